Context: an optimization exercise on an open-source flow, tuned for small area, a short achievable clock period and few clock cycles. The choices shown serve that exercise and are no tape-out recipe. At most, simulation tests tie the RTL to the original design; equivalence was not proved. Runs are listed by start time; runs that overlapped did not see each other's results, and the first one shown may already differ from the original design. Not every run is shown, and edits may drop behaviour that the tests do not exercise. Only the layout flow was run in runs 3 to 6 and 14 to 16; the RTL was not checked for function there. No activity file was given, so power comes from the tool's default toggle rates.

[design/flow/run.sh]
#!/bin/bash
# synth_recipe.tcl (not shown) runs the flow's synth.tcl, then flattens the netlist and writes it again
# the make line also repeats each setting of config.mk as NAME=value (left out here)
make -C /OpenROAD-flow-scripts/flow DESIGN_CONFIG=/design/flow/config.mk WORK_HOME=/design/flow/orfs CLKGATE_MAP_FILE= SYNTH_SCRIPT=/design/flow/synth_recipe.tcl finish
[design/flow/config.mk]
export PLATFORM = sky130hd
export DESIGN_NAME = dot_prod
export DESIGN_NICKNAME = dot_prod
export VERILOG_FILES = /design/flow/design.v
export SDC_FILE = /design/flow/constraint.sdc
export NUM_CORES = 4
export LEC_CHECK = 0
export CAP_MARGIN = 20
export CORE_MARGIN = 2
export CORE_UTILIZATION = 40
export SLEW_MARGIN = 20
[design/flow/constraint.sdc]
create_clock -name core_clock -period 14.0 [get_ports {clk}]
set_input_delay 2.8000 -clock core_clock [delete_from_list [all_inputs] [get_ports {clk}]]
set_output_delay 2.8000 -clock core_clock [all_outputs]
set_load 0.01 [all_outputs]
[design/flow/design.v]
`default_nettype none
module dot_prod (
  input wire clk, r_enable,
  input wire[9:0] init_i_t_a,
  input wire signed[63:0] init_acc_t_a,
  output wire[9:0] a_addr,
  input wire signed[26:0] a_rdata,
  output wire[9:0] b_addr,
  input wire signed[26:0] b_rdata,
  output reg w_enable,
  output reg signed[63:0] result
);
  reg[4:0] stateR;
  reg[4:0] linkreg;
  reg[63:0] reg0;
  wire[63:0] stationReg0;
  reg[63:0] reg1;
  wire[63:0] stationReg1;
  reg[63:0] reg2;
  wire[63:0] stationReg2;
  reg[63:0] reg3;
  wire[63:0] stationReg3;
  reg[63:0] reg4;
  wire[63:0] stationReg4;
  reg[63:0] reg5;
  wire[63:0] stationReg5;
  reg[63:0] reg6;
  wire[63:0] stationReg6;
  reg[63:0] reg7;
  wire[63:0] stationReg7;
  reg[63:0] reg8;
  wire[63:0] stationReg8;
  reg[63:0] reg9;
  wire[63:0] stationReg9;
  reg[63:0] reg10;
  wire[63:0] stationReg10;
  reg[63:0] reg11;
  wire[63:0] stationReg11;
  reg[63:0] reg12;
  wire[63:0] stationReg12;
  reg[63:0] reg13;
  wire[63:0] stationReg13;
  reg[63:0] reg14;
  wire[63:0] stationReg14;
  reg[63:0] reg15;
  wire[63:0] stationReg15;
  reg[63:0] reg16;
  wire[63:0] stationReg16;
  reg[63:0] reg17;
  wire[63:0] stationReg17;
  reg[63:0] reg18;
  wire[63:0] stationReg18;
  reg[63:0] reg19;
  wire[63:0] stationReg19;
  reg[63:0] reg20;
  wire[63:0] stationReg20;
  reg[63:0] reg21;
  wire[63:0] stationReg21;
  reg[63:0] reg22;
  wire[63:0] stationReg22;
  reg[63:0] reg23;
  wire[63:0] stationReg23;
  wire[9:0] in0_Bin0;
  wire[9:0] in1_Bin0;
  wire out0_Bin0 = in0_Bin0 == in1_Bin0;
  wire[9:0] in0_Bin1;
  wire in1_Bin1;
  wire[9:0] out0_Bin1 = in0_Bin1 + in1_Bin1;
  wire signed[63:0] in0_Bin2;
  wire signed[26:0] in1_Bin2;
  wire signed[63:0] out0_Bin2 = in0_Bin2 * in1_Bin2;
  wire signed[63:0] in0_Bin3;
  wire signed[63:0] in1_Bin3;
  wire signed[63:0] out0_Bin3 = in0_Bin3 + in1_Bin3;
  wire[9:0] arrAddr_a;
  wire signed[26:0] arrRData_a = a_rdata;
  assign a_addr = arrAddr_a;
  wire[9:0] arrAddr_b;
  wire signed[26:0] arrRData_b = b_rdata;
  assign b_addr = arrAddr_b;
  assign in1_Bin2 =
    stateR == 5'd7 ? {reg14[63], reg14[26:0]} :
    stateR == 5'd10 ? {reg14[63], reg14[26:0]} :
    stateR == 5'd11 ? {reg14[63], reg14[26:0]} :
    stateR == 5'd12 ? {reg19[63], reg19[26:0]} :
    stateR == 5'd15 ? {reg19[63], reg19[26:0]} :
    stateR == 5'd16 ? {reg19[63], reg19[26:0]} :
    stateR == 5'd17 ? {reg9[63], reg9[26:0]} :
    'x;
  assign in0_Bin0 =
    stateR == 5'd1 ? reg0[9:0] :
    stateR == 5'd2 ? reg10[9:0] :
    stateR == 5'd5 ? reg12[9:0] :
    stateR == 5'd10 ? reg13[9:0] :
    stateR == 5'd15 ? reg20[9:0] :
    'x;
  assign in1_Bin3 =
    stateR == 5'd8 ? reg17 :
    stateR == 5'd12 ? reg17 :
    stateR == 5'd13 ? reg15 :
    stateR == 5'd15 ? reg17 :
    stateR == 5'd16 ? reg17 :
    stateR == 5'd17 ? reg15 :
    stateR == 5'd18 ? reg23 :
    'x;
  assign in0_Bin1 =
    stateR == 5'd1 ? reg0[9:0] :
    stateR == 5'd2 ? reg10[9:0] :
    stateR == 5'd5 ? reg12[9:0] :
    stateR == 5'd10 ? reg13[9:0] :
    stateR == 5'd15 ? reg20[9:0] :
    'x;
  assign in0_Bin3 =
    stateR == 5'd8 ? reg1 :
    stateR == 5'd12 ? reg1 :
    stateR == 5'd13 ? reg17 :
    stateR == 5'd15 ? reg1 :
    stateR == 5'd16 ? reg1 :
    stateR == 5'd17 ? reg17 :
    stateR == 5'd18 ? reg22 :
    'x;
  assign in1_Bin1 =
    stateR == 5'd1 ? 1'd1 :
    stateR == 5'd2 ? 1'd1 :
    stateR == 5'd5 ? 1'd1 :
    stateR == 5'd10 ? 1'd1 :
    stateR == 5'd15 ? 1'd1 :
    'x;
  assign in0_Bin2 =
    stateR == 5'd7 ? reg15 :
    stateR == 5'd10 ? reg15 :
    stateR == 5'd11 ? reg15 :
    stateR == 5'd12 ? reg18 :
    stateR == 5'd15 ? reg18 :
    stateR == 5'd16 ? reg18 :
    stateR == 5'd17 ? reg14 :
    'x;
  assign in1_Bin0 =
    stateR == 5'd1 ? 10'd1000 :
    stateR == 5'd2 ? 10'd1000 :
    stateR == 5'd5 ? 10'd1000 :
    stateR == 5'd10 ? 10'd1000 :
    stateR == 5'd15 ? 10'd1000 :
    'x;
  assign arrAddr_a =
    stateR == 5'd2 ? reg0[9:0] :
    stateR == 5'd5 ? reg10[9:0] :
    stateR == 5'd10 ? reg12[9:0] :
    stateR == 5'd15 ? reg13[9:0] :
    10'd0;
  assign arrAddr_b =
    stateR == 5'd2 ? reg0[9:0] :
    stateR == 5'd5 ? reg10[9:0] :
    stateR == 5'd10 ? reg12[9:0] :
    stateR == 5'd15 ? reg13[9:0] :
    10'd0;
  assign stationReg0 =
    stateR == 5'd15 ? {54'd0, out0_Bin1} :
    reg0;
  assign stationReg1 =
    stateR == 5'd15 ? {63'd0, out0_Bin0} :
    reg1;
  assign stationReg2 =
    stateR == 5'd18 ? out0_Bin3 :
    reg2;
  assign stationReg3 =
    reg3;
  assign stationReg4 =
    reg4;
  assign stationReg5 =
    reg5;
  assign stationReg6 =
    reg6;
  assign stationReg7 =
    reg7;
  assign stationReg8 =
    reg8;
  assign stationReg9 =
    stateR == 5'd1 ? {63'd0, out0_Bin0} :
    stateR == 5'd15 ? {{37{arrRData_b[26]}}, arrRData_b} :
    stateR == 5'd16 ? {{37{arrRData_b[26]}}, arrRData_b} :
    reg9;
  assign stationReg10 =
    stateR == 5'd1 ? {54'd0, out0_Bin1} :
    reg10;
  assign stationReg11 =
    stateR == 5'd2 ? {63'd0, out0_Bin0} :
    reg11;
  assign stationReg12 =
    stateR == 5'd2 ? {54'd0, out0_Bin1} :
    reg12;
  assign stationReg13 =
    stateR == 5'd5 ? {54'd0, out0_Bin1} :
    reg13;
  assign stationReg14 =
    stateR == 5'd5 ? {{37{arrRData_b[26]}}, arrRData_b} :
    stateR == 5'd6 ? {{37{arrRData_b[26]}}, arrRData_b} :
    stateR == 5'd15 ? {{37{arrRData_a[26]}}, arrRData_a} :
    stateR == 5'd16 ? {{37{arrRData_a[26]}}, arrRData_a} :
    reg14;
  assign stationReg15 =
    stateR == 5'd5 ? {{37{arrRData_a[26]}}, arrRData_a} :
    stateR == 5'd6 ? {{37{arrRData_a[26]}}, arrRData_a} :
    stateR == 5'd12 ? out0_Bin2 :
    stateR == 5'd15 ? out0_Bin2 :
    stateR == 5'd16 ? out0_Bin2 :
    reg15;
  assign stationReg16 =
    stateR == 5'd5 ? {63'd0, out0_Bin0} :
    reg16;
  assign stationReg17 =
    stateR == 5'd7 ? out0_Bin2 :
    stateR == 5'd8 ? out0_Bin3 :
    stateR == 5'd10 ? out0_Bin2 :
    stateR == 5'd11 ? out0_Bin2 :
    stateR == 5'd12 ? out0_Bin3 :
    stateR == 5'd15 ? out0_Bin3 :
    stateR == 5'd16 ? out0_Bin3 :
    reg17;
  assign stationReg18 =
    stateR == 5'd10 ? {{37{arrRData_a[26]}}, arrRData_a} :
    stateR == 5'd11 ? {{37{arrRData_a[26]}}, arrRData_a} :
    reg18;
  assign stationReg19 =
    stateR == 5'd10 ? {{37{arrRData_b[26]}}, arrRData_b} :
    stateR == 5'd11 ? {{37{arrRData_b[26]}}, arrRData_b} :
    reg19;
  assign stationReg20 =
    stateR == 5'd10 ? {54'd0, out0_Bin1} :
    reg20;
  assign stationReg21 =
    stateR == 5'd10 ? {63'd0, out0_Bin0} :
    reg21;
  assign stationReg22 =
    stateR == 5'd13 ? out0_Bin3 :
    stateR == 5'd17 ? out0_Bin3 :
    reg22;
  assign stationReg23 =
    stateR == 5'd17 ? out0_Bin2 :
    reg23;
  always @(posedge clk) begin
    if(r_enable) begin
      stateR <= '0;
      linkreg <= '1;
      w_enable <= 1'd0;
      reg0 <= {54'd0, init_i_t_a};
      reg1 <= init_acc_t_a;
    end else begin
      case(stateR)
        '1: begin
          w_enable <= 1'd1;
          result <= reg0;
        end
        5'd0: stateR <= 5'd1;
        5'd1: stateR <= (stationReg9) ? 5'd4 : 5'd2;
        5'd2: stateR <= (stationReg11) ? 5'd6 : 5'd5;
        5'd4: stateR <= linkreg;
        5'd5: stateR <= (stationReg16) ? 5'd11 : 5'd10;
        5'd6: stateR <= 5'd7;
        5'd7: stateR <= 5'd8;
        5'd8: stateR <= linkreg;
        5'd10: stateR <= (stationReg21) ? 5'd16 : 5'd15;
        5'd11: stateR <= 5'd12;
        5'd12: stateR <= 5'd13;
        5'd13: stateR <= linkreg;
        5'd15: stateR <= (stationReg1) ? 5'd16 : 5'd15;
        5'd16: stateR <= 5'd17;
        5'd17: stateR <= 5'd18;
        5'd18: stateR <= linkreg;
      endcase
      case(stateR)
        5'd4: reg0 <= stationReg1;
        5'd8: reg0 <= stationReg17;
        5'd13: reg0 <= stationReg22;
        5'd15: reg0 <= stationReg10;
        5'd18: reg0 <= stationReg2;
        default: reg0 <= stationReg0;
      endcase
      case(stateR)
        5'd15: reg1 <= stationReg17;
        default: reg1 <= stationReg1;
      endcase
      case(stateR)
        5'd15: reg2 <= stationReg5;
        default: reg2 <= stationReg2;
      endcase
      case(stateR)
        default: reg3 <= stationReg3;
      endcase
      case(stateR)
        default: reg4 <= stationReg4;
      endcase
      case(stateR)
        5'd15: reg5 <= stationReg3;
        default: reg5 <= stationReg5;
      endcase
      case(stateR)
        default: reg6 <= stationReg6;
      endcase
      case(stateR)
        default: reg7 <= stationReg7;
      endcase
      case(stateR)
        5'd15: reg8 <= stationReg6;
        default: reg8 <= stationReg8;
      endcase
      case(stateR)
        5'd15: reg9 <= stationReg11;
        default: reg9 <= stationReg9;
      endcase
      case(stateR)
        5'd15: reg10 <= stationReg12;
        default: reg10 <= stationReg10;
      endcase
      case(stateR)
        5'd15: reg11 <= stationReg16;
        default: reg11 <= stationReg11;
      endcase
      case(stateR)
        5'd15: reg12 <= stationReg13;
        default: reg12 <= stationReg12;
      endcase
      case(stateR)
        5'd15: reg13 <= stationReg20;
        default: reg13 <= stationReg13;
      endcase
      case(stateR)
        5'd15: reg14 <= stationReg19;
        default: reg14 <= stationReg14;
      endcase
      case(stateR)
        5'd15: reg15 <= stationReg18;
        default: reg15 <= stationReg15;
      endcase
      case(stateR)
        5'd15: reg16 <= stationReg21;
        default: reg16 <= stationReg16;
      endcase
      case(stateR)
        5'd15: reg17 <= stationReg15;
        default: reg17 <= stationReg17;
      endcase
      case(stateR)
        5'd15: reg18 <= stationReg14;
        default: reg18 <= stationReg18;
      endcase
      case(stateR)
        5'd15: reg19 <= stationReg9;
        default: reg19 <= stationReg19;
      endcase
      case(stateR)
        5'd15: reg20 <= stationReg0;
        default: reg20 <= stationReg20;
      endcase
      case(stateR)
        5'd15: reg21 <= stationReg1;
        default: reg21 <= stationReg21;
      endcase
      case(stateR)
        5'd15: reg22 <= stationReg2;
        default: reg22 <= stationReg22;
      endcase
      case(stateR)
        5'd15: reg23 <= stationReg8;
        default: reg23 <= stationReg23;
      endcase
    end
  end
endmodule  
`default_nettype wire
==> impl_metrics.ini, run 1 <==
[status]
status = timing/DRC/antenna clean

[clock_network]
cts_hold_buf = 0
cts_buffers = 120
htree_num_levels = 3
cts.sinks = 1074
cts_buffer_depth = 3
clk_pin_slew_worst_paths_ps = 60
clock_latency_ps = 800
tritoncts = built
cts_root_buf = clkbuf_16
cts_resized = 0
cts_setup_buffers = 0

[route]
drtPass1Iterations = 9
antenna_left = 0
vias_per_cell = 5.92
drc = 0
wl_per_cell_um = 28.1
routed_wl_mm = 385
num_vias = 81000
drtIter0Drc = 10100

[final_layout]
finalNetCount = 12000
area_growth_pct = 10.4
final_common_cell = nand2_1
layout-drive-gt1-share_pct = 6.11
layout.cells.most_common_list = 1,947 x nand2_1, 1,349 x inv_1, 1,206 x fa_1

[synthesis]
synth_edf_count = 1003
synth_top_area_share_pct = 31.0
ys_warn_count = 1
syn_area_mm2 = 0.0971
ys_seq_area_share_pct = 32.5
yosysTopAreaCell = edfxtp_1
ys_top_cells_by_area = edfxtp_1 31%, fa_1 25%, nand2_1 7.6%, inv_1 5.2%, nor2_1 3.8%
synth.distinct_cells = 84
postSynth.asyncResetShare_pct = 0
ys_ff_latch = 1074
avgSynthCellArea_um2 = 9.22
synth_nets = 12100
synthCells = 10500
synth_flop_cell = edfxtp_1

[worst_setup_path]
critPathSlowestCell = mux2i_2
worst-path-buf-inv = 6
r2r_cells = 32
worstPathRequired_ps = 14610
crit_top_cell = fa_1
r2r_start = stateR[4]$_SDFFE_PP0P_
crit_path_max_incr_delay_ps = 870
crit_type = reg -> reg
arrival_ps = 13420
timing.rr.end = reg15[60]$_DFFE_PN_
path_delay_family = adder cells
critPathMaxFanout = 53
setup.worst_path.start_class = flop
r2r_setup_slack_ps = 1190
cp-end-kind = flop

[sta]
setup_viol = 0
fmax_ghz = 0.0781
slew_headroom_pct = 22.7
finalClockSkew_ps = 100
period_minus_slack_ps = 12810
worst_slew_pin_slew_ps = 1140
slew_viol_final = 0
hold_viol = 0
rsz0062_at_grt = false
fin_setup_tns_ps = 0
finalCritPeriodShare_pct = 91.5

[floorplan]
fp.coreArea_mm2 = 0.241
rows = 180
die_x_um = 497
die_y_um = 497
initial_utilization_pct = 40.3
dieArea_mm2 = 0.247
io_pins = 215

[run]
max-cap-violations = 0

[placed_design]
hpwl_mm = 288
gp_congestion = 0.997
place.port_buffers = 214

[hold_path]
hp-class = reg -> reg
worstHoldEndpoint = result[42]$_DFFE_PP_
holdPathStages = 0
hp-start = reg0[42]$_SDFF_PP0_

[grt]
grt_pass1_wl_mm = 558
antenna_found_initial = 22
grt.total_usage_pct = 30.9
grt_pass1_vias = 80100
grt_max_degree = 194
globalRoute.totalOverflow = 0
-- routing by layer --
layer,GRT usage [%],share of wire [%],up-vias
met5,0,0.014,-
met4,15.6,6.0,8
met3,7.08,11,761
met2,45.2,43,4632
met1,42.8,40,41200
li1,-,-,34400
-- cells in the mapped netlist (61+ instances only) --
cell type	number
xnor2_1	113
and2_1	61
nand2_1	1955
a21oi_1	659
a22o_1	67
a31oi_1	118
buf_1	73
and3_1	109
fa_1	1206
inv_1	1350
nor2_1	982
clkbuf_1	657
o22ai_1	197
ha_1	257
dfxtp_1	71
o21ai_0	490
edfxtp_1	1003
a21o_1	184
nand3_1	201
-- logic make-up after synthesis --
kind of cell / Yosys count / share of synthesized area [%]
compound gates: 2124 / 13.6
xor+xnor: 170 / 1.60
fa+ha+maj: 1463 / 28.2
buf+inv: 2118 / 8.29
flops: 1074 / 32.5
mux: 116 / 1.30
simple gates: 3470 / 14.6
-- how the worst max path moves through the flow --
stage,start,endpoint,slack (ps),depth (start not counted)
after floorplan,r_enable,flop,400,4
after global placement,stateR[4]$_SDFFE_PP0P_,flop,1800,32
after detailed placement,stateR[4]$_SDFFE_PP0P_,reg15[60]$_DFFE_PN_,1590,32
after CTS,stateR[4]$_SDFFE_PP0P_,flop,1520,32
after global routing,stateR[4]$_SDFFE_PP0P_,reg15[56]$_DFFE_PN_,790,32
final,stateR[4]$_SDFFE_PP0P_,reg15[60]$_DFFE_PN_,1190,32
-- area by class of cell --
| type | instances | area (µm²) |
|---|---|---|
| fillers | 23300 | 134000 |
| multi-input cells | 7343 | 58100 |
| flip-flops and latches | 1074 | 31500 |
| inverters | 1352 | 5080 |
| repair buffers | 496 | 4370 |
| well taps | 3185 | 3990 |
| clock buffers | 174 | 3370 |
| clock inverters | 52 | 666 |
| diodes | 5 | 12.5 |
-- stage by stage --
stage / setup slack [ps] / hold WS [ps] / cells / utilization (%) / cell area [µm²]
after global placement: 1800 / 418 / 13400 / 42.7 / 103000
after global routing: 790 / 441 / 13700 / 44.5 / 107000
after floorplan: 399 / 408 / 10500 / - / 97100
final: 1190 / 431 / 13700 / 44.5 / 107000
after detailed placement: 1590 / 420 / 13400 / 42.8 / 103000
after CTS: 1520 / 433 / 13700 / 44.5 / 107000
-- worst register-to-register path: cells and delay by family (launching register included) --
family | cells | cell delay [ps]
compound gates | 10 | 3710
xor+xnor | 1 | 700
fa+ha+maj | 8 | 3910
buf+inv | 6 | 770
flops | 1 | 810
mux | 2 | 1300
simple gates | 5 | 1450
Testbench counts, summed over its fixed seeds: cycles 64,448.
Power of run 1 is left out: the tool's default activity adds up to more than one toggle a clock period on the data nets, which glitch-free logic cannot reach.
==> run 2: changes to the inputs <==
==> design/flow/design.v (replaced) <==
`default_nettype none
module dot_prod (
  input wire clk, r_enable,
  input wire[9:0] init_i_t_a,
  input wire signed[63:0] init_acc_t_a,
  output wire[9:0] a_addr,
  input wire signed[26:0] a_rdata,
  output wire[9:0] b_addr,
  input wire signed[26:0] b_rdata,
  output reg w_enable,
  output reg signed[63:0] result
);
  reg [9:0] k;
  assign a_addr = k;
  assign b_addr = k;
  wire stop = (k == 10'd1000);
  reg v1;       
  reg f;        
  reg q1, q2;   
  always @(posedge clk) begin
    if (r_enable) begin
      k <= init_i_t_a;
      v1 <= 1'b0;
      q1 <= 1'b0;
      q2 <= 1'b0;
      w_enable <= 1'b0;
    end else begin
      if (!stop) k <= k + 10'd1;
      v1 <= !stop;
      q1 <= stop;
      q2 <= q1;
      w_enable <= q2;
    end
    f <= r_enable;
  end
  reg [26:0] ra;
  reg [13:0] bone, btwo, bneg;
  wire [27:0] bx = {b_rdata[26], b_rdata};
  wire [13:0] e_one, e_two, e_neg;
  genvar gi;
  generate
    for (gi = 0; gi < 14; gi = gi + 1) begin : enc
      wire bl = (gi == 0) ? 1'b0 : bx[2*gi-1];
      wire bm = bx[2*gi];
      wire bh = bx[2*gi+1];
      assign e_one[gi] = bm ^ bl;
      assign e_two[gi] = (bh & ~bm & ~bl) | (~bh & bm & bl);
      assign e_neg[gi] = bh;
    end
  endgenerate
  always @(posedge clk) begin
    ra <= (v1 && !r_enable) ? a_rdata : 27'd0;
    bone <= e_one;
    btwo <= e_two;
    bneg <= e_neg;
  end
  wire [27:0] ax = {ra[26], ra};
  wire [27:0] pp0;
  wire [27:0] pp1;
  wire [27:0] pp2;
  wire [27:0] pp3;
  wire [27:0] pp4;
  wire [27:0] pp5;
  wire [27:0] pp6;
  wire [27:0] pp7;
  wire [27:0] pp8;
  wire [27:0] pp9;
  wire [27:0] pp10;
  wire [27:0] pp11;
  wire [27:0] pp12;
  wire [27:0] pp13;
  generate
    for (gi = 0; gi < 28; gi = gi + 1) begin : sel
      wire alo = (gi == 0) ? 1'b0 : ax[gi-1];
      wire y0 = ((bone[0] & ax[gi]) | (btwo[0] & alo)) ^ bneg[0];
      assign pp0[gi] = (gi == 27) ? ~y0 : y0;
      wire y1 = ((bone[1] & ax[gi]) | (btwo[1] & alo)) ^ bneg[1];
      assign pp1[gi] = (gi == 27) ? ~y1 : y1;
      wire y2 = ((bone[2] & ax[gi]) | (btwo[2] & alo)) ^ bneg[2];
      assign pp2[gi] = (gi == 27) ? ~y2 : y2;
      wire y3 = ((bone[3] & ax[gi]) | (btwo[3] & alo)) ^ bneg[3];
      assign pp3[gi] = (gi == 27) ? ~y3 : y3;
      wire y4 = ((bone[4] & ax[gi]) | (btwo[4] & alo)) ^ bneg[4];
      assign pp4[gi] = (gi == 27) ? ~y4 : y4;
      wire y5 = ((bone[5] & ax[gi]) | (btwo[5] & alo)) ^ bneg[5];
      assign pp5[gi] = (gi == 27) ? ~y5 : y5;
      wire y6 = ((bone[6] & ax[gi]) | (btwo[6] & alo)) ^ bneg[6];
      assign pp6[gi] = (gi == 27) ? ~y6 : y6;
      wire y7 = ((bone[7] & ax[gi]) | (btwo[7] & alo)) ^ bneg[7];
      assign pp7[gi] = (gi == 27) ? ~y7 : y7;
      wire y8 = ((bone[8] & ax[gi]) | (btwo[8] & alo)) ^ bneg[8];
      assign pp8[gi] = (gi == 27) ? ~y8 : y8;
      wire y9 = ((bone[9] & ax[gi]) | (btwo[9] & alo)) ^ bneg[9];
      assign pp9[gi] = (gi == 27) ? ~y9 : y9;
      wire y10 = ((bone[10] & ax[gi]) | (btwo[10] & alo)) ^ bneg[10];
      assign pp10[gi] = (gi == 27) ? ~y10 : y10;
      wire y11 = ((bone[11] & ax[gi]) | (btwo[11] & alo)) ^ bneg[11];
      assign pp11[gi] = (gi == 27) ? ~y11 : y11;
      wire y12 = ((bone[12] & ax[gi]) | (btwo[12] & alo)) ^ bneg[12];
      assign pp12[gi] = (gi == 27) ? ~y12 : y12;
      wire y13 = ((bone[13] & ax[gi]) | (btwo[13] & alo)) ^ bneg[13];
      assign pp13[gi] = (gi == 27) ? ~y13 : y13;
    end
  endgenerate
  wire [299:0] fs, fc;
  wire [37:0] hs, hc;
  assign hs[0] = bneg[12] ^ pp0[24];
  assign hc[0] = bneg[12] & pp0[24];
  assign hs[1] = pp0[25] ^ pp10[5];
  assign hc[1] = pp0[25] & pp10[5];
  assign fs[0] = bneg[13] ^ pp0[26] ^ pp10[6];
  assign fc[0] = (bneg[13] & pp0[26]) | (bneg[13] & pp10[6]) | (pp0[26] & pp10[6]);
  assign hs[2] = pp11[4] ^ pp12[2];
  assign hc[2] = pp11[4] & pp12[2];
  assign fs[1] = pp0[27] ^ pp10[7] ^ pp11[5];
  assign fc[1] = (pp0[27] & pp10[7]) | (pp0[27] & pp11[5]) | (pp10[7] & pp11[5]);
  assign hs[3] = pp12[3] ^ pp13[1];
  assign hc[3] = pp12[3] & pp13[1];
  assign fs[2] = pp10[8] ^ pp11[6] ^ pp12[4];
  assign fc[2] = (pp10[8] & pp11[6]) | (pp10[8] & pp12[4]) | (pp11[6] & pp12[4]);
  assign hs[4] = pp10[9] ^ pp11[7];
  assign hc[4] = pp10[9] & pp11[7];
  assign hs[5] = bneg[8] ^ pp0[16];
  assign hc[5] = bneg[8] & pp0[16];
  assign hs[6] = pp0[17] ^ pp1[15];
  assign hc[6] = pp0[17] & pp1[15];
  assign fs[3] = bneg[9] ^ pp0[18] ^ pp1[16];
  assign fc[3] = (bneg[9] & pp0[18]) | (bneg[9] & pp1[16]) | (pp0[18] & pp1[16]);
  assign hs[7] = pp2[14] ^ pp3[12];
  assign hc[7] = pp2[14] & pp3[12];
  assign fs[4] = pp0[19] ^ pp1[17] ^ pp2[15];
  assign fc[4] = (pp0[19] & pp1[17]) | (pp0[19] & pp2[15]) | (pp1[17] & pp2[15]);
  assign hs[8] = pp3[13] ^ pp4[11];
  assign hc[8] = pp3[13] & pp4[11];
  assign fs[5] = bneg[10] ^ pp0[20] ^ pp10[0];
  assign fc[5] = (bneg[10] & pp0[20]) | (bneg[10] & pp10[0]) | (pp0[20] & pp10[0]);
  assign fs[6] = pp1[18] ^ pp2[16] ^ pp3[14];
  assign fc[6] = (pp1[18] & pp2[16]) | (pp1[18] & pp3[14]) | (pp2[16] & pp3[14]);
  assign hs[9] = pp4[12] ^ pp5[10];
  assign hc[9] = pp4[12] & pp5[10];
  assign fs[7] = pp0[21] ^ pp10[1] ^ pp1[19];
  assign fc[7] = (pp0[21] & pp10[1]) | (pp0[21] & pp1[19]) | (pp10[1] & pp1[19]);
  assign fs[8] = pp2[17] ^ pp3[15] ^ pp4[13];
  assign fc[8] = (pp2[17] & pp3[15]) | (pp2[17] & pp4[13]) | (pp3[15] & pp4[13]);
  assign hs[10] = pp5[11] ^ pp6[9];
  assign hc[10] = pp5[11] & pp6[9];
  assign fs[9] = bneg[11] ^ pp0[22] ^ pp10[2];
  assign fc[9] = (bneg[11] & pp0[22]) | (bneg[11] & pp10[2]) | (pp0[22] & pp10[2]);
  assign fs[10] = pp11[0] ^ pp1[20] ^ pp2[18];
  assign fc[10] = (pp11[0] & pp1[20]) | (pp11[0] & pp2[18]) | (pp1[20] & pp2[18]);
  assign fs[11] = pp3[16] ^ pp4[14] ^ pp5[12];
  assign fc[11] = (pp3[16] & pp4[14]) | (pp3[16] & pp5[12]) | (pp4[14] & pp5[12]);
  assign hs[11] = pp6[10] ^ pp7[8];
  assign hc[11] = pp6[10] & pp7[8];
  assign fs[12] = pp0[23] ^ pp10[3] ^ pp11[1];
  assign fc[12] = (pp0[23] & pp10[3]) | (pp0[23] & pp11[1]) | (pp10[3] & pp11[1]);
  assign fs[13] = pp1[21] ^ pp2[19] ^ pp3[17];
  assign fc[13] = (pp1[21] & pp2[19]) | (pp1[21] & pp3[17]) | (pp2[19] & pp3[17]);
  assign fs[14] = pp4[15] ^ pp5[13] ^ pp6[11];
  assign fc[14] = (pp4[15] & pp5[13]) | (pp4[15] & pp6[11]) | (pp5[13] & pp6[11]);
  assign hs[12] = pp7[9] ^ pp8[7];
  assign hc[12] = pp7[9] & pp8[7];
  assign fs[15] = pp10[4] ^ pp11[2] ^ pp12[0];
  assign fc[15] = (pp10[4] & pp11[2]) | (pp10[4] & pp12[0]) | (pp11[2] & pp12[0]);
  assign fs[16] = pp1[22] ^ pp2[20] ^ pp3[18];
  assign fc[16] = (pp1[22] & pp2[20]) | (pp1[22] & pp3[18]) | (pp2[20] & pp3[18]);
  assign fs[17] = pp4[16] ^ pp5[14] ^ pp6[12];
  assign fc[17] = (pp4[16] & pp5[14]) | (pp4[16] & pp6[12]) | (pp5[14] & pp6[12]);
  assign fs[18] = pp7[10] ^ pp8[8] ^ pp9[6];
  assign fc[18] = (pp7[10] & pp8[8]) | (pp7[10] & pp9[6]) | (pp8[8] & pp9[6]);
  assign fs[19] = pp11[3] ^ pp12[1] ^ pp1[23];
  assign fc[19] = (pp11[3] & pp12[1]) | (pp11[3] & pp1[23]) | (pp12[1] & pp1[23]);
  assign fs[20] = pp2[21] ^ pp3[19] ^ pp4[17];
  assign fc[20] = (pp2[21] & pp3[19]) | (pp2[21] & pp4[17]) | (pp3[19] & pp4[17]);
  assign fs[21] = pp5[15] ^ pp6[13] ^ pp7[11];
  assign fc[21] = (pp5[15] & pp6[13]) | (pp5[15] & pp7[11]) | (pp6[13] & pp7[11]);
  assign fs[22] = pp8[9] ^ pp9[7] ^ hc[0];
  assign fc[22] = (pp8[9] & pp9[7]) | (pp8[9] & hc[0]) | (pp9[7] & hc[0]);
  assign fs[23] = pp13[0] ^ pp1[24] ^ pp2[22];
  assign fc[23] = (pp13[0] & pp1[24]) | (pp13[0] & pp2[22]) | (pp1[24] & pp2[22]);
  assign fs[24] = pp3[20] ^ pp4[18] ^ pp5[16];
  assign fc[24] = (pp3[20] & pp4[18]) | (pp3[20] & pp5[16]) | (pp4[18] & pp5[16]);
  assign fs[25] = pp6[14] ^ pp7[12] ^ pp8[10];
  assign fc[25] = (pp6[14] & pp7[12]) | (pp6[14] & pp8[10]) | (pp7[12] & pp8[10]);
  assign fs[26] = pp9[8] ^ hc[1] ^ hs[2];
  assign fc[26] = (pp9[8] & hc[1]) | (pp9[8] & hs[2]) | (hc[1] & hs[2]);
  assign fs[27] = pp1[25] ^ pp2[23] ^ pp3[21];
  assign fc[27] = (pp1[25] & pp2[23]) | (pp1[25] & pp3[21]) | (pp2[23] & pp3[21]);
  assign fs[28] = pp4[19] ^ pp5[17] ^ pp6[15];
  assign fc[28] = (pp4[19] & pp5[17]) | (pp4[19] & pp6[15]) | (pp5[17] & pp6[15]);
  assign fs[29] = pp7[13] ^ pp8[11] ^ pp9[9];
  assign fc[29] = (pp7[13] & pp8[11]) | (pp7[13] & pp9[9]) | (pp8[11] & pp9[9]);
  assign fs[30] = hc[2] ^ hs[3] ^ fc[0];
  assign fc[30] = (hc[2] & hs[3]) | (hc[2] & fc[0]) | (hs[3] & fc[0]);
  assign fs[31] = pp13[2] ^ pp1[26] ^ pp2[24];
  assign fc[31] = (pp13[2] & pp1[26]) | (pp13[2] & pp2[24]) | (pp1[26] & pp2[24]);
  assign fs[32] = pp3[22] ^ pp4[20] ^ pp5[18];
  assign fc[32] = (pp3[22] & pp4[20]) | (pp3[22] & pp5[18]) | (pp4[20] & pp5[18]);
  assign fs[33] = pp6[16] ^ pp7[14] ^ pp8[12];
  assign fc[33] = (pp6[16] & pp7[14]) | (pp6[16] & pp8[12]) | (pp7[14] & pp8[12]);
  assign fs[34] = pp9[10] ^ hc[3] ^ fc[1];
  assign fc[34] = (pp9[10] & hc[3]) | (pp9[10] & fc[1]) | (hc[3] & fc[1]);
  assign fs[35] = pp12[5] ^ pp13[3] ^ pp1[27];
  assign fc[35] = (pp12[5] & pp13[3]) | (pp12[5] & pp1[27]) | (pp13[3] & pp1[27]);
  assign fs[36] = pp2[25] ^ pp3[23] ^ pp4[21];
  assign fc[36] = (pp2[25] & pp3[23]) | (pp2[25] & pp4[21]) | (pp3[23] & pp4[21]);
  assign fs[37] = pp5[19] ^ pp6[17] ^ pp7[15];
  assign fc[37] = (pp5[19] & pp6[17]) | (pp5[19] & pp7[15]) | (pp6[17] & pp7[15]);
  assign fs[38] = pp8[13] ^ pp9[11] ^ hs[4];
  assign fc[38] = (pp8[13] & pp9[11]) | (pp8[13] & hs[4]) | (pp9[11] & hs[4]);
  assign fs[39] = pp10[10] ^ pp11[8] ^ pp12[6];
  assign fc[39] = (pp10[10] & pp11[8]) | (pp10[10] & pp12[6]) | (pp11[8] & pp12[6]);
  assign fs[40] = pp13[4] ^ pp2[26] ^ pp3[24];
  assign fc[40] = (pp13[4] & pp2[26]) | (pp13[4] & pp3[24]) | (pp2[26] & pp3[24]);
  assign fs[41] = pp4[22] ^ pp5[20] ^ pp6[18];
  assign fc[41] = (pp4[22] & pp5[20]) | (pp4[22] & pp6[18]) | (pp5[20] & pp6[18]);
  assign fs[42] = pp7[16] ^ pp8[14] ^ pp9[12];
  assign fc[42] = (pp7[16] & pp8[14]) | (pp7[16] & pp9[12]) | (pp8[14] & pp9[12]);
  assign fs[43] = pp10[11] ^ pp11[9] ^ pp12[7];
  assign fc[43] = (pp10[11] & pp11[9]) | (pp10[11] & pp12[7]) | (pp11[9] & pp12[7]);
  assign fs[44] = pp13[5] ^ pp2[27] ^ pp3[25];
  assign fc[44] = (pp13[5] & pp2[27]) | (pp13[5] & pp3[25]) | (pp2[27] & pp3[25]);
  assign fs[45] = pp4[23] ^ pp5[21] ^ pp6[19];
  assign fc[45] = (pp4[23] & pp5[21]) | (pp4[23] & pp6[19]) | (pp5[21] & pp6[19]);
  assign hs[13] = pp7[17] ^ pp8[15];
  assign hc[13] = pp7[17] & pp8[15];
  assign fs[46] = pp10[12] ^ pp11[10] ^ pp12[8];
  assign fc[46] = (pp10[12] & pp11[10]) | (pp10[12] & pp12[8]) | (pp11[10] & pp12[8]);
  assign fs[47] = pp13[6] ^ pp3[26] ^ pp4[24];
  assign fc[47] = (pp13[6] & pp3[26]) | (pp13[6] & pp4[24]) | (pp3[26] & pp4[24]);
  assign fs[48] = pp5[22] ^ pp6[20] ^ pp7[18];
  assign fc[48] = (pp5[22] & pp6[20]) | (pp5[22] & pp7[18]) | (pp6[20] & pp7[18]);
  assign fs[49] = pp10[13] ^ pp11[11] ^ pp12[9];
  assign fc[49] = (pp10[13] & pp11[11]) | (pp10[13] & pp12[9]) | (pp11[11] & pp12[9]);
  assign fs[50] = pp13[7] ^ pp3[27] ^ pp4[25];
  assign fc[50] = (pp13[7] & pp3[27]) | (pp13[7] & pp4[25]) | (pp3[27] & pp4[25]);
  assign hs[14] = pp5[23] ^ pp6[21];
  assign hc[14] = pp5[23] & pp6[21];
  assign fs[51] = pp10[14] ^ pp11[12] ^ pp12[10];
  assign fc[51] = (pp10[14] & pp11[12]) | (pp10[14] & pp12[10]) | (pp11[12] & pp12[10]);
  assign fs[52] = pp13[8] ^ pp4[26] ^ pp5[24];
  assign fc[52] = (pp13[8] & pp4[26]) | (pp13[8] & pp5[24]) | (pp4[26] & pp5[24]);
  assign fs[53] = pp10[15] ^ pp11[13] ^ pp12[11];
  assign fc[53] = (pp10[15] & pp11[13]) | (pp10[15] & pp12[11]) | (pp11[13] & pp12[11]);
  assign hs[15] = pp13[9] ^ pp4[27];
  assign hc[15] = pp13[9] & pp4[27];
  assign fs[54] = pp10[16] ^ pp11[14] ^ pp12[12];
  assign fc[54] = (pp10[16] & pp11[14]) | (pp10[16] & pp12[12]) | (pp11[14] & pp12[12]);
  assign hs[16] = pp10[17] ^ pp11[15];
  assign hc[16] = pp10[17] & pp11[15];
  assign hs[17] = bneg[5] ^ pp0[10];
  assign hc[17] = bneg[5] & pp0[10];
  assign hs[18] = pp0[11] ^ pp1[9];
  assign hc[18] = pp0[11] & pp1[9];
  assign fs[55] = bneg[6] ^ pp0[12] ^ pp1[10];
  assign fc[55] = (bneg[6] & pp0[12]) | (bneg[6] & pp1[10]) | (pp0[12] & pp1[10]);
  assign hs[19] = pp2[8] ^ pp3[6];
  assign hc[19] = pp2[8] & pp3[6];
  assign fs[56] = pp0[13] ^ pp1[11] ^ pp2[9];
  assign fc[56] = (pp0[13] & pp1[11]) | (pp0[13] & pp2[9]) | (pp1[11] & pp2[9]);
  assign hs[20] = pp3[7] ^ pp4[5];
  assign hc[20] = pp3[7] & pp4[5];
  assign fs[57] = bneg[7] ^ pp0[14] ^ pp1[12];
  assign fc[57] = (bneg[7] & pp0[14]) | (bneg[7] & pp1[12]) | (pp0[14] & pp1[12]);
  assign fs[58] = pp2[10] ^ pp3[8] ^ pp4[6];
  assign fc[58] = (pp2[10] & pp3[8]) | (pp2[10] & pp4[6]) | (pp3[8] & pp4[6]);
  assign hs[21] = pp5[4] ^ pp6[2];
  assign hc[21] = pp5[4] & pp6[2];
  assign fs[59] = pp0[15] ^ pp1[13] ^ pp2[11];
  assign fc[59] = (pp0[15] & pp1[13]) | (pp0[15] & pp2[11]) | (pp1[13] & pp2[11]);
  assign fs[60] = pp3[9] ^ pp4[7] ^ pp5[5];
  assign fc[60] = (pp3[9] & pp4[7]) | (pp3[9] & pp5[5]) | (pp4[7] & pp5[5]);
  assign hs[22] = pp6[3] ^ pp7[1];
  assign hc[22] = pp6[3] & pp7[1];
  assign fs[61] = pp1[14] ^ pp2[12] ^ pp3[10];
  assign fc[61] = (pp1[14] & pp2[12]) | (pp1[14] & pp3[10]) | (pp2[12] & pp3[10]);
  assign fs[62] = pp4[8] ^ pp5[6] ^ pp6[4];
  assign fc[62] = (pp4[8] & pp5[6]) | (pp4[8] & pp6[4]) | (pp5[6] & pp6[4]);
  assign fs[63] = pp7[2] ^ pp8[0] ^ hs[5];
  assign fc[63] = (pp7[2] & pp8[0]) | (pp7[2] & hs[5]) | (pp8[0] & hs[5]);
  assign fs[64] = pp2[13] ^ pp3[11] ^ pp4[9];
  assign fc[64] = (pp2[13] & pp3[11]) | (pp2[13] & pp4[9]) | (pp3[11] & pp4[9]);
  assign fs[65] = pp5[7] ^ pp6[5] ^ pp7[3];
  assign fc[65] = (pp5[7] & pp6[5]) | (pp5[7] & pp7[3]) | (pp6[5] & pp7[3]);
  assign fs[66] = pp8[1] ^ hc[5] ^ hs[6];
  assign fc[66] = (pp8[1] & hc[5]) | (pp8[1] & hs[6]) | (hc[5] & hs[6]);
  assign fs[67] = pp4[10] ^ pp5[8] ^ pp6[6];
  assign fc[67] = (pp4[10] & pp5[8]) | (pp4[10] & pp6[6]) | (pp5[8] & pp6[6]);
  assign fs[68] = pp7[4] ^ pp8[2] ^ pp9[0];
  assign fc[68] = (pp7[4] & pp8[2]) | (pp7[4] & pp9[0]) | (pp8[2] & pp9[0]);
  assign fs[69] = hc[6] ^ hs[7] ^ fs[3];
  assign fc[69] = (hc[6] & hs[7]) | (hc[6] & fs[3]) | (hs[7] & fs[3]);
  assign fs[70] = pp5[9] ^ pp6[7] ^ pp7[5];
  assign fc[70] = (pp5[9] & pp6[7]) | (pp5[9] & pp7[5]) | (pp6[7] & pp7[5]);
  assign fs[71] = pp8[3] ^ pp9[1] ^ hc[7];
  assign fc[71] = (pp8[3] & pp9[1]) | (pp8[3] & hc[7]) | (pp9[1] & hc[7]);
  assign fs[72] = hs[8] ^ fc[3] ^ fs[4];
  assign fc[72] = (hs[8] & fc[3]) | (hs[8] & fs[4]) | (fc[3] & fs[4]);
  assign fs[73] = pp6[8] ^ pp7[6] ^ pp8[4];
  assign fc[73] = (pp6[8] & pp7[6]) | (pp6[8] & pp8[4]) | (pp7[6] & pp8[4]);
  assign fs[74] = pp9[2] ^ hc[8] ^ hs[9];
  assign fc[74] = (pp9[2] & hc[8]) | (pp9[2] & hs[9]) | (hc[8] & hs[9]);
  assign fs[75] = fc[4] ^ fs[5] ^ fs[6];
  assign fc[75] = (fc[4] & fs[5]) | (fc[4] & fs[6]) | (fs[5] & fs[6]);
  assign fs[76] = pp7[7] ^ pp8[5] ^ pp9[3];
  assign fc[76] = (pp7[7] & pp8[5]) | (pp7[7] & pp9[3]) | (pp8[5] & pp9[3]);
  assign fs[77] = hc[9] ^ hs[10] ^ fc[5];
  assign fc[77] = (hc[9] & hs[10]) | (hc[9] & fc[5]) | (hs[10] & fc[5]);
  assign fs[78] = fc[6] ^ fs[7] ^ fs[8];
  assign fc[78] = (fc[6] & fs[7]) | (fc[6] & fs[8]) | (fs[7] & fs[8]);
  assign fs[79] = pp8[6] ^ pp9[4] ^ hc[10];
  assign fc[79] = (pp8[6] & pp9[4]) | (pp8[6] & hc[10]) | (pp9[4] & hc[10]);
  assign fs[80] = hs[11] ^ fc[7] ^ fc[8];
  assign fc[80] = (hs[11] & fc[7]) | (hs[11] & fc[8]) | (fc[7] & fc[8]);
  assign fs[81] = fs[10] ^ fs[11] ^ fs[9];
  assign fc[81] = (fs[10] & fs[11]) | (fs[10] & fs[9]) | (fs[11] & fs[9]);
  assign fs[82] = pp9[5] ^ hc[11] ^ hs[12];
  assign fc[82] = (pp9[5] & hc[11]) | (pp9[5] & hs[12]) | (hc[11] & hs[12]);
  assign fs[83] = fc[10] ^ fc[11] ^ fc[9];
  assign fc[83] = (fc[10] & fc[11]) | (fc[10] & fc[9]) | (fc[11] & fc[9]);
  assign fs[84] = fs[12] ^ fs[13] ^ fs[14];
  assign fc[84] = (fs[12] & fs[13]) | (fs[12] & fs[14]) | (fs[13] & fs[14]);
  assign fs[85] = hc[12] ^ hs[0] ^ fc[12];
  assign fc[85] = (hc[12] & hs[0]) | (hc[12] & fc[12]) | (hs[0] & fc[12]);
  assign fs[86] = fc[13] ^ fc[14] ^ fs[15];
  assign fc[86] = (fc[13] & fc[14]) | (fc[13] & fs[15]) | (fc[14] & fs[15]);
  assign fs[87] = fs[16] ^ fs[17] ^ fs[18];
  assign fc[87] = (fs[16] & fs[17]) | (fs[16] & fs[18]) | (fs[17] & fs[18]);
  assign fs[88] = hs[1] ^ fc[15] ^ fc[16];
  assign fc[88] = (hs[1] & fc[15]) | (hs[1] & fc[16]) | (fc[15] & fc[16]);
  assign fs[89] = fc[17] ^ fc[18] ^ fs[19];
  assign fc[89] = (fc[17] & fc[18]) | (fc[17] & fs[19]) | (fc[18] & fs[19]);
  assign fs[90] = fs[20] ^ fs[21] ^ fs[22];
  assign fc[90] = (fs[20] & fs[21]) | (fs[20] & fs[22]) | (fs[21] & fs[22]);
  assign fs[91] = fc[19] ^ fc[20] ^ fc[21];
  assign fc[91] = (fc[19] & fc[20]) | (fc[19] & fc[21]) | (fc[20] & fc[21]);
  assign fs[92] = fs[0] ^ fs[23] ^ fs[24];
  assign fc[92] = (fs[0] & fs[23]) | (fs[0] & fs[24]) | (fs[23] & fs[24]);
  assign fs[93] = fs[25] ^ fc[22] ^ fs[26];
  assign fc[93] = (fs[25] & fc[22]) | (fs[25] & fs[26]) | (fc[22] & fs[26]);
  assign fs[94] = fc[23] ^ fc[24] ^ fc[25];
  assign fc[94] = (fc[23] & fc[24]) | (fc[23] & fc[25]) | (fc[24] & fc[25]);
  assign fs[95] = fs[1] ^ fs[27] ^ fs[28];
  assign fc[95] = (fs[1] & fs[27]) | (fs[1] & fs[28]) | (fs[27] & fs[28]);
  assign fs[96] = fs[29] ^ fc[26] ^ fs[30];
  assign fc[96] = (fs[29] & fc[26]) | (fs[29] & fs[30]) | (fc[26] & fs[30]);
  assign fs[97] = fc[27] ^ fc[28] ^ fc[29];
  assign fc[97] = (fc[27] & fc[28]) | (fc[27] & fc[29]) | (fc[28] & fc[29]);
  assign fs[98] = fs[2] ^ fs[31] ^ fs[32];
  assign fc[98] = (fs[2] & fs[31]) | (fs[2] & fs[32]) | (fs[31] & fs[32]);
  assign fs[99] = fs[33] ^ fc[30] ^ fs[34];
  assign fc[99] = (fs[33] & fc[30]) | (fs[33] & fs[34]) | (fc[30] & fs[34]);
  assign fs[100] = fc[2] ^ fc[31] ^ fc[32];
  assign fc[100] = (fc[2] & fc[31]) | (fc[2] & fc[32]) | (fc[31] & fc[32]);
  assign fs[101] = fc[33] ^ fs[35] ^ fs[36];
  assign fc[101] = (fc[33] & fs[35]) | (fc[33] & fs[36]) | (fs[35] & fs[36]);
  assign fs[102] = fs[37] ^ fc[34] ^ fs[38];
  assign fc[102] = (fs[37] & fc[34]) | (fs[37] & fs[38]) | (fc[34] & fs[38]);
  assign fs[103] = hc[4] ^ fc[35] ^ fc[36];
  assign fc[103] = (hc[4] & fc[35]) | (hc[4] & fc[36]) | (fc[35] & fc[36]);
  assign fs[104] = fc[37] ^ fs[39] ^ fs[40];
  assign fc[104] = (fc[37] & fs[39]) | (fc[37] & fs[40]) | (fs[39] & fs[40]);
  assign fs[105] = fs[41] ^ fs[42] ^ fc[38];
  assign fc[105] = (fs[41] & fs[42]) | (fs[41] & fc[38]) | (fs[42] & fc[38]);
  assign fs[106] = pp9[13] ^ hs[13] ^ fc[39];
  assign fc[106] = (pp9[13] & hs[13]) | (pp9[13] & fc[39]) | (hs[13] & fc[39]);
  assign fs[107] = fc[40] ^ fc[41] ^ fc[42];
  assign fc[107] = (fc[40] & fc[41]) | (fc[40] & fc[42]) | (fc[41] & fc[42]);
  assign fs[108] = fs[43] ^ fs[44] ^ fs[45];
  assign fc[108] = (fs[43] & fs[44]) | (fs[43] & fs[45]) | (fs[44] & fs[45]);
  assign fs[109] = pp8[16] ^ pp9[14] ^ hc[13];
  assign fc[109] = (pp8[16] & pp9[14]) | (pp8[16] & hc[13]) | (pp9[14] & hc[13]);
  assign fs[110] = fc[43] ^ fc[44] ^ fc[45];
  assign fc[110] = (fc[43] & fc[44]) | (fc[43] & fc[45]) | (fc[44] & fc[45]);
  assign fs[111] = fs[46] ^ fs[47] ^ fs[48];
  assign fc[111] = (fs[46] & fs[47]) | (fs[46] & fs[48]) | (fs[47] & fs[48]);
  assign fs[112] = pp7[19] ^ pp8[17] ^ pp9[15];
  assign fc[112] = (pp7[19] & pp8[17]) | (pp7[19] & pp9[15]) | (pp8[17] & pp9[15]);
  assign fs[113] = hs[14] ^ fc[46] ^ fc[47];
  assign fc[113] = (hs[14] & fc[46]) | (hs[14] & fc[47]) | (fc[46] & fc[47]);
  assign fs[114] = fc[48] ^ fs[49] ^ fs[50];
  assign fc[114] = (fc[48] & fs[49]) | (fc[48] & fs[50]) | (fs[49] & fs[50]);
  assign fs[115] = pp6[22] ^ pp7[20] ^ pp8[18];
  assign fc[115] = (pp6[22] & pp7[20]) | (pp6[22] & pp8[18]) | (pp7[20] & pp8[18]);
  assign fs[116] = pp9[16] ^ hc[14] ^ fc[49];
  assign fc[116] = (pp9[16] & hc[14]) | (pp9[16] & fc[49]) | (hc[14] & fc[49]);
  assign fs[117] = fc[50] ^ fs[51] ^ fs[52];
  assign fc[117] = (fc[50] & fs[51]) | (fc[50] & fs[52]) | (fs[51] & fs[52]);
  assign fs[118] = pp5[25] ^ pp6[23] ^ pp7[21];
  assign fc[118] = (pp5[25] & pp6[23]) | (pp5[25] & pp7[21]) | (pp6[23] & pp7[21]);
  assign fs[119] = pp8[19] ^ pp9[17] ^ hs[15];
  assign fc[119] = (pp8[19] & pp9[17]) | (pp8[19] & hs[15]) | (pp9[17] & hs[15]);
  assign fs[120] = fc[51] ^ fc[52] ^ fs[53];
  assign fc[120] = (fc[51] & fc[52]) | (fc[51] & fs[53]) | (fc[52] & fs[53]);
  assign fs[121] = pp13[10] ^ pp5[26] ^ pp6[24];
  assign fc[121] = (pp13[10] & pp5[26]) | (pp13[10] & pp6[24]) | (pp5[26] & pp6[24]);
  assign fs[122] = pp7[22] ^ pp8[20] ^ pp9[18];
  assign fc[122] = (pp7[22] & pp8[20]) | (pp7[22] & pp9[18]) | (pp8[20] & pp9[18]);
  assign fs[123] = hc[15] ^ fc[53] ^ fs[54];
  assign fc[123] = (hc[15] & fc[53]) | (hc[15] & fs[54]) | (fc[53] & fs[54]);
  assign fs[124] = pp12[13] ^ pp13[11] ^ pp5[27];
  assign fc[124] = (pp12[13] & pp13[11]) | (pp12[13] & pp5[27]) | (pp13[11] & pp5[27]);
  assign fs[125] = pp6[25] ^ pp7[23] ^ pp8[21];
  assign fc[125] = (pp6[25] & pp7[23]) | (pp6[25] & pp8[21]) | (pp7[23] & pp8[21]);
  assign fs[126] = pp9[19] ^ hs[16] ^ fc[54];
  assign fc[126] = (pp9[19] & hs[16]) | (pp9[19] & fc[54]) | (hs[16] & fc[54]);
  assign fs[127] = pp10[18] ^ pp11[16] ^ pp12[14];
  assign fc[127] = (pp10[18] & pp11[16]) | (pp10[18] & pp12[14]) | (pp11[16] & pp12[14]);
  assign fs[128] = pp13[12] ^ pp6[26] ^ pp7[24];
  assign fc[128] = (pp13[12] & pp6[26]) | (pp13[12] & pp7[24]) | (pp6[26] & pp7[24]);
  assign fs[129] = pp8[22] ^ pp9[20] ^ hc[16];
  assign fc[129] = (pp8[22] & pp9[20]) | (pp8[22] & hc[16]) | (pp9[20] & hc[16]);
  assign fs[130] = pp10[19] ^ pp11[17] ^ pp12[15];
  assign fc[130] = (pp10[19] & pp11[17]) | (pp10[19] & pp12[15]) | (pp11[17] & pp12[15]);
  assign fs[131] = pp13[13] ^ pp6[27] ^ pp7[25];
  assign fc[131] = (pp13[13] & pp6[27]) | (pp13[13] & pp7[25]) | (pp6[27] & pp7[25]);
  assign hs[23] = pp8[23] ^ pp9[21];
  assign hc[23] = pp8[23] & pp9[21];
  assign fs[132] = pp10[20] ^ pp11[18] ^ pp12[16];
  assign fc[132] = (pp10[20] & pp11[18]) | (pp10[20] & pp12[16]) | (pp11[18] & pp12[16]);
  assign fs[133] = pp13[14] ^ pp7[26] ^ pp8[24];
  assign fc[133] = (pp13[14] & pp7[26]) | (pp13[14] & pp8[24]) | (pp7[26] & pp8[24]);
  assign fs[134] = pp10[21] ^ pp11[19] ^ pp12[17];
  assign fc[134] = (pp10[21] & pp11[19]) | (pp10[21] & pp12[17]) | (pp11[19] & pp12[17]);
  assign hs[24] = pp13[15] ^ pp7[27];
  assign hc[24] = pp13[15] & pp7[27];
  assign fs[135] = pp10[22] ^ pp11[20] ^ pp12[18];
  assign fc[135] = (pp10[22] & pp11[20]) | (pp10[22] & pp12[18]) | (pp11[20] & pp12[18]);
  assign hs[25] = pp10[23] ^ pp11[21];
  assign hc[25] = pp10[23] & pp11[21];
  assign hs[26] = bneg[3] ^ pp0[6];
  assign hc[26] = bneg[3] & pp0[6];
  assign hs[27] = pp0[7] ^ pp1[5];
  assign hc[27] = pp0[7] & pp1[5];
  assign fs[136] = bneg[4] ^ pp0[8] ^ pp1[6];
  assign fc[136] = (bneg[4] & pp0[8]) | (bneg[4] & pp1[6]) | (pp0[8] & pp1[6]);
  assign hs[28] = pp2[4] ^ pp3[2];
  assign hc[28] = pp2[4] & pp3[2];
  assign fs[137] = pp0[9] ^ pp1[7] ^ pp2[5];
  assign fc[137] = (pp0[9] & pp1[7]) | (pp0[9] & pp2[5]) | (pp1[7] & pp2[5]);
  assign hs[29] = pp3[3] ^ pp4[1];
  assign hc[29] = pp3[3] & pp4[1];
  assign fs[138] = pp1[8] ^ pp2[6] ^ pp3[4];
  assign fc[138] = (pp1[8] & pp2[6]) | (pp1[8] & pp3[4]) | (pp2[6] & pp3[4]);
  assign fs[139] = pp4[2] ^ pp5[0] ^ hs[17];
  assign fc[139] = (pp4[2] & pp5[0]) | (pp4[2] & hs[17]) | (pp5[0] & hs[17]);
  assign fs[140] = pp2[7] ^ pp3[5] ^ pp4[3];
  assign fc[140] = (pp2[7] & pp3[5]) | (pp2[7] & pp4[3]) | (pp3[5] & pp4[3]);
  assign fs[141] = pp5[1] ^ hc[17] ^ hs[18];
  assign fc[141] = (pp5[1] & hc[17]) | (pp5[1] & hs[18]) | (hc[17] & hs[18]);
  assign fs[142] = pp4[4] ^ pp5[2] ^ pp6[0];
  assign fc[142] = (pp4[4] & pp5[2]) | (pp4[4] & pp6[0]) | (pp5[2] & pp6[0]);
  assign fs[143] = hc[18] ^ hs[19] ^ fs[55];
  assign fc[143] = (hc[18] & hs[19]) | (hc[18] & fs[55]) | (hs[19] & fs[55]);
  assign fs[144] = pp5[3] ^ pp6[1] ^ hc[19];
  assign fc[144] = (pp5[3] & pp6[1]) | (pp5[3] & hc[19]) | (pp6[1] & hc[19]);
  assign fs[145] = hs[20] ^ fc[55] ^ fs[56];
  assign fc[145] = (hs[20] & fc[55]) | (hs[20] & fs[56]) | (fc[55] & fs[56]);
  assign fs[146] = pp7[0] ^ hc[20] ^ hs[21];
  assign fc[146] = (pp7[0] & hc[20]) | (pp7[0] & hs[21]) | (hc[20] & hs[21]);
  assign fs[147] = fc[56] ^ fs[57] ^ fs[58];
  assign fc[147] = (fc[56] & fs[57]) | (fc[56] & fs[58]) | (fs[57] & fs[58]);
  assign fs[148] = hc[21] ^ hs[22] ^ fc[57];
  assign fc[148] = (hc[21] & hs[22]) | (hc[21] & fc[57]) | (hs[22] & fc[57]);
  assign fs[149] = fc[58] ^ fs[59] ^ fs[60];
  assign fc[149] = (fc[58] & fs[59]) | (fc[58] & fs[60]) | (fs[59] & fs[60]);
  assign fs[150] = hc[22] ^ fc[59] ^ fc[60];
  assign fc[150] = (hc[22] & fc[59]) | (hc[22] & fc[60]) | (fc[59] & fc[60]);
  assign fs[151] = fs[61] ^ fs[62] ^ fs[63];
  assign fc[151] = (fs[61] & fs[62]) | (fs[61] & fs[63]) | (fs[62] & fs[63]);
  assign fs[152] = fc[61] ^ fc[62] ^ fs[64];
  assign fc[152] = (fc[61] & fc[62]) | (fc[61] & fs[64]) | (fc[62] & fs[64]);
  assign fs[153] = fs[65] ^ fc[63] ^ fs[66];
  assign fc[153] = (fs[65] & fc[63]) | (fs[65] & fs[66]) | (fc[63] & fs[66]);
  assign fs[154] = fc[64] ^ fc[65] ^ fs[67];
  assign fc[154] = (fc[64] & fc[65]) | (fc[64] & fs[67]) | (fc[65] & fs[67]);
  assign fs[155] = fs[68] ^ fc[66] ^ fs[69];
  assign fc[155] = (fs[68] & fc[66]) | (fs[68] & fs[69]) | (fc[66] & fs[69]);
  assign fs[156] = fc[67] ^ fc[68] ^ fs[70];
  assign fc[156] = (fc[67] & fc[68]) | (fc[67] & fs[70]) | (fc[68] & fs[70]);
  assign fs[157] = fs[71] ^ fc[69] ^ fs[72];
  assign fc[157] = (fs[71] & fc[69]) | (fs[71] & fs[72]) | (fc[69] & fs[72]);
  assign fs[158] = fc[70] ^ fs[73] ^ fc[71];
  assign fc[158] = (fc[70] & fs[73]) | (fc[70] & fc[71]) | (fs[73] & fc[71]);
  assign fs[159] = fs[74] ^ fc[72] ^ fs[75];
  assign fc[159] = (fs[74] & fc[72]) | (fs[74] & fs[75]) | (fc[72] & fs[75]);
  assign fs[160] = fc[73] ^ fs[76] ^ fc[74];
  assign fc[160] = (fc[73] & fs[76]) | (fc[73] & fc[74]) | (fs[76] & fc[74]);
  assign fs[161] = fc[75] ^ fs[77] ^ fs[78];
  assign fc[161] = (fc[75] & fs[77]) | (fc[75] & fs[78]) | (fs[77] & fs[78]);
  assign fs[162] = fc[76] ^ fs[79] ^ fc[77];
  assign fc[162] = (fc[76] & fs[79]) | (fc[76] & fc[77]) | (fs[79] & fc[77]);
  assign fs[163] = fc[78] ^ fs[80] ^ fs[81];
  assign fc[163] = (fc[78] & fs[80]) | (fc[78] & fs[81]) | (fs[80] & fs[81]);
  assign fs[164] = fc[79] ^ fc[80] ^ fs[82];
  assign fc[164] = (fc[79] & fc[80]) | (fc[79] & fs[82]) | (fc[80] & fs[82]);
  assign fs[165] = fc[81] ^ fs[83] ^ fs[84];
  assign fc[165] = (fc[81] & fs[83]) | (fc[81] & fs[84]) | (fs[83] & fs[84]);
  assign fs[166] = fc[82] ^ fc[83] ^ fc[84];
  assign fc[166] = (fc[82] & fc[83]) | (fc[82] & fc[84]) | (fc[83] & fc[84]);
  assign fs[167] = fs[85] ^ fs[86] ^ fs[87];
  assign fc[167] = (fs[85] & fs[86]) | (fs[85] & fs[87]) | (fs[86] & fs[87]);
  assign fs[168] = fc[85] ^ fc[86] ^ fc[87];
  assign fc[168] = (fc[85] & fc[86]) | (fc[85] & fc[87]) | (fc[86] & fc[87]);
  assign fs[169] = fs[88] ^ fs[89] ^ fs[90];
  assign fc[169] = (fs[88] & fs[89]) | (fs[88] & fs[90]) | (fs[89] & fs[90]);
  assign fs[170] = fc[88] ^ fc[89] ^ fs[91];
  assign fc[170] = (fc[88] & fc[89]) | (fc[88] & fs[91]) | (fc[89] & fs[91]);
  assign fs[171] = fs[92] ^ fc[90] ^ fs[93];
  assign fc[171] = (fs[92] & fc[90]) | (fs[92] & fs[93]) | (fc[90] & fs[93]);
  assign fs[172] = fc[91] ^ fc[92] ^ fs[94];
  assign fc[172] = (fc[91] & fc[92]) | (fc[91] & fs[94]) | (fc[92] & fs[94]);
  assign fs[173] = fs[95] ^ fc[93] ^ fs[96];
  assign fc[173] = (fs[95] & fc[93]) | (fs[95] & fs[96]) | (fc[93] & fs[96]);
  assign fs[174] = fc[94] ^ fc[95] ^ fs[97];
  assign fc[174] = (fc[94] & fc[95]) | (fc[94] & fs[97]) | (fc[95] & fs[97]);
  assign fs[175] = fs[98] ^ fc[96] ^ fs[99];
  assign fc[175] = (fs[98] & fc[96]) | (fs[98] & fs[99]) | (fc[96] & fs[99]);
  assign fs[176] = fc[97] ^ fc[98] ^ fs[100];
  assign fc[176] = (fc[97] & fc[98]) | (fc[97] & fs[100]) | (fc[98] & fs[100]);
  assign fs[177] = fs[101] ^ fc[99] ^ fs[102];
  assign fc[177] = (fs[101] & fc[99]) | (fs[101] & fs[102]) | (fc[99] & fs[102]);
  assign fs[178] = fc[100] ^ fc[101] ^ fs[103];
  assign fc[178] = (fc[100] & fc[101]) | (fc[100] & fs[103]) | (fc[101] & fs[103]);
  assign fs[179] = fs[104] ^ fc[102] ^ fs[105];
  assign fc[179] = (fs[104] & fc[102]) | (fs[104] & fs[105]) | (fc[102] & fs[105]);
  assign fs[180] = fc[103] ^ fc[104] ^ fs[106];
  assign fc[180] = (fc[103] & fc[104]) | (fc[103] & fs[106]) | (fc[104] & fs[106]);
  assign fs[181] = fs[107] ^ fs[108] ^ fc[105];
  assign fc[181] = (fs[107] & fs[108]) | (fs[107] & fc[105]) | (fs[108] & fc[105]);
  assign fs[182] = fs[109] ^ fc[106] ^ fc[107];
  assign fc[182] = (fs[109] & fc[106]) | (fs[109] & fc[107]) | (fc[106] & fc[107]);
  assign fs[183] = fc[108] ^ fs[110] ^ fs[111];
  assign fc[183] = (fc[108] & fs[110]) | (fc[108] & fs[111]) | (fs[110] & fs[111]);
  assign fs[184] = fs[112] ^ fc[109] ^ fc[110];
  assign fc[184] = (fs[112] & fc[109]) | (fs[112] & fc[110]) | (fc[109] & fc[110]);
  assign fs[185] = fc[111] ^ fs[113] ^ fs[114];
  assign fc[185] = (fc[111] & fs[113]) | (fc[111] & fs[114]) | (fs[113] & fs[114]);
  assign fs[186] = fc[112] ^ fs[115] ^ fc[113];
  assign fc[186] = (fc[112] & fs[115]) | (fc[112] & fc[113]) | (fs[115] & fc[113]);
  assign fs[187] = fc[114] ^ fs[116] ^ fs[117];
  assign fc[187] = (fc[114] & fs[116]) | (fc[114] & fs[117]) | (fs[116] & fs[117]);
  assign fs[188] = fc[115] ^ fs[118] ^ fc[116];
  assign fc[188] = (fc[115] & fs[118]) | (fc[115] & fc[116]) | (fs[118] & fc[116]);
  assign fs[189] = fs[119] ^ fc[117] ^ fs[120];
  assign fc[189] = (fs[119] & fc[117]) | (fs[119] & fs[120]) | (fc[117] & fs[120]);
  assign fs[190] = fc[118] ^ fs[121] ^ fs[122];
  assign fc[190] = (fc[118] & fs[121]) | (fc[118] & fs[122]) | (fs[121] & fs[122]);
  assign fs[191] = fc[119] ^ fc[120] ^ fs[123];
  assign fc[191] = (fc[119] & fc[120]) | (fc[119] & fs[123]) | (fc[120] & fs[123]);
  assign fs[192] = fc[121] ^ fc[122] ^ fs[124];
  assign fc[192] = (fc[121] & fc[122]) | (fc[121] & fs[124]) | (fc[122] & fs[124]);
  assign fs[193] = fs[125] ^ fc[123] ^ fs[126];
  assign fc[193] = (fs[125] & fc[123]) | (fs[125] & fs[126]) | (fc[123] & fs[126]);
  assign fs[194] = fc[124] ^ fc[125] ^ fs[127];
  assign fc[194] = (fc[124] & fc[125]) | (fc[124] & fs[127]) | (fc[125] & fs[127]);
  assign fs[195] = fs[128] ^ fs[129] ^ fc[126];
  assign fc[195] = (fs[128] & fs[129]) | (fs[128] & fc[126]) | (fs[129] & fc[126]);
  assign fs[196] = hs[23] ^ fc[127] ^ fc[128];
  assign fc[196] = (hs[23] & fc[127]) | (hs[23] & fc[128]) | (fc[127] & fc[128]);
  assign fs[197] = fs[130] ^ fs[131] ^ fc[129];
  assign fc[197] = (fs[130] & fs[131]) | (fs[130] & fc[129]) | (fs[131] & fc[129]);
  assign fs[198] = pp9[22] ^ hc[23] ^ fc[130];
  assign fc[198] = (pp9[22] & hc[23]) | (pp9[22] & fc[130]) | (hc[23] & fc[130]);
  assign fs[199] = fc[131] ^ fs[132] ^ fs[133];
  assign fc[199] = (fc[131] & fs[132]) | (fc[131] & fs[133]) | (fs[132] & fs[133]);
  assign fs[200] = pp8[25] ^ pp9[23] ^ hs[24];
  assign fc[200] = (pp8[25] & pp9[23]) | (pp8[25] & hs[24]) | (pp9[23] & hs[24]);
  assign fs[201] = fc[132] ^ fc[133] ^ fs[134];
  assign fc[201] = (fc[132] & fc[133]) | (fc[132] & fs[134]) | (fc[133] & fs[134]);
  assign fs[202] = pp13[16] ^ pp8[26] ^ pp9[24];
  assign fc[202] = (pp13[16] & pp8[26]) | (pp13[16] & pp9[24]) | (pp8[26] & pp9[24]);
  assign fs[203] = hc[24] ^ fc[134] ^ fs[135];
  assign fc[203] = (hc[24] & fc[134]) | (hc[24] & fs[135]) | (fc[134] & fs[135]);
  assign fs[204] = pp12[19] ^ pp13[17] ^ pp8[27];
  assign fc[204] = (pp12[19] & pp13[17]) | (pp12[19] & pp8[27]) | (pp13[17] & pp8[27]);
  assign fs[205] = pp9[25] ^ hs[25] ^ fc[135];
  assign fc[205] = (pp9[25] & hs[25]) | (pp9[25] & fc[135]) | (hs[25] & fc[135]);
  assign fs[206] = pp10[24] ^ pp11[22] ^ pp12[20];
  assign fc[206] = (pp10[24] & pp11[22]) | (pp10[24] & pp12[20]) | (pp11[22] & pp12[20]);
  assign fs[207] = pp13[18] ^ pp9[26] ^ hc[25];
  assign fc[207] = (pp13[18] & pp9[26]) | (pp13[18] & hc[25]) | (pp9[26] & hc[25]);
  assign fs[208] = pp10[25] ^ pp11[23] ^ pp12[21];
  assign fc[208] = (pp10[25] & pp11[23]) | (pp10[25] & pp12[21]) | (pp11[23] & pp12[21]);
  assign hs[30] = pp13[19] ^ pp9[27];
  assign hc[30] = pp13[19] & pp9[27];
  assign fs[209] = pp10[26] ^ pp11[24] ^ pp12[22];
  assign fc[209] = (pp10[26] & pp11[24]) | (pp10[26] & pp12[22]) | (pp11[24] & pp12[22]);
  assign hs[31] = pp10[27] ^ pp11[25];
  assign hc[31] = pp10[27] & pp11[25];
  assign hs[32] = bneg[2] ^ pp0[4];
  assign hc[32] = bneg[2] & pp0[4];
  assign hs[33] = pp0[5] ^ pp1[3];
  assign hc[33] = pp0[5] & pp1[3];
  assign fs[210] = pp1[4] ^ pp2[2] ^ pp3[0];
  assign fc[210] = (pp1[4] & pp2[2]) | (pp1[4] & pp3[0]) | (pp2[2] & pp3[0]);
  assign fs[211] = pp2[3] ^ pp3[1] ^ hc[26];
  assign fc[211] = (pp2[3] & pp3[1]) | (pp2[3] & hc[26]) | (pp3[1] & hc[26]);
  assign fs[212] = pp4[0] ^ hc[27] ^ hs[28];
  assign fc[212] = (pp4[0] & hc[27]) | (pp4[0] & hs[28]) | (hc[27] & hs[28]);
  assign fs[213] = hc[28] ^ hs[29] ^ fc[136];
  assign fc[213] = (hc[28] & hs[29]) | (hc[28] & fc[136]) | (hs[29] & fc[136]);
  assign fs[214] = hc[29] ^ fc[137] ^ fs[138];
  assign fc[214] = (hc[29] & fc[137]) | (hc[29] & fs[138]) | (fc[137] & fs[138]);
  assign fs[215] = fc[138] ^ fs[140] ^ fc[139];
  assign fc[215] = (fc[138] & fs[140]) | (fc[138] & fc[139]) | (fs[140] & fc[139]);
  assign fs[216] = fc[140] ^ fs[142] ^ fc[141];
  assign fc[216] = (fc[140] & fs[142]) | (fc[140] & fc[141]) | (fs[142] & fc[141]);
  assign fs[217] = fc[142] ^ fs[144] ^ fc[143];
  assign fc[217] = (fc[142] & fs[144]) | (fc[142] & fc[143]) | (fs[144] & fc[143]);
  assign fs[218] = fc[144] ^ fs[146] ^ fc[145];
  assign fc[218] = (fc[144] & fs[146]) | (fc[144] & fc[145]) | (fs[146] & fc[145]);
  assign fs[219] = fc[146] ^ fc[147] ^ fs[148];
  assign fc[219] = (fc[146] & fc[147]) | (fc[146] & fs[148]) | (fc[147] & fs[148]);
  assign fs[220] = fc[148] ^ fc[149] ^ fs[150];
  assign fc[220] = (fc[148] & fc[149]) | (fc[148] & fs[150]) | (fc[149] & fs[150]);
  assign fs[221] = fc[150] ^ fs[152] ^ fc[151];
  assign fc[221] = (fc[150] & fs[152]) | (fc[150] & fc[151]) | (fs[152] & fc[151]);
  assign fs[222] = fc[152] ^ fs[154] ^ fc[153];
  assign fc[222] = (fc[152] & fs[154]) | (fc[152] & fc[153]) | (fs[154] & fc[153]);
  assign fs[223] = fc[154] ^ fs[156] ^ fc[155];
  assign fc[223] = (fc[154] & fs[156]) | (fc[154] & fc[155]) | (fs[156] & fc[155]);
  assign fs[224] = fc[156] ^ fs[158] ^ fc[157];
  assign fc[224] = (fc[156] & fs[158]) | (fc[156] & fc[157]) | (fs[158] & fc[157]);
  assign fs[225] = fc[158] ^ fs[160] ^ fc[159];
  assign fc[225] = (fc[158] & fs[160]) | (fc[158] & fc[159]) | (fs[160] & fc[159]);
  assign fs[226] = fc[160] ^ fs[162] ^ fc[161];
  assign fc[226] = (fc[160] & fs[162]) | (fc[160] & fc[161]) | (fs[162] & fc[161]);
  assign fs[227] = fc[162] ^ fs[164] ^ fc[163];
  assign fc[227] = (fc[162] & fs[164]) | (fc[162] & fc[163]) | (fs[164] & fc[163]);
  assign fs[228] = fc[164] ^ fc[165] ^ fs[166];
  assign fc[228] = (fc[164] & fc[165]) | (fc[164] & fs[166]) | (fc[165] & fs[166]);
  assign fs[229] = fc[166] ^ fc[167] ^ fs[168];
  assign fc[229] = (fc[166] & fc[167]) | (fc[166] & fs[168]) | (fc[167] & fs[168]);
  assign fs[230] = fc[168] ^ fs[170] ^ fc[169];
  assign fc[230] = (fc[168] & fs[170]) | (fc[168] & fc[169]) | (fs[170] & fc[169]);
  assign fs[231] = fc[170] ^ fs[172] ^ fc[171];
  assign fc[231] = (fc[170] & fs[172]) | (fc[170] & fc[171]) | (fs[172] & fc[171]);
  assign fs[232] = fc[172] ^ fs[174] ^ fc[173];
  assign fc[232] = (fc[172] & fs[174]) | (fc[172] & fc[173]) | (fs[174] & fc[173]);
  assign fs[233] = fc[174] ^ fs[176] ^ fc[175];
  assign fc[233] = (fc[174] & fs[176]) | (fc[174] & fc[175]) | (fs[176] & fc[175]);
  assign fs[234] = fc[176] ^ fs[178] ^ fc[177];
  assign fc[234] = (fc[176] & fs[178]) | (fc[176] & fc[177]) | (fs[178] & fc[177]);
  assign fs[235] = fc[178] ^ fs[180] ^ fc[179];
  assign fc[235] = (fc[178] & fs[180]) | (fc[178] & fc[179]) | (fs[180] & fc[179]);
  assign fs[236] = fc[180] ^ fs[182] ^ fc[181];
  assign fc[236] = (fc[180] & fs[182]) | (fc[180] & fc[181]) | (fs[182] & fc[181]);
  assign fs[237] = fc[182] ^ fs[184] ^ fc[183];
  assign fc[237] = (fc[182] & fs[184]) | (fc[182] & fc[183]) | (fs[184] & fc[183]);
  assign fs[238] = fc[184] ^ fs[186] ^ fc[185];
  assign fc[238] = (fc[184] & fs[186]) | (fc[184] & fc[185]) | (fs[186] & fc[185]);
  assign fs[239] = fc[186] ^ fs[188] ^ fc[187];
  assign fc[239] = (fc[186] & fs[188]) | (fc[186] & fc[187]) | (fs[188] & fc[187]);
  assign fs[240] = fs[190] ^ fc[188] ^ fc[189];
  assign fc[240] = (fs[190] & fc[188]) | (fs[190] & fc[189]) | (fc[188] & fc[189]);
  assign fs[241] = fc[190] ^ fs[192] ^ fc[191];
  assign fc[241] = (fc[190] & fs[192]) | (fc[190] & fc[191]) | (fs[192] & fc[191]);
  assign fs[242] = fc[192] ^ fs[194] ^ fc[193];
  assign fc[242] = (fc[192] & fs[194]) | (fc[192] & fc[193]) | (fs[194] & fc[193]);
  assign fs[243] = fc[194] ^ fs[196] ^ fs[197];
  assign fc[243] = (fc[194] & fs[196]) | (fc[194] & fs[197]) | (fs[196] & fs[197]);
  assign fs[244] = fc[196] ^ fs[198] ^ fs[199];
  assign fc[244] = (fc[196] & fs[198]) | (fc[196] & fs[199]) | (fs[198] & fs[199]);
  assign fs[245] = fc[198] ^ fs[200] ^ fc[199];
  assign fc[245] = (fc[198] & fs[200]) | (fc[198] & fc[199]) | (fs[200] & fc[199]);
  assign fs[246] = fs[202] ^ fc[200] ^ fc[201];
  assign fc[246] = (fs[202] & fc[200]) | (fs[202] & fc[201]) | (fc[200] & fc[201]);
  assign fs[247] = fc[202] ^ fs[204] ^ fc[203];
  assign fc[247] = (fc[202] & fs[204]) | (fc[202] & fc[203]) | (fs[204] & fc[203]);
  assign fs[248] = fc[204] ^ fs[206] ^ fs[207];
  assign fc[248] = (fc[204] & fs[206]) | (fc[204] & fs[207]) | (fs[206] & fs[207]);
  assign fs[249] = hs[30] ^ fc[206] ^ fs[208];
  assign fc[249] = (hs[30] & fc[206]) | (hs[30] & fs[208]) | (fc[206] & fs[208]);
  assign fs[250] = pp13[20] ^ hc[30] ^ fc[208];
  assign fc[250] = (pp13[20] & hc[30]) | (pp13[20] & fc[208]) | (hc[30] & fc[208]);
  assign fs[251] = pp12[23] ^ pp13[21] ^ hs[31];
  assign fc[251] = (pp12[23] & pp13[21]) | (pp12[23] & hs[31]) | (pp13[21] & hs[31]);
  assign fs[252] = pp11[26] ^ pp12[24] ^ pp13[22];
  assign fc[252] = (pp11[26] & pp12[24]) | (pp11[26] & pp13[22]) | (pp12[24] & pp13[22]);
  assign hs[34] = pp11[27] ^ pp12[25];
  assign hc[34] = pp11[27] & pp12[25];
  assign hs[35] = bneg[1] ^ pp0[2];
  assign hc[35] = bneg[1] & pp0[2];
  assign hs[36] = pp0[3] ^ pp1[1];
  assign hc[36] = pp0[3] & pp1[1];
  assign fs[253] = pp1[2] ^ pp2[0] ^ hs[32];
  assign fc[253] = (pp1[2] & pp2[0]) | (pp1[2] & hs[32]) | (pp2[0] & hs[32]);
  assign fs[254] = pp2[1] ^ hc[32] ^ hs[33];
  assign fc[254] = (pp2[1] & hc[32]) | (pp2[1] & hs[33]) | (hc[32] & hs[33]);
  assign fs[255] = hc[33] ^ hs[26] ^ fs[210];
  assign fc[255] = (hc[33] & hs[26]) | (hc[33] & fs[210]) | (hs[26] & fs[210]);
  assign fs[256] = hs[27] ^ fc[210] ^ fs[211];
  assign fc[256] = (hs[27] & fc[210]) | (hs[27] & fs[211]) | (fc[210] & fs[211]);
  assign fs[257] = fs[136] ^ fc[211] ^ fs[212];
  assign fc[257] = (fs[136] & fc[211]) | (fs[136] & fs[212]) | (fc[211] & fs[212]);
  assign fs[258] = fs[137] ^ fc[212] ^ fs[213];
  assign fc[258] = (fs[137] & fc[212]) | (fs[137] & fs[213]) | (fc[212] & fs[213]);
  assign fs[259] = fc[213] ^ fs[139] ^ fs[214];
  assign fc[259] = (fc[213] & fs[139]) | (fc[213] & fs[214]) | (fs[139] & fs[214]);
  assign fs[260] = fs[141] ^ fc[214] ^ fs[215];
  assign fc[260] = (fs[141] & fc[214]) | (fs[141] & fs[215]) | (fc[214] & fs[215]);
  assign fs[261] = fs[143] ^ fc[215] ^ fs[216];
  assign fc[261] = (fs[143] & fc[215]) | (fs[143] & fs[216]) | (fc[215] & fs[216]);
  assign fs[262] = fs[145] ^ fc[216] ^ fs[217];
  assign fc[262] = (fs[145] & fc[216]) | (fs[145] & fs[217]) | (fc[216] & fs[217]);
  assign fs[263] = fs[147] ^ fc[217] ^ fs[218];
  assign fc[263] = (fs[147] & fc[217]) | (fs[147] & fs[218]) | (fc[217] & fs[218]);
  assign fs[264] = fs[149] ^ fc[218] ^ fs[219];
  assign fc[264] = (fs[149] & fc[218]) | (fs[149] & fs[219]) | (fc[218] & fs[219]);
  assign fs[265] = fc[219] ^ fs[151] ^ fs[220];
  assign fc[265] = (fc[219] & fs[151]) | (fc[219] & fs[220]) | (fs[151] & fs[220]);
  assign fs[266] = fc[220] ^ fs[153] ^ fs[221];
  assign fc[266] = (fc[220] & fs[153]) | (fc[220] & fs[221]) | (fs[153] & fs[221]);
  assign fs[267] = fs[155] ^ fc[221] ^ fs[222];
  assign fc[267] = (fs[155] & fc[221]) | (fs[155] & fs[222]) | (fc[221] & fs[222]);
  assign fs[268] = fs[157] ^ fc[222] ^ fs[223];
  assign fc[268] = (fs[157] & fc[222]) | (fs[157] & fs[223]) | (fc[222] & fs[223]);
  assign fs[269] = fs[159] ^ fc[223] ^ fs[224];
  assign fc[269] = (fs[159] & fc[223]) | (fs[159] & fs[224]) | (fc[223] & fs[224]);
  assign fs[270] = fs[161] ^ fc[224] ^ fs[225];
  assign fc[270] = (fs[161] & fc[224]) | (fs[161] & fs[225]) | (fc[224] & fs[225]);
  assign fs[271] = fs[163] ^ fc[225] ^ fs[226];
  assign fc[271] = (fs[163] & fc[225]) | (fs[163] & fs[226]) | (fc[225] & fs[226]);
  assign fs[272] = fs[165] ^ fc[226] ^ fs[227];
  assign fc[272] = (fs[165] & fc[226]) | (fs[165] & fs[227]) | (fc[226] & fs[227]);
  assign fs[273] = fs[167] ^ fc[227] ^ fs[228];
  assign fc[273] = (fs[167] & fc[227]) | (fs[167] & fs[228]) | (fc[227] & fs[228]);
  assign fs[274] = fs[169] ^ fc[228] ^ fs[229];
  assign fc[274] = (fs[169] & fc[228]) | (fs[169] & fs[229]) | (fc[228] & fs[229]);
  assign fs[275] = fc[229] ^ fs[171] ^ fs[230];
  assign fc[275] = (fc[229] & fs[171]) | (fc[229] & fs[230]) | (fs[171] & fs[230]);
  assign fs[276] = fs[173] ^ fc[230] ^ fs[231];
  assign fc[276] = (fs[173] & fc[230]) | (fs[173] & fs[231]) | (fc[230] & fs[231]);
  assign fs[277] = fs[175] ^ fc[231] ^ fs[232];
  assign fc[277] = (fs[175] & fc[231]) | (fs[175] & fs[232]) | (fc[231] & fs[232]);
  assign fs[278] = fs[177] ^ fc[232] ^ fs[233];
  assign fc[278] = (fs[177] & fc[232]) | (fs[177] & fs[233]) | (fc[232] & fs[233]);
  assign fs[279] = fs[179] ^ fc[233] ^ fs[234];
  assign fc[279] = (fs[179] & fc[233]) | (fs[179] & fs[234]) | (fc[233] & fs[234]);
  assign fs[280] = fs[181] ^ fc[234] ^ fs[235];
  assign fc[280] = (fs[181] & fc[234]) | (fs[181] & fs[235]) | (fc[234] & fs[235]);
  assign fs[281] = fs[183] ^ fc[235] ^ fs[236];
  assign fc[281] = (fs[183] & fc[235]) | (fs[183] & fs[236]) | (fc[235] & fs[236]);
  assign fs[282] = fs[185] ^ fc[236] ^ fs[237];
  assign fc[282] = (fs[185] & fc[236]) | (fs[185] & fs[237]) | (fc[236] & fs[237]);
  assign fs[283] = fs[187] ^ fc[237] ^ fs[238];
  assign fc[283] = (fs[187] & fc[237]) | (fs[187] & fs[238]) | (fc[237] & fs[238]);
  assign fs[284] = fs[189] ^ fc[238] ^ fs[239];
  assign fc[284] = (fs[189] & fc[238]) | (fs[189] & fs[239]) | (fc[238] & fs[239]);
  assign fs[285] = fs[191] ^ fc[239] ^ fs[240];
  assign fc[285] = (fs[191] & fc[239]) | (fs[191] & fs[240]) | (fc[239] & fs[240]);
  assign fs[286] = fs[193] ^ fc[240] ^ fs[241];
  assign fc[286] = (fs[193] & fc[240]) | (fs[193] & fs[241]) | (fc[240] & fs[241]);
  assign fs[287] = fs[195] ^ fc[241] ^ fs[242];
  assign fc[287] = (fs[195] & fc[241]) | (fs[195] & fs[242]) | (fc[241] & fs[242]);
  assign fs[288] = fc[195] ^ fs[243] ^ fc[242];
  assign fc[288] = (fc[195] & fs[243]) | (fc[195] & fc[242]) | (fs[243] & fc[242]);
  assign fs[289] = fc[197] ^ fs[244] ^ fc[243];
  assign fc[289] = (fc[197] & fs[244]) | (fc[197] & fc[243]) | (fs[244] & fc[243]);
  assign fs[290] = fs[201] ^ fc[244] ^ fs[245];
  assign fc[290] = (fs[201] & fc[244]) | (fs[201] & fs[245]) | (fc[244] & fs[245]);
  assign fs[291] = fs[203] ^ fc[245] ^ fs[246];
  assign fc[291] = (fs[203] & fc[245]) | (fs[203] & fs[246]) | (fc[245] & fs[246]);
  assign fs[292] = fs[205] ^ fc[246] ^ fs[247];
  assign fc[292] = (fs[205] & fc[246]) | (fs[205] & fs[247]) | (fc[246] & fs[247]);
  assign fs[293] = fc[205] ^ fs[248] ^ fc[247];
  assign fc[293] = (fc[205] & fs[248]) | (fc[205] & fc[247]) | (fs[248] & fc[247]);
  assign fs[294] = fc[207] ^ fs[249] ^ fc[248];
  assign fc[294] = (fc[207] & fs[249]) | (fc[207] & fc[248]) | (fs[249] & fc[248]);
  assign fs[295] = fs[209] ^ fc[249] ^ fs[250];
  assign fc[295] = (fs[209] & fc[249]) | (fs[209] & fs[250]) | (fc[249] & fs[250]);
  assign fs[296] = fc[209] ^ fc[250] ^ fs[251];
  assign fc[296] = (fc[209] & fc[250]) | (fc[209] & fs[251]) | (fc[250] & fs[251]);
  assign fs[297] = hc[31] ^ fs[252] ^ fc[251];
  assign fc[297] = (hc[31] & fs[252]) | (hc[31] & fc[251]) | (fs[252] & fc[251]);
  assign fs[298] = pp13[23] ^ hs[34] ^ fc[252];
  assign fc[298] = (pp13[23] & hs[34]) | (pp13[23] & fc[252]) | (hs[34] & fc[252]);
  assign fs[299] = pp12[26] ^ pp13[24] ^ hc[34];
  assign fc[299] = (pp12[26] & pp13[24]) | (pp12[26] & hc[34]) | (pp13[24] & hc[34]);
  assign hs[37] = pp12[27] ^ pp13[25];
  assign hc[37] = pp12[27] & pp13[25];
  reg [53:0] s, c;
  always @(posedge clk) begin
    s <= {pp13[27], pp13[26], hs[37], fs[299], fs[298], fc[296], fc[295], fs[295], fs[294], fc[292], fc[291], fc[290], fs[290], fs[289], fc[287], fc[286], fc[285], fc[284], fc[283], fc[282], fc[281], fc[280], fc[279], fc[278], fc[277], fc[276], fc[275], fc[274], fc[273], fc[272], fc[271], fc[270], fc[269], fc[268], fc[267], fc[266], fc[265], fc[264], fc[263], fc[262], fc[261], fc[260], fc[259], fc[258], fc[257], fc[256], fc[255], fc[254], fc[253], hc[36], hc[35], pp1[0], pp0[1], bneg[0]};
    c <= {1'b0, hc[37], fc[299], fc[298], fc[297], fs[297], fs[296], fc[294], fc[293], fs[293], fs[292], fs[291], fc[289], fc[288], fs[288], fs[287], fs[286], fs[285], fs[284], fs[283], fs[282], fs[281], fs[280], fs[279], fs[278], fs[277], fs[276], fs[275], fs[274], fs[273], fs[272], fs[271], fs[270], fs[269], fs[268], fs[267], fs[266], fs[265], fs[264], fs[263], fs[262], fs[261], fs[260], fs[259], fs[258], fs[257], fs[256], fs[255], fs[254], fs[253], hs[36], hs[35], 1'b0, pp0[0]};
  end
  localparam [63:0] DNEG = 64'hffd5555558000000;
  wire [63:0] se = {10'd0, s};
  wire [63:0] ce = {10'd0, c};
  wire [63:0] x1 = se ^ ce ^ DNEG;
  wire [63:0] y1 = (se & ce) | (se & DNEG) | (ce & DNEG);
  wire [63:0] xg = f ? 64'd0 : x1;
  wire [63:0] yg = f ? 64'd0 : {y1[62:0], 1'b0};
  wire [63:0] x2 = result ^ xg ^ yg;
  wire [63:0] y2 = (result & xg) | (result & yg) | (xg & yg);
  wire [63:0] sum = x2 + {y2[62:0], 1'b0};
  always @(posedge clk) begin
    result <= r_enable ? init_acc_t_a : sum;
  end
endmodule
`default_nettype wire
==> run 2 against run 1 <==
Clock skew fell by 79 ps; sequential share of layout area fell by 13 points; critical path depth fell by 16; register-to-register slack improved by 8200 ps; routed wire length fell by 77%; count of clock-buffer cells in the layout fell by 129; utilization rose by 1.3 points; fmax rose to 2.8 times the previous value; first-iteration DRC count fell by 82%; final cell count fell by 70%; global-route usage fell by 6.4 points; critical path type unchanged.
==> impl_metrics.ini, run 2 <==
[floorplan]
die_x_um = 269
io_pins = 215
dieArea_mm2 = 0.0723
fp.coreArea_mm2 = 0.0698
die_y_um = 269
initial_utilization_pct = 40.2
rows = 97

[worst_setup_path]
critPathSlowestCell = buf_4
arrival_ps = 5100
critPathMaxFanout = 44
path_cells = inv_2, buf_4, nand2_1, fa_1, inv_1, ha_1, a21oi_2, a2bb2oi_2, a32oi_1, a221oi_2, nand3_1, a221oi_2, o21bai_2, a41oi_2, xor2_1, o21ai_1
cp-end-kind = flop
crit_type = reg -> reg
worstPathRequired_ps = 14460
crit_path_max_incr_delay_ps = 520
crit_top_cell = a221oi_2
setup.worst_path.start_class = flop

[synthesis]
synth_common_cells = 486 x inv_1, 352 x fa_1, 340 x a22oi_1, 261 x xnor2_1, 243 x dfxtp_1
syn_area_mm2 = 0.0281
synth_edf_count = 10
yosysTopAreaCell = fa_1
synth_flop_cell = dfxtp_1
ys_ff_latch = 253
synthAdderAreaFrac_pct = 32.5
ys_warn_count = 1
synth_top_area_share_pct = 25.1
synth.distinct_cells = 77
synthCells = 3122
synth_mux_area_share_pct = 0.406
synth.most_common_cell = inv_1
synth_nets = 3769
ys_seq_area_share_pct = 18.4
ys_top_cells_by_area = fa_1 25%, dfxtp_1 17%, a22oi_1 9.1%, xnor2_1 8.1%, ha_1 7.4%
synth_top_family_by_area = adder cells
yosys.area_share.simple_pct = 7.95
avgSynthCellArea_um2 = 8.99
synthXorXnorAreaFrac_pct = 14.7
postSynth.asyncResetShare_pct = 0
synth-compound-area-share_pct = 15.8

[final_layout]
layout-drive-gt1-share_pct = 5.63
top_register = result
fillers = 6721
largest_reg_flops = 64
finalCoreUtilization_pct = 45.8
final_common_cell = inv_1
finalNetCount = 3819
layout.cells.most_common_list = 486 x inv_1, 352 x fa_1, 340 x a22oi_1
reg.largest.list = result x64, s x54, c x52
area_growth_pct = 13.8

[sta]
period_minus_slack_ps = 4650
worst_slew_pin_slew_ps = 930
setup_ws_ps = 9350
finalClockSkew_ps = 21.1
hold_viol = 0
rsz0062_at_grt = false
setup_viol = 0
slew_viol_final = 0
finalCritPeriodShare_pct = 33.2
fmax_ghz = 0.215
fin_setup_tns_ps = 0
slew_headroom_pct = 38.0

[clock_network]
cts_hold_buf = 0
cts_resized = 0
cts_setup_buffers = 0
tritoncts = built
htree_num_levels = 1
clk_pin_slew_worst_paths_ps = 60
clock_latency_ps = 590
cts_root_buf = clkbuf_16
cts_buffer_depth = 3
cts_buffers = 30
cts.sinks = 253

[grt]
grt_use_met3_pct = 5.70
grt_pass1_vias = 23000
globalRoute.totalOverflow = 0
busiest_layer = met2
antenna_found_initial = 3
met2_usage_pct = 39.3
grt.total_usage_pct = 24.5
grt_max_degree = 74
use_met1_pct = 32.9
grt_pass1_wl_mm = 136

[route]
routed_wl_mm = 88.1
wl_per_cell_um = 21.3
vias_per_cell = 5.32
num_vias = 22000
antenna_left = 0
drtIter0Drc = 1814
drtPass1Iterations = 7
drc = 0

[placed_design]
place.port_buffers = 214
hpwl_mm = 59.7
place_ws_ps = 9160
gp_congestion = 0.907

[power]
power_density_mw_per_mm2 = 231
leakagePower_nw = 13.6
total_power_mw = 7.37
ir_drop_v = 0.000121

[status]
status = timing/DRC/antenna clean

[hold_path]
hp-class = reg -> reg

[run]
max-cap-violations = 0
## run 2: path summary, 6_finish.rpt
kind / from / slack (ps) / end / cells after the start
max: f$_DFF_P_ / 9350 / result[50]$_DFF_P_ / 16
min: q2$_SDFF_PP0_ / 440 / w_enable$_SDFF_PP0_ / 1
max reg2reg: f$_DFF_P_ / 9350 / result[50]$_DFF_P_ / 16
min reg2reg: q2$_SDFF_PP0_ / 440 / w_enable$_SDFF_PP0_ / 1
## run 2: cell type report
cell class                      instances  area, µm²  area share (%)
Timing Repair Buffer                  281       2640            8.27
Clock inverter                         10        164           0.513
Antenna cell                            1       2.50         0.00783
Inverter                              489       1840            5.74
Clock buffer                           45        918            2.87
Tap cell                              940       1180            3.68
Multi-Input combinational cell       2117      20000            62.7
Sequential cell                       253       5170            16.2
## run 2: layer usage
layer  up-vias  part of all wire, %
met2      1055                   45
met3       194                  9.7
li1      10100                    -
met5         -                0.012
met1     10600                   43
met4         2                  2.8
## run 2: critical path: cells and delay by family, from the launching register on
family	cells	cell delay [ps]
AOI/OAI and AO/OA	8	1960
xor gates and xnor gates	1	170
adders and majority gates	2	920
buffers and inverters	3	860
DFF	1	310
and+or+nand+nor	2	290
## run 2: metrics by stage
step	cells	hold WS, ps	instance area (µm²)
after floorplan	3122	329	28100
after global placement	4080	421	30900
after detailed placement	4080	425	30900
after CTS	4135	439	31900
after global routing	4136	451	32000
final	4136	437	32000
## run 2: where the power goes
part	leakage (nW)	internal (mW)	total (mW)	switching, mW
Sequential	2.15	1.04	1.19	0.155
Clock	0.530	0.524	0.851	0.327
Combinational	10.9	2.15	5.33	3.18
## run 2: cells by family (layout without fill, tap and decap cells)
group / Yosys count / in the layout
compound gates: 647 / 647
xor+xnor: 472 / 472
fa+ha+maj: 517 / 517
buf+inv: 752 / 825
flops: 253 / 253
mux: 10 / 10
other cells: 0 / 1
simple gates: 471 / 471
Testbench counts for the RTL of run 2, summed over its fixed seeds: cycles 64,256.
==> run 3: changes to the inputs <==
==> design/flow/design.v (replaced) <==
`default_nettype none
module dot_prod (
  input wire clk, r_enable,
  input wire[9:0] init_i_t_a,
  input wire signed[63:0] init_acc_t_a,
  output wire[9:0] a_addr,
  input wire signed[26:0] a_rdata,
  output wire[9:0] b_addr,
  input wire signed[26:0] b_rdata,
  output reg w_enable,
  output reg signed[63:0] result
);
  reg [9:0] k;
  assign a_addr = k;
  assign b_addr = k;
  wire stop = (k == 10'd1000);
  reg v1, v2, v3;   
  reg q1, q2;       
  always @(posedge clk) begin
    if (r_enable) begin
      k <= init_i_t_a;
      v1 <= 1'b0;
      v2 <= 1'b0;
      v3 <= 1'b0;
      q1 <= 1'b0;
      q2 <= 1'b0;
      w_enable <= 1'b0;
    end else begin
      if (!stop) k <= k + 10'd1;
      v1 <= !stop;
      v2 <= v1;
      v3 <= v2;
      q1 <= stop;
      q2 <= q1;
      w_enable <= q2;
    end
  end
  reg [26:0] ra;
  reg [13:0] bone, btwo, bneg;
  wire [27:0] bx = {b_rdata[26], b_rdata};
  wire [13:0] e_one, e_two, e_neg;
  genvar gi;
  generate
    for (gi = 0; gi < 14; gi = gi + 1) begin : enc
      wire bl = (gi == 0) ? 1'b0 : bx[2*gi-1];
      wire bm = bx[2*gi];
      wire bh = bx[2*gi+1];
      assign e_one[gi] = bm ^ bl;
      assign e_two[gi] = (bh & ~bm & ~bl) | (~bh & bm & bl);
      assign e_neg[gi] = bh;
    end
  endgenerate
  always @(posedge clk) begin
    ra <= a_rdata;
    bone <= e_one;
    btwo <= e_two;
    bneg <= e_neg;
  end
  wire [27:0] ax = {ra[26], ra};
  wire [27:0] pp0;
  wire [27:0] pp1;
  wire [27:0] pp2;
  wire [27:0] pp3;
  wire [27:0] pp4;
  wire [27:0] pp5;
  wire [27:0] pp6;
  wire [27:0] pp7;
  wire [27:0] pp8;
  wire [27:0] pp9;
  wire [27:0] pp10;
  wire [27:0] pp11;
  wire [27:0] pp12;
  wire [27:0] pp13;
  generate
    for (gi = 0; gi < 28; gi = gi + 1) begin : sel
      wire alo = (gi == 0) ? 1'b0 : ax[gi-1];
      wire y0 = ((bone[0] & ax[gi]) | (btwo[0] & alo)) ^ bneg[0];
      assign pp0[gi] = (gi == 27) ? ~y0 : y0;
      wire y1 = ((bone[1] & ax[gi]) | (btwo[1] & alo)) ^ bneg[1];
      assign pp1[gi] = (gi == 27) ? ~y1 : y1;
      wire y2 = ((bone[2] & ax[gi]) | (btwo[2] & alo)) ^ bneg[2];
      assign pp2[gi] = (gi == 27) ? ~y2 : y2;
      wire y3 = ((bone[3] & ax[gi]) | (btwo[3] & alo)) ^ bneg[3];
      assign pp3[gi] = (gi == 27) ? ~y3 : y3;
      wire y4 = ((bone[4] & ax[gi]) | (btwo[4] & alo)) ^ bneg[4];
      assign pp4[gi] = (gi == 27) ? ~y4 : y4;
      wire y5 = ((bone[5] & ax[gi]) | (btwo[5] & alo)) ^ bneg[5];
      assign pp5[gi] = (gi == 27) ? ~y5 : y5;
      wire y6 = ((bone[6] & ax[gi]) | (btwo[6] & alo)) ^ bneg[6];
      assign pp6[gi] = (gi == 27) ? ~y6 : y6;
      wire y7 = ((bone[7] & ax[gi]) | (btwo[7] & alo)) ^ bneg[7];
      assign pp7[gi] = (gi == 27) ? ~y7 : y7;
      wire y8 = ((bone[8] & ax[gi]) | (btwo[8] & alo)) ^ bneg[8];
      assign pp8[gi] = (gi == 27) ? ~y8 : y8;
      wire y9 = ((bone[9] & ax[gi]) | (btwo[9] & alo)) ^ bneg[9];
      assign pp9[gi] = (gi == 27) ? ~y9 : y9;
      wire y10 = ((bone[10] & ax[gi]) | (btwo[10] & alo)) ^ bneg[10];
      assign pp10[gi] = (gi == 27) ? ~y10 : y10;
      wire y11 = ((bone[11] & ax[gi]) | (btwo[11] & alo)) ^ bneg[11];
      assign pp11[gi] = (gi == 27) ? ~y11 : y11;
      wire y12 = ((bone[12] & ax[gi]) | (btwo[12] & alo)) ^ bneg[12];
      assign pp12[gi] = (gi == 27) ? ~y12 : y12;
      wire y13 = ((bone[13] & ax[gi]) | (btwo[13] & alo)) ^ bneg[13];
      assign pp13[gi] = (gi == 27) ? ~y13 : y13;
    end
  endgenerate
  wire [312:0] fs, fc;
  wire [37:0] hs, hc;
  dp_ha u_ha0 (.a(bneg[12]), .b(pp0[24]), .s(hs[0]), .co(hc[0]));
  dp_ha u_ha1 (.a(pp0[25]), .b(pp10[5]), .s(hs[1]), .co(hc[1]));
  dp_fa u_fa0 (.a(bneg[13]), .b(pp0[26]), .c(pp10[6]), .s(fs[0]), .co(fc[0]));
  dp_ha u_ha2 (.a(pp11[4]), .b(pp12[2]), .s(hs[2]), .co(hc[2]));
  assign fs[1] = ~(pp0[27] ^ pp10[7]);
  assign fc[1] = pp0[27] | pp10[7];
  dp_fa u_fa2 (.a(pp11[5]), .b(pp12[3]), .c(pp13[1]), .s(fs[2]), .co(fc[2]));
  assign fs[3] = ~(pp10[8] ^ pp11[6]);
  assign fc[3] = pp10[8] | pp11[6];
  dp_ha u_ha3 (.a(pp12[4]), .b(pp13[2]), .s(hs[3]), .co(hc[3]));
  dp_fa u_fa4 (.a(pp10[9]), .b(pp11[7]), .c(pp12[5]), .s(fs[4]), .co(fc[4]));
  assign hs[4] = ~pp10[10];
  assign hc[4] = pp10[10];
  dp_ha u_ha5 (.a(bneg[8]), .b(pp0[16]), .s(hs[5]), .co(hc[5]));
  dp_ha u_ha6 (.a(pp0[17]), .b(pp1[15]), .s(hs[6]), .co(hc[6]));
  dp_fa u_fa5 (.a(bneg[9]), .b(pp0[18]), .c(pp1[16]), .s(fs[5]), .co(fc[5]));
  dp_ha u_ha7 (.a(pp2[14]), .b(pp3[12]), .s(hs[7]), .co(hc[7]));
  dp_fa u_fa6 (.a(pp0[19]), .b(pp1[17]), .c(pp2[15]), .s(fs[6]), .co(fc[6]));
  dp_ha u_ha8 (.a(pp3[13]), .b(pp4[11]), .s(hs[8]), .co(hc[8]));
  dp_fa u_fa7 (.a(bneg[10]), .b(pp0[20]), .c(pp10[0]), .s(fs[7]), .co(fc[7]));
  dp_fa u_fa8 (.a(pp1[18]), .b(pp2[16]), .c(pp3[14]), .s(fs[8]), .co(fc[8]));
  dp_ha u_ha9 (.a(pp4[12]), .b(pp5[10]), .s(hs[9]), .co(hc[9]));
  dp_fa u_fa9 (.a(pp0[21]), .b(pp10[1]), .c(pp1[19]), .s(fs[9]), .co(fc[9]));
  dp_fa u_fa10 (.a(pp2[17]), .b(pp3[15]), .c(pp4[13]), .s(fs[10]), .co(fc[10]));
  dp_ha u_ha10 (.a(pp5[11]), .b(pp6[9]), .s(hs[10]), .co(hc[10]));
  dp_fa u_fa11 (.a(bneg[11]), .b(pp0[22]), .c(pp10[2]), .s(fs[11]), .co(fc[11]));
  dp_fa u_fa12 (.a(pp11[0]), .b(pp1[20]), .c(pp2[18]), .s(fs[12]), .co(fc[12]));
  dp_fa u_fa13 (.a(pp3[16]), .b(pp4[14]), .c(pp5[12]), .s(fs[13]), .co(fc[13]));
  dp_ha u_ha11 (.a(pp6[10]), .b(pp7[8]), .s(hs[11]), .co(hc[11]));
  dp_fa u_fa14 (.a(pp0[23]), .b(pp10[3]), .c(pp11[1]), .s(fs[14]), .co(fc[14]));
  dp_fa u_fa15 (.a(pp1[21]), .b(pp2[19]), .c(pp3[17]), .s(fs[15]), .co(fc[15]));
  dp_fa u_fa16 (.a(pp4[15]), .b(pp5[13]), .c(pp6[11]), .s(fs[16]), .co(fc[16]));
  dp_ha u_ha12 (.a(pp7[9]), .b(pp8[7]), .s(hs[12]), .co(hc[12]));
  dp_fa u_fa17 (.a(pp10[4]), .b(pp11[2]), .c(pp12[0]), .s(fs[17]), .co(fc[17]));
  dp_fa u_fa18 (.a(pp1[22]), .b(pp2[20]), .c(pp3[18]), .s(fs[18]), .co(fc[18]));
  dp_fa u_fa19 (.a(pp4[16]), .b(pp5[14]), .c(pp6[12]), .s(fs[19]), .co(fc[19]));
  dp_fa u_fa20 (.a(pp7[10]), .b(pp8[8]), .c(pp9[6]), .s(fs[20]), .co(fc[20]));
  dp_fa u_fa21 (.a(pp11[3]), .b(pp12[1]), .c(pp1[23]), .s(fs[21]), .co(fc[21]));
  dp_fa u_fa22 (.a(pp2[21]), .b(pp3[19]), .c(pp4[17]), .s(fs[22]), .co(fc[22]));
  dp_fa u_fa23 (.a(pp5[15]), .b(pp6[13]), .c(pp7[11]), .s(fs[23]), .co(fc[23]));
  dp_fa u_fa24 (.a(pp8[9]), .b(pp9[7]), .c(hc[0]), .s(fs[24]), .co(fc[24]));
  dp_fa u_fa25 (.a(pp13[0]), .b(pp1[24]), .c(pp2[22]), .s(fs[25]), .co(fc[25]));
  dp_fa u_fa26 (.a(pp3[20]), .b(pp4[18]), .c(pp5[16]), .s(fs[26]), .co(fc[26]));
  dp_fa u_fa27 (.a(pp6[14]), .b(pp7[12]), .c(pp8[10]), .s(fs[27]), .co(fc[27]));
  dp_fa u_fa28 (.a(pp9[8]), .b(hc[1]), .c(hs[2]), .s(fs[28]), .co(fc[28]));
  dp_fa u_fa29 (.a(pp1[25]), .b(pp2[23]), .c(pp3[21]), .s(fs[29]), .co(fc[29]));
  dp_fa u_fa30 (.a(pp4[19]), .b(pp5[17]), .c(pp6[15]), .s(fs[30]), .co(fc[30]));
  dp_fa u_fa31 (.a(pp7[13]), .b(pp8[11]), .c(pp9[9]), .s(fs[31]), .co(fc[31]));
  dp_fa u_fa32 (.a(hc[2]), .b(fc[0]), .c(fs[1]), .s(fs[32]), .co(fc[32]));
  dp_fa u_fa33 (.a(pp1[26]), .b(pp2[24]), .c(pp3[22]), .s(fs[33]), .co(fc[33]));
  dp_fa u_fa34 (.a(pp4[20]), .b(pp5[18]), .c(pp6[16]), .s(fs[34]), .co(fc[34]));
  dp_fa u_fa35 (.a(pp7[14]), .b(pp8[12]), .c(pp9[10]), .s(fs[35]), .co(fc[35]));
  dp_fa u_fa36 (.a(hs[3]), .b(fc[1]), .c(fc[2]), .s(fs[36]), .co(fc[36]));
  dp_fa u_fa37 (.a(pp13[3]), .b(pp1[27]), .c(pp2[25]), .s(fs[37]), .co(fc[37]));
  dp_fa u_fa38 (.a(pp3[23]), .b(pp4[21]), .c(pp5[19]), .s(fs[38]), .co(fc[38]));
  dp_fa u_fa39 (.a(pp6[17]), .b(pp7[15]), .c(pp8[13]), .s(fs[39]), .co(fc[39]));
  dp_fa u_fa40 (.a(pp9[11]), .b(hc[3]), .c(fc[3]), .s(fs[40]), .co(fc[40]));
  dp_fa u_fa41 (.a(pp11[8]), .b(pp12[6]), .c(pp13[4]), .s(fs[41]), .co(fc[41]));
  dp_fa u_fa42 (.a(pp2[26]), .b(pp3[24]), .c(pp4[22]), .s(fs[42]), .co(fc[42]));
  dp_fa u_fa43 (.a(pp5[20]), .b(pp6[18]), .c(pp7[16]), .s(fs[43]), .co(fc[43]));
  dp_fa u_fa44 (.a(pp8[14]), .b(pp9[12]), .c(hs[4]), .s(fs[44]), .co(fc[44]));
  dp_fa u_fa45 (.a(pp10[11]), .b(pp11[9]), .c(pp12[7]), .s(fs[45]), .co(fc[45]));
  dp_fa u_fa46 (.a(pp13[5]), .b(pp2[27]), .c(pp3[25]), .s(fs[46]), .co(fc[46]));
  dp_fa u_fa47 (.a(pp4[23]), .b(pp5[21]), .c(pp6[19]), .s(fs[47]), .co(fc[47]));
  dp_fa u_fa48 (.a(pp7[17]), .b(pp8[15]), .c(pp9[13]), .s(fs[48]), .co(fc[48]));
  assign fs[49] = ~(pp10[12] ^ pp11[10]);
  assign fc[49] = pp10[12] | pp11[10];
  dp_fa u_fa50 (.a(pp12[8]), .b(pp13[6]), .c(pp3[26]), .s(fs[50]), .co(fc[50]));
  dp_fa u_fa51 (.a(pp4[24]), .b(pp5[22]), .c(pp6[20]), .s(fs[51]), .co(fc[51]));
  dp_ha u_ha13 (.a(pp7[18]), .b(pp8[16]), .s(hs[13]), .co(hc[13]));
  dp_fa u_fa52 (.a(pp10[13]), .b(pp11[11]), .c(pp12[9]), .s(fs[52]), .co(fc[52]));
  dp_fa u_fa53 (.a(pp13[7]), .b(pp3[27]), .c(pp4[25]), .s(fs[53]), .co(fc[53]));
  dp_fa u_fa54 (.a(pp5[23]), .b(pp6[21]), .c(pp7[19]), .s(fs[54]), .co(fc[54]));
  assign fs[55] = ~(pp10[14] ^ pp11[12]);
  assign fc[55] = pp10[14] | pp11[12];
  dp_fa u_fa56 (.a(pp12[10]), .b(pp13[8]), .c(pp4[26]), .s(fs[56]), .co(fc[56]));
  dp_ha u_ha14 (.a(pp5[24]), .b(pp6[22]), .s(hs[14]), .co(hc[14]));
  dp_fa u_fa57 (.a(pp10[15]), .b(pp11[13]), .c(pp12[11]), .s(fs[57]), .co(fc[57]));
  dp_fa u_fa58 (.a(pp13[9]), .b(pp4[27]), .c(pp5[25]), .s(fs[58]), .co(fc[58]));
  assign fs[59] = ~(pp10[16] ^ pp11[14]);
  assign fc[59] = pp10[16] | pp11[14];
  dp_ha u_ha15 (.a(pp12[12]), .b(pp13[10]), .s(hs[15]), .co(hc[15]));
  dp_fa u_fa60 (.a(pp10[17]), .b(pp11[15]), .c(pp12[13]), .s(fs[60]), .co(fc[60]));
  assign hs[16] = ~pp10[18];
  assign hc[16] = pp10[18];
  dp_ha u_ha17 (.a(bneg[5]), .b(pp0[10]), .s(hs[17]), .co(hc[17]));
  dp_ha u_ha18 (.a(pp0[11]), .b(pp1[9]), .s(hs[18]), .co(hc[18]));
  dp_fa u_fa61 (.a(bneg[6]), .b(pp0[12]), .c(pp1[10]), .s(fs[61]), .co(fc[61]));
  dp_ha u_ha19 (.a(pp2[8]), .b(pp3[6]), .s(hs[19]), .co(hc[19]));
  dp_fa u_fa62 (.a(pp0[13]), .b(pp1[11]), .c(pp2[9]), .s(fs[62]), .co(fc[62]));
  dp_ha u_ha20 (.a(pp3[7]), .b(pp4[5]), .s(hs[20]), .co(hc[20]));
  dp_fa u_fa63 (.a(bneg[7]), .b(pp0[14]), .c(pp1[12]), .s(fs[63]), .co(fc[63]));
  dp_fa u_fa64 (.a(pp2[10]), .b(pp3[8]), .c(pp4[6]), .s(fs[64]), .co(fc[64]));
  dp_ha u_ha21 (.a(pp5[4]), .b(pp6[2]), .s(hs[21]), .co(hc[21]));
  dp_fa u_fa65 (.a(pp0[15]), .b(pp1[13]), .c(pp2[11]), .s(fs[65]), .co(fc[65]));
  dp_fa u_fa66 (.a(pp3[9]), .b(pp4[7]), .c(pp5[5]), .s(fs[66]), .co(fc[66]));
  dp_ha u_ha22 (.a(pp6[3]), .b(pp7[1]), .s(hs[22]), .co(hc[22]));
  dp_fa u_fa67 (.a(pp1[14]), .b(pp2[12]), .c(pp3[10]), .s(fs[67]), .co(fc[67]));
  dp_fa u_fa68 (.a(pp4[8]), .b(pp5[6]), .c(pp6[4]), .s(fs[68]), .co(fc[68]));
  dp_fa u_fa69 (.a(pp7[2]), .b(pp8[0]), .c(hs[5]), .s(fs[69]), .co(fc[69]));
  dp_fa u_fa70 (.a(pp2[13]), .b(pp3[11]), .c(pp4[9]), .s(fs[70]), .co(fc[70]));
  dp_fa u_fa71 (.a(pp5[7]), .b(pp6[5]), .c(pp7[3]), .s(fs[71]), .co(fc[71]));
  dp_fa u_fa72 (.a(pp8[1]), .b(hc[5]), .c(hs[6]), .s(fs[72]), .co(fc[72]));
  dp_fa u_fa73 (.a(pp4[10]), .b(pp5[8]), .c(pp6[6]), .s(fs[73]), .co(fc[73]));
  dp_fa u_fa74 (.a(pp7[4]), .b(pp8[2]), .c(pp9[0]), .s(fs[74]), .co(fc[74]));
  dp_fa u_fa75 (.a(hc[6]), .b(hs[7]), .c(fs[5]), .s(fs[75]), .co(fc[75]));
  dp_fa u_fa76 (.a(pp5[9]), .b(pp6[7]), .c(pp7[5]), .s(fs[76]), .co(fc[76]));
  dp_fa u_fa77 (.a(pp8[3]), .b(pp9[1]), .c(hc[7]), .s(fs[77]), .co(fc[77]));
  dp_fa u_fa78 (.a(hs[8]), .b(fc[5]), .c(fs[6]), .s(fs[78]), .co(fc[78]));
  dp_fa u_fa79 (.a(pp6[8]), .b(pp7[6]), .c(pp8[4]), .s(fs[79]), .co(fc[79]));
  dp_fa u_fa80 (.a(pp9[2]), .b(hc[8]), .c(hs[9]), .s(fs[80]), .co(fc[80]));
  dp_fa u_fa81 (.a(fc[6]), .b(fs[7]), .c(fs[8]), .s(fs[81]), .co(fc[81]));
  dp_fa u_fa82 (.a(pp7[7]), .b(pp8[5]), .c(pp9[3]), .s(fs[82]), .co(fc[82]));
  dp_fa u_fa83 (.a(hc[9]), .b(hs[10]), .c(fc[7]), .s(fs[83]), .co(fc[83]));
  dp_fa u_fa84 (.a(fc[8]), .b(fs[10]), .c(fs[9]), .s(fs[84]), .co(fc[84]));
  dp_fa u_fa85 (.a(pp8[6]), .b(pp9[4]), .c(hc[10]), .s(fs[85]), .co(fc[85]));
  dp_fa u_fa86 (.a(hs[11]), .b(fc[10]), .c(fc[9]), .s(fs[86]), .co(fc[86]));
  dp_fa u_fa87 (.a(fs[11]), .b(fs[12]), .c(fs[13]), .s(fs[87]), .co(fc[87]));
  dp_fa u_fa88 (.a(pp9[5]), .b(hc[11]), .c(hs[12]), .s(fs[88]), .co(fc[88]));
  dp_fa u_fa89 (.a(fc[11]), .b(fc[12]), .c(fc[13]), .s(fs[89]), .co(fc[89]));
  dp_fa u_fa90 (.a(fs[14]), .b(fs[15]), .c(fs[16]), .s(fs[90]), .co(fc[90]));
  dp_fa u_fa91 (.a(hc[12]), .b(hs[0]), .c(fc[14]), .s(fs[91]), .co(fc[91]));
  dp_fa u_fa92 (.a(fc[15]), .b(fc[16]), .c(fs[17]), .s(fs[92]), .co(fc[92]));
  dp_fa u_fa93 (.a(fs[18]), .b(fs[19]), .c(fs[20]), .s(fs[93]), .co(fc[93]));
  dp_fa u_fa94 (.a(hs[1]), .b(fc[17]), .c(fc[18]), .s(fs[94]), .co(fc[94]));
  dp_fa u_fa95 (.a(fc[19]), .b(fc[20]), .c(fs[21]), .s(fs[95]), .co(fc[95]));
  dp_fa u_fa96 (.a(fs[22]), .b(fs[23]), .c(fs[24]), .s(fs[96]), .co(fc[96]));
  dp_fa u_fa97 (.a(fc[21]), .b(fc[22]), .c(fc[23]), .s(fs[97]), .co(fc[97]));
  dp_fa u_fa98 (.a(fs[0]), .b(fs[25]), .c(fs[26]), .s(fs[98]), .co(fc[98]));
  dp_fa u_fa99 (.a(fs[27]), .b(fc[24]), .c(fs[28]), .s(fs[99]), .co(fc[99]));
  dp_fa u_fa100 (.a(fc[25]), .b(fc[26]), .c(fc[27]), .s(fs[100]), .co(fc[100]));
  dp_fa u_fa101 (.a(fs[29]), .b(fs[2]), .c(fs[30]), .s(fs[101]), .co(fc[101]));
  dp_fa u_fa102 (.a(fs[31]), .b(fc[28]), .c(fs[32]), .s(fs[102]), .co(fc[102]));
  dp_fa u_fa103 (.a(fc[29]), .b(fc[30]), .c(fc[31]), .s(fs[103]), .co(fc[103]));
  dp_fa u_fa104 (.a(fs[33]), .b(fs[34]), .c(fs[35]), .s(fs[104]), .co(fc[104]));
  dp_fa u_fa105 (.a(fs[3]), .b(fc[32]), .c(fs[36]), .s(fs[105]), .co(fc[105]));
  dp_fa u_fa106 (.a(fc[33]), .b(fc[34]), .c(fc[35]), .s(fs[106]), .co(fc[106]));
  dp_fa u_fa107 (.a(fs[37]), .b(fs[38]), .c(fs[39]), .s(fs[107]), .co(fc[107]));
  dp_fa u_fa108 (.a(fs[4]), .b(fc[36]), .c(fs[40]), .s(fs[108]), .co(fc[108]));
  dp_fa u_fa109 (.a(fc[37]), .b(fc[38]), .c(fc[39]), .s(fs[109]), .co(fc[109]));
  dp_fa u_fa110 (.a(fc[4]), .b(fs[41]), .c(fs[42]), .s(fs[110]), .co(fc[110]));
  dp_fa u_fa111 (.a(fs[43]), .b(fc[40]), .c(fs[44]), .s(fs[111]), .co(fc[111]));
  dp_fa u_fa112 (.a(hc[4]), .b(fc[41]), .c(fc[42]), .s(fs[112]), .co(fc[112]));
  dp_fa u_fa113 (.a(fc[43]), .b(fs[45]), .c(fs[46]), .s(fs[113]), .co(fc[113]));
  dp_fa u_fa114 (.a(fs[47]), .b(fs[48]), .c(fc[44]), .s(fs[114]), .co(fc[114]));
  dp_fa u_fa115 (.a(pp9[14]), .b(hs[13]), .c(fc[45]), .s(fs[115]), .co(fc[115]));
  dp_fa u_fa116 (.a(fc[46]), .b(fc[47]), .c(fc[48]), .s(fs[116]), .co(fc[116]));
  dp_fa u_fa117 (.a(fs[49]), .b(fs[50]), .c(fs[51]), .s(fs[117]), .co(fc[117]));
  dp_fa u_fa118 (.a(pp8[17]), .b(pp9[15]), .c(hc[13]), .s(fs[118]), .co(fc[118]));
  dp_fa u_fa119 (.a(fc[49]), .b(fc[50]), .c(fc[51]), .s(fs[119]), .co(fc[119]));
  dp_fa u_fa120 (.a(fs[52]), .b(fs[53]), .c(fs[54]), .s(fs[120]), .co(fc[120]));
  dp_fa u_fa121 (.a(pp7[20]), .b(pp8[18]), .c(pp9[16]), .s(fs[121]), .co(fc[121]));
  dp_fa u_fa122 (.a(hs[14]), .b(fc[52]), .c(fc[53]), .s(fs[122]), .co(fc[122]));
  dp_fa u_fa123 (.a(fc[54]), .b(fs[55]), .c(fs[56]), .s(fs[123]), .co(fc[123]));
  dp_fa u_fa124 (.a(pp6[23]), .b(pp7[21]), .c(pp8[19]), .s(fs[124]), .co(fc[124]));
  dp_fa u_fa125 (.a(pp9[17]), .b(hc[14]), .c(fc[55]), .s(fs[125]), .co(fc[125]));
  dp_fa u_fa126 (.a(fc[56]), .b(fs[57]), .c(fs[58]), .s(fs[126]), .co(fc[126]));
  dp_fa u_fa127 (.a(pp5[26]), .b(pp6[24]), .c(pp7[22]), .s(fs[127]), .co(fc[127]));
  dp_fa u_fa128 (.a(pp8[20]), .b(pp9[18]), .c(hs[15]), .s(fs[128]), .co(fc[128]));
  dp_fa u_fa129 (.a(fc[57]), .b(fc[58]), .c(fs[59]), .s(fs[129]), .co(fc[129]));
  dp_fa u_fa130 (.a(pp13[11]), .b(pp5[27]), .c(pp6[25]), .s(fs[130]), .co(fc[130]));
  dp_fa u_fa131 (.a(pp7[23]), .b(pp8[21]), .c(pp9[19]), .s(fs[131]), .co(fc[131]));
  dp_fa u_fa132 (.a(hc[15]), .b(fc[59]), .c(fs[60]), .s(fs[132]), .co(fc[132]));
  dp_fa u_fa133 (.a(pp11[16]), .b(pp12[14]), .c(pp13[12]), .s(fs[133]), .co(fc[133]));
  dp_fa u_fa134 (.a(pp6[26]), .b(pp7[24]), .c(pp8[22]), .s(fs[134]), .co(fc[134]));
  dp_fa u_fa135 (.a(pp9[20]), .b(hs[16]), .c(fc[60]), .s(fs[135]), .co(fc[135]));
  dp_fa u_fa136 (.a(pp10[19]), .b(pp11[17]), .c(pp12[15]), .s(fs[136]), .co(fc[136]));
  dp_fa u_fa137 (.a(pp13[13]), .b(pp6[27]), .c(pp7[25]), .s(fs[137]), .co(fc[137]));
  dp_fa u_fa138 (.a(pp8[23]), .b(pp9[21]), .c(hc[16]), .s(fs[138]), .co(fc[138]));
  assign fs[139] = ~(pp10[20] ^ pp11[18]);
  assign fc[139] = pp10[20] | pp11[18];
  dp_fa u_fa140 (.a(pp12[16]), .b(pp13[14]), .c(pp7[26]), .s(fs[140]), .co(fc[140]));
  dp_ha u_ha23 (.a(pp8[24]), .b(pp9[22]), .s(hs[23]), .co(hc[23]));
  dp_fa u_fa141 (.a(pp10[21]), .b(pp11[19]), .c(pp12[17]), .s(fs[141]), .co(fc[141]));
  dp_fa u_fa142 (.a(pp13[15]), .b(pp7[27]), .c(pp8[25]), .s(fs[142]), .co(fc[142]));
  assign fs[143] = ~(pp10[22] ^ pp11[20]);
  assign fc[143] = pp10[22] | pp11[20];
  dp_ha u_ha24 (.a(pp12[18]), .b(pp13[16]), .s(hs[24]), .co(hc[24]));
  dp_fa u_fa144 (.a(pp10[23]), .b(pp11[21]), .c(pp12[19]), .s(fs[144]), .co(fc[144]));
  assign hs[25] = ~pp10[24];
  assign hc[25] = pp10[24];
  dp_ha u_ha26 (.a(bneg[3]), .b(pp0[6]), .s(hs[26]), .co(hc[26]));
  dp_ha u_ha27 (.a(pp0[7]), .b(pp1[5]), .s(hs[27]), .co(hc[27]));
  dp_fa u_fa145 (.a(bneg[4]), .b(pp0[8]), .c(pp1[6]), .s(fs[145]), .co(fc[145]));
  dp_ha u_ha28 (.a(pp2[4]), .b(pp3[2]), .s(hs[28]), .co(hc[28]));
  dp_fa u_fa146 (.a(pp0[9]), .b(pp1[7]), .c(pp2[5]), .s(fs[146]), .co(fc[146]));
  dp_ha u_ha29 (.a(pp3[3]), .b(pp4[1]), .s(hs[29]), .co(hc[29]));
  dp_fa u_fa147 (.a(pp1[8]), .b(pp2[6]), .c(pp3[4]), .s(fs[147]), .co(fc[147]));
  dp_fa u_fa148 (.a(pp4[2]), .b(pp5[0]), .c(hs[17]), .s(fs[148]), .co(fc[148]));
  dp_fa u_fa149 (.a(pp2[7]), .b(pp3[5]), .c(pp4[3]), .s(fs[149]), .co(fc[149]));
  dp_fa u_fa150 (.a(pp5[1]), .b(hc[17]), .c(hs[18]), .s(fs[150]), .co(fc[150]));
  dp_fa u_fa151 (.a(pp4[4]), .b(pp5[2]), .c(pp6[0]), .s(fs[151]), .co(fc[151]));
  dp_fa u_fa152 (.a(hc[18]), .b(hs[19]), .c(fs[61]), .s(fs[152]), .co(fc[152]));
  dp_fa u_fa153 (.a(pp5[3]), .b(pp6[1]), .c(hc[19]), .s(fs[153]), .co(fc[153]));
  dp_fa u_fa154 (.a(hs[20]), .b(fc[61]), .c(fs[62]), .s(fs[154]), .co(fc[154]));
  dp_fa u_fa155 (.a(pp7[0]), .b(hc[20]), .c(hs[21]), .s(fs[155]), .co(fc[155]));
  dp_fa u_fa156 (.a(fc[62]), .b(fs[63]), .c(fs[64]), .s(fs[156]), .co(fc[156]));
  dp_fa u_fa157 (.a(hc[21]), .b(hs[22]), .c(fc[63]), .s(fs[157]), .co(fc[157]));
  dp_fa u_fa158 (.a(fc[64]), .b(fs[65]), .c(fs[66]), .s(fs[158]), .co(fc[158]));
  dp_fa u_fa159 (.a(hc[22]), .b(fc[65]), .c(fc[66]), .s(fs[159]), .co(fc[159]));
  dp_fa u_fa160 (.a(fs[67]), .b(fs[68]), .c(fs[69]), .s(fs[160]), .co(fc[160]));
  dp_fa u_fa161 (.a(fc[67]), .b(fc[68]), .c(fs[70]), .s(fs[161]), .co(fc[161]));
  dp_fa u_fa162 (.a(fs[71]), .b(fc[69]), .c(fs[72]), .s(fs[162]), .co(fc[162]));
  dp_fa u_fa163 (.a(fc[70]), .b(fc[71]), .c(fs[73]), .s(fs[163]), .co(fc[163]));
  dp_fa u_fa164 (.a(fs[74]), .b(fc[72]), .c(fs[75]), .s(fs[164]), .co(fc[164]));
  dp_fa u_fa165 (.a(fc[73]), .b(fc[74]), .c(fs[76]), .s(fs[165]), .co(fc[165]));
  dp_fa u_fa166 (.a(fs[77]), .b(fc[75]), .c(fs[78]), .s(fs[166]), .co(fc[166]));
  dp_fa u_fa167 (.a(fc[76]), .b(fs[79]), .c(fc[77]), .s(fs[167]), .co(fc[167]));
  dp_fa u_fa168 (.a(fs[80]), .b(fc[78]), .c(fs[81]), .s(fs[168]), .co(fc[168]));
  dp_fa u_fa169 (.a(fc[79]), .b(fs[82]), .c(fc[80]), .s(fs[169]), .co(fc[169]));
  dp_fa u_fa170 (.a(fc[81]), .b(fs[83]), .c(fs[84]), .s(fs[170]), .co(fc[170]));
  dp_fa u_fa171 (.a(fc[82]), .b(fs[85]), .c(fc[83]), .s(fs[171]), .co(fc[171]));
  dp_fa u_fa172 (.a(fc[84]), .b(fs[86]), .c(fs[87]), .s(fs[172]), .co(fc[172]));
  dp_fa u_fa173 (.a(fc[85]), .b(fc[86]), .c(fs[88]), .s(fs[173]), .co(fc[173]));
  dp_fa u_fa174 (.a(fc[87]), .b(fs[89]), .c(fs[90]), .s(fs[174]), .co(fc[174]));
  dp_fa u_fa175 (.a(fc[88]), .b(fc[89]), .c(fc[90]), .s(fs[175]), .co(fc[175]));
  dp_fa u_fa176 (.a(fs[91]), .b(fs[92]), .c(fs[93]), .s(fs[176]), .co(fc[176]));
  dp_fa u_fa177 (.a(fc[91]), .b(fc[92]), .c(fc[93]), .s(fs[177]), .co(fc[177]));
  dp_fa u_fa178 (.a(fs[94]), .b(fs[95]), .c(fs[96]), .s(fs[178]), .co(fc[178]));
  dp_fa u_fa179 (.a(fc[94]), .b(fc[95]), .c(fs[97]), .s(fs[179]), .co(fc[179]));
  dp_fa u_fa180 (.a(fs[98]), .b(fc[96]), .c(fs[99]), .s(fs[180]), .co(fc[180]));
  dp_fa u_fa181 (.a(fc[97]), .b(fc[98]), .c(fs[100]), .s(fs[181]), .co(fc[181]));
  dp_fa u_fa182 (.a(fs[101]), .b(fc[99]), .c(fs[102]), .s(fs[182]), .co(fc[182]));
  dp_fa u_fa183 (.a(fc[100]), .b(fc[101]), .c(fs[103]), .s(fs[183]), .co(fc[183]));
  dp_fa u_fa184 (.a(fs[104]), .b(fc[102]), .c(fs[105]), .s(fs[184]), .co(fc[184]));
  dp_fa u_fa185 (.a(fc[103]), .b(fc[104]), .c(fs[106]), .s(fs[185]), .co(fc[185]));
  dp_fa u_fa186 (.a(fs[107]), .b(fc[105]), .c(fs[108]), .s(fs[186]), .co(fc[186]));
  dp_fa u_fa187 (.a(fc[106]), .b(fc[107]), .c(fs[109]), .s(fs[187]), .co(fc[187]));
  dp_fa u_fa188 (.a(fs[110]), .b(fc[108]), .c(fs[111]), .s(fs[188]), .co(fc[188]));
  dp_fa u_fa189 (.a(fc[109]), .b(fc[110]), .c(fs[112]), .s(fs[189]), .co(fc[189]));
  dp_fa u_fa190 (.a(fs[113]), .b(fc[111]), .c(fs[114]), .s(fs[190]), .co(fc[190]));
  dp_fa u_fa191 (.a(fc[112]), .b(fc[113]), .c(fs[115]), .s(fs[191]), .co(fc[191]));
  dp_fa u_fa192 (.a(fs[116]), .b(fs[117]), .c(fc[114]), .s(fs[192]), .co(fc[192]));
  dp_fa u_fa193 (.a(fs[118]), .b(fc[115]), .c(fc[116]), .s(fs[193]), .co(fc[193]));
  dp_fa u_fa194 (.a(fc[117]), .b(fs[119]), .c(fs[120]), .s(fs[194]), .co(fc[194]));
  dp_fa u_fa195 (.a(fs[121]), .b(fc[118]), .c(fc[119]), .s(fs[195]), .co(fc[195]));
  dp_fa u_fa196 (.a(fc[120]), .b(fs[122]), .c(fs[123]), .s(fs[196]), .co(fc[196]));
  dp_fa u_fa197 (.a(fc[121]), .b(fs[124]), .c(fc[122]), .s(fs[197]), .co(fc[197]));
  dp_fa u_fa198 (.a(fc[123]), .b(fs[125]), .c(fs[126]), .s(fs[198]), .co(fc[198]));
  dp_fa u_fa199 (.a(fc[124]), .b(fs[127]), .c(fc[125]), .s(fs[199]), .co(fc[199]));
  dp_fa u_fa200 (.a(fs[128]), .b(fc[126]), .c(fs[129]), .s(fs[200]), .co(fc[200]));
  dp_fa u_fa201 (.a(fc[127]), .b(fs[130]), .c(fs[131]), .s(fs[201]), .co(fc[201]));
  dp_fa u_fa202 (.a(fc[128]), .b(fc[129]), .c(fs[132]), .s(fs[202]), .co(fc[202]));
  dp_fa u_fa203 (.a(fc[130]), .b(fc[131]), .c(fs[133]), .s(fs[203]), .co(fc[203]));
  dp_fa u_fa204 (.a(fs[134]), .b(fc[132]), .c(fs[135]), .s(fs[204]), .co(fc[204]));
  dp_fa u_fa205 (.a(fc[133]), .b(fc[134]), .c(fs[136]), .s(fs[205]), .co(fc[205]));
  dp_fa u_fa206 (.a(fs[137]), .b(fs[138]), .c(fc[135]), .s(fs[206]), .co(fc[206]));
  dp_fa u_fa207 (.a(hs[23]), .b(fc[136]), .c(fc[137]), .s(fs[207]), .co(fc[207]));
  dp_fa u_fa208 (.a(fs[139]), .b(fs[140]), .c(fc[138]), .s(fs[208]), .co(fc[208]));
  dp_fa u_fa209 (.a(pp9[23]), .b(hc[23]), .c(fc[139]), .s(fs[209]), .co(fc[209]));
  dp_fa u_fa210 (.a(fc[140]), .b(fs[141]), .c(fs[142]), .s(fs[210]), .co(fc[210]));
  dp_fa u_fa211 (.a(pp8[26]), .b(pp9[24]), .c(hs[24]), .s(fs[211]), .co(fc[211]));
  dp_fa u_fa212 (.a(fc[141]), .b(fc[142]), .c(fs[143]), .s(fs[212]), .co(fc[212]));
  dp_fa u_fa213 (.a(pp13[17]), .b(pp8[27]), .c(pp9[25]), .s(fs[213]), .co(fc[213]));
  dp_fa u_fa214 (.a(hc[24]), .b(fc[143]), .c(fs[144]), .s(fs[214]), .co(fc[214]));
  dp_fa u_fa215 (.a(pp11[22]), .b(pp12[20]), .c(pp13[18]), .s(fs[215]), .co(fc[215]));
  dp_fa u_fa216 (.a(pp9[26]), .b(hs[25]), .c(fc[144]), .s(fs[216]), .co(fc[216]));
  dp_fa u_fa217 (.a(pp10[25]), .b(pp11[23]), .c(pp12[21]), .s(fs[217]), .co(fc[217]));
  dp_fa u_fa218 (.a(pp13[19]), .b(pp9[27]), .c(hc[25]), .s(fs[218]), .co(fc[218]));
  assign fs[219] = ~(pp10[26] ^ pp11[24]);
  assign fc[219] = pp10[26] | pp11[24];
  dp_ha u_ha30 (.a(pp12[22]), .b(pp13[20]), .s(hs[30]), .co(hc[30]));
  dp_fa u_fa220 (.a(pp10[27]), .b(pp11[25]), .c(pp12[23]), .s(fs[220]), .co(fc[220]));
  assign hs[31] = ~pp11[26];
  assign hc[31] = pp11[26];
  dp_ha u_ha32 (.a(bneg[2]), .b(pp0[4]), .s(hs[32]), .co(hc[32]));
  dp_ha u_ha33 (.a(pp0[5]), .b(pp1[3]), .s(hs[33]), .co(hc[33]));
  dp_fa u_fa221 (.a(pp1[4]), .b(pp2[2]), .c(pp3[0]), .s(fs[221]), .co(fc[221]));
  dp_fa u_fa222 (.a(pp2[3]), .b(pp3[1]), .c(hc[26]), .s(fs[222]), .co(fc[222]));
  dp_fa u_fa223 (.a(pp4[0]), .b(hc[27]), .c(hs[28]), .s(fs[223]), .co(fc[223]));
  dp_fa u_fa224 (.a(hc[28]), .b(hs[29]), .c(fc[145]), .s(fs[224]), .co(fc[224]));
  dp_fa u_fa225 (.a(hc[29]), .b(fc[146]), .c(fs[147]), .s(fs[225]), .co(fc[225]));
  dp_fa u_fa226 (.a(fc[147]), .b(fs[149]), .c(fc[148]), .s(fs[226]), .co(fc[226]));
  dp_fa u_fa227 (.a(fc[149]), .b(fs[151]), .c(fc[150]), .s(fs[227]), .co(fc[227]));
  dp_fa u_fa228 (.a(fc[151]), .b(fs[153]), .c(fc[152]), .s(fs[228]), .co(fc[228]));
  dp_fa u_fa229 (.a(fc[153]), .b(fs[155]), .c(fc[154]), .s(fs[229]), .co(fc[229]));
  dp_fa u_fa230 (.a(fc[155]), .b(fc[156]), .c(fs[157]), .s(fs[230]), .co(fc[230]));
  dp_fa u_fa231 (.a(fc[157]), .b(fc[158]), .c(fs[159]), .s(fs[231]), .co(fc[231]));
  dp_fa u_fa232 (.a(fc[159]), .b(fs[161]), .c(fc[160]), .s(fs[232]), .co(fc[232]));
  dp_fa u_fa233 (.a(fc[161]), .b(fs[163]), .c(fc[162]), .s(fs[233]), .co(fc[233]));
  dp_fa u_fa234 (.a(fc[163]), .b(fs[165]), .c(fc[164]), .s(fs[234]), .co(fc[234]));
  dp_fa u_fa235 (.a(fc[165]), .b(fs[167]), .c(fc[166]), .s(fs[235]), .co(fc[235]));
  dp_fa u_fa236 (.a(fc[167]), .b(fs[169]), .c(fc[168]), .s(fs[236]), .co(fc[236]));
  dp_fa u_fa237 (.a(fc[169]), .b(fs[171]), .c(fc[170]), .s(fs[237]), .co(fc[237]));
  dp_fa u_fa238 (.a(fc[171]), .b(fs[173]), .c(fc[172]), .s(fs[238]), .co(fc[238]));
  dp_fa u_fa239 (.a(fc[173]), .b(fc[174]), .c(fs[175]), .s(fs[239]), .co(fc[239]));
  dp_fa u_fa240 (.a(fc[175]), .b(fc[176]), .c(fs[177]), .s(fs[240]), .co(fc[240]));
  dp_fa u_fa241 (.a(fc[177]), .b(fs[179]), .c(fc[178]), .s(fs[241]), .co(fc[241]));
  dp_fa u_fa242 (.a(fc[179]), .b(fs[181]), .c(fc[180]), .s(fs[242]), .co(fc[242]));
  dp_fa u_fa243 (.a(fc[181]), .b(fs[183]), .c(fc[182]), .s(fs[243]), .co(fc[243]));
  dp_fa u_fa244 (.a(fc[183]), .b(fs[185]), .c(fc[184]), .s(fs[244]), .co(fc[244]));
  dp_fa u_fa245 (.a(fc[185]), .b(fs[187]), .c(fc[186]), .s(fs[245]), .co(fc[245]));
  dp_fa u_fa246 (.a(fc[187]), .b(fs[189]), .c(fc[188]), .s(fs[246]), .co(fc[246]));
  dp_fa u_fa247 (.a(fc[189]), .b(fs[191]), .c(fc[190]), .s(fs[247]), .co(fc[247]));
  dp_fa u_fa248 (.a(fc[191]), .b(fs[193]), .c(fc[192]), .s(fs[248]), .co(fc[248]));
  dp_fa u_fa249 (.a(fc[193]), .b(fs[195]), .c(fc[194]), .s(fs[249]), .co(fc[249]));
  dp_fa u_fa250 (.a(fc[195]), .b(fs[197]), .c(fc[196]), .s(fs[250]), .co(fc[250]));
  dp_fa u_fa251 (.a(fc[197]), .b(fs[199]), .c(fc[198]), .s(fs[251]), .co(fc[251]));
  dp_fa u_fa252 (.a(fs[201]), .b(fc[199]), .c(fc[200]), .s(fs[252]), .co(fc[252]));
  dp_fa u_fa253 (.a(fc[201]), .b(fs[203]), .c(fc[202]), .s(fs[253]), .co(fc[253]));
  dp_fa u_fa254 (.a(fc[203]), .b(fs[205]), .c(fc[204]), .s(fs[254]), .co(fc[254]));
  dp_fa u_fa255 (.a(fc[205]), .b(fs[207]), .c(fs[208]), .s(fs[255]), .co(fc[255]));
  dp_fa u_fa256 (.a(fc[207]), .b(fs[209]), .c(fs[210]), .s(fs[256]), .co(fc[256]));
  dp_fa u_fa257 (.a(fc[209]), .b(fs[211]), .c(fc[210]), .s(fs[257]), .co(fc[257]));
  dp_fa u_fa258 (.a(fs[213]), .b(fc[211]), .c(fc[212]), .s(fs[258]), .co(fc[258]));
  dp_fa u_fa259 (.a(fc[213]), .b(fs[215]), .c(fc[214]), .s(fs[259]), .co(fc[259]));
  dp_fa u_fa260 (.a(fc[215]), .b(fs[217]), .c(fs[218]), .s(fs[260]), .co(fc[260]));
  dp_fa u_fa261 (.a(hs[30]), .b(fc[217]), .c(fs[219]), .s(fs[261]), .co(fc[261]));
  dp_fa u_fa262 (.a(pp13[21]), .b(hc[30]), .c(fc[219]), .s(fs[262]), .co(fc[262]));
  dp_fa u_fa263 (.a(pp12[24]), .b(pp13[22]), .c(hs[31]), .s(fs[263]), .co(fc[263]));
  dp_fa u_fa264 (.a(pp11[27]), .b(pp12[25]), .c(pp13[23]), .s(fs[264]), .co(fc[264]));
  assign hs[34] = ~pp12[26];
  assign hc[34] = pp12[26];
  dp_ha u_ha35 (.a(bneg[1]), .b(pp0[2]), .s(hs[35]), .co(hc[35]));
  dp_ha u_ha36 (.a(pp0[3]), .b(pp1[1]), .s(hs[36]), .co(hc[36]));
  dp_fa u_fa265 (.a(pp1[2]), .b(pp2[0]), .c(hs[32]), .s(fs[265]), .co(fc[265]));
  dp_fa u_fa266 (.a(pp2[1]), .b(hc[32]), .c(hs[33]), .s(fs[266]), .co(fc[266]));
  dp_fa u_fa267 (.a(hc[33]), .b(hs[26]), .c(fs[221]), .s(fs[267]), .co(fc[267]));
  dp_fa u_fa268 (.a(hs[27]), .b(fc[221]), .c(fs[222]), .s(fs[268]), .co(fc[268]));
  dp_fa u_fa269 (.a(fs[145]), .b(fc[222]), .c(fs[223]), .s(fs[269]), .co(fc[269]));
  dp_fa u_fa270 (.a(fs[146]), .b(fc[223]), .c(fs[224]), .s(fs[270]), .co(fc[270]));
  dp_fa u_fa271 (.a(fc[224]), .b(fs[148]), .c(fs[225]), .s(fs[271]), .co(fc[271]));
  dp_fa u_fa272 (.a(fs[150]), .b(fc[225]), .c(fs[226]), .s(fs[272]), .co(fc[272]));
  dp_fa u_fa273 (.a(fs[152]), .b(fc[226]), .c(fs[227]), .s(fs[273]), .co(fc[273]));
  dp_fa u_fa274 (.a(fs[154]), .b(fc[227]), .c(fs[228]), .s(fs[274]), .co(fc[274]));
  dp_fa u_fa275 (.a(fs[156]), .b(fc[228]), .c(fs[229]), .s(fs[275]), .co(fc[275]));
  dp_fa u_fa276 (.a(fs[158]), .b(fc[229]), .c(fs[230]), .s(fs[276]), .co(fc[276]));
  dp_fa u_fa277 (.a(fc[230]), .b(fs[160]), .c(fs[231]), .s(fs[277]), .co(fc[277]));
  dp_fa u_fa278 (.a(fc[231]), .b(fs[162]), .c(fs[232]), .s(fs[278]), .co(fc[278]));
  dp_fa u_fa279 (.a(fs[164]), .b(fc[232]), .c(fs[233]), .s(fs[279]), .co(fc[279]));
  dp_fa u_fa280 (.a(fs[166]), .b(fc[233]), .c(fs[234]), .s(fs[280]), .co(fc[280]));
  dp_fa u_fa281 (.a(fs[168]), .b(fc[234]), .c(fs[235]), .s(fs[281]), .co(fc[281]));
  dp_fa u_fa282 (.a(fs[170]), .b(fc[235]), .c(fs[236]), .s(fs[282]), .co(fc[282]));
  dp_fa u_fa283 (.a(fs[172]), .b(fc[236]), .c(fs[237]), .s(fs[283]), .co(fc[283]));
  dp_fa u_fa284 (.a(fs[174]), .b(fc[237]), .c(fs[238]), .s(fs[284]), .co(fc[284]));
  dp_fa u_fa285 (.a(fs[176]), .b(fc[238]), .c(fs[239]), .s(fs[285]), .co(fc[285]));
  dp_fa u_fa286 (.a(fs[178]), .b(fc[239]), .c(fs[240]), .s(fs[286]), .co(fc[286]));
  dp_fa u_fa287 (.a(fc[240]), .b(fs[180]), .c(fs[241]), .s(fs[287]), .co(fc[287]));
  dp_fa u_fa288 (.a(fs[182]), .b(fc[241]), .c(fs[242]), .s(fs[288]), .co(fc[288]));
  dp_fa u_fa289 (.a(fs[184]), .b(fc[242]), .c(fs[243]), .s(fs[289]), .co(fc[289]));
  dp_fa u_fa290 (.a(fs[186]), .b(fc[243]), .c(fs[244]), .s(fs[290]), .co(fc[290]));
  dp_fa u_fa291 (.a(fs[188]), .b(fc[244]), .c(fs[245]), .s(fs[291]), .co(fc[291]));
  dp_fa u_fa292 (.a(fs[190]), .b(fc[245]), .c(fs[246]), .s(fs[292]), .co(fc[292]));
  dp_fa u_fa293 (.a(fs[192]), .b(fc[246]), .c(fs[247]), .s(fs[293]), .co(fc[293]));
  dp_fa u_fa294 (.a(fs[194]), .b(fc[247]), .c(fs[248]), .s(fs[294]), .co(fc[294]));
  dp_fa u_fa295 (.a(fs[196]), .b(fc[248]), .c(fs[249]), .s(fs[295]), .co(fc[295]));
  dp_fa u_fa296 (.a(fs[198]), .b(fc[249]), .c(fs[250]), .s(fs[296]), .co(fc[296]));
  dp_fa u_fa297 (.a(fs[200]), .b(fc[250]), .c(fs[251]), .s(fs[297]), .co(fc[297]));
  dp_fa u_fa298 (.a(fs[202]), .b(fc[251]), .c(fs[252]), .s(fs[298]), .co(fc[298]));
  dp_fa u_fa299 (.a(fs[204]), .b(fc[252]), .c(fs[253]), .s(fs[299]), .co(fc[299]));
  dp_fa u_fa300 (.a(fs[206]), .b(fc[253]), .c(fs[254]), .s(fs[300]), .co(fc[300]));
  dp_fa u_fa301 (.a(fc[206]), .b(fs[255]), .c(fc[254]), .s(fs[301]), .co(fc[301]));
  dp_fa u_fa302 (.a(fc[208]), .b(fs[256]), .c(fc[255]), .s(fs[302]), .co(fc[302]));
  dp_fa u_fa303 (.a(fs[212]), .b(fc[256]), .c(fs[257]), .s(fs[303]), .co(fc[303]));
  dp_fa u_fa304 (.a(fs[214]), .b(fc[257]), .c(fs[258]), .s(fs[304]), .co(fc[304]));
  dp_fa u_fa305 (.a(fs[216]), .b(fc[258]), .c(fs[259]), .s(fs[305]), .co(fc[305]));
  dp_fa u_fa306 (.a(fc[216]), .b(fs[260]), .c(fc[259]), .s(fs[306]), .co(fc[306]));
  dp_fa u_fa307 (.a(fc[218]), .b(fs[261]), .c(fc[260]), .s(fs[307]), .co(fc[307]));
  dp_fa u_fa308 (.a(fs[220]), .b(fc[261]), .c(fs[262]), .s(fs[308]), .co(fc[308]));
  dp_fa u_fa309 (.a(fc[220]), .b(fc[262]), .c(fs[263]), .s(fs[309]), .co(fc[309]));
  dp_fa u_fa310 (.a(hc[31]), .b(fs[264]), .c(fc[263]), .s(fs[310]), .co(fc[310]));
  dp_fa u_fa311 (.a(pp13[24]), .b(hs[34]), .c(fc[264]), .s(fs[311]), .co(fc[311]));
  dp_fa u_fa312 (.a(pp12[27]), .b(pp13[25]), .c(hc[34]), .s(fs[312]), .co(fc[312]));
  assign hs[37] = ~pp13[26];
  assign hc[37] = pp13[26];
  reg [53:0] s, c;
  always @(posedge clk) begin
    s <= {pp13[27], hs[37], fs[312], fs[311], fc[309], fc[308], fs[308], fs[307], fc[305], fc[304], fc[303], fs[303], fs[302], fc[300], fc[299], fc[298], fc[297], fc[296], fc[295], fc[294], fc[293], fc[292], fc[291], fc[290], fc[289], fc[288], fc[287], fc[286], fc[285], fc[284], fc[283], fc[282], fc[281], fc[280], fc[279], fc[278], fc[277], fc[276], fc[275], fc[274], fc[273], fc[272], fc[271], fc[270], fc[269], fc[268], fc[267], fc[266], fc[265], hc[36], hc[35], pp1[0], pp0[1], bneg[0]};
    c <= {hc[37], fc[312], fc[311], fc[310], fs[310], fs[309], fc[307], fc[306], fs[306], fs[305], fs[304], fc[302], fc[301], fs[301], fs[300], fs[299], fs[298], fs[297], fs[296], fs[295], fs[294], fs[293], fs[292], fs[291], fs[290], fs[289], fs[288], fs[287], fs[286], fs[285], fs[284], fs[283], fs[282], fs[281], fs[280], fs[279], fs[278], fs[277], fs[276], fs[275], fs[274], fs[273], fs[272], fs[271], fs[270], fs[269], fs[268], fs[267], fs[266], fs[265], hs[36], hs[35], 1'b0, pp0[0]};
  end
  wire [63:0] x2, y2;
  dp_fa u_l2_0 (.a(result[0]), .b(s[0]), .c(c[0]), .s(x2[0]), .co(y2[0]));
  dp_ha u_l2_1 (.a(result[1]), .b(s[1]), .s(x2[1]), .co(y2[1]));
  dp_fa u_l2_2 (.a(result[2]), .b(s[2]), .c(c[2]), .s(x2[2]), .co(y2[2]));
  dp_fa u_l2_3 (.a(result[3]), .b(s[3]), .c(c[3]), .s(x2[3]), .co(y2[3]));
  dp_fa u_l2_4 (.a(result[4]), .b(s[4]), .c(c[4]), .s(x2[4]), .co(y2[4]));
  dp_fa u_l2_5 (.a(result[5]), .b(s[5]), .c(c[5]), .s(x2[5]), .co(y2[5]));
  dp_fa u_l2_6 (.a(result[6]), .b(s[6]), .c(c[6]), .s(x2[6]), .co(y2[6]));
  dp_fa u_l2_7 (.a(result[7]), .b(s[7]), .c(c[7]), .s(x2[7]), .co(y2[7]));
  dp_fa u_l2_8 (.a(result[8]), .b(s[8]), .c(c[8]), .s(x2[8]), .co(y2[8]));
  dp_fa u_l2_9 (.a(result[9]), .b(s[9]), .c(c[9]), .s(x2[9]), .co(y2[9]));
  dp_fa u_l2_10 (.a(result[10]), .b(s[10]), .c(c[10]), .s(x2[10]), .co(y2[10]));
  dp_fa u_l2_11 (.a(result[11]), .b(s[11]), .c(c[11]), .s(x2[11]), .co(y2[11]));
  dp_fa u_l2_12 (.a(result[12]), .b(s[12]), .c(c[12]), .s(x2[12]), .co(y2[12]));
  dp_fa u_l2_13 (.a(result[13]), .b(s[13]), .c(c[13]), .s(x2[13]), .co(y2[13]));
  dp_fa u_l2_14 (.a(result[14]), .b(s[14]), .c(c[14]), .s(x2[14]), .co(y2[14]));
  dp_fa u_l2_15 (.a(result[15]), .b(s[15]), .c(c[15]), .s(x2[15]), .co(y2[15]));
  dp_fa u_l2_16 (.a(result[16]), .b(s[16]), .c(c[16]), .s(x2[16]), .co(y2[16]));
  dp_fa u_l2_17 (.a(result[17]), .b(s[17]), .c(c[17]), .s(x2[17]), .co(y2[17]));
  dp_fa u_l2_18 (.a(result[18]), .b(s[18]), .c(c[18]), .s(x2[18]), .co(y2[18]));
  dp_fa u_l2_19 (.a(result[19]), .b(s[19]), .c(c[19]), .s(x2[19]), .co(y2[19]));
  dp_fa u_l2_20 (.a(result[20]), .b(s[20]), .c(c[20]), .s(x2[20]), .co(y2[20]));
  dp_fa u_l2_21 (.a(result[21]), .b(s[21]), .c(c[21]), .s(x2[21]), .co(y2[21]));
  dp_fa u_l2_22 (.a(result[22]), .b(s[22]), .c(c[22]), .s(x2[22]), .co(y2[22]));
  dp_fa u_l2_23 (.a(result[23]), .b(s[23]), .c(c[23]), .s(x2[23]), .co(y2[23]));
  dp_fa u_l2_24 (.a(result[24]), .b(s[24]), .c(c[24]), .s(x2[24]), .co(y2[24]));
  dp_fa u_l2_25 (.a(result[25]), .b(s[25]), .c(c[25]), .s(x2[25]), .co(y2[25]));
  dp_fa u_l2_26 (.a(result[26]), .b(s[26]), .c(c[26]), .s(x2[26]), .co(y2[26]));
  dp_fa u_l2_27 (.a(result[27]), .b(s[27]), .c(c[27]), .s(x2[27]), .co(y2[27]));
  dp_fa u_l2_28 (.a(result[28]), .b(s[28]), .c(c[28]), .s(x2[28]), .co(y2[28]));
  dp_fa u_l2_29 (.a(result[29]), .b(s[29]), .c(c[29]), .s(x2[29]), .co(y2[29]));
  dp_fa u_l2_30 (.a(result[30]), .b(s[30]), .c(c[30]), .s(x2[30]), .co(y2[30]));
  dp_fa u_l2_31 (.a(result[31]), .b(s[31]), .c(c[31]), .s(x2[31]), .co(y2[31]));
  dp_fa u_l2_32 (.a(result[32]), .b(s[32]), .c(c[32]), .s(x2[32]), .co(y2[32]));
  dp_fa u_l2_33 (.a(result[33]), .b(s[33]), .c(c[33]), .s(x2[33]), .co(y2[33]));
  dp_fa u_l2_34 (.a(result[34]), .b(s[34]), .c(c[34]), .s(x2[34]), .co(y2[34]));
  dp_fa u_l2_35 (.a(result[35]), .b(s[35]), .c(c[35]), .s(x2[35]), .co(y2[35]));
  dp_fa u_l2_36 (.a(result[36]), .b(s[36]), .c(c[36]), .s(x2[36]), .co(y2[36]));
  dp_fa u_l2_37 (.a(result[37]), .b(s[37]), .c(c[37]), .s(x2[37]), .co(y2[37]));
  dp_fa u_l2_38 (.a(result[38]), .b(s[38]), .c(c[38]), .s(x2[38]), .co(y2[38]));
  dp_fa u_l2_39 (.a(result[39]), .b(s[39]), .c(c[39]), .s(x2[39]), .co(y2[39]));
  dp_fa u_l2_40 (.a(result[40]), .b(s[40]), .c(c[40]), .s(x2[40]), .co(y2[40]));
  dp_fa u_l2_41 (.a(result[41]), .b(s[41]), .c(c[41]), .s(x2[41]), .co(y2[41]));
  dp_fa u_l2_42 (.a(result[42]), .b(s[42]), .c(c[42]), .s(x2[42]), .co(y2[42]));
  dp_fa u_l2_43 (.a(result[43]), .b(s[43]), .c(c[43]), .s(x2[43]), .co(y2[43]));
  dp_fa u_l2_44 (.a(result[44]), .b(s[44]), .c(c[44]), .s(x2[44]), .co(y2[44]));
  dp_fa u_l2_45 (.a(result[45]), .b(s[45]), .c(c[45]), .s(x2[45]), .co(y2[45]));
  dp_fa u_l2_46 (.a(result[46]), .b(s[46]), .c(c[46]), .s(x2[46]), .co(y2[46]));
  dp_fa u_l2_47 (.a(result[47]), .b(s[47]), .c(c[47]), .s(x2[47]), .co(y2[47]));
  dp_fa u_l2_48 (.a(result[48]), .b(s[48]), .c(c[48]), .s(x2[48]), .co(y2[48]));
  dp_fa u_l2_49 (.a(result[49]), .b(s[49]), .c(c[49]), .s(x2[49]), .co(y2[49]));
  dp_fa u_l2_50 (.a(result[50]), .b(s[50]), .c(c[50]), .s(x2[50]), .co(y2[50]));
  dp_fa u_l2_51 (.a(result[51]), .b(s[51]), .c(c[51]), .s(x2[51]), .co(y2[51]));
  dp_fa u_l2_52 (.a(result[52]), .b(s[52]), .c(c[52]), .s(x2[52]), .co(y2[52]));
  dp_fa u_l2_53 (.a(result[53]), .b(s[53]), .c(c[53]), .s(x2[53]), .co(y2[53]));
  wire t54 = 1'b0;
  assign x2[54] = ~(result[54] ^ t54);
  assign y2[54] = result[54] | t54;
  assign x2[55] = ~result[55];
  assign y2[55] = result[55];
  assign x2[56] = ~result[56];
  assign y2[56] = result[56];
  assign x2[57] = ~result[57];
  assign y2[57] = result[57];
  assign x2[58] = ~result[58];
  assign y2[58] = result[58];
  assign x2[59] = ~result[59];
  assign y2[59] = result[59];
  assign x2[60] = ~result[60];
  assign y2[60] = result[60];
  assign x2[61] = ~result[61];
  assign y2[61] = result[61];
  assign x2[62] = ~result[62];
  assign y2[62] = result[62];
  assign x2[63] = ~result[63];
  assign y2[63] = result[63];
  wire [63:0] sum = x2 + {y2[62:0], 1'b0};
  always @(posedge clk) begin
    if (r_enable) result <= init_acc_t_a;
    else if (v3) result <= sum;
  end
endmodule
`default_nettype wire
module dp_fa (input wire a, b, c, output wire s, co);
  assign s = a ^ b ^ c;
  assign co = (a & b) | (a & c) | (b & c);
endmodule
module dp_fx (input wire a, b, output wire s, co);
  assign s = ~(a ^ b);
  assign co = a | b;
endmodule
module dp_ha (input wire a, b, output wire s, co);
  assign s = a ^ b;
  assign co = a & b;
endmodule
==> design/flow/flow/run.sh (new file) <==
#!/bin/bash
# Standard ORFS layout, except that the port buffers inserted by buffer_ports are
# sky130_fd_sc_hd__buf_2 instead of the resizer's default pick (a clock delay buffer).
set -euo pipefail
export BUFFER_PORTS_ARGS="-buffer_cell sky130_fd_sc_hd__buf_2"
bash standard.sh > run_standard.log 2>&1
==> design/flow/standard.sh (new file) <==
#!/bin/bash
# synth_recipe.tcl (not shown) runs the flow's synth.tcl, then flattens the netlist and writes it again
# the make line also repeats each setting of config.mk as NAME=value (left out here)
make -C /OpenROAD-flow-scripts/flow DESIGN_CONFIG=/design/flow/config.mk WORK_HOME=/design/flow/orfs CLKGATE_MAP_FILE= SYNTH_SCRIPT=/design/flow/synth_recipe.tcl "${@:-finish}"
--- a/design/flow/config.mk
+++ b/design/flow/config.mk
@@ -9,3 +9,6 @@
 export CORE_MARGIN = 2
-export CORE_UTILIZATION = 40
-export SLEW_MARGIN = 20
+export CORE_UTILIZATION = 60
+export CTS_CLUSTER_SIZE = 40
+export SLEW_MARGIN = 60
+export SYNTH_HIERARCHICAL = 1
+export SYNTH_MINIMUM_KEEP_SIZE = 0
removed: design/flow/run.sh
==> run 3 against run 2 <==
Highest routed layer is now met4; critical endpoint is now result[57]$_DFFE_PP_; final cell count down 25%; routed wire length is 10% lower; clock skew rose by 30 ps; sequential share of layout area up 4.6 points; largest cell class unchanged.
==> impl_metrics.ini, run 3 <==
[placed_design]
place.port_buffers = 214
gp_congestion = 0.933
hpwl_mm = 53.4
place_ws_ps = 9140
dp.cells = 3052

[clock_network]
htree_num_levels = 1
cts_setup_buffers = 0
cts_buffer_depth = 3
clk_pin_slew_worst_paths_ps = 60
cts.sinks = 254
tritoncts = built
cts_hold_buf = 0
cts_resized = 0
clock_latency_ps = 620
cts_root_buf = clkbuf_16
cts_buffers = 29

[final_layout]
layout.cells.most_common_list = 397 x xnor2_1, 359 x fa_1, 338 x a22oi_1
area_growth_pct = 9.14
layout-drive-gt1-share_pct = 13.9
reg.largest.list = result x64, c x53, s x53
largest_reg_flops = 64
fin_cells = 3108
antenna_cells = 0
finalNetCount = 3141
top_register = result
fillers = 3437
final_common_cell = xnor2_1

[sta]
setup_viol = 0
period_minus_slack_ps = 4380
finalClockSkew_ps = 50.8
slew_viol_final = 0
fin_setup_tns_ps = 0
fmax_ghz = 0.228
slew_headroom_pct = 62.0
hold_viol = 0
rsz0062_at_grt = false
setup_ws_ps = 9620
finalCritPeriodShare_pct = 31.3
worst_slew_pin_slew_ps = 570

[worst_setup_path]
r2r_cells = 12
critPathMaxFanout = 5
crit_path_max_incr_delay_ps = 580
startpoint = result[26]$_DFFE_PP_
cp-endpoint = result[57]$_DFFE_PP_
setup.worst_path.start_class = flop
critPathSlowestCell = or4_1
crit_cells = 12
cp-end-kind = flop
crit_type = reg -> reg
timing.rr.end = result[57]$_DFFE_PP_
r2r_setup_slack_ps = 9620
r2r_start = result[26]$_DFFE_PP_
arrival_ps = 4710
crit_top_cell = a21oi_1
path_delay_family = compound AO/OA/AOI/OAI gates
worst-path-buf-inv = 0
path_cells = fa_1, ha_1, and2_1, nand3_1, or4_1, a21oi_1, nor3_1, o21ai_1, a21oi_1, o31a_1, xnor2_1, mux2_2
worstPathRequired_ps = 14330

[synthesis]
synth.distinct_cells = 66
syn_area_mm2 = 0.0257
ys_ff_latch = 254
postSynth.asyncResetShare_pct = 0
avgSynthCellArea_um2 = 10.3
synth_top_area_share_pct = 27.9
synthCells = 2489
synth_nets = 3083
ys_seq_area_share_pct = 22.6
ys_top_cells_by_area = fa_1 28%, dfxtp_1 14%, xnor2_1 14%, a22oi_1 9.9%, edfxtp_1 8.6%
ys_warn_count = 7
synth_common_cells = 397 x xnor2_1, 359 x fa_1, 338 x a22oi_1, 180 x dfxtp_1, 172 x clkbuf_1
synth_flop_cell = dfxtp_1
synth_edf_count = 74
synth.most_common_cell = xnor2_1
yosysTopAreaCell = fa_1

[grt]
globalRoute.totalOverflow = 0
grt_pass1_wl_mm = 121
grt_pass1_vias = 21100
antenna_found_initial = 0
grt.total_usage_pct = 35.7
grt_max_degree = 92

[floorplan]
initial_utilization_pct = 61.1
die_y_um = 211
rows = 75
dieArea_mm2 = 0.0446
io_pins = 215
fp.coreArea_mm2 = 0.0421
die_x_um = 211

[route]
num_vias = 20300
wl_per_cell_um = 25.5
drc = 0
drtPass1Iterations = 9
antenna_left = 0
vias_per_cell = 6.52
drtIter0Drc = 2187
routed_wl_mm = 79.2

[hold_path]
hp-class = reg -> reg
holdPathStages = 1

[run]
max-cap-violations = 0

[status]
status = timing/DRC/antenna clean
-- run 3: changes by cell type after synthesis, sizes merged, moves of 7 or more --
cell,change
ha,-60
xnor2,+136
xor2,-142
dfxtp,-63
nand2,-77
inv,-430
o21ai,-9
fa,+7
edfxtp,+64
clkbuf,-14
buf,+11
nor2b,-13
and2,-24
or2,-24
-- run 3: modules after synthesis (local to each module, per instance) --
module    cell area, µm²  flops+latches
dp_ha               12.5              0
dp_fa               20.0              0
dot_prod           18200            254
-- run 3: routing by layer --
| metal | up-vias | routed length (µm) | track usage, % |
|---|---|---|---|
| li1 | 8687 | - | - |
| met1 | 10100 | 32600 | 49.5 |
| met2 | 1269 | 34900 | 54.9 |
| met3 | 220 | 9140 | 9.40 |
| met4 | 0 | 2620 | 11.3 |
| met5 | - | 0 | 0 |
-- run 3: area by class of cell --
type | count | area, µm² | area share (%)
multi-input cells | 1916 | 18600 | 66.4
flip-flops and latches | 254 | 5840 | 20.8
repair buffers | 287 | 1740 | 6.21
clock buffers | 37 | 807 | 2.87
well taps | 539 | 674 | 2.40
inverters | 59 | 221 | 0.789
clock inverters | 16 | 150 | 0.535
-- run 3: worst min path at each step --
stage / end / start / slack [ps]
6_report: q2$_SDFF_PP0_ / q1$_SDFF_PP0_ / 440
5_1_grt: q2$_SDFF_PP0_ / q1$_SDFF_PP0_ / 460
4_1_cts: q2$_SDFF_PP0_ / q1$_SDFF_PP0_ / 440
3_5_place_dp: q2$_SDFF_PP0_ / q1$_SDFF_PP0_ / 420
3_3_place_gp: w_enable$_SDFF_PP0_ / q2$_SDFF_PP0_ / 430
2_1_floorplan: s[0]$_DFF_P_ / bneg[0]$_DFF_P_ / 330
-- run 3: cells by family after synthesis --
logic type | synth area share [%]
buffers and inverters | 4.95
adders and majority gates | 33.0
and+or+nand+nor | 5.98
muxes | 0.219
xor gates and xnor gates | 15.9
AOI/OAI and AO/OA | 17.3
DFF | 22.6
-- run 3: stage by stage --
step	util, %	hold WS, ps	cell area [µm²]
4_1_cts	66.4	437	28000
6_report	66.7	436	28100
5_1_grt	66.7	459	28100
3_5_place_dp	64.1	422	27000
3_3_place_gp	63.9	426	26900
2_1_floorplan	-	329	25700
Power of run 3 is not shown: the default activity estimate is doubtful for this run.
==> run 4: changes to the inputs <==
==> design/flow/run.sh (new file) <==
#!/bin/bash
# synth_recipe.tcl (not shown) runs the flow's synth.tcl, then flattens the netlist and writes it again
# the make line also repeats each setting of config.mk as NAME=value (left out here)
make -C /OpenROAD-flow-scripts/flow DESIGN_CONFIG=/design/flow/config.mk WORK_HOME=/design/flow/orfs CLKGATE_MAP_FILE= SYNTH_SCRIPT=/design/flow/synth_recipe.tcl finish
removed: design/flow/flow/run.sh
removed: design/flow/standard.sh
==> run 4 against run 3 <==
Still clean on timing, DRC and antenna; sequential share of layout area decreased by 0.81 points; die area unchanged; synthesized cell count unchanged; area after synthesis unchanged; utilization increased by 2.5 points; global-route usage increased by 0.56 points; count of clock-buffer cells in the layout increased by 2; design area increased by 3.8%; fmax decreased by 3.1%; via count increased by 0.55%; critical path depth decreased by 11; worst hold slack improved by 10 ps; critical endpoint is now b_addr[2].
==> impl_metrics.ini, run 4 <==
[worst_setup_path]
cp-end-kind = output port
worst-path-buf-inv = 1
arrival_ps = 1720
path_delay_family = buffers and inverters
crit_path_max_incr_delay_ps = 610
crit_type = reg -> out
startpoint = k[2]$_DFFE_PP_
r2r_start = result[2]$_DFFE_PP_
setup.worst_path.start_class = flop
path_cells = clkdlybuf4s50_1
worstPathRequired_ps = 11200
critPathMaxFanout = 8
critPathSlowestCell = clkdlybuf4s50_1

[final_layout]
largest_reg_flops = 64
area_growth_pct = 13.3
layout-drive-gt1-share_pct = 5.60
finalNetCount = 3141
top_register = result
fillers = 3207
reg.largest.list = result x64, c x53, s x53
final_common_cell = xnor2_1
layout.cells.most_common_list = 397 x xnor2_1, 359 x fa_1, 338 x a22oi_1

[grt]
grt_max_degree = 100
grt.total_usage_pct = 36.2
globalRoute.totalOverflow = 0
grt_pass1_vias = 21400
grt_pass1_wl_mm = 124
antenna_found_initial = 1

[synthesis]
ys_warn_count = 7
synth_edf_count = 74
synth_top_area_share_pct = 27.9
ys_ff_latch = 254
avgSynthCellArea_um2 = 10.3
postSynth.asyncResetShare_pct = 0
synth.distinct_cells = 66
synth.most_common_cell = xnor2_1
ys_seq_area_share_pct = 22.6
synth_common_cells = 397 x xnor2_1, 359 x fa_1, 338 x a22oi_1, 180 x dfxtp_1, 172 x clkbuf_1
yosysTopAreaCell = fa_1
synthCells = 2489
synth_nets = 3083
syn_area_mm2 = 0.0257
ys_top_cells_by_area = fa_1 28%, dfxtp_1 14%, xnor2_1 14%, a22oi_1 9.9%, edfxtp_1 8.6%
synth_flop_cell = dfxtp_1

[hold_path]
hp-class = reg -> reg
hp-start = v2$_SDFF_PP0_

[sta]
fmax_ghz = 0.221
period_minus_slack_ps = 4520
hold_viol = 0
worst_slew_pin_slew_ps = 612
slew_headroom_pct = 59.2
rsz0062_at_grt = false
fin_setup_tns_ps = 0
finalCritPeriodShare_pct = 32.3
setup_viol = 0
slew_viol_final = 0
hold_ws_ps = 446
finalClockSkew_ps = 27.9

[route]
drtPass1Iterations = 6
wl_per_cell_um = 25.7
antenna_left = 0
routed_wl_mm = 79.9
num_vias = 20400
drc = 0
drtIter0Drc = 2061
vias_per_cell = 6.55

[clock_network]
clock_latency_ps = 590
cts.sinks = 254
cts_setup_buffers = 0
tritoncts = built
cts_buffers = 30
cts_buffer_depth = 3
cts_hold_buf = 0
htree_num_levels = 1
cts_resized = 0
clk_pin_slew_worst_paths_ps = 60
cts_root_buf = clkbuf_16

[placed_design]
place.port_buffers = 214
hpwl_mm = 54.1
gp_congestion = 0.952

[floorplan]
rows = 75
die_y_um = 211
die_x_um = 211
dieArea_mm2 = 0.0446
fp.coreArea_mm2 = 0.0421
io_pins = 215
initial_utilization_pct = 61.1

[run]
max-cap-violations = 0

[status]
status = timing/DRC/antenna clean
## run 4: modules after synthesis, one instance, submodules excluded
module	cells	cell area [µm²]	flops+latches	copies in the design
dot_prod	2098	18200	254	1
dp_fa	1	20.0	0	358
dp_ha	1	12.5	0	33
## run 4: logic make-up after synthesis
family / Yosys count / synth area share (%)
buffers and inverters: 319 / 4.95
AOI/OAI and AO/OA: 654 / 17.3
and+or+nand+nor: 327 / 5.98
DFF: 254 / 22.6
adders and majority gates: 464 / 33.0
xor gates and xnor gates: 466 / 15.9
muxes: 5 / 0.219
## run 4: per-stage QoR
stage	utilization (%)	setup WS [ps]	cells	instance area [µm²]
global placement	66.5	8910	3053	28000
floorplan	-	9350	2489	25700
detailed placement	66.6	9260	3053	28000
finish	69.2	9480	3111	29200
global route	69.2	9300	3110	29200
CTS	69.1	9440	3109	29100
## run 4: worst paths after layout
| path | endpoint | slack (ps) | depth (start not counted) |
|---|---|---|---|
| max | b_addr[2] | 9480 | 1 |
| min | v3$_SDFF_PP0_ | 450 | 1 |
| max reg2reg | result[59]$_DFFE_PP_ | 9590 | 13 |
| min reg2reg | v3$_SDFF_PP0_ | 450 | 1 |
## run 4: cell type report
type	instances	area, µm²	area share, %
Sequential cell	254	5830	20.0
Antenna cell	1	2.50	0.00858
Clock buffer	39	898	3.08
Tap cell	539	674	2.31
Clock inverter	17	156	0.536
Inverter	59	221	0.760
Multi-Input combinational cell	1916	18600	63.9
Timing Repair Buffer	286	2730	9.38
## run 4: layer usage
| metal | up-vias | wire length [µm] | GRT usage (%) | part of all wire, % |
|---|---|---|---|---|
| met1 | 10200 | 32300 | 49.9 | 40 |
| met4 | 2 | 2400 | 12.9 | 3.0 |
| met2 | 1319 | 35400 | 54.5 | 44 |
| li1 | 8692 | - | - | - |
| met5 | - | 12 | 0 | 0.015 |
| met3 | 212 | 9780 | 10.9 | 12 |
Power of run 4 is not shown: the default activity estimate is doubtful for this run.
==> run 5: too many edits to list; what changed since run 4 <==
design/flow/design.v: 573 -> 1095 lines; modules unchanged: 3
  dot_prod: edited, 559 -> 1074 lines, shown in part
  dp_pc: new, 4 lines
  dp_gc: new, 3 lines
==> module dot_prod, changes in run 5, first 30 of 681 lines <==
@@ -27,3 +27,3 @@
     end else begin
-      if (!stop) k <= k + 10'd1;
+      k <= k + {9'd0, ~stop};
       v1 <= !stop;
@@ -477,82 +477,597 @@
   end
+  wire g = v3;
+  wire [53:0] sg = s & {54{g}};
+  wire [53:0] cg = c & {54{g}};
   wire [63:0] x2, y2;
-  dp_fa u_l2_0 (.a(result[0]), .b(s[0]), .c(c[0]), .s(x2[0]), .co(y2[0]));
-  dp_ha u_l2_1 (.a(result[1]), .b(s[1]), .s(x2[1]), .co(y2[1]));
-  dp_fa u_l2_2 (.a(result[2]), .b(s[2]), .c(c[2]), .s(x2[2]), .co(y2[2]));
-  dp_fa u_l2_3 (.a(result[3]), .b(s[3]), .c(c[3]), .s(x2[3]), .co(y2[3]));
-  dp_fa u_l2_4 (.a(result[4]), .b(s[4]), .c(c[4]), .s(x2[4]), .co(y2[4]));
-  dp_fa u_l2_5 (.a(result[5]), .b(s[5]), .c(c[5]), .s(x2[5]), .co(y2[5]));
-  dp_fa u_l2_6 (.a(result[6]), .b(s[6]), .c(c[6]), .s(x2[6]), .co(y2[6]));
-  dp_fa u_l2_7 (.a(result[7]), .b(s[7]), .c(c[7]), .s(x2[7]), .co(y2[7]));
-  dp_fa u_l2_8 (.a(result[8]), .b(s[8]), .c(c[8]), .s(x2[8]), .co(y2[8]));
-  dp_fa u_l2_9 (.a(result[9]), .b(s[9]), .c(c[9]), .s(x2[9]), .co(y2[9]));
-  dp_fa u_l2_10 (.a(result[10]), .b(s[10]), .c(c[10]), .s(x2[10]), .co(y2[10]));
-  dp_fa u_l2_11 (.a(result[11]), .b(s[11]), .c(c[11]), .s(x2[11]), .co(y2[11]));
-  dp_fa u_l2_12 (.a(result[12]), .b(s[12]), .c(c[12]), .s(x2[12]), .co(y2[12]));
-  dp_fa u_l2_13 (.a(result[13]), .b(s[13]), .c(c[13]), .s(x2[13]), .co(y2[13]));
-  dp_fa u_l2_14 (.a(result[14]), .b(s[14]), .c(c[14]), .s(x2[14]), .co(y2[14]));
-  dp_fa u_l2_15 (.a(result[15]), .b(s[15]), .c(c[15]), .s(x2[15]), .co(y2[15]));
-  dp_fa u_l2_16 (.a(result[16]), .b(s[16]), .c(c[16]), .s(x2[16]), .co(y2[16]));
-  dp_fa u_l2_17 (.a(result[17]), .b(s[17]), .c(c[17]), .s(x2[17]), .co(y2[17]));
-  dp_fa u_l2_18 (.a(result[18]), .b(s[18]), .c(c[18]), .s(x2[18]), .co(y2[18]));
==> module dp_pc as of run 5 <==
module dp_pc (input wire gh, ph, gl, pl, output wire g, p);
  assign g = gh | (ph & gl);
  assign p = ph & pl;
endmodule
==> module dp_gc as of run 5 <==
module dp_gc (input wire gh, ph, gl, output wire g);
  assign g = gh | (ph & gl);
endmodule
removed: design/flow/run.sh
==> design/flow/flow/run.sh (new file) <==
#!/bin/bash
# Standard ORFS layout, except that the port buffers inserted by buffer_ports are
# sky130_fd_sc_hd__buf_2 instead of the resizer's default pick (a clock delay buffer).
set -euo pipefail
export BUFFER_PORTS_ARGS="-buffer_cell sky130_fd_sc_hd__buf_2"
bash standard.sh > run_standard.log 2>&1
==> design/flow/standard.sh (new file) <==
#!/bin/bash
# synth_recipe.tcl (not shown) runs the flow's synth.tcl, then flattens the netlist and writes it again
# the make line also repeats each setting of config.mk as NAME=value (left out here)
make -C /OpenROAD-flow-scripts/flow DESIGN_CONFIG=/design/flow/config.mk WORK_HOME=/design/flow/orfs CLKGATE_MAP_FILE= SYNTH_SCRIPT=/design/flow/synth_recipe.tcl "${@:-finish}"
==> run 5 against run 4 <==
Area after synthesis down 0.39%; worst hold slack lost 4.9 ps; via count down 4.6%; design area fell by 3.8%; synthesized cell count is 0.36% lower; count of clock-buffer cells in the layout is 4 higher; first-iteration DRC count up 13%; non-clock buffer count rose by 2; critical path type is now reg -> reg; largest cell class unchanged; highest routed layer unchanged.
==> impl_metrics.ini, run 5 <==
[floorplan]
fp.coreArea_mm2 = 0.0420
die_y_um = 211
initial_utilization_pct = 61.0
rows = 75
die_x_um = 211
dieArea_mm2 = 0.0444
io_pins = 215

[placed_design]
dp.cells = 3063
gp_congestion = 0.880
place.port_buffers = 214
hpwl_mm = 46.9
place_area_mm2 = 0.0269

[sta]
finalClockSkew_ps = 13.2
hold_ws_ps = 441
slew_headroom_pct = 59.7
fmax_ghz = 0.238
rsz0062_at_grt = false
worst_slew_pin_slew_ps = 604
period_minus_slack_ps = 4200
setup_viol = 0
finalCritPeriodShare_pct = 30.0
slew_viol_final = 0
hold_viol = 0
fin_setup_tns_ps = 0

[final_layout]
layout-drive-gt1-share_pct = 13.6
final_common_cell = xnor2_1
fillers = 3433
reg.largest.list = result x64, c x53, s x53
fin_cells = 3123
top_register = result
layout.cells.most_common_list = 427 x xnor2_1, 358 x fa_1, 338 x a22oi_1
area_growth_pct = 9.43
largest_reg_flops = 64
antenna_cells = 0
finalNetCount = 3164
design_area_mm2 = 0.0281

[grt]
grt_pass1_vias = 20500
grt_pass1_wl_mm = 113
antenna_found_initial = 1
grt.total_usage_pct = 32.6
globalRoute.totalOverflow = 0
grt_max_degree = 85

[synthesis]
avgSynthCellArea_um2 = 10.3
synth.distinct_cells = 33
synth_top_family_by_area = adder cells
syn_area_mm2 = 0.0256
synthXorXnorAreaFrac_pct = 16.1
synth.most_common_cell = xnor2_1
synth_mux_area_share_pct = 0.176
synth_top_area_share_pct = 28.0
synth_edf_count = 0
synth_flop_cell = dfxtp_1
synthAdderAreaFrac_pct = 33.6
postSynth.asyncResetShare_pct = 0
ys_seq_area_share_pct = 19.8
synth_nets = 3084
synth-compound-area-share_pct = 17.3
synthCells = 2480
ys_ff_latch = 254
synth_common_cells = 427 x xnor2_1, 358 x fa_1, 338 x a22oi_1, 254 x dfxtp_1, 231 x and2_1
ys_warn_count = 7
yosys.area_share.simple_pct = 8.51
yosysTopAreaCell = fa_1
ys_top_cells_by_area = fa_1 28%, dfxtp_1 20%, xnor2_1 15%, a22oi_1 9.9%, ha_1 5.7%

[worst_setup_path]
critPathMaxFanout = 65
critPathSlowestCell = dfxtp_4
crit_type = reg -> reg
cp-end-kind = flop
crit_path_max_incr_delay_ps = 600
path_cells = buf_6, and2_1, fa_1, ha_1, and2_1, a21o_1, a21o_1, a21o_1, buf_4, a21o_1, buf_4, a21o_1, xnor2_1, o21ai_0
worstPathRequired_ps = 14440
arrival_ps = 4640
setup.worst_path.start_class = flop
worst-path-buf-inv = 3
crit_top_cell = a21o_1
path_delay_family = compound AO/OA/AOI/OAI gates

[clock_network]
htree_num_levels = 1
cts_root_buf = clkbuf_16
tritoncts = built
clk_pin_slew_worst_paths_ps = 60
cts.sinks = 254
cts_setup_buffers = 0
cts_hold_buf = 0
cts_resized = 0
cts_buffers = 31
clock_latency_ps = 590
cts_buffer_depth = 3

[run]
max-cap-violations = 0

[route]
vias_per_cell = 6.23
drc = 0
drtIter0Drc = 2319
wl_per_cell_um = 23.1
antenna_left = 0
drtPass1Iterations = 7
num_vias = 19400
routed_wl_mm = 72.3

[power]
power_density_mw_per_mm2 = 190
leakagePower_nw = 12.8
ir_drop_v = 0.000121

[hold_path]
hp-class = reg -> reg

[status]
status = timing/DRC/antenna clean
[run 5: cell count changes after synthesis, sizes merged, moves of 32 or more]
cell and change:
o21ai -32, a21oi -78, inv -32, buf +44, a21o +159, and2 +222
edfxtp -74, nor2 -36, clkbuf -63, nand2 -54, dfxtp +74
[run 5: report_power, final]
part / total [mW] / switching [mW] / internal (mW)
Clock: 0.826 / 0.331 / 0.495
Sequential: 1.16 / 0.128 / 1.03
Combinational: 3.33 / 1.79 / 1.54
[run 5: cells by family (layout without fill, tap and decap cells)]
logic type,after synthesis,count (layout)
AO/OA/AOI/OAI,621,621
adder cells (fa/ha/maj),474,474
XOR/XNOR,470,470
AND/OR/NAND/NOR,389,389
buffers and inverters,267,371
flip-flops,254,254
multiplexers,4,4
other,1,1
[run 5: cell type report]
class                           instances  area (µm²)  share of cell area (%)
Multi-Input combinational cell       1959       19400                    69.2
Sequential cell                       254        5100                    18.2
Timing Repair Buffer                  288        1720                    6.14
Clock buffer                           43         881                    3.14
Tap cell                              539         674                    2.40
Clock inverter                         14         173                   0.615
Inverter                               26        97.6                   0.348
[run 5: worst register-to-register path: stages (launching register included)]
cell and delay (ps):
dfxtp_4 600, buf_6 400, and2_1 250, fa_1 430
ha_1 340, and2_1 140, a21o_1 220, a21o_1 340
a21o_1 170, buf_4 230, a21o_1 170, buf_4 360
a21o_1 210, xnor2_1 110, o21ai_0 90
[run 5: metrics by stage]
stage	util [%]	power (mW)	worst slack (ps)
6_report	66.7	5.32	9800
5_1_grt	66.7	5.82	9390
4_1_cts	66.5	5.33	9620
3_5_place_dp	64.0	4.49	9400
3_3_place_gp	63.9	4.39	9210
2_1_floorplan	-	3.38	10180
[run 5: metal layers]
metal	vias up	share of wire [%]	wire [µm]	GRT usage, %
met2	1208	43	31400	49.2
met1	9490	42	30500	45.5
met4	2	3.2	2290	11.8
li1	8510	-	-	-
met3	233	11	8050	8.56
met5	-	0.018	13	0
[run 5: per-module statistics from Yosys (local to each module, per instance)]
| module | cell area (µm²) | flops+latches | cells | copies in the design |
|---|---|---|---|---|
| dp_gc | 7.51 | 0 | 1 | 62 |
| dp_ha | 12.5 | 0 | 1 | 96 |
| dp_pc | 13.8 | 0 | 2 | 124 |
| dp_fa | 20.0 | 0 | 1 | 358 |
| dot_prod | 15100 | 254 | 1716 | 1 |
[run 5: path summary, 6_finish.rpt]
path                 startpoint            endpoint  slack [ps]  cells after the start
setup / recovery  v3$_SDFF_PP0_  result[42]$_DFF_P_        9800                     14
setup reg to reg  v3$_SDFF_PP0_  result[42]$_DFF_P_        9800                     14
hold / removal    q1$_SDFF_PP0_       q2$_SDFF_PP0_         440                      1
hold reg to reg   q1$_SDFF_PP0_       q2$_SDFF_PP0_         440                      1
==> run 6: changes to the inputs <==
--- a/design/flow/design.v
+++ b/design/flow/design.v
@@ -556,517 +556,3 @@
   assign y2[63] = result[63] & g;
-  wire [63:0] ay = {y2[62:0], 1'b0};
-  wire [63:0] pg_g, pg_p, sum;
-  assign pg_g[0] = 1'b0;
-  assign pg_p[0] = x2[0];
-  dp_ha u_pg1 (.a(x2[1]), .b(ay[1]), .s(pg_p[1]), .co(pg_g[1]));
-  dp_ha u_pg2 (.a(x2[2]), .b(ay[2]), .s(pg_p[2]), .co(pg_g[2]));
-  dp_ha u_pg3 (.a(x2[3]), .b(ay[3]), .s(pg_p[3]), .co(pg_g[3]));
-  dp_ha u_pg4 (.a(x2[4]), .b(ay[4]), .s(pg_p[4]), .co(pg_g[4]));
-  dp_ha u_pg5 (.a(x2[5]), .b(ay[5]), .s(pg_p[5]), .co(pg_g[5]));
-  dp_ha u_pg6 (.a(x2[6]), .b(ay[6]), .s(pg_p[6]), .co(pg_g[6]));
-  dp_ha u_pg7 (.a(x2[7]), .b(ay[7]), .s(pg_p[7]), .co(pg_g[7]));
-  dp_ha u_pg8 (.a(x2[8]), .b(ay[8]), .s(pg_p[8]), .co(pg_g[8]));
-  dp_ha u_pg9 (.a(x2[9]), .b(ay[9]), .s(pg_p[9]), .co(pg_g[9]));
-  dp_ha u_pg10 (.a(x2[10]), .b(ay[10]), .s(pg_p[10]), .co(pg_g[10]));
-  dp_ha u_pg11 (.a(x2[11]), .b(ay[11]), .s(pg_p[11]), .co(pg_g[11]));
-  dp_ha u_pg12 (.a(x2[12]), .b(ay[12]), .s(pg_p[12]), .co(pg_g[12]));
-  dp_ha u_pg13 (.a(x2[13]), .b(ay[13]), .s(pg_p[13]), .co(pg_g[13]));
-  dp_ha u_pg14 (.a(x2[14]), .b(ay[14]), .s(pg_p[14]), .co(pg_g[14]));
-  dp_ha u_pg15 (.a(x2[15]), .b(ay[15]), .s(pg_p[15]), .co(pg_g[15]));
-  dp_ha u_pg16 (.a(x2[16]), .b(ay[16]), .s(pg_p[16]), .co(pg_g[16]));
-  dp_ha u_pg17 (.a(x2[17]), .b(ay[17]), .s(pg_p[17]), .co(pg_g[17]));
-  dp_ha u_pg18 (.a(x2[18]), .b(ay[18]), .s(pg_p[18]), .co(pg_g[18]));
-  dp_ha u_pg19 (.a(x2[19]), .b(ay[19]), .s(pg_p[19]), .co(pg_g[19]));
-  dp_ha u_pg20 (.a(x2[20]), .b(ay[20]), .s(pg_p[20]), .co(pg_g[20]));
-  dp_ha u_pg21 (.a(x2[21]), .b(ay[21]), .s(pg_p[21]), .co(pg_g[21]));
-  dp_ha u_pg22 (.a(x2[22]), .b(ay[22]), .s(pg_p[22]), .co(pg_g[22]));
-  dp_ha u_pg23 (.a(x2[23]), .b(ay[23]), .s(pg_p[23]), .co(pg_g[23]));
-  dp_ha u_pg24 (.a(x2[24]), .b(ay[24]), .s(pg_p[24]), .co(pg_g[24]));
-  dp_ha u_pg25 (.a(x2[25]), .b(ay[25]), .s(pg_p[25]), .co(pg_g[25]));
-  dp_ha u_pg26 (.a(x2[26]), .b(ay[26]), .s(pg_p[26]), .co(pg_g[26]));
-  dp_ha u_pg27 (.a(x2[27]), .b(ay[27]), .s(pg_p[27]), .co(pg_g[27]));
-  dp_ha u_pg28 (.a(x2[28]), .b(ay[28]), .s(pg_p[28]), .co(pg_g[28]));
-  dp_ha u_pg29 (.a(x2[29]), .b(ay[29]), .s(pg_p[29]), .co(pg_g[29]));
-  dp_ha u_pg30 (.a(x2[30]), .b(ay[30]), .s(pg_p[30]), .co(pg_g[30]));
-  dp_ha u_pg31 (.a(x2[31]), .b(ay[31]), .s(pg_p[31]), .co(pg_g[31]));
-  dp_ha u_pg32 (.a(x2[32]), .b(ay[32]), .s(pg_p[32]), .co(pg_g[32]));
-  dp_ha u_pg33 (.a(x2[33]), .b(ay[33]), .s(pg_p[33]), .co(pg_g[33]));
-  dp_ha u_pg34 (.a(x2[34]), .b(ay[34]), .s(pg_p[34]), .co(pg_g[34]));
-  dp_ha u_pg35 (.a(x2[35]), .b(ay[35]), .s(pg_p[35]), .co(pg_g[35]));
-  dp_ha u_pg36 (.a(x2[36]), .b(ay[36]), .s(pg_p[36]), .co(pg_g[36]));
-  dp_ha u_pg37 (.a(x2[37]), .b(ay[37]), .s(pg_p[37]), .co(pg_g[37]));
-  dp_ha u_pg38 (.a(x2[38]), .b(ay[38]), .s(pg_p[38]), .co(pg_g[38]));
-  dp_ha u_pg39 (.a(x2[39]), .b(ay[39]), .s(pg_p[39]), .co(pg_g[39]));
-  dp_ha u_pg40 (.a(x2[40]), .b(ay[40]), .s(pg_p[40]), .co(pg_g[40]));
-  dp_ha u_pg41 (.a(x2[41]), .b(ay[41]), .s(pg_p[41]), .co(pg_g[41]));
-  dp_ha u_pg42 (.a(x2[42]), .b(ay[42]), .s(pg_p[42]), .co(pg_g[42]));
-  dp_ha u_pg43 (.a(x2[43]), .b(ay[43]), .s(pg_p[43]), .co(pg_g[43]));
-  dp_ha u_pg44 (.a(x2[44]), .b(ay[44]), .s(pg_p[44]), .co(pg_g[44]));
-  dp_ha u_pg45 (.a(x2[45]), .b(ay[45]), .s(pg_p[45]), .co(pg_g[45]));
-  dp_ha u_pg46 (.a(x2[46]), .b(ay[46]), .s(pg_p[46]), .co(pg_g[46]));
-  dp_ha u_pg47 (.a(x2[47]), .b(ay[47]), .s(pg_p[47]), .co(pg_g[47]));
-  dp_ha u_pg48 (.a(x2[48]), .b(ay[48]), .s(pg_p[48]), .co(pg_g[48]));
-  dp_ha u_pg49 (.a(x2[49]), .b(ay[49]), .s(pg_p[49]), .co(pg_g[49]));
-  dp_ha u_pg50 (.a(x2[50]), .b(ay[50]), .s(pg_p[50]), .co(pg_g[50]));
-  dp_ha u_pg51 (.a(x2[51]), .b(ay[51]), .s(pg_p[51]), .co(pg_g[51]));
-  dp_ha u_pg52 (.a(x2[52]), .b(ay[52]), .s(pg_p[52]), .co(pg_g[52]));
-  dp_ha u_pg53 (.a(x2[53]), .b(ay[53]), .s(pg_p[53]), .co(pg_g[53]));
-  dp_ha u_pg54 (.a(x2[54]), .b(ay[54]), .s(pg_p[54]), .co(pg_g[54]));
-  dp_ha u_pg55 (.a(x2[55]), .b(ay[55]), .s(pg_p[55]), .co(pg_g[55]));
-  dp_ha u_pg56 (.a(x2[56]), .b(ay[56]), .s(pg_p[56]), .co(pg_g[56]));
-  dp_ha u_pg57 (.a(x2[57]), .b(ay[57]), .s(pg_p[57]), .co(pg_g[57]));
-  dp_ha u_pg58 (.a(x2[58]), .b(ay[58]), .s(pg_p[58]), .co(pg_g[58]));
-  dp_ha u_pg59 (.a(x2[59]), .b(ay[59]), .s(pg_p[59]), .co(pg_g[59]));
-  dp_ha u_pg60 (.a(x2[60]), .b(ay[60]), .s(pg_p[60]), .co(pg_g[60]));
-  dp_ha u_pg61 (.a(x2[61]), .b(ay[61]), .s(pg_p[61]), .co(pg_g[61]));
-  dp_ha u_pg62 (.a(x2[62]), .b(ay[62]), .s(pg_p[62]), .co(pg_g[62]));
-  dp_ha u_pg63 (.a(x2[63]), .b(ay[63]), .s(pg_p[63]), .co(pg_g[63]));
-  wire sk0_g1;
-  dp_gc u_sk0_1 (.gh(pg_g[1]), .ph(pg_p[1]), .gl(pg_g[0]), .g(sk0_g1));
-  wire sk0_g3, sk0_p3;
-  dp_pc u_sk0_3 (.gh(pg_g[3]), .ph(pg_p[3]), .gl(pg_g[2]), .pl(pg_p[2]), .g(sk0_g3), .p(sk0_p3));
-  wire sk0_g5, sk0_p5;
-  dp_pc u_sk0_5 (.gh(pg_g[5]), .ph(pg_p[5]), .gl(pg_g[4]), .pl(pg_p[4]), .g(sk0_g5), .p(sk0_p5));
-  wire sk0_g7, sk0_p7;
-  dp_pc u_sk0_7 (.gh(pg_g[7]), .ph(pg_p[7]), .gl(pg_g[6]), .pl(pg_p[6]), .g(sk0_g7), .p(sk0_p7));
-  wire sk0_g9, sk0_p9;
-  dp_pc u_sk0_9 (.gh(pg_g[9]), .ph(pg_p[9]), .gl(pg_g[8]), .pl(pg_p[8]), .g(sk0_g9), .p(sk0_p9));
-  wire sk0_g11, sk0_p11;
-  dp_pc u_sk0_11 (.gh(pg_g[11]), .ph(pg_p[11]), .gl(pg_g[10]), .pl(pg_p[10]), .g(sk0_g11), .p(sk0_p11));
-  wire sk0_g13, sk0_p13;
-  dp_pc u_sk0_13 (.gh(pg_g[13]), .ph(pg_p[13]), .gl(pg_g[12]), .pl(pg_p[12]), .g(sk0_g13), .p(sk0_p13));
-  wire sk0_g15, sk0_p15;
-  dp_pc u_sk0_15 (.gh(pg_g[15]), .ph(pg_p[15]), .gl(pg_g[14]), .pl(pg_p[14]), .g(sk0_g15), .p(sk0_p15));
-  wire sk0_g17, sk0_p17;
-  dp_pc u_sk0_17 (.gh(pg_g[17]), .ph(pg_p[17]), .gl(pg_g[16]), .pl(pg_p[16]), .g(sk0_g17), .p(sk0_p17));
-  wire sk0_g19, sk0_p19;
-  dp_pc u_sk0_19 (.gh(pg_g[19]), .ph(pg_p[19]), .gl(pg_g[18]), .pl(pg_p[18]), .g(sk0_g19), .p(sk0_p19));
-  wire sk0_g21, sk0_p21;
-  dp_pc u_sk0_21 (.gh(pg_g[21]), .ph(pg_p[21]), .gl(pg_g[20]), .pl(pg_p[20]), .g(sk0_g21), .p(sk0_p21));
-  wire sk0_g23, sk0_p23;
-  dp_pc u_sk0_23 (.gh(pg_g[23]), .ph(pg_p[23]), .gl(pg_g[22]), .pl(pg_p[22]), .g(sk0_g23), .p(sk0_p23));
-  wire sk0_g25, sk0_p25;
-  dp_pc u_sk0_25 (.gh(pg_g[25]), .ph(pg_p[25]), .gl(pg_g[24]), .pl(pg_p[24]), .g(sk0_g25), .p(sk0_p25));
-  wire sk0_g27, sk0_p27;
-  dp_pc u_sk0_27 (.gh(pg_g[27]), .ph(pg_p[27]), .gl(pg_g[26]), .pl(pg_p[26]), .g(sk0_g27), .p(sk0_p27));
-  wire sk0_g29, sk0_p29;
-  dp_pc u_sk0_29 (.gh(pg_g[29]), .ph(pg_p[29]), .gl(pg_g[28]), .pl(pg_p[28]), .g(sk0_g29), .p(sk0_p29));
-  wire sk0_g31, sk0_p31;
-  dp_pc u_sk0_31 (.gh(pg_g[31]), .ph(pg_p[31]), .gl(pg_g[30]), .pl(pg_p[30]), .g(sk0_g31), .p(sk0_p31));
-  wire sk0_g33, sk0_p33;
-  dp_pc u_sk0_33 (.gh(pg_g[33]), .ph(pg_p[33]), .gl(pg_g[32]), .pl(pg_p[32]), .g(sk0_g33), .p(sk0_p33));
-  wire sk0_g35, sk0_p35;
-  dp_pc u_sk0_35 (.gh(pg_g[35]), .ph(pg_p[35]), .gl(pg_g[34]), .pl(pg_p[34]), .g(sk0_g35), .p(sk0_p35));
-  wire sk0_g37, sk0_p37;
-  dp_pc u_sk0_37 (.gh(pg_g[37]), .ph(pg_p[37]), .gl(pg_g[36]), .pl(pg_p[36]), .g(sk0_g37), .p(sk0_p37));
-  wire sk0_g39, sk0_p39;
-  dp_pc u_sk0_39 (.gh(pg_g[39]), .ph(pg_p[39]), .gl(pg_g[38]), .pl(pg_p[38]), .g(sk0_g39), .p(sk0_p39));
-  wire sk0_g41, sk0_p41;
-  dp_pc u_sk0_41 (.gh(pg_g[41]), .ph(pg_p[41]), .gl(pg_g[40]), .pl(pg_p[40]), .g(sk0_g41), .p(sk0_p41));
-  wire sk0_g43, sk0_p43;
-  dp_pc u_sk0_43 (.gh(pg_g[43]), .ph(pg_p[43]), .gl(pg_g[42]), .pl(pg_p[42]), .g(sk0_g43), .p(sk0_p43));
-  wire sk0_g45, sk0_p45;
-  dp_pc u_sk0_45 (.gh(pg_g[45]), .ph(pg_p[45]), .gl(pg_g[44]), .pl(pg_p[44]), .g(sk0_g45), .p(sk0_p45));
-  wire sk0_g47, sk0_p47;
-  dp_pc u_sk0_47 (.gh(pg_g[47]), .ph(pg_p[47]), .gl(pg_g[46]), .pl(pg_p[46]), .g(sk0_g47), .p(sk0_p47));
-  wire sk0_g49, sk0_p49;
-  dp_pc u_sk0_49 (.gh(pg_g[49]), .ph(pg_p[49]), .gl(pg_g[48]), .pl(pg_p[48]), .g(sk0_g49), .p(sk0_p49));
-  wire sk0_g51, sk0_p51;
-  dp_pc u_sk0_51 (.gh(pg_g[51]), .ph(pg_p[51]), .gl(pg_g[50]), .pl(pg_p[50]), .g(sk0_g51), .p(sk0_p51));
-  wire sk0_g53, sk0_p53;
-  dp_pc u_sk0_53 (.gh(pg_g[53]), .ph(pg_p[53]), .gl(pg_g[52]), .pl(pg_p[52]), .g(sk0_g53), .p(sk0_p53));
-  wire sk0_g55, sk0_p55;
-  dp_pc u_sk0_55 (.gh(pg_g[55]), .ph(pg_p[55]), .gl(pg_g[54]), .pl(pg_p[54]), .g(sk0_g55), .p(sk0_p55));
-  wire sk0_g57, sk0_p57;
-  dp_pc u_sk0_57 (.gh(pg_g[57]), .ph(pg_p[57]), .gl(pg_g[56]), .pl(pg_p[56]), .g(sk0_g57), .p(sk0_p57));
-  wire sk0_g59, sk0_p59;
-  dp_pc u_sk0_59 (.gh(pg_g[59]), .ph(pg_p[59]), .gl(pg_g[58]), .pl(pg_p[58]), .g(sk0_g59), .p(sk0_p59));
-  wire sk0_g61, sk0_p61;
-  dp_pc u_sk0_61 (.gh(pg_g[61]), .ph(pg_p[61]), .gl(pg_g[60]), .pl(pg_p[60]), .g(sk0_g61), .p(sk0_p61));
-  wire sk0_g63, sk0_p63;
-  dp_pc u_sk0_63 (.gh(pg_g[63]), .ph(pg_p[63]), .gl(pg_g[62]), .pl(pg_p[62]), .g(sk0_g63), .p(sk0_p63));
-  wire sk1_g2;
-  dp_gc u_sk1_2 (.gh(pg_g[2]), .ph(pg_p[2]), .gl(sk0_g1), .g(sk1_g2));
-  wire sk1_g3;
-  dp_gc u_sk1_3 (.gh(sk0_g3), .ph(sk0_p3), .gl(sk0_g1), .g(sk1_g3));
-  wire sk1_g6, sk1_p6;
-  dp_pc u_sk1_6 (.gh(pg_g[6]), .ph(pg_p[6]), .gl(sk0_g5), .pl(sk0_p5), .g(sk1_g6), .p(sk1_p6));
-  wire sk1_g7, sk1_p7;
-  dp_pc u_sk1_7 (.gh(sk0_g7), .ph(sk0_p7), .gl(sk0_g5), .pl(sk0_p5), .g(sk1_g7), .p(sk1_p7));
-  wire sk1_g10, sk1_p10;
-  dp_pc u_sk1_10 (.gh(pg_g[10]), .ph(pg_p[10]), .gl(sk0_g9), .pl(sk0_p9), .g(sk1_g10), .p(sk1_p10));
-  wire sk1_g11, sk1_p11;
-  dp_pc u_sk1_11 (.gh(sk0_g11), .ph(sk0_p11), .gl(sk0_g9), .pl(sk0_p9), .g(sk1_g11), .p(sk1_p11));
-  wire sk1_g14, sk1_p14;
-  dp_pc u_sk1_14 (.gh(pg_g[14]), .ph(pg_p[14]), .gl(sk0_g13), .pl(sk0_p13), .g(sk1_g14), .p(sk1_p14));
-  wire sk1_g15, sk1_p15;
-  dp_pc u_sk1_15 (.gh(sk0_g15), .ph(sk0_p15), .gl(sk0_g13), .pl(sk0_p13), .g(sk1_g15), .p(sk1_p15));
-  wire sk1_g18, sk1_p18;
-  dp_pc u_sk1_18 (.gh(pg_g[18]), .ph(pg_p[18]), .gl(sk0_g17), .pl(sk0_p17), .g(sk1_g18), .p(sk1_p18));
-  wire sk1_g19, sk1_p19;
-  dp_pc u_sk1_19 (.gh(sk0_g19), .ph(sk0_p19), .gl(sk0_g17), .pl(sk0_p17), .g(sk1_g19), .p(sk1_p19));
-  wire sk1_g22, sk1_p22;
-  dp_pc u_sk1_22 (.gh(pg_g[22]), .ph(pg_p[22]), .gl(sk0_g21), .pl(sk0_p21), .g(sk1_g22), .p(sk1_p22));
-  wire sk1_g23, sk1_p23;
-  dp_pc u_sk1_23 (.gh(sk0_g23), .ph(sk0_p23), .gl(sk0_g21), .pl(sk0_p21), .g(sk1_g23), .p(sk1_p23));
-  wire sk1_g26, sk1_p26;
-  dp_pc u_sk1_26 (.gh(pg_g[26]), .ph(pg_p[26]), .gl(sk0_g25), .pl(sk0_p25), .g(sk1_g26), .p(sk1_p26));
-  wire sk1_g27, sk1_p27;
-  dp_pc u_sk1_27 (.gh(sk0_g27), .ph(sk0_p27), .gl(sk0_g25), .pl(sk0_p25), .g(sk1_g27), .p(sk1_p27));
-  wire sk1_g30, sk1_p30;
-  dp_pc u_sk1_30 (.gh(pg_g[30]), .ph(pg_p[30]), .gl(sk0_g29), .pl(sk0_p29), .g(sk1_g30), .p(sk1_p30));
-  wire sk1_g31, sk1_p31;
-  dp_pc u_sk1_31 (.gh(sk0_g31), .ph(sk0_p31), .gl(sk0_g29), .pl(sk0_p29), .g(sk1_g31), .p(sk1_p31));
-  wire sk1_g34, sk1_p34;
-  dp_pc u_sk1_34 (.gh(pg_g[34]), .ph(pg_p[34]), .gl(sk0_g33), .pl(sk0_p33), .g(sk1_g34), .p(sk1_p34));
-  wire sk1_g35, sk1_p35;
-  dp_pc u_sk1_35 (.gh(sk0_g35), .ph(sk0_p35), .gl(sk0_g33), .pl(sk0_p33), .g(sk1_g35), .p(sk1_p35));
-  wire sk1_g38, sk1_p38;
-  dp_pc u_sk1_38 (.gh(pg_g[38]), .ph(pg_p[38]), .gl(sk0_g37), .pl(sk0_p37), .g(sk1_g38), .p(sk1_p38));
-  wire sk1_g39, sk1_p39;
-  dp_pc u_sk1_39 (.gh(sk0_g39), .ph(sk0_p39), .gl(sk0_g37), .pl(sk0_p37), .g(sk1_g39), .p(sk1_p39));
-  wire sk1_g42, sk1_p42;
-  dp_pc u_sk1_42 (.gh(pg_g[42]), .ph(pg_p[42]), .gl(sk0_g41), .pl(sk0_p41), .g(sk1_g42), .p(sk1_p42));
-  wire sk1_g43, sk1_p43;
-  dp_pc u_sk1_43 (.gh(sk0_g43), .ph(sk0_p43), .gl(sk0_g41), .pl(sk0_p41), .g(sk1_g43), .p(sk1_p43));
-  wire sk1_g46, sk1_p46;
-  dp_pc u_sk1_46 (.gh(pg_g[46]), .ph(pg_p[46]), .gl(sk0_g45), .pl(sk0_p45), .g(sk1_g46), .p(sk1_p46));
-  wire sk1_g47, sk1_p47;
-  dp_pc u_sk1_47 (.gh(sk0_g47), .ph(sk0_p47), .gl(sk0_g45), .pl(sk0_p45), .g(sk1_g47), .p(sk1_p47));
-  wire sk1_g50, sk1_p50;
-  dp_pc u_sk1_50 (.gh(pg_g[50]), .ph(pg_p[50]), .gl(sk0_g49), .pl(sk0_p49), .g(sk1_g50), .p(sk1_p50));
-  wire sk1_g51, sk1_p51;
-  dp_pc u_sk1_51 (.gh(sk0_g51), .ph(sk0_p51), .gl(sk0_g49), .pl(sk0_p49), .g(sk1_g51), .p(sk1_p51));
-  wire sk1_g54, sk1_p54;
-  dp_pc u_sk1_54 (.gh(pg_g[54]), .ph(pg_p[54]), .gl(sk0_g53), .pl(sk0_p53), .g(sk1_g54), .p(sk1_p54));
-  wire sk1_g55, sk1_p55;
-  dp_pc u_sk1_55 (.gh(sk0_g55), .ph(sk0_p55), .gl(sk0_g53), .pl(sk0_p53), .g(sk1_g55), .p(sk1_p55));
-  wire sk1_g58, sk1_p58;
-  dp_pc u_sk1_58 (.gh(pg_g[58]), .ph(pg_p[58]), .gl(sk0_g57), .pl(sk0_p57), .g(sk1_g58), .p(sk1_p58));
-  wire sk1_g59, sk1_p59;
-  dp_pc u_sk1_59 (.gh(sk0_g59), .ph(sk0_p59), .gl(sk0_g57), .pl(sk0_p57), .g(sk1_g59), .p(sk1_p59));
-  wire sk1_g62, sk1_p62;
-  dp_pc u_sk1_62 (.gh(pg_g[62]), .ph(pg_p[62]), .gl(sk0_g61), .pl(sk0_p61), .g(sk1_g62), .p(sk1_p62));
-  wire sk1_g63, sk1_p63;
-  dp_pc u_sk1_63 (.gh(sk0_g63), .ph(sk0_p63), .gl(sk0_g61), .pl(sk0_p61), .g(sk1_g63), .p(sk1_p63));
-  wire sk2_g4;
-  dp_gc u_sk2_4 (.gh(pg_g[4]), .ph(pg_p[4]), .gl(sk1_g3), .g(sk2_g4));
-  wire sk2_g5;
-  dp_gc u_sk2_5 (.gh(sk0_g5), .ph(sk0_p5), .gl(sk1_g3), .g(sk2_g5));
-  wire sk2_g6;
-  dp_gc u_sk2_6 (.gh(sk1_g6), .ph(sk1_p6), .gl(sk1_g3), .g(sk2_g6));
-  wire sk2_g7;
-  dp_gc u_sk2_7 (.gh(sk1_g7), .ph(sk1_p7), .gl(sk1_g3), .g(sk2_g7));
-  wire sk2_g12, sk2_p12;
-  dp_pc u_sk2_12 (.gh(pg_g[12]), .ph(pg_p[12]), .gl(sk1_g11), .pl(sk1_p11), .g(sk2_g12), .p(sk2_p12));
-  wire sk2_g13, sk2_p13;
-  dp_pc u_sk2_13 (.gh(sk0_g13), .ph(sk0_p13), .gl(sk1_g11), .pl(sk1_p11), .g(sk2_g13), .p(sk2_p13));
-  wire sk2_g14, sk2_p14;
-  dp_pc u_sk2_14 (.gh(sk1_g14), .ph(sk1_p14), .gl(sk1_g11), .pl(sk1_p11), .g(sk2_g14), .p(sk2_p14));
-  wire sk2_g15, sk2_p15;
-  dp_pc u_sk2_15 (.gh(sk1_g15), .ph(sk1_p15), .gl(sk1_g11), .pl(sk1_p11), .g(sk2_g15), .p(sk2_p15));
-  wire sk2_g20, sk2_p20;
-  dp_pc u_sk2_20 (.gh(pg_g[20]), .ph(pg_p[20]), .gl(sk1_g19), .pl(sk1_p19), .g(sk2_g20), .p(sk2_p20));
-  wire sk2_g21, sk2_p21;
-  dp_pc u_sk2_21 (.gh(sk0_g21), .ph(sk0_p21), .gl(sk1_g19), .pl(sk1_p19), .g(sk2_g21), .p(sk2_p21));
-  wire sk2_g22, sk2_p22;
-  dp_pc u_sk2_22 (.gh(sk1_g22), .ph(sk1_p22), .gl(sk1_g19), .pl(sk1_p19), .g(sk2_g22), .p(sk2_p22));
-  wire sk2_g23, sk2_p23;
-  dp_pc u_sk2_23 (.gh(sk1_g23), .ph(sk1_p23), .gl(sk1_g19), .pl(sk1_p19), .g(sk2_g23), .p(sk2_p23));
-  wire sk2_g28, sk2_p28;
-  dp_pc u_sk2_28 (.gh(pg_g[28]), .ph(pg_p[28]), .gl(sk1_g27), .pl(sk1_p27), .g(sk2_g28), .p(sk2_p28));
-  wire sk2_g29, sk2_p29;
-  dp_pc u_sk2_29 (.gh(sk0_g29), .ph(sk0_p29), .gl(sk1_g27), .pl(sk1_p27), .g(sk2_g29), .p(sk2_p29));
-  wire sk2_g30, sk2_p30;
-  dp_pc u_sk2_30 (.gh(sk1_g30), .ph(sk1_p30), .gl(sk1_g27), .pl(sk1_p27), .g(sk2_g30), .p(sk2_p30));
-  wire sk2_g31, sk2_p31;
-  dp_pc u_sk2_31 (.gh(sk1_g31), .ph(sk1_p31), .gl(sk1_g27), .pl(sk1_p27), .g(sk2_g31), .p(sk2_p31));
-  wire sk2_g36, sk2_p36;
-  dp_pc u_sk2_36 (.gh(pg_g[36]), .ph(pg_p[36]), .gl(sk1_g35), .pl(sk1_p35), .g(sk2_g36), .p(sk2_p36));
-  wire sk2_g37, sk2_p37;
-  dp_pc u_sk2_37 (.gh(sk0_g37), .ph(sk0_p37), .gl(sk1_g35), .pl(sk1_p35), .g(sk2_g37), .p(sk2_p37));
-  wire sk2_g38, sk2_p38;
-  dp_pc u_sk2_38 (.gh(sk1_g38), .ph(sk1_p38), .gl(sk1_g35), .pl(sk1_p35), .g(sk2_g38), .p(sk2_p38));
-  wire sk2_g39, sk2_p39;
-  dp_pc u_sk2_39 (.gh(sk1_g39), .ph(sk1_p39), .gl(sk1_g35), .pl(sk1_p35), .g(sk2_g39), .p(sk2_p39));
-  wire sk2_g44, sk2_p44;
-  dp_pc u_sk2_44 (.gh(pg_g[44]), .ph(pg_p[44]), .gl(sk1_g43), .pl(sk1_p43), .g(sk2_g44), .p(sk2_p44));
-  wire sk2_g45, sk2_p45;
-  dp_pc u_sk2_45 (.gh(sk0_g45), .ph(sk0_p45), .gl(sk1_g43), .pl(sk1_p43), .g(sk2_g45), .p(sk2_p45));
-  wire sk2_g46, sk2_p46;
-  dp_pc u_sk2_46 (.gh(sk1_g46), .ph(sk1_p46), .gl(sk1_g43), .pl(sk1_p43), .g(sk2_g46), .p(sk2_p46));
-  wire sk2_g47, sk2_p47;
-  dp_pc u_sk2_47 (.gh(sk1_g47), .ph(sk1_p47), .gl(sk1_g43), .pl(sk1_p43), .g(sk2_g47), .p(sk2_p47));
-  wire sk2_g52, sk2_p52;
-  dp_pc u_sk2_52 (.gh(pg_g[52]), .ph(pg_p[52]), .gl(sk1_g51), .pl(sk1_p51), .g(sk2_g52), .p(sk2_p52));
-  wire sk2_g53, sk2_p53;
-  dp_pc u_sk2_53 (.gh(sk0_g53), .ph(sk0_p53), .gl(sk1_g51), .pl(sk1_p51), .g(sk2_g53), .p(sk2_p53));
-  wire sk2_g54, sk2_p54;
-  dp_pc u_sk2_54 (.gh(sk1_g54), .ph(sk1_p54), .gl(sk1_g51), .pl(sk1_p51), .g(sk2_g54), .p(sk2_p54));
-  wire sk2_g55, sk2_p55;
-  dp_pc u_sk2_55 (.gh(sk1_g55), .ph(sk1_p55), .gl(sk1_g51), .pl(sk1_p51), .g(sk2_g55), .p(sk2_p55));
-  wire sk2_g60, sk2_p60;
-  dp_pc u_sk2_60 (.gh(pg_g[60]), .ph(pg_p[60]), .gl(sk1_g59), .pl(sk1_p59), .g(sk2_g60), .p(sk2_p60));
-  wire sk2_g61, sk2_p61;
-  dp_pc u_sk2_61 (.gh(sk0_g61), .ph(sk0_p61), .gl(sk1_g59), .pl(sk1_p59), .g(sk2_g61), .p(sk2_p61));
-  wire sk2_g62, sk2_p62;
-  dp_pc u_sk2_62 (.gh(sk1_g62), .ph(sk1_p62), .gl(sk1_g59), .pl(sk1_p59), .g(sk2_g62), .p(sk2_p62));
-  wire sk2_g63, sk2_p63;
-  dp_pc u_sk2_63 (.gh(sk1_g63), .ph(sk1_p63), .gl(sk1_g59), .pl(sk1_p59), .g(sk2_g63), .p(sk2_p63));
-  wire sk3_g8;
-  dp_gc u_sk3_8 (.gh(pg_g[8]), .ph(pg_p[8]), .gl(sk2_g7), .g(sk3_g8));
-  wire sk3_g9;
-  dp_gc u_sk3_9 (.gh(sk0_g9), .ph(sk0_p9), .gl(sk2_g7), .g(sk3_g9));
-  wire sk3_g10;
-  dp_gc u_sk3_10 (.gh(sk1_g10), .ph(sk1_p10), .gl(sk2_g7), .g(sk3_g10));
-  wire sk3_g11;
-  dp_gc u_sk3_11 (.gh(sk1_g11), .ph(sk1_p11), .gl(sk2_g7), .g(sk3_g11));
-  wire sk3_g12;
-  dp_gc u_sk3_12 (.gh(sk2_g12), .ph(sk2_p12), .gl(sk2_g7), .g(sk3_g12));
-  wire sk3_g13;
-  dp_gc u_sk3_13 (.gh(sk2_g13), .ph(sk2_p13), .gl(sk2_g7), .g(sk3_g13));
-  wire sk3_g14;
-  dp_gc u_sk3_14 (.gh(sk2_g14), .ph(sk2_p14), .gl(sk2_g7), .g(sk3_g14));
-  wire sk3_g15;
-  dp_gc u_sk3_15 (.gh(sk2_g15), .ph(sk2_p15), .gl(sk2_g7), .g(sk3_g15));
-  wire sk3_g24, sk3_p24;
-  dp_pc u_sk3_24 (.gh(pg_g[24]), .ph(pg_p[24]), .gl(sk2_g23), .pl(sk2_p23), .g(sk3_g24), .p(sk3_p24));
-  wire sk3_g25, sk3_p25;
-  dp_pc u_sk3_25 (.gh(sk0_g25), .ph(sk0_p25), .gl(sk2_g23), .pl(sk2_p23), .g(sk3_g25), .p(sk3_p25));
-  wire sk3_g26, sk3_p26;
-  dp_pc u_sk3_26 (.gh(sk1_g26), .ph(sk1_p26), .gl(sk2_g23), .pl(sk2_p23), .g(sk3_g26), .p(sk3_p26));
-  wire sk3_g27, sk3_p27;
-  dp_pc u_sk3_27 (.gh(sk1_g27), .ph(sk1_p27), .gl(sk2_g23), .pl(sk2_p23), .g(sk3_g27), .p(sk3_p27));
-  wire sk3_g28, sk3_p28;
-  dp_pc u_sk3_28 (.gh(sk2_g28), .ph(sk2_p28), .gl(sk2_g23), .pl(sk2_p23), .g(sk3_g28), .p(sk3_p28));
-  wire sk3_g29, sk3_p29;
-  dp_pc u_sk3_29 (.gh(sk2_g29), .ph(sk2_p29), .gl(sk2_g23), .pl(sk2_p23), .g(sk3_g29), .p(sk3_p29));
-  wire sk3_g30, sk3_p30;
-  dp_pc u_sk3_30 (.gh(sk2_g30), .ph(sk2_p30), .gl(sk2_g23), .pl(sk2_p23), .g(sk3_g30), .p(sk3_p30));
-  wire sk3_g31, sk3_p31;
-  dp_pc u_sk3_31 (.gh(sk2_g31), .ph(sk2_p31), .gl(sk2_g23), .pl(sk2_p23), .g(sk3_g31), .p(sk3_p31));
-  wire sk3_g40, sk3_p40;
-  dp_pc u_sk3_40 (.gh(pg_g[40]), .ph(pg_p[40]), .gl(sk2_g39), .pl(sk2_p39), .g(sk3_g40), .p(sk3_p40));
-  wire sk3_g41, sk3_p41;
-  dp_pc u_sk3_41 (.gh(sk0_g41), .ph(sk0_p41), .gl(sk2_g39), .pl(sk2_p39), .g(sk3_g41), .p(sk3_p41));
-  wire sk3_g42, sk3_p42;
-  dp_pc u_sk3_42 (.gh(sk1_g42), .ph(sk1_p42), .gl(sk2_g39), .pl(sk2_p39), .g(sk3_g42), .p(sk3_p42));
-  wire sk3_g43, sk3_p43;
-  dp_pc u_sk3_43 (.gh(sk1_g43), .ph(sk1_p43), .gl(sk2_g39), .pl(sk2_p39), .g(sk3_g43), .p(sk3_p43));
-  wire sk3_g44, sk3_p44;
-  dp_pc u_sk3_44 (.gh(sk2_g44), .ph(sk2_p44), .gl(sk2_g39), .pl(sk2_p39), .g(sk3_g44), .p(sk3_p44));
-  wire sk3_g45, sk3_p45;
-  dp_pc u_sk3_45 (.gh(sk2_g45), .ph(sk2_p45), .gl(sk2_g39), .pl(sk2_p39), .g(sk3_g45), .p(sk3_p45));
-  wire sk3_g46, sk3_p46;
-  dp_pc u_sk3_46 (.gh(sk2_g46), .ph(sk2_p46), .gl(sk2_g39), .pl(sk2_p39), .g(sk3_g46), .p(sk3_p46));
-  wire sk3_g47, sk3_p47;
-  dp_pc u_sk3_47 (.gh(sk2_g47), .ph(sk2_p47), .gl(sk2_g39), .pl(sk2_p39), .g(sk3_g47), .p(sk3_p47));
-  wire sk3_g56, sk3_p56;
-  dp_pc u_sk3_56 (.gh(pg_g[56]), .ph(pg_p[56]), .gl(sk2_g55), .pl(sk2_p55), .g(sk3_g56), .p(sk3_p56));
-  wire sk3_g57, sk3_p57;
-  dp_pc u_sk3_57 (.gh(sk0_g57), .ph(sk0_p57), .gl(sk2_g55), .pl(sk2_p55), .g(sk3_g57), .p(sk3_p57));
-  wire sk3_g58, sk3_p58;
-  dp_pc u_sk3_58 (.gh(sk1_g58), .ph(sk1_p58), .gl(sk2_g55), .pl(sk2_p55), .g(sk3_g58), .p(sk3_p58));
-  wire sk3_g59, sk3_p59;
-  dp_pc u_sk3_59 (.gh(sk1_g59), .ph(sk1_p59), .gl(sk2_g55), .pl(sk2_p55), .g(sk3_g59), .p(sk3_p59));
-  wire sk3_g60, sk3_p60;
-  dp_pc u_sk3_60 (.gh(sk2_g60), .ph(sk2_p60), .gl(sk2_g55), .pl(sk2_p55), .g(sk3_g60), .p(sk3_p60));
-  wire sk3_g61, sk3_p61;
-  dp_pc u_sk3_61 (.gh(sk2_g61), .ph(sk2_p61), .gl(sk2_g55), .pl(sk2_p55), .g(sk3_g61), .p(sk3_p61));
-  wire sk3_g62, sk3_p62;
-  dp_pc u_sk3_62 (.gh(sk2_g62), .ph(sk2_p62), .gl(sk2_g55), .pl(sk2_p55), .g(sk3_g62), .p(sk3_p62));
-  wire sk3_g63, sk3_p63;
-  dp_pc u_sk3_63 (.gh(sk2_g63), .ph(sk2_p63), .gl(sk2_g55), .pl(sk2_p55), .g(sk3_g63), .p(sk3_p63));
-  wire sk4_g16;
-  dp_gc u_sk4_16 (.gh(pg_g[16]), .ph(pg_p[16]), .gl(sk3_g15), .g(sk4_g16));
-  wire sk4_g17;
-  dp_gc u_sk4_17 (.gh(sk0_g17), .ph(sk0_p17), .gl(sk3_g15), .g(sk4_g17));
-  wire sk4_g18;
-  dp_gc u_sk4_18 (.gh(sk1_g18), .ph(sk1_p18), .gl(sk3_g15), .g(sk4_g18));
-  wire sk4_g19;
-  dp_gc u_sk4_19 (.gh(sk1_g19), .ph(sk1_p19), .gl(sk3_g15), .g(sk4_g19));
-  wire sk4_g20;
-  dp_gc u_sk4_20 (.gh(sk2_g20), .ph(sk2_p20), .gl(sk3_g15), .g(sk4_g20));
-  wire sk4_g21;
-  dp_gc u_sk4_21 (.gh(sk2_g21), .ph(sk2_p21), .gl(sk3_g15), .g(sk4_g21));
-  wire sk4_g22;
-  dp_gc u_sk4_22 (.gh(sk2_g22), .ph(sk2_p22), .gl(sk3_g15), .g(sk4_g22));
-  wire sk4_g23;
-  dp_gc u_sk4_23 (.gh(sk2_g23), .ph(sk2_p23), .gl(sk3_g15), .g(sk4_g23));
-  wire sk4_g24;
-  dp_gc u_sk4_24 (.gh(sk3_g24), .ph(sk3_p24), .gl(sk3_g15), .g(sk4_g24));
-  wire sk4_g25;
-  dp_gc u_sk4_25 (.gh(sk3_g25), .ph(sk3_p25), .gl(sk3_g15), .g(sk4_g25));
-  wire sk4_g26;
-  dp_gc u_sk4_26 (.gh(sk3_g26), .ph(sk3_p26), .gl(sk3_g15), .g(sk4_g26));
-  wire sk4_g27;
-  dp_gc u_sk4_27 (.gh(sk3_g27), .ph(sk3_p27), .gl(sk3_g15), .g(sk4_g27));
-  wire sk4_g28;
-  dp_gc u_sk4_28 (.gh(sk3_g28), .ph(sk3_p28), .gl(sk3_g15), .g(sk4_g28));
-  wire sk4_g29;
-  dp_gc u_sk4_29 (.gh(sk3_g29), .ph(sk3_p29), .gl(sk3_g15), .g(sk4_g29));
-  wire sk4_g30;
-  dp_gc u_sk4_30 (.gh(sk3_g30), .ph(sk3_p30), .gl(sk3_g15), .g(sk4_g30));
-  wire sk4_g31;
-  dp_gc u_sk4_31 (.gh(sk3_g31), .ph(sk3_p31), .gl(sk3_g15), .g(sk4_g31));
-  wire sk4_g48, sk4_p48;
-  dp_pc u_sk4_48 (.gh(pg_g[48]), .ph(pg_p[48]), .gl(sk3_g47), .pl(sk3_p47), .g(sk4_g48), .p(sk4_p48));
-  wire sk4_g49, sk4_p49;
-  dp_pc u_sk4_49 (.gh(sk0_g49), .ph(sk0_p49), .gl(sk3_g47), .pl(sk3_p47), .g(sk4_g49), .p(sk4_p49));
-  wire sk4_g50, sk4_p50;
-  dp_pc u_sk4_50 (.gh(sk1_g50), .ph(sk1_p50), .gl(sk3_g47), .pl(sk3_p47), .g(sk4_g50), .p(sk4_p50));
-  wire sk4_g51, sk4_p51;
-  dp_pc u_sk4_51 (.gh(sk1_g51), .ph(sk1_p51), .gl(sk3_g47), .pl(sk3_p47), .g(sk4_g51), .p(sk4_p51));
-  wire sk4_g52, sk4_p52;
-  dp_pc u_sk4_52 (.gh(sk2_g52), .ph(sk2_p52), .gl(sk3_g47), .pl(sk3_p47), .g(sk4_g52), .p(sk4_p52));
-  wire sk4_g53, sk4_p53;
-  dp_pc u_sk4_53 (.gh(sk2_g53), .ph(sk2_p53), .gl(sk3_g47), .pl(sk3_p47), .g(sk4_g53), .p(sk4_p53));
-  wire sk4_g54, sk4_p54;
-  dp_pc u_sk4_54 (.gh(sk2_g54), .ph(sk2_p54), .gl(sk3_g47), .pl(sk3_p47), .g(sk4_g54), .p(sk4_p54));
-  wire sk4_g55, sk4_p55;
-  dp_pc u_sk4_55 (.gh(sk2_g55), .ph(sk2_p55), .gl(sk3_g47), .pl(sk3_p47), .g(sk4_g55), .p(sk4_p55));
-  wire sk4_g56, sk4_p56;
-  dp_pc u_sk4_56 (.gh(sk3_g56), .ph(sk3_p56), .gl(sk3_g47), .pl(sk3_p47), .g(sk4_g56), .p(sk4_p56));
-  wire sk4_g57, sk4_p57;
-  dp_pc u_sk4_57 (.gh(sk3_g57), .ph(sk3_p57), .gl(sk3_g47), .pl(sk3_p47), .g(sk4_g57), .p(sk4_p57));
-  wire sk4_g58, sk4_p58;
-  dp_pc u_sk4_58 (.gh(sk3_g58), .ph(sk3_p58), .gl(sk3_g47), .pl(sk3_p47), .g(sk4_g58), .p(sk4_p58));
-  wire sk4_g59, sk4_p59;
-  dp_pc u_sk4_59 (.gh(sk3_g59), .ph(sk3_p59), .gl(sk3_g47), .pl(sk3_p47), .g(sk4_g59), .p(sk4_p59));
-  wire sk4_g60, sk4_p60;
-  dp_pc u_sk4_60 (.gh(sk3_g60), .ph(sk3_p60), .gl(sk3_g47), .pl(sk3_p47), .g(sk4_g60), .p(sk4_p60));
-  wire sk4_g61, sk4_p61;
-  dp_pc u_sk4_61 (.gh(sk3_g61), .ph(sk3_p61), .gl(sk3_g47), .pl(sk3_p47), .g(sk4_g61), .p(sk4_p61));
-  wire sk4_g62, sk4_p62;
-  dp_pc u_sk4_62 (.gh(sk3_g62), .ph(sk3_p62), .gl(sk3_g47), .pl(sk3_p47), .g(sk4_g62), .p(sk4_p62));
-  wire sk4_g63, sk4_p63;
-  dp_pc u_sk4_63 (.gh(sk3_g63), .ph(sk3_p63), .gl(sk3_g47), .pl(sk3_p47), .g(sk4_g63), .p(sk4_p63));
-  wire sk5_g32;
-  dp_gc u_sk5_32 (.gh(pg_g[32]), .ph(pg_p[32]), .gl(sk4_g31), .g(sk5_g32));
-  wire sk5_g33;
-  dp_gc u_sk5_33 (.gh(sk0_g33), .ph(sk0_p33), .gl(sk4_g31), .g(sk5_g33));
-  wire sk5_g34;
-  dp_gc u_sk5_34 (.gh(sk1_g34), .ph(sk1_p34), .gl(sk4_g31), .g(sk5_g34));
-  wire sk5_g35;
-  dp_gc u_sk5_35 (.gh(sk1_g35), .ph(sk1_p35), .gl(sk4_g31), .g(sk5_g35));
-  wire sk5_g36;
-  dp_gc u_sk5_36 (.gh(sk2_g36), .ph(sk2_p36), .gl(sk4_g31), .g(sk5_g36));
-  wire sk5_g37;
-  dp_gc u_sk5_37 (.gh(sk2_g37), .ph(sk2_p37), .gl(sk4_g31), .g(sk5_g37));
-  wire sk5_g38;
-  dp_gc u_sk5_38 (.gh(sk2_g38), .ph(sk2_p38), .gl(sk4_g31), .g(sk5_g38));
-  wire sk5_g39;
-  dp_gc u_sk5_39 (.gh(sk2_g39), .ph(sk2_p39), .gl(sk4_g31), .g(sk5_g39));
-  wire sk5_g40;
-  dp_gc u_sk5_40 (.gh(sk3_g40), .ph(sk3_p40), .gl(sk4_g31), .g(sk5_g40));
-  wire sk5_g41;
-  dp_gc u_sk5_41 (.gh(sk3_g41), .ph(sk3_p41), .gl(sk4_g31), .g(sk5_g41));
-  wire sk5_g42;
-  dp_gc u_sk5_42 (.gh(sk3_g42), .ph(sk3_p42), .gl(sk4_g31), .g(sk5_g42));
-  wire sk5_g43;
-  dp_gc u_sk5_43 (.gh(sk3_g43), .ph(sk3_p43), .gl(sk4_g31), .g(sk5_g43));
-  wire sk5_g44;
-  dp_gc u_sk5_44 (.gh(sk3_g44), .ph(sk3_p44), .gl(sk4_g31), .g(sk5_g44));
-  wire sk5_g45;
-  dp_gc u_sk5_45 (.gh(sk3_g45), .ph(sk3_p45), .gl(sk4_g31), .g(sk5_g45));
-  wire sk5_g46;
-  dp_gc u_sk5_46 (.gh(sk3_g46), .ph(sk3_p46), .gl(sk4_g31), .g(sk5_g46));
-  wire sk5_g47;
-  dp_gc u_sk5_47 (.gh(sk3_g47), .ph(sk3_p47), .gl(sk4_g31), .g(sk5_g47));
-  wire sk5_g48;
-  dp_gc u_sk5_48 (.gh(sk4_g48), .ph(sk4_p48), .gl(sk4_g31), .g(sk5_g48));
-  wire sk5_g49;
-  dp_gc u_sk5_49 (.gh(sk4_g49), .ph(sk4_p49), .gl(sk4_g31), .g(sk5_g49));
-  wire sk5_g50;
-  dp_gc u_sk5_50 (.gh(sk4_g50), .ph(sk4_p50), .gl(sk4_g31), .g(sk5_g50));
-  wire sk5_g51;
-  dp_gc u_sk5_51 (.gh(sk4_g51), .ph(sk4_p51), .gl(sk4_g31), .g(sk5_g51));
-  wire sk5_g52;
-  dp_gc u_sk5_52 (.gh(sk4_g52), .ph(sk4_p52), .gl(sk4_g31), .g(sk5_g52));
-  wire sk5_g53;
-  dp_gc u_sk5_53 (.gh(sk4_g53), .ph(sk4_p53), .gl(sk4_g31), .g(sk5_g53));
-  wire sk5_g54;
-  dp_gc u_sk5_54 (.gh(sk4_g54), .ph(sk4_p54), .gl(sk4_g31), .g(sk5_g54));
-  wire sk5_g55;
-  dp_gc u_sk5_55 (.gh(sk4_g55), .ph(sk4_p55), .gl(sk4_g31), .g(sk5_g55));
-  wire sk5_g56;
-  dp_gc u_sk5_56 (.gh(sk4_g56), .ph(sk4_p56), .gl(sk4_g31), .g(sk5_g56));
-  wire sk5_g57;
-  dp_gc u_sk5_57 (.gh(sk4_g57), .ph(sk4_p57), .gl(sk4_g31), .g(sk5_g57));
-  wire sk5_g58;
-  dp_gc u_sk5_58 (.gh(sk4_g58), .ph(sk4_p58), .gl(sk4_g31), .g(sk5_g58));
-  wire sk5_g59;
-  dp_gc u_sk5_59 (.gh(sk4_g59), .ph(sk4_p59), .gl(sk4_g31), .g(sk5_g59));
-  wire sk5_g60;
-  dp_gc u_sk5_60 (.gh(sk4_g60), .ph(sk4_p60), .gl(sk4_g31), .g(sk5_g60));
-  wire sk5_g61;
-  dp_gc u_sk5_61 (.gh(sk4_g61), .ph(sk4_p61), .gl(sk4_g31), .g(sk5_g61));
-  wire sk5_g62;
-  dp_gc u_sk5_62 (.gh(sk4_g62), .ph(sk4_p62), .gl(sk4_g31), .g(sk5_g62));
-  wire sk5_g63;
-  dp_gc u_sk5_63 (.gh(sk4_g63), .ph(sk4_p63), .gl(sk4_g31), .g(sk5_g63));
-  assign sum[0] = pg_p[0];
-  assign sum[1] = pg_p[1] ^ pg_g[0];
-  assign sum[2] = pg_p[2] ^ sk0_g1;
-  assign sum[3] = pg_p[3] ^ sk1_g2;
-  assign sum[4] = pg_p[4] ^ sk1_g3;
-  assign sum[5] = pg_p[5] ^ sk2_g4;
-  assign sum[6] = pg_p[6] ^ sk2_g5;
-  assign sum[7] = pg_p[7] ^ sk2_g6;
-  assign sum[8] = pg_p[8] ^ sk2_g7;
-  assign sum[9] = pg_p[9] ^ sk3_g8;
-  assign sum[10] = pg_p[10] ^ sk3_g9;
-  assign sum[11] = pg_p[11] ^ sk3_g10;
-  assign sum[12] = pg_p[12] ^ sk3_g11;
-  assign sum[13] = pg_p[13] ^ sk3_g12;
-  assign sum[14] = pg_p[14] ^ sk3_g13;
-  assign sum[15] = pg_p[15] ^ sk3_g14;
-  assign sum[16] = pg_p[16] ^ sk3_g15;
-  assign sum[17] = pg_p[17] ^ sk4_g16;
-  assign sum[18] = pg_p[18] ^ sk4_g17;
-  assign sum[19] = pg_p[19] ^ sk4_g18;
-  assign sum[20] = pg_p[20] ^ sk4_g19;
-  assign sum[21] = pg_p[21] ^ sk4_g20;
-  assign sum[22] = pg_p[22] ^ sk4_g21;
-  assign sum[23] = pg_p[23] ^ sk4_g22;
-  assign sum[24] = pg_p[24] ^ sk4_g23;
-  assign sum[25] = pg_p[25] ^ sk4_g24;
-  assign sum[26] = pg_p[26] ^ sk4_g25;
-  assign sum[27] = pg_p[27] ^ sk4_g26;
-  assign sum[28] = pg_p[28] ^ sk4_g27;
-  assign sum[29] = pg_p[29] ^ sk4_g28;
-  assign sum[30] = pg_p[30] ^ sk4_g29;
-  assign sum[31] = pg_p[31] ^ sk4_g30;
-  assign sum[32] = pg_p[32] ^ sk4_g31;
-  assign sum[33] = pg_p[33] ^ sk5_g32;
-  assign sum[34] = pg_p[34] ^ sk5_g33;
-  assign sum[35] = pg_p[35] ^ sk5_g34;
-  assign sum[36] = pg_p[36] ^ sk5_g35;
-  assign sum[37] = pg_p[37] ^ sk5_g36;
-  assign sum[38] = pg_p[38] ^ sk5_g37;
-  assign sum[39] = pg_p[39] ^ sk5_g38;
-  assign sum[40] = pg_p[40] ^ sk5_g39;
-  assign sum[41] = pg_p[41] ^ sk5_g40;
-  assign sum[42] = pg_p[42] ^ sk5_g41;
-  assign sum[43] = pg_p[43] ^ sk5_g42;
-  assign sum[44] = pg_p[44] ^ sk5_g43;
-  assign sum[45] = pg_p[45] ^ sk5_g44;
-  assign sum[46] = pg_p[46] ^ sk5_g45;
-  assign sum[47] = pg_p[47] ^ sk5_g46;
-  assign sum[48] = pg_p[48] ^ sk5_g47;
-  assign sum[49] = pg_p[49] ^ sk5_g48;
-  assign sum[50] = pg_p[50] ^ sk5_g49;
-  assign sum[51] = pg_p[51] ^ sk5_g50;
-  assign sum[52] = pg_p[52] ^ sk5_g51;
-  assign sum[53] = pg_p[53] ^ sk5_g52;
-  assign sum[54] = pg_p[54] ^ sk5_g53;
-  assign sum[55] = pg_p[55] ^ sk5_g54;
-  assign sum[56] = pg_p[56] ^ sk5_g55;
-  assign sum[57] = pg_p[57] ^ sk5_g56;
-  assign sum[58] = pg_p[58] ^ sk5_g57;
-  assign sum[59] = pg_p[59] ^ sk5_g58;
-  assign sum[60] = pg_p[60] ^ sk5_g59;
-  assign sum[61] = pg_p[61] ^ sk5_g60;
-  assign sum[62] = pg_p[62] ^ sk5_g61;
-  assign sum[63] = pg_p[63] ^ sk5_g62;
+  wire [63:0] sum = x2 + {y2[62:0], 1'b0};
   always @(posedge clk) begin
@@ -1084,9 +570,2 @@
 endmodule
-module dp_pc (input wire gh, ph, gl, pl, output wire g, p);
-  assign g = gh | (ph & gl);
-  assign p = ph & pl;
-endmodule
-module dp_gc (input wire gh, ph, gl, output wire g);
-  assign g = gh | (ph & gl);
-endmodule
 module dp_ha (input wire a, b, output wire s, co);
==> run 6 against run 5 <==
Design area hardly changed; utilization down 0.11 points; global-route usage is 2.9 points higher; still clean; largest power group unchanged; routed wire length is 9.9% higher; clock skew is 5.0 ps higher; first-iteration DRC count decreased by 5.7%; sequential cell count unchanged; critical path depth stayed put; sequential share of layout area about the same; non-clock buffer count stayed put; count of clock-buffer cells in the layout decreased by 9; critical endpoint is now result[58]$_DFF_P_.
==> impl_metrics.ini, run 6 <==
[sta]
slew_headroom_pct = 59.1
finalClockSkew_ps = 18.2
period_minus_slack_ps = 4730
hold_viol = 0
rsz0062_at_grt = false
worst_slew_pin_slew_ps = 614
finalCritPeriodShare_pct = 33.8
fin_setup_tns_ps = 0
setup_viol = 0
slew_viol_final = 0
fmax_ghz = 0.211

[route]
drtPass1Iterations = 7
drtIter0Drc = 2187
routed_wl_mm = 79.4
antenna_left = 0
wl_per_cell_um = 24.8
drc = 0
num_vias = 20500
vias_per_cell = 6.41

[clock_network]
cts_resized = 0
cts.sinks = 254
cts_hold_buf = 0
tritoncts = built
htree_num_levels = 1
cts_buffer_depth = 3
clock_latency_ps = 570
cts_buffers = 28
cts_root_buf = clkbuf_16
clk_pin_slew_worst_paths_ps = 60
cts_setup_buffers = 0

[placed_design]
hpwl_mm = 54.0
place.port_buffers = 214
gp_congestion = 0.928
dp.cells = 3153

[grt]
grt_pass1_wl_mm = 121
grt_max_degree = 101
globalRoute.totalOverflow = 0
grt.total_usage_pct = 35.5
antenna_found_initial = 2
grt_pass1_vias = 21400

[hold_path]
hp-class = reg -> reg

[floorplan]
initial_utilization_pct = 61.1
die_x_um = 211
rows = 75
die_y_um = 211
fp.coreArea_mm2 = 0.0421
io_pins = 215
dieArea_mm2 = 0.0446

[power]
power_density_mw_per_mm2 = 204
leakagePower_nw = 11.4
ir_drop_v = 0.000122

[worst_setup_path]
path_cells = buf_6, and2_1, fa_1, ha_1, o21ai_1, o21ai_1, nand3_1, a31oi_1, a41oi_2, o41ai_4, a31o_2, a21oi_1, o2111ai_1, o211ai_1
worst-path-buf-inv = 1
crit_top_cell = o21ai_1
critPathSlowestCell = dfxtp_2
setup.worst_path.start_class = flop
critPathMaxFanout = 100
crit_type = reg -> reg
arrival_ps = 5170
path_delay_family = compound AO/OA/AOI/OAI gates
cp-end-kind = flop
worstPathRequired_ps = 14440
crit_path_max_incr_delay_ps = 530

[final_layout]
antenna_cells = 0
top_register = result
fin_cells = 3205
fillers = 3436
area_growth_pct = 9.00
layout.cells.most_common_list = 401 x xnor2_1, 359 x fa_1, 338 x a22oi_1
largest_reg_flops = 64
finalNetCount = 3250
reg.largest.list = result x64, c x53, s x53
layout-drive-gt1-share_pct = 13.6
final_common_cell = xnor2_1

[synthesis]
avgSynthCellArea_um2 = 9.95
synth_nets = 3193
ys_ff_latch = 254
postSynth.asyncResetShare_pct = 0
synth_common_cells = 401 x xnor2_1, 359 x fa_1, 338 x a22oi_1, 254 x dfxtp_1, 184 x clkbuf_1
synth.most_common_cell = xnor2_1
ys_seq_area_share_pct = 19.7
synth_flop_cell = dfxtp_1
ys_top_cells_by_area = fa_1 28%, dfxtp_1 20%, xnor2_1 14%, a22oi_1 9.9%, ha_1 5.6%
synth_top_area_share_pct = 27.9
synth_edf_count = 0
synthCells = 2589
yosysTopAreaCell = fa_1
ys_warn_count = 7
syn_area_mm2 = 0.0258
synth.distinct_cells = 66

[run]
max-cap-violations = 0

[status]
status = timing/DRC/antenna clean
[run 6: per-module statistics from Yosys (local to each module, per instance)]
module	cell area, µm²	flops+latches	times used	cells
dp_fa	20.0	0	358	1
dot_prod	18200	254	1	2198
dp_ha	12.5	0	33	1
[run 6: layout make-up]
type	instances	area [µm²]	share of cell area, %
Multi-Input combinational cell	2033	19500	69.5
Clock buffer	34	764	2.72
Timing Repair Buffer	288	1730	6.16
Tap cell	539	674	2.40
Sequential cell	254	5090	18.1
Inverter	41	154	0.548
Clock inverter	16	158	0.562
[run 6: path summary, 6_finish.rpt]
check / start / endpoint / slack [ps] / cells after the start
setup / recovery: v3$_SDFF_PP0_ / result[58]$_DFF_P_ / 9270 / 14
hold / removal: v2$_SDFF_PP0_ / v3$_SDFF_PP0_ / 450 / 1
setup reg to reg: v3$_SDFF_PP0_ / result[58]$_DFF_P_ / 9270 / 14
hold reg to reg: v2$_SDFF_PP0_ / v3$_SDFF_PP0_ / 450 / 1
[run 6: report_power, final]
group          switching, mW  internal (mW)
Clock                  0.312          0.426
Combinational           2.17           1.64
Sequential             0.140           1.03
Total                   2.62           3.10
[run 6: logic make-up after synthesis]
| logic type | Yosys count | synth area share, % |
|---|---|---|
| AOI/OAI and AO/OA | 656 | 17.5 |
| xor gates and xnor gates | 469 | 16.0 |
| adders and majority gates | 474 | 33.5 |
| buffers and inverters | 302 | 4.55 |
| DFF | 254 | 19.7 |
| muxes | 8 | 0.345 |
| and+or+nand+nor | 426 | 8.41 |
[run 6: through the flow]
step | utilization (%) | area (µm²) | total power, mW | hold slack, ps | setup slack, ps
after global placement | 64.1 | 27000 | 4.79 | 426 | 9300
after detailed placement | 64.3 | 27100 | 4.91 | 432 | 9330
after global routing | 66.6 | 28100 | 6.17 | 454 | 8970
final | 66.6 | 28100 | 5.72 | 446 | 9270
after floorplan | - | 25800 | 3.47 | 329 | 9840
after CTS | 66.5 | 28000 | 5.66 | 448 | 9300
[run 6: layer usage]
layer	GRT usage, %	up-vias	part of all wire, %
met5	0	-	0.013
met4	12.8	2	3.1
met3	9.31	239	12
met2	54.5	1328	44
met1	48.7	10000	41
li1	-	8940	-
==> run 7: changes to the inputs <==
--- a/design/flow/design.v
+++ b/design/flow/design.v
@@ -478,5 +478,4 @@
   end
-  wire g = v3;
-  wire [53:0] sg = s & {54{g}};
-  wire [53:0] cg = c & {54{g}};
+  wire [53:0] sg = s;
+  wire [53:0] cg = c;
   wire [63:0] x2, y2;
@@ -536,25 +535,540 @@
   dp_fa u_l2_53 (.a(result[53]), .b(sg[53]), .c(cg[53]), .s(x2[53]), .co(y2[53]));
-  assign x2[54] = result[54] ^ g;
-  assign y2[54] = result[54] & g;
-  assign x2[55] = result[55] ^ g;
-  assign y2[55] = result[55] & g;
-  assign x2[56] = result[56] ^ g;
-  assign y2[56] = result[56] & g;
-  assign x2[57] = result[57] ^ g;
-  assign y2[57] = result[57] & g;
-  assign x2[58] = result[58] ^ g;
-  assign y2[58] = result[58] & g;
-  assign x2[59] = result[59] ^ g;
-  assign y2[59] = result[59] & g;
-  assign x2[60] = result[60] ^ g;
-  assign y2[60] = result[60] & g;
-  assign x2[61] = result[61] ^ g;
-  assign y2[61] = result[61] & g;
-  assign x2[62] = result[62] ^ g;
-  assign y2[62] = result[62] & g;
-  assign x2[63] = result[63] ^ g;
-  assign y2[63] = result[63] & g;
-  wire [63:0] sum = x2 + {y2[62:0], 1'b0};
+  assign x2[54] = ~result[54];
+  assign y2[54] = result[54];
+  assign x2[55] = ~result[55];
+  assign y2[55] = result[55];
+  assign x2[56] = ~result[56];
+  assign y2[56] = result[56];
+  assign x2[57] = ~result[57];
+  assign y2[57] = result[57];
+  assign x2[58] = ~result[58];
+  assign y2[58] = result[58];
+  assign x2[59] = ~result[59];
+  assign y2[59] = result[59];
+  assign x2[60] = ~result[60];
+  assign y2[60] = result[60];
+  assign x2[61] = ~result[61];
+  assign y2[61] = result[61];
+  assign x2[62] = ~result[62];
+  assign y2[62] = result[62];
+  assign x2[63] = ~result[63];
+  assign y2[63] = result[63];
+  wire [63:0] ay = {y2[62:0], 1'b0};
+  wire [63:0] pg_g, pg_p, sum;
+  assign pg_g[0] = 1'b0;
+  assign pg_p[0] = x2[0];
+  dp_ha u_pg1 (.a(x2[1]), .b(ay[1]), .s(pg_p[1]), .co(pg_g[1]));
+  dp_ha u_pg2 (.a(x2[2]), .b(ay[2]), .s(pg_p[2]), .co(pg_g[2]));
+  dp_ha u_pg3 (.a(x2[3]), .b(ay[3]), .s(pg_p[3]), .co(pg_g[3]));
+  dp_ha u_pg4 (.a(x2[4]), .b(ay[4]), .s(pg_p[4]), .co(pg_g[4]));
+  dp_ha u_pg5 (.a(x2[5]), .b(ay[5]), .s(pg_p[5]), .co(pg_g[5]));
+  dp_ha u_pg6 (.a(x2[6]), .b(ay[6]), .s(pg_p[6]), .co(pg_g[6]));
+  dp_ha u_pg7 (.a(x2[7]), .b(ay[7]), .s(pg_p[7]), .co(pg_g[7]));
+  dp_ha u_pg8 (.a(x2[8]), .b(ay[8]), .s(pg_p[8]), .co(pg_g[8]));
+  dp_ha u_pg9 (.a(x2[9]), .b(ay[9]), .s(pg_p[9]), .co(pg_g[9]));
+  dp_ha u_pg10 (.a(x2[10]), .b(ay[10]), .s(pg_p[10]), .co(pg_g[10]));
+  dp_ha u_pg11 (.a(x2[11]), .b(ay[11]), .s(pg_p[11]), .co(pg_g[11]));
+  dp_ha u_pg12 (.a(x2[12]), .b(ay[12]), .s(pg_p[12]), .co(pg_g[12]));
+  dp_ha u_pg13 (.a(x2[13]), .b(ay[13]), .s(pg_p[13]), .co(pg_g[13]));
+  dp_ha u_pg14 (.a(x2[14]), .b(ay[14]), .s(pg_p[14]), .co(pg_g[14]));
+  dp_ha u_pg15 (.a(x2[15]), .b(ay[15]), .s(pg_p[15]), .co(pg_g[15]));
+  dp_ha u_pg16 (.a(x2[16]), .b(ay[16]), .s(pg_p[16]), .co(pg_g[16]));
+  dp_ha u_pg17 (.a(x2[17]), .b(ay[17]), .s(pg_p[17]), .co(pg_g[17]));
+  dp_ha u_pg18 (.a(x2[18]), .b(ay[18]), .s(pg_p[18]), .co(pg_g[18]));
+  dp_ha u_pg19 (.a(x2[19]), .b(ay[19]), .s(pg_p[19]), .co(pg_g[19]));
+  dp_ha u_pg20 (.a(x2[20]), .b(ay[20]), .s(pg_p[20]), .co(pg_g[20]));
+  dp_ha u_pg21 (.a(x2[21]), .b(ay[21]), .s(pg_p[21]), .co(pg_g[21]));
+  dp_ha u_pg22 (.a(x2[22]), .b(ay[22]), .s(pg_p[22]), .co(pg_g[22]));
+  dp_ha u_pg23 (.a(x2[23]), .b(ay[23]), .s(pg_p[23]), .co(pg_g[23]));
+  dp_ha u_pg24 (.a(x2[24]), .b(ay[24]), .s(pg_p[24]), .co(pg_g[24]));
+  dp_ha u_pg25 (.a(x2[25]), .b(ay[25]), .s(pg_p[25]), .co(pg_g[25]));
+  dp_ha u_pg26 (.a(x2[26]), .b(ay[26]), .s(pg_p[26]), .co(pg_g[26]));
+  dp_ha u_pg27 (.a(x2[27]), .b(ay[27]), .s(pg_p[27]), .co(pg_g[27]));
+  dp_ha u_pg28 (.a(x2[28]), .b(ay[28]), .s(pg_p[28]), .co(pg_g[28]));
+  dp_ha u_pg29 (.a(x2[29]), .b(ay[29]), .s(pg_p[29]), .co(pg_g[29]));
+  dp_ha u_pg30 (.a(x2[30]), .b(ay[30]), .s(pg_p[30]), .co(pg_g[30]));
+  dp_ha u_pg31 (.a(x2[31]), .b(ay[31]), .s(pg_p[31]), .co(pg_g[31]));
+  dp_ha u_pg32 (.a(x2[32]), .b(ay[32]), .s(pg_p[32]), .co(pg_g[32]));
+  dp_ha u_pg33 (.a(x2[33]), .b(ay[33]), .s(pg_p[33]), .co(pg_g[33]));
+  dp_ha u_pg34 (.a(x2[34]), .b(ay[34]), .s(pg_p[34]), .co(pg_g[34]));
+  dp_ha u_pg35 (.a(x2[35]), .b(ay[35]), .s(pg_p[35]), .co(pg_g[35]));
+  dp_ha u_pg36 (.a(x2[36]), .b(ay[36]), .s(pg_p[36]), .co(pg_g[36]));
+  dp_ha u_pg37 (.a(x2[37]), .b(ay[37]), .s(pg_p[37]), .co(pg_g[37]));
+  dp_ha u_pg38 (.a(x2[38]), .b(ay[38]), .s(pg_p[38]), .co(pg_g[38]));
+  dp_ha u_pg39 (.a(x2[39]), .b(ay[39]), .s(pg_p[39]), .co(pg_g[39]));
+  dp_ha u_pg40 (.a(x2[40]), .b(ay[40]), .s(pg_p[40]), .co(pg_g[40]));
+  dp_ha u_pg41 (.a(x2[41]), .b(ay[41]), .s(pg_p[41]), .co(pg_g[41]));
+  dp_ha u_pg42 (.a(x2[42]), .b(ay[42]), .s(pg_p[42]), .co(pg_g[42]));
+  dp_ha u_pg43 (.a(x2[43]), .b(ay[43]), .s(pg_p[43]), .co(pg_g[43]));
+  dp_ha u_pg44 (.a(x2[44]), .b(ay[44]), .s(pg_p[44]), .co(pg_g[44]));
+  dp_ha u_pg45 (.a(x2[45]), .b(ay[45]), .s(pg_p[45]), .co(pg_g[45]));
+  dp_ha u_pg46 (.a(x2[46]), .b(ay[46]), .s(pg_p[46]), .co(pg_g[46]));
+  dp_ha u_pg47 (.a(x2[47]), .b(ay[47]), .s(pg_p[47]), .co(pg_g[47]));
+  dp_ha u_pg48 (.a(x2[48]), .b(ay[48]), .s(pg_p[48]), .co(pg_g[48]));
+  dp_ha u_pg49 (.a(x2[49]), .b(ay[49]), .s(pg_p[49]), .co(pg_g[49]));
+  dp_ha u_pg50 (.a(x2[50]), .b(ay[50]), .s(pg_p[50]), .co(pg_g[50]));
+  dp_ha u_pg51 (.a(x2[51]), .b(ay[51]), .s(pg_p[51]), .co(pg_g[51]));
+  dp_ha u_pg52 (.a(x2[52]), .b(ay[52]), .s(pg_p[52]), .co(pg_g[52]));
+  dp_ha u_pg53 (.a(x2[53]), .b(ay[53]), .s(pg_p[53]), .co(pg_g[53]));
+  dp_ha u_pg54 (.a(x2[54]), .b(ay[54]), .s(pg_p[54]), .co(pg_g[54]));
+  dp_ha u_pg55 (.a(x2[55]), .b(ay[55]), .s(pg_p[55]), .co(pg_g[55]));
+  dp_ha u_pg56 (.a(x2[56]), .b(ay[56]), .s(pg_p[56]), .co(pg_g[56]));
+  dp_ha u_pg57 (.a(x2[57]), .b(ay[57]), .s(pg_p[57]), .co(pg_g[57]));
+  dp_ha u_pg58 (.a(x2[58]), .b(ay[58]), .s(pg_p[58]), .co(pg_g[58]));
+  dp_ha u_pg59 (.a(x2[59]), .b(ay[59]), .s(pg_p[59]), .co(pg_g[59]));
+  dp_ha u_pg60 (.a(x2[60]), .b(ay[60]), .s(pg_p[60]), .co(pg_g[60]));
+  dp_ha u_pg61 (.a(x2[61]), .b(ay[61]), .s(pg_p[61]), .co(pg_g[61]));
+  dp_ha u_pg62 (.a(x2[62]), .b(ay[62]), .s(pg_p[62]), .co(pg_g[62]));
+  dp_ha u_pg63 (.a(x2[63]), .b(ay[63]), .s(pg_p[63]), .co(pg_g[63]));
+  wire sk0_g1;
+  dp_gc u_sk0_1 (.gh(pg_g[1]), .ph(pg_p[1]), .gl(pg_g[0]), .g(sk0_g1));
+  wire sk0_g3, sk0_p3;
+  dp_pc u_sk0_3 (.gh(pg_g[3]), .ph(pg_p[3]), .gl(pg_g[2]), .pl(pg_p[2]), .g(sk0_g3), .p(sk0_p3));
+  wire sk0_g5, sk0_p5;
+  dp_pc u_sk0_5 (.gh(pg_g[5]), .ph(pg_p[5]), .gl(pg_g[4]), .pl(pg_p[4]), .g(sk0_g5), .p(sk0_p5));
+  wire sk0_g7, sk0_p7;
+  dp_pc u_sk0_7 (.gh(pg_g[7]), .ph(pg_p[7]), .gl(pg_g[6]), .pl(pg_p[6]), .g(sk0_g7), .p(sk0_p7));
+  wire sk0_g9, sk0_p9;
+  dp_pc u_sk0_9 (.gh(pg_g[9]), .ph(pg_p[9]), .gl(pg_g[8]), .pl(pg_p[8]), .g(sk0_g9), .p(sk0_p9));
+  wire sk0_g11, sk0_p11;
+  dp_pc u_sk0_11 (.gh(pg_g[11]), .ph(pg_p[11]), .gl(pg_g[10]), .pl(pg_p[10]), .g(sk0_g11), .p(sk0_p11));
+  wire sk0_g13, sk0_p13;
+  dp_pc u_sk0_13 (.gh(pg_g[13]), .ph(pg_p[13]), .gl(pg_g[12]), .pl(pg_p[12]), .g(sk0_g13), .p(sk0_p13));
+  wire sk0_g15, sk0_p15;
+  dp_pc u_sk0_15 (.gh(pg_g[15]), .ph(pg_p[15]), .gl(pg_g[14]), .pl(pg_p[14]), .g(sk0_g15), .p(sk0_p15));
+  wire sk0_g17, sk0_p17;
+  dp_pc u_sk0_17 (.gh(pg_g[17]), .ph(pg_p[17]), .gl(pg_g[16]), .pl(pg_p[16]), .g(sk0_g17), .p(sk0_p17));
+  wire sk0_g19, sk0_p19;
+  dp_pc u_sk0_19 (.gh(pg_g[19]), .ph(pg_p[19]), .gl(pg_g[18]), .pl(pg_p[18]), .g(sk0_g19), .p(sk0_p19));
+  wire sk0_g21, sk0_p21;
+  dp_pc u_sk0_21 (.gh(pg_g[21]), .ph(pg_p[21]), .gl(pg_g[20]), .pl(pg_p[20]), .g(sk0_g21), .p(sk0_p21));
+  wire sk0_g23, sk0_p23;
+  dp_pc u_sk0_23 (.gh(pg_g[23]), .ph(pg_p[23]), .gl(pg_g[22]), .pl(pg_p[22]), .g(sk0_g23), .p(sk0_p23));
+  wire sk0_g25, sk0_p25;
+  dp_pc u_sk0_25 (.gh(pg_g[25]), .ph(pg_p[25]), .gl(pg_g[24]), .pl(pg_p[24]), .g(sk0_g25), .p(sk0_p25));
+  wire sk0_g27, sk0_p27;
+  dp_pc u_sk0_27 (.gh(pg_g[27]), .ph(pg_p[27]), .gl(pg_g[26]), .pl(pg_p[26]), .g(sk0_g27), .p(sk0_p27));
+  wire sk0_g29, sk0_p29;
+  dp_pc u_sk0_29 (.gh(pg_g[29]), .ph(pg_p[29]), .gl(pg_g[28]), .pl(pg_p[28]), .g(sk0_g29), .p(sk0_p29));
+  wire sk0_g31, sk0_p31;
+  dp_pc u_sk0_31 (.gh(pg_g[31]), .ph(pg_p[31]), .gl(pg_g[30]), .pl(pg_p[30]), .g(sk0_g31), .p(sk0_p31));
+  wire sk0_g33, sk0_p33;
+  dp_pc u_sk0_33 (.gh(pg_g[33]), .ph(pg_p[33]), .gl(pg_g[32]), .pl(pg_p[32]), .g(sk0_g33), .p(sk0_p33));
+  wire sk0_g35, sk0_p35;
+  dp_pc u_sk0_35 (.gh(pg_g[35]), .ph(pg_p[35]), .gl(pg_g[34]), .pl(pg_p[34]), .g(sk0_g35), .p(sk0_p35));
+  wire sk0_g37, sk0_p37;
+  dp_pc u_sk0_37 (.gh(pg_g[37]), .ph(pg_p[37]), .gl(pg_g[36]), .pl(pg_p[36]), .g(sk0_g37), .p(sk0_p37));
+  wire sk0_g39, sk0_p39;
+  dp_pc u_sk0_39 (.gh(pg_g[39]), .ph(pg_p[39]), .gl(pg_g[38]), .pl(pg_p[38]), .g(sk0_g39), .p(sk0_p39));
+  wire sk0_g41, sk0_p41;
+  dp_pc u_sk0_41 (.gh(pg_g[41]), .ph(pg_p[41]), .gl(pg_g[40]), .pl(pg_p[40]), .g(sk0_g41), .p(sk0_p41));
+  wire sk0_g43, sk0_p43;
+  dp_pc u_sk0_43 (.gh(pg_g[43]), .ph(pg_p[43]), .gl(pg_g[42]), .pl(pg_p[42]), .g(sk0_g43), .p(sk0_p43));
+  wire sk0_g45, sk0_p45;
+  dp_pc u_sk0_45 (.gh(pg_g[45]), .ph(pg_p[45]), .gl(pg_g[44]), .pl(pg_p[44]), .g(sk0_g45), .p(sk0_p45));
+  wire sk0_g47, sk0_p47;
+  dp_pc u_sk0_47 (.gh(pg_g[47]), .ph(pg_p[47]), .gl(pg_g[46]), .pl(pg_p[46]), .g(sk0_g47), .p(sk0_p47));
+  wire sk0_g49, sk0_p49;
+  dp_pc u_sk0_49 (.gh(pg_g[49]), .ph(pg_p[49]), .gl(pg_g[48]), .pl(pg_p[48]), .g(sk0_g49), .p(sk0_p49));
+  wire sk0_g51, sk0_p51;
+  dp_pc u_sk0_51 (.gh(pg_g[51]), .ph(pg_p[51]), .gl(pg_g[50]), .pl(pg_p[50]), .g(sk0_g51), .p(sk0_p51));
+  wire sk0_g53, sk0_p53;
+  dp_pc u_sk0_53 (.gh(pg_g[53]), .ph(pg_p[53]), .gl(pg_g[52]), .pl(pg_p[52]), .g(sk0_g53), .p(sk0_p53));
+  wire sk0_g55, sk0_p55;
+  dp_pc u_sk0_55 (.gh(pg_g[55]), .ph(pg_p[55]), .gl(pg_g[54]), .pl(pg_p[54]), .g(sk0_g55), .p(sk0_p55));
+  wire sk0_g57, sk0_p57;
+  dp_pc u_sk0_57 (.gh(pg_g[57]), .ph(pg_p[57]), .gl(pg_g[56]), .pl(pg_p[56]), .g(sk0_g57), .p(sk0_p57));
+  wire sk0_g59, sk0_p59;
+  dp_pc u_sk0_59 (.gh(pg_g[59]), .ph(pg_p[59]), .gl(pg_g[58]), .pl(pg_p[58]), .g(sk0_g59), .p(sk0_p59));
+  wire sk0_g61, sk0_p61;
+  dp_pc u_sk0_61 (.gh(pg_g[61]), .ph(pg_p[61]), .gl(pg_g[60]), .pl(pg_p[60]), .g(sk0_g61), .p(sk0_p61));
+  wire sk0_g63, sk0_p63;
+  dp_pc u_sk0_63 (.gh(pg_g[63]), .ph(pg_p[63]), .gl(pg_g[62]), .pl(pg_p[62]), .g(sk0_g63), .p(sk0_p63));
+  wire sk1_g2;
+  dp_gc u_sk1_2 (.gh(pg_g[2]), .ph(pg_p[2]), .gl(sk0_g1), .g(sk1_g2));
+  wire sk1_g3;
+  dp_gc u_sk1_3 (.gh(sk0_g3), .ph(sk0_p3), .gl(sk0_g1), .g(sk1_g3));
+  wire sk1_g6, sk1_p6;
+  dp_pc u_sk1_6 (.gh(pg_g[6]), .ph(pg_p[6]), .gl(sk0_g5), .pl(sk0_p5), .g(sk1_g6), .p(sk1_p6));
+  wire sk1_g7, sk1_p7;
+  dp_pc u_sk1_7 (.gh(sk0_g7), .ph(sk0_p7), .gl(sk0_g5), .pl(sk0_p5), .g(sk1_g7), .p(sk1_p7));
+  wire sk1_g10, sk1_p10;
+  dp_pc u_sk1_10 (.gh(pg_g[10]), .ph(pg_p[10]), .gl(sk0_g9), .pl(sk0_p9), .g(sk1_g10), .p(sk1_p10));
+  wire sk1_g11, sk1_p11;
+  dp_pc u_sk1_11 (.gh(sk0_g11), .ph(sk0_p11), .gl(sk0_g9), .pl(sk0_p9), .g(sk1_g11), .p(sk1_p11));
+  wire sk1_g14, sk1_p14;
+  dp_pc u_sk1_14 (.gh(pg_g[14]), .ph(pg_p[14]), .gl(sk0_g13), .pl(sk0_p13), .g(sk1_g14), .p(sk1_p14));
+  wire sk1_g15, sk1_p15;
+  dp_pc u_sk1_15 (.gh(sk0_g15), .ph(sk0_p15), .gl(sk0_g13), .pl(sk0_p13), .g(sk1_g15), .p(sk1_p15));
+  wire sk1_g18, sk1_p18;
+  dp_pc u_sk1_18 (.gh(pg_g[18]), .ph(pg_p[18]), .gl(sk0_g17), .pl(sk0_p17), .g(sk1_g18), .p(sk1_p18));
+  wire sk1_g19, sk1_p19;
+  dp_pc u_sk1_19 (.gh(sk0_g19), .ph(sk0_p19), .gl(sk0_g17), .pl(sk0_p17), .g(sk1_g19), .p(sk1_p19));
+  wire sk1_g22, sk1_p22;
+  dp_pc u_sk1_22 (.gh(pg_g[22]), .ph(pg_p[22]), .gl(sk0_g21), .pl(sk0_p21), .g(sk1_g22), .p(sk1_p22));
+  wire sk1_g23, sk1_p23;
+  dp_pc u_sk1_23 (.gh(sk0_g23), .ph(sk0_p23), .gl(sk0_g21), .pl(sk0_p21), .g(sk1_g23), .p(sk1_p23));
+  wire sk1_g26, sk1_p26;
+  dp_pc u_sk1_26 (.gh(pg_g[26]), .ph(pg_p[26]), .gl(sk0_g25), .pl(sk0_p25), .g(sk1_g26), .p(sk1_p26));
+  wire sk1_g27, sk1_p27;
+  dp_pc u_sk1_27 (.gh(sk0_g27), .ph(sk0_p27), .gl(sk0_g25), .pl(sk0_p25), .g(sk1_g27), .p(sk1_p27));
+  wire sk1_g30, sk1_p30;
+  dp_pc u_sk1_30 (.gh(pg_g[30]), .ph(pg_p[30]), .gl(sk0_g29), .pl(sk0_p29), .g(sk1_g30), .p(sk1_p30));
+  wire sk1_g31, sk1_p31;
+  dp_pc u_sk1_31 (.gh(sk0_g31), .ph(sk0_p31), .gl(sk0_g29), .pl(sk0_p29), .g(sk1_g31), .p(sk1_p31));
+  wire sk1_g34, sk1_p34;
+  dp_pc u_sk1_34 (.gh(pg_g[34]), .ph(pg_p[34]), .gl(sk0_g33), .pl(sk0_p33), .g(sk1_g34), .p(sk1_p34));
+  wire sk1_g35, sk1_p35;
+  dp_pc u_sk1_35 (.gh(sk0_g35), .ph(sk0_p35), .gl(sk0_g33), .pl(sk0_p33), .g(sk1_g35), .p(sk1_p35));
+  wire sk1_g38, sk1_p38;
+  dp_pc u_sk1_38 (.gh(pg_g[38]), .ph(pg_p[38]), .gl(sk0_g37), .pl(sk0_p37), .g(sk1_g38), .p(sk1_p38));
+  wire sk1_g39, sk1_p39;
+  dp_pc u_sk1_39 (.gh(sk0_g39), .ph(sk0_p39), .gl(sk0_g37), .pl(sk0_p37), .g(sk1_g39), .p(sk1_p39));
+  wire sk1_g42, sk1_p42;
+  dp_pc u_sk1_42 (.gh(pg_g[42]), .ph(pg_p[42]), .gl(sk0_g41), .pl(sk0_p41), .g(sk1_g42), .p(sk1_p42));
+  wire sk1_g43, sk1_p43;
+  dp_pc u_sk1_43 (.gh(sk0_g43), .ph(sk0_p43), .gl(sk0_g41), .pl(sk0_p41), .g(sk1_g43), .p(sk1_p43));
+  wire sk1_g46, sk1_p46;
+  dp_pc u_sk1_46 (.gh(pg_g[46]), .ph(pg_p[46]), .gl(sk0_g45), .pl(sk0_p45), .g(sk1_g46), .p(sk1_p46));
+  wire sk1_g47, sk1_p47;
+  dp_pc u_sk1_47 (.gh(sk0_g47), .ph(sk0_p47), .gl(sk0_g45), .pl(sk0_p45), .g(sk1_g47), .p(sk1_p47));
+  wire sk1_g50, sk1_p50;
+  dp_pc u_sk1_50 (.gh(pg_g[50]), .ph(pg_p[50]), .gl(sk0_g49), .pl(sk0_p49), .g(sk1_g50), .p(sk1_p50));
+  wire sk1_g51, sk1_p51;
+  dp_pc u_sk1_51 (.gh(sk0_g51), .ph(sk0_p51), .gl(sk0_g49), .pl(sk0_p49), .g(sk1_g51), .p(sk1_p51));
+  wire sk1_g54, sk1_p54;
+  dp_pc u_sk1_54 (.gh(pg_g[54]), .ph(pg_p[54]), .gl(sk0_g53), .pl(sk0_p53), .g(sk1_g54), .p(sk1_p54));
+  wire sk1_g55, sk1_p55;
+  dp_pc u_sk1_55 (.gh(sk0_g55), .ph(sk0_p55), .gl(sk0_g53), .pl(sk0_p53), .g(sk1_g55), .p(sk1_p55));
+  wire sk1_g58, sk1_p58;
+  dp_pc u_sk1_58 (.gh(pg_g[58]), .ph(pg_p[58]), .gl(sk0_g57), .pl(sk0_p57), .g(sk1_g58), .p(sk1_p58));
+  wire sk1_g59, sk1_p59;
+  dp_pc u_sk1_59 (.gh(sk0_g59), .ph(sk0_p59), .gl(sk0_g57), .pl(sk0_p57), .g(sk1_g59), .p(sk1_p59));
+  wire sk1_g62, sk1_p62;
+  dp_pc u_sk1_62 (.gh(pg_g[62]), .ph(pg_p[62]), .gl(sk0_g61), .pl(sk0_p61), .g(sk1_g62), .p(sk1_p62));
+  wire sk1_g63, sk1_p63;
+  dp_pc u_sk1_63 (.gh(sk0_g63), .ph(sk0_p63), .gl(sk0_g61), .pl(sk0_p61), .g(sk1_g63), .p(sk1_p63));
+  wire sk2_g4;
+  dp_gc u_sk2_4 (.gh(pg_g[4]), .ph(pg_p[4]), .gl(sk1_g3), .g(sk2_g4));
+  wire sk2_g5;
+  dp_gc u_sk2_5 (.gh(sk0_g5), .ph(sk0_p5), .gl(sk1_g3), .g(sk2_g5));
+  wire sk2_g6;
+  dp_gc u_sk2_6 (.gh(sk1_g6), .ph(sk1_p6), .gl(sk1_g3), .g(sk2_g6));
+  wire sk2_g7;
+  dp_gc u_sk2_7 (.gh(sk1_g7), .ph(sk1_p7), .gl(sk1_g3), .g(sk2_g7));
+  wire sk2_g12, sk2_p12;
+  dp_pc u_sk2_12 (.gh(pg_g[12]), .ph(pg_p[12]), .gl(sk1_g11), .pl(sk1_p11), .g(sk2_g12), .p(sk2_p12));
+  wire sk2_g13, sk2_p13;
+  dp_pc u_sk2_13 (.gh(sk0_g13), .ph(sk0_p13), .gl(sk1_g11), .pl(sk1_p11), .g(sk2_g13), .p(sk2_p13));
+  wire sk2_g14, sk2_p14;
+  dp_pc u_sk2_14 (.gh(sk1_g14), .ph(sk1_p14), .gl(sk1_g11), .pl(sk1_p11), .g(sk2_g14), .p(sk2_p14));
+  wire sk2_g15, sk2_p15;
+  dp_pc u_sk2_15 (.gh(sk1_g15), .ph(sk1_p15), .gl(sk1_g11), .pl(sk1_p11), .g(sk2_g15), .p(sk2_p15));
+  wire sk2_g20, sk2_p20;
+  dp_pc u_sk2_20 (.gh(pg_g[20]), .ph(pg_p[20]), .gl(sk1_g19), .pl(sk1_p19), .g(sk2_g20), .p(sk2_p20));
+  wire sk2_g21, sk2_p21;
+  dp_pc u_sk2_21 (.gh(sk0_g21), .ph(sk0_p21), .gl(sk1_g19), .pl(sk1_p19), .g(sk2_g21), .p(sk2_p21));
+  wire sk2_g22, sk2_p22;
+  dp_pc u_sk2_22 (.gh(sk1_g22), .ph(sk1_p22), .gl(sk1_g19), .pl(sk1_p19), .g(sk2_g22), .p(sk2_p22));
+  wire sk2_g23, sk2_p23;
+  dp_pc u_sk2_23 (.gh(sk1_g23), .ph(sk1_p23), .gl(sk1_g19), .pl(sk1_p19), .g(sk2_g23), .p(sk2_p23));
+  wire sk2_g28, sk2_p28;
+  dp_pc u_sk2_28 (.gh(pg_g[28]), .ph(pg_p[28]), .gl(sk1_g27), .pl(sk1_p27), .g(sk2_g28), .p(sk2_p28));
+  wire sk2_g29, sk2_p29;
+  dp_pc u_sk2_29 (.gh(sk0_g29), .ph(sk0_p29), .gl(sk1_g27), .pl(sk1_p27), .g(sk2_g29), .p(sk2_p29));
+  wire sk2_g30, sk2_p30;
+  dp_pc u_sk2_30 (.gh(sk1_g30), .ph(sk1_p30), .gl(sk1_g27), .pl(sk1_p27), .g(sk2_g30), .p(sk2_p30));
+  wire sk2_g31, sk2_p31;
+  dp_pc u_sk2_31 (.gh(sk1_g31), .ph(sk1_p31), .gl(sk1_g27), .pl(sk1_p27), .g(sk2_g31), .p(sk2_p31));
+  wire sk2_g36, sk2_p36;
+  dp_pc u_sk2_36 (.gh(pg_g[36]), .ph(pg_p[36]), .gl(sk1_g35), .pl(sk1_p35), .g(sk2_g36), .p(sk2_p36));
+  wire sk2_g37, sk2_p37;
+  dp_pc u_sk2_37 (.gh(sk0_g37), .ph(sk0_p37), .gl(sk1_g35), .pl(sk1_p35), .g(sk2_g37), .p(sk2_p37));
+  wire sk2_g38, sk2_p38;
+  dp_pc u_sk2_38 (.gh(sk1_g38), .ph(sk1_p38), .gl(sk1_g35), .pl(sk1_p35), .g(sk2_g38), .p(sk2_p38));
+  wire sk2_g39, sk2_p39;
+  dp_pc u_sk2_39 (.gh(sk1_g39), .ph(sk1_p39), .gl(sk1_g35), .pl(sk1_p35), .g(sk2_g39), .p(sk2_p39));
+  wire sk2_g44, sk2_p44;
+  dp_pc u_sk2_44 (.gh(pg_g[44]), .ph(pg_p[44]), .gl(sk1_g43), .pl(sk1_p43), .g(sk2_g44), .p(sk2_p44));
+  wire sk2_g45, sk2_p45;
+  dp_pc u_sk2_45 (.gh(sk0_g45), .ph(sk0_p45), .gl(sk1_g43), .pl(sk1_p43), .g(sk2_g45), .p(sk2_p45));
+  wire sk2_g46, sk2_p46;
+  dp_pc u_sk2_46 (.gh(sk1_g46), .ph(sk1_p46), .gl(sk1_g43), .pl(sk1_p43), .g(sk2_g46), .p(sk2_p46));
+  wire sk2_g47, sk2_p47;
+  dp_pc u_sk2_47 (.gh(sk1_g47), .ph(sk1_p47), .gl(sk1_g43), .pl(sk1_p43), .g(sk2_g47), .p(sk2_p47));
+  wire sk2_g52, sk2_p52;
+  dp_pc u_sk2_52 (.gh(pg_g[52]), .ph(pg_p[52]), .gl(sk1_g51), .pl(sk1_p51), .g(sk2_g52), .p(sk2_p52));
+  wire sk2_g53, sk2_p53;
+  dp_pc u_sk2_53 (.gh(sk0_g53), .ph(sk0_p53), .gl(sk1_g51), .pl(sk1_p51), .g(sk2_g53), .p(sk2_p53));
+  wire sk2_g54, sk2_p54;
+  dp_pc u_sk2_54 (.gh(sk1_g54), .ph(sk1_p54), .gl(sk1_g51), .pl(sk1_p51), .g(sk2_g54), .p(sk2_p54));
+  wire sk2_g55, sk2_p55;
+  dp_pc u_sk2_55 (.gh(sk1_g55), .ph(sk1_p55), .gl(sk1_g51), .pl(sk1_p51), .g(sk2_g55), .p(sk2_p55));
+  wire sk2_g60, sk2_p60;
+  dp_pc u_sk2_60 (.gh(pg_g[60]), .ph(pg_p[60]), .gl(sk1_g59), .pl(sk1_p59), .g(sk2_g60), .p(sk2_p60));
+  wire sk2_g61, sk2_p61;
+  dp_pc u_sk2_61 (.gh(sk0_g61), .ph(sk0_p61), .gl(sk1_g59), .pl(sk1_p59), .g(sk2_g61), .p(sk2_p61));
+  wire sk2_g62, sk2_p62;
+  dp_pc u_sk2_62 (.gh(sk1_g62), .ph(sk1_p62), .gl(sk1_g59), .pl(sk1_p59), .g(sk2_g62), .p(sk2_p62));
+  wire sk2_g63, sk2_p63;
+  dp_pc u_sk2_63 (.gh(sk1_g63), .ph(sk1_p63), .gl(sk1_g59), .pl(sk1_p59), .g(sk2_g63), .p(sk2_p63));
+  wire sk3_g8;
+  dp_gc u_sk3_8 (.gh(pg_g[8]), .ph(pg_p[8]), .gl(sk2_g7), .g(sk3_g8));
+  wire sk3_g9;
+  dp_gc u_sk3_9 (.gh(sk0_g9), .ph(sk0_p9), .gl(sk2_g7), .g(sk3_g9));
+  wire sk3_g10;
+  dp_gc u_sk3_10 (.gh(sk1_g10), .ph(sk1_p10), .gl(sk2_g7), .g(sk3_g10));
+  wire sk3_g11;
+  dp_gc u_sk3_11 (.gh(sk1_g11), .ph(sk1_p11), .gl(sk2_g7), .g(sk3_g11));
+  wire sk3_g12;
+  dp_gc u_sk3_12 (.gh(sk2_g12), .ph(sk2_p12), .gl(sk2_g7), .g(sk3_g12));
+  wire sk3_g13;
+  dp_gc u_sk3_13 (.gh(sk2_g13), .ph(sk2_p13), .gl(sk2_g7), .g(sk3_g13));
+  wire sk3_g14;
+  dp_gc u_sk3_14 (.gh(sk2_g14), .ph(sk2_p14), .gl(sk2_g7), .g(sk3_g14));
+  wire sk3_g15;
+  dp_gc u_sk3_15 (.gh(sk2_g15), .ph(sk2_p15), .gl(sk2_g7), .g(sk3_g15));
+  wire sk3_g24, sk3_p24;
+  dp_pc u_sk3_24 (.gh(pg_g[24]), .ph(pg_p[24]), .gl(sk2_g23), .pl(sk2_p23), .g(sk3_g24), .p(sk3_p24));
+  wire sk3_g25, sk3_p25;
+  dp_pc u_sk3_25 (.gh(sk0_g25), .ph(sk0_p25), .gl(sk2_g23), .pl(sk2_p23), .g(sk3_g25), .p(sk3_p25));
+  wire sk3_g26, sk3_p26;
+  dp_pc u_sk3_26 (.gh(sk1_g26), .ph(sk1_p26), .gl(sk2_g23), .pl(sk2_p23), .g(sk3_g26), .p(sk3_p26));
+  wire sk3_g27, sk3_p27;
+  dp_pc u_sk3_27 (.gh(sk1_g27), .ph(sk1_p27), .gl(sk2_g23), .pl(sk2_p23), .g(sk3_g27), .p(sk3_p27));
+  wire sk3_g28, sk3_p28;
+  dp_pc u_sk3_28 (.gh(sk2_g28), .ph(sk2_p28), .gl(sk2_g23), .pl(sk2_p23), .g(sk3_g28), .p(sk3_p28));
+  wire sk3_g29, sk3_p29;
+  dp_pc u_sk3_29 (.gh(sk2_g29), .ph(sk2_p29), .gl(sk2_g23), .pl(sk2_p23), .g(sk3_g29), .p(sk3_p29));
+  wire sk3_g30, sk3_p30;
+  dp_pc u_sk3_30 (.gh(sk2_g30), .ph(sk2_p30), .gl(sk2_g23), .pl(sk2_p23), .g(sk3_g30), .p(sk3_p30));
+  wire sk3_g31, sk3_p31;
+  dp_pc u_sk3_31 (.gh(sk2_g31), .ph(sk2_p31), .gl(sk2_g23), .pl(sk2_p23), .g(sk3_g31), .p(sk3_p31));
+  wire sk3_g40, sk3_p40;
+  dp_pc u_sk3_40 (.gh(pg_g[40]), .ph(pg_p[40]), .gl(sk2_g39), .pl(sk2_p39), .g(sk3_g40), .p(sk3_p40));
+  wire sk3_g41, sk3_p41;
+  dp_pc u_sk3_41 (.gh(sk0_g41), .ph(sk0_p41), .gl(sk2_g39), .pl(sk2_p39), .g(sk3_g41), .p(sk3_p41));
+  wire sk3_g42, sk3_p42;
+  dp_pc u_sk3_42 (.gh(sk1_g42), .ph(sk1_p42), .gl(sk2_g39), .pl(sk2_p39), .g(sk3_g42), .p(sk3_p42));
+  wire sk3_g43, sk3_p43;
+  dp_pc u_sk3_43 (.gh(sk1_g43), .ph(sk1_p43), .gl(sk2_g39), .pl(sk2_p39), .g(sk3_g43), .p(sk3_p43));
+  wire sk3_g44, sk3_p44;
+  dp_pc u_sk3_44 (.gh(sk2_g44), .ph(sk2_p44), .gl(sk2_g39), .pl(sk2_p39), .g(sk3_g44), .p(sk3_p44));
+  wire sk3_g45, sk3_p45;
+  dp_pc u_sk3_45 (.gh(sk2_g45), .ph(sk2_p45), .gl(sk2_g39), .pl(sk2_p39), .g(sk3_g45), .p(sk3_p45));
+  wire sk3_g46, sk3_p46;
+  dp_pc u_sk3_46 (.gh(sk2_g46), .ph(sk2_p46), .gl(sk2_g39), .pl(sk2_p39), .g(sk3_g46), .p(sk3_p46));
+  wire sk3_g47, sk3_p47;
+  dp_pc u_sk3_47 (.gh(sk2_g47), .ph(sk2_p47), .gl(sk2_g39), .pl(sk2_p39), .g(sk3_g47), .p(sk3_p47));
+  wire sk3_g56, sk3_p56;
+  dp_pc u_sk3_56 (.gh(pg_g[56]), .ph(pg_p[56]), .gl(sk2_g55), .pl(sk2_p55), .g(sk3_g56), .p(sk3_p56));
+  wire sk3_g57, sk3_p57;
+  dp_pc u_sk3_57 (.gh(sk0_g57), .ph(sk0_p57), .gl(sk2_g55), .pl(sk2_p55), .g(sk3_g57), .p(sk3_p57));
+  wire sk3_g58, sk3_p58;
+  dp_pc u_sk3_58 (.gh(sk1_g58), .ph(sk1_p58), .gl(sk2_g55), .pl(sk2_p55), .g(sk3_g58), .p(sk3_p58));
+  wire sk3_g59, sk3_p59;
+  dp_pc u_sk3_59 (.gh(sk1_g59), .ph(sk1_p59), .gl(sk2_g55), .pl(sk2_p55), .g(sk3_g59), .p(sk3_p59));
+  wire sk3_g60, sk3_p60;
+  dp_pc u_sk3_60 (.gh(sk2_g60), .ph(sk2_p60), .gl(sk2_g55), .pl(sk2_p55), .g(sk3_g60), .p(sk3_p60));
+  wire sk3_g61, sk3_p61;
+  dp_pc u_sk3_61 (.gh(sk2_g61), .ph(sk2_p61), .gl(sk2_g55), .pl(sk2_p55), .g(sk3_g61), .p(sk3_p61));
+  wire sk3_g62, sk3_p62;
+  dp_pc u_sk3_62 (.gh(sk2_g62), .ph(sk2_p62), .gl(sk2_g55), .pl(sk2_p55), .g(sk3_g62), .p(sk3_p62));
+  wire sk3_g63, sk3_p63;
+  dp_pc u_sk3_63 (.gh(sk2_g63), .ph(sk2_p63), .gl(sk2_g55), .pl(sk2_p55), .g(sk3_g63), .p(sk3_p63));
+  wire sk4_g16;
+  dp_gc u_sk4_16 (.gh(pg_g[16]), .ph(pg_p[16]), .gl(sk3_g15), .g(sk4_g16));
+  wire sk4_g17;
+  dp_gc u_sk4_17 (.gh(sk0_g17), .ph(sk0_p17), .gl(sk3_g15), .g(sk4_g17));
+  wire sk4_g18;
+  dp_gc u_sk4_18 (.gh(sk1_g18), .ph(sk1_p18), .gl(sk3_g15), .g(sk4_g18));
+  wire sk4_g19;
+  dp_gc u_sk4_19 (.gh(sk1_g19), .ph(sk1_p19), .gl(sk3_g15), .g(sk4_g19));
+  wire sk4_g20;
+  dp_gc u_sk4_20 (.gh(sk2_g20), .ph(sk2_p20), .gl(sk3_g15), .g(sk4_g20));
+  wire sk4_g21;
+  dp_gc u_sk4_21 (.gh(sk2_g21), .ph(sk2_p21), .gl(sk3_g15), .g(sk4_g21));
+  wire sk4_g22;
+  dp_gc u_sk4_22 (.gh(sk2_g22), .ph(sk2_p22), .gl(sk3_g15), .g(sk4_g22));
+  wire sk4_g23;
+  dp_gc u_sk4_23 (.gh(sk2_g23), .ph(sk2_p23), .gl(sk3_g15), .g(sk4_g23));
+  wire sk4_g24;
+  dp_gc u_sk4_24 (.gh(sk3_g24), .ph(sk3_p24), .gl(sk3_g15), .g(sk4_g24));
+  wire sk4_g25;
+  dp_gc u_sk4_25 (.gh(sk3_g25), .ph(sk3_p25), .gl(sk3_g15), .g(sk4_g25));
+  wire sk4_g26;
+  dp_gc u_sk4_26 (.gh(sk3_g26), .ph(sk3_p26), .gl(sk3_g15), .g(sk4_g26));
+  wire sk4_g27;
+  dp_gc u_sk4_27 (.gh(sk3_g27), .ph(sk3_p27), .gl(sk3_g15), .g(sk4_g27));
+  wire sk4_g28;
+  dp_gc u_sk4_28 (.gh(sk3_g28), .ph(sk3_p28), .gl(sk3_g15), .g(sk4_g28));
+  wire sk4_g29;
+  dp_gc u_sk4_29 (.gh(sk3_g29), .ph(sk3_p29), .gl(sk3_g15), .g(sk4_g29));
+  wire sk4_g30;
+  dp_gc u_sk4_30 (.gh(sk3_g30), .ph(sk3_p30), .gl(sk3_g15), .g(sk4_g30));
+  wire sk4_g31;
+  dp_gc u_sk4_31 (.gh(sk3_g31), .ph(sk3_p31), .gl(sk3_g15), .g(sk4_g31));
+  wire sk4_g48, sk4_p48;
+  dp_pc u_sk4_48 (.gh(pg_g[48]), .ph(pg_p[48]), .gl(sk3_g47), .pl(sk3_p47), .g(sk4_g48), .p(sk4_p48));
+  wire sk4_g49, sk4_p49;
+  dp_pc u_sk4_49 (.gh(sk0_g49), .ph(sk0_p49), .gl(sk3_g47), .pl(sk3_p47), .g(sk4_g49), .p(sk4_p49));
+  wire sk4_g50, sk4_p50;
+  dp_pc u_sk4_50 (.gh(sk1_g50), .ph(sk1_p50), .gl(sk3_g47), .pl(sk3_p47), .g(sk4_g50), .p(sk4_p50));
+  wire sk4_g51, sk4_p51;
+  dp_pc u_sk4_51 (.gh(sk1_g51), .ph(sk1_p51), .gl(sk3_g47), .pl(sk3_p47), .g(sk4_g51), .p(sk4_p51));
+  wire sk4_g52, sk4_p52;
+  dp_pc u_sk4_52 (.gh(sk2_g52), .ph(sk2_p52), .gl(sk3_g47), .pl(sk3_p47), .g(sk4_g52), .p(sk4_p52));
+  wire sk4_g53, sk4_p53;
+  dp_pc u_sk4_53 (.gh(sk2_g53), .ph(sk2_p53), .gl(sk3_g47), .pl(sk3_p47), .g(sk4_g53), .p(sk4_p53));
+  wire sk4_g54, sk4_p54;
+  dp_pc u_sk4_54 (.gh(sk2_g54), .ph(sk2_p54), .gl(sk3_g47), .pl(sk3_p47), .g(sk4_g54), .p(sk4_p54));
+  wire sk4_g55, sk4_p55;
+  dp_pc u_sk4_55 (.gh(sk2_g55), .ph(sk2_p55), .gl(sk3_g47), .pl(sk3_p47), .g(sk4_g55), .p(sk4_p55));
+  wire sk4_g56, sk4_p56;
+  dp_pc u_sk4_56 (.gh(sk3_g56), .ph(sk3_p56), .gl(sk3_g47), .pl(sk3_p47), .g(sk4_g56), .p(sk4_p56));
+  wire sk4_g57, sk4_p57;
+  dp_pc u_sk4_57 (.gh(sk3_g57), .ph(sk3_p57), .gl(sk3_g47), .pl(sk3_p47), .g(sk4_g57), .p(sk4_p57));
+  wire sk4_g58, sk4_p58;
+  dp_pc u_sk4_58 (.gh(sk3_g58), .ph(sk3_p58), .gl(sk3_g47), .pl(sk3_p47), .g(sk4_g58), .p(sk4_p58));
+  wire sk4_g59, sk4_p59;
+  dp_pc u_sk4_59 (.gh(sk3_g59), .ph(sk3_p59), .gl(sk3_g47), .pl(sk3_p47), .g(sk4_g59), .p(sk4_p59));
+  wire sk4_g60, sk4_p60;
+  dp_pc u_sk4_60 (.gh(sk3_g60), .ph(sk3_p60), .gl(sk3_g47), .pl(sk3_p47), .g(sk4_g60), .p(sk4_p60));
+  wire sk4_g61, sk4_p61;
+  dp_pc u_sk4_61 (.gh(sk3_g61), .ph(sk3_p61), .gl(sk3_g47), .pl(sk3_p47), .g(sk4_g61), .p(sk4_p61));
+  wire sk4_g62, sk4_p62;
+  dp_pc u_sk4_62 (.gh(sk3_g62), .ph(sk3_p62), .gl(sk3_g47), .pl(sk3_p47), .g(sk4_g62), .p(sk4_p62));
+  wire sk4_g63, sk4_p63;
+  dp_pc u_sk4_63 (.gh(sk3_g63), .ph(sk3_p63), .gl(sk3_g47), .pl(sk3_p47), .g(sk4_g63), .p(sk4_p63));
+  wire sk5_g32;
+  dp_gc u_sk5_32 (.gh(pg_g[32]), .ph(pg_p[32]), .gl(sk4_g31), .g(sk5_g32));
+  wire sk5_g33;
+  dp_gc u_sk5_33 (.gh(sk0_g33), .ph(sk0_p33), .gl(sk4_g31), .g(sk5_g33));
+  wire sk5_g34;
+  dp_gc u_sk5_34 (.gh(sk1_g34), .ph(sk1_p34), .gl(sk4_g31), .g(sk5_g34));
+  wire sk5_g35;
+  dp_gc u_sk5_35 (.gh(sk1_g35), .ph(sk1_p35), .gl(sk4_g31), .g(sk5_g35));
+  wire sk5_g36;
+  dp_gc u_sk5_36 (.gh(sk2_g36), .ph(sk2_p36), .gl(sk4_g31), .g(sk5_g36));
+  wire sk5_g37;
+  dp_gc u_sk5_37 (.gh(sk2_g37), .ph(sk2_p37), .gl(sk4_g31), .g(sk5_g37));
+  wire sk5_g38;
+  dp_gc u_sk5_38 (.gh(sk2_g38), .ph(sk2_p38), .gl(sk4_g31), .g(sk5_g38));
+  wire sk5_g39;
+  dp_gc u_sk5_39 (.gh(sk2_g39), .ph(sk2_p39), .gl(sk4_g31), .g(sk5_g39));
+  wire sk5_g40;
+  dp_gc u_sk5_40 (.gh(sk3_g40), .ph(sk3_p40), .gl(sk4_g31), .g(sk5_g40));
+  wire sk5_g41;
+  dp_gc u_sk5_41 (.gh(sk3_g41), .ph(sk3_p41), .gl(sk4_g31), .g(sk5_g41));
+  wire sk5_g42;
+  dp_gc u_sk5_42 (.gh(sk3_g42), .ph(sk3_p42), .gl(sk4_g31), .g(sk5_g42));
+  wire sk5_g43;
+  dp_gc u_sk5_43 (.gh(sk3_g43), .ph(sk3_p43), .gl(sk4_g31), .g(sk5_g43));
+  wire sk5_g44;
+  dp_gc u_sk5_44 (.gh(sk3_g44), .ph(sk3_p44), .gl(sk4_g31), .g(sk5_g44));
+  wire sk5_g45;
+  dp_gc u_sk5_45 (.gh(sk3_g45), .ph(sk3_p45), .gl(sk4_g31), .g(sk5_g45));
+  wire sk5_g46;
+  dp_gc u_sk5_46 (.gh(sk3_g46), .ph(sk3_p46), .gl(sk4_g31), .g(sk5_g46));
+  wire sk5_g47;
+  dp_gc u_sk5_47 (.gh(sk3_g47), .ph(sk3_p47), .gl(sk4_g31), .g(sk5_g47));
+  wire sk5_g48;
+  dp_gc u_sk5_48 (.gh(sk4_g48), .ph(sk4_p48), .gl(sk4_g31), .g(sk5_g48));
+  wire sk5_g49;
+  dp_gc u_sk5_49 (.gh(sk4_g49), .ph(sk4_p49), .gl(sk4_g31), .g(sk5_g49));
+  wire sk5_g50;
+  dp_gc u_sk5_50 (.gh(sk4_g50), .ph(sk4_p50), .gl(sk4_g31), .g(sk5_g50));
+  wire sk5_g51;
+  dp_gc u_sk5_51 (.gh(sk4_g51), .ph(sk4_p51), .gl(sk4_g31), .g(sk5_g51));
+  wire sk5_g52;
+  dp_gc u_sk5_52 (.gh(sk4_g52), .ph(sk4_p52), .gl(sk4_g31), .g(sk5_g52));
+  wire sk5_g53;
+  dp_gc u_sk5_53 (.gh(sk4_g53), .ph(sk4_p53), .gl(sk4_g31), .g(sk5_g53));
+  wire sk5_g54;
+  dp_gc u_sk5_54 (.gh(sk4_g54), .ph(sk4_p54), .gl(sk4_g31), .g(sk5_g54));
+  wire sk5_g55;
+  dp_gc u_sk5_55 (.gh(sk4_g55), .ph(sk4_p55), .gl(sk4_g31), .g(sk5_g55));
+  wire sk5_g56;
+  dp_gc u_sk5_56 (.gh(sk4_g56), .ph(sk4_p56), .gl(sk4_g31), .g(sk5_g56));
+  wire sk5_g57;
+  dp_gc u_sk5_57 (.gh(sk4_g57), .ph(sk4_p57), .gl(sk4_g31), .g(sk5_g57));
+  wire sk5_g58;
+  dp_gc u_sk5_58 (.gh(sk4_g58), .ph(sk4_p58), .gl(sk4_g31), .g(sk5_g58));
+  wire sk5_g59;
+  dp_gc u_sk5_59 (.gh(sk4_g59), .ph(sk4_p59), .gl(sk4_g31), .g(sk5_g59));
+  wire sk5_g60;
+  dp_gc u_sk5_60 (.gh(sk4_g60), .ph(sk4_p60), .gl(sk4_g31), .g(sk5_g60));
+  wire sk5_g61;
+  dp_gc u_sk5_61 (.gh(sk4_g61), .ph(sk4_p61), .gl(sk4_g31), .g(sk5_g61));
+  wire sk5_g62;
+  dp_gc u_sk5_62 (.gh(sk4_g62), .ph(sk4_p62), .gl(sk4_g31), .g(sk5_g62));
+  wire sk5_g63;
+  dp_gc u_sk5_63 (.gh(sk4_g63), .ph(sk4_p63), .gl(sk4_g31), .g(sk5_g63));
+  assign sum[0] = pg_p[0];
+  assign sum[1] = pg_p[1] ^ pg_g[0];
+  assign sum[2] = pg_p[2] ^ sk0_g1;
+  assign sum[3] = pg_p[3] ^ sk1_g2;
+  assign sum[4] = pg_p[4] ^ sk1_g3;
+  assign sum[5] = pg_p[5] ^ sk2_g4;
+  assign sum[6] = pg_p[6] ^ sk2_g5;
+  assign sum[7] = pg_p[7] ^ sk2_g6;
+  assign sum[8] = pg_p[8] ^ sk2_g7;
+  assign sum[9] = pg_p[9] ^ sk3_g8;
+  assign sum[10] = pg_p[10] ^ sk3_g9;
+  assign sum[11] = pg_p[11] ^ sk3_g10;
+  assign sum[12] = pg_p[12] ^ sk3_g11;
+  assign sum[13] = pg_p[13] ^ sk3_g12;
+  assign sum[14] = pg_p[14] ^ sk3_g13;
+  assign sum[15] = pg_p[15] ^ sk3_g14;
+  assign sum[16] = pg_p[16] ^ sk3_g15;
+  assign sum[17] = pg_p[17] ^ sk4_g16;
+  assign sum[18] = pg_p[18] ^ sk4_g17;
+  assign sum[19] = pg_p[19] ^ sk4_g18;
+  assign sum[20] = pg_p[20] ^ sk4_g19;
+  assign sum[21] = pg_p[21] ^ sk4_g20;
+  assign sum[22] = pg_p[22] ^ sk4_g21;
+  assign sum[23] = pg_p[23] ^ sk4_g22;
+  assign sum[24] = pg_p[24] ^ sk4_g23;
+  assign sum[25] = pg_p[25] ^ sk4_g24;
+  assign sum[26] = pg_p[26] ^ sk4_g25;
+  assign sum[27] = pg_p[27] ^ sk4_g26;
+  assign sum[28] = pg_p[28] ^ sk4_g27;
+  assign sum[29] = pg_p[29] ^ sk4_g28;
+  assign sum[30] = pg_p[30] ^ sk4_g29;
+  assign sum[31] = pg_p[31] ^ sk4_g30;
+  assign sum[32] = pg_p[32] ^ sk4_g31;
+  assign sum[33] = pg_p[33] ^ sk5_g32;
+  assign sum[34] = pg_p[34] ^ sk5_g33;
+  assign sum[35] = pg_p[35] ^ sk5_g34;
+  assign sum[36] = pg_p[36] ^ sk5_g35;
+  assign sum[37] = pg_p[37] ^ sk5_g36;
+  assign sum[38] = pg_p[38] ^ sk5_g37;
+  assign sum[39] = pg_p[39] ^ sk5_g38;
+  assign sum[40] = pg_p[40] ^ sk5_g39;
+  assign sum[41] = pg_p[41] ^ sk5_g40;
+  assign sum[42] = pg_p[42] ^ sk5_g41;
+  assign sum[43] = pg_p[43] ^ sk5_g42;
+  assign sum[44] = pg_p[44] ^ sk5_g43;
+  assign sum[45] = pg_p[45] ^ sk5_g44;
+  assign sum[46] = pg_p[46] ^ sk5_g45;
+  assign sum[47] = pg_p[47] ^ sk5_g46;
+  assign sum[48] = pg_p[48] ^ sk5_g47;
+  assign sum[49] = pg_p[49] ^ sk5_g48;
+  assign sum[50] = pg_p[50] ^ sk5_g49;
+  assign sum[51] = pg_p[51] ^ sk5_g50;
+  assign sum[52] = pg_p[52] ^ sk5_g51;
+  assign sum[53] = pg_p[53] ^ sk5_g52;
+  assign sum[54] = pg_p[54] ^ sk5_g53;
+  assign sum[55] = pg_p[55] ^ sk5_g54;
+  assign sum[56] = pg_p[56] ^ sk5_g55;
+  assign sum[57] = pg_p[57] ^ sk5_g56;
+  assign sum[58] = pg_p[58] ^ sk5_g57;
+  assign sum[59] = pg_p[59] ^ sk5_g58;
+  assign sum[60] = pg_p[60] ^ sk5_g59;
+  assign sum[61] = pg_p[61] ^ sk5_g60;
+  assign sum[62] = pg_p[62] ^ sk5_g61;
+  assign sum[63] = pg_p[63] ^ sk5_g62;
   always @(posedge clk) begin
-    result <= r_enable ? init_acc_t_a : sum;
+    if (r_enable) result <= init_acc_t_a;
+    else if (v3) result <= sum;
   end
@@ -570,2 +1084,9 @@
 endmodule
+module dp_pc (input wire gh, ph, gl, pl, output wire g, p);
+  assign g = gh | (ph & gl);
+  assign p = ph & pl;
+endmodule
+module dp_gc (input wire gh, ph, gl, output wire g);
+  assign g = gh | (ph & gl);
+endmodule
 module dp_ha (input wire a, b, output wire s, co);
==> design/flow/flow/run.sh (replaced) <==
#!/bin/bash
# Standard ORFS layout, except:
#  - port buffers are sky130_fd_sc_hd__buf_2 instead of the resizer's default pick;
#  - repair_timing (after CTS and global route) aims for extra setup slack.
set -euo pipefail
export BUFFER_PORTS_ARGS="-buffer_cell sky130_fd_sc_hd__buf_2"
export SETUP_SLACK_MARGIN=10.1
bash standard.sh > run_standard.log 2>&1
==> run 7 against run 6 <==
Still clean; routed wire length shrank 7.8%; die area is 0.68% lower; area after synthesis fell by 0.69%.
==> impl_metrics.ini, run 7 <==
[worst_setup_path]
r2r_setup_slack_ps = 10130
setup.worst_path.start_class = flop
cp-end-kind = output port
critPathSlowestCell = edfxtp_1
path_cells = buf_2
worstPathRequired_ps = 11200
worst-path-buf-inv = 1
path_delay_family = flip-flops
arrival_ps = 1190
crit_path_max_incr_delay_ps = 440
timing.rr.end = c[29]$_DFF_P_
critPathMaxFanout = 3
r2r_start = btwo[12]$_DFF_P_
r2r_cells = 9
crit_type = reg -> out

[final_layout]
largest_reg_flops = 64
top_register = result
finalCoreUtilization_pct = 68.1
finalNetCount = 3140
antenna_cells = 0
fillers = 3273
area_growth_pct = 12.0
reg.largest.list = result x64, c x53, s x53
layout.cells.most_common_list = 427 x xnor2_1, 358 x fa_1, 338 x a22oi_1
layout-drive-gt1-share_pct = 17.6
final_common_cell = xnor2_1

[floorplan]
fp.coreArea_mm2 = 0.0420
die_y_um = 210
io_pins = 215
die_x_um = 210
dieArea_mm2 = 0.0443
initial_utilization_pct = 60.8
rows = 75

[grt]
grt_pass1_wl_mm = 113
met2_usage_pct = 53.2
grt_use_met3_pct = 6.93
use_met1_pct = 43.8
antenna_found_initial = 4
grt_max_degree = 89
busiest_layer = met2
grt_pass1_vias = 20400
grt.total_usage_pct = 33.0
globalRoute.totalOverflow = 0

[sta]
worst_slew_pin_slew_ps = 592
period_minus_slack_ps = 3990
finalClockSkew_ps = 14.9
slew_headroom_pct = 60.6
hold_ws_ps = 441
fmax_ghz = 0.251
fin_setup_tns_ps = 0
finalCritPeriodShare_pct = 28.5
rsz0062_at_grt = true
setup_viol = 0
hold_viol = 0
slew_viol_final = 0

[synthesis]
ys_seq_area_share_pct = 22.4
synth.distinct_cells = 35
avgSynthCellArea_um2 = 10.8
yosysTopAreaCell = fa_1
synth_common_cells = 427 x xnor2_1, 358 x fa_1, 338 x a22oi_1, 190 x dfxtp_1, 186 x a21o_1
synth_nets = 2968
syn_area_mm2 = 0.0256
synth_flop_cell = dfxtp_1
postSynth.asyncResetShare_pct = 0
synthCells = 2373
ys_ff_latch = 254
ys_top_cells_by_area = fa_1 28%, dfxtp_1 15%, xnor2_1 15%, a22oi_1 9.9%, edfxtp_1 7.5%
ys_warn_count = 7
synth_edf_count = 64
synth.most_common_cell = xnor2_1
synth_top_area_share_pct = 28.0

[placed_design]
gp_congestion = 0.911
hpwl_mm = 47.3
place.port_buffers = 214

[clock_network]
cts_hold_buf = 0
cts_buffers = 30
clock_latency_ps = 580
htree_num_levels = 1
cts_root_buf = clkbuf_16
cts_buffer_depth = 3
cts.sinks = 254
tritoncts = built
clk_pin_slew_worst_paths_ps = 60

[route]
vias_per_cell = 6.24
antenna_left = 0
routed_wl_mm = 73.2
drtPass1Iterations = 6
num_vias = 19400
wl_per_cell_um = 23.5
drc = 0
drtIter0Drc = 1832

[hold_path]
hp-start = v1$_SDFF_PP0_
holdPathStages = 1
worstHoldEndpoint = v2$_SDFF_PP0_
hp-class = reg -> reg

[status]
status = timing/DRC/antenna clean

[run]
max-cap-violations = 0
[run 7: worst max path at each step]
stage | startpoint | endpoint | slack, ps | cells past startpoint
floorplan | r_enable | result[0]$_DFFE_PP_ | 10050 | 3
global placement | r_enable | k[7]$_DFF_P_ | 9200 | 5
detailed placement | r_enable | k[7]$_DFF_P_ | 9380 | 5
CTS | result[32]$_DFFE_PP_ | result[32] | 9990 | 1
global route | result[62]$_DFFE_PP_ | result[62] | 9980 | 1
finish | result[62]$_DFFE_PP_ | result[62] | 10010 | 1
[run 7: modules after synthesis, one instance, submodules excluded]
module,cells,times used,flops+latches
dp_ha,1,96,0
dp_pc,2,124,0
dp_fa,1,358,0
dot_prod,1609,1,254
dp_gc,1,62,0
[run 7: final cells by class]
cell class,count,area (µm²),area share [%]
Multi-Input combinational cell,1844,18600,65.0
Sequential cell,254,5760,20.1
Timing Repair Buffer,379,2440,8.53
Clock buffer,46,922,3.22
Tap cell,539,674,2.35
Inverter,36,135,0.472
Clock inverter,10,77.6,0.271
[run 7: logic make-up (layout without fill, tap and decap cells)]
family	count (synthesis)	count (layout)	synth area share (%)
AO/OA/AOI/OAI	621	621	17.4
XOR/XNOR	469	469	16.1
adder cells (fa/ha/maj)	465	465	33.3
buffers and inverters	275	471	4.81
flip-flops	254	254	22.4
multiplexers	4	4	0.176
other	1	1	0.0147
AND/OR/NAND/NOR	284	284	5.92
[run 7: metrics by stage]
step                cell area, µm²  setup slack [ps]  std cells
detailed placement           26800              9380       2959
global placement             26800              9200       2957
global route                 28600              9980       3108
floorplan                    25600             10050       2373
finish                       28600             10010       3108
CTS                          28400              9990       3085
[run 7: what timing repair did]
item	in CTS	in global routing
setup buffers	70	23
endpoints found under the setup margin	85	73
resized for setup	21	16
[run 7: routing by layer]
metal	share of wire, %	routed length, µm
met5	0.049	36
met4	4.1	2970
met3	9.8	7190
met2	46	33700
met1	40	29300
Testbench counts for the RTL of run 7, summed over its fixed seeds: cycles 64,256.
Power of run 7 is not shown: the default activity estimate is doubtful for this run.
==> run 8: changes to the inputs <==
==> design/flow/flow/run.sh (replaced) <==
#!/bin/bash
# Standard ORFS layout, except that the port buffers inserted by buffer_ports are
# sky130_fd_sc_hd__buf_2 instead of the resizer's default pick (a clock delay buffer).
set -euo pipefail
export BUFFER_PORTS_ARGS="-buffer_cell sky130_fd_sc_hd__buf_2"
bash standard.sh > run_standard.log 2>&1
==> run 8 against run 7 <==
Sequential share of layout area increased by 0.42 points; area after synthesis unchanged; clock skew increased by 17 ps; register-to-register slack got worse by 140 ps; first-iteration DRC count decreased by 8.4%; sequential cell count unchanged; count of clock-buffer cells in the layout decreased by 7; die area unchanged; non-clock buffer count decreased by 90; critical path type unchanged; largest cell class unchanged.
==> impl_metrics.ini, run 8 <==
[status]
status = timing/DRC/antenna clean

[hold_path]
holdPathStages = 1
hp-class = reg -> reg

[route]
drc = 0
drtPass1Iterations = 6
wl_per_cell_um = 23.9
drtIter0Drc = 1678
routed_wl_mm = 71.9
antenna_left = 0
num_vias = 18900
vias_per_cell = 6.26

[synthesis]
synthCells = 2373
postSynth.asyncResetShare_pct = 0
syn_area_mm2 = 0.0256
ys_top_cells_by_area = fa_1 28%, dfxtp_1 15%, xnor2_1 15%, a22oi_1 9.9%, edfxtp_1 7.5%
synth_nets = 2968
synth_edf_count = 64
avgSynthCellArea_um2 = 10.8
synth_top_area_share_pct = 28.0
yosysTopAreaCell = fa_1
ys_ff_latch = 254
synth.most_common_cell = xnor2_1
synth.distinct_cells = 35
ys_seq_area_share_pct = 22.4
synth_flop_cell = dfxtp_1
synth_common_cells = 427 x xnor2_1, 358 x fa_1, 338 x a22oi_1, 190 x dfxtp_1, 186 x a21o_1
ys_warn_count = 7

[floorplan]
rows = 75
dieArea_mm2 = 0.0443
fp.coreArea_mm2 = 0.0420
die_y_um = 210
io_pins = 215
die_x_um = 210
initial_utilization_pct = 60.8

[final_layout]
reg.largest.list = result x64, c x53, s x53
largest_reg_flops = 64
antenna_cells = 0
layout.cells.most_common_list = 427 x xnor2_1, 358 x fa_1, 338 x a22oi_1
fillers = 3427
layout-drive-gt1-share_pct = 14.1
area_growth_pct = 9.02
final_common_cell = xnor2_1
top_register = result
finalNetCount = 3049

[grt]
grt_pass1_wl_mm = 112
grt_max_degree = 80
grt_pass1_vias = 20100
globalRoute.totalOverflow = 0
grt.total_usage_pct = 32.6
antenna_found_initial = 1

[worst_setup_path]
critPathSlowestCell = dfxtp_1
path_delay_family = flip-flops
setup.worst_path.start_class = flop
crit_path_max_incr_delay_ps = 480
worst-path-buf-inv = 1
r2r_setup_slack_ps = 9990
crit_cells = 1
path_cells = buf_2
r2r_cells = 9
timing.rr.end = c[29]$_DFF_P_
r2r_start = ra[5]$_DFF_P_
worstPathRequired_ps = 11200
critPathMaxFanout = 8
cp-endpoint = b_addr[2]
crit_type = reg -> out
cp-end-kind = output port
startpoint = k[2]$_DFF_P_
arrival_ps = 1240

[sta]
slew_headroom_pct = 58.7
finalCritPeriodShare_pct = 28.8
period_minus_slack_ps = 4040
rsz0062_at_grt = false
finalClockSkew_ps = 32.0
worst_slew_pin_slew_ps = 619
fmax_ghz = 0.248
setup_viol = 0
hold_viol = 0
slew_viol_final = 0
fin_setup_tns_ps = 0

[clock_network]
clock_latency_ps = 590
cts_buffer_depth = 3
tritoncts = built
cts_buffers = 29
cts_hold_buf = 0
cts.sinks = 254
cts_resized = 0
htree_num_levels = 1
clk_pin_slew_worst_paths_ps = 60
cts_setup_buffers = 0
cts_root_buf = clkbuf_16

[placed_design]
place.port_buffers = 214
gp_congestion = 0.918
hpwl_mm = 47.1

[run]
max-cap-violations = 0
-- run 8: cell counts after synthesis --
No cell type changed its count.
-- run 8: cell type report --
class                           instances  area, µm²  area share [%]
Timing Repair Buffer                  289       1720            6.17
Inverter                               36        135           0.485
Tap cell                              539        674            2.42
Clock buffer                           39        845            3.03
Sequential cell                       254       5730            20.5
Multi-Input combinational cell       1844      18600            66.8
Clock inverter                         13        151           0.543
-- run 8: kinds of logic after synthesis --
| family | share of synthesized area [%] |
|---|---|
| AO/OA/AOI/OAI | 17.4 |
| XOR/XNOR | 16.1 |
| adder cells (fa/ha/maj) | 33.3 |
| buffers and inverters | 4.81 |
| flip-flops | 22.4 |
| multiplexers | 0.176 |
| other | 0.0147 |
| AND/OR/NAND/NOR | 5.92 |
-- run 8: metal layers --
metal  share of wire, %  routed length, µm  vias up  global-route usage [%]
li1                   -                  -     8232                       -
met1                 41              29300     9356                    44.2
met2                 46              33300     1061                    52.7
met3                9.5               6850      205                    5.68
met4                3.5               2480        0                    12.5
met5                  0                  0        -                       0
-- run 8: per-module statistics from Yosys, one instance, submodules excluded --
module    cell area [µm²]  flops+latches  times used  cells inside
dp_fa                20.0              0         358             1
dp_ha                12.5              0          96             1
dot_prod            15000            254           1          1609
dp_pc                13.8              0         124             2
dp_gc                7.51              0          62             1
-- run 8: worst min path at each step --
stage / end / from / slack [ps]
2_1_floorplan: s[0]$_DFF_P_ / bneg[0]$_DFF_P_ / 330
5_1_grt: v2$_SDFF_PP0_ / v1$_SDFF_PP0_ / 460
4_1_cts: q2$_SDFF_PP0_ / q1$_SDFF_PP0_ / 440
3_5_place_dp: q2$_SDFF_PP0_ / q1$_SDFF_PP0_ / 430
3_3_place_gp: v2$_SDFF_PP0_ / v1$_SDFF_PP0_ / 420
6_report: v3$_SDFF_PP0_ / v2$_SDFF_PP0_ / 440
-- run 8: metrics by stage --
| step | hold WS [ps] | instances | instance area [µm²] | setup WS [ps] | util [%] |
|---|---|---|---|---|---|
| detailed placement | 425 | 2961 | 26900 | 9380 | 63.9 |
| global route | 458 | 3014 | 27900 | 9830 | 66.3 |
| finish | 443 | 3014 | 27900 | 9960 | 66.3 |
| floorplan | 326 | 2373 | 25600 | 9510 | - |
| global placement | 419 | 2958 | 26800 | 9000 | 63.6 |
| CTS | 443 | 3013 | 27900 | 9930 | 66.3 |
Power of run 8 is not shown: the default activity estimate is doubtful for this run.
==> run 9: too many edits to list; what changed since run 8 <==
design/flow/design.v: 1095 -> 997 lines; modules unchanged: 5
  dot_prod: edited, 1074 -> 976 lines, shown in part
==> module dot_prod, changes in run 9, first 29 of 767 lines <==
@@ -621,450 +621,352 @@
   dp_ha u_pg63 (.a(x2[63]), .b(ay[63]), .s(pg_p[63]), .co(pg_g[63]));
-  wire sk0_g1;
-  dp_gc u_sk0_1 (.gh(pg_g[1]), .ph(pg_p[1]), .gl(pg_g[0]), .g(sk0_g1));
-  wire sk0_g3, sk0_p3;
-  dp_pc u_sk0_3 (.gh(pg_g[3]), .ph(pg_p[3]), .gl(pg_g[2]), .pl(pg_p[2]), .g(sk0_g3), .p(sk0_p3));
-  wire sk0_g5, sk0_p5;
-  dp_pc u_sk0_5 (.gh(pg_g[5]), .ph(pg_p[5]), .gl(pg_g[4]), .pl(pg_p[4]), .g(sk0_g5), .p(sk0_p5));
+  wire ska_g1;
+  dp_gc u_ska_1 (.gh(pg_g[1]), .ph(pg_p[1]), .gl(pg_g[0]), .g(ska_g1));
+  wire ska_g3, ska_p3;
+  dp_pc u_ska_3 (.gh(pg_g[3]), .ph(pg_p[3]), .gl(pg_g[2]), .pl(pg_p[2]), .g(ska_g3), .p(ska_p3));
+  wire ska_g5, ska_p5;
+  dp_pc u_ska_5 (.gh(pg_g[5]), .ph(pg_p[5]), .gl(pg_g[4]), .pl(pg_p[4]), .g(ska_g5), .p(ska_p5));
+  wire ska_g7, ska_p7;
+  dp_pc u_ska_7 (.gh(pg_g[7]), .ph(pg_p[7]), .gl(pg_g[6]), .pl(pg_p[6]), .g(ska_g7), .p(ska_p7));
+  wire ska_g9, ska_p9;
+  dp_pc u_ska_9 (.gh(pg_g[9]), .ph(pg_p[9]), .gl(pg_g[8]), .pl(pg_p[8]), .g(ska_g9), .p(ska_p9));
+  wire ska_g11, ska_p11;
+  dp_pc u_ska_11 (.gh(pg_g[11]), .ph(pg_p[11]), .gl(pg_g[10]), .pl(pg_p[10]), .g(ska_g11), .p(ska_p11));
+  wire ska_g13, ska_p13;
+  dp_pc u_ska_13 (.gh(pg_g[13]), .ph(pg_p[13]), .gl(pg_g[12]), .pl(pg_p[12]), .g(ska_g13), .p(ska_p13));
+  wire ska_g15, ska_p15;
+  dp_pc u_ska_15 (.gh(pg_g[15]), .ph(pg_p[15]), .gl(pg_g[14]), .pl(pg_p[14]), .g(ska_g15), .p(ska_p15));
+  wire ska_g17, ska_p17;
+  dp_pc u_ska_17 (.gh(pg_g[17]), .ph(pg_p[17]), .gl(pg_g[16]), .pl(pg_p[16]), .g(ska_g17), .p(ska_p17));
+  wire ska_g19, ska_p19;
+  dp_pc u_ska_19 (.gh(pg_g[19]), .ph(pg_p[19]), .gl(pg_g[18]), .pl(pg_p[18]), .g(ska_g19), .p(ska_p19));
+  wire ska_g21, ska_p21;
--- a/design/flow/config.mk
+++ b/design/flow/config.mk
@@ -10,3 +10,4 @@
 export CORE_UTILIZATION = 60
-export CTS_CLUSTER_SIZE = 40
+export CTS_CLUSTER_DIAMETER = 200
+export CTS_CLUSTER_SIZE = 24
 export SLEW_MARGIN = 60
==> run 9 against run 8 <==
Still clean on timing, DRC and antenna; die area shrank 2.6%; via count fell by 3.7%; first-iteration DRC count increased by 16%; setup slack gained 18 ps; register-to-register slack improved by 60 ps; non-clock buffer count is the same; critical path depth did not move; design area shrank 4.5%; critical endpoint is now b_addr[3]; largest cell class unchanged; highest routed layer unchanged.
==> impl_metrics.ini, run 9 <==
[final_layout]
largest_reg_flops = 64
area_growth_pct = 6.91
regArea_mm2 = 0.00573
layout.cells.most_common_list = 427 x xnor2_1, 358 x fa_1, 338 x a22oi_1
finalNetCount = 2936
multi_input_area_mm2 = 0.0179
fillers = 3341
top_register = result
final_common_cell = xnor2_1
layout-drive-gt1-share_pct = 13.4
reg.largest.list = result x64, c x53, s x53

[synthesis]
synth.distinct_cells = 35
synth_edf_count = 64
postSynth.asyncResetShare_pct = 0
ys_warn_count = 7
synth.most_common_cell = xnor2_1
ys_seq_area_share_pct = 23.0
syn_area_mm2 = 0.0249
synth_flop_cell = dfxtp_1
synth_nets = 2870
synth_common_cells = 427 x xnor2_1, 358 x fa_1, 338 x a22oi_1, 190 x dfxtp_1, 137 x a21o_1
avgSynthCellArea_um2 = 10.9
ys_top_cells_by_area = fa_1 29%, dfxtp_1 15%, xnor2_1 15%, a22oi_1 10%, edfxtp_1 7.7%
ys_ff_latch = 254
yosysTopAreaCell = fa_1
synth_top_area_share_pct = 28.8
synthCells = 2275

[worst_setup_path]
worst-path-buf-inv = 1
r2r_cells = 9
crit_type = reg -> out
crit_cells = 1
timing.rr.end = c[29]$_DFF_P_
r2r_setup_slack_ps = 10050
critPathSlowestCell = dfxtp_1
r2r_start = ra[5]$_DFF_P_
path_cells = buf_2
crit_path_max_incr_delay_ps = 510
cp-end-kind = output port
path_delay_family = flip-flops
worstPathRequired_ps = 11200
cp-endpoint = b_addr[3]
critPathMaxFanout = 7
setup.worst_path.start_class = flop
startpoint = k[3]$_DFF_P_
arrival_ps = 1220

[grt]
grt_max_degree = 85
grt_pass1_vias = 19300
globalRoute.totalOverflow = 0
grt.total_usage_pct = 32.2
antenna_found_initial = 1
grt_pass1_wl_mm = 109

[sta]
slew_viol_final = 0
period_minus_slack_ps = 4020
finalCritPeriodShare_pct = 28.7
setup_viol = 0
fmax_ghz = 0.249
rsz0062_at_grt = false
slew_headroom_pct = 60.4
fin_setup_tns_ps = 0
hold_viol = 0
setup_ws_ps = 9980
finalClockSkew_ps = 27.5
worst_slew_pin_slew_ps = 594

[placed_design]
place.port_buffers = 214
hpwl_mm = 46.0
place_ws_ps = 9400
gp_congestion = 0.878

[route]
dr_wl_met3_mm = 7.13
drtPass1Iterations = 6
num_vias = 18200
wl_per_cell_um = 24.2
drc = 0
antenna_left = 0
wl_met1_mm = 28.7
wl_met2_mm = 31.8
drtIter0Drc = 1945
vias_per_cell = 6.30
top_layer = met4
routed_wl_mm = 69.6

[floorplan]
dieArea_mm2 = 0.0431
io_pins = 215
fp.coreArea_mm2 = 0.0409
initial_utilization_pct = 60.8
die_x_um = 208
rows = 74
die_y_um = 208

[clock_network]
cts_hold_buf = 0
htree_num_levels = 1
clk_pin_slew_worst_paths_ps = 100
cts_root_buf = clkbuf_16
clock_latency_ps = 520
tritoncts = built
cts_resized = 0
cts_setup_buffers = 0
cts_buffer_depth = 3
cts.sinks = 254
cts_buffers = 14

[run]
max-cap-violations = 0

[hold_path]
hp-class = reg -> reg

[status]
status = timing/DRC/antenna clean
[run 9: changes by cell type after synthesis, sizes merged]
cell,change
and2,-49
a21o,-49
[run 9: per-layer routing]
metal | vias to the layer above | track usage, %
met5 | - | 0
met4 | 0 | 10.8
met3 | 180 | 6.35
met2 | 1048 | 50.6
met1 | 9084 | 44.9
li1 | 7841 | -
[run 9: cell families (layout without fill, tap and decap cells)]
kind of cell | count (synthesis) | after routing | share of synthesized area (%)
XOR/XNOR | 469 | 469 | 16.5
buffers and inverters | 275 | 348 | 4.94
AO/OA/AOI/OAI | 572 | 572 | 16.4
adder cells (fa/ha/maj) | 465 | 465 | 34.2
multiplexers | 4 | 4 | 0.181
AND/OR/NAND/NOR | 235 | 235 | 4.84
other | 1 | 2 | 0.0151
flip-flops | 254 | 254 | 23.0
[run 9: area by class of cell]
class | instances | share of cell area [%]
diodes | 1 | 0.00940
clock buffers | 22 | 1.51
clock inverters | 1 | 0.0423
inverters | 36 | 0.508
multi-input cells | 1746 | 67.4
flip-flops and latches | 254 | 21.5
well taps | 532 | 2.50
repair buffers | 289 | 6.51
[run 9: metrics by stage]
step,util (%),hold slack [ps],cells,area [µm²]
2_1_floorplan,-,326,2275,24900
3_3_place_gp,63.7,419,2852,26100
3_5_place_dp,63.9,421,2856,26200
4_1_cts,65.0,449,2879,26600
5_1_grt,65.0,467,2880,26600
6_report,65.0,441,2881,26600
[run 9: modules after synthesis (local to each module, per instance)]
module / flops+latches / cells inside / area [µm²]
dp_ha: 0 / 1 / 12.5
dp_pc: 0 / 2 / 13.8
dot_prod: 254 / 1609 / 15000
dp_gc: 0 / 1 / 7.51
dp_fa: 0 / 1 / 20.0
[run 9: worst min-delay path by stage]
stage / startpoint / endpoint / slack (ps) / cells past startpoint
2_1_floorplan: bneg[0]$_DFF_P_ / s[0]$_DFF_P_ / 330 / 0
4_1_cts: q2$_SDFF_PP0_ / w_enable$_SDFF_PP0_ / 450 / 1
3_5_place_dp: q2$_SDFF_PP0_ / w_enable$_SDFF_PP0_ / 420 / 1
6_report: q1$_SDFF_PP0_ / q2$_SDFF_PP0_ / 440 / 1
3_3_place_gp: v2$_SDFF_PP0_ / v3$_SDFF_PP0_ / 420 / 1
5_1_grt: v2$_SDFF_PP0_ / v3$_SDFF_PP0_ / 470 / 1
Testbench counts for the RTL of run 9, summed over its fixed seeds: cycles 64,256.
Power of run 9 is not shown: the default activity estimate is doubtful for this run.
==> run 10: changes to the inputs <==
==> design/flow/flow/run.sh (replaced) <==
#!/bin/bash
# Standard ORFS layout, except that the port buffers inserted by buffer_ports are
# sky130_fd_sc_hd__buf_1 instead of the resizer's default pick (a clock delay buffer).
set -euo pipefail
export BUFFER_PORTS_ARGS="-buffer_cell sky130_fd_sc_hd__buf_1"
bash standard.sh > run_standard.log 2>&1
--- a/design/flow/config.mk
+++ b/design/flow/config.mk
@@ -9,5 +9,5 @@
 export CORE_MARGIN = 2
-export CORE_UTILIZATION = 60
+export CORE_UTILIZATION = 70
 export CTS_CLUSTER_DIAMETER = 200
-export CTS_CLUSTER_SIZE = 24
+export CTS_CLUSTER_SIZE = 20
 export SLEW_MARGIN = 60
==> run 10 against run 9 <==
Count of clock-buffer cells in the layout is 1 higher; via count is 3.2% higher; design area is 1.5% lower; die area is 14% lower; synthesized cell count stayed put; fmax is 1.6% lower; clock skew is 5.2 ps higher; setup slack worse by 65 ps; utilization is 9.2 points higher; largest cell class unchanged.
==> impl_metrics.ini, run 10 <==
[status]
status = timing/DRC/antenna clean

[final_layout]
largest_reg_flops = 64
final_common_cell = xnor2_1
reg.largest.list = result x64, c x53, s x53
antenna_cells = 0
layout.cells.most_common_list = 427 x xnor2_1, 358 x fa_1, 338 x a22oi_1
finalNetCount = 2934
finalCoreUtilization_pct = 74.3
layout-drive-gt1-share_pct = 4.22
fin_cells = 2806
fillers = 2560
top_register = result
area_growth_pct = 5.33

[sta]
hold_viol = 0
rsz0062_at_grt = false
finalCritPeriodShare_pct = 29.2
setup_viol = 0
worst_slew_pin_slew_ps = 638
finalClockSkew_ps = 32.7
slew_viol_final = 0
fin_setup_tns_ps = 0
fmax_ghz = 0.245
slew_headroom_pct = 57.5
period_minus_slack_ps = 4080

[grt]
grt_max_degree = 91
grt_pass1_vias = 19300
grt.total_usage_pct = 37.1
globalRoute.totalOverflow = 0
grt_pass1_wl_mm = 105
antenna_found_initial = 2

[synthesis]
syn_area_mm2 = 0.0249
synth.distinct_cells = 35
synth_edf_count = 64
synth_nets = 2870
ys_ff_latch = 254
synth_top_area_share_pct = 28.8
synth_flop_cell = dfxtp_1
synthCells = 2275
avgSynthCellArea_um2 = 10.9
ys_warn_count = 7
postSynth.asyncResetShare_pct = 0
ys_top_cells_by_area = fa_1 29%, dfxtp_1 15%, xnor2_1 15%, a22oi_1 10%, edfxtp_1 7.7%
synth_common_cells = 427 x xnor2_1, 358 x fa_1, 338 x a22oi_1, 190 x dfxtp_1, 137 x a21o_1
synth.most_common_cell = xnor2_1
ys_seq_area_share_pct = 23.0
yosysTopAreaCell = fa_1

[worst_setup_path]
arrival_ps = 4240
crit_path_max_incr_delay_ps = 520
crit_top_cell = buf_4
worstPathRequired_ps = 14150
r2r_setup_slack_ps = 10020
cp-end-kind = flop
r2r_cells = 9
critPathMaxFanout = 60
critPathSlowestCell = or2_4
path_cells = buf_4, or2_4, buf_4
r2r_start = ra[5]$_DFF_P_
timing.rr.end = c[29]$_DFF_P_
setup.worst_path.start_class = input pin
crit_type = in -> reg

[placed_design]
gp_congestion = 0.922
dp.cells = 2782
place.port_buffers = 214
hpwl_mm = 44.6

[clock_network]
htree_num_levels = 1
clock_latency_ps = 530
tritoncts = built
cts_root_buf = clkbuf_16
cts_buffers = 16
cts_buffer_depth = 3
cts_resized = 0
cts_hold_buf = 0
cts.sinks = 254
cts_setup_buffers = 0
clk_pin_slew_worst_paths_ps = 80

[hold_path]
worstHoldEndpoint = v3$_SDFF_PP0_
holdPathStages = 1
hp-start = v2$_SDFF_PP0_
hp-class = reg -> reg

[floorplan]
die_x_um = 193
dieArea_mm2 = 0.0371
rows = 69
fp.coreArea_mm2 = 0.0353
io_pins = 215
die_y_um = 193
initial_utilization_pct = 70.5

[route]
drc = 0
drtIter0Drc = 2012
num_vias = 18700
vias_per_cell = 6.67
antenna_left = 0
drtPass1Iterations = 9
routed_wl_mm = 68.5
wl_per_cell_um = 24.4

[run]
max-cap-violations = 0
==> run 10: worst max-delay path by stage <==
stage / start / endpoint / slack, ps / cells after the start
global route: r_enable / k[7]$_DFF_P_ / 9780 / 5
detailed placement: r_enable / result[43]$_DFFE_PP_ / 9330 / 3
CTS: r_enable / result[43]$_DFFE_PP_ / 9850 / 3
floorplan: r_enable / result[0]$_DFFE_PP_ / 9510 / 3
finish: r_enable / result[43]$_DFFE_PP_ / 9920 / 3
global placement: r_enable / result[43]$_DFFE_PP_ / 9140 / 3
==> run 10: Yosys stat by module, one instance, submodules excluded <==
module    cell area [µm²]  copies in the design
dot_prod            15000                     1
dp_pc                13.8                    75
dp_ha                12.5                    96
dp_fa                20.0                   358
dp_gc                7.51                    62
==> run 10: cell families (layout without fill, tap and decap cells) <==
family	after synthesis	in the layout	synth area share (%)
buffers and inverters	275	345	4.94
and+or+nand+nor	235	235	4.84
other	1	1	0.0151
xor gates and xnor gates	469	469	16.5
adders and majority gates	465	465	34.2
muxes	4	4	0.181
AOI/OAI and AO/OA	572	572	16.4
DFF	254	254	23.0
==> run 10: per-layer routing <==
layer,share of wire (%),track usage (%),vias to the layer above,wire (µm)
met5,0.042,0,-,29
met4,4.5,15.6,4,3110
met3,13,9.47,322,8800
met2,45,57.7,1384,30600
met1,38,49.4,9184,26000
li1,-,-,7835,-
==> run 10: metrics by stage <==
stage	area [µm²]	hold WS [ps]	setup WS, ps
after floorplan	24900	326	9510
after global placement	25700	419	9140
after detailed placement	25800	432	9330
after CTS	26200	452	9850
after global routing	26200	474	9780
final	26200	453	9920
==> run 10: area by class of cell <==
cell class / count / area, µm² / share of cell area, %
Clock buffer: 23 / 448 / 1.71
Timing Repair Buffer: 285 / 1390 / 5.28
Clock inverter: 1 / 8.76 / 0.0334
Multi-Input combinational cell: 1746 / 17900 / 68.4
Sequential cell: 254 / 5730 / 21.8
Inverter: 36 / 135 / 0.515
Tap cell: 461 / 577 / 2.20
==> run 10: worst max-delay path: cells and delay by family <==
family                 cells  cell delay (ps)
buffers and inverters      2              890
AND/OR/NAND/NOR            1              520
Power of run 10 is not shown: the default activity estimate is doubtful for this run.
==> run 11: changes to the inputs <==
--- a/design/flow/config.mk
+++ b/design/flow/config.mk
@@ -9,5 +9,5 @@
 export CORE_MARGIN = 2
-export CORE_UTILIZATION = 70
+export CORE_UTILIZATION = 60
 export CTS_CLUSTER_DIAMETER = 200
-export CTS_CLUSTER_SIZE = 20
+export CTS_CLUSTER_SIZE = 24
 export SLEW_MARGIN = 60
==> run 11 against run 10 <==
Final cell count increased by 2.5%; area after synthesis stayed put; sequential share of layout area down 0.079 points; critical path type is now reg -> out; largest cell class unchanged.
==> impl_metrics.ini, run 11 <==
[status]
status = timing/DRC/antenna clean

[grt]
grt_use_met3_pct = 5.85
grt_pass1_vias = 19200
grt.total_usage_pct = 33.1
globalRoute.totalOverflow = 0
grt_pass1_wl_mm = 111
grt_max_degree = 82
met2_usage_pct = 52.2
antenna_found_initial = 0
busiest_layer = met2
use_met1_pct = 45.9

[clock_network]
cts_setup_buffers = 0
cts.sinks = 254
cts_resized = 0
clk_pin_slew_worst_paths_ps = 100
cts_buffer_depth = 3
cts_hold_buf = 0
tritoncts = built
cts_buffers = 14
htree_num_levels = 1
cts_root_buf = clkbuf_16
clock_latency_ps = 540

[worst_setup_path]
worstPathRequired_ps = 11200
r2r_setup_slack_ps = 10030
critPathMaxFanout = 7
cp-end-kind = output port
path_delay_family = flip-flops
arrival_ps = 1220
critPathSlowestCell = dfxtp_1
crit_type = reg -> out
path_cells = buf_1
timing.rr.end = c[29]$_DFF_P_
r2r_start = bone[11]$_DFF_P_
r2r_cells = 9
setup.worst_path.start_class = flop
worst-path-buf-inv = 1
crit_path_max_incr_delay_ps = 520

[synthesis]
syn_area_mm2 = 0.0249
ys_ff_latch = 254
synth.distinct_cells = 35
synthCells = 2275
synth_common_cells = 427 x xnor2_1, 358 x fa_1, 338 x a22oi_1, 190 x dfxtp_1, 137 x a21o_1
postSynth.asyncResetShare_pct = 0
synth_flop_cell = dfxtp_1
synth_top_area_share_pct = 28.8
yosysTopAreaCell = fa_1
ys_top_cells_by_area = fa_1 29%, dfxtp_1 15%, xnor2_1 15%, a22oi_1 10%, edfxtp_1 7.7%
synth_nets = 2870
ys_warn_count = 7
synth_edf_count = 64
ys_seq_area_share_pct = 23.0
synth.most_common_cell = xnor2_1
avgSynthCellArea_um2 = 10.9

[final_layout]
largest_reg_flops = 64
reg.largest.list = result x64, c x53, s x53
final_common_cell = xnor2_1
area_growth_pct = 5.78
antenna_cells = 0
top_register = result
layout-drive-gt1-share_pct = 4.26
finalNetCount = 2934
layout.cells.most_common_list = 427 x xnor2_1, 358 x fa_1, 338 x a22oi_1

[run]
max-cap-violations = 0

[sta]
period_minus_slack_ps = 4020
finalClockSkew_ps = 42.6
hold_viol = 0
fin_setup_tns_ps = 0
finalCritPeriodShare_pct = 28.7
worst_slew_pin_slew_ps = 599
fmax_ghz = 0.249
setup_viol = 0
slew_viol_final = 0
slew_headroom_pct = 60.1
rsz0062_at_grt = false

[placed_design]
gp_congestion = 0.879
place.port_buffers = 214
hpwl_mm = 46.3

[floorplan]
io_pins = 215
initial_utilization_pct = 60.8
dieArea_mm2 = 0.0431
die_x_um = 208
rows = 74
fp.coreArea_mm2 = 0.0409
die_y_um = 208

[route]
routed_wl_mm = 71.5
num_vias = 18200
antenna_left = 0
drtPass1Iterations = 7
wl_per_cell_um = 24.9
drc = 0
vias_per_cell = 6.34
drtIter0Drc = 1964

[hold_path]
worstHoldEndpoint = w_enable$_SDFF_PP0_
holdPathStages = 1
hp-start = q2$_SDFF_PP0_
hp-class = reg -> reg
==> run 11: cell count changes in the layout (fill, tap and decap cells not counted), sizes merged <==
cell / previous run / this run
buf: 284 / 286
clkinv: 1 / 0
inv: 36 / 37
clkbuf: 24 / 22
==> run 11: worst max path at each step <==
stage / depth (start not counted) / end / slack, ps / start
final: 1 / b_addr[3] / 9980 / k[3]$_DFF_P_
after global routing: 1 / a_addr[2] / 9920 / k[2]$_DFF_P_
after CTS: 1 / b_addr[5] / 9960 / k[5]$_DFF_P_
after detailed placement: 5 / k[7]$_DFF_P_ / 9580 / r_enable
after global placement: 5 / k[7]$_DFF_P_ / 9170 / r_enable
after floorplan: 3 / result[0]$_DFFE_PP_ / 9510 / r_enable
==> run 11: modules after synthesis (local to each module, per instance) <==
module,copies in the design,area [µm²]
dp_pc,75,13.8
dot_prod,1,15000
dp_fa,358,20.0
dp_ha,96,12.5
dp_gc,62,7.51
==> run 11: layout make-up <==
cell class | count | area [µm²]
timing repair buffer | 287 | 1450
fill | 3316 | 14600
multi-input combinational | 1746 | 17900
sequential | 254 | 5730
clock inverter | 1 | 11.3
tap | 532 | 666
clock buffer | 21 | 398
inverter | 36 | 135
==> run 11: metal layers <==
layer  vias to the layer above  share of wire (%)
met1                      9105                 41
met4                         0                3.8
met5                         -                  0
met3                       206                9.6
li1                       7832                  -
met2                      1101                 46
==> run 11: cells by family after synthesis <==
| logic type | count (synthesis) | share of synthesized area (%) |
|---|---|---|
| mux | 4 | 0.181 |
| simple gates | 235 | 4.84 |
| xor+xnor | 469 | 16.5 |
| compound gates | 572 | 16.4 |
| fa+ha+maj | 465 | 34.2 |
| buf+inv | 275 | 4.94 |
| other cells | 1 | 0.0151 |
| flops | 254 | 23.0 |
==> run 11: worst register-to-register path, stage by stage (launching register included) <==
cell	delay, ps
dfxtp_1	320
buf_4	350
a22oi_1	190
xnor2_1	180
fa_1	490
fa_1	520
fa_1	470
fa_1	400
fa_1	510
fa_1	400
==> run 11: per-stage QoR <==
stage | utilization, % | area [µm²] | hold slack [ps] | instances | worst slack [ps]
2_1_floorplan | - | 24900 | 326 | 2275 | 9510
3_3_place_gp | 63.0 | 25800 | 418 | 2851 | 9170
3_5_place_dp | 63.3 | 25900 | 427 | 2854 | 9580
4_1_cts | 64.3 | 26300 | 449 | 2876 | 9960
5_1_grt | 64.4 | 26300 | 463 | 2877 | 9920
6_report | 64.4 | 26300 | 445 | 2877 | 9980
Power of run 11 is not shown: the default activity estimate is doubtful for this run.
==> run 12: changes to the inputs <==
--- a/design/flow/config.mk
+++ b/design/flow/config.mk
@@ -12,2 +12,3 @@
 export CTS_CLUSTER_SIZE = 24
+export GPL_TIMING_DRIVEN = 0
 export SLEW_MARGIN = 60
==> run 12 against run 11 <==
Setup slack worse by 490 ps; sequential cell count stayed put; register-to-register slack got worse by 540 ps; critical path type is now reg -> reg; clock skew is 4.5 ps lower.
==> impl_metrics.ini, run 12 <==
[status]
status = timing/DRC/antenna clean

[synthesis]
syn_area_mm2 = 0.0249
synth_edf_count = 64
synth.distinct_cells = 35
ys_seq_area_share_pct = 23.0
postSynth.asyncResetShare_pct = 0
ys_ff_latch = 254
synth_top_area_share_pct = 28.8
ys_top_cells_by_area = fa_1 29%, dfxtp_1 15%, xnor2_1 15%, a22oi_1 10%, edfxtp_1 7.7%
synth_common_cells = 427 x xnor2_1, 358 x fa_1, 338 x a22oi_1, 190 x dfxtp_1, 137 x a21o_1
avgSynthCellArea_um2 = 10.9
synth.most_common_cell = xnor2_1
synth_flop_cell = dfxtp_1
ys_warn_count = 7
yosysTopAreaCell = fa_1
synth_nets = 2870
synthCells = 2275

[worst_setup_path]
worst-path-buf-inv = 2
path_delay_family = adder cells
setup.worst_path.start_class = flop
crit_type = reg -> reg
cp-end-kind = flop
path_cells = clkbuf_1, clkbuf_1, a22oi_1, xnor2_1, fa_1, fa_1, fa_1, fa_1, fa_1, fa_1
crit_top_cell = fa_1
critPathMaxFanout = 10
critPathSlowestCell = fa_1
worstPathRequired_ps = 14400
crit_path_max_incr_delay_ps = 620
arrival_ps = 4900

[final_layout]
regArea_mm2 = 0.00573
finalCoreUtilization_pct = 65.8
antenna_cells = 0
area_growth_pct = 8.16
reg.largest.list = result x64, c x53, s x53
layout.cells.most_common_list = 425 x xnor2_1, 358 x fa_1, 338 x a22oi_1
layout-drive-gt1-share_pct = 8.71
finalNetCount = 3104
final_common_cell = xnor2_1
largest_reg_flops = 64
fillers = 3284
multi_input_area_mm2 = 0.0180
top_register = result

[floorplan]
initial_utilization_pct = 60.8
io_pins = 215
die_y_um = 208
dieArea_mm2 = 0.0431
fp.coreArea_mm2 = 0.0409
die_x_um = 208
rows = 74

[route]
vias_per_cell = 6.39
drc = 0
drtPass1Iterations = 6
antenna_left = 0
wl_per_cell_um = 27.2
routed_wl_mm = 82.9
drtIter0Drc = 2494
num_vias = 19500

[run]
max-cap-violations = 0

[clock_network]
cts_root_buf = clkbuf_16
cts_setup_buffers = 0
htree_num_levels = 1
clk_pin_slew_worst_paths_ps = 90
cts_buffer_depth = 3
tritoncts = built
cts.sinks = 254
cts_hold_buf = 0
cts_buffers = 14
cts_resized = 0
clock_latency_ps = 530

[placed_design]
hpwl_mm = 65.4
place.port_buffers = 214
gp_congestion = 1.01

[sta]
period_minus_slack_ps = 4510
finalClockSkew_ps = 38.1
fin_setup_tns_ps = 0
finalCritPeriodShare_pct = 32.2
setup_viol = 0
rsz0062_at_grt = false
slew_headroom_pct = 58.1
slew_viol_final = 0
fmax_ghz = 0.222
worst_slew_pin_slew_ps = 628
hold_viol = 0

[grt]
antenna_found_initial = 0
grt_max_degree = 27
globalRoute.totalOverflow = 0
grt_pass1_wl_mm = 123
grt_pass1_vias = 19900
grt.total_usage_pct = 37.9

[hold_path]
hp-class = reg -> reg
[run 12: cell count changes in the layout (fill, tap and decap cells not counted), sizes merged]
| cell | delta |
|---|---|
| buf | +107 |
| clkbuf | +63 |
[run 12: cells by family after synthesis]
logic type | Yosys count | synth area share, %
other | 1 | 0.0151
AO/OA/AOI/OAI | 572 | 16.4
XOR/XNOR | 469 | 16.5
adder cells (fa/ha/maj) | 465 | 34.2
buffers and inverters | 275 | 4.94
flip-flops | 254 | 23.0
AND/OR/NAND/NOR | 235 | 4.84
multiplexers | 4 | 0.181
[run 12: cell type report]
cell class              instances  area share [%]
multi-input cells            1746            66.7
clock buffers                  21            1.48
flip-flops and latches        254            21.3
inverters                      36           0.502
repair buffers                218            3.17
well taps                     532            2.47
plain buffers                 239            4.38
clock inverters                 1          0.0418
[run 12: per-module statistics from Yosys, one instance, submodules excluded]
module	cells inside	flip-flops and latches	cell area, µm²	copies in the design
dp_gc	1	0	7.51	62
dp_fa	1	0	20.0	358
dot_prod	1609	254	15000	1
dp_ha	1	0	12.5	96
dp_pc	2	0	13.8	75
[run 12: through the flow]
stage / std cells / hold slack, ps / instance area [µm²] / worst slack (ps)
3_5_place_dp: 3023 / 424 / 26500 / 9330
6_report: 3047 / 453 / 26900 / 9490
3_3_place_gp: 3021 / 424 / 26400 / 8520
5_1_grt: 3047 / 462 / 26900 / 9380
2_1_floorplan: 2275 / 326 / 24900 / 9510
4_1_cts: 3045 / 453 / 26900 / 9570
[run 12: worst reg2reg max path: stages, from the launching register on]
cell and delay, ps:
dfxtp_1 320, clkbuf_1 370, clkbuf_1 480, a22oi_1 170, xnor2_1 190, fa_1 450
fa_1 620, fa_1 470, fa_1 400, fa_1 510, fa_1 400
[run 12: routing by layer]
layer / routed length, µm / part of all wire [%] / up-vias / track usage, %
li1: - / - / 8193 / -
met1: 33400 / 40 / 9804 / 52.2
met2: 35400 / 43 / 1242 / 56.1
met3: 10100 / 12 / 232 / 11.6
met4: 4010 / 4.8 / 0 / 15.4
met5: 0 / 0 / - / 0.334
[run 12: worst paths after layout]
check,startpoint,slack (ps),end,depth (start not counted)
hold reg to reg,q2$_SDFF_PP0_,450,w_enable$_SDFF_PP0_,1
setup / recovery,btwo[11]$_DFF_P_,9490,c[29]$_DFF_P_,10
setup reg to reg,btwo[11]$_DFF_P_,9490,c[29]$_DFF_P_,10
hold / removal,q2$_SDFF_PP0_,450,w_enable$_SDFF_PP0_,1
Power of run 12 is not shown: the default activity estimate is doubtful for this run.
==> run 13: changes to the inputs <==
--- a/design/flow/config.mk
+++ b/design/flow/config.mk
@@ -12,3 +12,3 @@
 export CTS_CLUSTER_SIZE = 24
-export GPL_TIMING_DRIVEN = 0
+export PLACE_DENSITY = 0.72
 export SLEW_MARGIN = 60
==> run 13 against run 12 <==
Via count down 4.9%; design area decreased by 2.2%; final cell count shrank 5.5%; die area stayed put; setup slack better by 500 ps; still clean; utilization shrank 1.4 points; fmax up 12%; largest cell class unchanged; first-iteration DRC count down 15%; routed wire length shrank 17%.
==> impl_metrics.ini, run 13 <==
[grt]
antenna_found_initial = 0
met2_usage_pct = 51.0
grt_use_met3_pct = 7.82
grt.total_usage_pct = 31.9
busiest_layer = met2
grt_pass1_vias = 19700
grt_pass1_wl_mm = 109
use_met1_pct = 41.7
grt_max_degree = 82
globalRoute.totalOverflow = 0

[final_layout]
reg.largest.list = result x64, c x53, s x53
antenna_cells = 0
largest_reg_flops = 64
fin_cells = 2879
layout-drive-gt1-share_pct = 4.26
layout.cells.most_common_list = 427 x xnor2_1, 358 x fa_1, 338 x a22oi_1
final_common_cell = xnor2_1
finalNetCount = 2935
area_growth_pct = 5.80
top_register = result

[worst_setup_path]
critPathMaxFanout = 8
setup.worst_path.start_class = flop
path_cells = buf_1
worstPathRequired_ps = 11200
worst-path-buf-inv = 1
cp-end-kind = output port
critPathSlowestCell = dfxtp_1
arrival_ps = 1210
crit_type = reg -> out
crit_path_max_incr_delay_ps = 510
path_delay_family = flip-flops
r2r_setup_slack_ps = 10000

[placed_design]
place_ws_ps = 9540
hpwl_mm = 46.4
gp_congestion = 0.934
dp.cells = 2856
place.port_buffers = 214

[synthesis]
ys_top_cells_by_area = fa_1 29%, dfxtp_1 15%, xnor2_1 15%, a22oi_1 10%, edfxtp_1 7.7%
synth.most_common_cell = xnor2_1
synth_common_cells = 427 x xnor2_1, 358 x fa_1, 338 x a22oi_1, 190 x dfxtp_1, 137 x a21o_1
synth.distinct_cells = 35
synth_edf_count = 64
synth-compound-area-share_pct = 16.4
synth_nets = 2870
yosysTopAreaCell = fa_1
synth_top_family_by_area = adder cells
avgSynthCellArea_um2 = 10.9
synth_mux_area_share_pct = 0.181
postSynth.asyncResetShare_pct = 0
syn_area_mm2 = 0.0249
ys_seq_area_share_pct = 23.0
synth_flop_cell = dfxtp_1
synthXorXnorAreaFrac_pct = 16.5
yosys.area_share.simple_pct = 4.84
synthCells = 2275
synthAdderAreaFrac_pct = 34.2
synth_top_area_share_pct = 28.8
ys_warn_count = 7
ys_ff_latch = 254

[clock_network]
cts_resized = 0
cts_root_buf = clkbuf_16
tritoncts = built
cts_hold_buf = 0
htree_num_levels = 1
cts.sinks = 254
cts_buffer_depth = 3
clock_latency_ps = 520
clk_pin_slew_worst_paths_ps = 100
cts_buffers = 14
cts_setup_buffers = 0

[sta]
hold_viol = 0
slew_headroom_pct = 60.0
rsz0062_at_grt = false
slew_viol_final = 0
finalCritPeriodShare_pct = 28.6
hold_ws_ps = 445
fin_setup_tns_ps = 0
fmax_ghz = 0.249
period_minus_slack_ps = 4010
finalClockSkew_ps = 22.8
setup_ws_ps = 9990
worst_slew_pin_slew_ps = 600
setup_viol = 0

[floorplan]
dieArea_mm2 = 0.0431
initial_utilization_pct = 60.8
die_x_um = 208
rows = 74
io_pins = 215
die_y_um = 208
fp.coreArea_mm2 = 0.0409

[route]
routed_wl_mm = 69.2
wl_per_cell_um = 24.0
drtPass1Iterations = 8
drc = 0
antenna_left = 0
drtIter0Drc = 2117
num_vias = 18500
vias_per_cell = 6.43

[hold_path]
hp-class = reg -> reg

[run]
max-cap-violations = 0

[status]
status = timing/DRC/antenna clean
-- run 13: cell types whose count changed in the layout (fill, tap and decap cells not counted), sizes merged --
cell / change
clkbuf: -62
buf: -106
-- run 13: layer usage --
| layer | vias up | part of all wire, % |
|---|---|---|
| li1 | 7838 | - |
| met1 | 9113 | 38 |
| met2 | 1292 | 47 |
| met3 | 266 | 11 |
| met4 | 0 | 4.2 |
| met5 | - | 0 |
-- run 13: path summary, 6_finish.rpt --
check | start | endpoint | cells after the start
max | k[5]$_DFF_P_ | b_addr[5] | 1
min | q2$_SDFF_PP0_ | w_enable$_SDFF_PP0_ | 1
max reg2reg | bone[11]$_DFF_P_ | c[29]$_DFF_P_ | 9
min reg2reg | q2$_SDFF_PP0_ | w_enable$_SDFF_PP0_ | 1
-- run 13: metrics by stage --
stage | instance area, µm² | utilization, %
finish | 26300 | 64.4
global placement | 25800 | 63.0
global route | 26300 | 64.4
detailed placement | 25900 | 63.3
CTS | 26300 | 64.3
floorplan | 24900 | -
-- run 13: cells by family (layout without fill, tap and decap cells) --
logic type	after synthesis	after routing
mux	4	4
other cells	1	1
fa+ha+maj	465	465
xor+xnor	469	469
buf+inv	275	347
flops	254	254
compound gates	572	572
simple gates	235	235
-- run 13: modules after synthesis (local to each module, per instance) --
module,area [µm²],cells inside
dot_prod,15000,1609
dp_fa,20.0,1
dp_pc,13.8,2
dp_ha,12.5,1
dp_gc,7.51,1
-- run 13: cell type report --
class                           count  area, µm²
Multi-Input combinational cell   1746      17900
Fill cell                        3346      14600
Sequential cell                   254       5730
Timing Repair Buffer              288       1460
Tap cell                          532        666
Clock buffer                       22        402
Inverter                           36        135
Clock inverter                      1       11.3
Power of run 13 is not shown: the default activity estimate is doubtful for this run.
==> run 14: changes to the inputs <==
--- a/design/flow/design.v
+++ b/design/flow/design.v
@@ -13,4 +13,5 @@
   reg [9:0] k;
-  assign a_addr = k;
-  assign b_addr = k;
+  reg [9:0] kn;     
+  assign a_addr = ~kn;
+  assign b_addr = ~kn;
   wire stop = (k == 10'd1000);
@@ -21,2 +22,3 @@
       k <= init_i_t_a;
+      kn <= ~init_i_t_a;
       v1 <= 1'b0;
@@ -29,2 +31,3 @@
       k <= k + {9'd0, ~stop};
+      kn <= ~(k + {9'd0, ~stop});
       v1 <= !stop;
--- a/design/flow/config.mk
+++ b/design/flow/config.mk
@@ -12,3 +12,2 @@
 export CTS_CLUSTER_SIZE = 24
-export PLACE_DENSITY = 0.72
 export SLEW_MARGIN = 60
==> run 14 against run 13 <==
Still clean; register-to-register slack improved by 60 ps; non-clock buffer count fell by 5; final cell count increased by 1.1%; critical path type unchanged; critical endpoint is now result[33]; largest cell class unchanged; highest routed layer is now met5.
==> impl_metrics.ini, run 14 <==
[synthesis]
synthXorXnorAreaFrac_pct = 16.3
synth_top_area_share_pct = 28.5
ys_warn_count = 7
synthAdderAreaFrac_pct = 33.8
synth_nets = 2901
postSynth.asyncResetShare_pct = 0
synth_flop_cell = dfxtp_1
ys_top_cells_by_area = fa_1 28%, dfxtp_1 16%, xnor2_1 15%, a22oi_1 10%, edfxtp_1 7.6%
yosysTopAreaCell = fa_1
synth.distinct_cells = 41
ys_seq_area_share_pct = 23.6
synth.most_common_cell = xnor2_1
synthCells = 2306
synth_top_family_by_area = adder cells
synth-compound-area-share_pct = 16.4
synth_mux_area_share_pct = 0.169
synth_edf_count = 64
synth_common_cells = 427 x xnor2_1, 358 x fa_1, 338 x a22oi_1, 200 x dfxtp_1, 137 x a21o_1
avgSynthCellArea_um2 = 10.9
syn_area_mm2 = 0.0251
yosys.area_share.simple_pct = 4.90
ys_ff_latch = 264

[route]
wl_per_cell_um = 24.6
drc = 0
drtPass1Iterations = 6
num_vias = 18500
drtIter0Drc = 2181
vias_per_cell = 6.35
routed_wl_mm = 71.7
antenna_left = 0

[grt]
globalRoute.totalOverflow = 0
grt_max_degree = 96
grt_pass1_wl_mm = 112
antenna_found_initial = 3
grt_pass1_vias = 19500
grt.total_usage_pct = 33.2

[worst_setup_path]
critPathSlowestCell = edfxtp_1
worstPathRequired_ps = 11200
r2r_setup_slack_ps = 10060
crit_type = reg -> out
worst-path-buf-inv = 1
path_delay_family = flip-flops
crit_path_max_incr_delay_ps = 470
setup.worst_path.start_class = flop
critPathMaxFanout = 2
arrival_ps = 1180
path_cells = buf_1
cp-end-kind = output port

[clock_network]
cts.sinks = 264
cts_root_buf = clkbuf_16
htree_num_levels = 1
cts_hold_buf = 0
clk_pin_slew_worst_paths_ps = 100
tritoncts = built
cts_buffer_depth = 3
cts_resized = 0
clock_latency_ps = 540
cts_buffers = 14
cts_setup_buffers = 0

[final_layout]
largest_reg_flops = 64
layout-drive-gt1-share_pct = 4.01
reg.largest.list = result x64, c x53, s x53
antenna_cells = 0
layout.cells.most_common_list = 427 x xnor2_1, 358 x fa_1, 338 x a22oi_1
top_register = result
finalNetCount = 2960
finalCoreUtilization_pct = 63.9
area_growth_pct = 5.84
final_common_cell = xnor2_1

[placed_design]
place_ws_ps = 9470
hpwl_mm = 46.7
place.port_buffers = 214
gp_congestion = 0.871

[sta]
slew_viol_final = 0
finalCritPeriodShare_pct = 28.5
fin_setup_tns_ps = 0
hold_ws_ps = 443
finalClockSkew_ps = 46.6
setup_ws_ps = 10020
period_minus_slack_ps = 3980
rsz0062_at_grt = false
worst_slew_pin_slew_ps = 603
slew_headroom_pct = 59.8
hold_viol = 0
fmax_ghz = 0.251
setup_viol = 0

[run]
max-cap-violations = 0

[floorplan]
io_pins = 215
die_y_um = 209
rows = 75
die_x_um = 209
initial_utilization_pct = 60.4
dieArea_mm2 = 0.0436
fp.coreArea_mm2 = 0.0417

[status]
status = timing/DRC/antenna clean

[hold_path]
hp-class = reg -> reg
-- run 14: logic make-up after synthesis --
logic type               Yosys count
AO/OA/AOI/OAI                    578
XOR/XNOR                         469
adder cells (fa/ha/maj)          465
buffers and inverters            288
flip-flops                       264
AND/OR/NAND/NOR                  237
multiplexers                       4
other                              1
-- run 14: area by class of cell --
class | count | area (µm²)
clock buffer | 23 | 405
fill | 3453 | 15000
inverter | 48 | 180
multi-input combinational | 1754 | 18000
sequential | 264 | 5940
tap | 539 | 674
timing repair buffer | 283 | 1400
-- run 14: final timing paths --
path | start | to | cells after the start
hold / removal | v2$_SDFF_PP0_ | v3$_SDFF_PP0_ | 1
hold reg to reg | v2$_SDFF_PP0_ | v3$_SDFF_PP0_ | 1
setup / recovery | result[33]$_DFFE_PP_ | result[33] | 1
setup reg to reg | btwo[12]$_DFF_P_ | c[29]$_DFF_P_ | 9
-- run 14: Yosys stat by module, one instance, submodules excluded --
module | area [µm²] | cells | times used
dp_pc | 13.8 | 2 | 75
dp_fa | 20.0 | 1 | 358
dot_prod | 15300 | 1640 | 1
dp_gc | 7.51 | 1 | 62
dp_ha | 12.5 | 1 | 96
-- run 14: per-layer routing --
metal / vias up / track usage (%) / routed length, µm
li1: 7923 / - / -
met1: 9232 / 47.7 / 30400
met2: 1173 / 51.1 / 31500
met3: 168 / 7.09 / 7740
met4: 2 / 9.41 / 2040
met5: - / 0 / 18
-- run 14: metrics by stage --
stage	std cells	instance area, µm²
floorplan	2306	25100
global placement	2886	26100
detailed placement	2888	26200
CTS	2911	26600
global route	2911	26600
finish	2911	26600
-- run 14: worst register-to-register path, stage by stage (launching register included) --
cell and delay [ps]:
dfxtp_1 330, buf_4 390, a22oi_1 210, xnor2_1 180, fa_1 450, fa_1 520, fa_1 430, fa_1 390
fa_1 510, fa_1 410
Power of run 14 is not shown: the default activity estimate is doubtful for this run.
--- run 15: outline of the changes from run 14 ---
design/flow/design.v: 1000 -> 1023 lines; modules unchanged: 4
  dot_prod: edited, 979 -> 1006 lines, shown in part
  removed: dp_fx
==> module dot_prod, changes in run 15, first 52 of 973 lines <==
@@ -12,3 +12,3 @@
   reg [9:0] k;
-  reg [9:0] kn;     
+  reg [9:0] kn;
   assign a_addr = ~kn;
@@ -16,3 +16,4 @@
   wire stop = (k == 10'd1000);
-  reg v1, v2, v3;   
+  wire [9:0] knext = k + {9'd0, ~stop};
+  reg v1;           
   reg q1, q2;       
@@ -23,4 +24,2 @@
       v1 <= 1'b0;
-      v2 <= 1'b0;
-      v3 <= 1'b0;
       q1 <= 1'b0;
@@ -29,7 +28,5 @@
     end else begin
-      k <= k + {9'd0, ~stop};
-      kn <= ~(k + {9'd0, ~stop});
+      k <= knext;
+      kn <= ~knext;
       v1 <= !stop;
-      v2 <= v1;
-      v3 <= v2;
       q1 <= stop;
@@ -55,3 +52,3 @@
   always @(posedge clk) begin
-    ra <= a_rdata;
+    ra <= (v1 && !r_enable) ? a_rdata : 27'd0;
     bone <= e_one;
@@ -108,455 +105,486 @@
   endgenerate
-  wire [312:0] fs, fc;
-  wire [37:0] hs, hc;
-  dp_ha u_ha0 (.a(bneg[12]), .b(pp0[24]), .s(hs[0]), .co(hc[0]));
-  dp_ha u_ha1 (.a(pp0[25]), .b(pp10[5]), .s(hs[1]), .co(hc[1]));
-  dp_fa u_fa0 (.a(bneg[13]), .b(pp0[26]), .c(pp10[6]), .s(fs[0]), .co(fc[0]));
-  dp_ha u_ha2 (.a(pp11[4]), .b(pp12[2]), .s(hs[2]), .co(hc[2]));
-  assign fs[1] = ~(pp0[27] ^ pp10[7]);
-  assign fc[1] = pp0[27] | pp10[7];
-  dp_fa u_fa2 (.a(pp11[5]), .b(pp12[3]), .c(pp13[1]), .s(fs[2]), .co(fc[2]));
-  assign fs[3] = ~(pp10[8] ^ pp11[6]);
-  assign fc[3] = pp10[8] | pp11[6];
-  dp_ha u_ha3 (.a(pp12[4]), .b(pp13[2]), .s(hs[3]), .co(hc[3]));
-  dp_fa u_fa4 (.a(pp10[9]), .b(pp11[7]), .c(pp12[5]), .s(fs[4]), .co(fc[4]));
-  assign hs[4] = ~pp10[10];
-  assign hc[4] = pp10[10];
-  dp_ha u_ha5 (.a(bneg[8]), .b(pp0[16]), .s(hs[5]), .co(hc[5]));
-  dp_ha u_ha6 (.a(pp0[17]), .b(pp1[15]), .s(hs[6]), .co(hc[6]));
-  dp_fa u_fa5 (.a(bneg[9]), .b(pp0[18]), .c(pp1[16]), .s(fs[5]), .co(fc[5]));
-  dp_ha u_ha7 (.a(pp2[14]), .b(pp3[12]), .s(hs[7]), .co(hc[7]));
==> run 15 against run 14 <==
Critical path type unchanged; setup slack better by 28 ps; count of clock-buffer cells in the layout down 7; via count up 3.8%; first-iteration DRC count down 1.8%; utilization up 0.77 points; non-clock buffer count up 6; synthesized cell count up 7.9%; register-to-register slack better by 70 ps; die area up 2.5%; clock skew down 11 ps; critical path depth unchanged; still clean on timing, DRC and antenna.
==> impl_metrics.ini, run 15 <==
[sta]
slew_headroom_pct = 60.3
fin_setup_tns_ps = 0
setup_ws_ps = 10040
worst_slew_pin_slew_ps = 596
fmax_ghz = 0.253
slew_viol_final = 0
hold_viol = 0
finalClockSkew_ps = 35.4
hold_ws_ps = 442
setup_viol = 0
rsz0062_at_grt = false
finalCritPeriodShare_pct = 28.3
period_minus_slack_ps = 3960

[power]
ir_drop_v = 0.000128
leakagePower_nw = 10.9
power_density_mw_per_mm2 = 224
total_power_mw = 6.11

[synthesis]
synth.distinct_cells = 38
synth.most_common_cell = xnor2_1
synth_nets = 3109
synth_flop_cell = dfxtp_1
postSynth.asyncResetShare_pct = 0
synth_common_cells = 422 x xnor2_1, 356 x fa_1, 338 x a22oi_1, 268 x dfxtp_1, 137 x a21o_1
synthCells = 2489
ys_ff_latch = 268
synth_edf_count = 0
syn_area_mm2 = 0.0258
avgSynthCellArea_um2 = 10.4
yosysTopAreaCell = fa_1
ys_warn_count = 7
ys_top_cells_by_area = fa_1 28%, dfxtp_1 21%, xnor2_1 14%, a22oi_1 9.8%, ha_1 6.5%
ys_seq_area_share_pct = 20.8
synth_top_area_share_pct = 27.6

[final_layout]
top_register = result
largest_reg_flops = 64
area_growth_pct = 5.82
layout-drive-gt1-share_pct = 4.01
fillers = 3527
layout.cells.most_common_list = 422 x xnor2_1, 356 x fa_1, 338 x a22oi_1
reg.largest.list = result x64, s x54, c x53
antenna_cells = 0
fin_cells = 3080
finalCoreUtilization_pct = 64.7
final_common_cell = xnor2_1
design_area_mm2 = 0.0273
finalNetCount = 3160

[clock_network]
cts_setup_buffers = 0
htree_num_levels = 1
tritoncts = built
cts.sinks = 268
cts_hold_buf = 0
cts_buffer_depth = 3
clock_latency_ps = 530
cts_resized = 0
cts_root_buf = clkbuf_16
cts_buffers = 15
clk_pin_slew_worst_paths_ps = 110

[placed_design]
dp.cells = 3061
hpwl_mm = 47.9
place_ws_ps = 9900
place_area_mm2 = 0.0268
gp_congestion = 0.912
place.port_buffers = 214

[route]
drtPass1Iterations = 7
num_vias = 19200
antenna_left = 0
wl_per_cell_um = 23.5
drc = 0
vias_per_cell = 6.23
routed_wl_mm = 72.3
drtIter0Drc = 2141

[worst_setup_path]
critPathMaxFanout = 2
worstPathRequired_ps = 11200
setup.worst_path.start_class = flop
arrival_ps = 1160
path_cells = buf_1
crit_type = reg -> out
critPathSlowestCell = dfxtp_1
crit_path_max_incr_delay_ps = 440
cp-end-kind = output port
worst-path-buf-inv = 1
path_delay_family = flip-flops

[grt]
antenna_found_initial = 3
grt.total_usage_pct = 32.9
grt_max_degree = 82
grt_pass1_vias = 20100
grt_pass1_wl_mm = 114
globalRoute.totalOverflow = 0

[status]
status = timing/DRC/antenna clean

[floorplan]
die_x_um = 211
initial_utilization_pct = 61.1
dieArea_mm2 = 0.0447
rows = 75
die_y_um = 211
fp.coreArea_mm2 = 0.0422
io_pins = 215

[run]
max-cap-violations = 0

[hold_path]
hp-class = reg -> reg
==> run 15: final cells by class <==
cell class	count	area (µm²)	share of cell area, %
Clock buffer	16	379	1.39
Clock inverter	2	28.8	0.105
Inverter	50	188	0.687
Multi-Input combinational cell	1916	19200	70.1
Sequential cell	268	5370	19.7
Tap cell	539	674	2.47
Timing Repair Buffer	289	1510	5.54
==> run 15: power breakdown <==
group	leakage, nW	internal (mW)	switching [mW]
Sequential	2.24	1.02	0.168
Combinational	8.50	2.17	2.29
Clock	0.200	0.200	0.260
==> run 15: routing by layer <==
metal | wire length (µm) | vias up | track usage, %
li1 | - | 8398 | -
met1 | 30800 | 9382 | 46.4
met2 | 31100 | 1194 | 50.8
met3 | 7840 | 220 | 7.24
met4 | 2500 | 2 | 10.3
met5 | 13 | - | 0
==> run 15: kinds of logic after synthesis <==
kind of cell / Yosys count / share of synthesized area [%]
fa+ha+maj: 490 / 34.1
compound gates: 576 / 15.9
xor+xnor: 470 / 16.0
simple gates: 377 / 8.09
flops: 268 / 20.8
buf+inv: 305 / 5.01
mux: 3 / 0.121
==> run 15: final timing paths <==
path,startpoint,endpoint,slack (ps),cells after the start
hold reg to reg,q1$_SDFF_PP0_,q2$_SDFF_PP0_,440,1
setup reg to reg,ra[24]$_SDFF_PN0_,c[26]$_SDFF_PP0_,10130,9
setup / recovery,result[36]$_DFF_P_,result[36],10040,1
hold / removal,q1$_SDFF_PP0_,q2$_SDFF_PP0_,440,1
==> run 15: modules after synthesis, one instance, submodules excluded <==
| module | copies in the design | flip-flops and latches | cells |
|---|---|---|---|
| dot_prod | 1 | 268 | 1800 |
| dp_fa | 356 | 0 | 1 |
| dp_gc | 62 | 0 | 1 |
| dp_ha | 121 | 0 | 1 |
| dp_pc | 75 | 0 | 2 |
==> run 16: changes to the inputs <==
--- a/design/flow/design.v
+++ b/design/flow/design.v
@@ -13,5 +13,4 @@
   reg [9:0] k;
-  reg [9:0] kn;
-  assign a_addr = ~kn;
-  assign b_addr = ~kn;
+  assign a_addr = k;
+  assign b_addr = k;
   wire stop = (k == 10'd1000);
@@ -23,3 +22,2 @@
       k <= init_i_t_a;
-      kn <= ~init_i_t_a;
       v1 <= 1'b0;
@@ -30,3 +28,2 @@
       k <= knext;
-      kn <= ~knext;
       v1 <= !stop;
==> run 16 against run 15 <==
Area after synthesis down 0.98%; utilization down 0.49 points; sequential power down 4%; clock skew up 12 ps; register-to-register slack worse by 90 ps; critical path depth up 3; count of clock-buffer cells in the layout unchanged; power down 0.14%; setup slack worse by 35 ps; highest routed layer is now met4.
==> impl_metrics.ini, run 16 <==
[floorplan]
fp.coreArea_mm2 = 0.0419
initial_utilization_pct = 60.9
io_pins = 215
rows = 75
die_x_um = 210
dieArea_mm2 = 0.0442
die_y_um = 210

[worst_setup_path]
crit_type = in -> reg
timing.rr.end = c[23]$_SDFF_PP0_
critPathSlowestCell = buf_4
crit_path_max_incr_delay_ps = 530
r2r_cells = 9
r2r_start = ra[20]$_SDFF_PN0_
worst-path-buf-inv = 3
path_delay_family = buffers and inverters
path_cells = clkbuf_8, buf_4, buf_6, o21ai_0
cp-end-kind = flop
worstPathRequired_ps = 14410
r2r_setup_slack_ps = 10040
setup.worst_path.start_class = input pin
arrival_ps = 4400
critPathMaxFanout = 85

[grt]
globalRoute.totalOverflow = 0
antenna_found_initial = 3
grt_max_degree = 86
grt_pass1_vias = 20000
grt.total_usage_pct = 32.9
grt_pass1_wl_mm = 113

[synthesis]
synth_nets = 3077
syn_area_mm2 = 0.0255
synth_flop_cell = dfxtp_1
ys_warn_count = 7
ys_top_cells_by_area = fa_1 28%, dfxtp_1 20%, xnor2_1 14%, a22oi_1 9.9%, ha_1 6.6%
postSynth.asyncResetShare_pct = 0
yosysTopAreaCell = fa_1
synth_edf_count = 0
avgSynthCellArea_um2 = 10.4
ys_ff_latch = 258
ys_seq_area_share_pct = 20.2
synth_top_area_share_pct = 27.9
synth.distinct_cells = 34
synth.most_common_cell = xnor2_1
synth_common_cells = 422 x xnor2_1, 356 x fa_1, 338 x a22oi_1, 258 x dfxtp_1, 137 x a21o_1
synthCells = 2457

[power]
total_power_mw = 6.10
ir_drop_v = 0.000124
power_density_mw_per_mm2 = 227
leakagePower_nw = 10.7

[route]
routed_wl_mm = 71.9
vias_per_cell = 6.20
drc = 0
num_vias = 18900
drtIter0Drc = 1851
wl_per_cell_um = 23.6
antenna_left = 0
drtPass1Iterations = 6

[clock_network]
cts_root_buf = clkbuf_16
cts_setup_buffers = 0
cts.sinks = 258
cts_buffers = 14
cts_hold_buf = 0
cts_resized = 0
tritoncts = built
cts_buffer_depth = 3
clk_pin_slew_worst_paths_ps = 90
clock_latency_ps = 550
htree_num_levels = 1

[final_layout]
finalCoreUtilization_pct = 64.2
top_register = result
design_area_mm2 = 0.0269
fillers = 3532
layout.cells.most_common_list = 422 x xnor2_1, 356 x fa_1, 338 x a22oi_1
area_growth_pct = 5.35
largest_reg_flops = 64
antenna_cells = 0
layout-drive-gt1-share_pct = 4.07
finalNetCount = 3128
final_common_cell = xnor2_1
reg.largest.list = result x64, s x54, c x53

[status]
status = timing/DRC/antenna clean

[sta]
hold_ws_ps = 448
rsz0062_at_grt = false
slew_headroom_pct = 59.8
hold_viol = 0
finalCritPeriodShare_pct = 28.5
worst_slew_pin_slew_ps = 603
setup_viol = 0
fin_setup_tns_ps = 0
finalClockSkew_ps = 47.1
slew_viol_final = 0
period_minus_slack_ps = 3990
fmax_ghz = 0.251

[hold_path]
holdPathStages = 1
hp-start = q2$_SDFF_PP0_
hp-class = reg -> reg
worstHoldEndpoint = w_enable$_SDFF_PP0_

[run]
max-cap-violations = 0

[placed_design]
gp_congestion = 0.905
place_area_mm2 = 0.0265
place.port_buffers = 214
hpwl_mm = 47.2
-- run 16: how the worst max path moves through the flow --
stage               startpoint            endpoint  slack, ps  cells past startpoint
floorplan             r_enable   ra[10]$_SDFF_PN0_      10370                      4
global placement      r_enable  result[42]$_DFF_P_       9060                      4
detailed placement    r_enable  result[41]$_DFF_P_       9280                      4
CTS                   r_enable  result[41]$_DFF_P_       9850                      4
global route          r_enable  result[41]$_DFF_P_       9850                      4
finish                r_enable  result[44]$_DFF_P_      10010                      4
-- run 16: layer usage --
metal  GRT usage, %  part of all wire (%)  vias up
met5              0                     0        -
met4           10.2                   2.9        0
met3           8.13                    10      173
met2           51.1                    44     1155
met1           45.7                    43     9262
li1               -                     -     8309
-- run 16: worst register-to-register path, stage by stage (launching register included) --
cell,delay [ps]
dfxtp_1,310
buf_4,400
a22oi_1,210
xnor2_1,240
fa_1,470
fa_1,520
fa_1,420
fa_1,540
fa_1,510
nor2b_1,180
-- run 16: layout make-up --
cell class	instances	area (µm²)	share of cell area, %
clock buffers	16	379	1.41
clock inverters	1	8.76	0.0325
inverters	37	139	0.516
multi-input cells	1909	19100	71.0
flip-flops and latches	258	5170	19.2
well taps	539	674	2.51
repair buffers	288	1450	5.38
-- run 16: power breakdown --
group | switching (mW) | leakage (nW) | total, mW | internal [mW]
logic | 2.33 | 8.37 | 4.51 | 2.18
clock network | 0.253 | 0.190 | 0.447 | 0.195
registers | 0.154 | 2.16 | 1.14 | 0.986
total | 2.74 | 10.7 | 6.10 | 3.36
-- run 16: kinds of logic (layout without fill, tap and decap cells) --
group	count (synthesis)	count (layout)	share of synthesized area, %
AND/OR/NAND/NOR	373	373	8.05
adder cells (fa/ha/maj)	490	490	34.5
multiplexers	3	3	0.132
flip-flops	258	258	20.2
AO/OA/AOI/OAI	573	573	16.0
buffers and inverters	290	342	5.07
XOR/XNOR	470	470	16.1
-- run 16: per-module statistics from Yosys (local to each module, per instance) --
module | flops+latches | copies in the design
dot_prod | 258 | 1
dp_gc | 0 | 62
dp_fa | 0 | 356
dp_pc | 0 | 75
dp_ha | 0 | 121
-- run 16: through the flow --
step | setup WS (ps) | instances
after detailed placement | 9280 | 3030
after global routing | 9850 | 3048
after floorplan | 10370 | 2457
final | 10010 | 3048
after CTS | 9850 | 3047
after global placement | 9060 | 3027
==> run 17: changes to the inputs <==
==> design/flow/design.v: back to that of run 9 <==
--- a/design/flow/config.mk
+++ b/design/flow/config.mk
@@ -12,3 +12,3 @@
 export CTS_CLUSTER_SIZE = 24
-export SLEW_MARGIN = 60
+export SLEW_MARGIN = 50
 export SYNTH_HIERARCHICAL = 1
==> run 17 against run 16 <==
Still clean on timing, DRC and antenna; global-route usage barely moved; synthesized cell count fell by 7.4%; final cell count decreased by 5.7%; die area decreased by 2.5%; clock skew shrank 5.6 ps; critical endpoint is now k[7]$_DFF_P_; largest cell class unchanged.
==> impl_metrics.ini, run 17 <==
[status]
status = timing/DRC/antenna clean

[clock_network]
clk_pin_slew_worst_paths_ps = 100
cts.sinks = 254
cts_resized = 0
cts_hold_buf = 0
cts_buffers = 14
cts_buffer_depth = 3
cts_setup_buffers = 0
cts_root_buf = clkbuf_16
tritoncts = built
clock_latency_ps = 530
htree_num_levels = 1

[sta]
finalCritPeriodShare_pct = 29.4
rsz0062_at_grt = false
fin_setup_tns_ps = 0
setup_viol = 0
worst_slew_pin_slew_ps = 698
finalClockSkew_ps = 41.5
slew_headroom_pct = 53.4
period_minus_slack_ps = 4110
hold_viol = 0
fmax_ghz = 0.243
slew_viol_final = 0

[worst_setup_path]
r2r_cells = 9
critPathMaxFanout = 81
cp-end-kind = flop
r2r_setup_slack_ps = 10010
setup.worst_path.start_class = input pin
crit_type = in -> reg
timing.rr.end = c[29]$_DFF_P_
arrival_ps = 4520
r2r_start = bone[11]$_DFF_P_
worstPathRequired_ps = 14400

[synthesis]
synth.distinct_cells = 35
synth_common_cells = 427 x xnor2_1, 358 x fa_1, 338 x a22oi_1, 190 x dfxtp_1, 137 x a21o_1
ys_ff_latch = 254
avgSynthCellArea_um2 = 10.9
yosys.area_share.simple_pct = 4.84
ys_seq_area_share_pct = 23.0
ys_top_cells_by_area = fa_1 29%, dfxtp_1 15%, xnor2_1 15%, a22oi_1 10%, edfxtp_1 7.7%
synth.most_common_cell = xnor2_1
synth_top_family_by_area = adder cells
synth_edf_count = 64
synth-compound-area-share_pct = 16.4
synth_nets = 2870
yosysTopAreaCell = fa_1
syn_area_mm2 = 0.0249
synth_top_area_share_pct = 28.8
synth_flop_cell = dfxtp_1
postSynth.asyncResetShare_pct = 0
synthXorXnorAreaFrac_pct = 16.5
ys_warn_count = 7
synthCells = 2275
synth_mux_area_share_pct = 0.181
synthAdderAreaFrac_pct = 34.2

[floorplan]
die_y_um = 208
rows = 74
io_pins = 215
die_x_um = 208
fp.coreArea_mm2 = 0.0409
initial_utilization_pct = 60.8
dieArea_mm2 = 0.0431

[final_layout]
antenna_cells = 0
finalCoreUtilization_pct = 64.1
layout.cells.most_common_list = 427 x xnor2_1, 358 x fa_1, 338 x a22oi_1
design_area_mm2 = 0.0262
largest_reg_flops = 64
final_common_cell = xnor2_1
fillers = 3365
layout-drive-gt1-share_pct = 4.14
reg.largest.list = result x64, c x53, s x53
area_growth_pct = 5.34
top_register = result
finalNetCount = 2931

[route]
routed_wl_mm = 71.3
wl_per_cell_um = 24.8
antenna_left = 0
drtPass1Iterations = 6
vias_per_cell = 6.35
drc = 0
num_vias = 18300
drtIter0Drc = 1797

[placed_design]
hpwl_mm = 46.1
place.port_buffers = 214
gp_congestion = 0.879
place_area_mm2 = 0.0258

[grt]
grt_pass1_wl_mm = 111
grt.total_usage_pct = 32.9
globalRoute.totalOverflow = 0
grt_pass1_vias = 19200
grt_max_degree = 82
antenna_found_initial = 0

[hold_path]
holdPathStages = 1
hp-class = reg -> reg
hp-start = q2$_SDFF_PP0_
worstHoldEndpoint = w_enable$_SDFF_PP0_

[run]
max-cap-violations = 0
==> run 17: cell count changes in the layout (fill, tap and decap cells not counted), moves of 2 or more <==
cell and delta:
xor2_1 -6, fa_1 +2, dfxtp_1 -68, ha_1 -27, buf_4 +6, buf_6 -8, nor2b_1 -101, xnor2_1 +5
edfxtp_1 +64, clkbuf_1 +4, and2_1 -28, nor2_1 -6
==> run 17: worst max-delay path, stage by stage <==
cell and delay, ps:
clkbuf_4 520, buf_6 500, inv_1 230, o311a_2 190
a221o_1 270
==> run 17: cells by family after synthesis <==
logic type      count (synthesis)
fa+ha+maj                     465
compound gates                572
simple gates                  235
xor+xnor                      469
flops                         254
other cells                     1
mux                             4
buf+inv                       275
==> run 17: worst max path at each step <==
stage	startpoint	to	depth (start not counted)
6_report	r_enable	k[7]$_DFF_P_	5
5_1_grt	r_enable	k[7]$_DFF_P_	5
4_1_cts	r_enable	k[7]$_DFF_P_	5
3_5_place_dp	r_enable	k[7]$_DFF_P_	5
3_3_place_gp	r_enable	k[7]$_DFF_P_	5
2_1_floorplan	r_enable	result[0]$_DFFE_PP_	3
==> run 17: per-module statistics from Yosys (local to each module, per instance) <==
module | area, µm² | flip-flops and latches
dp_gc | 7.51 | 0
dp_ha | 12.5 | 0
dp_fa | 20.0 | 0
dp_pc | 13.8 | 0
dot_prod | 15000 | 254
==> run 17: metal layers <==
layer	routed length (µm)	vias to the layer above	part of all wire, %	global-route usage, %
li1	-	7824	-	-
met1	29000	9124	41	44.8
met2	32600	1086	46	52.5
met3	7080	223	9.9	6.69
met4	2690	0	3.8	11.9
met5	0	-	0	0
==> run 17: stage by stage <==
stage | worst slack [ps] | hold slack, ps | instances
3_5_place_dp | 9130 | 427 | 2852
2_1_floorplan | 9510 | 326 | 2275
6_report | 9890 | 445 | 2873
4_1_cts | 9680 | 449 | 2873
5_1_grt | 9710 | 462 | 2873
3_3_place_gp | 9170 | 418 | 2851
==> run 17: cell type report <==
| type | count | area, µm² | area share (%) |
|---|---|---|---|
| Tap cell | 532 | 666 | 2.54 |
| Inverter | 36 | 135 | 0.515 |
| Sequential cell | 254 | 5730 | 21.8 |
| Clock inverter | 1 | 11.3 | 0.0429 |
| Clock buffer | 20 | 394 | 1.50 |
| Timing Repair Buffer | 284 | 1350 | 5.14 |
| Multi-Input combinational cell | 1746 | 17900 | 68.4 |
Testbench counts for the RTL of run 17, summed over its fixed seeds: cycles 64,256.
Power of run 17 is not shown: the default activity estimate is doubtful for this run.
==> run 18: changes to the inputs <==
--- a/design/flow/config.mk
+++ b/design/flow/config.mk
@@ -12,3 +12,3 @@
 export CTS_CLUSTER_SIZE = 24
-export SLEW_MARGIN = 50
+export SLEW_MARGIN = 70
 export SYNTH_HIERARCHICAL = 1
==> run 18 against run 17 <==
Still clean; die area is the same; sequential cell count stayed put; via count is 0.51% lower; global-route usage about the same; design area grew 0.98%; register-to-register slack hardly changed; count of clock-buffer cells in the layout is 1 higher; critical endpoint is now b_addr[5]; highest routed layer is now met5.
==> impl_metrics.ini, run 18 <==
[route]
drtIter0Drc = 1785
drc = 0
antenna_left = 0
vias_per_cell = 6.31
drtPass1Iterations = 6
wl_per_cell_um = 24.8
routed_wl_mm = 71.5
num_vias = 18200

[synthesis]
ys_top_cells_by_area = fa_1 29%, dfxtp_1 15%, xnor2_1 15%, a22oi_1 10%, edfxtp_1 7.7%
synth_flop_cell = dfxtp_1
synth_common_cells = 427 x xnor2_1, 358 x fa_1, 338 x a22oi_1, 190 x dfxtp_1, 137 x a21o_1
yosysTopAreaCell = fa_1
ys_seq_area_share_pct = 23.0
postSynth.asyncResetShare_pct = 0
synth_nets = 2870
synth.most_common_cell = xnor2_1
ys_ff_latch = 254
avgSynthCellArea_um2 = 10.9
synth.distinct_cells = 35
syn_area_mm2 = 0.0249
synthCells = 2275
synth_top_area_share_pct = 28.8
synth_edf_count = 64
ys_warn_count = 7

[worst_setup_path]
path_delay_family = flip-flops
cp-end-kind = output port
crit_type = reg -> out
arrival_ps = 1210
worst-path-buf-inv = 1
critPathMaxFanout = 8
worstPathRequired_ps = 11200
path_cells = buf_1
setup.worst_path.start_class = flop
crit_cells = 1
crit_path_max_incr_delay_ps = 470
critPathSlowestCell = dfxtp_1
r2r_cells = 9

[sta]
period_minus_slack_ps = 4010
rsz0062_at_grt = false
finalClockSkew_ps = 45.6
finalCritPeriodShare_pct = 28.6
setup_viol = 0
hold_viol = 0
fmax_ghz = 0.249
fin_setup_tns_ps = 0
slew_viol_final = 0

[final_layout]
fillers = 3343
reg.largest.list = result x64, c x53, s x53
antenna_cells = 0
largest_reg_flops = 64
layout-drive-gt1-share_pct = 4.39
top_register = result
area_growth_pct = 6.37
final_common_cell = xnor2_1
layout.cells.most_common_list = 427 x xnor2_1, 358 x fa_1, 338 x a22oi_1
finalNetCount = 2937

[clock_network]
cts_root_buf = clkbuf_16
cts.sinks = 254
tritoncts = built
cts_hold_buf = 0
clock_latency_ps = 540
clk_pin_slew_worst_paths_ps = 100
cts_buffers = 14
cts_setup_buffers = 0
cts_buffer_depth = 3
cts_resized = 0
htree_num_levels = 1

[floorplan]
die_x_um = 208
fp.coreArea_mm2 = 0.0409
io_pins = 215
initial_utilization_pct = 60.8
die_y_um = 208
dieArea_mm2 = 0.0431
rows = 74

[grt]
grt_max_degree = 82
globalRoute.totalOverflow = 0
grt.total_usage_pct = 32.9
antenna_found_initial = 1
grt_pass1_vias = 19300
grt_pass1_wl_mm = 111

[placed_design]
place.port_buffers = 214
gp_congestion = 0.879
hpwl_mm = 46.2

[status]
status = timing/DRC/antenna clean

[run]
max-cap-violations = 0

[hold_path]
hp-class = reg -> reg
holdPathStages = 1
run 18: cell count changes in the layout (fill, tap and decap cells not counted), moves of 3 or more:
| cell | delta |
|---|---|
| buf_4 | -22 |
| buf_6 | +13 |
| clkbuf_8 | +5 |
| buf_16 | +3 |
| buf_8 | +8 |
run 18: kinds of logic after synthesis:
| family | count (synthesis) | share of synthesized area (%) |
|---|---|---|
| compound gates | 572 | 16.4 |
| xor+xnor | 469 | 16.5 |
| fa+ha+maj | 465 | 34.2 |
| buf+inv | 275 | 4.94 |
| flops | 254 | 23.0 |
| simple gates | 235 | 4.84 |
| mux | 4 | 0.181 |
| other cells | 1 | 0.0151 |
run 18: final timing paths:
path                                  startpoint                   to  slack [ps]
worst min-delay path               q2$_SDFF_PP0_  w_enable$_SDFF_PP0_         440
worst max-delay path                k[5]$_DFF_P_            b_addr[5]        9990
worst max register to register  bone[11]$_DFF_P_        c[29]$_DFF_P_       10020
worst min register to register     q2$_SDFF_PP0_  w_enable$_SDFF_PP0_         440
run 18: cell type report:
cell class,count,area (µm²),area share (%)
clock buffers,21,398,1.50
clock inverters,1,11.3,0.0425
inverters,36,135,0.510
multi-input cells,1746,18000,67.8
flip-flops and latches,254,5730,21.6
well taps,532,666,2.51
repair buffers,290,1590,6.02
run 18: per-stage QoR:
| step | utilization (%) | cell area, µm² | setup WS, ps | hold WS, ps | cells |
|---|---|---|---|---|---|
| floorplan | - | 24900 | 9510 | 326 | 2275 |
| global placement | 63.0 | 25800 | 9170 | 418 | 2851 |
| detailed placement | 63.4 | 25900 | 9680 | 427 | 2854 |
| CTS | 64.4 | 26400 | 9960 | 450 | 2876 |
| global route | 64.7 | 26500 | 9910 | 464 | 2880 |
| finish | 64.7 | 26500 | 9990 | 443 | 2880 |
run 18: metal layers:
metal | GRT usage (%) | vias to the layer above | part of all wire, %
met3 | 6.08 | 247 | 9.7
met5 | 0 | - | 0.013
met4 | 12.4 | 2 | 3.9
li1 | - | 7838 | -
met1 | 45.2 | 9003 | 41
met2 | 52.2 | 1074 | 46
run 18: per-module statistics from Yosys (local to each module, per instance):
module    copies in the design  flip-flops and latches  cells inside
dp_fa                      358                       0             1
dp_pc                       75                       0             2
dp_ha                       96                       0             1
dp_gc                       62                       0             1
dot_prod                     1                     254          1609
run 18: worst reg2reg max path, delay by kind of cell, from the launching register on:
family	cells	cell delay [ps]
AOI/OAI and AO/OA	1	200
xor gates and xnor gates	1	190
DFF	1	320
buffers and inverters	1	350
adders and majority gates	6	2800
Power of run 18 is not shown: the default activity estimate is doubtful for this run.

[re-timing with driven ports]
No port has a modelled driver above. Below, the same layouts with a new extraction and two added sets of constraints.
Step 1 sets driving cells, clkbuf_16 on the clock port and buf_2 on the other inputs (assumed; they add their load-dependent delay and slew).
Step 2, shift: input delay + t, output delay - t, t = (earliest + latest rising clock arrival at the registers) / 2. This alone moves slack from input paths to output paths.
a / b / c = ideal ports / drivers / drivers and shift; a / b = the first two.
run	t, ns	setup slack, ns	worst register clock-pin slew, ns
run 1	0.830	1.195 / 1.195 / 1.195	0.07 / 0.07
run 2	0.647	9.352 / 9.352 / 9.176	0.07 / 0.07
run 3	0.649	9.621 / 9.621 / 9.203	0.07 / 0.07
run 4	0.638	9.479 / 9.420 / 9.290	0.07 / 0.07
run 5	0.637	9.798 / 9.798 / 9.549	0.06 / 0.06
run 6	0.621	9.271 / 9.271 / 9.271	0.07 / 0.07
run 7	0.630	10.012 / 9.956 / 9.752	0.06 / 0.06
run 8	0.631	9.962 / 9.903 / 9.381	0.07 / 0.07
run 9	0.570	9.980 / 9.920 / 9.557	0.10 / 0.10
run 10	0.567	9.915 / 9.942 / 9.376	0.09 / 0.09
run 11	0.574	9.977 / 9.919 / 9.554	0.12 / 0.12
run 12	0.573	9.491 / 9.491 / 9.295	0.11 / 0.11
run 13	0.568	9.991 / 9.935 / 9.709	0.11 / 0.11
run 14	0.581	10.017 / 9.956 / 9.522	0.11 / 0.11
run 15	0.572	10.045 / 9.990 / 9.877	0.11 / 0.11
run 16	0.581	10.010 / 9.954 / 9.449	0.11 / 0.11
run 17	0.571	9.887 / 9.916 / 9.345	0.12 / 0.12
run 18	0.576	9.989 / 9.930 / 9.670	0.12 / 0.12
After both steps every run listed still meets setup and hold. The setup slack of run 8, which loses most, moves by -0.059 ns with the drivers and by -0.581 ns with both steps.
